Context: an optimization exercise on an open-source flow, tuned for small area, a short achievable clock period and few clock cycles per item. The choices shown serve that exercise and are no tape-out recipe.
At most, simulation tests tie the RTL to the original design; equivalence was not proved.
The runs stand in the order in which they began. Some may have run side by side, so a run need not build on the results above it, and the first need not be the original design.
Not every run is shown, and edits may drop behaviour that the tests do not exercise.
Function not checked in runs 2 to 5, 9, 10, 12 to 14, 18, 19, 27, 30, 33, 36 and 37: the RTL went through the layout flow alone.
No activity file was given, so power comes from the tool's default toggle rates.

==> design.v <==
/*verilator lint_off DECLFILENAME*/
module exe_log2_plus_one
(
    input [31:0] in,
    output [5:0] out
);
    reg [5:0] a;
    reg [31:0] b;
    always @* begin
        b = in;
        a = 0;
        if(b>=65536)begin a = a+16; b = {16'b0,b[31:16]};end
        if(b>=256)  begin a = a+ 8; b = {24'b0,b[15:8]}; end
        if(b>=16)   begin a = a+ 4; b = {28'b0,b[7:4]};  end
        case(b[3:0])
            4'h0: a = a+0;
            4'h1: a = a+1;
            4'h2: a = a+2;
            4'h3: a = a+2;
            4'h4: a = a+3;
            4'h5: a = a+3;
            4'h6: a = a+3;
            4'h7: a = a+3;
            4'h8: a = a+4;
            4'h9: a = a+4;
            4'ha: a = a+4;
            4'hb: a = a+4;
            4'hc: a = a+4;
            4'hd: a = a+4;
            4'he: a = a+4;
            4'hf: a = a+4;
        endcase
    end
    assign out = a;
endmodule
/*verilator lint_off DECLFILENAME*/
module div(
    input [0:0]         clk,
    input [0:0]         rstn,
    input flush_by_writeback,
    input [0:0]         div_en_in,
    input [0:0]         div_op,   
    input [0:0]         div_sign,
    input [ 31:0 ]      div_sr0,
    input [ 31:0 ]      div_sr1,
    input [ 4:0 ]       div_addr_in,
    input [31:0]        div_pc_in,
    input [31:0]        div_inst_in,
    output reg [0:0]    div_en_out,
    output reg [0:0]    stall_by_div,
    output reg [ 31:0 ] div_result,
    output reg [ 4:0 ]  div_addr_out,
    output [31:0]       div_pc_out,
    output [31:0]       div_inst_out
);
parameter IDLE      = 0;
parameter PREPARE   = 1;
parameter CALCULATE = 2;
parameter FINISH    = 3;
reg [1:0]   state;
reg [1:0]   next_state;
reg [5:0]   i;
reg [31:0]  dividend;
reg [31:0]  divisor;
reg [0:0]   op;
reg [0:0]   dividend_sign;
reg [0:0]   divisor_sign;
reg [4:0]   addr;
reg [31:0]  qoucient;
reg [5:0]   m;
reg [5:0]   n;
reg [31:0]  div_pc;
reg [31:0]  div_inst;
wire [5:0]  m_pre;
wire [5:0]  n_pre;
wire [31:0] a;
wire [31:0] b;
assign a                 = div_sign?div_sr0[31]==1?~div_sr0+1:div_sr0:div_sr0;
assign b                 = div_sign?div_sr1[31]==1?~div_sr1+1:div_sr1:div_sr1;
assign div_pc_out        = {32{div_en_out}}& div_pc;
assign div_inst_out      = {32{div_en_out}}&div_inst;
exe_log2_plus_one log2_1(a,m_pre);
exe_log2_plus_one log2_2(b,n_pre);
always @(posedge clk) begin
    if (!rstn||div_en_out||flush_by_writeback) begin
        state <= 0;
    end else begin
        state <= next_state;
    end
end
always @(*) begin
    case (state)
        IDLE: begin
            if(div_en_in)begin
                next_state = PREPARE;
            end else begin
                next_state = IDLE;
            end
        end
        PREPARE:begin
            if(m<n||n==0)begin
                next_state = FINISH;
            end else begin
                next_state = CALCULATE;
            end
        end
        CALCULATE:begin
            if(i==m-n+2)begin
                next_state = FINISH;
            end else begin
                next_state = CALCULATE;
            end
        end 
        FINISH:begin
            next_state     = IDLE;           
        end
    endcase
end
always @(posedge clk) 
    if(~rstn) begin
        div_en_out<=0;
        stall_by_div<=0;
        div_result<=0;
        div_addr_out<=0;
        i<=0;
        dividend<=0;
        divisor<=0;
        op<=0;
        dividend_sign<=0;
        divisor_sign<=0;
        addr<=0;
        qoucient<=0;
        m<=0;
        n<=0;
        div_pc<=0;
        div_inst<=0;
    end else begin
    case (state)
        IDLE: begin
            if(div_en_in)begin
                div_en_out             <= 0;
                stall_by_div <= 1;
                div_result             <= 0;
                div_addr_out           <= 0;
                i                      <= 0;
                dividend               <= a;
                divisor                <= b;
                op                     <= div_op;
                dividend_sign          <= div_sign?div_sr0[31]:0;
                divisor_sign           <= div_sign?div_sr1[31]:0;
                addr                   <= div_addr_in;
                qoucient               <= 0;
                m                      <= m_pre;
                n                      <= n_pre;
                div_pc                 <= div_pc_in;
                div_inst               <= div_inst_in;
            end else begin
                {div_en_out,
                stall_by_div,
                div_result,
                div_addr_out,
                i,
                dividend,
                divisor,
                op,
                dividend_sign,
                divisor_sign,
                addr,
                qoucient,
                m,
                n,
                div_pc,
                div_inst}               <= 0;
            end
        end
        PREPARE:begin
            if(m<n||n==0)begin
                div_en_out             <= 0;
                stall_by_div <= 1;
                div_result             <= op?(dividend_sign?~dividend+1:dividend):(divisor_sign==dividend_sign?qoucient:~qoucient+1);
                div_addr_out           <= addr;
                i                      <= 0;
                dividend               <= 0;
                divisor                <= 0;
                op                     <= 0;
                dividend_sign          <= 0;
                divisor_sign           <= 0;
                addr                   <= 0;
                qoucient               <= 0;
                m                      <= 0;
                n                      <= 0;
                div_pc                 <= div_pc;
                div_inst               <= div_inst;
            end else begin
                div_en_out             <= 0;
                stall_by_div <= 1;
                div_result             <= 0;
                div_addr_out           <= 0;
                i                      <= i+1;
                dividend               <= dividend;
                divisor                <= divisor<<m-n;
                op                     <= op;
                dividend_sign          <= dividend_sign;
                divisor_sign           <= divisor_sign;
                addr                   <= addr;
                qoucient               <= 0;
                m                      <= m;
                n                      <= n;
                div_pc                 <= div_pc;
                div_inst               <= div_inst;
            end
        end
        CALCULATE:begin
            if(i==m-n+2)begin
                div_en_out             <= 0;
                stall_by_div <= 1;
                div_result             <= op?(dividend_sign?~dividend+1:dividend):(divisor_sign==dividend_sign?qoucient:~qoucient+1);
                div_addr_out           <= addr;
                i                      <= 0;
                dividend               <= 0;
                divisor                <= 0;
                op                     <= 0;
                dividend_sign          <= 0;
                divisor_sign           <= 0;
                addr                   <= 0;
                qoucient               <= 0;
                m                      <= 0;
                n                      <= 0;
                div_pc                 <= div_pc;
                div_inst               <= div_inst;
            end else begin
                div_en_out             <= 0;
                stall_by_div <= 1;
                div_result             <= 0;
                div_addr_out           <= 0;
                i                      <= i+1;
                dividend               <= dividend>=divisor?dividend-divisor:dividend;
                divisor                <= {1'b0,divisor[31:1]};
                op                     <= op;
                dividend_sign          <= dividend_sign;
                divisor_sign           <= divisor_sign;
                addr                   <= addr;
                qoucient               <= dividend>=divisor?{qoucient[30:0],1'b1}:{qoucient[30:0],1'b0};
                m                      <= m;
                n                      <= n;
                div_pc                 <= div_pc;
                div_inst               <= div_inst;
            end
        end 
        FINISH:begin
            div_en_out                 <= 1;
            stall_by_div     <= 0;
            div_pc                     <= div_pc;
            div_inst                   <= div_inst;
        end
    endcase
end
endmodule
==> run.sh <==
#!/bin/bash
# synth_recipe.tcl (not shown) runs the flow's synth.tcl, then flattens the netlist and writes it again
# the make line also repeats each setting of config.mk as NAME=value (left out here)
make -C /OpenROAD-flow-scripts/flow DESIGN_CONFIG=/design/flow/config.mk WORK_HOME=/design/flow/orfs CLKGATE_MAP_FILE= SYNTH_SCRIPT=/design/flow/synth_recipe.tcl finish
==> config.mk <==
export PLATFORM = sky130hd
export DESIGN_NAME = div
export DESIGN_NICKNAME = div
export VERILOG_FILES = /design/flow/design.v
export SDC_FILE = /design/flow/constraint.sdc
export NUM_CORES = 4
export LEC_CHECK = 0
export CAP_MARGIN = 20
export CORE_MARGIN = 2
export CORE_UTILIZATION = 40
export PLACE_DENSITY = 0.6
export SLEW_MARGIN = 20
==> constraint.sdc <==
create_clock -name core_clock -period 6.0 [get_ports {clk}]
set_input_delay 1.2000 -clock core_clock [delete_from_list [all_inputs] [get_ports {clk}]]
set_output_delay 1.2000 -clock core_clock [all_outputs]
set_load 0.01 [all_outputs]
==> impl_metrics.yaml, run 1 <==
layout:
  finalNetCount: 2614
  final_util_pct: 50.4
  drive_above_1_share_pct: 8.76
  area_growth_pct: 23.9
  fillCellCount: 4158
  diodes: 0
die:
  dieArea_um2: 44700
  die_h_um: 211
  rows: 75
  io_pins: 242
  dieWidth_um: 211
  initial_utilization_pct: 40.7
  coreArea_um2: 42200
synth:
  synth_mux_area_share_pct: 4.93
  synth_top_family_by_area: "compound AO/OA/AOI/OAI gates"
  synth_warnings: 2
  async_flop_share_pct: 0
  synth_area_um2: 17200
  synth.avg_cell_area_um2: 7.71
  yosys.area.top_type_share_pct: 26.4
  synthCells: 2229
  synth_compound_area_share_pct: 28.1
  synth_fa_ha_area_share_pct: 3.94
  synth-seq-area-share_pct: 26.4
  synth_simple_gate_area_share_pct: 23.2
  synth_top_cell_by_area: "dfxtp_1"
  synth_edf_count: 0
  yosysMostFrequentCell: "nor2_1"
  ys_ff_latch: 227
  synth_ff_type: "dfxtp_1"
  ys_top_cells_by_area: "dfxtp_1 (26%), nor2_1 (5.7%), xnor2_1 (4.1%), xor2_1 (3.9%), a21oi_1 (3.8%)"
  yosysUniqueCellTypes: 92
  synth_common_cells: "nor2_1 (259), dfxtp_1 (227), nand2_1 (162)"
  yosys.area_share.xor_xnor_pct: 7.95
min_path:
  hp-class: "reg -> reg"
  worstHoldPathCells: 2
global_routing:
  track_usage_pct: 27.4
  grt_pass1_vias: 16839
  grt_pass1_wl_um: 97500
  grt_max_degree: 80
  antenna_found_initial: 0
  gr-total-overflow: 0
clocking:
  clk_pin_slew_ns: 0.06
  cts_max_level: 1
  cts.sinks: 227
  clk_latency_ns: 0.56
  cts_buffers: 27
  clockBufferDepth: 3
  cts-resized-gates: 0
  tritoncts: "done"
  root_buffer: "clkbuf_16"
  hold_buffers: 0
  cts_setup_buffers: 0
critical_path:
  arrival_ns: 5.63
  cp_max_fo: 9
  critPathLaunchType: "input pin"
  crit_required_ns: 6.44
  crit_type: "in -> reg"
  rr_worst_depth: 17
  cp-end-kind: "register"
sta:
  fin_tns_setup_ns: 0
  whs_ns: 0.458
  finalHoldViolations: 0
  setup-violations-final: 0
  clock-skew-final_ns: 0.0267
  fmax_ghz: 0.193
  fin_crit_sh_pct: 86.4
  slew_viol_final: 0
  relSlewSlack_pct: 33.0
  rsz0062_at_grt: "no"
  min_period_ns: 5.19
  tightestPinTransition_ns: 1.00
pwr:
  power_density_nw_per_um2: 231
  power_uw: 4920
  p_leak_uw: 0.00803
  ir_worst_vdd_mv: 0.152
routing:
  via_count: 17927
  antenna_left: 0
  first_pass_iters: 5
  dr.first_iter.drc_count: 1662
  wl_um: 63100
  viasPerCell: 6.01
  drc: 0
  routedWlPerCell_um: 21.2
job:
  maxCapViolCount: 0
place:
  dp_hpwl_um: 48100
  gp_congestion: 0.985
  portBuffers: 241
outcome:
  status: "timing/DRC/antenna clean"
==> placed cells by master, fill, tap and decap left out, types with 55 or more instances in the layout <==
| cell type | count |
|---|---|
| xor2_1 | 76 |
| o21ai_0 | 116 |
| nand2_1 | 162 |
| inv_1 | 71 |
| and2_1 | 102 |
| a31oi_1 | 55 |
| xnor2_1 | 78 |
| dfxtp_1 | 226 |
| a21oi_1 | 129 |
| buf_4 | 86 |
| clkdlybuf4s50_1 | 241 |
| nor2_1 | 259 |
| a211oi_1 | 57 |
| a22oi_1 | 84 |
==> through the flow <==
stage          std cells  setup slack (ns)  cell area, um^2
2_1_floorplan       2229             0.764            17200
3_5_place_dp        2932             0.281            20400
3_3_place_gp        2931             0.332            20300
4_1_cts             2981             0.869            21300
5_1_grt             2981             0.532            21300
6_report            2981             0.814            21300
==> critical path: stages <==
cell	delay (ns)
clkdlybuf4s50_1	0.48
or4_1	0.69
or4_4	0.62
or4_4	0.51
a21oi_2	0.18
o2111ai_2	0.20
nor3_2	0.33
o221ai_1	0.19
o31ai_2	0.30
nor2_4	0.06
inv_2	0.07
ha_1	0.13
inv_1	0.04
or3_1	0.36
a32o_1	0.25
==> state kept, by name, indices dropped and copies added, names as in the netlist <==
| name | cells |
|---|---|
| dividend | 32 |
| addr | 5 |
| stall_by_div | 1 |
| m | 6 |
| div_pc | 32 |
| div_result | 32 |
| i | 6 |
| div_en_out | 1 |
| div_inst | 32 |
| divisor | 32 |
| dividend_sign | 1 |
| div_addr_out | 5 |
| state | 2 |
| divisor_sign | 1 |
| op | 1 |
| qoucient | 32 |
| n | 6 |
==> where the power goes <==
| group | internal (uW) | switching, uW | total, uW | leakage, uW |
|---|---|---|---|---|
| combinational | 642 | 925 | 1570 | 0.00574 |
| sequential | 1570 | 72.6 | 1640 | 0.00185 |
| clock | 1040 | 676 | 1710 | 0.000441 |
==> routing by layer <==
metal,up-vias,GRT usage (%),wire (um)
met1,8514,36.7,27500
li1,8604,-,-
met4,0,9.64,2260
met3,94,4.09,4590
met5,-,0,0
met2,715,45.0,28700
==> final cells by class <==
class / count / area, um^2 / share of cell area, %
inverter: 78 / 299 / 1.40
clock inverter: 15 / 199 / 0.934
sequential: 227 / 4550 / 21.4
timing repair buffer: 328 / 3090 / 14.5
tap: 539 / 674 / 3.17
clock buffer: 34 / 732 / 3.44
multi-input combinational: 1760 / 11800 / 55.2
==> worst paths after layout <==
path / startpoint / end / slack, ns
worst max-delay path: div_sr0[13] / m[4] / 0.81
worst min-delay path: addr[4] / addr[4] / 0.46
worst max register to register: m[0] / m[0] / 1.44
worst min register to register: addr[4] / addr[4] / 0.46
==> logic make-up after synthesis <==
| family | count (synthesis) |
|---|---|
| adders and majority gates | 53 |
| buffers and inverters | 242 |
| AOI/OAI and AO/OA | 699 |
| xor gates and xnor gates | 156 |
| muxes | 61 |
| DFF | 227 |
| and+or+nand+nor | 791 |
Testbench counts, summed over its fixed seeds: cycles 147,551, items 12,000.
==> run 2: changes to the inputs <==
==> design.v (replaced) <==
/*verilator lint_off DECLFILENAME*/
module exe_log2_plus_one
(
    input [31:0] in,
    output [5:0] out
);
    wire [7:0] v;
    wire [1:0] p [0:7];
    genvar g;
    generate
        for (g = 0; g < 8; g = g + 1) begin : nib
            wire [3:0] x = in[4*g+3:4*g];
            assign v[g] = |x;
            assign p[g] = x[3] ? 2'd3 : x[2] ? 2'd2 : x[1] ? 2'd1 : 2'd0;
        end
    endgenerate
    wire [2:0] k = v[7] ? 3'd7 : v[6] ? 3'd6 : v[5] ? 3'd5 : v[4] ? 3'd4 :
                   v[3] ? 3'd3 : v[2] ? 3'd2 : v[1] ? 3'd1 : 3'd0;
    assign out = (|v) ? {1'b0, k, p[k]} + 6'd1 : 6'd0;
endmodule
/*verilator lint_off DECLFILENAME*/
module div(
    input [0:0]         clk,
    input [0:0]         rstn,
    input flush_by_writeback,
    input [0:0]         div_en_in,
    input [0:0]         div_op,
    input [0:0]         div_sign,
    input [ 31:0 ]      div_sr0,
    input [ 31:0 ]      div_sr1,
    input [ 4:0 ]       div_addr_in,
    input [31:0]        div_pc_in,
    input [31:0]        div_inst_in,
    output reg [0:0]    div_en_out,
    output reg [0:0]    stall_by_div,
    output [ 31:0 ]     div_result,
    output [ 4:0 ]      div_addr_out,
    output [31:0]       div_pc_out,
    output [31:0]       div_inst_out
);
localparam PREP = 2'd0;
localparam ITER = 2'd1;
localparam NEG  = 2'd2;
reg [1:0]  phase;
reg [31:0] rem;       
reg [31:0] y;         
reg        cin;       
reg [31:0] quo;       
reg [4:0]  cnt;       
reg        sel;       
reg        neg;       
reg [4:0]  addr;
reg [31:0] pc;
reg [31:0] inst;
wire        sa = div_sign & div_sr0[31];
wire        sb = div_sign & div_sr1[31];
wire [31:0] va = div_sr0 ^ {32{sa}};
wire [31:0] vb = div_sr1 ^ {32{sb}};
wire        pa = sa & ~|(div_sr0[30:0] & ~div_sr0[31:1]);
wire        pb = sb & ~|(div_sr1[30:0] & ~div_sr1[31:1]);
wire [31:0] xa = va | ({va[30:0], 1'b1} & {32{pa}});
wire [31:0] xb = vb | ({vb[30:0], 1'b1} & {32{pb}});
wire [5:0]  la;
wire [5:0]  lb;
exe_log2_plus_one log2_1(xa, la);
exe_log2_plus_one log2_2(xb, lb);
wire [6:0]  d  = {1'b0, la} - {1'b0, lb};
wire        go = ~d[6] && (div_sr1 != 0);
wire [31:0] bx = div_sr1 ^ {32{~sb}};
wire [63:0] ysh = {y, {32{cin}}} << cnt;
wire [32:0] t  = {1'b0, rem} + {1'b0, y} + {32'd0, cin};
wire        ge = t[32];
wire [31:0] mag = sel ? rem : quo;
assign div_result   = mag;
assign div_addr_out = addr;
assign div_pc_out   = pc;
assign div_inst_out = inst;
wire start = div_en_in & ~div_en_out;
always @(posedge clk) begin
    if (!rstn || flush_by_writeback) begin
        stall_by_div <= 0;
        div_en_out   <= 0;
    end else if (stall_by_div) begin
        if (phase == NEG || (phase == ITER && cnt == 0 && !neg)) begin
            stall_by_div <= 0;
            div_en_out   <= 1;
        end
    end else begin
        stall_by_div <= start & (go | (div_op & sa));
        div_en_out   <= start & ~(go | (div_op & sa));
    end
end
always @(posedge clk) begin
    if (stall_by_div) begin
        case (phase)
            PREP: begin
                y     <= ysh[63:32];
                phase <= ITER;
            end
            ITER: begin
                rem <= ge ? t[31:0] : rem;
                quo <= {quo[30:0], ge};
                y   <= {1'b1, y[31:1]};
                cnt <= cnt - 1;
                if (cnt == 0) phase <= NEG;
            end
            default: begin
                rem <= -mag;
                sel <= 1;
            end
        endcase
    end else begin
        phase <= go ? PREP : NEG;
        rem   <= sa ? -div_sr0 : div_sr0;
        quo   <= 0;
        y     <= bx;
        cin   <= ~sb;
        cnt   <= d[4:0];
        sel   <= div_op;
        neg   <= div_op ? sa : go & (sa ^ sb);
        addr  <= div_addr_in;
        pc    <= div_pc_in;
        inst  <= div_inst_in;
    end
end
endmodule
==> impl_metrics.yaml, run 2 <==
outcome:
  status: "timing/DRC/antenna clean"
global_routing:
  antenna_found_initial: 2
  grt_max_degree: 83
  grt_pass1_vias: 13539
  gr-total-overflow: 0
  grt_pass1_wl_um: 78100
  track_usage_pct: 26.5
min_path:
  hold_path_end: "quo[26]"
  hp-class: "reg -> reg"
  worstHoldPathCells: 1
  min_from: "quo[25]"
critical_path:
  r2r_setup_slack_ns: 0.96
  rr_worst_depth: 17
  path_buf_inv: 3
  arrival_ns: 6.24
  cp_max_fo: 17
  rr_startpoint: "cin"
  cp_slowest_cell: "or4_4"
  cp-end-kind: "register"
  crit_type: "in -> reg"
  critical_path.cell_chain: "clkdlybuf4s50_1 > nor2_2 > a21oi_1 > or4_4 > or4_4 > buf_8 > buf_4 > and3_1 > o21ai_0 > o21ai_1 > a2bb2oi_1 > o2111a_1 > o31a_1 > nor2_1 > ha_1 > and2_1 > fa_2 > a21o_1 > a21oi_2 > o21bai_1 > a21oi_2 > nor2_4 > o31a_1 > nor2_1"
  r2r_end: "rem[27]"
  crit_required_ns: 6.39
  critical_path.top_delay_family: "compound AO/OA/AOI/OAI gates"
  slowest_delay_ns: 0.54
  critPathLaunchType: "input pin"
routing:
  dr.first_iter.drc_count: 1128
  top_layer: "met5"
  routed-wl-met2_um: 23000
  drc: 0
  wl_met1_um: 23000
  antenna_left: 0
  first_pass_iters: 7
  routedWlPerCell_um: 20.9
  via_count: 14308
  viasPerCell: 5.82
  wl_um: 51300
  wl_met3_um: 3590
job:
  maxCapViolCount: 0
layout:
  finalNetCount: 2171
  final_cell_mix: "clkdlybuf4s50_1 (239), buf_4 (192), nor2_1 (145)"
  area_growth_pct: 32.4
  layout_commonest_cell: "clkdlybuf4s50_1"
  diodes: 0
  fin_cells: 2460
  drive_above_1_share_pct: 17.1
clocking:
  root_buffer: "clkbuf_16"
  clk_pin_slew_ns: 0.07
  cts_max_level: 4
  clk_latency_ns: 0.45
  cts.sinks: 177
  tritoncts: "done"
  cts_buffers: 17
  clockBufferDepth: 2
pwr:
  power_density_nw_per_um2: 288
  ir_worst_vdd_mv: 0.238
  power_uw: 5500
  p_leak_uw: 0.00753
sta:
  setup-violations-final: 0
  slew_viol_final: 0
  rsz0062_at_grt: "yes"
  min_period_ns: 5.85
  tightestPinTransition_ns: 1.17
  finalHoldViolations: 0
  clock-skew-final_ns: 0.0100
  fin_crit_sh_pct: 97.4
  fmax_ghz: 0.171
  relSlewSlack_pct: 21.8
die:
  initial_utilization_pct: 40.6
  die_h_um: 194
  io_pins: 242
  rows: 69
  dieArea_um2: 37600
  coreArea_um2: 35600
  dieWidth_um: 194
synth:
  synth_ff_type: "edfxtp_1"
  synth_warnings: 2
  synth-seq-area-share_pct: 34.5
  synth_common_cells: "nor2_1 (150), nand2_1 (144), edfxtp_1 (143)"
  yosysMostFrequentCell: "nor2_1"
  yosysUniqueCellTypes: 95
  synth.avg_cell_area_um2: 8.73
  ys_ff_latch: 177
  async_flop_share_pct: 0
  synth_area_um2: 14400
  synth_top_cell_by_area: "edfxtp_1"
  yosys.area.top_type_share_pct: 29.7
  ys_top_cells_by_area: "edfxtp_1 (30%), xnor2_1 (6.1%), dfxtp_1 (4.7%), o21ai_0 (4.6%), nor2_1 (3.9%)"
  synth_edf_count: 143
  synthCells: 1654
place:
  portBuffers: 241
  gp_congestion: 0.941
  dpl.cell_count: 2424
  dp_hpwl_um: 40000
[run 2: cell count changes after synthesis, moves of 43 or more]
cell / delta
dfxtp_1: -193
edfxtp_1: +143
nor2_1: -109
and2_1: -91
clkbuf_1: -56
a22oi_1: -54
xor2_1: -51
a211oi_1: -45
a221oi_1: -43
[run 2: power breakdown]
part | leakage (uW) | internal, uW | switching, uW | total, uW
registers | 0.00178 | 1500 | 218 | 1720
clock network | 0.000285 | 593 | 537 | 1130
logic | 0.00547 | 1160 | 1490 | 2650
[run 2: layout make-up]
cell class / count / area [um^2]
clock inverters: 15 / 168
inverters: 66 / 250
repair buffers: 434 / 3870
fillers: 3384 / 16400
well taps: 461 / 577
multi-input cells: 1290 / 8850
clock buffers: 17 / 425
flip-flops and latches: 177 / 4980
[run 2: routing by layer]
layer | global-route usage (%) | vias up
met3 | 3.76 | 103
met4 | 10.5 | 4
met5 | 0 | -
li1 | - | 6806
met1 | 36.4 | 6744
met2 | 42.2 | 651
[run 2: worst max-delay path by stage]
stage | startpoint | endpoint | slack (ns) | cells after the start
finish | div_sr0[1] | div_en_out | 0.15 | 24
global route | div_sr0[1] | div_en_out | -0.05 | 24
CTS | div_sr0[7] | neg | 0.01 | 24
detailed placement | div_sr0[7] | neg | -0.63 | 23
global placement | div_sr0[7] | neg | -0.46 | 23
floorplan | div_sr0[23] | neg | 0.22 | 24
[run 2: logic make-up (layout without fill, tap and decap cells)]
family,after synthesis,count (layout),synth area share (%)
multiplexers,93,93,7.89
buffers and inverters,187,532,5.10
adder cells (fa/ha/maj),46,46,4.14
AND/OR/NAND/NOR,497,497,16.3
XOR/XNOR,125,125,7.58
AO/OA/AOI/OAI,529,529,24.5
flip-flops,177,177,34.5
[run 2: metrics by stage]
stage | cell area [um^2] | hold slack, ns | utilization [%] | setup TNS, ns | setup slack, ns
finish | 19100 | 0.498 | 53.8 | 0 | 0.154
global route | 19100 | 0.509 | 53.8 | -0.120 | -0.0526
CTS | 19000 | 0.495 | 53.4 | 0 | 0.0107
detailed placement | 18400 | 0.474 | 51.7 | -3.19 | -0.627
global placement | 18400 | 0.475 | 51.7 | -2.13 | -0.459
floorplan | 14400 | 0.445 | - | 0 | 0.218
[run 2: what timing repair did]
action,in CTS,in global routing
endpoints found under the hold margin,0,0
endpoints found under the setup margin,4,6
pin swaps,1,10
hold buffers,0,0
gates resized for setup,2,28
setup buffers,1,3
==> run 3: changes to the inputs <==
--- a/config.mk
+++ b/config.mk
@@ -11,2 +11,3 @@
 export PLACE_DENSITY = 0.6
+export SETUP_SLACK_MARGIN = 2.5
 export SLEW_MARGIN = 20
==> impl_metrics.yaml, run 3 <==
place:
  placed_area_um2: 18400
  dpl.cell_count: 2390
  gp_congestion: 0.935
  dp_hpwl_um: 39400
  place_ws_ns: -0.168
  portBuffers: 241
clocking:
  clk_pin_slew_ns: 0.07
  cts_max_level: 4
  root_buffer: "clkbuf_16"
  hold_buffers: 0
  cts_buffers: 17
  clk_latency_ns: 0.45
  tritoncts: "done"
  cts.sinks: 177
  clockBufferDepth: 2
synth:
  synthCells: 1654
  ys_ff_latch: 177
  yosys.area.top_type_share_pct: 29.7
  synth_top_cell_by_area: "edfxtp_1"
  synth-seq-area-share_pct: 34.5
  synth_warnings: 2
  async_flop_share_pct: 0
  synth_ff_type: "edfxtp_1"
  ys_top_cells_by_area: "edfxtp_1 (30%), xnor2_1 (6.1%), dfxtp_1 (4.7%), o21ai_0 (4.6%), nor2_1 (3.9%)"
  yosysUniqueCellTypes: 95
  synth.avg_cell_area_um2: 8.73
  synth_common_cells: "nor2_1 (150), nand2_1 (144), edfxtp_1 (143)"
  synth_edf_count: 143
  synth_area_um2: 14400
  yosysMostFrequentCell: "nor2_1"
global_routing:
  track_usage_pct: 27.8
  gr-total-overflow: 0
  grt_pass1_wl_um: 82400
  antenna_found_initial: 0
  grt_max_degree: 79
  grt_pass1_vias: 14222
routing:
  antenna_left: 0
  viasPerCell: 5.89
  routedWlPerCell_um: 21.3
  wl_um: 53900
  drc: 0
  via_count: 14900
  dr.first_iter.drc_count: 1316
  first_pass_iters: 6
pwr:
  p_leak_uw: 0.00822
  power_density_nw_per_um2: 280
  ir_worst_vdd_mv: 0.238
sta:
  relSlewSlack_pct: 28.2
  fmax_ghz: 0.183
  fin_ws_ns: 0.525
  finalHoldViolations: 0
  clock-skew-final_ns: 0.0137
  setup-violations-final: 0
  rsz0062_at_grt: "yes"
  slew_viol_final: 0
  fin_crit_sh_pct: 91.3
  whs_ns: 0.500
  min_period_ns: 5.48
  tightestPinTransition_ns: 1.07
layout:
  final_util_pct: 58.2
  diodes: 0
  area_growth_pct: 43.4
  fin_cells: 2528
  layout_commonest_cell: "buf_4"
  finalNetCount: 2239
  final_cell_mix: "buf_4 (189), clkdlybuf4s50_1 (185), edfxtp_1 (143)"
  drive_above_1_share_pct: 26.0
  final_area_um2: 20700
critical_path:
  crit_type: "in -> reg"
  critPathLaunchType: "input pin"
  cp_slowest_cell: "o22ai_1"
  crit_required_ns: 6.16
  cp_max_fo: 4
  slowest_delay_ns: 0.17
  crit_path_frequent_cell: "buf_6"
  arrival_ns: 5.63
  cp-end-kind: "register"
die:
  die_h_um: 194
  dieWidth_um: 194
  rows: 69
  io_pins: 242
  initial_utilization_pct: 40.6
  dieArea_um2: 37600
  coreArea_um2: 35600
min_path:
  hp-class: "reg -> reg"
job:
  maxCapViolCount: 0
outcome:
  status: "timing/DRC/antenna clean"
-- run 3: cell counts after synthesis --
No cell type changed its count.
-- run 3: cell type report --
class | instances | area (um^2)
tap | 461 | 577
inverter | 66 | 255
fill | 3201 | 14900
clock buffer | 17 | 425
timing repair buffer | 499 | 4600
multi-input combinational | 1293 | 9690
sequential | 177 | 4980
clock inverter | 15 | 174
-- run 3: cell families after synthesis --
| family | after synthesis | synth area share, % |
|---|---|---|
| AOI/OAI and AO/OA | 529 | 24.5 |
| xor gates and xnor gates | 125 | 7.58 |
| muxes | 93 | 7.89 |
| DFF | 177 | 34.5 |
| and+or+nand+nor | 497 | 16.3 |
| buffers and inverters | 187 | 5.10 |
| adders and majority gates | 46 | 4.14 |
-- run 3: what timing repair did --
action / 4_1_cts / 5_1_grt
setup endpoints to repair: 99 / 71
pin swaps: 77 / 41
gates resized for setup: 265 / 55
setup buffers: 90 / 12
gates cloned: 4 / 0
-- run 3: metal layers --
| metal | wire length, um | GRT usage (%) |
|---|---|---|
| met1 | 23600 | 38.1 |
| met2 | 24900 | 45.5 |
| met3 | 3960 | 4.54 |
| met4 | 1390 | 7.83 |
| met5 | 0 | 0 |
-- run 3: final timing paths --
path | startpoint | end | slack [ns] | cells past startpoint
max | div_sr0[0] | rem[19] | 0.52 | 44
min | quo[31] | quo[31] | 0.50 | 1
max reg2reg | sel | rem[30] | 2.30 | 12
min reg2reg | quo[31] | quo[31] | 0.50 | 1
-- run 3: critical path: cells and delay by family --
family | cells | cell delay, ns
compound gates | 4 | 0.36
xor+xnor | 1 | 0.16
buf+inv | 36 | 3.65
simple gates | 3 | 0.21
-- run 3: power breakdown --
part | internal (uW) | total [uW] | switching, uW
Combinational | 1310 | 2930 | 1620
Clock | 628 | 1160 | 530
Sequential | 1500 | 1710 | 211
-- run 3: per-stage QoR --
step / TNS [ns] / power (uW)
after global placement: -0.0557 / 4340
final: 0 / 5800
after global routing: 0 / 6120
after CTS: 0 / 5720
after detailed placement: -0.522 / 4350
after floorplan: 0 / 3460
==> run 4: changes to the inputs <==
--- a/design.v
+++ b/design.v
@@ -19,2 +19,61 @@
     assign out = (|v) ? {1'b0, k, p[k]} + 6'd1 : 6'd0;
+endmodule
+module exe_add_pfx #(parameter W = 32, parameter L = 5)
+(
+    input  [W-1:0] a,
+    input  [W-1:0] b,
+    input          ci,
+    output [W-1:0] s,
+    output         co
+);
+    wire [W-1:0] g [0:L];
+    wire [W-1:0] p [0:L];
+    assign g[0] = a & b;
+    assign p[0] = a ^ b;
+    genvar i, j;
+    generate
+        for (i = 0; i < L; i = i + 1) begin : lvl
+            for (j = 0; j < W; j = j + 1) begin : bt
+                if (j & (1 << i)) begin : blk
+                    localparam integer K = ((j >> i) << i) - 1;
+                    assign g[i+1][j] = g[i][j] | (p[i][j] & g[i][K]);
+                    assign p[i+1][j] = p[i][j] & p[i][K];
+                end else begin : pass
+                    assign g[i+1][j] = g[i][j];
+                    assign p[i+1][j] = p[i][j];
+                end
+            end
+        end
+    endgenerate
+    wire [W:0] c;
+    assign c[0] = ci;
+    generate
+        for (j = 1; j <= W; j = j + 1) begin : cy
+            assign c[j] = g[L][j-1] | (p[L][j-1] & ci);
+        end
+    endgenerate
+    assign s  = p[0] ^ c[W-1:0];
+    assign co = c[W];
+endmodule
+module exe_neg_pfx #(parameter W = 32, parameter L = 5)
+(
+    input  [W-1:0] x,
+    output [W-1:0] y
+);
+    wire [W-1:0] o [0:L];
+    assign o[0] = x;
+    genvar i, j;
+    generate
+        for (i = 0; i < L; i = i + 1) begin : lvl
+            for (j = 0; j < W; j = j + 1) begin : bt
+                if (j & (1 << i)) begin : blk
+                    localparam integer K = ((j >> i) << i) - 1;
+                    assign o[i+1][j] = o[i][j] | o[i][K];
+                end else begin : pass
+                    assign o[i+1][j] = o[i][j];
+                end
+            end
+        end
+    endgenerate
+    assign y = x ^ {o[L][W-2:0], 1'b0};
 endmodule
@@ -48,3 +107,8 @@
 reg [31:0] quo;       
+reg [5:0]  la;        
+reg [5:0]  lb;        
+reg        bz;        
 reg [4:0]  cnt;       
+reg        sa_r;      
+reg        qn;        
 reg        sel;       
@@ -62,13 +126,15 @@
 wire [31:0] xb = vb | ({vb[30:0], 1'b1} & {32{pb}});
-wire [5:0]  la;
-wire [5:0]  lb;
-exe_log2_plus_one log2_1(xa, la);
-exe_log2_plus_one log2_2(xb, lb);
-wire [6:0]  d  = {1'b0, la} - {1'b0, lb};
-wire        go = ~d[6] && (div_sr1 != 0);
-wire [31:0] bx = div_sr1 ^ {32{~sb}};
-wire [63:0] ysh = {y, {32{cin}}} << cnt;
-wire [32:0] t  = {1'b0, rem} + {1'b0, y} + {32'd0, cin};
-wire        ge = t[32];
+wire [5:0]  la_w;
+wire [5:0]  lb_w;
+exe_log2_plus_one log2_1(xa, la_w);
+exe_log2_plus_one log2_2(xb, lb_w);
+wire [6:0]  d   = {1'b0, la} - {1'b0, lb};
+wire        go  = ~d[6] & ~bz;
+wire [63:0] ysh = {y, {32{cin}}} << d[4:0];
+wire [31:0] t;
+wire        ge;
+exe_add_pfx #(.W(32), .L(5)) add (.a(rem), .b(y), .ci(cin), .s(t), .co(ge));
 wire [31:0] mag = sel ? rem : quo;
+wire [31:0] nmag;
+exe_neg_pfx #(.W(32), .L(5)) ng (.x(mag), .y(nmag));
 assign div_result   = mag;
@@ -78,2 +144,4 @@
 wire start = div_en_in & ~div_en_out;
+wire fin   = (phase == NEG) || (phase == ITER && cnt == 0 && !neg) ||
+             (phase == PREP && !go);
 always @(posedge clk) begin
@@ -83,3 +151,3 @@
     end else if (stall_by_div) begin
-        if (phase == NEG || (phase == ITER && cnt == 0 && !neg)) begin
+        if (fin) begin
             stall_by_div <= 0;
@@ -88,4 +156,4 @@
     end else begin
-        stall_by_div <= start & (go | (div_op & sa));
-        div_en_out   <= start & ~(go | (div_op & sa));
+        stall_by_div <= start;
+        div_en_out   <= 0;
     end
@@ -96,3 +164,7 @@
             PREP: begin
+                if (sa_r & go) rem <= nmag;
+                quo   <= 0;
                 y     <= ysh[63:32];
+                cnt   <= d[4:0];
+                neg   <= go & (sel ? sa_r : qn);
                 phase <= ITER;
@@ -100,3 +172,3 @@
             ITER: begin
-                rem <= ge ? t[31:0] : rem;
+                if (ge) rem <= t;
                 quo <= {quo[30:0], ge};
@@ -107,3 +179,3 @@
             default: begin
-                rem <= -mag;
+                rem <= nmag;
                 sel <= 1;
@@ -112,10 +184,13 @@
     end else begin
-        phase <= go ? PREP : NEG;
-        rem   <= sa ? -div_sr0 : div_sr0;
-        quo   <= 0;
-        y     <= bx;
+        phase <= PREP;
+        rem   <= div_sr0;
+        quo   <= div_sr0;
+        y     <= div_sr1 ^ {32{~sb}};
         cin   <= ~sb;
-        cnt   <= d[4:0];
+        la    <= la_w;
+        lb    <= lb_w;
+        bz    <= div_sr1 == 0;
+        sa_r  <= sa;
+        qn    <= sa ^ sb;
         sel   <= div_op;
-        neg   <= div_op ? sa : go & (sa ^ sb);
         addr  <= div_addr_in;
--- a/config.mk
+++ b/config.mk
@@ -11,3 +11,3 @@
 export PLACE_DENSITY = 0.6
-export SETUP_SLACK_MARGIN = 2.5
+export SETUP_SLACK_MARGIN = 3.0
 export SLEW_MARGIN = 20
==> impl_metrics.yaml, run 4 <==
die:
  initial_utilization_pct: 40.2
  dieWidth_um: 192
  die_h_um: 192
  rows: 69
  coreArea_um2: 35300
  io_pins: 242
  dieArea_um2: 37000
sta:
  setup-violations-final: 0
  fin_crit_sh_pct: 68.0
  rsz0062_at_grt: "yes"
  min_period_ns: 4.08
  fmax_ghz: 0.245
  relSlewSlack_pct: 31.6
  tightestPinTransition_ns: 1.02
  slew_viol_final: 0
  fin_tns_setup_ns: 0
  finalHoldViolations: 0
  clock-skew-final_ns: 0.0140
critical_path:
  arrival_ns: 4.26
  slowest_delay_ns: 0.40
  cp-end-kind: "register"
  critical_path.cell_chain: "buf_6 > buf_6 > or2_4 > a221oi_4 > nand4_4 > buf_12 > buf_4 > o211ai_1 > o311ai_1 > a221oi_2 > nand3b_1 > o211ai_1 > a21oi_2 > ha_2 > buf_4 > buf_6 > xor2_1 > nor2_1"
  cp_max_fo: 5
  crit_type: "in -> reg"
  crit_path_frequent_cell: "buf_6"
  cp_slowest_cell: "a221oi_2"
  crit_required_ns: 6.18
  critPathLaunchType: "input pin"
synth:
  async_flop_share_pct: 0
  synth_ff_type: "edfxtp_1"
  synth_warnings: 4
  yosys.area.top_type_share_pct: 39.7
  yosysMostFrequentCell: "edfxtp_1"
  synth_common_cells: "edfxtp_1 (188), nand2_1 (153), nor2_1 (122)"
  synth_edf_count: 188
  yosysUniqueCellTypes: 89
  synth.avg_cell_area_um2: 9.42
  synth-seq-area-share_pct: 40.3
  synthCells: 1508
  synth_top_cell_by_area: "edfxtp_1"
  ys_ff_latch: 192
  synth_area_um2: 14200
  ys_top_cells_by_area: "edfxtp_1 (40%), ha_1 (4.1%), nand2_1 (4.0%), xnor2_1 (4.0%), a21oi_1 (3.7%)"
global_routing:
  track_usage_pct: 29.6
  grt_pass1_wl_um: 82300
  antenna_found_initial: 1
  gr-total-overflow: 0
  grt_max_degree: 75
  grt_pass1_vias: 13628
routing:
  viasPerCell: 6.09
  drc: 0
  antenna_left: 0
  dr.first_iter.drc_count: 1563
  wl_um: 57000
  first_pass_iters: 6
  routedWlPerCell_um: 23.6
  via_count: 14721
pwr:
  ir_worst_vdd_mv: 0.249
  power_density_nw_per_um2: 297
  p_leak_uw: 0.00849
clocking:
  tritoncts: "done"
  cts.sinks: 192
  cts_buffers: 17
  cts_max_level: 4
  clk_latency_ns: 0.46
  root_buffer: "clkbuf_16"
  clockBufferDepth: 2
  clk_pin_slew_ns: 0.08
outcome:
  status: "timing/DRC/antenna clean"
layout:
  final_area_um2: 21700
  fillCellCount: 2909
  layout_commonest_cell: "buf_4"
  final_cell_mix: "buf_4 (202), edfxtp_1 (188), clkdlybuf4s50_1 (144)"
  diodes: 0
  area_growth_pct: 53.1
  drive_above_1_share_pct: 37.6
  finalNetCount: 2130
place:
  gp_congestion: 0.929
  placed_area_um2: 17400
  portBuffers: 241
  dp_hpwl_um: 37500
min_path:
  hp-class: "reg -> reg"
job:
  maxCapViolCount: 0
==> run 4: cell types whose count changed in the layout (fill, tap and decap cells not counted), sizes merged, moves of 17 or more <==
cell / previous run / this run
nor2: 150 / 124
o21ai: 138 / 96
a211oi: 13 / 30
clkbuf: 20 / 41
dlygate4sd2: 33 / 5
xnor2: 100 / 65
a22o: 33 / 7
buf: 267 / 326
edfxtp: 143 / 188
dfxtp: 34 / 4
nor2b: 18 / 35
clkdlybuf4s50: 185 / 144
==> run 4: layer usage <==
| layer | up-vias | GRT usage, % | part of all wire (%) |
|---|---|---|---|
| li1 | 6569 | - | - |
| met1 | 7199 | 39.9 | 41 |
| met2 | 818 | 46.7 | 45 |
| met3 | 135 | 5.36 | 9.1 |
| met4 | 0 | 12.7 | 4.5 |
| met5 | - | 0 | 0 |
==> run 4: final cells by class <==
cell class	instances	area [um^2]	area share (%)
flip-flops and latches	192	5730	26.3
inverters	62	262	1.20
repair buffers	507	4740	21.8
well taps	461	577	2.65
clock inverters	14	199	0.915
clock buffers	18	429	1.97
multi-input cells	1162	9810	45.1
==> run 4: through the flow <==
step           utilization [%]  hold WS (ns)  cells  setup WS [ns]  total power (uW)
2_1_floorplan                -         0.513   1508           1.69              3290
5_1_grt                   61.6         0.572   2416           1.82              6740
3_5_place_dp              49.4         0.528   2149          0.719              4060
4_1_cts                   58.1         0.538   2351           2.04              5860
3_3_place_gp              49.4         0.503   2149          0.697              4050
6_report                  61.6         0.538   2416           1.92              6460
==> run 4: timing repair <==
| action | in CTS | in global routing |
|---|---|---|
| setup buffers | 159 | 61 |
| resized for setup | 583 | 258 |
| pin swaps | 93 | 114 |
| setup endpoints to repair | 127 | 122 |
| hold buffers | 0 | 0 |
| gates cloned | 11 | 4 |
==> run 4: cell families after synthesis <==
group	count (synthesis)	share of synthesized area (%)
buffers and inverters	158	4.45
adders and majority gates	49	4.42
muxes	82	7.22
xor gates and xnor gates	91	5.61
DFF	192	40.3
and+or+nand+nor	481	16.6
AOI/OAI and AO/OA	455	21.4
==> run 4: power by group <==
group	switching, uW	internal [uW]
Clock	573	672
Combinational	1800	1620
Sequential	157	1640
Total	2530	3930
==> run 4: critical path, delay by kind of cell <==
family                   cells  cell delay, ns
adder cells (fa/ha/maj)      1            0.21
AO/OA/AOI/OAI                6            1.29
XOR/XNOR                     1            0.13
buffers and inverters        6            0.75
AND/OR/NAND/NOR              4            0.67
==> run 4: final timing paths <==
check	startpoint	endpoint	slack (ns)	depth (start not counted)
worst min-delay path	div_en_out	div_en_out	0.54	2
worst min register to register	div_en_out	div_en_out	0.54	2
worst max register to register	sel	rem[28]	2.60	16
worst max-delay path	div_sr1[12]	lb[2]	1.92	18
==> run 5: changes to the inputs <==
--- a/config.mk
+++ b/config.mk
@@ -11,3 +11,2 @@
 export PLACE_DENSITY = 0.6
-export SETUP_SLACK_MARGIN = 3.0
 export SLEW_MARGIN = 20
==> impl_metrics.yaml, run 5 <==
sta:
  rsz0062_at_grt: "no"
  finalHoldViolations: 0
  slew_viol_final: 0
  min_period_ns: 5.08
  clock-skew-final_ns: 0.0189
  fin_tns_setup_ns: 0
  setup-violations-final: 0
  relSlewSlack_pct: 33.1
  fin_crit_sh_pct: 84.7
  tightestPinTransition_ns: 0.994
  fmax_ghz: 0.197
critical_path:
  slowest_delay_ns: 0.70
  crit_type: "in -> reg"
  path_buf_inv: 1
  path_depth: 14
  cp_max_fo: 10
  crit_path_frequent_cell: "a22oi_1"
  crit_required_ns: 6.30
  critPathLaunchType: "input pin"
  cp-end-kind: "register"
  critical_path.cell_chain: "clkdlybuf4s50_1 > nor2b_1 > nor4_1 > nand4_2 > o31a_1 > o32ai_1 > and2_1 > o21ai_1 > o21a_1 > o21bai_1 > a22oi_1 > ha_1 > or3b_1 > a22oi_1"
  cp_slowest_cell: "clkdlybuf4s50_1"
  rr_worst_depth: 12
  critical_path.top_delay_family: "simple AND/OR/NAND/NOR gates"
  arrival_ns: 5.38
synth:
  synth_edf_count: 188
  synth.avg_cell_area_um2: 9.42
  yosysUniqueCellTypes: 89
  ys_top_cells_by_area: "edfxtp_1 (40%), ha_1 (4.1%), nand2_1 (4.0%), xnor2_1 (4.0%), a21oi_1 (3.7%)"
  synth_area_um2: 14200
  synth-seq-area-share_pct: 40.3
  synth_warnings: 4
  yosysMostFrequentCell: "edfxtp_1"
  synthCells: 1508
  synth_top_cell_by_area: "edfxtp_1"
  async_flop_share_pct: 0
  synth_ff_type: "edfxtp_1"
  synth_common_cells: "edfxtp_1 (188), nand2_1 (153), nor2_1 (122)"
  yosys.area.top_type_share_pct: 39.7
  ys_ff_latch: 192
clocking:
  cts_max_level: 4
  cts_setup_buffers: 0
  tritoncts: "done"
  clockBufferDepth: 2
  root_buffer: "clkbuf_16"
  clk_pin_slew_ns: 0.07
  cts-resized-gates: 0
  cts.sinks: 192
  clk_latency_ns: 0.47
  hold_buffers: 0
  cts_buffers: 17
die:
  die_h_um: 192
  coreArea_um2: 35300
  initial_utilization_pct: 40.2
  rows: 69
  io_pins: 242
  dieArea_um2: 37000
  dieWidth_um: 192
routing:
  dr.first_iter.drc_count: 1014
  first_pass_iters: 5
  routedWlPerCell_um: 22.4
  drc: 0
  wl_um: 48900
  viasPerCell: 5.94
  via_count: 12980
  antenna_left: 0
layout:
  finalNetCount: 1899
  area_growth_pct: 24.5
  layout_commonest_cell: "clkdlybuf4s50_1"
  fin_cells: 2185
  diodes: 0
  drive_above_1_share_pct: 9.05
  final_cell_mix: "clkdlybuf4s50_1 (241), edfxtp_1 (188), nand2_1 (152)"
place:
  dp_hpwl_um: 37000
  portBuffers: 241
  dpl.cell_count: 2153
  gp_congestion: 0.945
min_path:
  worstHoldPathCells: 2
  hp-class: "reg -> reg"
global_routing:
  antenna_found_initial: 1
  grt_pass1_vias: 12229
  gr-total-overflow: 0
  grt_max_degree: 54
  grt_pass1_wl_um: 73800
  track_usage_pct: 26.4
pwr:
  power_density_nw_per_um2: 295
  p_leak_uw: 0.00665
  ir_worst_vdd_mv: 0.229
outcome:
  status: "timing/DRC/antenna clean"
job:
  maxCapViolCount: 0
==> run 5: cell counts after synthesis <==
Identical to the previous run, type by type.
==> run 5: report_power, final <==
| group | internal [uW] | switching (uW) |
|---|---|---|
| combinational | 932 | 1380 |
| sequential | 1640 | 140 |
| clock | 578 | 554 |
==> run 5: cells by family after synthesis <==
family | after synthesis | synth area share, %
AOI/OAI and AO/OA | 455 | 21.4
xor gates and xnor gates | 91 | 5.61
adders and majority gates | 49 | 4.42
buffers and inverters | 158 | 4.45
DFF | 192 | 40.3
muxes | 82 | 7.22
and+or+nand+nor | 481 | 16.6
==> run 5: metal layers <==
layer  GRT usage, %  routed length [um]  up-vias
met1           36.3               21700     6343
met4           7.22                 950        0
met3           4.98                3730       53
li1               -                   -     6061
met5              0                   0        -
met2           42.3               22600      523
==> run 5: path summary, 6_finish.rpt <==
kind                            startpoint    endpoint  slack (ns)
worst max-delay path            div_sr1[1]       lb[4]        0.92
worst min-delay path            div_en_out  div_en_out        0.54
worst max register to register       y[13]     rem[27]        1.33
worst min register to register  div_en_out  div_en_out        0.54
==> run 5: layout make-up <==
class | count | area, um^2
fillers | 3346 | 17600
multi-input cells | 1158 | 7890
flip-flops and latches | 192 | 5730
repair buffers | 280 | 2710
well taps | 461 | 577
clock buffers | 17 | 425
inverters | 62 | 235
clock inverters | 15 | 133
==> run 5: metrics by stage <==
step                area, um^2  util, %  hold slack [ns]  total power [uW]  worst slack (ns)
floorplan                14200        -            0.513              3230              1.38
detailed placement       17100     48.5            0.536              4060             0.545
CTS                      17700     50.1            0.549              5190              1.01
global placement         17100     48.5            0.507              4040             0.607
finish                   17700     50.1            0.542              5220             0.918
global route             17700     50.1            0.575              5500             0.609
==> run 5: worst reg2reg max path, delay by kind of cell (launching register included) <==
| family | cells | cell delay [ns] |
|---|---|---|
| and+or+nand+nor | 1 | 0.21 |
| AOI/OAI and AO/OA | 9 | 2.63 |
| buffers and inverters | 1 | 0.43 |
| adders and majority gates | 1 | 0.46 |
| DFF | 1 | 0.55 |
==> run 6: changes to the inputs <==
--- a/design.v
+++ b/design.v
@@ -18,3 +18,3 @@
                    v[3] ? 3'd3 : v[2] ? 3'd2 : v[1] ? 3'd1 : 3'd0;
-    assign out = (|v) ? {1'b0, k, p[k]} + 6'd1 : 6'd0;
+    assign out = (|v) ? {1'b0, k, p[k]} : 6'b111111;
 endmodule
@@ -104,9 +104,9 @@
 reg [31:0] rem;       
-reg [31:0] y;         
+reg [32:0] y;         
 reg        cin;       
 reg [31:0] quo;       
-reg [5:0]  la;        
-reg [5:0]  lb;        
+reg [5:0]  pa;        
+reg [5:0]  pb;        
 reg        bz;        
-reg [4:0]  cnt;       
+reg [5:0]  cnt;       
 reg        sa_r;      
@@ -120,18 +120,12 @@
 wire        sb = div_sign & div_sr1[31];
-wire [31:0] va = div_sr0 ^ {32{sa}};
-wire [31:0] vb = div_sr1 ^ {32{sb}};
-wire        pa = sa & ~|(div_sr0[30:0] & ~div_sr0[31:1]);
-wire        pb = sb & ~|(div_sr1[30:0] & ~div_sr1[31:1]);
-wire [31:0] xa = va | ({va[30:0], 1'b1} & {32{pa}});
-wire [31:0] xb = vb | ({vb[30:0], 1'b1} & {32{pb}});
-wire [5:0]  la_w;
-wire [5:0]  lb_w;
-exe_log2_plus_one log2_1(xa, la_w);
-exe_log2_plus_one log2_2(xb, lb_w);
-wire [6:0]  d   = {1'b0, la} - {1'b0, lb};
+wire [5:0]  pa_w;
+wire [5:0]  pb_w;
+exe_log2_plus_one log2_1(div_sr0 ^ {32{sa}}, pa_w);
+exe_log2_plus_one log2_2(div_sr1 ^ {32{sb}}, pb_w);
+wire [6:0]  d   = {pa[5], pa} - {pb[5], pb} + {6'd0, sa_r};
 wire        go  = ~d[6] & ~bz;
-wire [63:0] ysh = {y, {32{cin}}} << d[4:0];
-wire [31:0] t;
+wire [65:0] ysh = {y, {33{cin}}} << d[5:0];
+wire [32:0] t;
 wire        ge;
-exe_add_pfx #(.W(32), .L(5)) add (.a(rem), .b(y), .ci(cin), .s(t), .co(ge));
+exe_add_pfx #(.W(33), .L(6)) add (.a({1'b0, rem}), .b(y), .ci(cin), .s(t), .co(ge));
 wire [31:0] mag = sel ? rem : quo;
@@ -166,4 +160,4 @@
                 quo   <= 0;
-                y     <= ysh[63:32];
-                cnt   <= d[4:0];
+                y     <= ysh[65:33];
+                cnt   <= d[5:0];
                 neg   <= go & (sel ? sa_r : qn);
@@ -172,5 +166,5 @@
             ITER: begin
-                if (ge) rem <= t;
+                if (ge) rem <= t[31:0];
                 quo <= {quo[30:0], ge};
-                y   <= {1'b1, y[31:1]};
+                y   <= {1'b1, y[32:1]};
                 cnt <= cnt - 1;
@@ -187,6 +181,6 @@
         quo   <= div_sr0;
-        y     <= div_sr1 ^ {32{~sb}};
+        y     <= {1'b1, div_sr1 ^ {32{~sb}}};
         cin   <= ~sb;
-        la    <= la_w;
-        lb    <= lb_w;
+        pa    <= pa_w;
+        pb    <= pb_w;
         bz    <= div_sr1 == 0;
--- a/config.mk
+++ b/config.mk
@@ -11,2 +11,3 @@
 export PLACE_DENSITY = 0.6
+export SETUP_SLACK_MARGIN = 0
 export SLEW_MARGIN = 20
==> impl_metrics.yaml, run 6 <==
critical_path:
  path_depth: 11
  crit_type: "in -> reg"
  rr_worst_depth: 11
  cp_max_fo: 20
  crit_required_ns: 6.20
  critical_path.top_delay_family: "buffers and inverters"
  critPathLaunchType: "input pin"
  r2r_end: "rem[30]"
  slowest_delay_ns: 0.71
  rr_startpoint: "y[2]"
  cp-end-kind: "register"
  cp_slowest_cell: "clkdlybuf4s50_1"
  path_buf_inv: 2
  cp-startpoint: "div_sign[0]"
  endpoint: "pb[1]"
  arrival_ns: 4.65
  critical_path.cell_chain: "clkdlybuf4s50_1 > and2_4 > inv_2 > a22oi_1 > o21ai_1 > nand2_1 > a21oi_2 > mux4_1 > a41oi_1 > mux2i_1 > or4_1"
  r2r_setup_slack_ns: 1.63
clocking:
  cts_setup_buffers: 0
  cts_buffers: 17
  cts.sinks: 194
  clockBufferDepth: 2
  clk_latency_ns: 0.47
  hold_buffers: 0
  cts_max_level: 4
  clk_pin_slew_ns: 0.08
  root_buffer: "clkbuf_16"
  cts-resized-gates: 0
  tritoncts: "done"
layout:
  largest_reg_flops: 33
  fillCellCount: 3249
  area_growth_pct: 24.1
  final_util_pct: 50.4
  diodes: 0
  drive_above_1_share_pct: 8.34
  regMostFlops: "y"
  final_area_um2: 17400
  finalNetCount: 1822
  final_cell_mix: "clkdlybuf4s50_1 (241), edfxtp_1 (189), nand2_1 (157)"
  layout_commonest_cell: "clkdlybuf4s50_1"
pwr:
  switching_power_uw: 2010
  swShare_pct: 39.1
  p_int_uw: 3120
  p_seq_share_pct: 34.7
  power_frac_comb_pct: 43.8
  ir_worst_vdd_mv: 0.252
  p_leak_uw: 0.00652
  p_clk_share_pct: 21.5
  power_density_nw_per_um2: 294
routing:
  antenna_left: 0
  via_count: 12352
  first_pass_iters: 6
  wl_um: 46000
  routedWlPerCell_um: 21.9
  dr.first_iter.drc_count: 939
  drc: 0
  viasPerCell: 5.89
place:
  portBuffers: 241
  dp_hpwl_um: 34000
  gp_congestion: 0.951
  placed_area_um2: 16900
synth:
  yosysMostFrequentCell: "edfxtp_1"
  synth_area_um2: 14000
  synth_top_cell_by_area: "edfxtp_1"
  synth.avg_cell_area_um2: 9.77
  synth_warnings: 4
  synthCells: 1436
  synth_common_cells: "edfxtp_1 (189), nand2_1 (158), nor2_1 (110)"
  synth-seq-area-share_pct: 41.2
  synth_ff_type: "edfxtp_1"
  ys_top_cells_by_area: "edfxtp_1 (40%), ha_1 (4.5%), nand2_1 (4.2%), xnor2_1 (3.9%), mux2i_1 (3.9%)"
  yosys.area.top_type_share_pct: 40.4
  ys_ff_latch: 194
  yosysUniqueCellTypes: 93
  synth_edf_count: 189
  async_flop_share_pct: 0
sta:
  setup-violations-final: 0
  min_period_ns: 4.45
  whs_ns: 0.512
  fin_tns_setup_ns: 0
  fin_crit_sh_pct: 74.1
  tightestPinTransition_ns: 1.12
  fmax_ghz: 0.225
  relSlewSlack_pct: 25.1
  finalHoldViolations: 0
  clock-skew-final_ns: 0.0141
  slew_viol_final: 0
  rsz0062_at_grt: "no"
global_routing:
  track_usage_pct: 25.0
  antenna_found_initial: 0
  grt_max_degree: 73
  grt_pass1_vias: 11770
  grt_pass1_wl_um: 69400
  gr-total-overflow: 0
outcome:
  status: "timing/DRC/antenna clean"
die:
  die_h_um: 191
  dieArea_um2: 36600
  initial_utilization_pct: 40.6
  io_pins: 242
  coreArea_um2: 34500
  rows: 68
  dieWidth_um: 191
min_path:
  hp-class: "reg -> reg"
job:
  maxCapViolCount: 0
## run 6: worst register-to-register path: cells and delay by family, from the launching register on
family	cells	cell delay (ns)
AO/OA/AOI/OAI	8	2.58
flip-flops	1	0.53
adder cells (fa/ha/maj)	1	0.39
buffers and inverters	1	0.30
AND/OR/NAND/NOR	1	0.19
## run 6: power by group through the flow
stage	Combinational (uW)	Clock [uW]	Sequential [uW]
2_1_floorplan	1500	0	1750
5_1_grt	2440	1170	1790
3_5_place_dp	2200	0	1800
4_1_cts	2210	1120	1780
6_report	2250	1100	1780
3_3_place_gp	2190	0	1800
## run 6: cell families after synthesis
| group | share of synthesized area [%] |
|---|---|
| AO/OA/AOI/OAI | 19.3 |
| XOR/XNOR | 5.81 |
| adder cells (fa/ha/maj) | 4.83 |
| buffers and inverters | 4.05 |
| flip-flops | 41.2 |
| multiplexers | 8.72 |
| AND/OR/NAND/NOR | 16.1 |
## run 6: layout make-up
class                   count  area [um^2]  share of cell area [%]
clock buffers              18          429                    2.47
clock inverters            14          123                   0.704
flip-flops and latches    194         5780                    33.2
inverters                  47          179                    1.03
repair buffers            262         2570                    14.8
multi-input cells        1108         7760                    44.6
well taps                 455          569                    3.27
## run 6: worst min path at each step
stage,startpoint,to,slack [ns],depth (start not counted)
after floorplan,y[32],y[32],0.47,2
after global placement,y[32],y[32],0.49,2
after detailed placement,y[32],y[32],0.50,2
after CTS,y[32],y[32],0.51,2
after global routing,y[32],y[32],0.56,2
final,y[32],y[32],0.51,2
## run 6: stage by stage
stage,setup WS [ns],cells,power [uW]
floorplan,1.64,1436,3260
global placement,1.09,2066,3990
detailed placement,1.08,2066,4000
CTS,1.56,2098,5110
global route,1.36,2098,5390
finish,1.55,2098,5130
## run 6: routing by layer
layer | vias up | routed length, um | GRT usage, %
li1 | 5812 | - | -
met1 | 5956 | 20500 | 34.4
met2 | 517 | 21100 | 40.1
met3 | 67 | 3460 | 4.66
met4 | 0 | 987 | 7.49
met5 | - | 0 | 0
Testbench counts for the RTL of run 6, summed over its fixed seeds: cycles 131,977, items 12,000.
==> run 7: changes to the inputs <==
--- a/config.mk
+++ b/config.mk
@@ -11,3 +11,3 @@
 export PLACE_DENSITY = 0.6
-export SETUP_SLACK_MARGIN = 0
+export SETUP_SLACK_MARGIN = 3
 export SLEW_MARGIN = 20
==> impl_metrics.yaml, run 7 <==
outcome:
  status: "timing/DRC/antenna clean"
clocking:
  clk_pin_slew_ns: 0.08
  clk_latency_ns: 0.46
  root_buffer: "clkbuf_16"
  clockBufferDepth: 2
  cts_buffers: 17
  cts.sinks: 194
  tritoncts: "done"
  cts_max_level: 4
sta:
  min_period_ns: 3.72
  tightestPinTransition_ns: 1.09
  relSlewSlack_pct: 27.5
  rsz0062_at_grt: "yes"
  fmax_ghz: 0.269
  fin_crit_sh_pct: 62.1
  setup-violations-final: 0
  clock-skew-final_ns: 0.0193
  fin_tns_setup_ns: 0
  finalHoldViolations: 0
  slew_viol_final: 0
pwr:
  switching_power_uw: 2460
  p_leak_uw: 0.00815
  swShare_pct: 39.5
  power_frac_comb_pct: 52.5
  p_clk_share_pct: 18.9
  p_seq_share_pct: 28.6
  power_density_nw_per_um2: 296
  p_int_uw: 3770
  ir_worst_vdd_mv: 0.288
routing:
  drc: 0
  antenna_left: 0
  dr.first_iter.drc_count: 1431
  routedWlPerCell_um: 23.5
  via_count: 13693
  first_pass_iters: 5
  wl_um: 53800
  viasPerCell: 5.99
layout:
  finalNetCount: 2011
  fin_cells: 2287
  multiInputGateArea_um2: 9310
  seqCellArea_um2: 5780
  drive_above_1_share_pct: 31.1
  regMostFlops: "y"
  layout_commonest_cell: "edfxtp_1"
  largest_reg_flops: 33
  area_growth_pct: 49.9
  diodes: 0
  fillCellCount: 2913
  final_cell_mix: "edfxtp_1 (189), clkdlybuf4s50_1 (174), nand2_1 (144)"
synth:
  synth_warnings: 4
  synth-seq-area-share_pct: 41.2
  synthCells: 1436
  ys_ff_latch: 194
  synth.avg_cell_area_um2: 9.77
  yosysMostFrequentCell: "edfxtp_1"
  yosys.area.top_type_share_pct: 40.4
  yosysUniqueCellTypes: 93
  ys_top_cells_by_area: "edfxtp_1 (40%), ha_1 (4.5%), nand2_1 (4.2%), xnor2_1 (3.9%), mux2i_1 (3.9%)"
  async_flop_share_pct: 0
  synth_common_cells: "edfxtp_1 (189), nand2_1 (158), nor2_1 (110)"
  synth_top_cell_by_area: "edfxtp_1"
  synth_edf_count: 189
  synth_ff_type: "edfxtp_1"
  synth_area_um2: 14000
die:
  coreArea_um2: 34500
  die_h_um: 191
  dieArea_um2: 36600
  dieWidth_um: 191
  io_pins: 242
  rows: 68
  initial_utilization_pct: 40.6
critical_path:
  r2r_setup_slack_ns: 2.28
  critPathLaunchType: "register"
  cp_max_fo: 18
  r2r_end: "y[17]"
  cp-end-kind: "register"
  crit_required_ns: 6.18
  crit_type: "reg -> reg"
  arrival_ns: 3.91
  rr_startpoint: "sa_r"
  rr_worst_depth: 13
min_path:
  hp-class: "reg -> reg"
  worstHoldPathCells: 1
  hold_path_end: "div_en_out"
  min_from: "div_en_out"
global_routing:
  antenna_found_initial: 0
  use_met2_pct: 45.7
  grt_pass1_wl_um: 78800
  grt_use_met1_pct: 38.1
  track_usage_pct: 28.7
  busiest_layer: "met2"
  gr-total-overflow: 0
  grt_max_degree: 81
  grt_pass1_vias: 13036
  met3_usage_pct: 5.29
job:
  maxCapViolCount: 0
place:
  dp_hpwl_um: 34400
  dpl.cell_count: 2066
  portBuffers: 241
  gp_congestion: 0.935
run 7: worst max path at each step:
| stage | start | endpoint | slack (ns) | cells after the start |
|---|---|---|---|---|
| final | sa_r | y[17] | 2.28 | 13 |
| after global routing | sa_r | y[17] | 2.24 | 13 |
| after CTS | sa_r | y[32] | 2.39 | 14 |
| after detailed placement | div_sr1[31] | pb[1] | 1.09 | 11 |
| after global placement | div_sr1[31] | pb[1] | 1.13 | 11 |
| after floorplan | div_sr1[19] | pb[1] | 2.54 | 9 |
run 7: logic make-up (layout without fill, tap and decap cells):
logic type	after synthesis	after routing	share of synthesized area, %
adder cells (fa/ha/maj)	53	53	4.83
flip-flops	194	194	41.2
XOR/XNOR	93	93	5.81
AO/OA/AOI/OAI	406	406	19.3
buffers and inverters	134	528	4.05
AND/OR/NAND/NOR	463	465	16.1
multiplexers	93	93	8.72
run 7: critical path, stage by stage (launching register included):
cell	delay (ns)
edfxtp_1	0.39
inv_2	0.08
ha_4	0.26
inv_2	0.04
ha_4	0.15
fa_4	0.88
buf_16	0.22
mux4_2	0.36
nand2_1	0.12
nand3_1	0.14
a21oi_2	0.20
a211oi_2	0.07
a311oi_2	0.41
o22ai_1	0.12
run 7: repair_timing:
| item | CTS | global route |
|---|---|---|
| buffers inserted | 114 | 60 |
| pin swaps | 75 | 71 |
| setup endpoints to repair | 132 | 127 |
| cloned | 13 | 2 |
| hold buffers | 0 | 0 |
| resized for setup | 361 | 232 |
| endpoints found under the hold margin | 0 | 0 |
run 7: power groups by stage:
stage | clock (uW) | sequential [uW] | combinational (uW)
global placement | 0 | 1800 | 2230
finish | 1180 | 1780 | 3270
detailed placement | 0 | 1800 | 2240
CTS | 1190 | 1770 | 2860
global route | 1250 | 1790 | 3460
floorplan | 0 | 1750 | 1570
run 7: layout make-up:
type | instances | area share, %
multi-input combinational | 1110 | 44.3
timing repair buffer | 447 | 21.7
clock inverter | 13 | 0.720
inverter | 47 | 0.970
tap | 455 | 2.71
timing repair inverter | 2 | 0.0833
clock buffer | 19 | 2.11
sequential | 194 | 27.5
run 7: layer usage:
layer,vias up,wire (um)
li1,6207,-
met1,6690,21800
met2,683,24800
met3,113,5080
met4,0,2190
met5,-,0
run 7: metrics by stage:
stage          setup slack, ns  instance area (um^2)  util, %  power (uW)  hold WS (ns)
2_1_floorplan             2.54                 14200        -        3320         0.472
3_3_place_gp              1.13                 16900     49.1        4020         0.502
3_5_place_dp              1.09                 16900     49.1        4040         0.514
4_1_cts                   2.39                 19800     57.3        5820         0.531
5_1_grt                   2.24                 21000     60.9        6500         0.565
6_report                  2.28                 21000     60.9        6230         0.527
==> run 8: changes to the inputs <==
--- a/config.mk
+++ b/config.mk
@@ -11,3 +11,3 @@
 export PLACE_DENSITY = 0.6
-export SETUP_SLACK_MARGIN = 3
+export SETUP_SLACK_MARGIN = 4
 export SLEW_MARGIN = 20
==> impl_metrics.yaml, run 8 <==
outcome:
  status: "timing/DRC/antenna clean"
routing:
  antenna_left: 0
  first_pass_iters: 6
  dr.first_iter.drc_count: 1448
  viasPerCell: 6.02
  routedWlPerCell_um: 24.5
  wl_um: 57600
  via_count: 14150
  drc: 0
layout:
  area_growth_pct: 54.4
  diodes: 0
  regMostFlops: "y"
  fillCellCount: 2787
  final_cell_mix: "edfxtp_1 (189), buf_4 (171), nand2_1 (147)"
  finalNetCount: 2073
  largest_reg_flops: 33
  multiInputGateArea_um2: 9750
  drive_above_1_share_pct: 39.6
  layout_commonest_cell: "edfxtp_1"
  seqCellArea_um2: 5780
min_path:
  hp-class: "reg -> reg"
die:
  initial_utilization_pct: 40.6
  dieArea_um2: 36600
  io_pins: 242
  coreArea_um2: 34500
  rows: 68
  die_h_um: 191
  dieWidth_um: 191
global_routing:
  track_usage_pct: 30.0
  antenna_found_initial: 1
  grt_pass1_vias: 13366
  gr-total-overflow: 0
  grt_pass1_wl_um: 82400
  grt_max_degree: 82
synth:
  synthCells: 1436
  synth_top_cell_by_area: "edfxtp_1"
  synth_common_cells: "edfxtp_1 (189), nand2_1 (158), nor2_1 (110)"
  ys_ff_latch: 194
  synth_ff_type: "edfxtp_1"
  synth_warnings: 4
  yosysMostFrequentCell: "edfxtp_1"
  synth.avg_cell_area_um2: 9.77
  async_flop_share_pct: 0
  synth_edf_count: 189
  ys_top_cells_by_area: "edfxtp_1 (40%), ha_1 (4.5%), nand2_1 (4.2%), xnor2_1 (3.9%), mux2i_1 (3.9%)"
  yosysUniqueCellTypes: 93
  synth-seq-area-share_pct: 41.2
  synth_area_um2: 14000
  yosys.area.top_type_share_pct: 40.4
critical_path:
  crit_required_ns: 6.21
  arrival_ns: 3.96
  cp-end-kind: "register"
  critPathLaunchType: "register"
  cp_max_fo: 5
  crit_type: "reg -> reg"
place:
  dp_hpwl_um: 35900
  gp_congestion: 0.941
  portBuffers: 241
sta:
  finalHoldViolations: 0
  relSlewSlack_pct: 33.9
  whs_ns: 0.551
  clock-skew-final_ns: 0.0165
  tightestPinTransition_ns: 0.991
  fin_tns_setup_ns: 0
  fin_crit_sh_pct: 62.5
  setup-violations-final: 0
  slew_viol_final: 0
  min_period_ns: 3.75
  fmax_ghz: 0.266
  rsz0062_at_grt: "yes"
clocking:
  tritoncts: "done"
  clockBufferDepth: 2
  clk_latency_ns: 0.47
  cts_max_level: 4
  clk_pin_slew_ns: 0.08
  cts.sinks: 194
  root_buffer: "clkbuf_16"
  cts_buffers: 17
pwr:
  power_density_nw_per_um2: 298
  ir_worst_vdd_mv: 0.273
  power_uw: 6450
  p_leak_uw: 0.00849
job:
  maxCapViolCount: 0
run 8: cell counts after synthesis:
Identical to the previous run, type by type.
run 8: final cells by class:
cell class / instances / area share, %
multi-input cells: 1117 / 45.0
flip-flops and latches: 194 / 26.7
repair buffers: 503 / 21.9
well taps: 455 / 2.63
clock buffers: 18 / 1.98
inverters: 47 / 0.913
clock inverters: 14 / 0.855
repair inverters: 1 / 0.0404
run 8: worst paths after layout:
kind	cells past startpoint	slack, ns	start	end
worst max register to register	14	2.25	sa_r	y[23]
worst min-delay path	2	0.55	quo[28]	quo[29]
worst max-delay path	14	2.25	sa_r	y[23]
worst min register to register	2	0.55	quo[28]	quo[29]
run 8: kinds of logic after synthesis:
kind of cell,count (synthesis),synth area share (%)
simple gates,463,16.1
flops,194,41.2
mux,93,8.72
fa+ha+maj,53,4.83
buf+inv,134,4.05
xor+xnor,93,5.81
compound gates,406,19.3
run 8: routing by layer:
| layer | wire, um | GRT usage [%] | vias to the layer above |
|---|---|---|---|
| li1 | - | - | 6311 |
| met1 | 22600 | 39.8 | 6948 |
| met2 | 27900 | 49.4 | 762 |
| met3 | 4840 | 5.16 | 129 |
| met4 | 2230 | 10.6 | 0 |
| met5 | 0 | 0 | - |
run 8: timing repair:
item | 4_1_cts | 5_1_grt
pin swaps | 104 | 103
setup endpoints to repair | 399 | 262
cloned | 16 | 2
buffers inserted | 167 | 69
resized for setup | 722 | 186
hold endpoints to repair | 0 | 0
hold buffers | 0 | 0
run 8: power by group:
| part | internal (uW) | leakage, uW | switching [uW] | total (uW) |
|---|---|---|---|---|
| Sequential | 1640 | 0.00201 | 149 | 1790 |
| Combinational | 1600 | 0.00618 | 1830 | 3430 |
| Clock | 639 | 0.000299 | 590 | 1230 |
| Total | 3880 | 0.00849 | 2570 | 6450 |
run 8: worst max-delay path, cell delays in order (launching register included):
cell      delay [ns]
edfxtp_1        0.38
inv_2           0.08
ha_4            0.27
inv_2           0.04
ha_4            0.15
fa_4            0.88
buf_12          0.15
mux2i_4         0.22
mux2i_1         0.12
mux2i_1         0.27
and2_4          0.21
nor3_2          0.05
a311oi_2        0.29
a211oi_2        0.10
a221o_1         0.27
run 8: metrics by stage:
step           utilization [%]  cells  area [um^2]  setup WS (ns)
4_1_cts                   58.8   2278        20300           2.41
3_3_place_gp              50.6   2063        17500           1.48
3_5_place_dp              50.6   2063        17500           1.40
6_report                  62.7   2349        21700           2.25
2_1_floorplan                -   1436        15000           2.54
5_1_grt                   62.7   2349        21700           2.16
==> run 9: changes to the inputs <==
--- a/design.v
+++ b/design.v
@@ -99,6 +99,3 @@
 );
-localparam PREP = 2'd0;
-localparam ITER = 2'd1;
-localparam NEG  = 2'd2;
-reg [1:0]  phase;
+reg        iter;      
 reg [31:0] rem;       
@@ -133,3 +130,3 @@
 exe_neg_pfx #(.W(32), .L(5)) ng (.x(mag), .y(nmag));
-assign div_result   = mag;
+assign div_result   = neg ? nmag : mag;
 assign div_addr_out = addr;
@@ -138,4 +135,3 @@
 wire start = div_en_in & ~div_en_out;
-wire fin   = (phase == NEG) || (phase == ITER && cnt == 0 && !neg) ||
-             (phase == PREP && !go);
+wire fin   = iter ? cnt == 0 : !go;
 always @(posedge clk) begin
@@ -156,25 +152,18 @@
     if (stall_by_div) begin
-        case (phase)
-            PREP: begin
-                if (sa_r & go) rem <= nmag;
-                quo   <= 0;
-                y     <= ysh[65:33];
-                cnt   <= d[5:0];
-                neg   <= go & (sel ? sa_r : qn);
-                phase <= ITER;
-            end
-            ITER: begin
-                if (ge) rem <= t[31:0];
-                quo <= {quo[30:0], ge};
-                y   <= {1'b1, y[32:1]};
-                cnt <= cnt - 1;
-                if (cnt == 0) phase <= NEG;
-            end
-            default: begin
-                rem <= nmag;
-                sel <= 1;
-            end
-        endcase
+        if (!iter) begin
+            if (sa_r & go) rem <= nmag;
+            quo  <= 0;
+            y    <= ysh[65:33];
+            cnt  <= d[5:0];
+            neg  <= go & (sel ? sa_r : qn);
+            iter <= 1;
+        end else begin
+            if (ge) rem <= t[31:0];
+            quo <= {quo[30:0], ge};
+            y   <= {1'b1, y[32:1]};
+            cnt <= cnt - 1;
+        end
     end else begin
-        phase <= PREP;
+        iter  <= 0;
+        neg   <= 0;
         rem   <= div_sr0;
--- a/config.mk
+++ b/config.mk
@@ -11,3 +11,3 @@
 export PLACE_DENSITY = 0.6
-export SETUP_SLACK_MARGIN = 4
+export SETUP_SLACK_MARGIN = 2
 export SLEW_MARGIN = 20
==> impl_metrics.yaml, run 9 <==
sta:
  fin_ws_ns: 1.75
  relSlewSlack_pct: 32.1
  slew_viol_final: 0
  finalHoldViolations: 0
  fmax_ghz: 0.235
  min_period_ns: 4.25
  clock-skew-final_ns: 0.0151
  rsz0062_at_grt: "yes"
  setup-violations-final: 0
  fin_crit_sh_pct: 70.9
  tightestPinTransition_ns: 1.02
  fin_tns_setup_ns: 0
synth:
  yosysMostFrequentCell: "nand2_1"
  synthCells: 1515
  synth_ff_type: "edfxtp_1"
  synth_warnings: 4
  async_flop_share_pct: 0
  synth.avg_cell_area_um2: 9.33
  ys_ff_latch: 193
  synth_top_cell_by_area: "edfxtp_1"
  yosysUniqueCellTypes: 97
  yosys.area.top_type_share_pct: 26.5
  synth_area_um2: 14100
  ys_top_cells_by_area: "edfxtp_1 (27%), dfxtp_1 (9.6%), mux2i_1 (5.7%), nand2_1 (5.0%), ha_1 (4.5%)"
  synth_edf_count: 125
  synth_common_cells: "nand2_1 (187), edfxtp_1 (125), nor2_1 (94)"
  synth-seq-area-share_pct: 36.2
critical_path:
  arrival_ns: 3.05
  cp_slowest_cell: "edfxtp_1"
  path_buf_inv: 4
  rr_worst_depth: 24
  rr_startpoint: "sel"
  crit_path_frequent_cell: "buf_6"
  critical_path.cell_chain: "buf_6 > buf_12 > o32a_1 > nor4_4 > nand4b_4 > buf_6 > nor3_4 > nand2b_4 > xor2_2 > buf_2"
  r2r_setup_slack_ns: 1.87
  cp_max_fo: 11
  critPathLaunchType: "register"
  slowest_delay_ns: 0.48
  crit_type: "reg -> out"
  r2r_end: "rem[21]"
  crit_required_ns: 4.80
  critical_path.top_delay_family: "simple AND/OR/NAND/NOR gates"
  cp-end-kind: "primary output"
global_routing:
  track_usage_pct: 26.6
  gr-total-overflow: 0
  antenna_found_initial: 0
  grt_pass1_wl_um: 74300
  grt_pass1_vias: 12830
  grt_max_degree: 58
routing:
  antenna_left: 0
  wl_met1_um: 20400
  top_layer: "met4"
  first_pass_iters: 6
  routedWlPerCell_um: 22.5
  dr.first_iter.drc_count: 1207
  wl_met3_um: 3600
  via_count: 13179
  drc: 0
  wl_um: 50100
  routed-wl-met2_um: 24400
  viasPerCell: 5.92
die:
  io_pins: 242
  rows: 68
  dieArea_um2: 36900
  dieWidth_um: 192
  die_h_um: 192
  initial_utilization_pct: 40.7
  coreArea_um2: 34700
layout:
  final_util_pct: 52.5
  drive_above_1_share_pct: 15.0
  final_area_um2: 18200
  fillCellCount: 3170
  final_cell_mix: "clkdlybuf4s50_1 (211), nand2_1 (178), edfxtp_1 (125)"
  layout_commonest_cell: "clkdlybuf4s50_1"
  multiInputGateArea_um2: 8830
  finalNetCount: 1951
  largest_reg_flops: 33
  seqCellArea_um2: 5120
  area_growth_pct: 28.9
  regMostFlops: "y"
outcome:
  status: "timing/DRC/antenna clean"
min_path:
  min_from: "quo[30]"
  hp-class: "reg -> reg"
  worstHoldPathCells: 2
  hold_path_end: "quo[31]"
clocking:
  clk_latency_ns: 0.46
  cts_max_level: 4
  clockBufferDepth: 2
  cts.sinks: 193
  root_buffer: "clkbuf_16"
  clk_pin_slew_ns: 0.08
  cts_buffers: 17
  tritoncts: "done"
job:
  maxCapViolCount: 0
place:
  portBuffers: 241
  place_ws_ns: 1.25
  dp_hpwl_um: 37100
  placed_area_um2: 17000
  gp_congestion: 0.921
pwr:
  power_density_nw_per_um2: 294
  p_leak_uw: 0.00695
  ir_worst_vdd_mv: 0.234
[run 9: what timing repair did]
action,CTS,global route
hold buffers,0,0
buffers inserted,45,8
resized for setup,153,30
pin swaps,22,11
endpoints found under the setup margin,50,56
[run 9: power breakdown]
part / switching, uW / internal, uW / total (uW) / leakage [uW]
Clock: 553 / 566 / 1120 / 0.000264
Sequential: 173 / 1560 / 1740 / 0.00185
Combinational: 1430 / 1080 / 2510 / 0.00483
Total: 2150 / 3210 / 5360 / 0.00695
[run 9: per-stage QoR]
step / hold WS [ns] / power (uW) / std cells
final: 0.453 / 5360 / 2228
after global routing: 0.469 / 5620 / 2227
after CTS: 0.448 / 5320 / 2219
after detailed placement: 0.437 / 4160 / 2142
after global placement: 0.434 / 4140 / 2142
after floorplan: 0.422 / 3380 / 1515
[run 9: final cells by class]
type                    instances  area share (%)
diodes                          1          0.0137
clock buffers                  24            2.60
clock inverters                 8           0.371
inverters                      41           0.893
multi-input cells            1184            48.5
flip-flops and latches        193            28.1
well taps                     455            3.12
repair buffers                322            16.5
[run 9: kinds of logic (layout without fill, tap and decap cells)]
logic type / count (synthesis) / after routing / share of synthesized area (%)
flops: 193 / 193 / 36.2
buf+inv: 138 / 395 / 4.19
compound gates: 396 / 396 / 19.0
mux: 117 / 117 / 10.8
simple gates: 502 / 502 / 17.8
xor+xnor: 116 / 116 / 7.29
other cells: 0 / 1 / 0
fa+ha+maj: 53 / 53 / 4.80
[run 9: worst max-delay path by stage]
stage	from	endpoint	slack, ns	cells after the start
finish	sel	div_result[29]	1.75	10
floorplan	sel	div_result[26]	2.01	12
global route	sel	div_result[29]	1.64	11
global placement	sel	div_result[31]	1.29	10
detailed placement	sel	div_result[31]	1.25	10
CTS	sel	div_result[29]	1.80	11
[run 9: tightest hold or removal path, stage by stage (launching register included)]
cell,delay [ns]
dfxtp_1,0.32
nand2_1,0.05
nand2_1,0.04
[run 9: metal layers]
layer / track usage [%] / vias to the layer above
met4: 9.60 / 0
met5: 0 / -
met1: 34.2 / 6366
met3: 4.97 / 97
met2: 44.6 / 571
li1: - / 6145
==> run 10: changes to the inputs <==
--- a/design.v
+++ b/design.v
@@ -99,3 +99,6 @@
 );
-reg        iter;      
+localparam PREP = 2'd0;
+localparam ITER = 2'd1;
+localparam NEG  = 2'd2;
+reg [1:0]  phase;
 reg [31:0] rem;       
@@ -119,5 +122,7 @@
 wire [5:0]  pb_w;
-exe_log2_plus_one log2_1(div_sr0 ^ {32{sa}}, pa_w);
+exe_log2_plus_one log2_1(sa ? {~div_sr0[30:0], 1'b1} : div_sr0, pa_w);
 exe_log2_plus_one log2_2(div_sr1 ^ {32{sb}}, pb_w);
-wire [6:0]  d   = {pa[5], pa} - {pb[5], pb} + {6'd0, sa_r};
+wire [6:0]  d;
+wire        d_co;
+exe_add_pfx #(.W(7), .L(3)) dsub (.a({pa[5], pa}), .b(~{pb[5], pb}), .ci(1'b1), .s(d), .co(d_co));
 wire        go  = ~d[6] & ~bz;
@@ -130,3 +135,3 @@
 exe_neg_pfx #(.W(32), .L(5)) ng (.x(mag), .y(nmag));
-assign div_result   = neg ? nmag : mag;
+assign div_result   = mag;
 assign div_addr_out = addr;
@@ -135,3 +140,4 @@
 wire start = div_en_in & ~div_en_out;
-wire fin   = iter ? cnt == 0 : !go;
+wire fin   = (phase == NEG) || (phase == ITER && cnt == 0 && !neg) ||
+             (phase == PREP && !go);
 always @(posedge clk) begin
@@ -152,18 +158,27 @@
     if (stall_by_div) begin
-        if (!iter) begin
-            if (sa_r & go) rem <= nmag;
-            quo  <= 0;
-            y    <= ysh[65:33];
-            cnt  <= d[5:0];
-            neg  <= go & (sel ? sa_r : qn);
-            iter <= 1;
-        end else begin
-            if (ge) rem <= t[31:0];
-            quo <= {quo[30:0], ge};
-            y   <= {1'b1, y[32:1]};
-            cnt <= cnt - 1;
-        end
+        case (phase)
+            PREP: begin
+                if (sa_r & go) rem <= nmag;
+                quo   <= 0;
+                y     <= ysh[65:33];
+                cnt   <= d[5:0];
+                neg   <= go & (sel ? sa_r : qn);
+                phase <= ITER;
+            end
+            ITER: begin
+                if (ge) rem <= t[31:0];
+                quo <= {quo[30:0], ge};
+                y   <= {1'b1, y[32:1]};
+                cnt <= cnt - 1;
+                if (cnt == 0) phase <= NEG;
+            end
+            default: begin
+                rem <= nmag;
+                quo <= {quo[30:0], ge};
+                y   <= {1'b1, y[32:1]};
+                sel <= 1;
+            end
+        endcase
     end else begin
-        iter  <= 0;
-        neg   <= 0;
+        phase <= PREP;
         rem   <= div_sr0;
==> impl_metrics.yaml, run 10 <==
layout:
  fin_cells: 2114
  layout_commonest_cell: "clkdlybuf4s50_1"
  finalNetCount: 1845
  largest_reg_flops: 33
  drive_above_1_share_pct: 8.67
  final_cell_mix: "clkdlybuf4s50_1 (241), nand2_1 (189), edfxtp_1 (126)"
  diodes: 0
  area_growth_pct: 27.1
  regMostFlops: "y"
  final_util_pct: 51.6
critical_path:
  r2r_setup_slack_ns: 2.16
  crit_type: "reg -> reg"
  cp_max_fo: 20
  critPathLaunchType: "register"
  cp-end-kind: "register"
  rr_worst_depth: 11
  arrival_ns: 3.97
  crit_required_ns: 6.13
  rr_startpoint: "rem[3]"
  r2r_end: "rem[12]"
synth:
  synth_top_cell_by_area: "edfxtp_1"
  yosysMostFrequentCell: "nand2_1"
  yosys.area_share.xor_xnor_pct: 5.63
  synth.avg_cell_area_um2: 9.10
  synth_compound_area_share_pct: 19.8
  ys_ff_latch: 194
  synth_edf_count: 126
  synth_top_family_by_area: "compound AO/OA/AOI/OAI gates"
  yosysUniqueCellTypes: 81
  synth_common_cells: "nand2_1 (189), edfxtp_1 (126), o21ai_0 (104)"
  synth_simple_gate_area_share_pct: 17.4
  synth_ff_type: "edfxtp_1"
  ys_top_cells_by_area: "edfxtp_1 (29%), dfxtp_1 (10%), mux2i_1 (6.3%), nand2_1 (5.4%), ha_1 (4.4%)"
  synthCells: 1451
  synth_warnings: 5
  synth-seq-area-share_pct: 39.0
  yosys.area.top_type_share_pct: 28.6
  synth_fa_ha_area_share_pct: 4.51
  async_flop_share_pct: 0
  synth_area_um2: 13200
  synth_mux_area_share_pct: 9.90
min_path:
  min_from: "quo[0]"
  worstHoldPathCells: 2
  hp-class: "reg -> reg"
  hold_path_end: "quo[1]"
place:
  gp_congestion: 0.942
  dpl.cell_count: 2074
  dp_hpwl_um: 34100
  portBuffers: 241
clocking:
  root_buffer: "clkbuf_16"
  clk_pin_slew_ns: 0.08
  cts_buffers: 17
  clockBufferDepth: 2
  hold_buffers: 0
  tritoncts: "done"
  cts.sinks: 194
  cts_max_level: 4
  clk_latency_ns: 0.47
pwr:
  ir_worst_vdd_mv: 0.243
  p_leak_uw: 0.00640
  power_density_nw_per_um2: 285
  power_uw: 4780
global_routing:
  grt_pass1_wl_um: 69400
  track_usage_pct: 26.5
  antenna_found_initial: 0
  grt_max_degree: 80
  gr-total-overflow: 0
  grt_pass1_vias: 11768
die:
  rows: 66
  die_h_um: 186
  initial_utilization_pct: 40.6
  dieArea_um2: 34500
  io_pins: 242
  dieWidth_um: 186
  coreArea_um2: 32500
sta:
  fin_crit_sh_pct: 64.0
  min_period_ns: 3.84
  fmax_ghz: 0.260
  slew_viol_final: 0
  fin_tns_setup_ns: 0
  setup-violations-final: 0
  finalHoldViolations: 0
  relSlewSlack_pct: 25.9
  clock-skew-final_ns: 0.0128
  whs_ns: 0.455
  rsz0062_at_grt: "no"
  tightestPinTransition_ns: 1.11
routing:
  viasPerCell: 5.89
  via_count: 12456
  wl_um: 46200
  dr.first_iter.drc_count: 1158
  drc: 0
  first_pass_iters: 6
  routedWlPerCell_um: 21.8
  antenna_left: 0
outcome:
  status: "timing/DRC/antenna clean"
job:
  maxCapViolCount: 0
-- run 10: timing repair --
| action | 4_1_cts | 5_1_grt |
|---|---|---|
| cloned | 0 | 0 |
| endpoints found under the setup margin | 50 | 30 |
| resized for setup | 5 | 12 |
| pin swaps | 0 | 1 |
| buffers inserted | 3 | 5 |
-- run 10: cell families (layout without fill, tap and decap cells) --
kind of cell               Yosys count  in the layout
xor gates and xnor gates            84             84
AOI/OAI and AO/OA                  391            391
and+or+nand+nor                    486            486
DFF                                194            194
muxes                              121            121
adders and majority gates           47             47
buffers and inverters              128            349
-- run 10: how the worst max path moves through the flow --
stage | cells past startpoint | startpoint | end
5_1_grt | 13 | div_sr1[31] | pb[0]
3_3_place_gp | 10 | div_sr1[31] | pb[1]
3_5_place_dp | 13 | div_sr1[31] | pb[0]
6_report | 11 | rem[3] | rem[12]
2_1_floorplan | 13 | sel | rem[21]
4_1_cts | 11 | y[2] | rem[12]
-- run 10: routing by layer --
metal	share of wire, %	routed length (um)	global-route usage, %	vias up
met5	0	0	0	-
met4	3.3	1500	11.0	0
met3	7.6	3530	4.15	91
met2	45	20900	41.9	596
met1	44	20300	36.2	5951
li1	-	-	-	5818
-- run 10: cell type report --
type | count | area, um^2
clock buffer | 18 | 429
clock inverter | 14 | 145
fill | 3085 | 15800
inverter | 46 | 184
multi-input combinational | 1129 | 7680
sequential | 194 | 5150
tap | 442 | 553
timing repair buffer | 271 | 2650
-- run 10: worst max-delay path, stage by stage (launching register included) --
cell	delay, ns
edfxtp_1	0.44
ha_1	0.36
and2_1	0.19
nand3_1	0.12
a21oi_1	0.38
o21ai_2	0.19
a21oi_1	0.29
o2111a_1	0.24
nor2_1	0.09
o21a_1	0.24
a31oi_4	0.53
buf_4	0.42
-- run 10: report_power, final --
| part | internal, uW | leakage, uW | total [uW] | switching (uW) |
|---|---|---|---|---|
| Combinational | 814 | 0.00427 | 1930 | 1120 |
| Sequential | 1560 | 0.00186 | 1690 | 126 |
| Clock | 587 | 0.000275 | 1170 | 581 |
| Total | 2960 | 0.00640 | 4780 | 1820 |
-- run 10: through the flow --
| step | worst slack (ns) | instance area, um^2 |
|---|---|---|
| after floorplan | 2.14 | 13200 |
| after global placement | 1.28 | 16100 |
| after detailed placement | 1.14 | 16100 |
| after CTS | 2.03 | 16700 |
| after global routing | 1.99 | 16800 |
| final | 2.16 | 16800 |
==> run 11: changes to the inputs <==
--- a/design.v
+++ b/design.v
@@ -122,7 +122,5 @@
 wire [5:0]  pb_w;
-exe_log2_plus_one log2_1(sa ? {~div_sr0[30:0], 1'b1} : div_sr0, pa_w);
+exe_log2_plus_one log2_1(div_sr0 ^ {32{sa}}, pa_w);
 exe_log2_plus_one log2_2(div_sr1 ^ {32{sb}}, pb_w);
-wire [6:0]  d;
-wire        d_co;
-exe_add_pfx #(.W(7), .L(3)) dsub (.a({pa[5], pa}), .b(~{pb[5], pb}), .ci(1'b1), .s(d), .co(d_co));
+wire [6:0]  d   = {pa[5], pa} - {pb[5], pb} + {6'd0, sa_r};
 wire        go  = ~d[6] & ~bz;
@@ -176,4 +174,2 @@
                 rem <= nmag;
-                quo <= {quo[30:0], ge};
-                y   <= {1'b1, y[32:1]};
                 sel <= 1;
==> impl_metrics.yaml, run 11 <==
outcome:
  status: "timing/DRC/antenna clean"
critical_path:
  r2r_setup_slack_ns: 2.15
  arrival_ns: 4.08
  cp_max_fo: 6
  critical_path.cell_chain: "clkdlybuf4s50_1 > or2_0 > or3_4 > o22ai_4 > nand2_1 > a21oi_4 > mux4_1 > a41oi_1 > mux2i_1 > or4_1"
  crit_type: "in -> reg"
  critPathLaunchType: "input pin"
  rr_startpoint: "pb[0]"
  cp-end-kind: "register"
  cp_slowest_cell: "or4_1"
  r2r_end: "y[26]"
  slowest_delay_ns: 0.52
  crit_required_ns: 6.20
  rr_worst_depth: 13
place:
  placed_area_um2: 16900
  portBuffers: 241
  dp_hpwl_um: 34000
  dpl.cell_count: 2067
  gp_congestion: 0.932
synth:
  synth_area_um2: 14000
  synth.avg_cell_area_um2: 9.77
  synth_edf_count: 189
  async_flop_share_pct: 0
  yosys.area.top_type_share_pct: 40.4
  synth-seq-area-share_pct: 41.2
  ys_top_cells_by_area: "edfxtp_1 (40%), ha_1 (4.5%), nand2_1 (4.2%), xnor2_1 (3.9%), mux2i_1 (3.9%)"
  yosysUniqueCellTypes: 93
  ys_ff_latch: 194
  synthCells: 1436
  synth_common_cells: "edfxtp_1 (189), nand2_1 (158), nor2_1 (110)"
  synth_top_cell_by_area: "edfxtp_1"
  synth_ff_type: "edfxtp_1"
  synth_warnings: 4
  yosysMostFrequentCell: "edfxtp_1"
clocking:
  clockBufferDepth: 2
  cts_max_level: 4
  clk_latency_ns: 0.46
  cts.sinks: 194
  hold_buffers: 0
  clk_pin_slew_ns: 0.08
  tritoncts: "done"
  cts_buffers: 17
  root_buffer: "clkbuf_16"
sta:
  setup-violations-final: 0
  tightestPinTransition_ns: 0.976
  min_period_ns: 3.88
  relSlewSlack_pct: 34.9
  clock-skew-final_ns: 0.0161
  fin_tns_setup_ns: 0
  fmax_ghz: 0.258
  fin_crit_sh_pct: 64.7
  finalHoldViolations: 0
  slew_viol_final: 0
  rsz0062_at_grt: "no"
die:
  dieArea_um2: 36600
  initial_utilization_pct: 40.6
  die_h_um: 191
  rows: 68
  dieWidth_um: 191
  io_pins: 242
  coreArea_um2: 34500
job:
  maxCapViolCount: 0
routing:
  wl_um: 46300
  drc: 0
  dr.first_iter.drc_count: 1167
  first_pass_iters: 5
  via_count: 12390
  antenna_left: 0
  routedWlPerCell_um: 22.0
  viasPerCell: 5.89
layout:
  final_area_um2: 17600
  diodes: 0
  regMostFlops: "y"
  area_growth_pct: 25.6
  drive_above_1_share_pct: 8.98
  final_cell_mix: "clkdlybuf4s50_1 (238), edfxtp_1 (189), nand2_1 (157)"
  seqCellArea_um2: 5780
  layout_commonest_cell: "clkdlybuf4s50_1"
  largest_reg_flops: 33
  fillCellCount: 3217
  multiInputGateArea_um2: 7870
  finalNetCount: 1827
  final_util_pct: 51.0
  fin_cells: 2103
pwr:
  power_uw: 5260
  power_density_nw_per_um2: 298
  ir_worst_vdd_mv: 0.271
  p_leak_uw: 0.00660
min_path:
  hp-class: "reg -> reg"
  hold_path_end: "y[32]"
  min_from: "y[32]"
  worstHoldPathCells: 2
global_routing:
  grt_pass1_wl_um: 69300
  grt_max_degree: 82
  antenna_found_initial: 0
  gr-total-overflow: 0
  grt_pass1_vias: 11663
  track_usage_pct: 24.9
==> run 11: changes by cell type after synthesis, moves of 10 or more <==
cell	change
nand3_1	-23
nand2_1	-31
dfxtp_1	-63
o211ai_1	-20
a22oi_1	+12
mux4_2	+15
edfxtp_1	+63
mux2i_1	-29
mux2_2	-15
a21oi_1	+24
a211oi_1	+10
nor2_1	+14
==> run 11: cells by family after synthesis <==
group | count (synthesis) | synth area share (%)
AO/OA/AOI/OAI | 406 | 19.3
flip-flops | 194 | 41.2
AND/OR/NAND/NOR | 463 | 16.1
multiplexers | 93 | 8.72
adder cells (fa/ha/maj) | 53 | 4.83
XOR/XNOR | 93 | 5.81
buffers and inverters | 134 | 4.05
==> run 11: cell type report <==
class	instances	area share, %
clock buffer	18	2.44
sequential	194	32.8
tap	455	3.23
multi-input combinational	1108	44.7
clock inverter	14	0.838
timing repair buffer	267	15.0
inverter	47	1.03
==> run 11: critical path: cells and delay by family <==
| family | cells | cell delay [ns] |
|---|---|---|
| muxes | 2 | 0.47 |
| buffers and inverters | 1 | 0.47 |
| and+or+nand+nor | 4 | 1.26 |
| AOI/OAI and AO/OA | 3 | 0.67 |
==> run 11: metal layers <==
layer / GRT usage, % / vias to the layer above / part of all wire, %
li1: - / 5823 / -
met1: 34.0 / 5939 / 44
met2: 39.3 / 561 / 46
met3: 5.12 / 65 / 7.9
met4: 8.61 / 2 / 2.5
met5: 0 / - / 0.10
==> run 11: power by group <==
part           internal (uW)  total, uW  switching, uW
Combinational            990       2340           1350
Clock                    587       1140            554
Sequential              1640       1780            136
Total                   3220       5260           2040
==> run 11: worst max-delay path by stage <==
stage	from	depth (start not counted)	to	slack, ns
final	div_sr1[18]	10	pb[1]	2.12
after global routing	div_sr1[18]	10	pb[1]	2.01
after CTS	pb[0]	13	y[17]	1.87
after detailed placement	div_sign[0]	11	pb[1]	1.10
after global placement	div_sign[0]	11	pb[1]	1.18
after floorplan	stall_by_div	5	rem[0]	2.03
==> run 11: timing repair <==
item | 4_1_cts | 5_1_grt
pin swaps | 0 | 1
resized for setup | 5 | 20
setup endpoints to repair | 15 | 53
setup buffers | 0 | 4
==> run 11: through the flow <==
stage	worst slack, ns	hold WS (ns)
after global routing	2.01	0.538
after detailed placement	1.10	0.509
after global placement	1.18	0.497
final	2.12	0.521
after CTS	1.87	0.524
after floorplan	2.03	0.469
Testbench counts for the RTL of run 11, summed over its fixed seeds: cycles 131,977, items 12,000.
==> run 12: changes to the inputs <==
--- a/design.v
+++ b/design.v
@@ -101,7 +101,8 @@
 localparam ITER = 2'd1;
-localparam NEG  = 2'd2;
+localparam FIX  = 2'd2;
+localparam NEG  = 2'd3;
 reg [1:0]  phase;
-reg [31:0] rem;       
-reg [32:0] y;         
-reg        cin;       
+reg [33:0] rem;       
+reg [33:0] y;         
+reg        cin;
 reg [31:0] quo;       
@@ -122,11 +123,14 @@
 wire [5:0]  pb_w;
-exe_log2_plus_one log2_1(div_sr0 ^ {32{sa}}, pa_w);
+exe_log2_plus_one log2_1(sa ? {~div_sr0[30:0], 1'b1} : div_sr0, pa_w);
 exe_log2_plus_one log2_2(div_sr1 ^ {32{sb}}, pb_w);
-wire [6:0]  d   = {pa[5], pa} - {pb[5], pb} + {6'd0, sa_r};
+wire [6:0]  d;
+wire        d_co;
+exe_add_pfx #(.W(7), .L(3)) dsub (.a({pa[5], pa}), .b(~{pb[5], pb}), .ci(1'b1), .s(d), .co(d_co));
 wire        go  = ~d[6] & ~bz;
-wire [65:0] ysh = {y, {33{cin}}} << d[5:0];
-wire [32:0] t;
-wire        ge;
-exe_add_pfx #(.W(33), .L(6)) add (.a({1'b0, rem}), .b(y), .ci(cin), .s(t), .co(ge));
-wire [31:0] mag = sel ? rem : quo;
+wire [67:0] ysh = {y, {34{cin}}} << d[5:0];
+wire        rs = rem[33];
+wire [33:0] t;
+wire        t_co;
+exe_add_pfx #(.W(34), .L(6)) add (.a(rem), .b(y ^ {34{rs}}), .ci(cin ^ rs), .s(t), .co(t_co));
+wire [31:0] mag = sel ? rem[31:0] : quo;
 wire [31:0] nmag;
@@ -138,3 +142,6 @@
 wire start = div_en_in & ~div_en_out;
-wire fin   = (phase == NEG) || (phase == ITER && cnt == 0 && !neg) ||
+wire last  = cnt == 0;
+wire fix   = sel & t[33];     
+wire fin   = (phase == NEG) || (phase == FIX && !neg) ||
+             (phase == ITER && last && !fix && !neg) ||
              (phase == PREP && !go);
@@ -158,5 +165,5 @@
             PREP: begin
-                if (sa_r & go) rem <= nmag;
+                if (sa_r & go) rem <= {2'b00, nmag};
                 quo   <= 0;
-                y     <= ysh[65:33];
+                y     <= ysh[67:34];
                 cnt   <= d[5:0];
@@ -166,10 +173,14 @@
             ITER: begin
-                if (ge) rem <= t[31:0];
-                quo <= {quo[30:0], ge};
-                y   <= {1'b1, y[32:1]};
+                rem <= t;
+                quo <= {quo[30:0], ~t[33]};
+                if (!last) y <= {1'b1, y[33:1]};
                 cnt <= cnt - 1;
-                if (cnt == 0) phase <= NEG;
+                if (last) phase <= fix ? FIX : NEG;
+            end
+            FIX: begin
+                rem   <= t;
+                phase <= NEG;
             end
             default: begin
-                rem <= nmag;
+                rem <= {2'b00, nmag};
                 sel <= 1;
@@ -179,5 +190,5 @@
         phase <= PREP;
-        rem   <= div_sr0;
+        rem   <= {2'b00, div_sr0};
         quo   <= div_sr0;
-        y     <= {1'b1, div_sr1 ^ {32{~sb}}};
+        y     <= {2'b11, div_sr1 ^ {32{~sb}}};
         cin   <= ~sb;
==> impl_metrics.yaml, run 12 <==
die:
  io_pins: 242
  dieArea_um2: 38300
  die_h_um: 196
  dieWidth_um: 196
  coreArea_um2: 36400
  initial_utilization_pct: 40.4
  rows: 70
synth:
  synth_warnings: 5
  synth_common_cells: "edfxtp_1 (189), nand2_1 (137), nor2_1 (131)"
  synth_top_cell_by_area: "edfxtp_1"
  ys_top_cells_by_area: "edfxtp_1 (39%), mux2i_1 (6.2%), ha_1 (4.3%), xor2_1 (3.6%), xnor2_1 (3.5%)"
  synth-seq-area-share_pct: 39.7
  synth_ff_type: "edfxtp_1"
  yosysMostFrequentCell: "edfxtp_1"
  synth.avg_cell_area_um2: 9.73
  yosys.area.top_type_share_pct: 38.6
  ys_ff_latch: 197
  async_flop_share_pct: 0
  synth_edf_count: 189
  synth_area_um2: 14700
  yosysUniqueCellTypes: 93
  synthCells: 1512
layout:
  fillCellCount: 3436
  fin_cells: 2194
  finalNetCount: 1903
  reg.largest.list: "rem: 34 flops, y: 34 flops"
  seqCellArea_um2: 5840
  multiInputGateArea_um2: 8360
  final_util_pct: 50.1
  drive_above_1_share_pct: 8.57
  area_growth_pct: 24.1
  final_cell_mix: "clkdlybuf4s50_1 (240), edfxtp_1 (189), nand2_1 (135)"
  diodes: 0
  layout_commonest_cell: "clkdlybuf4s50_1"
clocking:
  root_buffer: "clkbuf_16"
  cts_buffers: 17
  cts.sinks: 197
  cts_max_level: 4
  clk_pin_slew_ns: 0.08
  clk_latency_ns: 0.46
  tritoncts: "done"
  clockBufferDepth: 2
place:
  gp_congestion: 0.930
  dp_hpwl_um: 39800
  dpl.cell_count: 2159
  portBuffers: 241
  place_ws_ns: 1.15
routing:
  drc: 0
  wl_um: 53400
  antenna_left: 0
  dr.first_iter.drc_count: 1336
  routedWlPerCell_um: 24.3
  wl_met3_um: 4910
  wl_met1_um: 22500
  first_pass_iters: 9
  top_layer: "met4"
  viasPerCell: 6.09
  routed-wl-met2_um: 24600
  via_count: 13357
critical_path:
  critPathLaunchType: "register"
  r2r_setup_slack_ns: 2.25
  critical_path.cell_chain: "buf_6 > mux2i_2 > inv_1 > clkdlybuf4s50_1"
  crit_required_ns: 4.80
  path_depth: 4
  rr_worst_depth: 8
  r2r_end: "rem[2]"
  slowest_delay_ns: 0.57
  cp-end-kind: "primary output"
  cp_slowest_cell: "edfxtp_1"
  rr_startpoint: "pa[1]"
  path_buf_inv: 3
  arrival_ns: 2.62
  critical_path.top_delay_family: "buffers and inverters"
  cp_max_fo: 49
  crit_type: "reg -> out"
job:
  maxCapViolCount: 0
outcome:
  status: "timing/DRC/antenna clean"
global_routing:
  grt_pass1_vias: 13102
  track_usage_pct: 27.6
  gr-total-overflow: 0
  antenna_found_initial: 0
  grt_max_degree: 72
  grt_pass1_wl_um: 80100
sta:
  fin_tns_setup_ns: 0
  fin_crit_sh_pct: 63.6
  whs_ns: 0.492
  rsz0062_at_grt: "no"
  finalHoldViolations: 0
  relSlewSlack_pct: 36.9
  fmax_ghz: 0.262
  slew_viol_final: 0
  tightestPinTransition_ns: 0.945
  setup-violations-final: 0
  min_period_ns: 3.82
  fin_ws_ns: 2.18
  clock-skew-final_ns: 0.0105
pwr:
  p_leak_uw: 0.00690
  ir_worst_vdd_mv: 0.220
  power_density_nw_per_um2: 312
min_path:
  worstHoldPathCells: 2
  min_from: "rem[32]"
  hold_path_end: "rem[32]"
  hp-class: "reg -> reg"
## run 12: cell count changes after synthesis, moves of 8 or more
cell      previous run  this run
mux2i_1             54        91
xor2_1              31        61
mux2_2              18        39
nand2_1            158       137
nor2_1             110       131
clkbuf_1            59        48
nor3_1              43        32
o22ai_1             11        22
a311oi_1            13         5
## run 12: per-stage QoR
step	total power, uW	instance area [um^2]
floorplan	3510	14700
finish	5700	18300
global route	5980	18300
global placement	4390	17500
detailed placement	4390	17500
CTS	5670	18200
## run 12: what timing repair did
| action | CTS | global route |
|---|---|---|
| endpoints found under the setup margin | 5 | 9 |
| pin swaps | 0 | 2 |
| hold buffers | 0 | 0 |
| cloned | 0 | 2 |
| resized for setup | 3 | 5 |
| setup buffers | 0 | 1 |
## run 12: power by group
part / leakage [uW] / switching (uW) / internal (uW)
Sequential: 0.00203 / 177 / 1710
Clock: 0.000312 / 643 / 617
Combinational: 0.00456 / 1480 / 1070
Total: 0.00690 / 2300 / 3390
## run 12: layout make-up
cell class,count,area share [%]
Tap cell,468,3.21
Sequential cell,197,32.0
Clock buffer,17,2.33
Multi-Input combinational cell,1185,45.8
Inverter,45,0.953
Timing Repair Buffer,267,14.4
Clock inverter,15,1.26
## run 12: worst max-delay path by stage
stage / from / end
floorplan: stall_by_div / cnt[0]
global placement: div_sr0[31] / pa[0]
detailed placement: div_sr0[31] / pa[0]
CTS: div_sr0[31] / pa[0]
global route: div_sign[0] / pa[1]
finish: sel / div_result[14]
## run 12: cells by family after synthesis
| group | synth area share [%] |
|---|---|
| AOI/OAI and AO/OA | 18.2 |
| xor gates and xnor gates | 7.15 |
| adders and majority gates | 4.39 |
| buffers and inverters | 3.94 |
| DFF | 39.7 |
| muxes | 11.3 |
| and+or+nand+nor | 15.3 |
## run 12: tightest hold or removal path: cells and delay by family, from the launching register on
kind	cells	cell delay, ns
compound gates	1	0.06
flops	1	0.32
simple gates	1	0.07
## run 12: per-layer routing
| layer | up-vias | track usage [%] |
|---|---|---|
| met5 | - | 0 |
| met4 | 0 | 8.05 |
| met3 | 83 | 6.84 |
| met2 | 669 | 44.4 |
| met1 | 6489 | 36.8 |
| li1 | 6116 | - |
==> run 13: changes to the inputs <==
--- a/design.v
+++ b/design.v
@@ -101,8 +101,7 @@
 localparam ITER = 2'd1;
-localparam FIX  = 2'd2;
-localparam NEG  = 2'd3;
+localparam NEG  = 2'd2;
 reg [1:0]  phase;
-reg [33:0] rem;       
-reg [33:0] y;         
-reg        cin;
+reg [31:0] rem;       
+reg [32:0] y;         
+reg        cin;       
 reg [31:0] quo;       
@@ -129,8 +128,7 @@
 wire        go  = ~d[6] & ~bz;
-wire [67:0] ysh = {y, {34{cin}}} << d[5:0];
-wire        rs = rem[33];
-wire [33:0] t;
-wire        t_co;
-exe_add_pfx #(.W(34), .L(6)) add (.a(rem), .b(y ^ {34{rs}}), .ci(cin ^ rs), .s(t), .co(t_co));
-wire [31:0] mag = sel ? rem[31:0] : quo;
+wire [65:0] ysh = {y, {33{cin}}} << d[5:0];
+wire [32:0] t;
+wire        ge;
+exe_add_pfx #(.W(33), .L(6)) add (.a({1'b0, rem}), .b(y), .ci(cin), .s(t), .co(ge));
+wire [31:0] mag = sel ? rem : quo;
 wire [31:0] nmag;
@@ -142,6 +140,3 @@
 wire start = div_en_in & ~div_en_out;
-wire last  = cnt == 0;
-wire fix   = sel & t[33];     
-wire fin   = (phase == NEG) || (phase == FIX && !neg) ||
-             (phase == ITER && last && !fix && !neg) ||
+wire fin   = (phase == NEG) || (phase == ITER && cnt == 0 && !neg) ||
              (phase == PREP && !go);
@@ -165,5 +160,5 @@
             PREP: begin
-                if (sa_r & go) rem <= {2'b00, nmag};
+                if (sa_r & go) rem <= nmag;
                 quo   <= 0;
-                y     <= ysh[67:34];
+                y     <= ysh[65:33];
                 cnt   <= d[5:0];
@@ -173,14 +168,12 @@
             ITER: begin
-                rem <= t;
-                quo <= {quo[30:0], ~t[33]};
-                if (!last) y <= {1'b1, y[33:1]};
+                if (ge) rem <= t[31:0];
+                quo <= {quo[30:0], ge};
+                y   <= {1'b1, y[32:1]};
                 cnt <= cnt - 1;
-                if (last) phase <= fix ? FIX : NEG;
-            end
-            FIX: begin
-                rem   <= t;
-                phase <= NEG;
+                if (cnt == 0) phase <= NEG;
             end
             default: begin
-                rem <= {2'b00, nmag};
+                rem <= nmag;
+                quo <= {quo[30:0], ge};
+                y   <= {1'b1, y[32:1]};
                 sel <= 1;
@@ -190,5 +183,5 @@
         phase <= PREP;
-        rem   <= {2'b00, div_sr0};
+        rem   <= div_sr0;
         quo   <= div_sr0;
-        y     <= {2'b11, div_sr1 ^ {32{~sb}}};
+        y     <= {1'b1, div_sr1 ^ {32{~sb}}};
         cin   <= ~sb;
--- a/config.mk
+++ b/config.mk
@@ -10,2 +10,3 @@
 export CORE_UTILIZATION = 40
+export CTS_BUF_LIST = sky130_fd_sc_hd__clkbuf_4 sky130_fd_sc_hd__clkbuf_8
 export PLACE_DENSITY = 0.6
==> impl_metrics.yaml, run 13 <==
outcome:
  status: "timing/DRC/antenna clean"
routing:
  first_pass_iters: 5
  antenna_left: 0
  viasPerCell: 5.86
  drc: 0
  via_count: 12403
  wl_um: 46000
  dr.first_iter.drc_count: 1148
  routedWlPerCell_um: 21.8
global_routing:
  grt_pass1_vias: 11740
  antenna_found_initial: 1
  grt_pass1_wl_um: 68800
  grt_max_degree: 80
  track_usage_pct: 26.4
  gr-total-overflow: 0
synth:
  synth_top_cell_by_area: "edfxtp_1"
  ys_ff_latch: 194
  yosys.area.top_type_share_pct: 28.6
  synth_edf_count: 126
  async_flop_share_pct: 0
  ys_top_cells_by_area: "edfxtp_1 (29%), dfxtp_1 (10%), mux2i_1 (6.3%), nand2_1 (5.4%), ha_1 (4.4%)"
  synthCells: 1451
  synth.avg_cell_area_um2: 9.10
  synth_area_um2: 13200
  synth_ff_type: "edfxtp_1"
  yosysMostFrequentCell: "nand2_1"
  synth-seq-area-share_pct: 39.0
  synth_common_cells: "nand2_1 (189), edfxtp_1 (126), o21ai_0 (104)"
  yosysUniqueCellTypes: 81
  synth_warnings: 5
pwr:
  ir_worst_vdd_mv: 0.183
  power_density_nw_per_um2: 271
  p_leak_uw: 0.00632
critical_path:
  cp_max_fo: 20
  slowest_delay_ns: 0.54
  rr_worst_depth: 11
  arrival_ns: 4.12
  crit_required_ns: 6.28
  critical_path.cell_chain: "clkdlybuf4s50_1 > nand2_1 > buf_4 > clkinvlp_4 > buf_4 > or3_1 > o32ai_2 > a21boi_4 > o311ai_0 > a221oi_1 > nand2_1"
  critPathLaunchType: "input pin"
  cp_slowest_cell: "clkdlybuf4s50_1"
  crit_type: "in -> reg"
  r2r_setup_slack_ns: 2.18
  cp-end-kind: "register"
layout:
  regMostFlops: "y"
  fin_cells: 2115
  largest_reg_flops: 33
  fillCellCount: 3109
  diodes: 0
  layout_commonest_cell: "clkdlybuf4s50_1"
  finalNetCount: 1846
  drive_above_1_share_pct: 8.79
  area_growth_pct: 25.6
  final_cell_mix: "clkdlybuf4s50_1 (241), nand2_1 (189), edfxtp_1 (126)"
place:
  portBuffers: 241
  gp_congestion: 0.942
  place_ws_ns: 1.14
  dp_hpwl_um: 34100
  dpl.cell_count: 2074
sta:
  fin_tns_setup_ns: 0
  clock-skew-final_ns: 0.0179
  rsz0062_at_grt: "yes"
  setup-violations-final: 0
  relSlewSlack_pct: 30.1
  fin_crit_sh_pct: 64.1
  whs_ns: 0.463
  slew_viol_final: 0
  min_period_ns: 3.85
  fin_ws_ns: 2.15
  finalHoldViolations: 0
  tightestPinTransition_ns: 1.05
  fmax_ghz: 0.260
clocking:
  clockBufferDepth: 2
  clk_latency_ns: 0.52
  cts.sinks: 194
  root_buffer: "clkbuf_8"
  cts_buffers: 17
  hold_buffers: 0
  tritoncts: "done"
  clk_pin_slew_ns: 0.11
  cts_max_level: 4
die:
  dieWidth_um: 186
  coreArea_um2: 32500
  die_h_um: 186
  dieArea_um2: 34500
  io_pins: 242
  initial_utilization_pct: 40.6
  rows: 66
min_path:
  worstHoldPathCells: 1
  hp-class: "reg -> reg"
job:
  maxCapViolCount: 0
run 13: changes by cell type after synthesis, moves of 19 or more:
cell and change:
o211ai_1 +21, nor2_1 -35, xor2_1 -36, edfxtp_1 -63, nand3_1 +19, dfxtp_1 +60
nand2_1 +52, a21oi_1 -20
run 13: what timing repair did:
| action | CTS | global route |
|---|---|---|
| endpoints found under the hold margin | 0 | 0 |
| resized for setup | 3 | 10 |
| buffers inserted | 1 | 8 |
| endpoints found under the setup margin | 50 | 33 |
| pin swaps | 0 | 1 |
run 13: cell families after synthesis:
family                   share of synthesized area [%]
AND/OR/NAND/NOR                                   17.4
AO/OA/AOI/OAI                                     19.8
flip-flops                                        39.0
buffers and inverters                             3.76
multiplexers                                      9.90
XOR/XNOR                                          5.63
adder cells (fa/ha/maj)                           4.51
run 13: worst max-delay path, delay by kind of cell:
kind	cells	cell delay (ns)
buffers and inverters	4	1.20
AND/OR/NAND/NOR	3	0.55
AO/OA/AOI/OAI	4	1.17
run 13: cell type report:
type / count / area (um^2) / area share, %
inverter: 46 / 181 / 1.09
clock buffer: 18 / 241 / 1.46
clock inverter: 14 / 145 / 0.875
sequential: 194 / 5150 / 31.0
timing repair buffer: 272 / 2650 / 15.9
tap: 442 / 553 / 3.33
multi-input combinational: 1129 / 7680 / 46.3
run 13: final timing paths:
kind,from,end
setup / recovery,div_sr0[31],pa[0]
hold / removal,quo[29],quo[30]
setup reg to reg,rem[3],rem[12]
hold reg to reg,quo[29],quo[30]
run 13: report_power, final:
| part | leakage (uW) | switching (uW) | internal (uW) | total [uW] |
|---|---|---|---|---|
| Clock | 0.000191 | 542 | 346 | 888 |
| Combinational | 0.00427 | 1120 | 814 | 1930 |
| Sequential | 0.00186 | 126 | 1560 | 1680 |
run 13: metal layers:
layer  part of all wire (%)  track usage, %  vias to the layer above
li1                       -               -                     5822
met1                     44            35.9                     5907
met2                     45            41.1                      583
met3                    7.9            4.97                       89
met4                    3.4            10.9                        2
met5                  0.028               0                        -
run 13: metrics by stage:
stage	util, %	power [uW]	area, um^2
finish	51.0	4500	16600
CTS	50.6	4490	16500
detailed placement	49.4	3600	16100
global route	51.0	4750	16600
floorplan	-	2920	13200
global placement	49.4	3580	16100
==> run 14: changes to the inputs <==
--- a/config.mk
+++ b/config.mk
@@ -9,5 +9,4 @@
 export CORE_MARGIN = 2
-export CORE_UTILIZATION = 40
-export CTS_BUF_LIST = sky130_fd_sc_hd__clkbuf_4 sky130_fd_sc_hd__clkbuf_8
-export PLACE_DENSITY = 0.6
+export CORE_UTILIZATION = 65
+export PLACE_DENSITY = 0.75
 export SETUP_SLACK_MARGIN = 2
==> impl_metrics.yaml, run 14 <==
critical_path:
  arrival_ns: 4.11
  rr_startpoint: "sel"
  critical_path.top_delay_family: "simple AND/OR/NAND/NOR gates"
  cp-end-kind: "register"
  cp_slowest_cell: "nor4_4"
  r2r_end: "rem[24]"
  slowest_delay_ns: 0.61
  rr_worst_depth: 11
  crit_required_ns: 6.19
  critical_path.cell_chain: "buf_6 > mux2i_1 > ha_1 > o221ai_2 > or4_4 > nor4_4 > and2_1 > nand2_1 > xnor2_1 > a21oi_1 > o21ai_0"
  path_buf_inv: 1
  cp_max_fo: 41
  r2r_setup_slack_ns: 2.08
  crit_type: "reg -> reg"
  critPathLaunchType: "register"
synth:
  synth_edf_count: 126
  yosysUniqueCellTypes: 81
  ys_top_cells_by_area: "edfxtp_1 (29%), dfxtp_1 (10%), mux2i_1 (6.3%), nand2_1 (5.4%), ha_1 (4.4%)"
  synth-seq-area-share_pct: 39.0
  synth_ff_type: "edfxtp_1"
  ys_ff_latch: 194
  synth.avg_cell_area_um2: 9.10
  yosysMostFrequentCell: "nand2_1"
  yosys.area.top_type_share_pct: 28.6
  synth_top_cell_by_area: "edfxtp_1"
  synth_warnings: 5
  synth_area_um2: 13200
  synth_common_cells: "nand2_1 (189), edfxtp_1 (126), o21ai_0 (104)"
  synthCells: 1451
  async_flop_share_pct: 0
sta:
  setup-violations-final: 0
  whs_ns: 0.452
  rsz0062_at_grt: "no"
  tightestPinTransition_ns: 1.16
  clock-skew-final_ns: 0.0179
  fin_crit_sh_pct: 65.4
  relSlewSlack_pct: 22.4
  min_period_ns: 3.92
  finalHoldViolations: 0
  fin_tns_setup_ns: 0
  fmax_ghz: 0.255
  fin_ws_ns: 2.08
  slew_viol_final: 0
min_path:
  worstHoldPathCells: 2
  min_from: "quo[18]"
  hp-class: "reg -> reg"
  hold_path_end: "quo[19]"
place:
  place_ws_ns: 1.02
  portBuffers: 241
  dp_hpwl_um: 33600
  gp_congestion: 0.993
layout:
  layout_commonest_cell: "clkdlybuf4s50_1"
  diodes: 0
  seqCellArea_um2: 5150
  regMostFlops: "y"
  multiInputGateArea_um2: 7650
  area_growth_pct: 25.7
  final_cell_mix: "clkdlybuf4s50_1 (239), nand2_1 (188), edfxtp_1 (126)"
  finalNetCount: 1847
  fillCellCount: 1150
  largest_reg_flops: 33
  drive_above_1_share_pct: 8.60
clocking:
  cts_max_level: 4
  cts.sinks: 194
  tritoncts: "done"
  clockBufferDepth: 2
  clk_latency_ns: 0.47
  root_buffer: "clkbuf_16"
  cts_buffers: 17
  clk_pin_slew_ns: 0.08
pwr:
  p_int_uw: 2950
  ir_worst_vdd_mv: 0.253
  swShare_pct: 39.5
  p_seq_share_pct: 34.7
  power_density_nw_per_um2: 294
  power_frac_comb_pct: 41.2
  p_clk_share_pct: 24.2
  switching_power_uw: 1930
  p_leak_uw: 0.00645
routing:
  antenna_left: 0
  drc: 0
  viasPerCell: 6.97
  dr.first_iter.drc_count: 2181
  routedWlPerCell_um: 24.5
  first_pass_iters: 7
  wl_um: 47700
  via_count: 13546
die:
  initial_utilization_pct: 65.7
  dieArea_um2: 21500
  coreArea_um2: 20100
  dieWidth_um: 147
  rows: 52
  io_pins: 242
  die_h_um: 147
global_routing:
  gr-total-overflow: 0
  grt_pass1_vias: 12641
  grt_pass1_wl_um: 71500
  antenna_found_initial: 1
  grt_max_degree: 73
  track_usage_pct: 42.9
job:
  maxCapViolCount: 0
outcome:
  status: "timing/DRC/antenna clean"
[run 14: layout make-up]
| cell class | count | share of cell area, % |
|---|---|---|
| clock buffer | 17 | 2.56 |
| clock inverter | 15 | 1.06 |
| inverter | 46 | 1.10 |
| multi-input combinational | 1130 | 46.1 |
| sequential | 194 | 31.0 |
| tap | 270 | 2.04 |
| timing repair buffer | 272 | 16.2 |
[run 14: cell families (layout without fill, tap and decap cells)]
group                      after synthesis  after routing  synth area share [%]
xor gates and xnor gates                84             84                  5.63
adders and majority gates               47             47                  4.51
DFF                                    194            194                  39.0
AOI/OAI and AO/OA                      391            391                  19.8
and+or+nand+nor                        486            487                  17.4
buffers and inverters                  128            350                  3.76
muxes                                  121            121                  9.90
[run 14: power by group through the flow]
| stage | registers (uW) | logic [uW] | clock network, uW |
|---|---|---|---|
| 2_1_floorplan | 1670 | 1250 | 0 |
| 3_3_place_gp | 1710 | 1820 | 0 |
| 3_5_place_dp | 1710 | 1870 | 0 |
| 4_1_cts | 1680 | 1910 | 1170 |
| 5_1_grt | 1700 | 2120 | 1220 |
| 6_report | 1690 | 2010 | 1180 |
[run 14: worst max-delay path by stage]
stage	from	to	cells past startpoint
after floorplan	sel	rem[21]	13
after global placement	div_sr0[31]	pa[0]	10
after detailed placement	div_sr0[31]	pa[0]	10
after CTS	div_sr0[31]	pa[0]	10
after global routing	sel	rem[30]	11
final	sel	rem[24]	11
[run 14: through the flow]
stage,util [%],cell area (um^2),std cells,power [uW]
3_5_place_dp,78.9,15900,1901,3590
2_1_floorplan,-,13200,1451,2920
5_1_grt,82.6,16600,1944,5040
4_1_cts,82.0,16500,1933,4770
3_3_place_gp,78.8,15800,1900,3520
6_report,82.6,16600,1944,4880
[run 14: what timing repair did]
item	4_1_cts	5_1_grt
pin swaps	0	2
gates resized for setup	3	12
setup endpoints to repair	3	35
buffers inserted	0	10
cloned	0	1
hold buffers	0	0
[run 14: worst register-to-register path: stages (launching register included)]
cell      delay [ns]
edfxtp_1        0.37
buf_6           0.40
mux2i_1         0.36
ha_1            0.27
o221ai_2        0.18
or4_4           0.57
nor4_4          0.61
and2_1          0.30
nand2_1         0.09
xnor2_1         0.13
a21oi_1         0.23
o21ai_0         0.15
[run 14: per-layer routing]
metal | up-vias | routed length, um | GRT usage (%)
li1 | 5835 | - | -
met1 | 6233 | 17200 | 54.4
met2 | 1220 | 21800 | 69.4
met3 | 258 | 6140 | 9.75
met4 | 0 | 2640 | 21.8
met5 | - | 0 | 0
==> run 15: changes to the inputs <==
--- a/design.v
+++ b/design.v
@@ -104,3 +104,3 @@
 reg [31:0] rem;       
-reg [32:0] y;         
+reg [34:0] y;         
 reg        cin;       
@@ -110,3 +110,3 @@
 reg        bz;        
-reg [5:0]  cnt;       
+reg [4:0]  cnt;       
 reg        sa_r;      
@@ -128,6 +128,16 @@
 wire        go  = ~d[6] & ~bz;
-wire [65:0] ysh = {y, {33{cin}}} << d[5:0];
-wire [32:0] t;
-wire        ge;
-exe_add_pfx #(.W(33), .L(6)) add (.a({1'b0, rem}), .b(y), .ci(cin), .s(t), .co(ge));
+wire [69:0] ysh = {y, {35{cin}}} << {d[5:1], 1'b0};
+wire [34:0] y2 = {y[33:0], cin};
+wire [31:0] t1, t2, t3;
+wire [2:0]  h1, h2;
+wire [3:0]  h3;
+wire        c1, c2, c3;
+exe_add_pfx #(.W(35), .L(6)) add1 (.a({3'b000, rem}), .b(y),  .ci(cin), .s({h1, t1}), .co(c1));
+exe_add_pfx #(.W(35), .L(6)) add2 (.a({3'b000, rem}), .b(y2), .ci(cin), .s({h2, t2}), .co(c2));
+wire [34:0] cs_s = {3'b000, rem} ^ y ^ y2;
+wire [34:0] cs_c = ({3'b000, rem} & y) | ({3'b000, rem} & y2) | (y & y2);
+exe_add_pfx #(.W(36), .L(6)) add3 (.a({1'b0, cs_s}), .b({cs_c, cin}), .ci(cin), .s({h3, t3}), .co(c3));
+wire        ge1 = c1;
+wire        ge2 = c2;
+wire        ge3 = c3;
 wire [31:0] mag = sel ? rem : quo;
@@ -162,4 +172,4 @@
                 quo   <= 0;
-                y     <= ysh[65:33];
-                cnt   <= d[5:0];
+                y     <= ysh[69:35];
+                cnt   <= d[5:1];
                 neg   <= go & (sel ? sa_r : qn);
@@ -168,5 +178,5 @@
             ITER: begin
-                if (ge) rem <= t[31:0];
-                quo <= {quo[30:0], ge};
-                y   <= {1'b1, y[32:1]};
+                if (ge1) rem <= ge2 ? (ge3 ? t3 : t2) : t1;
+                quo <= {quo[29:0], ge2, ge3 | (ge1 & ~ge2)};
+                y   <= {2'b11, y[34:2]};
                 cnt <= cnt - 1;
@@ -176,4 +186,4 @@
                 rem <= nmag;
-                quo <= {quo[30:0], ge};
-                y   <= {1'b1, y[32:1]};
+                quo <= {quo[29:0], ge2, ge3 | (ge1 & ~ge2)};
+                y   <= {2'b11, y[34:2]};
                 sel <= 1;
@@ -185,3 +195,3 @@
         quo   <= div_sr0;
-        y     <= {1'b1, div_sr1 ^ {32{~sb}}};
+        y     <= {3'b111, div_sr1 ^ {32{~sb}}};
         cin   <= ~sb;
--- a/config.mk
+++ b/config.mk
@@ -9,4 +9,4 @@
 export CORE_MARGIN = 2
-export CORE_UTILIZATION = 65
-export PLACE_DENSITY = 0.75
+export CORE_UTILIZATION = 40
+export PLACE_DENSITY = 0.6
 export SETUP_SLACK_MARGIN = 2
==> impl_metrics.yaml, run 15 <==
critical_path:
  crit_required_ns: 6.26
  crit_type: "reg -> reg"
  slowest_delay_ns: 0.59
  crit_path_frequent_cell: "a21oi_2"
  cp_slowest_cell: "fa_1"
  critical_path.cell_chain: "buf_6 > fa_1 > ha_4 > a21oi_2 > o21ai_2 > a221o_1 > or2_1 > o2111ai_2 > a21oi_2 > o31a_4 > mux2i_2 > nor3_1 > or4_1"
  critPathLaunchType: "register"
  cp_max_fo: 5
  cp-end-kind: "register"
  arrival_ns: 4.22
routing:
  viasPerCell: 6.00
  wl_um: 62400
  routedWlPerCell_um: 23.2
  drc: 0
  via_count: 16155
  first_pass_iters: 7
  antenna_left: 0
  dr.first_iter.drc_count: 1489
clocking:
  clk_latency_ns: 0.51
  tritoncts: "done"
  root_buffer: "clkbuf_16"
  clockBufferDepth: 2
  cts_max_level: 4
  clk_pin_slew_ns: 0.09
  cts_buffers: 17
  cts.sinks: 195
sta:
  tightestPinTransition_ns: 0.887
  fin_crit_sh_pct: 65.9
  clock-skew-final_ns: 0.0167
  setup-violations-final: 0
  fin_tns_setup_ns: 0
  rsz0062_at_grt: "yes"
  relSlewSlack_pct: 40.9
  finalHoldViolations: 0
  min_period_ns: 3.96
  fmax_ghz: 0.253
  slew_viol_final: 0
place:
  gp_congestion: 0.954
  dp_hpwl_um: 46900
  portBuffers: 241
synth:
  synthCells: 1898
  synth_common_cells: "nand2_1 (200), nor2_1 (138), a21oi_1 (137)"
  yosys.area.top_type_share_pct: 22.6
  yosysUniqueCellTypes: 82
  synth.avg_cell_area_um2: 8.76
  synth_ff_type: "edfxtp_1"
  synth-seq-area-share_pct: 31.0
  yosysMostFrequentCell: "nand2_1"
  synth_warnings: 6
  ys_top_cells_by_area: "edfxtp_1 (23%), ha_1 (8.8%), dfxtp_1 (8.4%), xnor2_1 (5.0%), nand2_1 (4.5%)"
  ys_ff_latch: 195
  synth_top_cell_by_area: "edfxtp_1"
  synth_area_um2: 16600
  synth_edf_count: 125
  async_flop_share_pct: 0
pwr:
  ir_worst_vdd_mv: 0.210
  p_leak_uw: 0.00843
  power_density_nw_per_um2: 336
layout:
  area_growth_pct: 26.3
  seqCellArea_um2: 5200
  layout_commonest_cell: "clkdlybuf4s50_1"
  final_cell_mix: "clkdlybuf4s50_1 (238), nand2_1 (197), a21oi_1 (134)"
  diodes: 0
  final_util_pct: 51.3
  fillCellCount: 3903
  regMostFlops: "y"
  multiInputGateArea_um2: 11200
  finalNetCount: 2436
  largest_reg_flops: 35
  drive_above_1_share_pct: 10.4
job:
  maxCapViolCount: 0
die:
  dieArea_um2: 43200
  coreArea_um2: 40900
  initial_utilization_pct: 40.6
  io_pins: 242
  dieWidth_um: 208
  die_h_um: 208
  rows: 74
global_routing:
  antenna_found_initial: 0
  met3_usage_pct: 4.42
  grt_pass1_vias: 15699
  gr-total-overflow: 0
  use_met2_pct: 45.7
  track_usage_pct: 28.2
  grt_max_degree: 68
  grt_use_met1_pct: 36.9
  grt_pass1_wl_um: 93100
  busiest_layer: "met2"
min_path:
  hp-class: "reg -> reg"
outcome:
  status: "timing/DRC/antenna clean"
run 15: worst max-delay path, delay by kind of cell (launching register included):
family | cells | cell delay [ns]
simple gates | 3 | 0.80
mux | 1 | 0.21
compound gates | 6 | 1.37
flops | 1 | 0.37
buf+inv | 1 | 0.13
fa+ha+maj | 2 | 0.82
run 15: kinds of logic (layout without fill, tap and decap cells):
logic type | count (synthesis) | count (layout) | share of synthesized area (%)
and+or+nand+nor | 581 | 581 | 16.6
xor gates and xnor gates | 141 | 141 | 7.43
buffers and inverters | 171 | 431 | 4.09
adders and majority gates | 150 | 150 | 12.8
muxes | 82 | 82 | 5.35
AOI/OAI and AO/OA | 578 | 580 | 22.8
DFF | 195 | 195 | 31.0
run 15: path summary, 6_finish.rpt:
path	from	end	slack [ns]	cells after the start
max	y[11]	rem[16]	2.04	13
min	quo[13]	quo[15]	0.46	2
max reg2reg	y[11]	rem[16]	2.04	13
min reg2reg	quo[13]	quo[15]	0.46	2
run 15: metrics by stage:
step | total power, uW | area (um^2) | hold WS [ns] | cells | worst slack (ns)
6_report | 7060 | 21000 | 0.459 | 2692 | 2.04
3_3_place_gp | 5370 | 19600 | 0.448 | 2618 | 1.03
4_1_cts | 6710 | 20400 | 0.459 | 2662 | 2.00
2_1_floorplan | 4290 | 16600 | 0.422 | 1898 | 2.02
3_5_place_dp | 5390 | 19600 | 0.449 | 2618 | 0.964
5_1_grt | 7480 | 21000 | 0.465 | 2692 | 1.91
run 15: final cells by class:
class                           count  area share, %
Multi-Input combinational cell   1534           53.2
Sequential cell                   195           24.8
Timing Repair Buffer              310           14.4
Tap cell                          532           3.17
Clock buffer                       19           2.06
Inverter                           88           1.62
Clock inverter                     13          0.733
Timing Repair inverter              1         0.0238
run 15: power breakdown:
group          total (uW)  switching [uW]  internal [uW]
clock network        1200             640            560
registers            1780             199           1580
logic                4080            2330           1760
total                7060            3170           3890
run 15: what timing repair did:
| action | in CTS | in global routing |
|---|---|---|
| gates cloned | 2 | 3 |
| resized for setup | 47 | 64 |
| hold buffers | 0 | 0 |
| endpoints found under the setup margin | 91 | 72 |
| setup buffers | 10 | 27 |
| pin swaps | 5 | 15 |
run 15: routing by layer:
metal  wire, um  share of wire, %
met5          0                 0
met4       2410               3.9
met3       4500               7.2
met2      29300                47
met1      26200                42
Testbench counts for the RTL of run 15, summed over its fixed seeds: cycles 87,333, items 12,000.
==> run 16: changes to the inputs <==
--- a/config.mk
+++ b/config.mk
@@ -11,3 +11,3 @@
 export PLACE_DENSITY = 0.6
-export SETUP_SLACK_MARGIN = 2
+export SETUP_SLACK_MARGIN = 2.5
 export SLEW_MARGIN = 20
==> impl_metrics.yaml, run 16 <==
routing:
  viasPerCell: 6.05
  wl_um: 65300
  routedWlPerCell_um: 23.8
  dr.first_iter.drc_count: 1570
  via_count: 16600
  antenna_left: 0
  first_pass_iters: 6
  drc: 0
sta:
  tightestPinTransition_ns: 1.05
  whs_ns: 0.455
  fmax_ghz: 0.256
  min_period_ns: 3.91
  finalHoldViolations: 0
  rsz0062_at_grt: "yes"
  clock-skew-final_ns: 0.0181
  fin_crit_sh_pct: 65.1
  setup-violations-final: 0
  relSlewSlack_pct: 29.8
  fin_ws_ns: 2.09
  fin_tns_setup_ns: 0
  slew_viol_final: 0
die:
  dieWidth_um: 208
  coreArea_um2: 40900
  initial_utilization_pct: 40.6
  die_h_um: 208
  io_pins: 242
  dieArea_um2: 43200
  rows: 74
critical_path:
  path_buf_inv: 0
  crit_type: "reg -> reg"
  cp_max_fo: 7
  critPathLaunchType: "register"
  crit_required_ns: 6.25
  critical_path.top_delay_family: "compound AO/OA/AOI/OAI gates"
  slowest_delay_ns: 0.52
  critical_path.cell_chain: "fa_1 > ha_4 > a41o_1 > a21oi_4 > nand3b_1 > a21oi_4 > o2111ai_4 > a21oi_2 > o31a_4 > mux2i_4 > nor3_1 > or4_1"
  cp-end-kind: "register"
  arrival_ns: 4.16
  cp_slowest_cell: "fa_1"
  crit_path_frequent_cell: "a21oi_4"
synth:
  synth-seq-area-share_pct: 31.0
  synth_area_um2: 16600
  synth_common_cells: "nand2_1 (200), nor2_1 (138), a21oi_1 (137)"
  ys_ff_latch: 195
  yosys.area.top_type_share_pct: 22.6
  async_flop_share_pct: 0
  synth_warnings: 6
  synth_top_cell_by_area: "edfxtp_1"
  ys_top_cells_by_area: "edfxtp_1 (23%), ha_1 (8.8%), dfxtp_1 (8.4%), xnor2_1 (5.0%), nand2_1 (4.5%)"
  synthCells: 1898
  synth_edf_count: 125
  yosysMostFrequentCell: "nand2_1"
  synth.avg_cell_area_um2: 8.76
  synth_ff_type: "edfxtp_1"
  yosysUniqueCellTypes: 82
pwr:
  swShare_pct: 45.2
  switching_power_uw: 3390
  ir_worst_vdd_mv: 0.234
  p_clk_share_pct: 16.1
  power_density_nw_per_um2: 340
  p_int_uw: 4110
  power_frac_comb_pct: 60.1
  p_seq_share_pct: 23.8
  p_leak_uw: 0.00886
global_routing:
  antenna_found_initial: 0
  gr-total-overflow: 0
  track_usage_pct: 29.3
  grt_pass1_wl_um: 96900
  grt_max_degree: 74
  grt_pass1_vias: 16036
layout:
  area_growth_pct: 32.7
  drive_above_1_share_pct: 15.9
  finalNetCount: 2486
  final_area_um2: 22100
  layout_commonest_cell: "clkdlybuf4s50_1"
  regMostFlops: "y"
  largest_reg_flops: 35
  fin_cells: 2743
  final_cell_mix: "clkdlybuf4s50_1 (224), nand2_1 (195), a21oi_1 (127)"
clocking:
  root_buffer: "clkbuf_16"
  clk_pin_slew_ns: 0.09
  hold_buffers: 0
  cts_max_level: 4
  tritoncts: "done"
  clk_latency_ns: 0.51
  clockBufferDepth: 2
  cts_buffers: 17
  cts.sinks: 195
place:
  place_ws_ns: 1.01
  gp_congestion: 0.976
  portBuffers: 241
  dp_hpwl_um: 48000
  placed_area_um2: 19800
  dpl.cell_count: 2618
min_path:
  hp-class: "reg -> reg"
job:
  maxCapViolCount: 0
outcome:
  status: "timing/DRC/antenna clean"
## run 16: cell counts after synthesis
No cell type changed its count.
## run 16: repair_timing
action / 4_1_cts / 5_1_grt
setup endpoints to repair: 126 / 105
gates resized for setup: 118 / 105
pin swaps: 22 / 41
buffers inserted: 47 / 38
cloned: 2 / 5
## run 16: final timing paths
path / start / end / slack (ns) / cells after the start
worst max-delay path: rem[2] / rem[16] / 2.09 / 12
worst min-delay path: quo[0] / quo[2] / 0.46 / 2
worst max register to register: rem[2] / rem[16] / 2.09 / 12
worst min register to register: quo[0] / quo[2] / 0.46 / 2
## run 16: layout make-up
type	count	area (um^2)
repair inverters	2	12.5
fillers	3772	18900
clock inverters	15	165
multi-input cells	1534	11700
repair buffers	359	3510
well taps	532	666
inverters	88	340
flip-flops and latches	195	5220
diodes	1	2.50
clock buffers	17	425
## run 16: cell families after synthesis
family	share of synthesized area (%)
simple gates	16.6
compound gates	22.8
flops	31.0
buf+inv	4.09
fa+ha+maj	12.8
xor+xnor	7.43
mux	5.35
## run 16: tightest hold or removal path: cells and delay by family, from the launching register on
kind             cells  cell delay [ns]
AO/OA/AOI/OAI        1             0.05
flip-flops           1             0.32
AND/OR/NAND/NOR      1             0.06
## run 16: layer usage
layer  global-route usage, %  vias to the layer above  part of all wire [%]
met5                       0                        -                     0
met4                    14.0                        0                   4.2
met3                    5.66                      155                   7.3
met2                    45.4                      783                    45
met1                    39.3                     8028                    43
li1                        -                     7634                     -
## run 16: power by group through the flow
stage | Sequential [uW] | Clock, uW | Combinational [uW]
3_5_place_dp | 1810 | 0 | 3690
4_1_cts | 1770 | 1230 | 3990
3_3_place_gp | 1810 | 0 | 3680
2_1_floorplan | 1730 | 0 | 2640
6_report | 1790 | 1210 | 4510
5_1_grt | 1800 | 1280 | 4850
## run 16: stage by stage
stage                     total power (uW)  utilization (%)
after floorplan                       4370                -
after global placement                5490             48.3
after detailed placement              5500             48.3
after CTS                             7000             51.9
after global routing                  7920             53.9
final                                 7500             53.9
==> run 17: changes to the inputs <==
--- a/config.mk
+++ b/config.mk
@@ -10,4 +10,5 @@
 export CORE_UTILIZATION = 40
+export CTS_BUF_LIST = sky130_fd_sc_hd__clkbuf_4 sky130_fd_sc_hd__clkbuf_8 sky130_fd_sc_hd__clkbuf_16
 export PLACE_DENSITY = 0.6
-export SETUP_SLACK_MARGIN = 2.5
+export SETUP_SLACK_MARGIN = 2
 export SLEW_MARGIN = 20
==> impl_metrics.yaml, run 17 <==
critical_path:
  r2r_end: "rem[16]"
  crit_type: "reg -> reg"
  crit_path_frequent_cell: "a21oi_2"
  crit_required_ns: 6.26
  cp-startpoint: "y[11]"
  cp_max_fo: 5
  path_buf_inv: 1
  cp-end-kind: "register"
  r2r_setup_slack_ns: 2.04
  critPathLaunchType: "register"
  cp_slowest_cell: "fa_1"
  slowest_delay_ns: 0.59
  arrival_ns: 4.22
  path_depth: 13
  rr_startpoint: "y[11]"
  rr_worst_depth: 13
  critical_path.top_delay_family: "compound AO/OA/AOI/OAI gates"
  critical_path.cell_chain: "buf_6 > fa_1 > ha_4 > a21oi_2 > o21ai_2 > a221o_1 > or2_1 > o2111ai_2 > a21oi_2 > o31a_4 > mux2i_2 > nor3_1 > or4_1"
  endpoint: "rem[16]"
clocking:
  cts_buffers: 17
  clk_pin_slew_ns: 0.09
  tritoncts: "done"
  clk_latency_ns: 0.51
  cts.sinks: 195
  clockBufferDepth: 2
  cts_max_level: 4
  root_buffer: "clkbuf_16"
global_routing:
  grt_max_degree: 68
  gr-total-overflow: 0
  antenna_found_initial: 0
  grt_pass1_wl_um: 93100
  grt_pass1_vias: 15704
  track_usage_pct: 28.2
routing:
  routedWlPerCell_um: 23.2
  drc: 0
  via_count: 16108
  viasPerCell: 5.98
  first_pass_iters: 5
  dr.first_iter.drc_count: 1513
  wl_um: 62400
  antenna_left: 0
die:
  coreArea_um2: 40900
  dieArea_um2: 43200
  rows: 74
  io_pins: 242
  die_h_um: 208
  initial_utilization_pct: 40.6
  dieWidth_um: 208
place:
  placed_area_um2: 19600
  portBuffers: 241
  dp_hpwl_um: 46900
  gp_congestion: 0.954
  place_ws_ns: 0.964
synth:
  async_flop_share_pct: 0
  synth_top_cell_by_area: "edfxtp_1"
  synth_area_um2: 16600
  ys_ff_latch: 195
  synth_common_cells: "nand2_1 (200), nor2_1 (138), a21oi_1 (137)"
  synth.avg_cell_area_um2: 8.76
  synth_warnings: 6
  ys_top_cells_by_area: "edfxtp_1 (23%), ha_1 (8.8%), dfxtp_1 (8.4%), xnor2_1 (5.0%), nand2_1 (4.5%)"
  synth-seq-area-share_pct: 31.0
  synth_ff_type: "edfxtp_1"
  yosysUniqueCellTypes: 82
  synth_edf_count: 125
  synthCells: 1898
  yosys.area.top_type_share_pct: 22.6
  yosysMostFrequentCell: "nand2_1"
sta:
  finalHoldViolations: 0
  fin_crit_sh_pct: 66.0
  tightestPinTransition_ns: 0.868
  rsz0062_at_grt: "yes"
  setup-violations-final: 0
  fin_tns_setup_ns: 0
  slew_viol_final: 0
  relSlewSlack_pct: 41.4
  fin_ws_ns: 2.04
  clock-skew-final_ns: 0.0171
  fmax_ghz: 0.253
  min_period_ns: 3.96
min_path:
  hp-class: "reg -> reg"
  worstHoldPathCells: 2
pwr:
  power_uw: 7080
  power_density_nw_per_um2: 337
  p_leak_uw: 0.00844
  ir_worst_vdd_mv: 0.210
job:
  maxCapViolCount: 0
layout:
  area_growth_pct: 26.3
  drive_above_1_share_pct: 10.5
  layout_commonest_cell: "clkdlybuf4s50_1"
  final_cell_mix: "clkdlybuf4s50_1 (238), nand2_1 (197), a21oi_1 (134)"
  finalNetCount: 2436
  largest_reg_flops: 35
  diodes: 0
  regMostFlops: "y"
  final_area_um2: 21000
outcome:
  status: "timing/DRC/antenna clean"
==> run 17: cell counts after synthesis <==
No cell type changed its count.
==> run 17: report_power, final <==
group	total [uW]	internal, uW	switching, uW
combinational	4090	1760	2330
sequential	1780	1580	200
clock	1210	570	643
==> run 17: cell type report <==
| class | instances | area [um^2] |
|---|---|---|
| fill | 3902 | 19900 |
| multi-input combinational | 1534 | 11200 |
| sequential | 195 | 5200 |
| timing repair buffer | 310 | 3030 |
| tap | 532 | 666 |
| clock buffer | 19 | 440 |
| inverter | 88 | 339 |
| clock inverter | 13 | 154 |
| timing repair inverter | 1 | 5.00 |
==> run 17: metal layers <==
layer  vias to the layer above  global-route usage, %  share of wire, %
met1                      7839                   36.9                43
met3                       114                   4.42               6.6
met4                         0                   12.9               3.8
met5                         -                      0                 0
met2                       641                   45.7                47
li1                       7514                      -                 -
==> run 17: cells by family after synthesis <==
logic type	synth area share, %
AND/OR/NAND/NOR	16.6
buffers and inverters	4.09
flip-flops	31.0
adder cells (fa/ha/maj)	12.8
XOR/XNOR	7.43
multiplexers	5.35
AO/OA/AOI/OAI	22.8
==> run 17: repair_timing <==
action                                  CTS  global route
hold buffers                              0             0
endpoints found under the setup margin   91            72
setup buffers                            10            27
gates resized for setup                  47            64
cloned                                    2             3
pin swaps                                 5            15
==> run 17: worst min path at each step <==
stage                        from      end  slack [ns]
after floorplan           quo[13]  quo[15]        0.42
after global placement    quo[19]  quo[21]        0.45
after detailed placement  quo[19]  quo[21]        0.45
after CTS                 quo[13]  quo[15]        0.46
after global routing      quo[13]  quo[15]        0.46
final                     quo[13]  quo[15]        0.46
==> run 17: through the flow <==
stage               cells  hold slack, ns  utilization [%]
CTS                  2662           0.459             50.0
finish               2692           0.459             51.3
detailed placement   2618           0.449             48.0
floorplan            1898           0.422                -
global placement     2618           0.448             48.0
global route         2692           0.465             51.3
==> run 17: tightest hold or removal path: cells and delay by family (launching register included) <==
family,cells,cell delay [ns]
flip-flops,1,0.32
AND/OR/NAND/NOR,2,0.10
==> run 18: changes to the inputs <==
--- a/design.v
+++ b/design.v
@@ -142,2 +142,4 @@
 wire        ge3 = c3;
+wire [31:0] rn  = ({32{ge3}} & t3) | ({32{ge2 & ~ge3}} & t2) |
+                  ({32{ge1 & ~ge2}} & t1) | ({32{~ge1}} & rem);
 wire [31:0] mag = sel ? rem : quo;
@@ -178,3 +180,3 @@
             ITER: begin
-                if (ge1) rem <= ge2 ? (ge3 ? t3 : t2) : t1;
+                rem <= rn;
                 quo <= {quo[29:0], ge2, ge3 | (ge1 & ~ge2)};
--- a/config.mk
+++ b/config.mk
@@ -10,3 +10,2 @@
 export CORE_UTILIZATION = 40
-export CTS_BUF_LIST = sky130_fd_sc_hd__clkbuf_4 sky130_fd_sc_hd__clkbuf_8 sky130_fd_sc_hd__clkbuf_16
 export PLACE_DENSITY = 0.6
==> impl_metrics.yaml, run 18 <==
job:
  maxCapViolCount: 0
clocking:
  cts.sinks: 195
  clockBufferDepth: 2
  root_buffer: "clkbuf_16"
  tritoncts: "done"
  cts_buffers: 17
  clk_latency_ns: 0.51
  clk_pin_slew_ns: 0.08
  cts_max_level: 4
synth:
  synth_area_um2: 16600
  ys_top_cells_by_area: "edfxtp_1 (23%), ha_1 (8.8%), dfxtp_1 (8.4%), xnor2_1 (5.4%), a21oi_1 (4.0%)"
  synthCells: 1829
  yosysUniqueCellTypes: 82
  synth_ff_type: "edfxtp_1"
  synth_edf_count: 125
  async_flop_share_pct: 0
  synth_simple_gate_area_share_pct: 15.5
  synth.avg_cell_area_um2: 9.09
  synth-seq-area-share_pct: 31.0
  synth_top_cell_by_area: "edfxtp_1"
  synth_fa_ha_area_share_pct: 12.8
  synth_top_family_by_area: "compound AO/OA/AOI/OAI gates"
  synth_warnings: 6
  yosysMostFrequentCell: "nand2_1"
  synth_mux_area_share_pct: 7.16
  ys_ff_latch: 195
  synth_compound_area_share_pct: 22.3
  synth_common_cells: "nand2_1 (173), a21oi_1 (134), edfxtp_1 (125)"
  yosys.area_share.xor_xnor_pct: 7.59
  yosys.area.top_type_share_pct: 22.6
place:
  place_ws_ns: 0.798
  gp_congestion: 0.985
  portBuffers: 241
  dp_hpwl_um: 44700
sta:
  clock-skew-final_ns: 0.0200
  finalHoldViolations: 0
  fin_ws_ns: 2.08
  fin_tns_setup_ns: 0
  fin_crit_sh_pct: 65.3
  fmax_ghz: 0.255
  relSlewSlack_pct: 27.2
  setup-violations-final: 0
  rsz0062_at_grt: "yes"
  min_period_ns: 3.92
  tightestPinTransition_ns: 1.09
  slew_viol_final: 0
layout:
  final_cell_mix: "clkdlybuf4s50_1 (240), nand2_1 (171), a21oi_1 (132)"
  area_growth_pct: 24.4
  seqCellArea_um2: 5200
  finalNetCount: 2342
  fillCellCount: 3874
  multiInputGateArea_um2: 11100
  drive_above_1_share_pct: 10.2
  layout_commonest_cell: "clkdlybuf4s50_1"
  largest_reg_flops: 35
  regMostFlops: "y"
critical_path:
  rr_startpoint: "rem[25]"
  critical_path.cell_chain: "fa_1 > ha_1 > nand4_1 > or4_1 > o21a_4 > and2_4 > a221o_1 > a221oi_1 > nor2_1"
  cp_max_fo: 13
  crit_required_ns: 6.25
  cp-startpoint: "rem[25]"
  path_buf_inv: 0
  cp_slowest_cell: "or4_1"
  crit_type: "reg -> reg"
  critical_path.top_delay_family: "simple AND/OR/NAND/NOR gates"
  critPathLaunchType: "register"
  arrival_ns: 4.17
  slowest_delay_ns: 0.72
  cp-end-kind: "register"
pwr:
  p_leak_uw: 0.00795
  power_density_nw_per_um2: 328
  ir_worst_vdd_mv: 0.211
routing:
  drc: 0
  via_count: 16003
  wl_um: 60500
  antenna_left: 0
  first_pass_iters: 6
  routedWlPerCell_um: 23.3
  dr.first_iter.drc_count: 1489
  viasPerCell: 6.16
die:
  coreArea_um2: 40900
  initial_utilization_pct: 40.6
  die_h_um: 208
  rows: 74
  io_pins: 242
  dieWidth_um: 208
  dieArea_um2: 43200
outcome:
  status: "timing/DRC/antenna clean"
global_routing:
  grt_pass1_vias: 15399
  track_usage_pct: 27.4
  grt_max_degree: 80
  grt_pass1_wl_um: 91800
  gr-total-overflow: 0
  antenna_found_initial: 1
min_path:
  hp-class: "reg -> reg"
  min_from: "quo[6]"
[run 18: cell count changes after synthesis, sizes merged, moves of 13 or more]
cell     previous run  this run
a221oi              6        32
clkbuf             53        70
inv                87        58
mux4                4        18
nand2             200       173
nand4              11        27
nor2              138       109
o21ai             137       118
o22ai              22        35
o2bb2ai             3        16
[run 18: final timing paths]
path	end	slack (ns)	cells past startpoint
setup / recovery	rem[14]	2.08	9
hold / removal	quo[8]	0.46	2
setup reg to reg	rem[14]	2.08	9
hold reg to reg	quo[8]	0.46	2
[run 18: cell families (layout without fill, tap and decap cells)]
kind of cell / count (synthesis) / count (layout)
fa+ha+maj: 150 / 150
xor+xnor: 144 / 144
mux: 94 / 94
buf+inv: 151 / 386
flops: 195 / 195
compound gates: 563 / 565
other cells: 0 / 1
simple gates: 532 / 532
[run 18: power by group]
group / internal, uW / leakage (uW) / switching [uW] / total [uW]
logic: 1610 / 0.00579 / 2160 / 3770
clock network: 563 / 0.000287 / 644 / 1210
registers: 1570 / 0.00187 / 237 / 1810
[run 18: repair_timing]
| action | CTS | global route |
|---|---|---|
| hold buffers | 0 | 0 |
| buffers inserted | 11 | 16 |
| endpoints found under the setup margin | 37 | 40 |
| gates cloned | 1 | 1 |
| pin swaps | 4 | 4 |
| resized for setup | 42 | 38 |
[run 18: per-layer routing]
layer / track usage, % / routed length [um] / part of all wire, % / up-vias
met4: 11.8 / 2450 / 4.0 / 0
met2: 44.1 / 27700 / 46 / 800
li1: - / - / - / 7398
met5: 0 / 0 / 0 / -
met3: 4.57 / 5040 / 8.3 / 130
met1: 36.5 / 25300 / 42 / 7675
[run 18: final cells by class]
| type | count | share of cell area, % |
|---|---|---|
| tap | 532 | 3.22 |
| sequential | 195 | 25.1 |
| antenna | 1 | 0.0121 |
| timing repair buffer | 296 | 13.9 |
| clock buffer | 17 | 2.06 |
| clock inverter | 15 | 0.877 |
| inverter | 58 | 1.08 |
| multi-input combinational | 1485 | 53.7 |
[run 18: worst register-to-register path, stage by stage (launching register included)]
cell	delay (ns)
edfxtp_1	0.49
fa_1	0.52
ha_1	0.38
nand4_1	0.29
or4_1	0.73
o21a_4	0.32
and2_4	0.23
a221o_1	0.35
a221oi_1	0.28
nor2_1	0.08
[run 18: per-stage QoR]
step	hold slack (ns)	cell area, um^2	util (%)	std cells	power [uW]
final	0.456	20700	50.6	2599	6790
after global routing	0.477	20700	50.6	2598	7190
after CTS	0.450	20400	49.8	2580	6620
after detailed placement	0.438	19600	47.9	2536	5300
after global placement	0.435	19600	47.9	2536	5270
after floorplan	0.419	16600	-	1829	4210
==> run 19: changes to the inputs <==
--- a/design.v
+++ b/design.v
@@ -78,2 +78,20 @@
     assign y = x ^ {o[L][W-2:0], 1'b0};
+endmodule
+module exe_orup_pfx #(parameter W = 32, parameter L = 5)
+(
+    input  [W-1:0] x,
+    output [W-1:0] y
+);
+    wire [W-1:0] r;
+    wire [W-1:0] o;
+    genvar j;
+    generate
+        for (j = 0; j < W; j = j + 1) begin : rv
+            assign r[j] = x[W-1-j];
+            assign y[j] = o[W-1-j];
+        end
+    endgenerate
+    wire [W-1:0] n;
+    exe_neg_pfx #(.W(W), .L(L)) p (.x(r), .y(n));
+    assign o = r | (r ^ n);
 endmodule
@@ -105,2 +123,3 @@
 reg [34:0] y;         
+reg [34:0] y3;        
 reg        cin;       
@@ -109,3 +128,2 @@
 reg [5:0]  pb;        
-reg        bz;        
 reg [4:0]  cnt;       
@@ -122,4 +140,10 @@
 wire [5:0]  pb_w;
-exe_log2_plus_one log2_1(sa ? {~div_sr0[30:0], 1'b1} : div_sr0, pa_w);
-exe_log2_plus_one log2_2(div_sr1 ^ {32{sb}}, pb_w);
+wire [31:0] xa = sa ? {~div_sr0[30:0], 1'b1} : div_sr0;
+wire [31:0] xb = div_sr1 ^ {32{sb}};
+wire        bz_w = div_sr1 == 0;
+exe_log2_plus_one log2_1(xa, pa_w);
+exe_log2_plus_one log2_2(xb, pb_w);
+wire [31:0] ta;       
+exe_orup_pfx #(.W(32), .L(5)) oa (.x(xa), .y(ta));
+wire        skip = bz_w | (|(xb & ~ta));
 wire [6:0]  d;
@@ -127,14 +151,14 @@
 exe_add_pfx #(.W(7), .L(3)) dsub (.a({pa[5], pa}), .b(~{pb[5], pb}), .ci(1'b1), .s(d), .co(d_co));
-wire        go  = ~d[6] & ~bz;
 wire [69:0] ysh = {y, {35{cin}}} << {d[5:1], 1'b0};
+wire [34:0] y1n = ysh[69:35];
+wire [34:0] y3n;
+wire        y3_co;
+exe_add_pfx #(.W(35), .L(6)) add0 (.a(y1n), .b({y1n[33:0], cin}), .ci(cin), .s(y3n), .co(y3_co));
 wire [34:0] y2 = {y[33:0], cin};
 wire [31:0] t1, t2, t3;
-wire [2:0]  h1, h2;
-wire [3:0]  h3;
+wire [2:0]  h1, h2, h3;
 wire        c1, c2, c3;
-exe_add_pfx #(.W(35), .L(6)) add1 (.a({3'b000, rem}), .b(y),  .ci(cin), .s({h1, t1}), .co(c1));
-exe_add_pfx #(.W(35), .L(6)) add2 (.a({3'b000, rem}), .b(y2), .ci(cin), .s({h2, t2}), .co(c2));
-wire [34:0] cs_s = {3'b000, rem} ^ y ^ y2;
-wire [34:0] cs_c = ({3'b000, rem} & y) | ({3'b000, rem} & y2) | (y & y2);
-exe_add_pfx #(.W(36), .L(6)) add3 (.a({1'b0, cs_s}), .b({cs_c, cin}), .ci(cin), .s({h3, t3}), .co(c3));
+exe_add_pfx #(.W(35), .L(6)) add1 (.a({3'b000, rem}), .b(y),  .ci(cin),  .s({h1, t1}), .co(c1));
+exe_add_pfx #(.W(35), .L(6)) add2 (.a({3'b000, rem}), .b(y2), .ci(cin),  .s({h2, t2}), .co(c2));
+exe_add_pfx #(.W(35), .L(6)) add3 (.a({3'b000, rem}), .b(y3), .ci(cin), .s({h3, t3}), .co(c3));
 wire        ge1 = c1;
@@ -152,4 +176,3 @@
 wire start = div_en_in & ~div_en_out;
-wire fin   = (phase == NEG) || (phase == ITER && cnt == 0 && !neg) ||
-             (phase == PREP && !go);
+wire fin   = (phase == NEG) || (phase == ITER && cnt == 0 && !neg);
 always @(posedge clk) begin
@@ -164,4 +187,4 @@
     end else begin
-        stall_by_div <= start;
-        div_en_out   <= 0;
+        stall_by_div <= start & ~skip;
+        div_en_out   <= start & skip;
     end
@@ -172,7 +195,8 @@
             PREP: begin
-                if (sa_r & go) rem <= nmag;
+                if (sa_r) rem <= nmag;
                 quo   <= 0;
-                y     <= ysh[69:35];
+                y     <= y1n;
+                y3    <= y3n;
                 cnt   <= d[5:1];
-                neg   <= go & (sel ? sa_r : qn);
+                neg   <= sel ? sa_r : qn;
                 phase <= ITER;
@@ -183,2 +207,3 @@
                 y   <= {2'b11, y[34:2]};
+                y3  <= {2'b11, y3[34:2]};
                 cnt <= cnt - 1;
@@ -190,2 +215,3 @@
                 y   <= {2'b11, y[34:2]};
+                y3  <= {2'b11, y3[34:2]};
                 sel <= 1;
@@ -196,4 +222,5 @@
         rem   <= div_sr0;
-        quo   <= div_sr0;
+        quo   <= skip ? 32'd0 : div_sr0;
         y     <= {3'b111, div_sr1 ^ {32{~sb}}};
+        y3    <= y3n;
         cin   <= ~sb;
@@ -201,3 +228,2 @@
         pb    <= pb_w;
-        bz    <= div_sr1 == 0;
         sa_r  <= sa;
@@ -205,2 +231,3 @@
         sel   <= div_op;
+        neg   <= 0;
         addr  <= div_addr_in;
==> impl_metrics.yaml, run 19 <==
outcome:
  status: "timing/DRC/antenna clean"
sta:
  slew_viol_final: 0
  fmax_ghz: 0.202
  tightestPinTransition_ns: 1.05
  finalHoldViolations: 0
  fin_crit_sh_pct: 82.7
  setup-violations-final: 0
  rsz0062_at_grt: "yes"
  fin_tns_setup_ns: 0
  min_period_ns: 4.96
  clock-skew-final_ns: 0.0173
  relSlewSlack_pct: 30.1
  fin_ws_ns: 1.04
synth:
  synth_edf_count: 122
  async_flop_share_pct: 0
  synth_top_cell_by_area: "edfxtp_1"
  synth-seq-area-share_pct: 31.0
  yosys.area.top_type_share_pct: 19.6
  synth_common_cells: "nand2_1 (223), a21oi_1 (170), nor2_1 (148)"
  synth_ff_type: "edfxtp_1"
  yosysUniqueCellTypes: 95
  ys_ff_latch: 229
  synth.avg_cell_area_um2: 8.73
  yosysMostFrequentCell: "nand2_1"
  ys_top_cells_by_area: "edfxtp_1 (20%), dfxtp_1 (11%), ha_1 (9.6%), xnor2_1 (5.0%), a21oi_1 (4.5%)"
  synth_warnings: 5
  synth_area_um2: 18700
  synthCells: 2147
critical_path:
  crit_type: "reg -> reg"
  critPathLaunchType: "register"
  critical_path.cell_chain: "inv_1 > ha_1 > o21a_1 > o21a_4 > o21a_4 > nor2_4 > buf_12 > xor2_4 > buf_12 > nand2_8 > buf_6 > o21ai_4 > ha_4 > a21o_1 > a21o_1 > a221o_1 > a211o_1 > o2111ai_2 > nand2_2 > a211o_1 > o31a_1 > xnor2_1 > nand2_1"
  rr_worst_depth: 23
  r2r_setup_slack_ns: 1.04
  r2r_end: "y3[34]"
  path_buf_inv: 4
  cp-startpoint: "pb[0]"
  rr_startpoint: "pb[0]"
  cp_slowest_cell: "edfxtp_1"
  cp_max_fo: 6
  critical_path.top_delay_family: "compound AO/OA/AOI/OAI gates"
  cp-end-kind: "register"
  crit_required_ns: 6.43
  arrival_ns: 5.40
  slowest_delay_ns: 0.39
pwr:
  power_density_nw_per_um2: 413
  ir_worst_vdd_mv: 0.263
  p_leak_uw: 0.00956
routing:
  viasPerCell: 6.19
  antenna_left: 0
  routedWlPerCell_um: 24.7
  via_count: 18837
  wl_um: 75100
  dr.first_iter.drc_count: 1831
  first_pass_iters: 6
  drc: 0
layout:
  layout_commonest_cell: "clkdlybuf4s50_1"
  drive_above_1_share_pct: 13.0
  finalNetCount: 2700
  fillCellCount: 4310
  final_cell_mix: "clkdlybuf4s50_1 (239), nand2_1 (216), a21oi_1 (158)"
  reg.largest.list: "y3: 35 flops, y: 35 flops"
  area_growth_pct: 28.5
min_path:
  hold_path_end: "y3[7]"
  hp-class: "reg -> reg"
  worstHoldPathCells: 2
  min_from: "y3[9]"
clocking:
  root_buffer: "clkbuf_16"
  clockBufferDepth: 3
  cts_buffers: 28
  clk_latency_ns: 0.58
  cts.sinks: 229
  cts_max_level: 1
  tritoncts: "done"
  clk_pin_slew_ns: 0.06
global_routing:
  antenna_found_initial: 4
  grt_max_degree: 52
  gr-total-overflow: 0
  track_usage_pct: 30.1
  grt_pass1_wl_um: 110000
  grt_pass1_vias: 17900
place:
  portBuffers: 241
  gp_congestion: 0.936
  dp_hpwl_um: 56800
  place_ws_ns: 0.657
die:
  dieArea_um2: 48600
  dieWidth_um: 220
  io_pins: 242
  coreArea_um2: 46400
  die_h_um: 220
  rows: 79
  initial_utilization_pct: 40.4
job:
  maxCapViolCount: 0
## run 19: worst max-delay path by stage
stage,slack [ns],depth (start not counted),to
CTS,1.06,22,y3[34]
detailed placement,0.66,20,y3[34]
global route,0.83,26,y3[31]
floorplan,1.34,21,y3[34]
finish,1.04,23,y3[34]
global placement,0.68,19,y3[34]
## run 19: routing by layer
metal	share of wire (%)	track usage, %	routed length [um]
met4	3.2	8.84	2400
met3	9.8	5.28	7340
met1	42	41.5	31700
met5	0.017	0	13
met2	45	48.0	33700
## run 19: final cells by class
type                       count  area (um^2)  share of cell area (%)
tap                          607          759                    3.16
multi-input combinational   1743        12900                    53.6
clock buffer                  35          778                    3.23
timing repair buffer         345         3410                    14.2
inverter                      67          263                    1.09
antenna                        2         5.00                  0.0208
clock inverter                16          153                   0.634
sequential                   229         5810                    24.1
## run 19: repair_timing
item                       CTS  global route
gates cloned                 4             1
buffers inserted            28            30
pin swaps                   32            51
setup endpoints to repair   99            99
gates resized for setup     80            80
hold buffers                 0             0
## run 19: per-stage QoR
stage	total power (uW)	hold slack [ns]	util [%]	area [um^2]	cells
after global routing	10500	0.495	51.9	24100	3042
after detailed placement	7260	0.453	47.2	21900	2927
after floorplan	5810	0.426	-	18900	2147
after global placement	7190	0.444	47.2	21900	2927
final	9930	0.465	51.9	24100	3044
after CTS	9410	0.468	50.6	23400	3010
## run 19: cell families (layout without fill, tap and decap cells)
| logic type | after synthesis | after routing | synth area share (%) |
|---|---|---|---|
| AO/OA/AOI/OAI | 709 | 709 | 26.1 |
| AND/OR/NAND/NOR | 619 | 623 | 15.5 |
| flip-flops | 229 | 229 | 31.0 |
| buffers and inverters | 179 | 463 | 4.12 |
| XOR/XNOR | 168 | 168 | 7.89 |
| adder cells (fa/ha/maj) | 147 | 147 | 9.94 |
| multiplexers | 96 | 96 | 5.44 |
| other | 0 | 2 | 0 |
## run 19: report_power, final
group | internal [uW] | switching, uW | leakage, uW
Clock | 1040 | 714 | 0.000462
Sequential | 1950 | 306 | 0.00215
Combinational | 2700 | 3220 | 0.00695
## run 19: worst reg2reg max path: cells and delay by family (launching register included)
kind	cells	cell delay [ns]
AO/OA/AOI/OAI	11	2.71
XOR/XNOR	2	0.37
adder cells (fa/ha/maj)	2	0.45
buffers and inverters	4	0.50
flip-flops	1	0.39
AND/OR/NAND/NOR	4	0.42
==> run 20: changes to the inputs <==
--- a/design.v
+++ b/design.v
@@ -123,3 +123,2 @@
 reg [34:0] y;         
-reg [34:0] y3;        
 reg        cin;       
@@ -152,13 +151,12 @@
 wire [69:0] ysh = {y, {35{cin}}} << {d[5:1], 1'b0};
-wire [34:0] y1n = ysh[69:35];
-wire [34:0] y3n;
-wire        y3_co;
-exe_add_pfx #(.W(35), .L(6)) add0 (.a(y1n), .b({y1n[33:0], cin}), .ci(cin), .s(y3n), .co(y3_co));
 wire [34:0] y2 = {y[33:0], cin};
 wire [31:0] t1, t2, t3;
-wire [2:0]  h1, h2, h3;
+wire [2:0]  h1, h2;
+wire [3:0]  h3;
 wire        c1, c2, c3;
-exe_add_pfx #(.W(35), .L(6)) add1 (.a({3'b000, rem}), .b(y),  .ci(cin),  .s({h1, t1}), .co(c1));
-exe_add_pfx #(.W(35), .L(6)) add2 (.a({3'b000, rem}), .b(y2), .ci(cin),  .s({h2, t2}), .co(c2));
-exe_add_pfx #(.W(35), .L(6)) add3 (.a({3'b000, rem}), .b(y3), .ci(cin), .s({h3, t3}), .co(c3));
+exe_add_pfx #(.W(35), .L(6)) add1 (.a({3'b000, rem}), .b(y),  .ci(cin), .s({h1, t1}), .co(c1));
+exe_add_pfx #(.W(35), .L(6)) add2 (.a({3'b000, rem}), .b(y2), .ci(cin), .s({h2, t2}), .co(c2));
+wire [34:0] cs_s = {3'b000, rem} ^ y ^ y2;
+wire [34:0] cs_c = ({3'b000, rem} & y) | ({3'b000, rem} & y2) | (y & y2);
+exe_add_pfx #(.W(36), .L(6)) add3 (.a({1'b0, cs_s}), .b({cs_c, cin}), .ci(cin), .s({h3, t3}), .co(c3));
 wire        ge1 = c1;
@@ -197,4 +195,3 @@
                 quo   <= 0;
-                y     <= y1n;
-                y3    <= y3n;
+                y     <= ysh[69:35];
                 cnt   <= d[5:1];
@@ -207,3 +204,2 @@
                 y   <= {2'b11, y[34:2]};
-                y3  <= {2'b11, y3[34:2]};
                 cnt <= cnt - 1;
@@ -215,3 +211,2 @@
                 y   <= {2'b11, y[34:2]};
-                y3  <= {2'b11, y3[34:2]};
                 sel <= 1;
@@ -224,3 +219,2 @@
         y     <= {3'b111, div_sr1 ^ {32{~sb}}};
-        y3    <= y3n;
         cin   <= ~sb;
==> impl_metrics.yaml, run 20 <==
clocking:
  tritoncts: "done"
  clk_latency_ns: 0.48
  hold_buffers: 0
  root_buffer: "clkbuf_16"
  cts_max_level: 4
  cts.sinks: 194
  clk_pin_slew_ns: 0.09
  clockBufferDepth: 2
  cts_buffers: 17
die:
  dieArea_um2: 43800
  dieWidth_um: 209
  coreArea_um2: 41800
  initial_utilization_pct: 40.4
  io_pins: 242
  die_h_um: 209
  rows: 75
global_routing:
  track_usage_pct: 29.2
  grt_pass1_vias: 15774
  antenna_found_initial: 1
  gr-total-overflow: 0
  grt_pass1_wl_um: 97300
  grt_max_degree: 55
critical_path:
  arrival_ns: 2.72
  critPathLaunchType: "register"
  rr_startpoint: "rem[7]"
  r2r_setup_slack_ns: 2.09
  slowest_delay_ns: 0.57
  cp-end-kind: "primary output"
  r2r_end: "rem[8]"
  cp-startpoint: "sel"
  critical_path.cell_chain: "buf_12 > buf_4 > mux2i_1 > inv_1 > clkdlybuf4s50_1"
  rr_worst_depth: 12
  cp_slowest_cell: "clkdlybuf4s50_1"
  cp_max_fo: 28
  endpoint: "div_result[29]"
  crit_required_ns: 4.80
  crit_type: "reg -> out"
synth:
  synth_top_cell_by_area: "edfxtp_1"
  yosysMostFrequentCell: "nand2_1"
  synth-seq-area-share_pct: 30.3
  synth_warnings: 6
  synth_area_um2: 16900
  synth_ff_type: "edfxtp_1"
  synth.avg_cell_area_um2: 8.81
  ys_ff_latch: 194
  yosysUniqueCellTypes: 81
  ys_top_cells_by_area: "edfxtp_1 (22%), ha_1 (8.6%), dfxtp_1 (8.4%), xnor2_1 (5.2%), a21oi_1 (4.9%)"
  synthCells: 1916
  synth_common_cells: "nand2_1 (176), a21oi_1 (165), o21ai_0 (137)"
  synth_edf_count: 123
  yosys.area.top_type_share_pct: 21.9
  async_flop_share_pct: 0
layout:
  drive_above_1_share_pct: 9.37
  area_growth_pct: 24.0
  multiInputGateArea_um2: 11400
  seqCellArea_um2: 5140
  final_cell_mix: "clkdlybuf4s50_1 (240), nand2_1 (176), a21oi_1 (163)"
  diodes: 0
  finalNetCount: 2421
  final_util_pct: 50.1
  fillCellCount: 4014
  largest_reg_flops: 35
  layout_commonest_cell: "clkdlybuf4s50_1"
  regMostFlops: "y"
sta:
  finalHoldViolations: 0
  fin_ws_ns: 2.08
  clock-skew-final_ns: 0.0126
  slew_viol_final: 0
  fin_tns_setup_ns: 0
  fin_crit_sh_pct: 65.3
  tightestPinTransition_ns: 1.11
  fmax_ghz: 0.255
  min_period_ns: 3.92
  relSlewSlack_pct: 26.1
  rsz0062_at_grt: "yes"
  whs_ns: 0.478
  setup-violations-final: 0
place:
  dp_hpwl_um: 49600
  place_ws_ns: 1.18
  portBuffers: 241
  gp_congestion: 0.985
routing:
  wl_um: 66100
  routedWlPerCell_um: 24.6
  antenna_left: 0
  dr.first_iter.drc_count: 1491
  via_count: 16599
  first_pass_iters: 8
  drc: 0
  viasPerCell: 6.18
job:
  maxCapViolCount: 0
pwr:
  p_leak_uw: 0.00806
  ir_worst_vdd_mv: 0.214
  power_uw: 6830
  power_density_nw_per_um2: 326
min_path:
  hp-class: "reg -> reg"
outcome:
  status: "timing/DRC/antenna clean"
run 20: cell type report:
class	instances	share of cell area, %
inverter	58	1.09
sequential	194	24.6
timing repair buffer	294	13.7
clock buffer	18	2.05
multi-input combinational	1568	54.6
clock inverter	14	0.760
tap	539	3.22
run 20: worst max-delay path, delay by kind of cell (launching register included):
kind | cells | cell delay [ns]
flip-flops | 1 | 0.54
multiplexers | 1 | 0.42
buffers and inverters | 4 | 1.25
run 20: kinds of logic (layout without fill, tap and decap cells):
family          after synthesis  in the layout  synth area share [%]
buf+inv                     156            384                  3.67
simple gates                525            527                  14.9
mux                          87             87                  5.46
compound gates              654            654                  25.3
flops                       194            194                  30.3
xor+xnor                    151            151                  7.84
fa+ha+maj                   149            149                  12.5
run 20: how the worst min path moves through the flow:
stage | cells past startpoint | end | startpoint | slack, ns
5_1_grt | 1 | quo[29] | quo[27] | 0.50
4_1_cts | 1 | quo[28] | quo[26] | 0.48
6_report | 1 | quo[28] | quo[26] | 0.48
3_3_place_gp | 1 | quo[3] | quo[1] | 0.45
2_1_floorplan | 2 | neg | neg | 0.43
3_5_place_dp | 1 | quo[3] | quo[1] | 0.46
run 20: timing repair:
action / CTS / global route
gates resized for setup: 24 / 52
pin swaps: 4 / 7
setup buffers: 6 / 15
hold endpoints to repair: 0 / 0
gates cloned: 0 / 2
setup endpoints to repair: 93 / 73
run 20: per-stage QoR:
stage / cells / cell area, um^2
after floorplan: 1916 / 16900
after global placement: 2630 / 19900
after detailed placement: 2630 / 19900
after CTS: 2668 / 20600
after global routing: 2685 / 20900
final: 2685 / 20900
run 20: layer usage:
metal | wire length, um | GRT usage (%) | vias up
met5 | 0 | 0 | -
met4 | 2710 | 11.6 | 0
met3 | 5790 | 5.96 | 132
met2 | 29600 | 45.9 | 843
met1 | 27900 | 39.3 | 7950
li1 | - | - | 7674
run 20: report_power, final:
| part | internal (uW) | leakage [uW] | total [uW] | switching, uW |
|---|---|---|---|---|
| logic | 1550 | 0.00592 | 3830 | 2280 |
| clock network | 561 | 0.000288 | 1190 | 631 |
| registers | 1570 | 0.00186 | 1810 | 236 |
| total | 3680 | 0.00806 | 6830 | 3150 |
Testbench counts for the RTL of run 20, summed over its fixed seeds: cycles 83,215, items 12,000.
==> run 21: changes to the inputs <==
--- a/config.mk
+++ b/config.mk
@@ -11,3 +11,3 @@
 export PLACE_DENSITY = 0.6
-export SETUP_SLACK_MARGIN = 2
+export SETUP_SLACK_MARGIN = 2.2
 export SLEW_MARGIN = 20
==> impl_metrics.yaml, run 21 <==
outcome:
  status: "timing/DRC/antenna clean"
sta:
  fin_tns_setup_ns: 0
  slew_viol_final: 0
  tightestPinTransition_ns: 0.978
  relSlewSlack_pct: 34.6
  fin_ws_ns: 2.19
  fmax_ghz: 0.262
  clock-skew-final_ns: 0.0104
  fin_crit_sh_pct: 63.5
  setup-violations-final: 0
  finalHoldViolations: 0
  rsz0062_at_grt: "yes"
  min_period_ns: 3.81
synth:
  synth_top_cell_by_area: "edfxtp_1"
  yosysMostFrequentCell: "nand2_1"
  synth_edf_count: 123
  async_flop_share_pct: 0
  synth.avg_cell_area_um2: 8.81
  synth_warnings: 6
  yosysUniqueCellTypes: 81
  synth_ff_type: "edfxtp_1"
  synth-seq-area-share_pct: 30.3
  synth_common_cells: "nand2_1 (176), a21oi_1 (165), o21ai_0 (137)"
  yosys.area.top_type_share_pct: 21.9
  synth_area_um2: 16900
  synthCells: 1916
  ys_top_cells_by_area: "edfxtp_1 (22%), ha_1 (8.6%), dfxtp_1 (8.4%), xnor2_1 (5.2%), a21oi_1 (4.9%)"
  ys_ff_latch: 194
job:
  maxCapViolCount: 0
global_routing:
  grt_pass1_wl_um: 96600
  gr-total-overflow: 0
  antenna_found_initial: 0
  grt_max_degree: 59
  track_usage_pct: 28.9
  grt_pass1_vias: 15629
critical_path:
  rr_startpoint: "y[2]"
  cp_slowest_cell: "dfxtp_2"
  cp_max_fo: 8
  critical_path.cell_chain: "fa_1 > ha_1 > o211ai_1 > o31a_1 > o21ai_4 > a21oi_2 > buf_4 > or2_4 > o31ai_4 > nor2b_4 > buf_12 > clkbuf_16 > a22oi_1 > a21oi_1"
  r2r_setup_slack_ns: 2.19
  slowest_delay_ns: 0.47
  cp-end-kind: "register"
  critical_path.top_delay_family: "compound AO/OA/AOI/OAI gates"
  path_buf_inv: 3
  crit_type: "reg -> reg"
  rr_worst_depth: 14
  critPathLaunchType: "register"
  r2r_end: "rem[16]"
  arrival_ns: 4.04
  crit_required_ns: 6.23
die:
  initial_utilization_pct: 40.4
  coreArea_um2: 41800
  io_pins: 242
  dieWidth_um: 209
  die_h_um: 209
  rows: 75
  dieArea_um2: 43800
layout:
  finalNetCount: 2478
  layout_commonest_cell: "clkdlybuf4s50_1"
  area_growth_pct: 30.3
  fillCellCount: 3849
  final_cell_mix: "clkdlybuf4s50_1 (232), nand2_1 (175), a21oi_1 (156)"
  largest_reg_flops: 35
  seqCellArea_um2: 5200
  drive_above_1_share_pct: 14.4
  multiInputGateArea_um2: 11800
  regMostFlops: "y"
  diodes: 0
routing:
  drc: 0
  antenna_left: 0
  routedWlPerCell_um: 24.3
  viasPerCell: 6.16
  first_pass_iters: 5
  via_count: 16882
  wl_um: 66700
  dr.first_iter.drc_count: 1722
clocking:
  clk_latency_ns: 0.48
  cts_buffers: 17
  cts.sinks: 194
  root_buffer: "clkbuf_16"
  clk_pin_slew_ns: 0.09
  tritoncts: "done"
  clockBufferDepth: 2
  cts_max_level: 4
pwr:
  p_leak_uw: 0.00850
  power_density_nw_per_um2: 334
  ir_worst_vdd_mv: 0.242
place:
  portBuffers: 241
  dp_hpwl_um: 49100
  place_ws_ns: 1.07
  gp_congestion: 0.955
min_path:
  hp-class: "reg -> reg"
  worstHoldPathCells: 1
  hold_path_end: "quo[30]"
  min_from: "quo[28]"
==> run 21: metrics by stage <==
| stage | instance area [um^2] | hold WS [ns] | power (uW) | utilization [%] | cells |
|---|---|---|---|---|---|
| after detailed placement | 19900 | 0.454 | 5410 | 47.7 | 2630 |
| after global placement | 19900 | 0.458 | 5370 | 47.7 | 2630 |
| final | 22000 | 0.475 | 7350 | 52.7 | 2742 |
| after floorplan | 17000 | 0.426 | 4260 | - | 1916 |
| after global routing | 22000 | 0.493 | 7770 | 52.7 | 2742 |
| after CTS | 20800 | 0.472 | 6720 | 49.9 | 2680 |
==> run 21: power breakdown <==
part	internal (uW)	switching, uW
Clock	560	639
Combinational	1860	2480
Sequential	1570	234
==> run 21: worst reg2reg max path, stage by stage (launching register included) <==
cell and delay, ns:
dfxtp_2 0.47, fa_1 0.47, ha_1 0.33, o211ai_1 0.18, o31a_1 0.36, o21ai_4 0.25
a21oi_2 0.08, buf_4 0.15, or2_4 0.27, o31ai_4 0.30, nor2b_4 0.07, buf_12 0.15
clkbuf_16 0.17, a22oi_1 0.22, a21oi_1 0.09
==> run 21: layout make-up <==
class	instances	area share [%]
clock inverters	15	0.706
inverters	58	1.03
clock buffers	17	1.93
repair buffers	352	15.8
flip-flops and latches	194	23.6
multi-input cells	1567	53.8
well taps	539	3.07
==> run 21: how the worst max path moves through the flow <==
stage,start,to,slack [ns],depth (start not counted)
final,y[2],rem[16],2.19,14
after global routing,rem[6],rem[18],2.07,14
after CTS,y[14],rem[26],2.09,13
after detailed placement,div_sign[0],stall_by_div,1.07,12
after global placement,div_sign[0],stall_by_div,1.18,12
after floorplan,sel,rem[31],2.13,18
==> run 21: kinds of logic (layout without fill, tap and decap cells) <==
group           count (synthesis)  after routing  share of synthesized area, %
flops                         194            194                          30.3
simple gates                  525            526                          14.9
buf+inv                       156            442                          3.67
compound gates                654            654                          25.3
mux                            87             87                          5.46
xor+xnor                      151            151                          7.84
fa+ha+maj                     149            149                          12.5
==> run 21: layer usage <==
layer  GRT usage (%)  share of wire [%]  vias up
met2            44.5                 44      833
met5               0                  0        -
met4            11.3                3.8        0
met1            40.3                 44     8137
li1                -                  -     7771
met3            5.13                8.6      141
==> run 21: repair_timing <==
item | in CTS | in global routing
gates resized for setup | 60 | 134
hold buffers | 0 | 0
setup buffers | 17 | 55
endpoints found under the hold margin | 0 | 0
pin swaps | 6 | 41
cloned | 1 | 7
setup endpoints to repair | 83 | 81
==> run 22: changes to the inputs <==
--- a/config.mk
+++ b/config.mk
@@ -11,3 +11,3 @@
 export PLACE_DENSITY = 0.6
-export SETUP_SLACK_MARGIN = 2.2
+export SETUP_SLACK_MARGIN = 1.8
 export SLEW_MARGIN = 20
==> impl_metrics.yaml, run 22 <==
sta:
  rsz0062_at_grt: "no"
  tightestPinTransition_ns: 1.03
  fin_crit_sh_pct: 67.8
  clock-skew-final_ns: 0.0135
  fin_tns_setup_ns: 0
  relSlewSlack_pct: 31.5
  slew_viol_final: 0
  finalHoldViolations: 0
  min_period_ns: 4.07
  setup-violations-final: 0
  fmax_ghz: 0.246
layout:
  area_growth_pct: 23.6
  largest_reg_flops: 35
  layout_commonest_cell: "clkdlybuf4s50_1"
  finalNetCount: 2421
  drive_above_1_share_pct: 8.43
  final_area_um2: 20900
  diodes: 0
  final_cell_mix: "clkdlybuf4s50_1 (240), nand2_1 (176), a21oi_1 (164)"
  final_util_pct: 49.9
  regMostFlops: "y"
routing:
  wl_um: 66700
  viasPerCell: 6.21
  antenna_left: 0
  first_pass_iters: 5
  drc: 0
  via_count: 16677
  dr.first_iter.drc_count: 1589
  routedWlPerCell_um: 24.8
critical_path:
  r2r_setup_slack_ns: 1.93
  critical_path.top_delay_family: "compound AO/OA/AOI/OAI gates"
  endpoint: "rem[13]"
  cp_max_fo: 14
  critical_path.cell_chain: "ha_1 > a21oi_1 > o21ai_0 > a21oi_1 > nor2_1 > a22oi_1 > o21ai_0 > a32oi_4 > buf_4 > a221o_1 > a221oi_1 > nor2_1"
  r2r_end: "rem[13]"
  cp-end-kind: "register"
  rr_worst_depth: 12
  crit_required_ns: 6.23
  rr_startpoint: "rem[9]"
  path_buf_inv: 1
  cp-startpoint: "rem[9]"
  critPathLaunchType: "register"
  arrival_ns: 4.30
  crit_type: "reg -> reg"
  cp_slowest_cell: "o21ai_0"
  path_depth: 12
  slowest_delay_ns: 0.62
clocking:
  cts.sinks: 194
  clockBufferDepth: 2
  clk_pin_slew_ns: 0.09
  clk_latency_ns: 0.48
  root_buffer: "clkbuf_16"
  cts_max_level: 4
  tritoncts: "done"
  hold_buffers: 0
  cts_buffers: 17
place:
  dp_hpwl_um: 50300
  portBuffers: 241
  gp_congestion: 0.945
  placed_area_um2: 20000
pwr:
  p_leak_uw: 0.00806
  power_uw: 6950
  power_density_nw_per_um2: 333
  ir_worst_vdd_mv: 0.265
synth:
  synth_ff_type: "edfxtp_1"
  synth.avg_cell_area_um2: 8.81
  yosysMostFrequentCell: "nand2_1"
  yosysUniqueCellTypes: 81
  synthCells: 1916
  ys_ff_latch: 194
  ys_top_cells_by_area: "edfxtp_1 (22%), ha_1 (8.6%), dfxtp_1 (8.4%), xnor2_1 (5.2%), a21oi_1 (4.9%)"
  yosys.area.top_type_share_pct: 21.9
  async_flop_share_pct: 0
  synth-seq-area-share_pct: 30.3
  synth_warnings: 6
  synth_area_um2: 16900
  synth_top_cell_by_area: "edfxtp_1"
  synth_edf_count: 123
  synth_common_cells: "nand2_1 (176), a21oi_1 (165), o21ai_0 (137)"
global_routing:
  grt_pass1_wl_um: 99400
  gr-total-overflow: 0
  grt_pass1_vias: 15936
  grt_use_met1_pct: 41.3
  track_usage_pct: 29.9
  grt_max_degree: 59
  met3_usage_pct: 5.81
  busiest_layer: "met2"
  use_met2_pct: 46.1
  antenna_found_initial: 0
min_path:
  hp-class: "reg -> reg"
outcome:
  status: "timing/DRC/antenna clean"
die:
  rows: 75
  coreArea_um2: 41800
  dieArea_um2: 43800
  initial_utilization_pct: 40.4
  die_h_um: 209
  dieWidth_um: 209
  io_pins: 242
job:
  maxCapViolCount: 0
==> run 22: cell counts after synthesis <==
No cell type changed its count.
==> run 22: how the worst min path moves through the flow <==
| stage | from | end | slack [ns] | cells after the start |
|---|---|---|---|---|
| finish | quo[28] | quo[30] | 0.47 | 1 |
| global route | quo[28] | quo[30] | 0.50 | 1 |
| CTS | quo[28] | quo[30] | 0.47 | 1 |
| detailed placement | quo[28] | quo[30] | 0.45 | 1 |
| global placement | quo[24] | quo[26] | 0.45 | 1 |
| floorplan | neg | neg | 0.43 | 2 |
==> run 22: metal layers <==
metal	share of wire (%)	vias to the layer above
li1	-	7670
met1	43	8027
met2	44	851
met3	8.7	129
met4	3.6	0
met5	0	-
==> run 22: stage by stage <==
| step | setup WS (ns) | std cells | hold WS, ns |
|---|---|---|---|
| 2_1_floorplan | 1.83 | 1916 | 0.426 |
| 3_3_place_gp | 1.25 | 2636 | 0.451 |
| 3_5_place_dp | 1.03 | 2636 | 0.453 |
| 4_1_cts | 1.81 | 2684 | 0.472 |
| 5_1_grt | 1.81 | 2685 | 0.500 |
| 6_report | 1.93 | 2685 | 0.474 |
==> run 22: cells by family after synthesis <==
kind of cell,after synthesis,synth area share [%]
muxes,87,5.46
xor gates and xnor gates,151,7.84
and+or+nand+nor,525,14.9
buffers and inverters,156,3.67
adders and majority gates,149,12.5
AOI/OAI and AO/OA,654,25.3
DFF,194,30.3
==> run 22: final cells by class <==
cell class,instances,area (um^2)
fillers,3966,20900
multi-input cells,1568,11300
flip-flops and latches,194,5140
repair buffers,294,2850
well taps,539,674
clock buffers,18,439
inverters,58,223
clock inverters,14,201
==> run 22: worst register-to-register path, delay by kind of cell (launching register included) <==
family	cells	cell delay [ns]
adders and majority gates	1	0.41
DFF	1	0.55
and+or+nand+nor	2	0.25
buffers and inverters	1	0.26
AOI/OAI and AO/OA	8	2.36
==> run 22: report_power, final <==
group          leakage [uW]  internal [uW]  total, uW  switching, uW
logic               0.00589           1570       3870           2300
registers           0.00186           1570       1790            217
clock network      0.000312            626       1290            667
==> run 22: repair_timing <==
item,4_1_cts,5_1_grt
cloned,2,0
buffers inserted,14,1
endpoints found under the setup margin,68,74
resized for setup,15,27
pin swaps,5,0
==> run 23: changes to the inputs <==
--- a/config.mk
+++ b/config.mk
@@ -9,5 +9,5 @@
 export CORE_MARGIN = 2
-export CORE_UTILIZATION = 40
-export PLACE_DENSITY = 0.6
-export SETUP_SLACK_MARGIN = 1.8
+export CORE_UTILIZATION = 50
+export PLACE_DENSITY = 0.65
+export SETUP_SLACK_MARGIN = 2
 export SLEW_MARGIN = 20
==> impl_metrics.yaml, run 23 <==
outcome:
  status: "timing/DRC/antenna clean"
die:
  rows: 67
  die_h_um: 188
  dieWidth_um: 188
  initial_utilization_pct: 50.6
  io_pins: 242
  coreArea_um2: 33400
  dieArea_um2: 35200
synth:
  synth_warnings: 6
  synth_ff_type: "edfxtp_1"
  synth_area_um2: 16900
  async_flop_share_pct: 0
  synth_edf_count: 123
  synth.avg_cell_area_um2: 8.81
  yosysUniqueCellTypes: 81
  ys_ff_latch: 194
  yosys.area.top_type_share_pct: 21.9
  ys_top_cells_by_area: "edfxtp_1 (22%), ha_1 (8.6%), dfxtp_1 (8.4%), xnor2_1 (5.2%), a21oi_1 (4.9%)"
  synth-seq-area-share_pct: 30.3
  synth_top_cell_by_area: "edfxtp_1"
  yosysMostFrequentCell: "nand2_1"
  synthCells: 1916
  synth_common_cells: "nand2_1 (176), a21oi_1 (165), o21ai_0 (137)"
clocking:
  cts_buffers: 17
  clk_pin_slew_ns: 0.08
  root_buffer: "clkbuf_16"
  cts_max_level: 4
  clk_latency_ns: 0.47
  cts.sinks: 194
  tritoncts: "done"
  clockBufferDepth: 2
sta:
  relSlewSlack_pct: 30.1
  finalHoldViolations: 0
  fin_crit_sh_pct: 65.9
  fmax_ghz: 0.253
  fin_tns_setup_ns: 0
  setup-violations-final: 0
  min_period_ns: 3.96
  rsz0062_at_grt: "yes"
  slew_viol_final: 0
  tightestPinTransition_ns: 1.03
  clock-skew-final_ns: 0.0166
critical_path:
  arrival_ns: 4.35
  cp_max_fo: 34
  critical_path.cell_chain: "clkdlybuf4s50_1 > and4_1 > a22oi_1 > o32ai_1 > o21ai_0 > a31oi_1 > o21ai_1 > a31oi_2 > a2111oi_4 > buf_12 > nand2_1 > a21boi_0"
  cp-end-kind: "register"
  crit_required_ns: 6.39
  path_buf_inv: 2
  crit_type: "in -> reg"
  critPathLaunchType: "input pin"
  cp_slowest_cell: "clkdlybuf4s50_1"
  slowest_delay_ns: 0.67
  critical_path.top_delay_family: "compound AO/OA/AOI/OAI gates"
global_routing:
  grt_pass1_vias: 15883
  gr-total-overflow: 0
  grt_max_degree: 57
  antenna_found_initial: 1
  track_usage_pct: 34.8
  grt_pass1_wl_um: 94900
layout:
  fin_cells: 2611
  finalNetCount: 2438
  final_cell_mix: "clkdlybuf4s50_1 (238), nand2_1 (176), a21oi_1 (163)"
  drive_above_1_share_pct: 9.99
  layout_commonest_cell: "clkdlybuf4s50_1"
  diodes: 0
  regMostFlops: "y"
  area_growth_pct: 23.9
  largest_reg_flops: 35
min_path:
  hp-class: "reg -> reg"
place:
  dpl.cell_count: 2540
  gp_congestion: 0.999
  portBuffers: 241
  dp_hpwl_um: 47500
routing:
  routed-wl-met2_um: 27700
  via_count: 16971
  viasPerCell: 6.50
  routedWlPerCell_um: 24.2
  wl_met3_um: 6200
  wl_met1_um: 26200
  first_pass_iters: 6
  antenna_left: 0
  drc: 0
  top_layer: "met5"
  wl_um: 63200
  dr.first_iter.drc_count: 1956
pwr:
  power_density_nw_per_um2: 326
  p_leak_uw: 0.00816
  ir_worst_vdd_mv: 0.275
job:
  maxCapViolCount: 0
-- run 23: changes by cell type in the layout (fill, tap and decap cells not counted), sizes merged --
cell	previous run	this run
bufinv	1	0
dlygate4sd2	0	1
inv	66	64
nor2b	20	19
dlymetal6s2s	1	2
clkbuf	18	20
clkinvlp	0	2
clkdlybuf4s50	240	238
buf	53	70
-- run 23: path summary, 6_finish.rpt --
path,startpoint,endpoint,slack (ns),cells after the start
min,neg,neg,0.48,2
max,div_sr0[1],stall_by_div,2.04,12
min reg2reg,neg,neg,0.48,2
max reg2reg,rem[2],rem[29],2.16,12
-- run 23: worst reg2reg max path, stage by stage (launching register included) --
cell,delay [ns]
edfxtp_1,0.53
fa_1,0.49
ha_1,0.31
o211ai_1,0.16
o31a_1,0.37
o21ai_4,0.27
a21oi_4,0.12
or2_2,0.34
o31ai_4,0.33
nor2b_2,0.10
buf_12,0.19
a221oi_1,0.28
a21oi_1,0.10
-- run 23: logic make-up after synthesis --
group | share of synthesized area, %
AO/OA/AOI/OAI | 25.3
AND/OR/NAND/NOR | 14.9
flip-flops | 30.3
buffers and inverters | 3.67
XOR/XNOR | 7.84
adder cells (fa/ha/maj) | 12.5
multiplexers | 5.46
-- run 23: repair_timing --
item | CTS | global route
buffers inserted | 10 | 27
gates cloned | 0 | 2
resized for setup | 33 | 49
setup endpoints to repair | 91 | 70
pin swaps | 2 | 7
hold buffers | 0 | 0
-- run 23: area by class of cell --
class,count,area (um^2)
sequential,194,5160
fill,2971,12500
inverter,58,229
multi-input combinational,1567,11400
clock inverter,12,105
timing repair inverter,1,5.00
clock buffer,20,489
tap,448,561
timing repair buffer,311,2990
-- run 23: stage by stage --
stage	setup slack [ns]	total power (uW)	hold slack (ns)	utilization [%]	area (um^2)
3_3_place_gp	1.28	5330	0.442	59.3	19800
5_1_grt	1.97	7200	0.516	62.7	20900
2_1_floorplan	2.02	4250	0.426	-	16900
4_1_cts	2.01	6620	0.475	61.5	20500
3_5_place_dp	1.20	5380	0.455	59.3	19800
6_report	2.04	6810	0.477	62.7	20900
-- run 23: layer usage --
layer	vias to the layer above	GRT usage [%]
li1	7717	-
met1	8073	46.8
met2	1000	54.1
met3	179	6.91
met4	2	16.5
met5	-	0
-- run 23: where the power goes --
group	switching, uW	total (uW)	internal, uW
Combinational	2230	3800	1570
Clock	596	1200	606
Sequential	235	1810	1570
Total	3060	6810	3750
==> run 24: changes to the inputs <==
--- a/config.mk
+++ b/config.mk
@@ -9,4 +9,4 @@
 export CORE_MARGIN = 2
-export CORE_UTILIZATION = 50
-export PLACE_DENSITY = 0.65
+export CORE_UTILIZATION = 40
+export PLACE_DENSITY = 0.5
 export SETUP_SLACK_MARGIN = 2
==> impl_metrics.yaml, run 24 <==
global_routing:
  track_usage_pct: 30.5
  antenna_found_initial: 0
  grt_pass1_wl_um: 100000
  grt_pass1_vias: 15721
  grt_max_degree: 67
  gr-total-overflow: 0
synth:
  synth.avg_cell_area_um2: 8.81
  synth_edf_count: 123
  synth_fa_ha_area_share_pct: 12.5
  synth_simple_gate_area_share_pct: 14.9
  yosysUniqueCellTypes: 81
  synth_warnings: 6
  async_flop_share_pct: 0
  synthCells: 1916
  synth_top_family_by_area: "compound AO/OA/AOI/OAI gates"
  ys_top_cells_by_area: "edfxtp_1 (22%), ha_1 (8.6%), dfxtp_1 (8.4%), xnor2_1 (5.2%), a21oi_1 (4.9%)"
  synth_area_um2: 16900
  synth_compound_area_share_pct: 25.3
  synth_common_cells: "nand2_1 (176), a21oi_1 (165), o21ai_0 (137)"
  ys_ff_latch: 194
  yosysMostFrequentCell: "nand2_1"
  synth_top_cell_by_area: "edfxtp_1"
  yosys.area_share.xor_xnor_pct: 7.84
  synth_mux_area_share_pct: 5.46
  synth_ff_type: "edfxtp_1"
  yosys.area.top_type_share_pct: 21.9
  synth-seq-area-share_pct: 30.3
critical_path:
  crit_required_ns: 6.25
  path_depth: 13
  cp_max_fo: 12
  critPathLaunchType: "register"
  cp-startpoint: "y[17]"
  arrival_ns: 4.21
  critical_path.top_delay_family: "compound AO/OA/AOI/OAI gates"
  critical_path.cell_chain: "buf_4 > ha_1 > a21oi_1 > o21ai_0 > and2_1 > a311oi_1 > a22o_1 > o21ai_0 > a32oi_2 > nor2_4 > buf_4 > a221oi_1 > a31oi_1"
  crit_type: "reg -> reg"
  path_buf_inv: 2
  slowest_delay_ns: 0.59
  rr_startpoint: "y[17]"
  r2r_end: "rem[30]"
  cp-end-kind: "register"
  rr_worst_depth: 13
  endpoint: "rem[30]"
  r2r_setup_slack_ns: 2.04
  cp_slowest_cell: "a311oi_1"
routing:
  wl_um: 67100
  drc: 0
  antenna_left: 0
  routedWlPerCell_um: 25.0
  dr.first_iter.drc_count: 1385
  viasPerCell: 6.13
  via_count: 16466
  first_pass_iters: 5
sta:
  fin_crit_sh_pct: 66.0
  slew_viol_final: 0
  fin_tns_setup_ns: 0
  tightestPinTransition_ns: 1.05
  finalHoldViolations: 0
  clock-skew-final_ns: 0.0108
  setup-violations-final: 0
  relSlewSlack_pct: 28.8
  rsz0062_at_grt: "yes"
  min_period_ns: 3.96
  fmax_ghz: 0.252
die:
  dieArea_um2: 43800
  rows: 75
  io_pins: 242
  dieWidth_um: 209
  initial_utilization_pct: 40.4
  die_h_um: 209
  coreArea_um2: 41800
clocking:
  tritoncts: "done"
  clk_latency_ns: 0.51
  root_buffer: "clkbuf_16"
  cts_buffers: 17
  clockBufferDepth: 2
  hold_buffers: 0
  cts.sinks: 194
  cts_max_level: 4
  clk_pin_slew_ns: 0.09
place:
  dpl.cell_count: 2639
  portBuffers: 241
  dp_hpwl_um: 51500
  gp_congestion: 0.950
pwr:
  ir_worst_vdd_mv: 0.248
  power_density_nw_per_um2: 328
  power_uw: 6840
  p_leak_uw: 0.00806
layout:
  final_cell_mix: "clkdlybuf4s50_1 (236), nand2_1 (176), a21oi_1 (164)"
  area_growth_pct: 23.6
  diodes: 0
  fillCellCount: 3988
  largest_reg_flops: 35
  drive_above_1_share_pct: 9.08
  fin_cells: 2687
  multiInputGateArea_um2: 11400
  layout_commonest_cell: "clkdlybuf4s50_1"
  seqCellArea_um2: 5140
  finalNetCount: 2424
  regMostFlops: "y"
job:
  maxCapViolCount: 0
min_path:
  hp-class: "reg -> reg"
outcome:
  status: "timing/DRC/antenna clean"
[run 24: cell counts after synthesis]
Identical to the previous run, type by type.
[run 24: how the worst min path moves through the flow]
stage / start / to / cells past startpoint
floorplan: neg / neg / 2
global placement: neg / neg / 2
detailed placement: neg / neg / 2
CTS: neg / neg / 2
global route: neg / neg / 2
finish: neg / neg / 2
[run 24: per-stage QoR]
| stage | worst slack [ns] | cell area [um^2] | utilization [%] | hold slack [ns] |
|---|---|---|---|---|
| 2_1_floorplan | 2.02 | 16900 | - | 0.426 |
| 3_3_place_gp | 0.906 | 20000 | 47.8 | 0.442 |
| 3_5_place_dp | 1.06 | 20000 | 47.8 | 0.443 |
| 4_1_cts | 2.00 | 20700 | 49.5 | 0.462 |
| 5_1_grt | 1.95 | 20900 | 49.9 | 0.495 |
| 6_report | 2.04 | 20900 | 49.9 | 0.466 |
[run 24: worst register-to-register path: stages (launching register included)]
cell	delay, ns
dfxtp_2	0.52
buf_4	0.25
ha_1	0.29
a21oi_1	0.14
o21ai_0	0.20
and2_1	0.21
a311oi_1	0.59
a22o_1	0.22
o21ai_0	0.16
a32oi_2	0.30
nor2_4	0.07
buf_4	0.21
a221oi_1	0.40
a31oi_1	0.14
[run 24: timing repair]
action / 4_1_cts / 5_1_grt
pin swaps: 4 / 9
endpoints found under the setup margin: 93 / 72
buffers inserted: 8 / 9
resized for setup: 33 / 34
[run 24: area by class of cell]
cell class	instances	area share, %
multi-input combinational	1566	54.5
sequential	194	24.7
timing repair buffer	299	13.8
tap	539	3.23
clock buffer	17	2.04
inverter	58	1.07
clock inverter	14	0.696
[run 24: report_power, final]
group	leakage, uW	switching (uW)	internal, uW
logic	0.00593	2310	1570
clock network	0.000276	638	551
registers	0.00186	208	1570
[run 24: logic make-up (layout without fill, tap and decap cells)]
logic type | Yosys count | in the layout
multiplexers | 87 | 87
AND/OR/NAND/NOR | 525 | 525
XOR/XNOR | 151 | 151
buffers and inverters | 156 | 388
AO/OA/AOI/OAI | 654 | 654
adder cells (fa/ha/maj) | 149 | 149
flip-flops | 194 | 194
[run 24: per-layer routing]
layer  global-route usage [%]  vias up  wire length, um
li1                         -     7658                -
met1                     42.0     7995            30000
met2                     48.6      724            30300
met3                     5.18       89             4850
met4                     10.2        0             1890
met5                        0        -                0
==> run 25: changes to the inputs <==
--- a/config.mk
+++ b/config.mk
@@ -10,4 +10,4 @@
 export CORE_UTILIZATION = 40
-export PLACE_DENSITY = 0.5
-export SETUP_SLACK_MARGIN = 2
+export PLACE_DENSITY = 0.6
+export SETUP_SLACK_MARGIN = 2.4
 export SLEW_MARGIN = 20
==> impl_metrics.yaml, run 25 <==
clocking:
  cts.sinks: 194
  root_buffer: "clkbuf_16"
  clockBufferDepth: 2
  cts_buffers: 17
  clk_pin_slew_ns: 0.08
  hold_buffers: 0
  cts_max_level: 4
  clk_latency_ns: 0.48
  tritoncts: "done"
synth:
  synth_edf_count: 123
  synth_ff_type: "edfxtp_1"
  async_flop_share_pct: 0
  synth_top_cell_by_area: "edfxtp_1"
  ys_top_cells_by_area: "edfxtp_1 (22%), ha_1 (8.6%), dfxtp_1 (8.4%), xnor2_1 (5.2%), a21oi_1 (4.9%)"
  yosysMostFrequentCell: "nand2_1"
  synth_common_cells: "nand2_1 (176), a21oi_1 (165), o21ai_0 (137)"
  synthCells: 1916
  synth_area_um2: 16900
  synth_warnings: 6
  synth-seq-area-share_pct: 30.3
  ys_ff_latch: 194
  yosysUniqueCellTypes: 81
  yosys.area.top_type_share_pct: 21.9
  synth.avg_cell_area_um2: 8.81
sta:
  relSlewSlack_pct: 39.4
  clock-skew-final_ns: 0.0109
  setup-violations-final: 0
  tightestPinTransition_ns: 0.908
  finalHoldViolations: 0
  min_period_ns: 3.74
  fin_crit_sh_pct: 62.3
  fin_ws_ns: 2.26
  rsz0062_at_grt: "yes"
  slew_viol_final: 0
  whs_ns: 0.460
  fmax_ghz: 0.267
  fin_tns_setup_ns: 0
pwr:
  p_leak_uw: 0.00872
  ir_worst_vdd_mv: 0.220
  power_density_nw_per_um2: 332
critical_path:
  arrival_ns: 3.97
  cp_max_fo: 4
  path_buf_inv: 3
  crit_type: "reg -> reg"
  r2r_setup_slack_ns: 2.26
  cp_slowest_cell: "or4b_4"
  slowest_delay_ns: 0.51
  critical_path.top_delay_family: "simple AND/OR/NAND/NOR gates"
  crit_required_ns: 6.23
  cp-end-kind: "register"
  critPathLaunchType: "register"
  critical_path.cell_chain: "buf_6 > mux2_4 > inv_4 > ha_4 > o221ai_4 > nor4_4 > buf_4 > or4b_4 > or3_4 > nor3_4 > nand4_1 > xnor2_1 > a31o_1 > a21oi_1"
layout:
  final_area_um2: 22400
  layout_commonest_cell: "clkdlybuf4s50_1"
  diodes: 0
  finalNetCount: 2497
  fillCellCount: 3867
  seqCellArea_um2: 5200
  drive_above_1_share_pct: 16.7
  area_growth_pct: 33.0
  final_cell_mix: "clkdlybuf4s50_1 (223), nand2_1 (173), a21oi_1 (152)"
  regMostFlops: "y"
  multiInputGateArea_um2: 12000
  largest_reg_flops: 35
place:
  place_ws_ns: 0.993
  dp_hpwl_um: 49300
  portBuffers: 241
  gp_congestion: 1.01
  placed_area_um2: 19900
routing:
  viasPerCell: 6.25
  routedWlPerCell_um: 25.0
  dr.first_iter.drc_count: 1685
  first_pass_iters: 7
  via_count: 17246
  drc: 0
  wl_um: 68900
  antenna_left: 0
global_routing:
  grt_pass1_wl_um: 100000
  antenna_found_initial: 0
  grt_max_degree: 65
  track_usage_pct: 30.1
  gr-total-overflow: 0
  grt_pass1_vias: 16460
die:
  initial_utilization_pct: 40.4
  dieWidth_um: 209
  coreArea_um2: 41800
  io_pins: 242
  die_h_um: 209
  rows: 75
  dieArea_um2: 43800
job:
  maxCapViolCount: 0
outcome:
  status: "timing/DRC/antenna clean"
min_path:
  hp-class: "reg -> reg"
[run 25: changes by cell type in the layout (fill, tap and decap cells not counted), moves of 14 or more]
cell / before / now
buf_6: 3 / 18
dfxtp_4: 3 / 20
dfxtp_1: 55 / 41
o21ai_0: 134 / 119
buf_4: 52 / 94
[run 25: per-layer routing]
layer  wire length (um)  up-vias  GRT usage, %
met5                  0        -             0
met4               2970        0          13.1
met3               5840      154          5.78
met2              31400      878          47.7
met1              28700     8394          40.2
li1                   -     7820             -
[run 25: worst paths after layout]
path	startpoint	endpoint	cells after the start
max reg2reg	sel	rem[31]	14
min	quo[6]	quo[8]	1
min reg2reg	quo[6]	quo[8]	1
max	sel	rem[31]	14
[run 25: report_power, final]
group | leakage (uW) | internal, uW | total (uW) | switching, uW
combinational | 0.00657 | 1890 | 4450 | 2560
clock | 0.000286 | 593 | 1200 | 605
sequential | 0.00186 | 1570 | 1790 | 219
[run 25: logic make-up after synthesis]
| kind of cell | synth area share [%] |
|---|---|
| buffers and inverters | 3.67 |
| multiplexers | 5.46 |
| adder cells (fa/ha/maj) | 12.5 |
| AO/OA/AOI/OAI | 25.3 |
| AND/OR/NAND/NOR | 14.9 |
| XOR/XNOR | 7.84 |
| flip-flops | 30.3 |
[run 25: stage by stage]
step	util [%]	power, uW	instances
floorplan	-	4260	1916
global route	53.7	7840	2761
CTS	51.6	6930	2725
detailed placement	47.7	5400	2630
global placement	47.7	5360	2629
finish	53.7	7440	2761
[run 25: cell type report]
class | count | share of cell area [%]
sequential | 194 | 23.2
timing repair buffer | 371 | 16.5
multi-input combinational | 1567 | 53.6
clock inverter | 15 | 0.764
tap | 539 | 3.01
inverter | 58 | 1.04
clock buffer | 17 | 1.90
[run 25: repair_timing]
action / CTS / global route
setup buffers: 60 / 32
cloned: 3 / 4
setup endpoints to repair: 113 / 99
gates resized for setup: 143 / 128
pin swaps: 19 / 56
==> run 26: changes to the inputs <==
--- a/config.mk
+++ b/config.mk
@@ -10,4 +10,6 @@
 export CORE_UTILIZATION = 40
+export CTS_CLUSTER_DIAMETER = 150
+export CTS_CLUSTER_SIZE = 50
 export PLACE_DENSITY = 0.6
-export SETUP_SLACK_MARGIN = 2.4
+export SETUP_SLACK_MARGIN = 2
 export SLEW_MARGIN = 20
==> impl_metrics.yaml, run 26 <==
critical_path:
  critPathLaunchType: "register"
  r2r_setup_slack_ns: 2.09
  arrival_ns: 2.72
  cp-end-kind: "primary output"
  cp_max_fo: 28
  rr_startpoint: "rem[7]"
  r2r_end: "rem[8]"
  crit_type: "reg -> out"
  crit_required_ns: 4.80
  rr_worst_depth: 12
synth:
  yosysUniqueCellTypes: 81
  synth_top_cell_by_area: "edfxtp_1"
  synth_warnings: 6
  synth_common_cells: "nand2_1 (176), a21oi_1 (165), o21ai_0 (137)"
  synth.avg_cell_area_um2: 8.81
  synthCells: 1916
  synth_ff_type: "edfxtp_1"
  synth_area_um2: 16900
  ys_top_cells_by_area: "edfxtp_1 (22%), ha_1 (8.6%), dfxtp_1 (8.4%), xnor2_1 (5.2%), a21oi_1 (4.9%)"
  synth_edf_count: 123
  async_flop_share_pct: 0
  ys_ff_latch: 194
  yosys.area.top_type_share_pct: 21.9
  yosysMostFrequentCell: "nand2_1"
  synth-seq-area-share_pct: 30.3
clocking:
  hold_buffers: 0
  cts_buffers: 17
  tritoncts: "done"
  clk_pin_slew_ns: 0.09
  clk_latency_ns: 0.48
  cts.sinks: 194
  cts_max_level: 4
  root_buffer: "clkbuf_16"
  clockBufferDepth: 2
min_path:
  hold_path_end: "quo[28]"
  min_from: "quo[26]"
  hp-class: "reg -> reg"
  worstHoldPathCells: 1
routing:
  antenna_left: 0
  first_pass_iters: 8
  routedWlPerCell_um: 24.6
  via_count: 16599
  wl_um: 66100
  dr.first_iter.drc_count: 1491
  viasPerCell: 6.18
  drc: 0
pwr:
  power_density_nw_per_um2: 326
  p_leak_uw: 0.00806
  power_frac_comb_pct: 56.1
  swShare_pct: 46.1
  p_clk_share_pct: 17.5
  p_int_uw: 3680
  switching_power_uw: 3150
  p_seq_share_pct: 26.5
  ir_worst_vdd_mv: 0.214
sta:
  setup-violations-final: 0
  fin_crit_sh_pct: 65.3
  clock-skew-final_ns: 0.0126
  tightestPinTransition_ns: 1.11
  fin_tns_setup_ns: 0
  rsz0062_at_grt: "yes"
  fmax_ghz: 0.255
  fin_ws_ns: 2.08
  min_period_ns: 3.92
  finalHoldViolations: 0
  slew_viol_final: 0
  relSlewSlack_pct: 26.1
die:
  dieArea_um2: 43800
  coreArea_um2: 41800
  die_h_um: 209
  dieWidth_um: 209
  initial_utilization_pct: 40.4
  io_pins: 242
  rows: 75
job:
  maxCapViolCount: 0
layout:
  layout_commonest_cell: "clkdlybuf4s50_1"
  area_growth_pct: 24.0
  regMostFlops: "y"
  fillCellCount: 4014
  finalNetCount: 2421
  diodes: 0
  drive_above_1_share_pct: 9.37
  final_cell_mix: "clkdlybuf4s50_1 (240), nand2_1 (176), a21oi_1 (163)"
  fin_cells: 2685
  largest_reg_flops: 35
place:
  gp_congestion: 0.985
  place_ws_ns: 1.18
  dpl.cell_count: 2630
  dp_hpwl_um: 49600
  portBuffers: 241
global_routing:
  grt_pass1_vias: 15774
  antenna_found_initial: 1
  grt_pass1_wl_um: 97300
  grt_max_degree: 55
  track_usage_pct: 29.2
  gr-total-overflow: 0
outcome:
  status: "timing/DRC/antenna clean"
## run 26: worst max path at each step
| stage | start | to | slack, ns | depth (start not counted) |
|---|---|---|---|---|
| after floorplan | sel | rem[31] | 2.02 | 18 |
| after CTS | y[3] | rem[23] | 1.95 | 11 |
| after global routing | rem[7] | rem[14] | 1.98 | 12 |
| final | sel | div_result[29] | 2.08 | 5 |
| after detailed placement | div_sign[0] | pa[0] | 1.18 | 12 |
| after global placement | div_sign[0] | quo[24] | 1.28 | 13 |
## run 26: cells by family after synthesis
kind of cell	after synthesis	synth area share (%)
flops	194	30.3
compound gates	654	25.3
xor+xnor	151	7.84
mux	87	5.46
buf+inv	156	3.67
simple gates	525	14.9
fa+ha+maj	149	12.5
## run 26: timing repair
action / 4_1_cts / 5_1_grt
setup endpoints to repair: 93 / 73
resized for setup: 24 / 52
gates cloned: 0 / 2
pin swaps: 4 / 7
buffers inserted: 6 / 15
endpoints found under the hold margin: 0 / 0
## run 26: through the flow
stage          total power (uW)  hold slack, ns  utilization [%]  cell area (um^2)
2_1_floorplan              4250           0.426                -             16900
3_3_place_gp               5390           0.452             47.6             19900
3_5_place_dp               5430           0.459             47.6             19900
4_1_cts                    6660           0.478             49.3             20600
5_1_grt                    7250           0.495             50.1             20900
6_report                   6830           0.478             50.1             20900
## run 26: power groups by stage
| stage | sequential, uW | clock (uW) | combinational [uW] |
|---|---|---|---|
| detailed placement | 1830 | 0 | 3590 |
| finish | 1810 | 1190 | 3830 |
| floorplan | 1740 | 0 | 2500 |
| global placement | 1830 | 0 | 3560 |
| global route | 1820 | 1270 | 4160 |
| CTS | 1800 | 1210 | 3650 |
## run 26: critical path, stage by stage (launching register included)
cell and delay [ns]:
edfxtp_1 0.54, buf_12 0.15, buf_4 0.35, mux2i_1 0.42
inv_1 0.18, clkdlybuf4s50_1 0.57
## run 26: metal layers
layer | routed length [um] | share of wire [%] | global-route usage [%]
met5 | 0 | 0 | 0
met4 | 2710 | 4.1 | 11.6
met3 | 5790 | 8.8 | 5.96
met2 | 29600 | 45 | 45.9
met1 | 27900 | 42 | 39.3
## run 26: cell type report
type	instances	area, um^2	area share [%]
clock buffer	18	429	2.05
clock inverter	14	159	0.760
inverter	58	228	1.09
multi-input combinational	1568	11400	54.6
sequential	194	5140	24.6
tap	539	674	3.22
timing repair buffer	294	2870	13.7
==> run 27: changes to the inputs <==
--- a/design.v
+++ b/design.v
@@ -78,20 +78,2 @@
     assign y = x ^ {o[L][W-2:0], 1'b0};
-endmodule
-module exe_orup_pfx #(parameter W = 32, parameter L = 5)
-(
-    input  [W-1:0] x,
-    output [W-1:0] y
-);
-    wire [W-1:0] r;
-    wire [W-1:0] o;
-    genvar j;
-    generate
-        for (j = 0; j < W; j = j + 1) begin : rv
-            assign r[j] = x[W-1-j];
-            assign y[j] = o[W-1-j];
-        end
-    endgenerate
-    wire [W-1:0] n;
-    exe_neg_pfx #(.W(W), .L(L)) p (.x(r), .y(n));
-    assign o = r | (r ^ n);
 endmodule
@@ -144,5 +126,7 @@
 exe_log2_plus_one log2_2(xb, pb_w);
-wire [31:0] ta;       
-exe_orup_pfx #(.W(32), .L(5)) oa (.x(xa), .y(ta));
-wire        skip = bz_w | (|(xb & ~ta));
+wire [6:0]  dw;
+wire        dw_co;
+exe_add_pfx #(.W(7), .L(3)) dwsub (.a({pa_w[5], pa_w}), .b(~{pb_w[5], pb_w}), .ci(1'b1), .s(dw), .co(dw_co));
+wire        skip   = bz_w | dw[6];
+wire        direct = ~sa & ~bz_w & (dw[6:1] == 6'd0);
 wire [6:0]  d;
@@ -215,5 +199,6 @@
     end else begin
-        phase <= PREP;
+        phase <= direct ? ITER : PREP;
+        cnt   <= 0;
         rem   <= div_sr0;
-        quo   <= skip ? 32'd0 : div_sr0;
+        quo   <= (skip | direct) ? 32'd0 : div_sr0;
         y     <= {3'b111, div_sr1 ^ {32{~sb}}};
@@ -225,3 +210,3 @@
         sel   <= div_op;
-        neg   <= 0;
+        neg   <= direct & ~div_op & sb;
         addr  <= div_addr_in;
--- a/config.mk
+++ b/config.mk
@@ -10,4 +10,2 @@
 export CORE_UTILIZATION = 40
-export CTS_CLUSTER_DIAMETER = 150
-export CTS_CLUSTER_SIZE = 50
 export PLACE_DENSITY = 0.6
==> impl_metrics.yaml, run 27 <==
outcome:
  status: "timing/DRC/antenna clean"
synth:
  yosysUniqueCellTypes: 104
  synth-seq-area-share_pct: 29.6
  synth_ff_type: "edfxtp_1"
  synth_warnings: 6
  synthCells: 1864
  ys_ff_latch: 194
  synth_edf_count: 121
  yosys.area.top_type_share_pct: 21.1
  async_flop_share_pct: 0
  synth_common_cells: "a21oi_1 (139), nand2_1 (130), ha_1 (123)"
  ys_top_cells_by_area: "edfxtp_1 (21%), ha_1 (8.9%), dfxtp_1 (8.5%), xnor2_1 (5.2%), mux2i_1 (4.2%)"
  yosysMostFrequentCell: "a21oi_1"
  synth_area_um2: 17200
  synth_top_cell_by_area: "edfxtp_1"
  synth.avg_cell_area_um2: 9.23
layout:
  seqCellArea_um2: 5160
  drive_above_1_share_pct: 16.4
  final_cell_mix: "clkdlybuf4s50_1 (198), a21oi_1 (137), nand2_1 (125)"
  finalNetCount: 2471
  diodes: 0
  fin_cells: 2729
  final_util_pct: 53.0
  area_growth_pct: 30.2
  largest_reg_flops: 35
  regMostFlops: "y"
  fillCellCount: 3849
  layout_commonest_cell: "clkdlybuf4s50_1"
  multiInputGateArea_um2: 12100
critical_path:
  arrival_ns: 5.26
  critical_path.cell_chain: "dlygate4sd2_1 > or3_4 > o32ai_4 > buf_6 > a31oi_4 > buf_6 > mux2i_1 > mux2i_1 > nor2_1 > or4_4 > ha_4 > o21ai_2 > a21boi_1 > o21a_1 > o21a_4 > o41ai_4 > nand2b_4 > nor2_4 > buf_12 > buf_12 > a22o_1"
  crit_type: "in -> reg"
  cp_max_fo: 8
  critPathLaunchType: "input pin"
  cp_slowest_cell: "or4_4"
  slowest_delay_ns: 0.48
  crit_required_ns: 6.37
  cp-end-kind: "register"
routing:
  viasPerCell: 6.25
  wl_um: 65300
  first_pass_iters: 8
  dr.first_iter.drc_count: 1639
  drc: 0
  via_count: 17055
  antenna_left: 0
  routedWlPerCell_um: 23.9
global_routing:
  track_usage_pct: 28.5
  gr-total-overflow: 0
  antenna_found_initial: 0
  grt_max_degree: 73
  grt_pass1_vias: 15998
  grt_pass1_wl_um: 96700
sta:
  rsz0062_at_grt: "yes"
  min_period_ns: 4.89
  clock-skew-final_ns: 0.0239
  fin_crit_sh_pct: 81.5
  relSlewSlack_pct: 28.6
  setup-violations-final: 0
  tightestPinTransition_ns: 1.07
  fin_ws_ns: 1.11
  fmax_ghz: 0.205
  finalHoldViolations: 0
  slew_viol_final: 0
  whs_ns: 0.485
pwr:
  power_uw: 7690
  ir_worst_vdd_mv: 0.177
  power_density_nw_per_um2: 343
  p_leak_uw: 0.00875
die:
  dieArea_um2: 44700
  coreArea_um2: 42200
  die_h_um: 211
  dieWidth_um: 211
  rows: 75
  io_pins: 242
  initial_utilization_pct: 40.7
clocking:
  clockBufferDepth: 2
  cts_max_level: 4
  clk_latency_ns: 0.50
  cts_buffers: 17
  tritoncts: "done"
  cts.sinks: 194
  root_buffer: "clkbuf_16"
  clk_pin_slew_ns: 0.08
place:
  place_ws_ns: -0.0200
  gp_congestion: 0.945
  portBuffers: 241
  dp_hpwl_um: 47600
  dpl.cell_count: 2614
job:
  maxCapViolCount: 0
min_path:
  hp-class: "reg -> reg"
[run 27: changes by cell type after synthesis, moves of 12 or more]
cell and delta:
o21ai_0 -74, clkbuf_1 -21, nor2_1 -13, a22oi_1 +12
nand2_1 -46, a21o_1 -13, o21ai_1 +37, a221o_1 +23
buf_2 +12, a21oi_1 -26, o22ai_1 -28
[run 27: worst paths after layout]
path | slack, ns | start | depth (start not counted) | to
min reg2reg | 0.48 | quo[1] | 1 | quo[3]
min | 0.48 | quo[1] | 1 | quo[3]
max reg2reg | 1.95 | y[12] | 11 | rem[18]
max | 1.11 | div_sr0[19] | 21 | quo[22]
[run 27: final cells by class]
type | count | share of cell area [%]
Multi-Input combinational cell | 1519 | 54.1
Clock buffer | 17 | 1.90
Clock inverter | 15 | 0.788
Timing Repair Buffer | 383 | 16.1
Sequential cell | 194 | 23.0
Inverter | 62 | 1.08
Tap cell | 539 | 3.01
[run 27: cell families (layout without fill, tap and decap cells)]
group | count (synthesis) | in the layout | share of synthesized area, %
multiplexers | 103 | 103 | 6.67
AND/OR/NAND/NOR | 510 | 510 | 15.2
AO/OA/AOI/OAI | 609 | 609 | 24.9
flip-flops | 194 | 194 | 29.6
adder cells (fa/ha/maj) | 155 | 155 | 12.7
XOR/XNOR | 142 | 142 | 7.27
buffers and inverters | 151 | 477 | 3.67
[run 27: worst max-delay path: cells and delay by family]
kind | cells | cell delay [ns]
buffers and inverters | 5 | 0.80
AOI/OAI and AO/OA | 8 | 1.47
and+or+nand+nor | 5 | 1.24
adders and majority gates | 1 | 0.23
muxes | 2 | 0.28
[run 27: through the flow]
| step | setup TNS (ns) | area (um^2) |
|---|---|---|
| after global placement | 0 | 20400 |
| after detailed placement | -0.147 | 20400 |
| after global routing | 0 | 22400 |
| after CTS | 0 | 22000 |
| after floorplan | 0 | 17300 |
| final | 0 | 22400 |
[run 27: timing repair]
item                                    in CTS  in global routing
gates resized for setup                    186                 46
pin swaps                                   56                 13
hold buffers                                 0                  0
setup buffers                               50                 29
endpoints found under the setup margin      70                 49
gates cloned                                 3                  1
[run 27: metal layers]
layer | vias to the layer above | track usage (%) | share of wire [%] | wire length [um]
met2 | 905 | 44.2 | 43 | 28400
met4 | 0 | 10.5 | 3.7 | 2440
met1 | 8239 | 39.4 | 44 | 28500
met5 | - | 0 | 0 | 0
li1 | 7806 | - | - | -
met3 | 105 | 5.61 | 9.1 | 5970
[run 27: where the power goes]
group / total (uW) / switching, uW / internal (uW)
Combinational: 4620 / 2620 / 2000
Clock: 1220 / 653 / 567
Sequential: 1840 / 249 / 1590
Total: 7690 / 3520 / 4160
==> run 28: changes to the inputs <==
--- a/design.v
+++ b/design.v
@@ -78,2 +78,20 @@
     assign y = x ^ {o[L][W-2:0], 1'b0};
+endmodule
+module exe_orup_pfx #(parameter W = 32, parameter L = 5)
+(
+    input  [W-1:0] x,
+    output [W-1:0] y
+);
+    wire [W-1:0] r;
+    wire [W-1:0] o;
+    genvar j;
+    generate
+        for (j = 0; j < W; j = j + 1) begin : rv
+            assign r[j] = x[W-1-j];
+            assign y[j] = o[W-1-j];
+        end
+    endgenerate
+    wire [W-1:0] n;
+    exe_neg_pfx #(.W(W), .L(L)) p (.x(r), .y(n));
+    assign o = r | (r ^ n);
 endmodule
@@ -126,7 +144,5 @@
 exe_log2_plus_one log2_2(xb, pb_w);
-wire [6:0]  dw;
-wire        dw_co;
-exe_add_pfx #(.W(7), .L(3)) dwsub (.a({pa_w[5], pa_w}), .b(~{pb_w[5], pb_w}), .ci(1'b1), .s(dw), .co(dw_co));
-wire        skip   = bz_w | dw[6];
-wire        direct = ~sa & ~bz_w & (dw[6:1] == 6'd0);
+wire [31:0] ta;       
+exe_orup_pfx #(.W(32), .L(5)) oa (.x(xa), .y(ta));
+wire        skip = bz_w | (|(xb & ~ta));
 wire [6:0]  d;
@@ -199,6 +215,5 @@
     end else begin
-        phase <= direct ? ITER : PREP;
-        cnt   <= 0;
+        phase <= PREP;
         rem   <= div_sr0;
-        quo   <= (skip | direct) ? 32'd0 : div_sr0;
+        quo   <= skip ? 32'd0 : div_sr0;
         y     <= {3'b111, div_sr1 ^ {32{~sb}}};
@@ -210,3 +225,3 @@
         sel   <= div_op;
-        neg   <= direct & ~div_op & sb;
+        neg   <= 0;
         addr  <= div_addr_in;
--- a/config.mk
+++ b/config.mk
@@ -13 +13,2 @@
 export SLEW_MARGIN = 20
+export TNS_END_PERCENT = 5
==> impl_metrics.yaml, run 28 <==
die:
  die_h_um: 209
  coreArea_um2: 41800
  initial_utilization_pct: 40.4
  dieArea_um2: 43800
  dieWidth_um: 209
  rows: 75
  io_pins: 242
pwr:
  ir_worst_vdd_mv: 0.214
  p_leak_uw: 0.00802
  power_density_nw_per_um2: 326
critical_path:
  critical_path.cell_chain: "fa_1 > ha_1 > nand4_1 > o31a_1 > o21ai_4 > a21oi_4 > or2_2 > o31ai_4 > nor2b_2 > buf_8 > a221oi_1 > nor2_1"
  path_buf_inv: 1
  cp_slowest_cell: "edfxtp_1"
  critical_path.top_delay_family: "compound AO/OA/AOI/OAI gates"
  cp-end-kind: "register"
  crit_type: "reg -> reg"
  crit_required_ns: 6.22
  critPathLaunchType: "register"
  arrival_ns: 4.16
  slowest_delay_ns: 0.52
  cp_max_fo: 32
synth:
  synth_area_um2: 16900
  yosysUniqueCellTypes: 81
  synth.avg_cell_area_um2: 8.81
  synth_top_cell_by_area: "edfxtp_1"
  yosys.area_share.xor_xnor_pct: 7.84
  synth_common_cells: "nand2_1 (176), a21oi_1 (165), o21ai_0 (137)"
  yosys.area.top_type_share_pct: 21.9
  synth_ff_type: "edfxtp_1"
  synth_edf_count: 123
  synth_fa_ha_area_share_pct: 12.5
  synth-seq-area-share_pct: 30.3
  ys_top_cells_by_area: "edfxtp_1 (22%), ha_1 (8.6%), dfxtp_1 (8.4%), xnor2_1 (5.2%), a21oi_1 (4.9%)"
  synthCells: 1916
  ys_ff_latch: 194
  synth_top_family_by_area: "compound AO/OA/AOI/OAI gates"
  synth_simple_gate_area_share_pct: 14.9
  synth_warnings: 6
  async_flop_share_pct: 0
  synth_compound_area_share_pct: 25.3
  synth_mux_area_share_pct: 5.46
  yosysMostFrequentCell: "nand2_1"
sta:
  fin_crit_sh_pct: 65.7
  rsz0062_at_grt: "yes"
  slew_viol_final: 0
  setup-violations-final: 0
  fin_ws_ns: 2.06
  finalHoldViolations: 0
  whs_ns: 0.479
  clock-skew-final_ns: 0.0127
  min_period_ns: 3.94
  fmax_ghz: 0.254
  tightestPinTransition_ns: 1.11
  fin_tns_setup_ns: 0
  relSlewSlack_pct: 25.8
routing:
  drc: 0
  viasPerCell: 6.18
  dr.first_iter.drc_count: 1653
  wl_um: 65700
  first_pass_iters: 6
  antenna_left: 0
  via_count: 16545
  routedWlPerCell_um: 24.5
global_routing:
  track_usage_pct: 29.2
  grt_max_degree: 55
  grt_pass1_vias: 15764
  gr-total-overflow: 0
  antenna_found_initial: 1
  grt_pass1_wl_um: 97200
layout:
  layout_commonest_cell: "clkdlybuf4s50_1"
  largest_reg_flops: 35
  multiInputGateArea_um2: 11400
  diodes: 0
  seqCellArea_um2: 5140
  drive_above_1_share_pct: 8.56
  fin_cells: 2678
  area_growth_pct: 23.3
  final_cell_mix: "clkdlybuf4s50_1 (240), nand2_1 (176), a21oi_1 (164)"
  fillCellCount: 4008
  finalNetCount: 2414
  regMostFlops: "y"
clocking:
  hold_buffers: 0
  cts_buffers: 17
  cts_max_level: 4
  tritoncts: "done"
  cts.sinks: 194
  root_buffer: "clkbuf_16"
  clk_latency_ns: 0.48
  clk_pin_slew_ns: 0.08
  clockBufferDepth: 2
place:
  place_ws_ns: 1.18
  gp_congestion: 0.985
  dpl.cell_count: 2630
  dp_hpwl_um: 49600
  portBuffers: 241
outcome:
  status: "timing/DRC/antenna clean"
min_path:
  hp-class: "reg -> reg"
job:
  maxCapViolCount: 0
-- run 28: cell types whose count changed after synthesis, moves of 13 or more --
| cell | before | now |
|---|---|---|
| a221o_1 | 29 | 6 |
| o21ai_1 | 42 | 5 |
| o22ai_1 | 19 | 47 |
| nand2_1 | 130 | 176 |
| o21ai_0 | 63 | 137 |
| clkbuf_1 | 49 | 70 |
| nor2_1 | 112 | 125 |
| a21o_1 | 18 | 31 |
| a21oi_1 | 139 | 165 |
-- run 28: path summary, 6_finish.rpt --
check / startpoint / to / slack (ns) / cells past startpoint
setup / recovery: rem[7] / rem[20] / 2.06 / 12
hold / removal: quo[1] / quo[3] / 0.48 / 1
setup reg to reg: rem[7] / rem[20] / 2.06 / 12
hold reg to reg: quo[1] / quo[3] / 0.48 / 1
-- run 28: cell families after synthesis --
group           count (synthesis)
compound gates                654
simple gates                  525
flops                         194
buf+inv                       156
xor+xnor                      151
fa+ha+maj                     149
mux                            87
-- run 28: layout make-up --
| class | count | area share [%] |
|---|---|---|
| clock inverter | 14 | 0.764 |
| tap | 539 | 3.24 |
| sequential | 194 | 24.7 |
| inverter | 58 | 1.09 |
| timing repair buffer | 288 | 13.6 |
| clock buffer | 18 | 2.06 |
| multi-input combinational | 1567 | 54.6 |
-- run 28: routing by layer --
metal	up-vias	routed length, um	share of wire (%)	GRT usage, %
met5	-	0	0	0
met4	0	2670	4.1	11.7
met1	7937	28100	43	39.3
li1	7659	-	-	-
met2	817	29300	45	45.8
met3	132	5660	8.6	5.97
-- run 28: what timing repair did --
action / CTS / global route
setup buffers: 5 / 10
pin swaps: 1 / 7
resized for setup: 19 / 42
hold endpoints to repair: 0 / 0
endpoints found under the setup margin: 93 / 75
cloned: 0 / 1
-- run 28: stage by stage --
stage	utilization (%)	area (um^2)	total power, uW
global placement	47.6	19900	5390
detailed placement	47.6	19900	5430
CTS	49.3	20600	6660
floorplan	-	16900	4250
global route	49.8	20800	7200
finish	49.8	20800	6780
-- run 28: report_power, final --
group,internal (uW),switching [uW]
Sequential,1570,237
Combinational,1530,2250
Clock,561,633
Testbench counts for the RTL of run 28, summed over its fixed seeds: cycles 83,215, items 12,000.
==> run 29: changes to the inputs <==
--- a/config.mk
+++ b/config.mk
@@ -13,2 +13,2 @@
 export SLEW_MARGIN = 20
-export TNS_END_PERCENT = 5
+export SYNTH_HIERARCHICAL = 1
==> impl_metrics.yaml, run 29 <==
layout:
  diodes: 0
  area_growth_pct: 29.0
  multiInputGateArea_um2: 13700
  finalNetCount: 2660
  regMostFlops: "y"
  layout_commonest_cell: "nor2_1"
  final_cell_mix: "nor2_1 (228), clkdlybuf4s50_1 (222), a21oi_1 (153)"
  seqCellArea_um2: 5170
  drive_above_1_share_pct: 19.3
  largest_reg_flops: 35
  fillCellCount: 4349
die:
  io_pins: 242
  rows: 79
  dieWidth_um: 221
  die_h_um: 221
  coreArea_um2: 46500
  dieArea_um2: 48700
  initial_utilization_pct: 40.4
critical_path:
  cp-end-kind: "register"
  crit_required_ns: 6.36
  arrival_ns: 4.78
  crit_type: "in -> reg"
  critPathLaunchType: "input pin"
  cp_max_fo: 8
clocking:
  hold_buffers: 0
  clockBufferDepth: 2
  cts_max_level: 4
  cts_buffers: 17
  clk_pin_slew_ns: 0.08
  clk_latency_ns: 0.48
  tritoncts: "done"
  root_buffer: "clkbuf_16"
  cts.sinks: 194
routing:
  dr.first_iter.drc_count: 1543
  wl_um: 68900
  viasPerCell: 5.99
  via_count: 17836
  first_pass_iters: 5
  drc: 0
  routedWlPerCell_um: 23.1
  antenna_left: 0
place:
  place_ws_ns: 0.111
  gp_congestion: 0.937
  dp_hpwl_um: 51800
  portBuffers: 241
pwr:
  p_leak_uw: 0.00930
  power_density_nw_per_um2: 250
  ir_worst_vdd_mv: 0.192
min_path:
  hp-class: "reg -> reg"
sta:
  relSlewSlack_pct: 34.1
  fin_ws_ns: 1.59
  fin_tns_setup_ns: 0
  fin_crit_sh_pct: 73.5
  fmax_ghz: 0.227
  finalHoldViolations: 0
  clock-skew-final_ns: 0.0229
  setup-violations-final: 0
  rsz0062_at_grt: "yes"
  tightestPinTransition_ns: 0.988
  slew_viol_final: 0
  min_period_ns: 4.41
synth:
  synthCells: 2069
  synth.avg_cell_area_um2: 9.08
  synth_warnings: 12
  synth_area_um2: 18800
job:
  maxCapViolCount: 0
outcome:
  status: "timing/DRC/antenna clean"
global_routing:
  grt_max_degree: 110
  grt_pass1_vias: 17117
  met3_usage_pct: 5.36
  antenna_found_initial: 0
  grt_pass1_wl_um: 102000
  gr-total-overflow: 0
  use_met2_pct: 45.4
  track_usage_pct: 27.5
  busiest_layer: "met2"
  grt_use_met1_pct: 36.7
-- run 29: routing by layer --
| metal | wire, um | share of wire (%) | vias up |
|---|---|---|---|
| li1 | - | - | 8293 |
| met1 | 29500 | 43 | 8703 |
| met2 | 32500 | 47 | 718 |
| met3 | 5220 | 7.6 | 122 |
| met4 | 1610 | 2.3 | 0 |
| met5 | 0 | 0 | - |
-- run 29: layout make-up --
cell class	instances	area share (%)
repair buffers	356	14.9
clock inverters	15	0.831
flip-flops and latches	194	21.3
multi-input cells	1689	56.4
inverters	100	1.63
well taps	607	3.13
clock buffers	17	1.76
-- run 29: stage by stage --
stage	util (%)	power [uW]	hold slack (ns)	cells	area, um^2
finish	52.1	6060	0.483	2978	24200
global route	52.1	6370	0.493	2978	24200
CTS	51.4	5970	0.478	2959	23900
detailed placement	48.1	4570	0.459	2882	22300
global placement	48.1	4530	0.459	2882	22300
floorplan	-	3720	0.445	2076	19100
-- run 29: final timing paths --
check | start | to | slack [ns] | depth (start not counted)
hold reg to reg | quo[11] | quo[13] | 0.48 | 1
setup reg to reg | rem[1] | rem[2] | 1.79 | 15
hold / removal | quo[11] | quo[13] | 0.48 | 1
setup / recovery | div_sr0[27] | quo[2] | 1.59 | 17
-- run 29: worst max-delay path, cell delays in order --
cell and delay, ns:
dlygate4sd2_1 0.48, a21oi_1 0.27, nor3b_4 0.38, nand4_4 0.24, buf_6 0.19, nor4_4 0.20, xnor2_1 0.08, or2_1 0.28
o22ai_2 0.21, nor4_4 0.06, or3b_4 0.40, o31ai_4 0.08, nor4_4 0.07, buf_6 0.16, buf_12 0.13, buf_16 0.14
a22o_1 0.20
-- run 29: repair_timing --
action / CTS / global route
resized for setup: 129 / 54
gates cloned: 9 / 0
endpoints found under the setup margin: 78 / 68
setup buffers: 36 / 19
pin swaps: 46 / 36
-- run 29: power by group --
group / total (uW) / switching [uW] / internal (uW)
combinational: 3190 / 1790 / 1400
clock: 1250 / 639 / 612
sequential: 1620 / 126 / 1490
total: 6060 / 2550 / 3510
==> run 30: changes to the inputs <==
--- a/design.v
+++ b/design.v
@@ -164,8 +164,10 @@
 wire        ge3 = c3;
-wire [31:0] rn  = ({32{ge3}} & t3) | ({32{ge2 & ~ge3}} & t2) |
-                  ({32{ge1 & ~ge2}} & t1) | ({32{~ge1}} & rem);
-wire [31:0] mag = sel ? rem : quo;
-wire [31:0] nmag;
-exe_neg_pfx #(.W(32), .L(5)) ng (.x(mag), .y(nmag));
-assign div_result   = mag;
+wire [1:0]  qd  = {ge2, ge3 | (ge1 & ~ge2)};
+wire        lq  = (cnt == 0) & ~sel;
+wire [31:0] rn  = ({32{~lq & ge3}} & t3) | ({32{~lq & ge2 & ~ge3}} & t2) |
+                  ({32{~lq & ge1 & ~ge2}} & t1) | ({32{~lq & ~ge1}} & rem) |
+                  ({32{lq}} & {quo[29:0], qd});
+wire [31:0] nrem;
+exe_neg_pfx #(.W(32), .L(5)) ng (.x(rem), .y(nrem));
+assign div_result   = rem;
 assign div_addr_out = addr;
@@ -193,3 +195,3 @@
             PREP: begin
-                if (sa_r) rem <= nmag;
+                if (sa_r) rem <= nrem;
                 quo   <= 0;
@@ -202,3 +204,3 @@
                 rem <= rn;
-                quo <= {quo[29:0], ge2, ge3 | (ge1 & ~ge2)};
+                quo <= {quo[29:0], qd};
                 y   <= {2'b11, y[34:2]};
@@ -208,6 +210,5 @@
             default: begin
-                rem <= nmag;
-                quo <= {quo[29:0], ge2, ge3 | (ge1 & ~ge2)};
+                rem <= nrem;
+                quo <= {quo[29:0], qd};
                 y   <= {2'b11, y[34:2]};
-                sel <= 1;
             end
@@ -216,4 +217,4 @@
         phase <= PREP;
-        rem   <= div_sr0;
-        quo   <= skip ? 32'd0 : div_sr0;
+        rem   <= (skip & ~div_op) ? 32'd0 : div_sr0;
+        quo   <= 0;
         y     <= {3'b111, div_sr1 ^ {32{~sb}}};
--- a/config.mk
+++ b/config.mk
@@ -13,2 +13 @@
 export SLEW_MARGIN = 20
-export SYNTH_HIERARCHICAL = 1
==> impl_metrics.yaml, run 30 <==
global_routing:
  gr-total-overflow: 0
  grt_use_met1_pct: 42.7
  use_met2_pct: 46.9
  met3_usage_pct: 6.65
  track_usage_pct: 31.6
  grt_pass1_wl_um: 106000
  antenna_found_initial: 2
  grt_pass1_vias: 16813
  grt_max_degree: 73
  busiest_layer: "met2"
min_path:
  hp-class: "reg -> reg"
  min_from: "quo[17]"
  hold_path_end: "quo[19]"
  worstHoldPathCells: 1
synth:
  synth_edf_count: 123
  synth_warnings: 6
  synthCells: 1944
  yosysUniqueCellTypes: 99
  synth_common_cells: "nand2_1 (180), a21oi_1 (159), edfxtp_1 (123)"
  synth_top_cell_by_area: "edfxtp_1"
  synth.avg_cell_area_um2: 8.88
  synth_ff_type: "edfxtp_1"
  ys_top_cells_by_area: "edfxtp_1 (21%), ha_1 (8.3%), dfxtp_1 (8.0%), xnor2_1 (4.8%), a21oi_1 (4.6%)"
  yosys.area.top_type_share_pct: 21.4
  synth-seq-area-share_pct: 29.4
  ys_ff_latch: 192
  async_flop_share_pct: 0
  yosysMostFrequentCell: "nand2_1"
  synth_area_um2: 17300
clocking:
  cts_buffers: 17
  root_buffer: "clkbuf_16"
  cts_max_level: 4
  hold_buffers: 0
  tritoncts: "done"
  clk_pin_slew_ns: 0.08
  cts.sinks: 192
  clk_latency_ns: 0.50
  clockBufferDepth: 2
critical_path:
  arrival_ns: 4.36
  cp-end-kind: "register"
  rr_startpoint: "rem[7]"
  crit_type: "reg -> reg"
  rr_worst_depth: 12
  r2r_setup_slack_ns: 1.89
  cp_max_fo: 5
  r2r_end: "rem[31]"
  crit_required_ns: 6.25
  critPathLaunchType: "register"
sta:
  fin_tns_setup_ns: 0
  min_period_ns: 4.11
  fin_crit_sh_pct: 68.4
  rsz0062_at_grt: "yes"
  clock-skew-final_ns: 0.0201
  finalHoldViolations: 0
  fin_ws_ns: 1.89
  tightestPinTransition_ns: 1.10
  relSlewSlack_pct: 25.9
  slew_viol_final: 0
  fmax_ghz: 0.244
  setup-violations-final: 0
place:
  place_ws_ns: 0.605
  dp_hpwl_um: 52500
  gp_congestion: 0.964
  portBuffers: 241
layout:
  layout_commonest_cell: "clkdlybuf4s50_1"
  drive_above_1_share_pct: 15.1
  final_cell_mix: "clkdlybuf4s50_1 (210), nand2_1 (178), a21oi_1 (151)"
  area_growth_pct: 29.8
  largest_reg_flops: 35
  finalNetCount: 2519
  regMostFlops: "y"
die:
  coreArea_um2: 42800
  dieWidth_um: 212
  die_h_um: 212
  io_pins: 242
  rows: 76
  initial_utilization_pct: 40.3
  dieArea_um2: 44800
routing:
  routedWlPerCell_um: 26.0
  dr.first_iter.drc_count: 2406
  first_pass_iters: 7
  via_count: 17961
  antenna_left: 0
  viasPerCell: 6.43
  drc: 0
  wl_um: 72700
pwr:
  p_clk_share_pct: 16.2
  p_leak_uw: 0.00886
  switching_power_uw: 3400
  swShare_pct: 45.8
  p_int_uw: 4030
  power_frac_comb_pct: 60.2
  power_density_nw_per_um2: 332
  ir_worst_vdd_mv: 0.246
  p_seq_share_pct: 23.6
outcome:
  status: "timing/DRC/antenna clean"
job:
  maxCapViolCount: 0
-- run 30: cell types whose count changed in the layout (fill, tap and decap cells not counted), moves of 31 or more --
| cell | previous run | this run |
|---|---|---|
| mux2_2 | 43 | 0 |
| nor2b_1 | 60 | 21 |
| inv_1 | 94 | 55 |
| and2_1 | 7 | 38 |
| nor2_1 | 228 | 111 |
| buf_4 | 80 | 129 |
| a22oi_2 | 34 | 1 |
| nand2_1 | 87 | 178 |
-- run 30: area by class of cell --
class                      instances  area [um^2]
antenna                            1         2.50
clock inverter                    15          179
multi-input combinational       1581        12200
timing repair buffer             380         3590
inverter                          61          248
fill                            3969        20400
sequential                       192         5140
tap                              546          683
clock buffer                      17          425
-- run 30: kinds of logic (layout without fill, tap and decap cells) --
group,count (synthesis),in the layout,share of synthesized area [%]
buffers and inverters,174,473,4.37
adders and majority gates,147,147,12.0
and+or+nand+nor,608,611,17.8
xor gates and xnor gates,141,141,7.15
DFF,192,192,29.4
AOI/OAI and AO/OA,622,622,25.3
muxes,60,60,3.99
other,0,1,0
-- run 30: through the flow --
stage | total power (uW) | area (um^2) | hold WS [ns] | std cells | utilization [%]
after floorplan | 4260 | 17300 | 0.420 | 1944 | -
after CTS | 7010 | 21600 | 0.460 | 2745 | 50.5
after global routing | 7810 | 22400 | 0.483 | 2792 | 52.4
after detailed placement | 5480 | 20200 | 0.442 | 2660 | 47.3
final | 7430 | 22400 | 0.458 | 2793 | 52.4
after global placement | 5430 | 20200 | 0.438 | 2660 | 47.3
-- run 30: power groups by stage --
stage / registers, uW / clock network [uW] / logic [uW]
after floorplan: 1740 / 0 / 2530
after global placement: 1810 / 0 / 3620
after detailed placement: 1810 / 0 / 3670
after CTS: 1750 / 1230 / 4030
after global routing: 1760 / 1260 / 4790
final: 1750 / 1200 / 4480
-- run 30: worst max path at each step --
stage	end	slack, ns	startpoint	depth (start not counted)
final	rem[31]	1.89	rem[7]	12
after global routing	rem[31]	1.85	rem[6]	12
after CTS	rem[2]	1.97	rem[7]	13
after detailed placement	rem[1]	0.60	div_sr0[31]	13
after global placement	rem[1]	0.67	div_sr0[31]	13
after floorplan	rem[3]	2.00	cin	17
-- run 30: worst max-delay path, stage by stage (launching register included) --
cell and delay [ns]:
edfxtp_1 0.48, fa_1 0.59, ha_4 0.22, and3_4 0.17, a221o_1 0.34, a32o_2 0.32
o2111ai_4 0.26, nand2_2 0.12, a21boi_4 0.25, nor2_4 0.12, a222oi_1 0.56, a21oi_1 0.16
a211o_1 0.25
-- run 30: metal layers --
metal / share of wire, % / up-vias
li1: - / 7983
met1: 41 / 8640
met2: 43 / 1118
met3: 10 / 218
met4: 5.7 / 2
met5: 0.018 / -
-- run 30: repair_timing --
item                       CTS  global route
setup endpoints to repair   37            32
pin swaps                   27            50
buffers inserted            50            44
cloned                       3             3
gates resized for setup     97           102
==> run 31: changes to the inputs <==
--- a/design.v
+++ b/design.v
@@ -164,10 +164,8 @@
 wire        ge3 = c3;
-wire [1:0]  qd  = {ge2, ge3 | (ge1 & ~ge2)};
-wire        lq  = (cnt == 0) & ~sel;
-wire [31:0] rn  = ({32{~lq & ge3}} & t3) | ({32{~lq & ge2 & ~ge3}} & t2) |
-                  ({32{~lq & ge1 & ~ge2}} & t1) | ({32{~lq & ~ge1}} & rem) |
-                  ({32{lq}} & {quo[29:0], qd});
-wire [31:0] nrem;
-exe_neg_pfx #(.W(32), .L(5)) ng (.x(rem), .y(nrem));
-assign div_result   = rem;
+wire [31:0] rn  = ({32{ge3}} & t3) | ({32{ge2 & ~ge3}} & t2) |
+                  ({32{ge1 & ~ge2}} & t1) | ({32{~ge1}} & rem);
+wire [31:0] mag = sel ? rem : quo;
+wire [31:0] nmag;
+exe_neg_pfx #(.W(32), .L(5)) ng (.x(mag), .y(nmag));
+assign div_result   = mag;
 assign div_addr_out = addr;
@@ -195,3 +193,3 @@
             PREP: begin
-                if (sa_r) rem <= nrem;
+                if (sa_r) rem <= nmag;
                 quo   <= 0;
@@ -204,3 +202,3 @@
                 rem <= rn;
-                quo <= {quo[29:0], qd};
+                quo <= {quo[29:0], ge2, ge3 | (ge1 & ~ge2)};
                 y   <= {2'b11, y[34:2]};
@@ -210,5 +208,6 @@
             default: begin
-                rem <= nrem;
-                quo <= {quo[29:0], qd};
+                rem <= nmag;
+                quo <= {quo[29:0], ge2, ge3 | (ge1 & ~ge2)};
                 y   <= {2'b11, y[34:2]};
+                sel <= 1;
             end
@@ -217,4 +216,4 @@
         phase <= PREP;
-        rem   <= (skip & ~div_op) ? 32'd0 : div_sr0;
-        quo   <= 0;
+        rem   <= div_sr0;
+        quo   <= skip ? 32'd0 : div_sr0;
         y     <= {3'b111, div_sr1 ^ {32{~sb}}};
--- a/config.mk
+++ b/config.mk
@@ -7,3 +7,3 @@
 export LEC_CHECK = 0
-export CAP_MARGIN = 20
+export CAP_MARGIN = 5
 export CORE_MARGIN = 2
@@ -12,2 +12,3 @@
 export SETUP_SLACK_MARGIN = 2
-export SLEW_MARGIN = 20
+export SLEW_MARGIN = 5
+export TNS_END_PERCENT = 5
==> impl_metrics.yaml, run 31 <==
place:
  place_ws_ns: 1.18
  portBuffers: 241
  gp_congestion: 0.985
  dp_hpwl_um: 49600
  placed_area_um2: 19900
  dpl.cell_count: 2630
synth:
  ys_top_cells_by_area: "edfxtp_1 (22%), ha_1 (8.6%), dfxtp_1 (8.4%), xnor2_1 (5.2%), a21oi_1 (4.9%)"
  synth_area_um2: 16900
  synth_ff_type: "edfxtp_1"
  synth-seq-area-share_pct: 30.3
  synth_top_cell_by_area: "edfxtp_1"
  synth_edf_count: 123
  yosysMostFrequentCell: "nand2_1"
  yosysUniqueCellTypes: 81
  synth_common_cells: "nand2_1 (176), a21oi_1 (165), o21ai_0 (137)"
  synthCells: 1916
  ys_ff_latch: 194
  synth_warnings: 6
  synth.avg_cell_area_um2: 8.81
  async_flop_share_pct: 0
  yosys.area.top_type_share_pct: 21.9
sta:
  relSlewSlack_pct: 24.8
  setup-violations-final: 0
  tightestPinTransition_ns: 1.13
  fmax_ghz: 0.246
  fin_tns_setup_ns: 0
  fin_crit_sh_pct: 67.7
  finalHoldViolations: 0
  min_period_ns: 4.06
  slew_viol_final: 0
  fin_ws_ns: 1.94
  rsz0062_at_grt: "yes"
  clock-skew-final_ns: 0.0122
routing:
  first_pass_iters: 9
  routed-wl-met2_um: 29300
  via_count: 16572
  wl_met3_um: 5530
  drc: 0
  wl_um: 65800
  antenna_left: 0
  viasPerCell: 6.20
  dr.first_iter.drc_count: 1530
  top_layer: "met4"
  wl_met1_um: 28300
  routedWlPerCell_um: 24.6
critical_path:
  crit_path_frequent_cell: "nor2_1"
  cp-end-kind: "register"
  critical_path.cell_chain: "fa_1 > ha_1 > nand2_1 > nor2_1 > a211oi_1 > o211ai_1 > a21oi_2 > or2_2 > o31ai_4 > buf_6 > a221o_1 > a221oi_1 > nor2_1"
  cp_max_fo: 32
  crit_type: "reg -> reg"
  arrival_ns: 4.28
  cp_slowest_cell: "dfxtp_1"
  slowest_delay_ns: 0.73
  crit_required_ns: 6.22
  critPathLaunchType: "register"
layout:
  largest_reg_flops: 35
  drive_above_1_share_pct: 7.45
  fillCellCount: 3996
  regMostFlops: "y"
  diodes: 0
  fin_cells: 2673
  layout_commonest_cell: "clkdlybuf4s50_1"
  final_area_um2: 20700
  finalNetCount: 2409
  area_growth_pct: 22.7
  final_cell_mix: "clkdlybuf4s50_1 (239), nand2_1 (176), a21oi_1 (164)"
clocking:
  clk_pin_slew_ns: 0.08
  tritoncts: "done"
  cts_max_level: 4
  cts.sinks: 194
  cts_buffers: 17
  clockBufferDepth: 2
  root_buffer: "clkbuf_16"
  clk_latency_ns: 0.48
outcome:
  status: "timing/DRC/antenna clean"
pwr:
  power_density_nw_per_um2: 326
  p_leak_uw: 0.00798
  power_uw: 6740
  ir_worst_vdd_mv: 0.218
die:
  coreArea_um2: 41800
  dieArea_um2: 43800
  initial_utilization_pct: 40.4
  io_pins: 242
  die_h_um: 209
  rows: 75
  dieWidth_um: 209
global_routing:
  grt_pass1_vias: 15764
  grt_max_degree: 55
  grt_pass1_wl_um: 97200
  antenna_found_initial: 1
  gr-total-overflow: 0
  track_usage_pct: 29.2
job:
  maxCapViolCount: 0
min_path:
  hp-class: "reg -> reg"
-- run 31: changes by cell type after synthesis, moves of 12 or more --
cell     delta
o22ai_1    +39
mux2_2     +20
and3_1     -13
o21ai_0    +43
mux2i_1    +12
a221o_1    -19
and2_1     -25
a22o_1     +21
-- run 31: final timing paths --
kind                             start      end  slack [ns]  cells past startpoint
worst max register to register   y[18]  rem[20]        1.94                     13
worst min-delay path            quo[1]   quo[3]        0.48                      1
worst max-delay path             y[18]  rem[20]        1.94                     13
worst min register to register  quo[1]   quo[3]        0.48                      1
-- run 31: power by group --
group          total [uW]  switching, uW  internal (uW)  leakage (uW)
logic                3750           2240           1510       0.00584
registers            1800            237           1560       0.00186
clock network        1190            627            560      0.000288
total                6740           3110           3640       0.00798
-- run 31: critical path, delay by kind of cell, from the launching register on --
family | cells | cell delay, ns
compound gates | 6 | 1.52
fa+ha+maj | 2 | 0.89
buf+inv | 1 | 0.22
flops | 1 | 0.73
simple gates | 4 | 0.41
-- run 31: layout make-up --
class,instances,area (um^2),area share (%)
well taps,539,674,3.26
clock inverters,14,159,0.768
multi-input cells,1567,11300,54.7
inverters,58,228,1.10
clock buffers,18,429,2.07
flip-flops and latches,194,5120,24.8
repair buffers,283,2760,13.3
-- run 31: per-stage QoR --
stage	hold WS, ns	util [%]
5_1_grt	0.495	49.6
4_1_cts	0.478	49.3
2_1_floorplan	0.426	-
3_3_place_gp	0.452	47.6
3_5_place_dp	0.459	47.6
6_report	0.480	49.6
-- run 31: layer usage --
layer / global-route usage (%) / vias to the layer above
met3: 5.97 / 134
met5: 0 / -
li1: - / 7644
met4: 11.7 / 0
met1: 39.3 / 7967
met2: 45.8 / 827
-- run 31: repair_timing --
item	4_1_cts	5_1_grt
setup buffers	5	4
gates cloned	0	2
endpoints found under the setup margin	93	81
pin swaps	1	4
gates resized for setup	19	20
hold buffers	0	0
-- run 31: logic make-up after synthesis --
family / Yosys count / share of synthesized area [%]
compound gates: 654 / 25.3
xor+xnor: 151 / 7.84
fa+ha+maj: 149 / 12.5
buf+inv: 156 / 3.67
flops: 194 / 30.3
mux: 87 / 5.46
simple gates: 525 / 14.9
Testbench counts for the RTL of run 31, summed over its fixed seeds: cycles 83,215, items 12,000.
==> run 32: changes to the inputs <==
--- a/config.mk
+++ b/config.mk
@@ -11,3 +11,3 @@
 export PLACE_DENSITY = 0.6
-export SETUP_SLACK_MARGIN = 2
+export SETUP_SLACK_MARGIN = 2.1
 export SLEW_MARGIN = 5
==> impl_metrics.yaml, run 32 <==
outcome:
  status: "timing/DRC/antenna clean"
pwr:
  p_leak_uw: 0.00810
  switching_power_uw: 3120
  p_seq_share_pct: 26.2
  swShare_pct: 45.7
  p_clk_share_pct: 17.6
  power_density_nw_per_um2: 326
  ir_worst_vdd_mv: 0.200
  power_frac_comb_pct: 56.2
  p_int_uw: 3710
synth:
  synth_top_cell_by_area: "edfxtp_1"
  synth_ff_type: "edfxtp_1"
  yosys.area.top_type_share_pct: 21.9
  synth_edf_count: 123
  synth.avg_cell_area_um2: 8.81
  ys_ff_latch: 194
  yosysUniqueCellTypes: 81
  yosysMostFrequentCell: "nand2_1"
  synth_warnings: 6
  synth_common_cells: "nand2_1 (176), a21oi_1 (165), o21ai_0 (137)"
  synth-seq-area-share_pct: 30.3
  ys_top_cells_by_area: "edfxtp_1 (22%), ha_1 (8.6%), dfxtp_1 (8.4%), xnor2_1 (5.2%), a21oi_1 (4.9%)"
  synthCells: 1916
  async_flop_share_pct: 0
  synth_area_um2: 16900
layout:
  layout_commonest_cell: "clkdlybuf4s50_1"
  area_growth_pct: 24.3
  final_util_pct: 50.2
  regMostFlops: "y"
  fillCellCount: 3904
  final_area_um2: 21000
  finalNetCount: 2428
  diodes: 0
  final_cell_mix: "clkdlybuf4s50_1 (241), nand2_1 (176), a21oi_1 (164)"
  drive_above_1_share_pct: 9.34
  largest_reg_flops: 35
sta:
  finalHoldViolations: 0
  setup-violations-final: 0
  tightestPinTransition_ns: 1.08
  clock-skew-final_ns: 0.0148
  fin_crit_sh_pct: 66.7
  slew_viol_final: 0
  fmax_ghz: 0.250
  rsz0062_at_grt: "yes"
  min_period_ns: 4.00
  relSlewSlack_pct: 28.0
  fin_tns_setup_ns: 0
min_path:
  hp-class: "reg -> reg"
  min_from: "neg"
clocking:
  clockBufferDepth: 2
  hold_buffers: 0
  root_buffer: "clkbuf_16"
  tritoncts: "done"
  clk_pin_slew_ns: 0.09
  clk_latency_ns: 0.48
  cts_max_level: 4
  cts_buffers: 17
  cts.sinks: 194
place:
  dp_hpwl_um: 49800
  gp_congestion: 0.971
  portBuffers: 241
  placed_area_um2: 19900
die:
  die_h_um: 209
  rows: 75
  coreArea_um2: 41800
  dieArea_um2: 43800
  io_pins: 242
  initial_utilization_pct: 40.4
  dieWidth_um: 209
routing:
  drc: 0
  via_count: 16627
  first_pass_iters: 8
  antenna_left: 0
  wl_um: 65600
  routedWlPerCell_um: 24.4
  dr.first_iter.drc_count: 1773
  viasPerCell: 6.18
critical_path:
  cp-startpoint: "y[0]"
  rr_startpoint: "y[0]"
  cp-end-kind: "register"
  critPathLaunchType: "register"
  arrival_ns: 4.22
  cp_max_fo: 35
  crit_required_ns: 6.22
  crit_type: "reg -> reg"
global_routing:
  gr-total-overflow: 0
  antenna_found_initial: 2
  grt_pass1_vias: 15897
  grt_pass1_wl_um: 98500
  track_usage_pct: 29.5
  grt_max_degree: 59
job:
  maxCapViolCount: 0
## run 32: cell counts after synthesis
No cell type changed its count.
## run 32: cells by family after synthesis
kind of cell	count (synthesis)	share of synthesized area (%)
AOI/OAI and AO/OA	654	25.3
and+or+nand+nor	525	14.9
DFF	194	30.3
buffers and inverters	156	3.67
xor gates and xnor gates	151	7.84
adders and majority gates	149	12.5
muxes	87	5.46
## run 32: power by group through the flow
stage / Clock [uW] / Combinational [uW] / Sequential (uW)
after floorplan: 0 / 2510 / 1740
after CTS: 1220 / 3750 / 1780
after global routing: 1260 / 4170 / 1800
after detailed placement: 0 / 3620 / 1810
final: 1210 / 3840 / 1790
after global placement: 0 / 3600 / 1810
## run 32: timing repair
action / 4_1_cts / 5_1_grt
buffers inserted: 16 / 9
endpoints found under the hold margin: 0 / 0
pin swaps: 7 / 9
endpoints found under the setup margin: 77 / 81
gates resized for setup: 43 / 22
gates cloned: 1 / 0
## run 32: layout make-up
class	count	area (um^2)	area share, %
clock buffers	17	425	2.03
clock inverters	15	184	0.877
inverters	58	228	1.09
multi-input cells	1567	11400	54.3
flip-flops and latches	194	5140	24.5
well taps	539	674	3.22
repair buffers	302	2930	13.9
## run 32: critical path: stages, from the launching register on
cell	delay [ns]
dfxtp_1	0.30
buf_4	0.18
ha_1	0.37
a211oi_1	0.28
nor2_1	0.11
a21oi_1	0.38
nand2_1	0.24
a22oi_1	0.28
o21ai_0	0.26
a32oi_2	0.22
buf_6	0.37
nor2_4	0.23
a221oi_1	0.39
a21oi_1	0.11
## run 32: worst paths after layout
path | to | slack [ns] | depth (start not counted)
setup / recovery | rem[16] | 2.00 | 13
hold / removal | neg | 0.48 | 2
setup reg to reg | rem[16] | 2.00 | 13
hold reg to reg | neg | 0.48 | 2
## run 32: routing by layer
metal  vias up  track usage, %  part of all wire (%)
li1       7675               -                     -
met1      7918            40.7                    43
met2       886            45.6                    44
met3       144            5.69                   8.8
met4         4            11.3                   3.9
met5         -               0                 0.038
## run 32: per-stage QoR
step           cells  worst slack (ns)  hold WS (ns)  power (uW)
2_1_floorplan   1916              2.10         0.426        4250
6_report        2692              2.00         0.484        6830
5_1_grt         2692              1.82         0.507        7230
3_3_place_gp    2634              1.07         0.453        5410
3_5_place_dp    2634              1.04         0.471        5440
4_1_cts         2683              1.97         0.485        6760
==> run 33: changes to the inputs <==
--- a/design.v
+++ b/design.v
@@ -193,3 +193,3 @@
             PREP: begin
-                if (sa_r) rem <= nmag;
+                rem   <= sa_r ? nmag : mag;
                 quo   <= 0;
--- a/config.mk
+++ b/config.mk
@@ -11,4 +11,3 @@
 export PLACE_DENSITY = 0.6
-export SETUP_SLACK_MARGIN = 2.1
+export SETUP_SLACK_MARGIN = 2
 export SLEW_MARGIN = 5
-export TNS_END_PERCENT = 5
==> impl_metrics.yaml, run 33 <==
clocking:
  cts_buffers: 17
  cts.sinks: 194
  clk_pin_slew_ns: 0.08
  clk_latency_ns: 0.49
  clockBufferDepth: 2
  cts_max_level: 4
  tritoncts: "done"
  root_buffer: "clkbuf_16"
synth:
  synth_warnings: 6
  synth-seq-area-share_pct: 27.5
  synth_edf_count: 91
  ys_ff_latch: 194
  synth_top_family_by_area: "compound AO/OA/AOI/OAI gates"
  synthCells: 2038
  yosys.area_share.xor_xnor_pct: 6.03
  async_flop_share_pct: 0
  synth_fa_ha_area_share_pct: 12.0
  yosysUniqueCellTypes: 93
  synth_ff_type: "dfxtp_1"
  synth_compound_area_share_pct: 27.9
  synth_common_cells: "a21oi_1 (167), nand2_1 (156), nor2_1 (147)"
  synth_mux_area_share_pct: 6.41
  synth.avg_cell_area_um2: 8.55
  yosys.area.top_type_share_pct: 15.7
  ys_top_cells_by_area: "edfxtp_1 (16%), dfxtp_1 (12%), ha_1 (8.3%), a21oi_1 (4.8%), xnor2_1 (4.2%)"
  synth_simple_gate_area_share_pct: 16.1
  synth_area_um2: 17400
  yosysMostFrequentCell: "a21oi_1"
  synth_top_cell_by_area: "edfxtp_1"
layout:
  fillCellCount: 4067
  drive_above_1_share_pct: 9.32
  seqCellArea_um2: 4840
  finalNetCount: 2528
  area_growth_pct: 22.8
  regMostFlops: "y"
  fin_cells: 2839
  final_area_um2: 21400
  largest_reg_flops: 35
  multiInputGateArea_um2: 12200
  final_cell_mix: "clkdlybuf4s50_1 (239), a21oi_1 (166), nand2_1 (156)"
  diodes: 0
  layout_commonest_cell: "clkdlybuf4s50_1"
critical_path:
  critPathLaunchType: "register"
  crit_type: "reg -> reg"
  cp-end-kind: "register"
  critical_path.cell_chain: "buf_6 > ha_1 > nor2b_1 > o211ai_1 > a21oi_1 > o21ai_4 > a2111oi_4 > buf_4 > o2111ai_4 > a2111oi_2 > a2111oi_2 > buf_4 > a221oi_1"
  cp_slowest_cell: "edfxtp_1"
  slowest_delay_ns: 0.51
  cp_max_fo: 29
  arrival_ns: 4.34
  crit_required_ns: 6.39
routing:
  viasPerCell: 6.30
  drc: 0
  dr.first_iter.drc_count: 1818
  antenna_left: 0
  wl_um: 73200
  first_pass_iters: 6
  via_count: 17890
  routedWlPerCell_um: 25.8
die:
  rows: 76
  dieArea_um2: 45300
  die_h_um: 213
  dieWidth_um: 213
  io_pins: 242
  coreArea_um2: 43100
  initial_utilization_pct: 40.5
place:
  dpl.cell_count: 2788
  dp_hpwl_um: 55300
  gp_congestion: 0.999
  placed_area_um2: 20400
  portBuffers: 241
global_routing:
  grt_pass1_vias: 17299
  grt_max_degree: 79
  gr-total-overflow: 0
  antenna_found_initial: 1
  grt_pass1_wl_um: 107000
  track_usage_pct: 31.7
sta:
  relSlewSlack_pct: 26.4
  tightestPinTransition_ns: 1.08
  fin_crit_sh_pct: 65.9
  rsz0062_at_grt: "yes"
  clock-skew-final_ns: 0.0156
  fmax_ghz: 0.253
  fin_tns_setup_ns: 0
  setup-violations-final: 0
  slew_viol_final: 0
  min_period_ns: 3.95
  finalHoldViolations: 0
outcome:
  status: "timing/DRC/antenna clean"
pwr:
  power_density_nw_per_um2: 345
  ir_worst_vdd_mv: 0.215
  p_leak_uw: 0.00815
job:
  maxCapViolCount: 0
min_path:
  hp-class: "reg -> reg"
run 33: cell types whose count changed in the layout (fill, tap and decap cells not counted), sizes merged, moves of 10 or more:
cell     delta
a2111oi    +13
a211oi     +11
a221oi     -11
buf        -10
dfxtp      +32
edfxtp     -32
mux2       +16
nand2      -18
nand3      +19
nor2       +21
o211ai     +13
o21a       +10
xnor2      -18
xor2       -13
run 33: timing repair:
action	4_1_cts	5_1_grt
resized for setup	51	30
endpoints found under the setup margin	73	69
pin swaps	4	6
setup buffers	7	9
hold buffers	0	0
gates cloned	2	1
endpoints found under the hold margin	0	0
run 33: final timing paths:
path | slack [ns] | end | startpoint | depth (start not counted)
min reg2reg | 0.47 | neg | neg | 2
max | 2.05 | rem[31] | cin | 13
max reg2reg | 2.05 | rem[31] | cin | 13
min | 0.47 | neg | neg | 2
run 33: cells by family after synthesis:
logic type / Yosys count
AO/OA/AOI/OAI: 720
flip-flops: 194
XOR/XNOR: 120
buffers and inverters: 176
multiplexers: 103
AND/OR/NAND/NOR: 577
adder cells (fa/ha/maj): 148
run 33: metrics by stage:
step / utilization, % / total power [uW] / hold slack, ns / worst slack (ns)
after floorplan: - / 4570 / 0.426 / 2.01
after global placement: 47.4 / 5840 / 0.436 / 1.06
after detailed placement: 47.4 / 5890 / 0.452 / 1.03
after CTS: 49.2 / 7230 / 0.472 / 1.97
after global routing: 49.7 / 7820 / 0.502 / 1.81
final: 49.7 / 7390 / 0.467 / 2.05
run 33: power by group:
part / total (uW) / internal, uW / switching, uW
Clock: 1180 / 581 / 595
Sequential: 1820 / 1540 / 280
Combinational: 4400 / 1800 / 2600
run 33: cell type report:
| class | count | area share, % |
|---|---|---|
| clock buffer | 20 | 2.04 |
| clock inverter | 12 | 0.590 |
| inverter | 65 | 1.16 |
| multi-input combinational | 1671 | 56.9 |
| sequential | 194 | 22.6 |
| tap | 585 | 3.42 |
| timing repair buffer | 292 | 13.3 |
run 33: per-layer routing:
layer	share of wire, %	wire, um	track usage (%)
met1	39	28800	40.2
met2	47	34300	51.1
met3	8.2	6010	5.46
met4	5.6	4070	18.0
met5	0	0	0
run 33: critical path, delay by kind of cell (launching register included):
kind | cells | cell delay (ns)
AO/OA/AOI/OAI | 8 | 2.18
flip-flops | 1 | 0.51
AND/OR/NAND/NOR | 1 | 0.16
buffers and inverters | 3 | 0.68
adder cells (fa/ha/maj) | 1 | 0.30
==> run 34: changes to the inputs <==
--- a/design.v
+++ b/design.v
@@ -193,3 +193,3 @@
             PREP: begin
-                rem   <= sa_r ? nmag : mag;
+                if (sa_r) rem <= nmag;
                 quo   <= 0;
==> impl_metrics.yaml, run 34 <==
outcome:
  status: "timing/DRC/antenna clean"
pwr:
  p_leak_uw: 0.00805
  power_density_nw_per_um2: 327
  ir_worst_vdd_mv: 0.214
clocking:
  cts.sinks: 194
  clk_latency_ns: 0.48
  root_buffer: "clkbuf_16"
  tritoncts: "done"
  cts_max_level: 4
  cts_buffers: 17
  clk_pin_slew_ns: 0.09
  clockBufferDepth: 2
sta:
  relSlewSlack_pct: 24.0
  whs_ns: 0.481
  fin_crit_sh_pct: 65.4
  finalHoldViolations: 0
  min_period_ns: 3.92
  fin_tns_setup_ns: 0
  tightestPinTransition_ns: 1.14
  rsz0062_at_grt: "yes"
  fmax_ghz: 0.255
  clock-skew-final_ns: 0.0152
  setup-violations-final: 0
  slew_viol_final: 0
critical_path:
  r2r_setup_slack_ns: 2.08
  arrival_ns: 2.72
  cp-end-kind: "primary output"
  crit_required_ns: 4.80
  critical_path.cell_chain: "buf_12 > buf_4 > mux2i_1 > inv_1 > clkdlybuf4s50_1"
  crit_type: "reg -> out"
  critPathLaunchType: "register"
  cp_slowest_cell: "clkdlybuf4s50_1"
  slowest_delay_ns: 0.57
  cp_max_fo: 28
synth:
  synth_ff_type: "edfxtp_1"
  synth.avg_cell_area_um2: 8.81
  ys_ff_latch: 194
  synth-seq-area-share_pct: 30.3
  yosysMostFrequentCell: "nand2_1"
  ys_top_cells_by_area: "edfxtp_1 (22%), ha_1 (8.6%), dfxtp_1 (8.4%), xnor2_1 (5.2%), a21oi_1 (4.9%)"
  synthCells: 1916
  synth_area_um2: 16900
  yosys.area.top_type_share_pct: 21.9
  synth_edf_count: 123
  synth_warnings: 6
  synth_top_cell_by_area: "edfxtp_1"
  synth_common_cells: "nand2_1 (176), a21oi_1 (165), o21ai_0 (137)"
  yosysUniqueCellTypes: 81
  async_flop_share_pct: 0
min_path:
  hp-class: "reg -> reg"
layout:
  largest_reg_flops: 35
  drive_above_1_share_pct: 9.06
  fillCellCount: 4010
  finalNetCount: 2417
  layout_commonest_cell: "clkdlybuf4s50_1"
  regMostFlops: "y"
  final_cell_mix: "clkdlybuf4s50_1 (239), nand2_1 (176), a21oi_1 (163)"
  fin_cells: 2681
  multiInputGateArea_um2: 11400
  seqCellArea_um2: 5140
  diodes: 0
  area_growth_pct: 23.8
place:
  dpl.cell_count: 2630
  portBuffers: 241
  gp_congestion: 0.985
  dp_hpwl_um: 49600
routing:
  drc: 0
  dr.first_iter.drc_count: 1426
  viasPerCell: 6.20
  wl_um: 66100
  via_count: 16629
  antenna_left: 0
  routedWlPerCell_um: 24.7
  first_pass_iters: 6
global_routing:
  grt_pass1_vias: 15774
  antenna_found_initial: 1
  grt_max_degree: 55
  grt_pass1_wl_um: 97300
  gr-total-overflow: 0
  track_usage_pct: 29.2
die:
  dieWidth_um: 209
  coreArea_um2: 41800
  initial_utilization_pct: 40.4
  die_h_um: 209
  io_pins: 242
  rows: 75
  dieArea_um2: 43800
job:
  maxCapViolCount: 0
run 34: cell count changes in the layout (fill, tap and decap cells not counted), moves of 11 or more:
cell,delta
a211oi_1,-11
nor2_1,-24
dfxtp_1,-19
xnor2_1,+16
nand2_1,+20
mux2_2,-15
dfxtp_2,-13
o211ai_1,-13
a221oi_1,+12
edfxtp_1,+32
xor2_1,+11
nand3_1,-19
run 34: logic make-up after synthesis:
group	count (synthesis)	share of synthesized area [%]
adders and majority gates	149	12.5
buffers and inverters	156	3.67
and+or+nand+nor	525	14.9
muxes	87	5.46
DFF	194	30.3
AOI/OAI and AO/OA	654	25.3
xor gates and xnor gates	151	7.84
run 34: layer usage:
| metal | track usage (%) | share of wire [%] |
|---|---|---|
| met1 | 39.3 | 43 |
| met2 | 45.9 | 44 |
| met3 | 5.96 | 8.8 |
| met4 | 11.6 | 4.4 |
| met5 | 0 | 0 |
run 34: final timing paths:
check | from | endpoint | cells past startpoint
max | sel | div_result[29] | 5
min | quo[1] | quo[3] | 1
max reg2reg | rem[7] | rem[20] | 12
min reg2reg | quo[1] | quo[3] | 1
run 34: layout make-up:
type | count | area share, %
tap | 539 | 3.23
sequential | 194 | 24.6
clock inverter | 14 | 0.761
multi-input combinational | 1567 | 54.6
clock buffer | 18 | 2.05
inverter | 58 | 1.09
timing repair buffer | 291 | 13.7
run 34: worst max-delay path, delay by kind of cell, from the launching register on:
kind	cells	cell delay, ns
DFF	1	0.54
buffers and inverters	4	1.25
muxes	1	0.42
run 34: what timing repair did:
action | in CTS | in global routing
endpoints found under the setup margin | 93 | 79
gates cloned | 0 | 2
gates resized for setup | 24 | 50
setup buffers | 6 | 11
hold buffers | 0 | 0
pin swaps | 4 | 8
run 34: power by group:
group	switching [uW]	internal [uW]	total, uW	leakage, uW
Clock	633	561	1190	0.000288
Combinational	2270	1550	3820	0.00590
Sequential	238	1570	1810	0.00186
run 34: stage by stage:
stage | util, % | area [um^2] | setup WS [ns] | total power (uW)
4_1_cts | 49.3 | 20600 | 1.95 | 6660
3_5_place_dp | 47.6 | 19900 | 1.18 | 5430
5_1_grt | 50.0 | 20900 | 1.95 | 7240
2_1_floorplan | - | 16900 | 2.02 | 4250
6_report | 50.0 | 20900 | 2.08 | 6820
3_3_place_gp | 47.6 | 19900 | 1.28 | 5390
Testbench counts for the RTL of run 34, summed over its fixed seeds: cycles 83,215, items 12,000.
==> run 35: changes to the inputs <==
--- a/config.mk
+++ b/config.mk
@@ -10,2 +10,3 @@
 export CORE_UTILIZATION = 40
+export GPL_ROUTABILITY_DRIVEN = 0
 export PLACE_DENSITY = 0.6
==> impl_metrics.yaml, run 35 <==
synth:
  synth_common_cells: "nand2_1 (176), a21oi_1 (165), o21ai_0 (137)"
  synth.avg_cell_area_um2: 8.81
  synth_ff_type: "edfxtp_1"
  ys_ff_latch: 194
  synth_warnings: 6
  yosysMostFrequentCell: "nand2_1"
  yosys.area.top_type_share_pct: 21.9
  ys_top_cells_by_area: "edfxtp_1 (22%), ha_1 (8.6%), dfxtp_1 (8.4%), xnor2_1 (5.2%), a21oi_1 (4.9%)"
  synth_edf_count: 123
  synth_area_um2: 16900
  synth-seq-area-share_pct: 30.3
  yosysUniqueCellTypes: 81
  async_flop_share_pct: 0
  synthCells: 1916
  synth_top_cell_by_area: "edfxtp_1"
layout:
  finalNetCount: 2427
  layout_commonest_cell: "clkdlybuf4s50_1"
  multiInputGateArea_um2: 11400
  regMostFlops: "y"
  drive_above_1_share_pct: 9.39
  area_growth_pct: 24.1
  final_area_um2: 20900
  fillCellCount: 3918
  seqCellArea_um2: 5150
  largest_reg_flops: 35
  final_cell_mix: "clkdlybuf4s50_1 (239), nand2_1 (176), a21oi_1 (163)"
global_routing:
  track_usage_pct: 28.5
  grt_max_degree: 86
  grt_pass1_wl_um: 96100
  grt_pass1_vias: 15906
  gr-total-overflow: 0
  antenna_found_initial: 2
place:
  dp_hpwl_um: 48600
  placed_area_um2: 19900
  portBuffers: 241
pwr:
  p_leak_uw: 0.00808
  power_density_nw_per_um2: 324
  power_uw: 6790
  ir_worst_vdd_mv: 0.219
sta:
  relSlewSlack_pct: 25.2
  rsz0062_at_grt: "yes"
  clock-skew-final_ns: 0.0161
  fmax_ghz: 0.257
  slew_viol_final: 0
  fin_tns_setup_ns: 0
  finalHoldViolations: 0
  min_period_ns: 3.90
  fin_crit_sh_pct: 64.9
  tightestPinTransition_ns: 1.12
  setup-violations-final: 0
routing:
  dr.first_iter.drc_count: 2018
  viasPerCell: 6.21
  first_pass_iters: 6
  wl_um: 63900
  antenna_left: 0
  routedWlPerCell_um: 23.7
  drc: 0
  via_count: 16724
clocking:
  root_buffer: "clkbuf_16"
  clockBufferDepth: 2
  clk_pin_slew_ns: 0.08
  cts_buffers: 17
  clk_latency_ns: 0.49
  cts.sinks: 194
  tritoncts: "done"
  cts_max_level: 4
critical_path:
  crit_type: "reg -> reg"
  slowest_delay_ns: 0.46
  cp-end-kind: "register"
  critical_path.cell_chain: "buf_4 > ha_1 > nor2b_1 > o2111ai_1 > a21o_1 > a21bo_2 > a211oi_2 > o21ai_0 > o21ai_0 > nor2b_2 > buf_6 > o311ai_1 > a31oi_1"
  arrival_ns: 4.22
  critical_path.top_delay_family: "compound AO/OA/AOI/OAI gates"
  r2r_setup_slack_ns: 2.10
  crit_path_frequent_cell: "o21ai_0"
  path_buf_inv: 2
  cp_max_fo: 32
  critPathLaunchType: "register"
  cp_slowest_cell: "edfxtp_1"
  crit_required_ns: 6.32
min_path:
  hp-class: "reg -> reg"
die:
  dieWidth_um: 209
  rows: 75
  io_pins: 242
  initial_utilization_pct: 40.4
  dieArea_um2: 43800
  coreArea_um2: 41800
  die_h_um: 209
job:
  maxCapViolCount: 0
outcome:
  status: "timing/DRC/antenna clean"
run 35: cell types whose count changed in the layout (fill, tap and decap cells not counted), moves of 2 or more:
cell / before / now
clkbuf_8: 1 / 3
dfxtp_2: 20 / 23
dfxtp_1: 50 / 47
o21ai_0: 132 / 134
mux2i_4: 0 / 2
o21ai_2: 3 / 1
inv_8: 5 / 3
mux2i_1: 64 / 62
buf_4: 38 / 51
buf_12: 2 / 0
run 35: repair_timing:
action                                  4_1_cts  5_1_grt
gates cloned                                  0        1
resized for setup                            24       42
endpoints found under the hold margin         0        0
hold buffers                                  0        0
endpoints found under the setup margin       88       77
pin swaps                                     1       12
buffers inserted                              5       24
run 35: report_power, final:
group / total (uW) / switching [uW] / internal (uW)
Combinational: 3790 / 2240 / 1550
Sequential: 1800 / 227 / 1570
Clock: 1200 / 620 / 584
run 35: metrics by stage:
step                      cells  hold WS, ns  utilization, %  worst slack [ns]
final                      2692        0.480            50.1              2.10
after floorplan            1916        0.426               -              2.02
after detailed placement   2629        0.457            47.6              1.38
after global routing       2691        0.492            50.1              1.93
after CTS                  2666        0.478            49.3              1.97
after global placement     2629        0.456            47.6              1.43
run 35: path summary, 6_finish.rpt:
path / from / end / depth (start not counted)
worst max-delay path: cin / rem[28] / 13
worst min-delay path: quo[0] / quo[2] / 1
worst max register to register: cin / rem[28] / 13
worst min register to register: quo[0] / quo[2] / 1
run 35: final cells by class:
class	instances	area share [%]
Timing Repair Buffer	301	13.9
Sequential cell	194	24.6
Clock buffer	19	2.16
Clock inverter	13	0.759
Multi-Input combinational cell	1567	54.3
Tap cell	539	3.22
Inverter	58	1.06
Antenna cell	1	0.0120
run 35: logic make-up (layout without fill, tap and decap cells):
| logic type | count (synthesis) | count (layout) | synth area share [%] |
|---|---|---|---|
| simple gates | 525 | 526 | 14.9 |
| flops | 194 | 194 | 30.3 |
| xor+xnor | 151 | 151 | 7.84 |
| fa+ha+maj | 149 | 149 | 12.5 |
| other cells | 0 | 1 | 0 |
| mux | 87 | 87 | 5.46 |
| buf+inv | 156 | 391 | 3.67 |
| compound gates | 654 | 654 | 25.3 |
run 35: metal layers:
metal | GRT usage [%] | share of wire, %
met5 | 0 | 0.020
met4 | 13.3 | 4.7
met3 | 6.63 | 10
met2 | 43.7 | 44
met1 | 38.2 | 41
==> run 36: changes to the inputs <==
--- a/design.v
+++ b/design.v
@@ -173,4 +173,7 @@
 assign div_inst_out = inst;
+wire [1:0] qd = {ge2, ge3 | (ge1 & ~ge2)};
+wire pstep = (d[5:1] == 5'd0) & ~sa_r;
 wire start = div_en_in & ~div_en_out;
-wire fin   = (phase == NEG) || (phase == ITER && cnt == 0 && !neg);
+wire fin   = (phase == NEG) || (phase == ITER && cnt == 0 && !neg) ||
+             (phase == PREP && pstep && (sel || !qn));
 always @(posedge clk) begin
@@ -193,4 +196,5 @@
             PREP: begin
-                if (sa_r) rem <= nmag;
-                quo   <= 0;
+                if (pstep) rem <= rn;
+                else if (sa_r) rem <= nmag;
+                quo   <= {30'd0, qd & {2{pstep}}};
                 y     <= ysh[69:35];
@@ -198,3 +202,3 @@
                 neg   <= sel ? sa_r : qn;
-                phase <= ITER;
+                phase <= pstep ? NEG : ITER;
             end
@@ -202,3 +206,3 @@
                 rem <= rn;
-                quo <= {quo[29:0], ge2, ge3 | (ge1 & ~ge2)};
+                quo <= {quo[29:0], qd};
                 y   <= {2'b11, y[34:2]};
@@ -209,3 +213,3 @@
                 rem <= nmag;
-                quo <= {quo[29:0], ge2, ge3 | (ge1 & ~ge2)};
+                quo <= {quo[29:0], qd};
                 y   <= {2'b11, y[34:2]};
--- a/config.mk
+++ b/config.mk
@@ -10,3 +10,2 @@
 export CORE_UTILIZATION = 40
-export GPL_ROUTABILITY_DRIVEN = 0
 export PLACE_DENSITY = 0.6
==> impl_metrics.yaml, run 36 <==
critical_path:
  endpoint: "pa[0]"
  crit_type: "in -> reg"
  arrival_ns: 4.26
  rr_worst_depth: 11
  rr_startpoint: "rem[6]"
  r2r_setup_slack_ns: 2.08
  cp-startpoint: "div_sr0[31]"
  r2r_end: "rem[8]"
  cp_max_fo: 36
  crit_required_ns: 6.32
  critPathLaunchType: "input pin"
  cp-end-kind: "register"
die:
  coreArea_um2: 42100
  die_h_um: 211
  dieArea_um2: 44500
  initial_utilization_pct: 40.7
  rows: 75
  io_pins: 242
  dieWidth_um: 211
layout:
  final_util_pct: 50.5
  finalNetCount: 2418
  drive_above_1_share_pct: 10.1
  layout_commonest_cell: "clkdlybuf4s50_1"
  fin_cells: 2684
  largest_reg_flops: 35
  area_growth_pct: 24.1
  regMostFlops: "y"
  final_cell_mix: "clkdlybuf4s50_1 (240), a21oi_1 (155), nand2_1 (148)"
synth:
  synthCells: 1919
  synth_simple_gate_area_share_pct: 15.0
  async_flop_share_pct: 0
  synth_edf_count: 123
  yosys.area_share.xor_xnor_pct: 7.49
  synth_ff_type: "edfxtp_1"
  synth_area_um2: 17100
  yosysMostFrequentCell: "a21oi_1"
  ys_top_cells_by_area: "edfxtp_1 (22%), ha_1 (8.5%), dfxtp_1 (8.3%), xnor2_1 (5.6%), a21oi_1 (4.6%)"
  synth.avg_cell_area_um2: 8.94
  synth-seq-area-share_pct: 29.8
  synth_fa_ha_area_share_pct: 12.2
  synth_top_cell_by_area: "edfxtp_1"
  yosysUniqueCellTypes: 95
  yosys.area.top_type_share_pct: 21.5
  synth_top_family_by_area: "compound AO/OA/AOI/OAI gates"
  synth_compound_area_share_pct: 24.9
  synth_warnings: 6
  ys_ff_latch: 194
  synth_mux_area_share_pct: 6.46
  synth_common_cells: "a21oi_1 (159), nand2_1 (149), nor2_1 (134)"
routing:
  routedWlPerCell_um: 24.7
  drc: 0
  dr.first_iter.drc_count: 1673
  viasPerCell: 6.24
  wl_um: 66400
  antenna_left: 0
  via_count: 16758
  first_pass_iters: 5
clocking:
  root_buffer: "clkbuf_16"
  tritoncts: "done"
  cts.sinks: 194
  clk_pin_slew_ns: 0.08
  clk_latency_ns: 0.48
  cts_buffers: 17
  cts_max_level: 4
  clockBufferDepth: 2
pwr:
  power_frac_comb_pct: 55.9
  p_seq_share_pct: 25.6
  p_clk_share_pct: 18.5
  switching_power_uw: 3120
  power_density_nw_per_um2: 330
  p_leak_uw: 0.00835
  power_uw: 7030
  ir_worst_vdd_mv: 0.198
  swShare_pct: 44.4
  p_int_uw: 3910
global_routing:
  track_usage_pct: 29.2
  grt_pass1_wl_um: 98200
  antenna_found_initial: 1
  gr-total-overflow: 0
  grt_pass1_vias: 15811
  grt_max_degree: 66
sta:
  relSlewSlack_pct: 34.1
  rsz0062_at_grt: "yes"
  finalHoldViolations: 0
  fin_ws_ns: 2.06
  setup-violations-final: 0
  clock-skew-final_ns: 0.0137
  slew_viol_final: 0
  fmax_ghz: 0.254
  min_period_ns: 3.94
  tightestPinTransition_ns: 0.979
  fin_tns_setup_ns: 0
  fin_crit_sh_pct: 65.6
place:
  portBuffers: 241
  place_ws_ns: 0.831
  gp_congestion: 0.934
  dp_hpwl_um: 50400
  dpl.cell_count: 2627
job:
  maxCapViolCount: 0
outcome:
  status: "timing/DRC/antenna clean"
min_path:
  hp-class: "reg -> reg"
run 36: cell count changes after synthesis, moves of 11 or more:
| cell | before | now |
|---|---|---|
| o211ai_1 | 17 | 30 |
| xor2_1 | 50 | 34 |
| nand2b_1 | 17 | 28 |
| buf_2 | 15 | 29 |
| o21ai_0 | 137 | 122 |
| or2_2 | 16 | 5 |
| o22ai_1 | 47 | 36 |
| mux2i_1 | 65 | 77 |
| nand2_1 | 176 | 149 |
run 36: cell type report:
cell class	instances	area [um^2]
diodes	1	2.50
fillers	3910	20900
clock buffers	17	425
inverters	65	259
flip-flops and latches	194	5150
clock inverters	15	229
multi-input cells	1558	11700
repair buffers	295	2880
well taps	539	674
run 36: worst min path at each step:
stage | cells after the start | start | endpoint | slack (ns)
3_3_place_gp | 1 | quo[20] | quo[22] | 0.45
5_1_grt | 1 | quo[15] | quo[17] | 0.50
2_1_floorplan | 1 | quo[25] | quo[27] | 0.44
3_5_place_dp | 1 | quo[1] | quo[3] | 0.45
4_1_cts | 1 | quo[20] | quo[22] | 0.48
6_report | 1 | quo[20] | quo[22] | 0.48
run 36: power by group through the flow:
stage | Clock [uW] | Sequential (uW) | Combinational [uW]
5_1_grt | 1360 | 1820 | 4280
3_5_place_dp | 0 | 1830 | 3660
6_report | 1300 | 1800 | 3930
2_1_floorplan | 0 | 1750 | 2600
3_3_place_gp | 0 | 1830 | 3630
4_1_cts | 1320 | 1800 | 3740
run 36: logic make-up (layout without fill, tap and decap cells):
kind of cell / count (synthesis) / count (layout)
buffers and inverters: 168 / 392
adder cells (fa/ha/maj): 148 / 148
XOR/XNOR: 145 / 146
AND/OR/NAND/NOR: 522 / 522
AO/OA/AOI/OAI: 641 / 641
other: 0 / 1
flip-flops: 194 / 194
multiplexers: 101 / 101
run 36: timing repair:
item	in CTS	in global routing
setup endpoints to repair	95	75
pin swaps	1	2
setup buffers	4	19
gates cloned	0	1
hold buffers	0	0
resized for setup	54	46
run 36: critical path, stage by stage:
cell and delay (ns):
clkdlybuf4s50_1 0.40, buf_4 0.21, nand2_8 0.19, inv_8 0.12, or4_1 0.49, o22ai_4 0.21, inv_1 0.12, nor2_2 0.16
nand4_1 0.19, nand2b_1 0.24, or3_1 0.47, inv_2 0.08, nor3_1 0.05, o211ai_1 0.09
run 36: per-layer routing:
layer / vias up / part of all wire [%] / global-route usage (%)
met2: 835 / 45 / 45.2
li1: 7730 / - / -
met3: 124 / 8.0 / 4.74
met1: 8069 / 43 / 40.3
met4: 0 / 4.0 / 12.3
met5: - / 0 / 0
run 36: stage by stage:
step	hold slack [ns]	cell area, um^2
finish	0.476	21300
CTS	0.478	20900
global placement	0.453	20100
detailed placement	0.453	20100
floorplan	0.438	17200
global route	0.497	21300
==> run 37: changes to the inputs <==
--- a/design.v
+++ b/design.v
@@ -129,2 +129,3 @@
 reg        sa_r;      
+reg        ma;        
 reg        qn;        
@@ -147,5 +148,7 @@
 wire        skip = bz_w | (|(xb & ~ta));
+wire        ma_w = sa & |(div_sr0[30:0] & ~div_sr0[31:1]);
 wire [6:0]  d;
 wire        d_co;
-exe_add_pfx #(.W(7), .L(3)) dsub (.a({pa[5], pa}), .b(~{pb[5], pb}), .ci(1'b1), .s(d), .co(d_co));
+exe_add_pfx #(.W(7), .L(3)) dsub (.a({pa[5], pa}), .b(~{pb[5], pb}), .ci(~ma), .s(d), .co(d_co));
+wire        go  = ~d[6];
 wire [69:0] ysh = {y, {35{cin}}} << {d[5:1], 1'b0};
@@ -173,7 +176,5 @@
 assign div_inst_out = inst;
-wire [1:0] qd = {ge2, ge3 | (ge1 & ~ge2)};
-wire pstep = (d[5:1] == 5'd0) & ~sa_r;
 wire start = div_en_in & ~div_en_out;
 wire fin   = (phase == NEG) || (phase == ITER && cnt == 0 && !neg) ||
-             (phase == PREP && pstep && (sel || !qn));
+             (phase == PREP && !go);
 always @(posedge clk) begin
@@ -196,9 +197,8 @@
             PREP: begin
-                if (pstep) rem <= rn;
-                else if (sa_r) rem <= nmag;
-                quo   <= {30'd0, qd & {2{pstep}}};
+                if (sa_r & go) rem <= nmag;
+                quo   <= 0;
                 y     <= ysh[69:35];
                 cnt   <= d[5:1];
-                neg   <= sel ? sa_r : qn;
-                phase <= pstep ? NEG : ITER;
+                neg   <= go & (sel ? sa_r : qn);
+                phase <= ITER;
             end
@@ -206,3 +206,3 @@
                 rem <= rn;
-                quo <= {quo[29:0], qd};
+                quo <= {quo[29:0], ge2, ge3 | (ge1 & ~ge2)};
                 y   <= {2'b11, y[34:2]};
@@ -213,3 +213,3 @@
                 rem <= nmag;
-                quo <= {quo[29:0], qd};
+                quo <= {quo[29:0], ge2, ge3 | (ge1 & ~ge2)};
                 y   <= {2'b11, y[34:2]};
@@ -227,2 +227,3 @@
         sa_r  <= sa;
+        ma    <= ma_w;
         qn    <= sa ^ sb;
==> impl_metrics.yaml, run 37 <==
sta:
  rsz0062_at_grt: "yes"
  finalHoldViolations: 0
  clock-skew-final_ns: 0.0118
  fmax_ghz: 0.252
  slew_viol_final: 0
  setup-violations-final: 0
  fin_tns_setup_ns: 0
  fin_crit_sh_pct: 66.2
  tightestPinTransition_ns: 0.802
  min_period_ns: 3.97
  relSlewSlack_pct: 46.5
min_path:
  hp-class: "reg -> reg"
pwr:
  power_density_nw_per_um2: 320
  p_leak_uw: 0.00842
  ir_worst_vdd_mv: 0.252
routing:
  first_pass_iters: 6
  viasPerCell: 6.40
  routedWlPerCell_um: 26.4
  via_count: 17958
  drc: 0
  dr.first_iter.drc_count: 2316
  antenna_left: 0
  wl_um: 74100
synth:
  synth_common_cells: "nand2_1 (175), a21oi_1 (160), o21ai_0 (129)"
  yosysUniqueCellTypes: 93
  synth.avg_cell_area_um2: 8.85
  synth_area_um2: 17700
  synth_edf_count: 124
  synth_ff_type: "edfxtp_1"
  synthCells: 1994
  synth_top_cell_by_area: "edfxtp_1"
  yosysMostFrequentCell: "nand2_1"
  async_flop_share_pct: 0
  yosys.area.top_type_share_pct: 21.1
  ys_ff_latch: 195
  ys_top_cells_by_area: "edfxtp_1 (21%), ha_1 (8.2%), dfxtp_1 (8.1%), xnor2_1 (4.6%), a21oi_1 (4.5%)"
  synth-seq-area-share_pct: 29.1
  synth_warnings: 6
critical_path:
  rr_startpoint: "y[2]"
  cp-startpoint: "div_sr0[6]"
  critPathLaunchType: "input pin"
  cp-end-kind: "register"
  arrival_ns: 4.25
  endpoint: "pa[0]"
  crit_required_ns: 6.27
  r2r_setup_slack_ns: 2.03
  cp_max_fo: 10
  r2r_end: "rem[10]"
  crit_type: "in -> reg"
  rr_worst_depth: 12
layout:
  multiInputGateArea_um2: 12000
  final_cell_mix: "clkdlybuf4s50_1 (234), nand2_1 (173), a21oi_1 (158)"
  fin_cells: 2806
  fillCellCount: 4145
  diodes: 0
  finalNetCount: 2496
  area_growth_pct: 23.4
  largest_reg_flops: 35
  seqCellArea_um2: 5170
  drive_above_1_share_pct: 10.1
  regMostFlops: "y"
  layout_commonest_cell: "clkdlybuf4s50_1"
job:
  maxCapViolCount: 0
global_routing:
  grt_pass1_vias: 16762
  grt_pass1_wl_um: 108000
  grt_max_degree: 67
  antenna_found_initial: 2
  gr-total-overflow: 0
  track_usage_pct: 31.3
clocking:
  cts_buffers: 17
  root_buffer: "clkbuf_16"
  tritoncts: "done"
  clk_pin_slew_ns: 0.09
  cts.sinks: 195
  clk_latency_ns: 0.51
  cts_max_level: 4
  clockBufferDepth: 2
  hold_buffers: 0
die:
  die_h_um: 214
  rows: 76
  coreArea_um2: 43400
  dieArea_um2: 45800
  dieWidth_um: 214
  io_pins: 242
  initial_utilization_pct: 40.7
place:
  portBuffers: 241
  gp_congestion: 1.01
  dpl.cell_count: 2733
  dp_hpwl_um: 55700
outcome:
  status: "timing/DRC/antenna clean"
[run 37: power by group]
group	total (uW)	internal, uW	switching, uW
clock network	1290	589	698
logic	3900	1590	2310
registers	1790	1570	214
total	6980	3750	3230
[run 37: what timing repair did]
item,CTS,global route
gates resized for setup,40,44
cloned,4,2
endpoints found under the setup margin,79,78
buffers inserted,4,31
pin swaps,4,6
[run 37: logic make-up (layout without fill, tap and decap cells)]
kind of cell / after synthesis / count (layout) / synth area share (%)
AO/OA/AOI/OAI: 693 / 697 / 26.8
XOR/XNOR: 140 / 140 / 6.94
adder cells (fa/ha/maj): 149 / 149 / 12.0
buffers and inverters: 193 / 414 / 4.56
flip-flops: 195 / 195 / 29.1
multiplexers: 97 / 97 / 5.94
AND/OR/NAND/NOR: 527 / 529 / 14.7
[run 37: metrics by stage]
step,setup WS [ns],utilization [%],hold WS [ns],total power [uW],instance area [um^2]
floorplan,2.05,-,0.432,4250,17700
global placement,1.06,47.4,0.447,5410,20600
detailed placement,0.997,47.4,0.454,5420,20600
CTS,1.97,49.3,0.467,6780,21400
global route,1.86,50.2,0.486,7330,21800
finish,2.03,50.2,0.468,6980,21800
[run 37: layer usage]
layer | vias up | global-route usage, % | wire length (um)
met2 | 1016 | 48.7 | 33400
li1 | 8045 | - | -
met3 | 186 | 6.31 | 7120
met4 | 2 | 13.8 | 3260
met1 | 8709 | 42.1 | 30300
met5 | - | 0 | 13
[run 37: layout make-up]
cell class              count  area share, %
multi-input cells        1612           54.9
flip-flops and latches    195           23.8
repair buffers            314           13.9
well taps                 585           3.36
clock buffers              17           1.95
inverters                  68           1.19
clock inverters            15          0.982
[run 37: worst min-delay path by stage]
stage / start / endpoint / slack [ns] / cells after the start
4_1_cts: neg / neg / 0.47 / 2
5_1_grt: neg / neg / 0.49 / 2
3_3_place_gp: neg / neg / 0.45 / 2
3_5_place_dp: neg / neg / 0.45 / 2
6_report: neg / neg / 0.47 / 2
2_1_floorplan: neg / neg / 0.43 / 2
[run 37: worst max-delay path, cell delays in order]
cell and delay, ns:
clkdlybuf4s50_1 0.83, or4_1 0.73, o22ai_2 0.25, nand2b_1 0.16, a21bo_2 0.14, a21boi_2 0.10
nor2_4 0.22, mux2_1 0.17, o21ai_0 0.08, a221o_1 0.36
==> run 38: changes to the inputs <==
--- a/design.v
+++ b/design.v
@@ -176,5 +176,7 @@
 assign div_inst_out = inst;
+wire [1:0] qd = {ge2, ge3 | (ge1 & ~ge2)};
+wire pstep = go & (d[5:1] == 5'd0) & ~sa_r;
 wire start = div_en_in & ~div_en_out;
 wire fin   = (phase == NEG) || (phase == ITER && cnt == 0 && !neg) ||
-             (phase == PREP && !go);
+             (phase == PREP && (!go || (pstep && (sel || !qn))));
 always @(posedge clk) begin
@@ -197,4 +199,5 @@
             PREP: begin
-                if (sa_r & go) rem <= nmag;
-                quo   <= 0;
+                if (pstep) rem <= rn;
+                else if (sa_r & go) rem <= nmag;
+                quo   <= {30'd0, qd & {2{pstep}}};
                 y     <= ysh[69:35];
@@ -202,3 +205,3 @@
                 neg   <= go & (sel ? sa_r : qn);
-                phase <= ITER;
+                phase <= pstep ? NEG : ITER;
             end
@@ -206,3 +209,3 @@
                 rem <= rn;
-                quo <= {quo[29:0], ge2, ge3 | (ge1 & ~ge2)};
+                quo <= {quo[29:0], qd};
                 y   <= {2'b11, y[34:2]};
@@ -213,3 +216,3 @@
                 rem <= nmag;
-                quo <= {quo[29:0], ge2, ge3 | (ge1 & ~ge2)};
+                quo <= {quo[29:0], qd};
                 y   <= {2'b11, y[34:2]};
==> impl_metrics.yaml, run 38 <==
clocking:
  clockBufferDepth: 2
  clk_pin_slew_ns: 0.08
  root_buffer: "clkbuf_16"
  clk_latency_ns: 0.48
  hold_buffers: 0
  cts.sinks: 195
  tritoncts: "done"
  cts_max_level: 4
  cts_buffers: 17
critical_path:
  arrival_ns: 4.20
  cp_slowest_cell: "dfxtp_1"
  crit_path_frequent_cell: "a21o_1"
  critPathLaunchType: "register"
  path_buf_inv: 1
  slowest_delay_ns: 0.63
  cp_max_fo: 16
  cp-end-kind: "register"
  critical_path.cell_chain: "fa_1 > ha_1 > a21o_1 > a21o_1 > a21o_1 > and3_1 > a21oi_4 > a21boi_4 > a31o_4 > buf_12 > a2111oi_0 > a2111oi_1 > o22ai_1"
  crit_type: "reg -> reg"
  critical_path.top_delay_family: "compound AO/OA/AOI/OAI gates"
  crit_required_ns: 6.32
global_routing:
  track_usage_pct: 28.4
  gr-total-overflow: 0
  grt_pass1_vias: 15794
  grt_max_degree: 78
  antenna_found_initial: 0
  grt_pass1_wl_um: 97100
place:
  portBuffers: 241
  gp_congestion: 0.967
  dp_hpwl_um: 50900
  place_ws_ns: 0.972
sta:
  finalHoldViolations: 0
  fin_ws_ns: 2.11
  setup-violations-final: 0
  fin_crit_sh_pct: 64.8
  fin_tns_setup_ns: 0
  clock-skew-final_ns: 0.0154
  whs_ns: 0.476
  tightestPinTransition_ns: 1.02
  rsz0062_at_grt: "yes"
  min_period_ns: 3.89
  relSlewSlack_pct: 31.8
  slew_viol_final: 0
  fmax_ghz: 0.257
layout:
  drive_above_1_share_pct: 10.1
  final_util_pct: 50.1
  largest_reg_flops: 35
  area_growth_pct: 23.1
  layout_commonest_cell: "clkdlybuf4s50_1"
  regMostFlops: "y"
  finalNetCount: 2463
  final_cell_mix: "clkdlybuf4s50_1 (239), nand2_1 (166), a21oi_1 (147)"
die:
  coreArea_um2: 43200
  rows: 76
  die_h_um: 214
  dieWidth_um: 214
  initial_utilization_pct: 40.7
  io_pins: 242
  dieArea_um2: 45600
routing:
  drc: 0
  routedWlPerCell_um: 24.0
  via_count: 17151
  dr.first_iter.drc_count: 1941
  viasPerCell: 6.18
  wl_um: 66600
  first_pass_iters: 6
  antenna_left: 0
synth:
  yosysUniqueCellTypes: 99
  yosys.area.top_type_share_pct: 21.2
  synth_edf_count: 124
  synthCells: 1968
  synth_area_um2: 17600
  synth.avg_cell_area_um2: 8.92
  synth_common_cells: "nand2_1 (168), a21oi_1 (149), o21ai_0 (129)"
  synth_warnings: 6
  synth_ff_type: "edfxtp_1"
  ys_top_cells_by_area: "edfxtp_1 (21%), ha_1 (8.3%), dfxtp_1 (8.1%), mux2i_1 (5.3%), xnor2_1 (4.8%)"
  ys_ff_latch: 195
  yosysMostFrequentCell: "nand2_1"
  synth-seq-area-share_pct: 29.3
  async_flop_share_pct: 0
  synth_top_cell_by_area: "edfxtp_1"
pwr:
  p_leak_uw: 0.00847
  power_density_nw_per_um2: 327
  ir_worst_vdd_mv: 0.162
outcome:
  status: "timing/DRC/antenna clean"
job:
  maxCapViolCount: 0
min_path:
  hp-class: "reg -> reg"
-- run 38: cells by family after synthesis --
family                   synth area share, %
flip-flops                              29.3
XOR/XNOR                                7.23
multiplexers                            6.79
AO/OA/AOI/OAI                           25.6
AND/OR/NAND/NOR                         14.8
adder cells (fa/ha/maj)                 11.9
buffers and inverters                   4.42
-- run 38: cell type report --
| class | instances | area (um^2) |
|---|---|---|
| Multi-Input combinational cell | 1590 | 11900 |
| Antenna cell | 1 | 2.50 |
| Clock buffer | 18 | 429 |
| Tap cell | 585 | 732 |
| Sequential cell | 195 | 5170 |
| Clock inverter | 14 | 163 |
| Timing Repair Buffer | 300 | 2980 |
| Fill cell | 4131 | 21600 |
| Inverter | 72 | 275 |
-- run 38: power breakdown --
group          total, uW  internal [uW]  switching [uW]
Clock               1190            595             599
Sequential          1820           1580             239
Combinational       4060           1700            2360
Total               7070           3870            3200
-- run 38: metrics by stage --
step | power, uW | area (um^2) | instances
floorplan | 4460 | 17600 | 1968
global placement | 5570 | 20500 | 2712
global route | 7500 | 21600 | 2774
CTS | 6900 | 21300 | 2757
detailed placement | 5610 | 20500 | 2712
finish | 7070 | 21600 | 2775
-- run 38: path summary, 6_finish.rpt --
path / start / endpoint / slack (ns) / depth (start not counted)
worst max-delay path: y[13] / rem[2] / 2.11 / 13
worst min-delay path: neg / neg / 0.48 / 2
worst max register to register: y[13] / rem[2] / 2.11 / 13
worst min register to register: neg / neg / 0.48 / 2
-- run 38: timing repair --
item,4_1_cts,5_1_grt
setup endpoints to repair,92,61
buffers inserted,13,15
resized for setup,35,40
pin swaps,7,7
cloned,0,2
-- run 38: layer usage --
layer	vias to the layer above	GRT usage [%]	share of wire [%]
met4	0	11.6	4.0
met2	867	44.3	44
met1	8282	38.9	44
li1	7868	-	-
met3	134	5.05	8.2
met5	-	0	0
-- run 38: worst reg2reg max path: cells and delay by family, from the launching register on --
family / cells / cell delay [ns]
adder cells (fa/ha/maj): 2 / 0.87
buffers and inverters: 1 / 0.16
flip-flops: 1 / 0.63
AND/OR/NAND/NOR: 1 / 0.20
AO/OA/AOI/OAI: 9 / 1.88
Testbench counts for the RTL of run 38, summed over its fixed seeds: cycles 80,335, items 12,000.
